This is an optimization exercise on Yosys and OpenROAD, whose aim is small area, not a production implementation. At most, simulation tests tie the RTL to the original design; equivalence was not proved. Order is by start time. A run may have started before the one above it ended, and the first run may already hold edits. The series may have gaps, and a smaller design here may also do less where the tests do not look. No functional check of the RTL was part of runs 4, 5 and 21. Power figures rest on the tool's default switching activity, not on a simulated workload.

===== design/flow/run.sh =====
#!/bin/bash
# synth_recipe.tcl (not shown) runs the flow's synth.tcl, then flattens the netlist and writes it again
# the make line also repeats each setting of config.mk as NAME=value (left out here)
make -C /OpenROAD-flow-scripts/flow DESIGN_CONFIG=/design/flow/config.mk WORK_HOME=/design/flow/orfs CLKGATE_MAP_FILE= SYNTH_SCRIPT=/design/flow/synth_recipe.tcl finish

===== design/flow/config.mk =====
export PLATFORM = sky130hd
export DESIGN_NAME = MULTI_FIFOS
export DESIGN_NICKNAME = MULTI_FIFOS
export VERILOG_FILES = /design/flow/design.v
export SDC_FILE = /design/flow/constraint.sdc
export NUM_CORES = 4
export LEC_CHECK = 0
export CAP_MARGIN = 20
export CORE_MARGIN = 2
export CORE_UTILIZATION = 40
export SLEW_MARGIN = 20

===== design/flow/constraint.sdc =====
create_clock -name core_clock -period 5.0 [get_ports {CLK}]
set_input_delay 1.0000 -clock core_clock [delete_from_list [all_inputs] [get_ports {CLK}]]
set_output_delay 1.0000 -clock core_clock [all_outputs]
set_load 0.01 [all_outputs]

===== design/flow/design.v =====
module FIFO #(
    parameter DATA_WIDTH = 8,            
    parameter FIFO_DEPTH = 16            
)(
    input  wire CLK,                     
    input  wire RST_N,                   
    input  wire WR_EN,                   
    input  wire RD_EN,                   
    input  wire [DATA_WIDTH-1:0] DIN,    
    output reg  [DATA_WIDTH-1:0] DOUT,   
    output reg  FULL,                    
    output reg  EMPTY,                   
    output reg  [1:0] ERROR_FLAGS        
);
    reg [DATA_WIDTH-1:0] mem [FIFO_DEPTH-1:0];   
    reg [$clog2(FIFO_DEPTH):0] write_ptr;    
    reg [$clog2(FIFO_DEPTH):0] read_ptr;     
    reg [$clog2(FIFO_DEPTH):0] fifo_count;   
    always @(*) begin
        if (!RST_N) begin
            FULL = 1'b0;
        end else begin
            FULL = (fifo_count == FIFO_DEPTH);
        end
    end
    always @(*) begin
        if (!RST_N) begin
            EMPTY = 1'b1;
        end else begin
            EMPTY = (fifo_count == 0);
        end
    end
    always @(posedge CLK or negedge RST_N) begin
        if (!RST_N) begin
            write_ptr <= 1'b0;
        end else if (WR_EN && !FULL && !RD_EN) begin
            mem[write_ptr] <= DIN;
            write_ptr <= (write_ptr == FIFO_DEPTH-1) ? 0 : (write_ptr + 1);
        end
    end
    always @(posedge CLK or negedge RST_N) begin
        if (!RST_N) begin
            read_ptr <= 1'b0;
            DOUT <= 0;
        end else if (RD_EN && !EMPTY && !WR_EN) begin
            DOUT <= mem[read_ptr];
            read_ptr <= (read_ptr == FIFO_DEPTH-1) ? 0 : (read_ptr + 1);
        end else if (EMPTY) begin
          	DOUT <= 0;
        end
    end
    always @(posedge CLK or negedge RST_N) begin
        if (!RST_N) begin
            fifo_count <= 0;
        end else begin
            case ({WR_EN, RD_EN})
                2'b10: if (!FULL) fifo_count <= fifo_count + 1;      
                2'b01: if (!EMPTY) fifo_count <= fifo_count - 1;     
                default: ;                                           
            endcase
        end
    end
    always @(posedge CLK or negedge RST_N) begin
        if (!RST_N) begin
            ERROR_FLAGS <= 2'b00;
        end else begin
            ERROR_FLAGS[1] <= WR_EN && FULL && !RD_EN;               
            ERROR_FLAGS[0] <= RD_EN && EMPTY && !WR_EN;              
        end
    end
endmodule
module MULTI_FIFOS #(
    parameter DATA_WIDTH = 8,                        
    parameter FIFO_DEPTH = 16,                       
    parameter NUM_FIFOS = 4                          
)(
    input  wire CLK,
    input  wire RST_N,
    input  wire [NUM_FIFOS-1:0] WR_EN,                
    input  wire [NUM_FIFOS-1:0] RD_EN,                
    input  wire [NUM_FIFOS*DATA_WIDTH-1:0] DIN,       
    output wire [NUM_FIFOS*DATA_WIDTH-1:0] DOUT,     
    output wire [NUM_FIFOS-1:0] FULL,                
    output wire [NUM_FIFOS-1:0] EMPTY                
);
    genvar i;
    generate
        for (i=0; i<NUM_FIFOS; i=i+1) begin : fifo_instances
            FIFO #(
                .DATA_WIDTH(DATA_WIDTH),
                .FIFO_DEPTH(FIFO_DEPTH)
            ) fifo_inst (
                .CLK(CLK),
                .RST_N(RST_N),
                .WR_EN(WR_EN[i]),
                .RD_EN(RD_EN[i]),
                .DIN(DIN[(i + 1) * DATA_WIDTH - 1:i * DATA_WIDTH]),
                .DOUT(DOUT[(i + 1) * DATA_WIDTH - 1:i * DATA_WIDTH]),
                .FULL(FULL[i]),
                .EMPTY(EMPTY[i])
            );
        end
    endgenerate
endmodule

==> reports/results.ini, run 1 <==
[outcome]
status = timing/DRC/antenna clean

[detailed_routing]
antenna_left = 0
avgViaCountPerCell = 5.709
vias = 15610
dr.first_iter.drc_count = 1680
firstDrtPassIters = 8
route.detailed.drc = 0
finalWirelength_um = 63980
wire_per_inst_um = 23.39

[logic_synthesis]
synth_ff_type = edfxtp_1
synth_xor_area_share_pct = 0.9784
yosysUniqueCellTypes = 66
synth_compound_area_share_pct = 12.57
synth_area_per_cell_um2 = 14.17
synth_top_family_by_area = compound AO/OA/AOI/OAI gates
yosys_warnings = 2
ys_ff_latch = 604
synthAdderAreaFrac_pct = 2.915
synth-edff-count = 512
syn_nets = 1867
synthArstFlopShare_pct = 15.23
synth-simple-area-share_pct = 8.586
netlist_area_mm2 = 0.02506
synth_seq_area_share_pct = 70.53
netlist_instances = 1769
yosys-mux-area-fraction_pct = 1.747

[power]
powerDensity_mw_per_mm2 = 528.1
ir_drop_v = 0.0002871
leakage_nw = 9.676

[clock_network]
root_buffer = clkbuf_16
clk_pin_slew_ns = 0.06
insertion_delay_ns = 0.61
htree_levels = 3
cts.sinks = 604
cts_tree = done
cts.path.max_buffers = 3
post-cts-setup-buffers = 0
cts_resized = 0
cts_made_buffers = 67
ctsHoldBuffers = 0

[worst_setup_path]
path_cells = or4_1, nor2_1, clkdlybuf4s50_1
startpoint_type = flop
crit_path_max_fanout = 4
worstSetupPathType = flop to output port
end_kind = output port
slowest_delay_ns = 0.69
worstPathRequired_ns = 4.00
crit_family = simple AND/OR/NAND/NOR gates
arrival_ns = 2.63
crit_slowest_cell = or4_1
crit_buf_inv = 1

[global_routing]
antenna_found_initial = 0
grt_pass1_wl_um = 96030
grt_max_degree = 52
grt_pass1_vias = 15620
grt.overflow.total = 0
track_usage_pct = 19.85

[sta]
hold_viol = 0
tns_ns = 0
setup_viol = 0
rsz0062_at_grt = no
clock_skew_ns = 0.02778
maxSlewHeadroom_pct = 28.08
fin_crit_sh_pct = 72.50
clock.fmax_mhz = 275.9
period_needed_ns = 3.625
drv_slew = 0
tightest_slew_ns = 1.075

[final_layout]
nFillCells = 5373
fin_area_mm2 = 0.02899
utilization_pct = 46.89
drive_above_1_share_pct = 8.746
antenna_cells = 0
nNetsFinal = 1941
areaGrowthSynthToFinish_pct = 15.67

[die]
die_w_um = 254.3
coreArea_mm2 = 0.06183
die_area_mm2 = 0.06468
rows = 91
fp.dieH_um = 254.3
initial_core_util_pct = 40.54
io_pins = 82

[run]
maxCapViolations = 0

[hold_path]
hold_path.class = input port to asynchronous set/reset pin

[placed_design]
port_buffers = 81
dp_hpwl_um = 41200
post_dp_cell_area_mm2 = 0.02672
place_congestion = 0.8686

==> layout by cell type, fill, tap and decap left out, types with 15 or more instances in the layout <==
cell,instances
clkbuf_16,70
a31oi_1,15
or3_1,18
nand3_1,50
and3_1,16
nor3_1,30
xnor2_1,28
o211ai_1,18
nand3b_1,18
mux2i_1,28
o22ai_1,22
inv_1,50
clkbuf_1,15
ha_1,49
buf_4,35
a22oi_1,64
a21oi_1,63
dfrtp_1,90
nor2_1,84
edfxtp_1,512
nand2b_1,19
nor2b_1,18
o21ai_0,89
a221oi_1,42
a222oi_1,20
o21a_1,15
clkdlybuf4s50_1,80
nand2_1,125
==> registers in the layout (all words and copies together), names as in the netlist <==
| name | flops |
|---|---|
| fifo_instances.fifo_inst.mem | 512 |
| fifo_instances.fifo_inst.read_ptr | 20 |
| fifo_instances.fifo_inst.DOUT | 32 |
| fifo_instances.fifo_inst.write_ptr | 20 |
| fifo_instances.fifo_inst.fifo_count | 20 |
==> worst register-to-register path: cells and delay by family (launching register included) <==
family,cells,cell delay [ns]
AO/OA/AOI/OAI,4,1.32
buffers and inverters,1,0.12
adder cells (fa/ha/maj),1,0.85
AND/OR/NAND/NOR,1,0.47
flip-flops,1,0.43
==> final cells by class <==
class	count	area (µm²)	area share, %
well taps	837	1047	3.612
multi-input cells	1003	6744	23.26
flip-flops and latches	604	17680	60.98
clock buffers	87	1836	6.331
repair buffers	117	1080	3.724
inverters	50	187.7	0.6474
clock inverters	37	417.9	1.441
==> cell usage after synthesis (22+ instances only) <==
library cell	n	area, µm²
edfxtp_1	512	15370
nand2_1	125	469.2
dfrtp_1	92	2302
o21ai_0	89	445.4
nor2_1	84	315.3
clkbuf_1	68	255.2
a22oi_1	64	480.5
a21oi_1	63	315.3
ha_1	52	650.6
inv_1	50	187.7
nand3_1	50	250.2
a221oi_1	42	367.9
nor3_1	30	150.1
mux2i_1	28	280.3
xnor2_1	28	245.2
o22ai_1	22	137.6
==> path summary, 6_finish.rpt <==
check	start	end	slack, ns	cells after the start
hold / removal	RST_N	fifo_instances[2].fifo_inst.DOUT[3]$_DFFE_PN0P_	0.34	1
setup reg to reg	fifo_instances[3].fifo_inst.read_ptr[0]$_DFFE_PN0P_	fifo_instances[3].fifo_inst.DOUT[3]$_DFFE_PN0P_	1.66	7
min in group core_clock	fifo_instances[3].fifo_inst.DOUT[2]$_DFFE_PN0P_	fifo_instances[3].fifo_inst.DOUT[2]$_DFFE_PN0P_	0.48	2
max in group asynchronous	RST_N	fifo_instances[3].fifo_inst.DOUT[7]$_DFFE_PN0P_	3.86	2
hold reg to reg	fifo_instances[3].fifo_inst.DOUT[2]$_DFFE_PN0P_	fifo_instances[3].fifo_inst.DOUT[2]$_DFFE_PN0P_	0.48	2
setup / recovery	fifo_instances[0].fifo_inst.fifo_count[1]$_DFFE_PN0P_	FULL[0]	1.37	3
==> power by group <==
group	internal, mW	total (mW)	leakage, nW	switching [mW]
logic	1.48	4.01	2.80	2.53
clock network	3.02	5.03	1.10	2.00
registers	5.83	6.27	5.77	0.438
total	10.3	15.3	9.68	4.97
==> stage by stage <==
stage	power, mW	setup slack, ns	hold WS, ns	std cells
5_1_grt	16.02	1.255	0.3355	2735
3_5_place_dp	10.35	1.312	0.4738	2610
2_1_floorplan	8.894	2.218	0.4487	1769
4_1_cts	15.39	1.315	0.3183	2734
3_3_place_gp	10.28	1.381	0.4680	2610
6_report	15.31	1.375	0.3357	2735
==> per-layer routing <==
metal	global-route usage (%)	routed length, µm	vias to the layer above
li1	-	-	7055
met1	26.90	27080	7815
met2	32.18	30740	613
met3	3.593	4159	130
met4	7.076	1996	0
met5	0	0	-
==> logic make-up (layout without fill, tap and decap cells) <==
kind of cell               after synthesis  in the layout
adders and majority gates               56             56
buffers and inverters                  162            291
xor gates and xnor gates                28             28
and+or+nand+nor                        431            431
AOI/OAI and AO/OA                      446            446
muxes                                   42             42
DFF                                    604            604
==> run 2: changes to the inputs <==
==> design/flow/design.v (replaced) <==
module FIFO #(
    parameter DATA_WIDTH = 8,
    parameter FIFO_DEPTH = 16
)(
    input  wire CLK,
    input  wire RST_N,
    input  wire WR_EN,
    input  wire RD_EN,
    input  wire [DATA_WIDTH-1:0] DIN,
    output reg  [DATA_WIDTH-1:0] DOUT,
    output wire FULL,
    output wire EMPTY
);
    reg [DATA_WIDTH-1:0] mem [0:15];
    reg [4:0] sn;
    wire [4:0] s = ~sn;             
    assign EMPTY = s[4];
    assign FULL  = (s == 5'd15);
    wire wr_ok = WR_EN & ~RD_EN & ~FULL;
    wire rd_ok = RD_EN & ~WR_EN & ~EMPTY;
    integer k;
    always @(posedge CLK) begin
        if (wr_ok) begin
            mem[0] <= DIN;
            for (k = 1; k < 16; k = k + 1)
                mem[k] <= mem[k-1];
        end
    end
    always @(posedge CLK or negedge RST_N) begin
        if (!RST_N)
            sn <= 5'd0;
        else if (wr_ok)
            sn <= sn - 1'b1;
        else if (rd_ok)
            sn <= sn + 1'b1;
    end
    wire [15:0] oh;
    genvar g;
    generate
        for (g = 0; g < 16; g = g + 1) begin : dec
            assign oh[g] = rd_ok & (s[3:0] == g);
        end
    endgenerate
    wire hold = ~rd_ok & ~EMPTY;
    wire [DATA_WIDTH-1:0] dnext;
    generate
        for (g = 0; g < DATA_WIDTH; g = g + 1) begin : bit_
            wire [4:0] t;
            AO222 a0 (.a(mem[0][g]),  .sa(oh[0]),  .b(mem[1][g]),  .sb(oh[1]),  .c(mem[2][g]),  .sc(oh[2]),  .yn(t[0]));
            AO222 a1 (.a(mem[3][g]),  .sa(oh[3]),  .b(mem[4][g]),  .sb(oh[4]),  .c(mem[5][g]),  .sc(oh[5]),  .yn(t[1]));
            AO222 a2 (.a(mem[6][g]),  .sa(oh[6]),  .b(mem[7][g]),  .sb(oh[7]),  .c(mem[8][g]),  .sc(oh[8]),  .yn(t[2]));
            AO222 a3 (.a(mem[9][g]),  .sa(oh[9]),  .b(mem[10][g]), .sb(oh[10]), .c(mem[11][g]), .sc(oh[11]), .yn(t[3]));
            AO222 a4 (.a(mem[12][g]), .sa(oh[12]), .b(mem[13][g]), .sb(oh[13]), .c(mem[14][g]), .sc(oh[14]), .yn(t[4]));
            SELTAIL tl (.tn(t), .a(mem[15][g]), .sa(oh[15]), .b(DOUT[g]), .sb(hold), .y(dnext[g]));
        end
    endgenerate
    always @(posedge CLK or negedge RST_N) begin
        if (!RST_N)
            DOUT <= 0;
        else
            DOUT <= dnext;
    end
endmodule
module AO222 (
    input  wire a, sa, b, sb, c, sc,
    output wire yn
);
    assign yn = ~((a & sa) | (b & sb) | (c & sc));
endmodule
module SELTAIL (
    input  wire [4:0] tn,
    input  wire a, sa, b, sb,
    output wire y
);
    assign y = ~&tn | (a & sa) | (b & sb);
endmodule
module MULTI_FIFOS #(
    parameter DATA_WIDTH = 8,                        
    parameter FIFO_DEPTH = 16,                       
    parameter NUM_FIFOS = 4                          
)(
    input  wire CLK,
    input  wire RST_N,
    input  wire [NUM_FIFOS-1:0] WR_EN,                
    input  wire [NUM_FIFOS-1:0] RD_EN,                
    input  wire [NUM_FIFOS*DATA_WIDTH-1:0] DIN,       
    output wire [NUM_FIFOS*DATA_WIDTH-1:0] DOUT,     
    output wire [NUM_FIFOS-1:0] FULL,                
    output wire [NUM_FIFOS-1:0] EMPTY                
);
    genvar i;
    generate
        for (i=0; i<NUM_FIFOS; i=i+1) begin : fifo_instances
            FIFO #(
                .DATA_WIDTH(DATA_WIDTH),
                .FIFO_DEPTH(FIFO_DEPTH)
            ) fifo_inst (
                .CLK(CLK),
                .RST_N(RST_N),
                .WR_EN(WR_EN[i]),
                .RD_EN(RD_EN[i]),
                .DIN(DIN[(i + 1) * DATA_WIDTH - 1:i * DATA_WIDTH]),
                .DOUT(DOUT[(i + 1) * DATA_WIDTH - 1:i * DATA_WIDTH]),
                .FULL(FULL[i]),
                .EMPTY(EMPTY[i])
            );
        end
    endgenerate
endmodule
--- a/design/flow/config.mk
+++ b/design/flow/config.mk
@@ -9,3 +9,5 @@
 export CORE_MARGIN = 2
 export CORE_UTILIZATION = 40
 export SLEW_MARGIN = 20
+export SYNTH_HIERARCHICAL = 1
+export SYNTH_MINIMUM_KEEP_SIZE = 0
==> run 2 against run 1 <==
Effect of this change: global-route usage decreased by 4.8 points; power down 24%; synthesized area fell by 17%; final area is 16% lower; combinational power down 65%; setup slack improved by 0.43 ns; critical path depth is the same; clock power is 16% lower; fmax rose by 13%.
==> reports/results.ini, run 2 <==
[global_routing]
grt_pass1_wl_um = 64120  ; -33%
track_usage_pct = 15.08  ; -4.8 points
antenna_found_initial = 8  ; +8
grt.overflow.total = 0  ; unchanged
grt_pass1_vias = 11160  ; -29%
grt_max_degree = 129  ; +150%

[sta]
clock_skew_ns = 0.01800  ; -0.009772 ns
setup_viol = 0  ; unchanged
period_needed_ns = 3.198  ; -0.4275 ns
drv_slew = 0  ; unchanged
hold_viol = 0  ; unchanged
rsz0062_at_grt = no
fin_crit_sh_pct = 63.95  ; -8.6 points
tightest_slew_ns = 1.036  ; -0.03876 ns
maxSlewHeadroom_pct = 30.39  ; +2.3 points
tns_ns = 0  ; unchanged
clock.fmax_mhz = 312.7  ; +13%

[final_layout]
utilization_pct = 47.32  ; +0.42 points
fin_area_mm2 = 0.02437  ; -16%
nNetsFinal = 1329  ; -32%
nFillCells = 4384  ; -18%
antenna_cells = 0  ; unchanged
final-instance-count-excl-fill = 1999  ; -27%
final_common_cell = edfxtp_1
regMostFlops = fifo_instances.fifo_inst.mem
reg.largest.list = fifo_instances.fifo_inst.mem x512, fifo_instances.fifo_inst.DOUT x32, fifo_instances.fifo_inst.sn x20
largest_reg_flops = 512  ; unchanged
drive_above_1_share_pct = 8.719  ; -0.027 points
areaGrowthSynthToFinish_pct = 16.47
layout_common_cells = edfxtp_1, a222oi_1, clkdlybuf4s50_1

[detailed_routing]
antenna_left = 0  ; unchanged
finalWirelength_um = 40900  ; -36%
vias = 11410  ; -27%
dr.first_iter.drc_count = 1846  ; +9.9%
firstDrtPassIters = 9  ; +1
route.detailed.drc = 0  ; unchanged
avgViaCountPerCell = 5.707  ; about the same
wire_per_inst_um = 20.46  ; -13%

[clock_network]
cts_resized = 0  ; unchanged
cts.path.max_buffers = 3  ; unchanged
insertion_delay_ns = 0.61  ; about the same
clk_pin_slew_ns = 0.06  ; about the same
cts_tree = done
ctsHoldBuffers = 0  ; unchanged
post-cts-setup-buffers = 0  ; unchanged
root_buffer = clkbuf_16
cts_made_buffers = 58  ; -13%
cts.sinks = 564  ; -6.6%
htree_levels = 2  ; -1

[run]
maxCapViolations = 0  ; unchanged

[logic_synthesis]
yosysMostFrequentCell = edfxtp_1
yosys.area.top_type = edfxtp_1
syn_nets = 1198  ; -36%
netlist_instances = 1140  ; -36%
ys_ff_latch = 564  ; -6.6%
synth_top_area_share_pct = 73.48  ; +12 points
netlist_area_mm2 = 0.02093  ; -17%
synth_seq_area_share_pct = 79.69  ; +9.2 points
synth-edff-count = 512  ; unchanged
synthTopCellsByCount = edfxtp_1, a222oi_1, nand2_1
yosys_warnings = 9  ; +7
synth_ff_type = edfxtp_1
ys_top_cells_by_area = edfxtp_1, a222oi_1, dfrtp_1
yosysUniqueCellTypes = 32  ; -52%
synth_area_per_cell_um2 = 18.36  ; +30%
synthArstFlopShare_pct = 9.220  ; -6.0 points

[power]
leakage_nw = 8.379  ; -13%
ir_drop_v = 0.0002858  ; -0.45%
finalPower_mw = 11.61  ; -24%
powerDensity_mw_per_mm2 = 476.2  ; -9.8%

[die]
die_w_um = 232.7  ; -8.5%
coreArea_mm2 = 0.05151  ; -17%
fp.dieH_um = 232.7  ; -8.5%
io_pins = 82  ; unchanged
die_area_mm2 = 0.05416  ; -16%
initial_core_util_pct = 40.62  ; +0.084 points
rows = 83  ; -8.8%

[placed_design]
dp_hpwl_um = 26180  ; -36%
placed_cells = 1891  ; -28%
place_congestion = 0.8255  ; -5.0%
port_buffers = 81  ; unchanged
post_dp_cell_area_mm2 = 0.02250  ; -16%

[hold_path]
hold_path.class = input port to asynchronous set/reset pin

[worst_setup_path]
startpoint_type = flop
worstPathRequired_ns = 4.00  ; about the same
worstSetupPathType = flop to output port
end_kind = output port
arrival_ns = 2.20  ; -0.43 ns
crit_path_max_fanout = 10  ; +6

[outcome]
status = timing/DRC/antenna clean

-- run 2: worst paths after layout --
| path | from | endpoint | slack (ns) | cells past startpoint |
|---|---|---|---|---|
| max in group asynchronous | RST_N | fifo_instances[2].fifo_inst.sn[0]$_DFFE_PN0P_ | 3.61 | 2 |
| max | fifo_instances[2].fifo_inst.sn[2]$_DFFE_PN0P_ | FULL[2] | 1.80 | 3 |
| min in group core_clock | fifo_instances[1].fifo_inst.mem[4][3]$_DFFE_PP_ | fifo_instances[1].fifo_inst.mem[5][3]$_DFFE_PP_ | 0.44 | 0 |
| min reg2reg | fifo_instances[1].fifo_inst.mem[4][3]$_DFFE_PP_ | fifo_instances[1].fifo_inst.mem[5][3]$_DFFE_PP_ | 0.44 | 0 |
| max reg2reg | fifo_instances[1].fifo_inst.sn[2]$_DFFE_PN0P_ | fifo_instances[1].fifo_inst.sn[4]$_DFFE_PN0P_ | 2.49 | 10 |
| min | RST_N | fifo_instances[3].fifo_inst.DOUT[6]$_DFF_PN0_ | 0.43 | 1 |
-- run 2: through the flow --
step	hold slack, ns	setup WS [ns]
after floorplan	0.4260	0.5039
after global placement	0.4273	1.406
after detailed placement	0.4313	1.278
after CTS	0.4076	1.767
after global routing	0.4359	1.602
final	0.4254	1.802
-- run 2: critical path: stages, from the launching register on --
cell	delay, ns
dfrtp_1	0.51
nor4_4	0.32
and2_4	0.22
clkdlybuf4s50_1	0.53
-- run 2: kinds of logic (layout without fill, tap and decap cells) --
logic type,Yosys count,count (layout),synth area share [%]
compound gates,256,256,10.95
xor+xnor,12,12,0.5023
fa+ha+maj,16,16,1.100
buf+inv,44,223,1.411
flops,564,564,79.69
mux,4,4,0.1913
simple gates,244,244,6.147
-- run 2: per-layer routing --
metal	wire length, µm	global-route usage, %	vias to the layer above
li1	-	-	5175
met1	18870	22.68	5678
met2	17820	21.54	470
met3	3249	3.480	70
met4	855	4.996	16
met5	104	0	-
-- run 2: final cells by class --
cell class | instances | area [µm²] | area share, %
inverters | 24 | 105.1 | 0.4312
well taps | 680 | 850.8 | 3.491
multi-input cells | 532 | 3954 | 16.22
repair buffers | 91 | 918.4 | 3.768
clock inverters | 29 | 307.8 | 1.263
flip-flops and latches | 564 | 16680 | 68.42
clock buffers | 79 | 1560 | 6.402
-- run 2: Yosys stat by module (local to each module, per instance), a selection --
module | flops+latches | cells
AO222 | 0 | 1
SELTAIL | 0 | 4
-- run 2: report_power, final --
| part | switching, mW | internal, mW |
|---|---|---|
| clock network | 1.78 | 2.45 |
| registers | 0.391 | 5.59 |
| logic | 0.776 | 0.621 |
| total | 2.95 | 8.66 |
==> run 3: changes to the inputs <==
==> design/flow/flow/run.sh (new file) <==
#!/bin/bash
# Standard ORFS layout (standard.sh, unchanged synthesis) with two changes:
# port buffers use the smallest buffer cell, and clock tree synthesis uses
# small clock buffers without dummy loads.
set -euo pipefail
cd "$(dirname "$0")/.."
source flow/settings.sh
bash standard.sh > flow_make.log 2>&1
==> design/flow/flow/settings.sh (new file) <==
export BUFFER_PORTS_ARGS="-buffer_cell sky130_fd_sc_hd__buf_1"
export CTS_ARGS="-sink_clustering_enable -repair_clock_nets -dont_use_dummy_load -sink_clustering_size 20 -sink_clustering_max_diameter 50 -buf_list sky130_fd_sc_hd__clkbuf_8"
==> design/flow/standard.sh (new file) <==
#!/bin/bash
# synth_recipe.tcl (not shown) runs the flow's synth.tcl, then flattens the netlist and writes it again
# the make line also repeats each setting of config.mk as NAME=value (left out here)
make -C /OpenROAD-flow-scripts/flow DESIGN_CONFIG=/design/flow/config.mk WORK_HOME=/design/flow/orfs CLKGATE_MAP_FILE= SYNTH_SCRIPT=/design/flow/synth_recipe.tcl "${@:-finish}"
--- a/design/flow/config.mk
+++ b/design/flow/config.mk
@@ -7,7 +7,7 @@
 export LEC_CHECK = 0
 export CAP_MARGIN = 20
 export CORE_MARGIN = 2
-export CORE_UTILIZATION = 40
+export CORE_UTILIZATION = 60
 export SLEW_MARGIN = 20
 export SYNTH_HIERARCHICAL = 1
 export SYNTH_MINIMUM_KEEP_SIZE = 0
removed: design/flow/run.sh
==> run 3 against run 2 <==
Effect of this change: still clean; synthesized area unchanged; clock power down about 50%; register-to-register slack worse by 0.46 ns; die area down 33%; clock skew up 0.051 ns; synthesized cell count unchanged; critical path depth up 3; core utilization up 17 points; setup slack better by 0.19 ns.
==> reports/results.ini, run 3 <==
[outcome]
status = timing/DRC/antenna clean

[logic_synthesis]
ys_ff_latch = 564  ; unchanged
synth-edff-count = 512  ; unchanged
yosysMostFrequentCell = edfxtp_1
synth_area_per_cell_um2 = 18.36  ; unchanged
yosysUniqueCellTypes = 32  ; unchanged
ys_top_cells_by_area = edfxtp_1, a222oi_1, dfrtp_1
synthTopCellsByCount = edfxtp_1, a222oi_1, nand2_1
synth_ff_type = edfxtp_1
synth_top_area_share_pct = 73.48  ; unchanged
synth_compound_area_share_pct = 10.95  ; unchanged
synthArstFlopShare_pct = 9.220  ; unchanged
synth-simple-area-share_pct = 6.147  ; unchanged
netlist_area_mm2 = 0.02093  ; unchanged
yosys-mux-area-fraction_pct = 0.1913  ; unchanged
yosys.area.top_type = edfxtp_1
yosys_warnings = 9  ; unchanged
synthAdderAreaFrac_pct = 1.100  ; unchanged
synth_top_family_by_area = compound AO/OA/AOI/OAI gates
syn_nets = 1198  ; unchanged
synth_seq_area_share_pct = 79.69  ; unchanged
netlist_instances = 1140  ; unchanged
synth_xor_area_share_pct = 0.5023  ; unchanged

[clock_network]
cts_resized = 0  ; unchanged
cts.path.max_buffers = 3  ; unchanged
ctsHoldBuffers = 0  ; unchanged
cts_tree = done
root_buffer = clkbuf_8
htree_levels = 2  ; unchanged
post-cts-setup-buffers = 0  ; unchanged
cts.sinks = 564  ; unchanged
insertion_delay_ns = 0.60  ; about the same
clk_pin_slew_ns = 0.11  ; +0.05 ns
cts_made_buffers = 44  ; -24%

[worst_setup_path]
worstPathRequired_ns = 5.17  ; +1.17 ns
end_kind = flop
crit_start = RD_EN[0]
startpoint_type = input port
arrival_ns = 3.18  ; +0.98 ns
crit_buf_inv = 4  ; +3
crit_slowest_cell = buf_4
worstSetupPathType = input port to flop
crit_family = buffers and inverters
slowest_delay_ns = 0.86  ; +0.33 ns
crit_path_max_fanout = 81  ; +71
cpMostUsedCell = buf_4
path_cells = buf_1, a21oi_2, nand2_2, clkinvlp_4, buf_4, buf_4
reg2reg_from = fifo_instances[0].fifo_inst.sn[3]$_DFFE_PN0P_

[run]
maxCapViolations = 0  ; unchanged

[detailed_routing]
finalWirelength_um = 38220  ; -6.5%
route.detailed.drc = 0  ; unchanged
avgViaCountPerCell = 6.551  ; +15%
firstDrtPassIters = 8  ; -1
dr_wl_met2_um = 17430  ; -2.2%
m1WireLength_um = 17070  ; -9.5%
vias = 11210  ; -1.8%
antenna_left = 0  ; unchanged
wire_per_inst_um = 22.34  ; +9.2%
dr.first_iter.drc_count = 1609  ; -13%
dr.max_layer_used = met4
met3_length_um = 2925  ; -10%

[die]
coreArea_mm2 = 0.03446  ; -33%
die_w_um = 190.8  ; -18%
rows = 68  ; -18%
io_pins = 82  ; unchanged
fp.dieH_um = 190.8  ; -18%
initial_core_util_pct = 60.73  ; +20 points
die_area_mm2 = 0.03639  ; -33%

[sta]
fin_crit_sh_pct = 60.06  ; -3.9 points
drv_slew = 0  ; unchanged
tns_ns = 0  ; unchanged
setup_viol = 0  ; unchanged
clock.fmax_mhz = 333.0  ; +6.5%
rsz0062_at_grt = no
maxSlewHeadroom_pct = 27.08  ; -3.3 points
tightest_slew_ns = 1.094  ; +0.05772 ns
clock_skew_ns = 0.06939  ; +0.05138 ns
period_needed_ns = 3.003  ; -0.1945 ns
hold_viol = 0  ; unchanged

[placed_design]
place_congestion = 0.8099  ; -1.9%
dp_hpwl_um = 24790  ; -5.3%
port_buffers = 81  ; unchanged

[final_layout]
drive_above_1_share_pct = 6.688  ; -2.0 points
areaGrowthSynthToFinish_pct = 6.637
layout_common_cells = edfxtp_1, a222oi_1, buf_1
largest_reg_flops = 512  ; unchanged
antenna_cells = 0  ; unchanged
regMostFlops = fifo_instances.fifo_inst.mem
reg.largest.list = fifo_instances.fifo_inst.mem x512, fifo_instances.fifo_inst.DOUT x32, fifo_instances.fifo_inst.sn x20
final_common_cell = edfxtp_1
utilization_pct = 64.76  ; +17 points
nNetsFinal = 1316  ; -0.98%

[hold_path]
hold_path.class = flop to flop
min_from = fifo_instances[0].fifo_inst.mem[10][4]$_DFFE_PP_

[global_routing]
track_usage_pct = 21.05  ; +6.0 points
antenna_found_initial = 0  ; -8
grt.overflow.total = 0  ; unchanged
grt_pass1_vias = 10630  ; -4.7%
grt_pass1_wl_um = 59530  ; -7.2%
grt_max_degree = 129  ; unchanged

[power]
powerDensity_mw_per_mm2 = 416.6  ; -13%
p_int_mw = 6.845  ; -21%
ir_drop_v = 0.0002582  ; -9.7%
pwr-share-seq_pct = 64.1  ; +13 points
p_switching_mw = 2.450  ; -17%
p_comb_share_pct = 13.4  ; +1.4 points
leakage_nw = 7.590  ; -9.4%
pwr-share-clk_pct = 22.6  ; -14 points
switching_share_pct = 26.36  ; +0.98 points

## run 3: cell count changes in the layout (fill, tap and decap cells not counted), moves of 3 or more
cell,previous run,this run
buf_1,0,80
bufinv_16,5,0
clkbuf_1,18,0
clkbuf_16,58,0
clkbuf_8,3,44
clkdlybuf4s50_1,80,0
clkinv_1,14,0
clkinv_2,3,0
## run 3: kinds of logic (layout without fill, tap and decap cells)
group / after synthesis / after routing
muxes: 4 / 4
AOI/OAI and AO/OA: 256 / 256
and+or+nand+nor: 244 / 244
adders and majority gates: 16 / 16
DFF: 564 / 564
xor gates and xnor gates: 12 / 12
buffers and inverters: 44 / 160
## run 3: modules after synthesis, one instance, submodules excluded, a selection
module | flops+latches | area [µm²] | times used
AO222 | 0 | 10.01 | 160
SELTAIL | 0 | 23.77 | 32
## run 3: layout make-up
class | count | area (µm²)
clock buffer | 44 | 605.6
fill | 2417 | 12140
inverter | 24 | 105.1
multi-input combinational | 532 | 3954
sequential | 564 | 16680
tap | 455 | 569.3
timing repair buffer | 92 | 404.1
## run 3: power by group through the flow
stage                     clock network (mW)  logic, mW  registers (mW)
after global routing                    2.33       1.40            6.01
after global placement                     0       1.21            6.05
after floorplan                            0       1.05            5.91
after CTS                               2.19       1.24            5.95
after detailed placement                   0       1.24            6.06
final                                   2.10       1.24            5.96
## run 3: layer usage
layer / GRT usage (%) / vias up
li1: - / 5074
met3: 3.570 / 64
met2: 31.35 / 440
met4: 5.844 / 0
met5: 0 / -
met1: 32.57 / 5630
## run 3: path summary, 6_finish.rpt
path,slack (ns),cells past startpoint,endpoint
setup / recovery,2.00,6,fifo_instances[0].fifo_inst.mem[6][0]$_DFFE_PP_
hold / removal,0.42,0,fifo_instances[0].fifo_inst.mem[11][4]$_DFFE_PP_
setup reg to reg,2.03,6,fifo_instances[0].fifo_inst.mem[6][0]$_DFFE_PP_
hold reg to reg,0.42,0,fifo_instances[0].fifo_inst.mem[11][4]$_DFFE_PP_
max in group asynchronous,3.63,2,fifo_instances[2].fifo_inst.sn[3]$_DFFE_PN0P_
min in group asynchronous,0.43,1,fifo_instances[0].fifo_inst.sn[0]$_DFFE_PN0P_
## run 3: metrics by stage
stage / instances / setup WS, ns / total power [mW] / cell area, µm² / hold WS, ns
finish: 1711 / 1.997 / 9.295 / 22310 / 0.4189
global placement: 1667 / 1.534 / 7.260 / 21700 / 0.4268
global route: 1711 / 1.781 / 9.738 / 22310 / 0.4281
detailed placement: 1667 / 1.410 / 7.296 / 21700 / 0.4319
CTS: 1711 / 2.014 / 9.382 / 22310 / 0.4194
floorplan: 1140 / 0.5039 / 6.962 / 20940 / 0.4260
==> run 4: changes to the inputs <==
--- a/design/flow/design.v
+++ b/design/flow/design.v
@@ -26,13 +26,22 @@
                 mem[k] <= mem[k-1];
         end
     end
+    wire [4:0] lo1, lo0;
+    assign lo1[0] = 1'b1;
+    assign lo0[0] = 1'b1;
+    genvar i;
+    generate
+        for (i = 1; i < 5; i = i + 1) begin : pfx
+            assign lo1[i] = lo1[i-1] & sn[i-1];
+            assign lo0[i] = lo0[i-1] & ~sn[i-1];
+        end
+    endgenerate
+    wire [4:0] tgl = ({5{rd_ok}} & lo1) | ({5{wr_ok}} & lo0);
     always @(posedge CLK or negedge RST_N) begin
         if (!RST_N)
             sn <= 5'd0;
-        else if (wr_ok)
-            sn <= sn - 1'b1;
-        else if (rd_ok)
-            sn <= sn + 1'b1;
+        else
+            sn <= sn ^ tgl;
     end
     wire [15:0] oh;
     genvar g;
==> design/flow/flow/settings.sh (replaced) <==
export BUFFER_PORTS_ARGS="-buffer_cell sky130_fd_sc_hd__buf_1"
export CTS_ARGS="-sink_clustering_enable -repair_clock_nets -dont_use_dummy_load -sink_clustering_size 12 -sink_clustering_max_diameter 40 -buf_list sky130_fd_sc_hd__clkbuf_4"
==> run 4 against run 3 <==
Effect of this change: non-clock buffer count is 1 higher; core utilization is 0.53 points higher; critical path depth is 3 lower; largest power group unchanged; sequential share of layout area is 1.4 points higher; clock power is 6% lower; highest routed layer unchanged; largest cell class unchanged; sequential power is 2% higher; die area is 2.2% lower; wire length is 5.7% higher; final area is 1.9% lower; synthesized cell count is 3.5% lower.
==> reports/results.ini, run 4 <==
[final_layout]
fin_area_mm2 = 0.02189  ; -1.9%
drive_above_1_share_pct = 9.670  ; +3.0 points
nNetsFinal = 1285  ; -2.4%
areaGrowthSynthToFinish_pct = 6.976
layout_common_cells = edfxtp_1, a222oi_1, buf_1
regMostFlops = fifo_instances.fifo_inst.mem
final_common_cell = edfxtp_1
reg.largest.list = fifo_instances.fifo_inst.mem x512, fifo_instances.fifo_inst.DOUT x32, fifo_instances.fifo_inst.sn x20
largest_reg_flops = 512  ; unchanged
nFillCells = 2368  ; -2.0%

[logic_synthesis]
syn_nets = 1142  ; -4.7%
ys_ff_latch = 564  ; unchanged
synthTopCellsByCount = edfxtp_1, a222oi_1, nor2_1
synthAdderAreaFrac_pct = 0  ; -1.1 points
yosysUniqueCellTypes = 33  ; +3.1%
synth_xor_area_share_pct = 0  ; -0.50 points
synth-simple-area-share_pct = 6.163  ; +0.016 points
synth_seq_area_share_pct = 81.49  ; +1.8 points
synth_area_per_cell_um2 = 18.60  ; +1.4%
netlist_instances = 1100  ; -3.5%
yosys.area.top_type = edfxtp_1
synth-edff-count = 512  ; unchanged
yosys-mux-area-fraction_pct = 0  ; -0.19 points
ys_top_cells_by_area = edfxtp_1, a222oi_1, dfrtp_1
yosys_warnings = 9  ; unchanged
synth_top_family_by_area = compound AO/OA/AOI/OAI gates
synth_top_area_share_pct = 75.13  ; +1.7 points
synthArstFlopShare_pct = 9.220  ; unchanged
yosysMostFrequentCell = edfxtp_1
synth_compound_area_share_pct = 11.67  ; +0.71 points
netlist_area_mm2 = 0.02046  ; -2.2%
synth_ff_type = edfxtp_1

[power]
powerDensity_mw_per_mm2 = 424.5  ; +1.9%
finalPower_mw = 9.293  ; about the same
pwr-share-clk_pct = 21.3  ; -1.3 points
ir_drop_v = 0.0002549  ; -1.3%
p_switching_mw = 2.502  ; +2.1%
leakage_nw = 7.343  ; -3.3%
p_comb_share_pct = 13.6  ; +0.2 points
pwr-share-seq_pct = 65.1  ; +1.0 points
p_int_mw = 6.791  ; -0.79%
switching_share_pct = 26.92  ; +0.56 points

[die]
die_area_mm2 = 0.03560  ; -2.2%
die_w_um = 188.7  ; -1.1%
io_pins = 82  ; unchanged
coreArea_mm2 = 0.03353  ; -2.7%
fp.dieH_um = 188.7  ; -1.1%
rows = 67  ; -1.5%
initial_core_util_pct = 61.03  ; +0.30 points

[detailed_routing]
avgViaCountPerCell = 6.683  ; +2.0%
route.detailed.drc = 0  ; unchanged
antenna_left = 0  ; unchanged
vias = 11300  ; +0.78%
firstDrtPassIters = 8  ; unchanged
wire_per_inst_um = 23.91  ; +7.0%
finalWirelength_um = 40400  ; +5.7%
dr.first_iter.drc_count = 1571  ; -2.4%

[clock_network]
root_buffer = clkbuf_4
cts_made_buffers = 68  ; +55%
cts_tree = done
insertion_delay_ns = 0.75  ; +0.15 ns
cts_resized = 0  ; unchanged
post-cts-setup-buffers = 0  ; unchanged
cts.path.max_buffers = 3  ; unchanged
ctsHoldBuffers = 0  ; unchanged
clk_pin_slew_ns = 0.12  ; about the same
htree_levels = 3  ; +1
cts.sinks = 564  ; unchanged

[worst_setup_path]
arrival_ns = 2.31  ; -0.87 ns
crit_slowest_cell = dfrtp_1
path_cells = or2_2, nor3_1, buf_1
crit_path_max_fanout = 10  ; -88%
startpoint_type = flop
slowest_delay_ns = 0.48  ; -0.38 ns
end_kind = output port
worstPathRequired_ns = 4.00  ; -1.17 ns
worst-r2r-setup-slack_ns = 2.38  ; +0.35 ns
worstSetupPathType = flop to output port

[global_routing]
grt.overflow.total = 0  ; unchanged
grt_max_degree = 85  ; -34%
track_usage_pct = 22.72  ; +1.7 points
grt_pass1_vias = 10800  ; +1.6%
grt_pass1_wl_um = 61630  ; +3.5%
antenna_found_initial = 1  ; +1

[sta]
fin_crit_sh_pct = 66.15  ; +6.1 points
maxSlewHeadroom_pct = 28.34  ; +1.3 points
hold_viol = 0  ; unchanged
setup_viol = 0  ; unchanged
drv_slew = 0  ; unchanged
clock.fmax_mhz = 302.3  ; -9.2%
tightest_slew_ns = 1.067  ; -0.02713 ns
period_needed_ns = 3.308  ; +0.3046 ns
clock_skew_ns = 0.07871  ; +0.009325 ns
rsz0062_at_grt = no
tns_ns = 0  ; unchanged
holdWs_ns = 0.2129  ; -0.2061 ns

[run]
maxCapViolations = 0  ; unchanged

[hold_path]
hold_path.class = input port to asynchronous set/reset pin

[outcome]
status = timing/DRC/antenna clean

[placed_design]
post_dp_cell_area_mm2 = 0.02137  ; -1.5%
dp_hpwl_um = 24530  ; -1.1%
port_buffers = 81  ; unchanged
place_congestion = 0.8125  ; +0.32%

==> run 4: cell count changes after synthesis, sizes merged, moves of 12 or more <==
cell and change:
xnor2 -12, a21oi -20, buf -12, nand2 -28
clkbuf +12, nand2b +12, or2 +12, ha -12
==> run 4: through the flow <==
stage | util (%) | setup slack, ns | std cells
after floorplan | - | 0.6876 | 1100
after global placement | 63.73 | 1.934 | 1621
after detailed placement | 63.73 | 1.867 | 1621
after CTS | 65.25 | 1.533 | 1689
after global routing | 65.29 | 1.443 | 1690
final | 65.29 | 1.692 | 1690
==> run 4: final timing paths <==
path / startpoint / to / cells after the start
worst min-delay path: RST_N / fifo_instances[0].fifo_inst.DOUT[5]$_DFF_PN0_ / 1
worst max register to register: fifo_instances[0].fifo_inst.sn[0]$_DFF_PN0_ / fifo_instances[0].fifo_inst.mem[8][6]$_DFFE_PP_ / 4
worst max-delay path: fifo_instances[0].fifo_inst.sn[2]$_DFF_PN0_ / FULL[0] / 3
worst min register to register: fifo_instances[3].fifo_inst.mem[1][7]$_DFFE_PP_ / fifo_instances[3].fifo_inst.mem[2][7]$_DFFE_PP_ / 0
min in group core_clock: fifo_instances[3].fifo_inst.mem[1][7]$_DFFE_PP_ / fifo_instances[3].fifo_inst.mem[2][7]$_DFFE_PP_ / 0
max in group asynchronous: RST_N / fifo_instances[3].fifo_inst.sn[1]$_DFF_PN0_ / 2
==> run 4: metal layers <==
layer,track usage [%],vias up,wire length (µm)
li1,-,5077,-
met2,33.88,496,18640
met3,5.532,56,3298
met1,33.82,5666,17800
met5,0,-,0
met4,6.761,0,665
==> run 4: power by group through the flow <==
stage	Sequential, mW	Clock (mW)	Combinational (mW)
after floorplan	6.04	0	0.910
after detailed placement	6.15	0	1.26
after global placement	6.14	0	1.24
after global routing	6.12	2.27	1.40
final	6.05	1.98	1.26
after CTS	6.05	2.08	1.26
==> run 4: final cells by class <==
type | instances | area, µm² | area share [%]
Clock buffer | 68 | 510.5 | 2.332
Inverter | 16 | 70.07 | 0.3201
Tap cell | 448 | 560.5 | 2.560
Multi-Input combinational cell | 500 | 3665 | 16.74
Antenna cell | 1 | 2.502 | 0.01143
Sequential cell | 564 | 16680 | 76.17
Timing Repair Buffer | 93 | 407.9 | 1.863
==> run 4: cells by family (layout without fill, tap and decap cells) <==
kind of cell / Yosys count / count (layout)
buf+inv: 36 / 177
flops: 564 / 564
compound gates: 256 / 256
other cells: 0 / 1
simple gates: 244 / 244
==> run 4: per-module statistics from Yosys, one instance, submodules excluded, a selection <==
module / flip-flops and latches / copies in the design
SELTAIL: 0 / 32
AO222: 0 / 160
==> run 4: worst max-delay path: cells and delay by family (launching register included) <==
family / cells / cell delay (ns)
and+or+nand+nor: 2 / 0.87
DFF: 1 / 0.48
buffers and inverters: 1 / 0.22
==> run 5: changes to the inputs <==
--- a/design/flow/design.v
+++ b/design/flow/design.v
@@ -81,7 +81,15 @@
     input  wire a, sa, b, sb,
     output wire y
 );
-    assign y = ~&tn | (a & sa) | (b & sb);
+    wire q;
+    NAND3 u_q (.a(tn[0]), .b(tn[1]), .c(tn[2]), .y(q));
+    TAIL2 u_y (.q(q), .t3(tn[3]), .t4(tn[4]), .a(a), .sa(sa), .b(b), .sb(sb), .y(y));
+endmodule
+module NAND3 (input wire a, b, c, output wire y);
+    assign y = ~(a & b & c);
+endmodule
+module TAIL2 (input wire q, t3, t4, a, sa, b, sb, output wire y);
+    assign y = q | ~t3 | ~t4 | (a & sa) | (b & sb);
 endmodule
 module MULTI_FIFOS #(
     parameter DATA_WIDTH = 8,                        
==> design/flow/flow/settings.sh (replaced) <==
export BUFFER_PORTS_ARGS="-buffer_cell sky130_fd_sc_hd__buf_1"
export CTS_ARGS="-sink_clustering_enable -repair_clock_nets -dont_use_dummy_load -sink_clustering_size 10 -sink_clustering_max_diameter 40 -buf_list sky130_fd_sc_hd__clkbuf_4"
==> run 5 against run 4 <==
Effect of this change: first-iteration DRC count increased by 12%; global-route usage decreased by 0.87 points; critical path depth unchanged; worst hold slack improved by 0.12 ns; largest cell class unchanged; count of clock-buffer cells in the layout increased by 7; flip-flop and latch count unchanged; synthesized cell count decreased by 2.9%; register-to-register slack improved by 0.08 ns; power increased by 0.59%; via count decreased by 0.39%.
==> reports/results.ini, run 5 <==
[sta]
rsz0062_at_grt = no
period_needed_ns = 3.091  ; -0.2170 ns
setup_viol = 0  ; unchanged
fin_crit_sh_pct = 61.81  ; -4.3 points
tns_ns = 0  ; unchanged
clock_skew_ns = 0.04605  ; -0.03266 ns
clock.fmax_mhz = 323.6  ; +7.0%
hold_viol = 0  ; unchanged
tightest_slew_ns = 0.9592  ; -0.1075 ns
drv_slew = 0  ; unchanged
maxSlewHeadroom_pct = 35.52  ; +7.2 points

[logic_synthesis]
yosysUniqueCellTypes = 32  ; -3.0%
synth-edff-count = 512  ; unchanged
yosys.area.top_type = edfxtp_1
yosysMostFrequentCell = edfxtp_1
netlist_instances = 1068  ; -2.9%
ys_top_cells_by_area = edfxtp_1, a222oi_1, dfrtp_1
synthArstFlopShare_pct = 9.220  ; unchanged
yosys_warnings = 9  ; unchanged
ys_ff_latch = 564  ; unchanged
synth_top_area_share_pct = 75.42  ; +0.30 points
synth_ff_type = edfxtp_1
netlist_area_mm2 = 0.02038  ; -0.39%
synth_area_per_cell_um2 = 19.09  ; +2.6%
synth_seq_area_share_pct = 81.81  ; +0.32 points
syn_nets = 1110  ; -2.8%
synthTopCellsByCount = edfxtp_1, a222oi_1, nor2_1

[clock_network]
ctsHoldBuffers = 0  ; unchanged
cts_resized = 0  ; unchanged
cts.sinks = 564  ; unchanged
insertion_delay_ns = 0.72  ; -0.03 ns
cts_tree = done
root_buffer = clkbuf_4
htree_levels = 3  ; unchanged
cts.path.max_buffers = 3  ; unchanged
clk_pin_slew_ns = 0.11  ; about the same
post-cts-setup-buffers = 0  ; unchanged
cts_made_buffers = 75  ; +10%

[detailed_routing]
dr.first_iter.drc_count = 1754  ; +12%
antenna_left = 0  ; unchanged
finalWirelength_um = 38710  ; -4.2%
wire_per_inst_um = 23.26  ; -2.7%
avgViaCountPerCell = 6.761  ; +1.2%
firstDrtPassIters = 10  ; +2
met3_length_um = 2893  ; -12%
route.detailed.drc = 0  ; unchanged
m1WireLength_um = 17580  ; -1.2%
dr_wl_met2_um = 17680  ; -5.1%
dr.max_layer_used = met4
vias = 11250  ; -0.39%

[worst_setup_path]
worstPathRequired_ns = 4.00  ; about the same
worst-r2r-setup-slack_ns = 2.46  ; +0.08 ns
slowest_delay_ns = 0.48  ; about the same
crit_slowest_cell = dfrtp_1
crit_start = fifo_instances[3].fifo_inst.sn[2]$_DFF_PN0_
startpoint_type = flop
r2r_end = fifo_instances[1].fifo_inst.mem[7][3]$_DFFE_PP_
arrival_ns = 2.09  ; -0.22 ns
crit_path_max_fanout = 10  ; unchanged
end_kind = output port
rr_worst_depth = 4  ; unchanged
endpoint = FULL[3]
reg2reg_from = fifo_instances[1].fifo_inst.sn[0]$_DFF_PN0_
worstSetupPathType = flop to output port
path_cells = or2_2, nor3_1, buf_1

[power]
leakage_nw = 7.040  ; -4.1%
powerDensity_mw_per_mm2 = 427.4  ; +0.67%
finalPower_mw = 9.348  ; +0.59%
ir_drop_v = 0.0002548  ; about the same

[global_routing]
track_usage_pct = 21.84  ; -0.87 points
grt_pass1_vias = 10740  ; -0.60%
antenna_found_initial = 1  ; unchanged
grt_max_degree = 129  ; +52%
grt.overflow.total = 0  ; unchanged
grt_pass1_wl_um = 60690  ; -1.5%

[outcome]
status = timing/DRC/antenna clean

[die]
fp.dieH_um = 188.3  ; -0.19%
die_w_um = 188.3  ; -0.19%
die_area_mm2 = 0.03546  ; -0.38%
initial_core_util_pct = 60.79  ; -0.24 points
coreArea_mm2 = 0.03353  ; unchanged
io_pins = 82  ; unchanged
rows = 67  ; unchanged

[final_layout]
nFillCells = 2361  ; -0.30%
seqCellArea_mm2 = 0.01668  ; unchanged
multi_input_area_mm2 = 0.003591  ; -2.0%
nNetsFinal = 1259  ; -2.0%
layout_common_cells = edfxtp_1, a222oi_1, buf_1
largest_reg_flops = 512  ; unchanged
final_common_cell = edfxtp_1
areaGrowthSynthToFinish_pct = 7.304
reg.largest.list = fifo_instances.fifo_inst.mem x512, fifo_instances.fifo_inst.DOUT x32, fifo_instances.fifo_inst.sn x20
regMostFlops = fifo_instances.fifo_inst.mem
drive_above_1_share_pct = 10.45  ; +0.78 points

[placed_design]
dp_hpwl_um = 24630  ; +0.44%
place_congestion = 0.8103  ; -0.27%
port_buffers = 81  ; unchanged

[run]
maxCapViolations = 0  ; unchanged

[hold_path]
hold_path.class = input port to asynchronous set/reset pin

run 5: cell types whose count changed after synthesis, sizes merged:
cell	change
nand4b	+32
a22oi	+32
or3	-32
a22o	-32
nand2	-32
run 5: where the power goes:
part	total (mW)	switching (mW)	internal [mW]
combinational	1.23	0.767	0.459
clock	2.06	1.36	0.693
sequential	6.06	0.391	5.67
run 5: area by class of cell:
cell class / count / area share (%)
flip-flops and latches: 564 / 76.24
repair buffers: 92 / 1.876
diodes: 1 / 0.01144
multi-input cells: 468 / 16.42
clock buffers: 75 / 2.574
well taps: 448 / 2.563
inverters: 16 / 0.3203
run 5: how the worst min path moves through the flow:
stage	to	slack (ns)	from
after global routing	fifo_instances[1].fifo_inst.DOUT[2]$_DFF_PN0_	0.30	RST_N
final	fifo_instances[1].fifo_inst.DOUT[2]$_DFF_PN0_	0.34	RST_N
after global placement	fifo_instances[2].fifo_inst.mem[6][6]$_DFFE_PP_	0.43	fifo_instances[2].fifo_inst.mem[5][6]$_DFFE_PP_
after floorplan	fifo_instances[0].fifo_inst.mem[10][0]$_DFFE_PP_	0.43	fifo_instances[0].fifo_inst.mem[9][0]$_DFFE_PP_
after CTS	fifo_instances[1].fifo_inst.DOUT[2]$_DFF_PN0_	0.28	RST_N
after detailed placement	fifo_instances[3].fifo_inst.mem[10][3]$_DFFE_PP_	0.43	fifo_instances[3].fifo_inst.mem[9][3]$_DFFE_PP_
run 5: per-layer routing:
| metal | up-vias | GRT usage [%] |
|---|---|---|
| met5 | - | 0 |
| met4 | 0 | 6.791 |
| met3 | 49 | 4.880 |
| met2 | 510 | 31.61 |
| met1 | 5678 | 33.74 |
| li1 | 5014 | - |
run 5: metrics by stage:
stage | instances | hold WS (ns) | utilization, % | setup slack (ns) | area, µm²
after floorplan | 1068 | 0.4260 | - | 0.6876 | 20380
after global placement | 1587 | 0.4283 | 63.50 | 1.933 | 21290
after detailed placement | 1588 | 0.4320 | 63.51 | 1.884 | 21300
after CTS | 1663 | 0.2762 | 65.19 | 1.773 | 21860
after global routing | 1664 | 0.3025 | 65.23 | 1.757 | 21870
final | 1664 | 0.3363 | 65.23 | 1.909 | 21870
run 5: logic make-up (layout without fill, tap and decap cells):
kind of cell | count (synthesis) | count (layout) | synth area share, %
flops | 564 | 564 | 81.81
compound gates | 256 | 256 | 11.51
simple gates | 212 | 212 | 5.991
buf+inv | 36 | 183 | 0.6875
other cells | 0 | 1 | 0
run 5: critical path, delay by kind of cell, from the launching register on:
family	cells	cell delay, ns
and+or+nand+nor	2	0.70
DFF	1	0.48
buffers and inverters	1	0.22
run 5: per-module statistics from Yosys (local to each module, per instance), a selection:
module,copies in the design,flops+latches,area [µm²],cells
TAIL2,32,0,16.27,2
AO222,160,0,10.01,1
NAND3,32,0,5.005,1
==> run 6: changes to the inputs <==
--- a/design/flow/design.v
+++ b/design/flow/design.v
@@ -12,12 +12,12 @@
     output wire EMPTY
 );
     reg [DATA_WIDTH-1:0] mem [0:15];
-    reg [4:0] sn;
-    wire [4:0] s = ~sn;             
-    assign EMPTY = s[4];
-    assign FULL  = (s == 5'd15);
-    wire wr_ok = WR_EN & ~RD_EN & ~FULL;
-    wire rd_ok = RD_EN & ~WR_EN & ~EMPTY;
+    wire wr_ok, hold;
+    wire [15:0] oh;
+    FIFO_CTRL u_ctrl (
+        .CLK(CLK), .RST_N(RST_N), .WR_EN(WR_EN), .RD_EN(RD_EN),
+        .wr_ok(wr_ok), .oh(oh), .hold(hold), .FULL(FULL), .EMPTY(EMPTY)
+    );
     integer k;
     always @(posedge CLK) begin
         if (wr_ok) begin
@@ -26,31 +26,7 @@
                 mem[k] <= mem[k-1];
         end
     end
-    wire [4:0] lo1, lo0;
-    assign lo1[0] = 1'b1;
-    assign lo0[0] = 1'b1;
-    genvar i;
-    generate
-        for (i = 1; i < 5; i = i + 1) begin : pfx
-            assign lo1[i] = lo1[i-1] & sn[i-1];
-            assign lo0[i] = lo0[i-1] & ~sn[i-1];
-        end
-    endgenerate
-    wire [4:0] tgl = ({5{rd_ok}} & lo1) | ({5{wr_ok}} & lo0);
-    always @(posedge CLK or negedge RST_N) begin
-        if (!RST_N)
-            sn <= 5'd0;
-        else
-            sn <= sn ^ tgl;
-    end
-    wire [15:0] oh;
     genvar g;
-    generate
-        for (g = 0; g < 16; g = g + 1) begin : dec
-            assign oh[g] = rd_ok & (s[3:0] == g);
-        end
-    endgenerate
-    wire hold = ~rd_ok & ~EMPTY;
     wire [DATA_WIDTH-1:0] dnext;
     generate
         for (g = 0; g < DATA_WIDTH; g = g + 1) begin : bit_
@@ -70,6 +46,77 @@
             DOUT <= dnext;
     end
 endmodule
+module FIFO_CTRL (
+    input  wire CLK,
+    input  wire RST_N,
+    input  wire WR_EN,
+    input  wire RD_EN,
+    output wire wr_ok,
+    output wire [15:0] oh,
+    output wire hold,
+    output wire FULL,
+    output wire EMPTY
+);
+    reg  [4:0] s;
+    wire [4:0] s_nx;
+    always @(posedge CLK or negedge RST_N) begin
+        if (!RST_N)
+            s <= 5'b11111;
+        else
+            s <= s_nx;
+    end
+    assign EMPTY = s[4];
+    wire hin3, rd_ok;
+    G_NAND2  g_hin3 (.a(s[3]), .b(s[2]), .y(hin3));             
+    wire lon0, lon1, lon2, lon3;
+    G_NAND2  g_lon3 (.a(s[1]), .b(s[0]), .y(lon3));             
+    G_NOR3   g_full (.a(s[4]), .b(lon3), .c(hin3), .y(FULL));   
+    G_NOR3B  g_wrok (.a(RD_EN), .b(FULL), .cn(WR_EN), .y(wr_ok));
+    G_NOR3B  g_rdok (.a(WR_EN), .b(s[4]), .cn(RD_EN), .y(rd_ok));
+    G_NOR2   g_hold (.a(rd_ok), .b(s[4]), .y(hold));
+    G_OR2    g_lon0 (.a(s[1]), .b(s[0]), .y(lon0));
+    G_NAND2B g_lon1 (.an(s[1]), .b(s[0]), .y(lon1));
+    G_NAND2B g_lon2 (.an(s[0]), .b(s[1]), .y(lon2));
+    wire [3:0] lon = {lon3, lon2, lon1, lon0};
+    wire [3:0] hrn;
+    G_OR3B   g_hrn0 (.a(s[3]), .b(s[2]), .cn(rd_ok), .y(hrn[0]));
+    G_NAND3B g_hrn1 (.an(s[3]), .b(s[2]), .c(rd_ok), .y(hrn[1]));
+    G_NAND3B g_hrn2 (.an(s[2]), .b(s[3]), .c(rd_ok), .y(hrn[2]));
+    G_NAND3  g_hrn3 (.a(s[3]), .b(s[2]), .c(rd_ok), .y(hrn[3]));
+    genvar g;
+    generate
+        for (g = 0; g < 16; g = g + 1) begin : dec
+            G_NOR2 g_oh (.a(lon[g%4]), .b(hrn[g/4]), .y(oh[g]));
+        end
+    endgenerate
+    wire act, t1n, w, r, t2, t3n, neq, t4;
+    G_OR2    g_act  (.a(wr_ok), .b(rd_ok), .y(act));
+    G_XOR2   g_s0   (.a(s[0]), .b(act), .y(s_nx[0]));
+    G_MUX2I  g_t1   (.a0(rd_ok), .a1(wr_ok), .s(s[0]), .y(t1n));    
+    G_XNOR2  g_s1   (.a(s[1]), .b(t1n), .y(s_nx[1]));
+    G_AND3   g_w    (.a(wr_ok), .b(s[1]), .c(s[0]), .y(w));
+    G_NOR3B  g_r    (.a(s[1]), .b(s[0]), .cn(rd_ok), .y(r));
+    G_OR2    g_t2   (.a(w), .b(r), .y(t2));
+    G_XOR2   g_s2   (.a(s[2]), .b(t2), .y(s_nx[2]));
+    G_MUX2I  g_t3   (.a0(r), .a1(w), .s(s[2]), .y(t3n));           
+    G_XNOR2  g_s3   (.a(s[3]), .b(t3n), .y(s_nx[3]));
+    G_XOR2   g_neq  (.a(s[3]), .b(s[2]), .y(neq));
+    G_NOR2   g_t4   (.a(t3n), .b(neq), .y(t4));
+    G_XOR2   g_s4   (.a(s[4]), .b(t4), .y(s_nx[4]));
+endmodule
+module G_NOR2   (input wire a, b, output wire y);        assign y = ~(a | b);        endmodule
+module G_NAND2  (input wire a, b, output wire y);        assign y = ~(a & b);        endmodule
+module G_OR2    (input wire a, b, output wire y);        assign y = a | b;           endmodule
+module G_NAND2B (input wire an, b, output wire y);       assign y = ~(~an & b);      endmodule
+module G_NOR3   (input wire a, b, c, output wire y);     assign y = ~(a | b | c);    endmodule
+module G_NOR3B  (input wire a, b, cn, output wire y);    assign y = ~(a | b | ~cn);  endmodule
+module G_OR3B   (input wire a, b, cn, output wire y);    assign y = a | b | ~cn;     endmodule
+module G_NAND3  (input wire a, b, c, output wire y);     assign y = ~(a & b & c);    endmodule
+module G_NAND3B (input wire an, b, c, output wire y);    assign y = ~(~an & b & c);  endmodule
+module G_AND3   (input wire a, b, c, output wire y);     assign y = a & b & c;       endmodule
+module G_XOR2   (input wire a, b, output wire y);        assign y = a ^ b;           endmodule
+module G_XNOR2  (input wire a, b, output wire y);        assign y = ~(a ^ b);        endmodule
+module G_MUX2I  (input wire a0, a1, s, output wire y);   assign y = ~(s ? a1 : a0);  endmodule
 module AO222 (
     input  wire a, sa, b, sb, c, sc,
     output wire yn
==> run 6 against run 5 <==
Effect of this change: still clean; clock power is essentially flat; power decreased by 1.8%; wire length shrank 7.0%; clock skew grew 0.026 ns; count of clock-buffer cells in the layout decreased by 3; die area down 1.7%; non-clock buffer count fell by 4; critical path type unchanged; critical endpoint is now FULL[1]; highest routed layer unchanged.
==> reports/results.ini, run 6 <==
[outcome]
status = timing/DRC/antenna clean

[final_layout]
utilization_pct = 65.94  ; +0.70 points
drive_above_1_share_pct = 10.10  ; -0.35 points
areaGrowthSynthToFinish_pct = 7.652
nFillCells = 2244  ; -5.0%
final_common_cell = edfxtp_1
fin_area_mm2 = 0.02156  ; -1.4%
regMostFlops = fifo_instances.fifo_inst.mem
reg.largest.list = fifo_instances.fifo_inst.mem x512, fifo_instances.fifo_inst.DOUT x32, fifo_instances.fifo_inst.u_ctrl.s x20
layout_common_cells = edfxtp_1, a222oi_1, buf_1
nNetsFinal = 1192  ; -5.3%
largest_reg_flops = 512  ; unchanged

[placed_design]
pre_cts_ws_ns = 1.769  ; -0.1155 ns
post_dp_cell_area_mm2 = 0.02101  ; -1.4%
place_congestion = 0.7773  ; -4.1%
port_buffers = 81  ; unchanged
dp_hpwl_um = 22500  ; -8.7%

[global_routing]
antenna_found_initial = 1  ; unchanged
grt_pass1_vias = 9994  ; -6.9%
track_usage_pct = 20.53  ; -1.3 points
grt_max_degree = 132  ; +2.3%
grt.overflow.total = 0  ; unchanged
grt_pass1_wl_um = 56520  ; -6.9%

[detailed_routing]
finalWirelength_um = 35990  ; -7.0%
wire_per_inst_um = 22.62  ; -2.8%
dr.first_iter.drc_count = 1742  ; -0.68%
antenna_left = 0  ; unchanged
firstDrtPassIters = 9  ; -1
vias = 10570  ; -6.1%
route.detailed.drc = 0  ; unchanged
avgViaCountPerCell = 6.644  ; -1.7%

[die]
initial_core_util_pct = 61.25  ; +0.46 points
fp.dieH_um = 186.7  ; -0.86%
rows = 66  ; -1.5%
coreArea_mm2 = 0.03270  ; -2.5%
die_w_um = 186.7  ; -0.86%
io_pins = 82  ; unchanged
die_area_mm2 = 0.03486  ; -1.7%

[sta]
clock_skew_ns = 0.07249  ; +0.02644 ns
tightest_slew_ns = 0.8093  ; -0.1499 ns
setup_viol = 0  ; unchanged
period_needed_ns = 3.057  ; -0.03347 ns
hold_viol = 0  ; unchanged
maxSlewHeadroom_pct = 45.85  ; +10 points
clock.fmax_mhz = 327.1  ; +1.1%
rsz0062_at_grt = no
drv_slew = 0  ; unchanged
holdWs_ns = 0.3837  ; +0.04741 ns
worst_slack_ns = 1.943  ; +0.03347 ns
fin_crit_sh_pct = 61.14  ; -0.67 points

[power]
ir_drop_v = 0.0002922  ; +15%
leakage_nw = 6.937  ; -1.5%
powerDensity_mw_per_mm2 = 425.6  ; -0.40%

[worst_setup_path]
worstPathRequired_ns = 4.00  ; about the same
arrival_ns = 2.06  ; -0.03 ns
crit_slowest_cell = dfstp_2
crit_buf_inv = 1  ; unchanged
path_cells = nand2_1, nor3_2, buf_1
reg2reg_from = fifo_instances[1].fifo_inst.u_ctrl.s[4]$_DFF_PN1_
end_kind = output port
rr_worst_depth = 6  ; +2
worst-r2r-setup-slack_ns = 2.46  ; about the same
worstSetupPathType = flop to output port
r2r_end = fifo_instances[1].fifo_inst.DOUT[7]$_DFF_PN0_
crit_path_max_fanout = 8  ; -2
startpoint_type = flop
crit_family = flip-flops
cp.depth = 3  ; unchanged
slowest_delay_ns = 0.62  ; +0.14 ns

[logic_synthesis]
synth_top_area_share_pct = 76.76  ; +1.3 points
yosysUniqueCellTypes = 19  ; -41%
yosys.area.top_type = edfxtp_1
yosys_warnings = 10  ; +1
synth_seq_area_share_pct = 83.38  ; +1.6 points
netlist_instances = 988  ; -7.5%
yosysMostFrequentCell = edfxtp_1
ys_ff_latch = 564  ; unchanged
synth_area_per_cell_um2 = 20.27  ; +6.2%
synthTopCellsByCount = edfxtp_1, a222oi_1, nor2_1
synthArstFlopShare_pct = 9.220  ; unchanged
ys_top_cells_by_area = edfxtp_1, a222oi_1, dfrtp_1
syn_nets = 1030  ; -7.2%
synth_ff_type = edfxtp_1
netlist_area_mm2 = 0.02003  ; -1.7%
synth-edff-count = 512  ; unchanged

[clock_network]
post-cts-setup-buffers = 0  ; unchanged
ctsHoldBuffers = 0  ; unchanged
cts.sinks = 564  ; unchanged
cts.path.max_buffers = 3  ; unchanged
cts_made_buffers = 72  ; -4.0%
cts_tree = done
cts_resized = 0  ; unchanged
clk_pin_slew_ns = 0.10  ; about the same
htree_levels = 3  ; unchanged
insertion_delay_ns = 0.75  ; +0.03 ns
root_buffer = clkbuf_4

[run]
maxCapViolations = 0  ; unchanged

[hold_path]
min_from = fifo_instances[3].fifo_inst.mem[9][0]$_DFFE_PP_
hold_path_depth = 0
hold_path.class = flop to flop
hold_end = fifo_instances[3].fifo_inst.mem[10][0]$_DFFE_PP_

run 6: layout make-up:
| cell class | instances | area (µm²) | share of cell area [%] |
|---|---|---|---|
| diodes | 1 | 2.502 | 0.01161 |
| clock buffers | 72 | 540.5 | 2.507 |
| multi-input cells | 424 | 3353 | 15.55 |
| flip-flops and latches | 564 | 16700 | 77.46 |
| well taps | 442 | 553.0 | 2.565 |
| repair buffers | 88 | 411.6 | 1.909 |
run 6: how the worst max path moves through the flow:
| stage | start | to | slack [ns] |
|---|---|---|---|
| global placement | RD_EN[0] | fifo_instances[0].fifo_inst.DOUT[3]$_DFF_PN0_ | 1.84 |
| CTS | fifo_instances[3].fifo_inst.u_ctrl.s[0]$_DFF_PN1_ | FULL[3] | 1.86 |
| detailed placement | RD_EN[0] | fifo_instances[0].fifo_inst.DOUT[3]$_DFF_PN0_ | 1.77 |
| floorplan | WR_EN[0] | fifo_instances[0].fifo_inst.u_ctrl.s[4]$_DFF_PN1_ | -0.16 |
| global route | fifo_instances[1].fifo_inst.u_ctrl.s[0]$_DFF_PN1_ | FULL[1] | 1.83 |
| finish | fifo_instances[1].fifo_inst.u_ctrl.s[0]$_DFF_PN1_ | FULL[1] | 1.94 |
run 6: modules after synthesis (local to each module, per instance), a selection:
module / flops+latches / times used / area, µm²
AO222: 0 / 160 / 10.01
G_AND3: 0 / 4 / 6.256
G_MUX2I: 0 / 8 / 10.01
G_NAND2: 0 / 8 / 3.754
G_NAND2B: 0 / 8 / 6.256
G_NAND3B: 0 / 8 / 7.507
G_NOR2: 0 / 72 / 3.754
G_NOR3: 0 / 4 / 10.01
G_NOR3B: 0 / 12 / 12.51
G_OR2: 0 / 12 / 6.256
G_XNOR2: 0 / 8 / 8.758
G_XOR2: 0 / 16 / 8.758
TAIL2: 0 / 32 / 16.27
run 6: logic make-up (layout without fill, tap and decap cells):
logic type	Yosys count	after routing	share of synthesized area, %
flops	564	564	83.38
other cells	0	1	0
buf+inv	0	160	0
compound gates	192	192	9.195
mux	8	8	0.3998
xor+xnor	24	24	1.049
simple gates	200	200	5.972
run 6: worst register-to-register path, cell delays in order, from the launching register on:
cell and delay (ns):
dfstp_2 0.43, nor3b_2 0.52, or3b_1 0.48, nor2_1 0.49
a222oi_1 0.26, nand3_1 0.19, nand4b_1 0.12
run 6: where the power goes:
part | total (mW) | switching [mW] | internal (mW)
registers | 6.10 | 0.373 | 5.72
clock network | 2.03 | 1.36 | 0.666
logic | 1.05 | 0.662 | 0.390
total | 9.18 | 2.40 | 6.78
run 6: metal layers:
layer	wire [µm]	vias to the layer above	global-route usage (%)
li1	-	4692	-
met1	16280	5355	32.12
met4	718	0	7.234
met2	16300	472	29.57
met5	0	-	0
met3	2681	51	3.592
run 6: per-stage QoR:
step	TNS [ns]	cells	power, mW
6_report	0	1591	9.178
5_1_grt	0	1591	9.622
4_1_cts	0	1589	9.272
3_5_place_dp	0	1517	7.248
3_3_place_gp	0	1517	7.202
2_1_floorplan	-1.084	988	6.831
==> run 7: changes to the inputs <==
==> design/flow/flow/recover.tcl (new file) <==
# Downsize cells off the critical paths (area/power recovery) before detailed placement.
log_cmd repair_timing -recover_power 100
==> design/flow/flow/settings.sh (replaced) <==
export BUFFER_PORTS_ARGS="-buffer_cell sky130_fd_sc_hd__buf_1"
export CTS_ARGS="-sink_clustering_enable -repair_clock_nets -dont_use_dummy_load -sink_clustering_size 10 -sink_clustering_max_diameter 40 -buf_list sky130_fd_sc_hd__clkbuf_4"
export POST_RESIZE_TCL="$PWD/flow/recover.tcl"
==> run 7 against run 6 <==
Effect of this change: still clean; combinational power is essentially flat; power shrank 0.48%; first-iteration DRC count shrank 5.5%; wire length shrank 0.48%; synthesized area is the same; clock skew grew 0.0029 ns; critical path depth is the same; largest cell class unchanged.
==> reports/results.ini, run 7 <==
[die]
coreArea_mm2 = 0.03270  ; unchanged
rows = 66  ; unchanged
initial_core_util_pct = 61.25  ; unchanged
die_area_mm2 = 0.03486  ; unchanged
fp.dieH_um = 186.7  ; unchanged
io_pins = 82  ; unchanged
die_w_um = 186.7  ; unchanged

[logic_synthesis]
yosysUniqueCellTypes = 19  ; unchanged
synthAdderAreaFrac_pct = 0  ; unchanged
synth-simple-area-share_pct = 5.972  ; unchanged
synth_ff_type = edfxtp_1
yosys.area.top_type = edfxtp_1
synth_compound_area_share_pct = 9.195  ; unchanged
synthArstFlopShare_pct = 9.220  ; unchanged
synth_xor_area_share_pct = 1.049  ; unchanged
ys_top_cells_by_area = edfxtp_1, a222oi_1, dfrtp_1
netlist_area_mm2 = 0.02003  ; unchanged
synth_seq_area_share_pct = 83.38  ; unchanged
synth_area_per_cell_um2 = 20.27  ; unchanged
yosys_warnings = 10  ; unchanged
synthTopCellsByCount = edfxtp_1, a222oi_1, nor2_1
synth-edff-count = 512  ; unchanged
ys_ff_latch = 564  ; unchanged
yosys-mux-area-fraction_pct = 0.3998  ; unchanged
synth_top_area_share_pct = 76.76  ; unchanged
netlist_instances = 988  ; unchanged
syn_nets = 1030  ; unchanged
yosysMostFrequentCell = edfxtp_1
synth_top_family_by_area = compound AO/OA/AOI/OAI gates

[global_routing]
grt.overflow.total = 0  ; unchanged
antenna_found_initial = 2  ; +1
grt_pass1_vias = 10020  ; +0.30%
grt_pass1_wl_um = 56100  ; -0.73%
grt_max_degree = 132  ; unchanged
track_usage_pct = 20.40  ; -0.13 points

[worst_setup_path]
crit_path_max_fanout = 8  ; unchanged
reg2reg_from = fifo_instances[2].fifo_inst.u_ctrl.s[4]$_DFF_PN1_
rr_worst_depth = 6  ; unchanged
r2r_end = fifo_instances[2].fifo_inst.DOUT[4]$_DFF_PN0_
path_cells = nand2_1, nor3_1, buf_1
endpoint = FULL[3]
startpoint_type = flop
crit_family = flip-flops
end_kind = output port
arrival_ns = 2.21  ; +0.15 ns
crit_slowest_cell = dfstp_2
crit_start = fifo_instances[3].fifo_inst.u_ctrl.s[0]$_DFF_PN1_
slowest_delay_ns = 0.63  ; about the same
cp.depth = 3  ; unchanged
worstSetupPathType = flop to output port
worstPathRequired_ns = 4.00  ; about the same
worst-r2r-setup-slack_ns = 2.10  ; -0.36 ns
crit_buf_inv = 1  ; unchanged

[clock_network]
clk_pin_slew_ns = 0.11  ; about the same
insertion_delay_ns = 0.75  ; about the same
cts_resized = 0  ; unchanged
cts.path.max_buffers = 3  ; unchanged
cts_made_buffers = 71  ; -1.4%
cts_tree = done
post-cts-setup-buffers = 0  ; unchanged
cts.sinks = 564  ; unchanged
ctsHoldBuffers = 0  ; unchanged
htree_levels = 3  ; unchanged
root_buffer = clkbuf_4

[final_layout]
reg.largest.list = fifo_instances.fifo_inst.mem x512, fifo_instances.fifo_inst.DOUT x32, fifo_instances.fifo_inst.u_ctrl.s x20
areaGrowthSynthToFinish_pct = 7.334
final-instance-count-excl-fill = 1592  ; +0.063%
largest_reg_flops = 512  ; unchanged
layout_common_cells = edfxtp_1, a222oi_1, buf_1
nFillCells = 2272  ; +1.2%
nNetsFinal = 1192  ; unchanged
drive_above_1_share_pct = 8.711  ; -1.4 points
final_common_cell = edfxtp_1
regMostFlops = fifo_instances.fifo_inst.mem

[detailed_routing]
vias = 10590  ; +0.21%
finalWirelength_um = 35810  ; -0.48%
firstDrtPassIters = 11  ; +2
dr.first_iter.drc_count = 1646  ; -5.5%
wire_per_inst_um = 22.49  ; -0.55%
avgViaCountPerCell = 6.653  ; +0.15%
route.detailed.drc = 0  ; unchanged
antenna_left = 0  ; unchanged

[power]
leakage_nw = 6.919  ; -0.26%
p_int_mw = 6.762  ; -0.28%
pwr-share-seq_pct = 66.6  ; +0.2 points
p_comb_share_pct = 11.3  ; -0.2 points
powerDensity_mw_per_mm2 = 424.8  ; -0.19%
p_switching_mw = 2.371  ; -1.1%
pwr-share-clk_pct = 22.1  ; about the same
switching_share_pct = 25.96  ; -0.15 points
ir_drop_v = 0.0002967  ; +1.5%

[sta]
clock_skew_ns = 0.07540  ; +0.002919 ns
tightest_slew_ns = 0.9208  ; +0.1115 ns
clock.fmax_mhz = 311.6  ; -4.7%
tns_ns = 0  ; unchanged
maxSlewHeadroom_pct = 38.48  ; -7.4 points
rsz0062_at_grt = no
drv_slew = 0  ; unchanged
period_needed_ns = 3.210  ; +0.1524 ns
fin_crit_sh_pct = 64.19  ; +3.0 points
setup_viol = 0  ; unchanged
hold_viol = 0  ; unchanged

[placed_design]
dp_hpwl_um = 22480  ; about the same
place_congestion = 0.7773  ; unchanged
placed_cells = 1517  ; unchanged
port_buffers = 81  ; unchanged

[run]
maxCapViolations = 0  ; unchanged

[outcome]
status = timing/DRC/antenna clean

[hold_path]
hold_path.class = flop to flop

-- run 7: cell counts after synthesis --
Identical to the previous run, type by type.
-- run 7: kinds of logic after synthesis --
| group | Yosys count |
|---|---|
| xor gates and xnor gates | 24 |
| AOI/OAI and AO/OA | 192 |
| DFF | 564 |
| muxes | 8 |
| and+or+nand+nor | 200 |
-- run 7: worst reg2reg max path: stages (launching register included) --
cell      delay, ns
dfstp_1        0.42
nor3b_1        0.75
or3b_1         0.48
nor2_1         0.57
a222oi_1       0.30
nand3_1        0.18
nand4b_1       0.13
-- run 7: per-layer routing --
layer / track usage (%) / wire length (µm) / vias to the layer above
met5: 0 / 0 / -
met4: 6.288 / 672 / 0
met3: 4.326 / 2770 / 62
met2: 29.84 / 16220 / 475
met1: 31.35 / 16150 / 5345
li1: - / - / 4710
-- run 7: worst min-delay path by stage --
stage                                                                 from                                                to  cells after the start
after detailed placement   fifo_instances[2].fifo_inst.mem[9][4]$_DFFE_PP_  fifo_instances[2].fifo_inst.mem[10][4]$_DFFE_PP_                      0
after floorplan            fifo_instances[0].fifo_inst.mem[9][0]$_DFFE_PP_  fifo_instances[0].fifo_inst.mem[10][0]$_DFFE_PP_                      0
after global placement    fifo_instances[0].fifo_inst.mem[12][6]$_DFFE_PP_  fifo_instances[0].fifo_inst.mem[13][6]$_DFFE_PP_                      0
final                      fifo_instances[3].fifo_inst.mem[9][7]$_DFFE_PP_  fifo_instances[3].fifo_inst.mem[10][7]$_DFFE_PP_                      0
after CTS                                                          DIN[22]   fifo_instances[2].fifo_inst.mem[0][6]$_DFFE_PP_                      1
after global routing                                               DIN[10]   fifo_instances[1].fifo_inst.mem[0][2]$_DFFE_PP_                      1
-- run 7: power by group through the flow --
| stage | sequential [mW] | clock [mW] | combinational [mW] |
|---|---|---|---|
| floorplan | 6.14 | 0 | 0.689 |
| global placement | 6.17 | 0 | 1.03 |
| detailed placement | 6.19 | 0 | 1.03 |
| CTS | 6.09 | 2.10 | 1.03 |
| global route | 6.14 | 2.28 | 1.14 |
| finish | 6.08 | 2.02 | 1.04 |
-- run 7: stage by stage --
| step | power (mW) | utilization (%) | area (µm²) | setup WS, ns | hold WS [ns] |
|---|---|---|---|---|---|
| after global placement | 7.202 | 64.24 | 21010 | 1.840 | 0.4281 |
| after detailed placement | 7.220 | 63.94 | 20910 | 1.278 | 0.4312 |
| after global routing | 9.566 | 65.74 | 21500 | 1.631 | 0.3355 |
| after CTS | 9.222 | 65.57 | 21440 | 1.659 | 0.3242 |
| final | 9.133 | 65.74 | 21500 | 1.790 | 0.3997 |
| after floorplan | 6.831 | - | 20050 | -0.1640 | 0.4260 |
-- run 7: per-module statistics from Yosys (local to each module, per instance), excerpt --
module | flops+latches | cells | area [µm²] | times used
FIFO_CTRL | 5 | 5 | 131.4 | 4
TAIL2 | 0 | 2 | 16.27 | 32
AO222 | 0 | 1 | 10.01 | 160
G_AND3 | 0 | 1 | 6.256 | 4
G_NAND3 | 0 | 1 | 5.005 | 4
NAND3 | 0 | 1 | 5.005 | 32
-- run 7: final cells by class --
| class | count | area (µm²) | area share, % |
|---|---|---|---|
| Sequential cell | 564 | 16700 | 77.69 |
| Timing Repair Buffer | 89 | 431.7 | 2.008 |
| Multi-Input combinational cell | 424 | 3274 | 15.23 |
| Antenna cell | 2 | 5.005 | 0.02328 |
| Clock buffer | 71 | 533.0 | 2.479 |
| Tap cell | 442 | 553.0 | 2.572 |
==> run 8: changes to the inputs <==
--- a/design/flow/config.mk
+++ b/design/flow/config.mk
@@ -7,7 +7,7 @@
 export LEC_CHECK = 0
 export CAP_MARGIN = 20
 export CORE_MARGIN = 2
-export CORE_UTILIZATION = 60
+export CORE_UTILIZATION = 75
 export SLEW_MARGIN = 20
 export SYNTH_HIERARCHICAL = 1
 export SYNTH_MINIMUM_KEEP_SIZE = 0
==> run 8 against run 7 <==
Effect of this change: still clean; clock power down 4%; die area down 20%; non-clock buffer count down 1; power down 0.49%; synthesized cell count unchanged; flip-flop and latch count unchanged; via count up 2.2%; synthesized area unchanged; final area down 0.82%; critical path type unchanged; largest power group unchanged; highest routed layer unchanged.
==> reports/results.ini, run 8 <==
[sta]
period_needed_ns = 3.122  ; -0.08714 ns
clock.fmax_mhz = 320.3  ; +2.8%
tightest_slew_ns = 1.024  ; +0.1036 ns
maxSlewHeadroom_pct = 31.63  ; -6.8 points
drv_slew = 0  ; unchanged
hold_viol = 0  ; unchanged
rsz0062_at_grt = no
tns_ns = 0  ; unchanged
clock_skew_ns = 0.05245  ; -0.02296 ns
fin_crit_sh_pct = 62.45  ; -1.7 points
setup_viol = 0  ; unchanged

[logic_synthesis]
synthTopCellsByCount = edfxtp_1, a222oi_1, nor2_1
synth-edff-count = 512  ; unchanged
netlist_area_mm2 = 0.02003  ; unchanged
yosysMostFrequentCell = edfxtp_1
netlist_instances = 988  ; unchanged
yosys_warnings = 10  ; unchanged
synthArstFlopShare_pct = 9.220  ; unchanged
yosysUniqueCellTypes = 19  ; unchanged
syn_nets = 1030  ; unchanged
synth_seq_area_share_pct = 83.38  ; unchanged
synth_area_per_cell_um2 = 20.27  ; unchanged
synth_ff_type = edfxtp_1
yosys.area.top_type = edfxtp_1
ys_ff_latch = 564  ; unchanged
synth_top_area_share_pct = 76.76  ; unchanged
ys_top_cells_by_area = edfxtp_1, a222oi_1, dfrtp_1

[clock_network]
htree_levels = 3  ; unchanged
root_buffer = clkbuf_4
cts_resized = 0  ; unchanged
cts.path.max_buffers = 3  ; unchanged
insertion_delay_ns = 0.69  ; -0.06 ns
cts_made_buffers = 67  ; -5.6%
clk_pin_slew_ns = 0.10  ; about the same
post-cts-setup-buffers = 0  ; unchanged
cts.sinks = 564  ; unchanged
ctsHoldBuffers = 0  ; unchanged
cts_tree = done

[run]
maxCapViolations = 0  ; unchanged

[die]
die_w_um = 167.4  ; -10%
fp.dieH_um = 167.4  ; -10%
io_pins = 82  ; unchanged
initial_core_util_pct = 76.64  ; +15 points
die_area_mm2 = 0.02803  ; -20%
coreArea_mm2 = 0.02613  ; -20%
rows = 59  ; -11%

[power]
pwr-share-seq_pct = 67.1  ; +0.5 points
ir_drop_v = 0.0003007  ; +1.4%
powerDensity_mw_per_mm2 = 426.3  ; +0.34%
p_int_mw = 6.727  ; -0.51%
leakage_nw = 6.895  ; -0.35%
p_switching_mw = 2.362  ; -0.40%
p_comb_share_pct = 11.6  ; +0.3 points
pwr-share-clk_pct = 21.3  ; -0.8 points
switching_share_pct = 25.99  ; about the same

[final_layout]
areaGrowthSynthToFinish_pct = 6.453
nNetsFinal = 1187  ; -0.42%
drive_above_1_share_pct = 8.399  ; -0.31 points
layout_common_cells = edfxtp_1, a222oi_1, buf_1
final-instance-count-excl-fill = 1479  ; -7.1%
largest_reg_flops = 512  ; unchanged
regMostFlops = fifo_instances.fifo_inst.mem
reg.largest.list = fifo_instances.fifo_inst.mem x512, fifo_instances.fifo_inst.DOUT x32, fifo_instances.fifo_inst.u_ctrl.s x20
final_common_cell = edfxtp_1

[detailed_routing]
route.detailed.drc = 0  ; unchanged
antenna_left = 0  ; unchanged
vias = 10830  ; +2.2%
dr.first_iter.drc_count = 1960  ; +19%
finalWirelength_um = 35730  ; -0.22%
avgViaCountPerCell = 7.322  ; +10%
wire_per_inst_um = 24.16  ; +7.4%
firstDrtPassIters = 22  ; +11

[global_routing]
track_usage_pct = 25.50  ; +5.1 points
grt_pass1_vias = 10290  ; +2.7%
grt_max_degree = 132  ; unchanged
grt.overflow.total = 0  ; unchanged
antenna_found_initial = 1  ; -1
grt_pass1_wl_um = 55590  ; -0.91%

[worst_setup_path]
rr_worst_depth = 6  ; unchanged
path_cells = nand2_1, nor3_1, buf_1
worstPathRequired_ns = 4.00  ; about the same
arrival_ns = 2.12  ; -0.09 ns
crit_family = flip-flops
worstSetupPathType = flop to output port
slowest_delay_ns = 0.63  ; about the same
end_kind = output port
startpoint_type = flop
cp.depth = 3  ; unchanged
crit_slowest_cell = dfstp_2
crit_path_max_fanout = 8  ; unchanged
crit_buf_inv = 1  ; unchanged

[placed_design]
port_buffers = 81  ; unchanged
placed_cells = 1410  ; -7.1%
dp_hpwl_um = 22720  ; +1.1%
place_congestion = 0.8180  ; +5.2%

[outcome]
status = timing/DRC/antenna clean

[hold_path]
hold_path_depth = 0  ; unchanged
hold_path.class = flop to flop

-- run 8: cell counts after synthesis --
Identical to the previous run, type by type.
-- run 8: kinds of logic (layout without fill, tap and decap cells) --
logic type	after synthesis	after routing	synth area share, %
AO/OA/AOI/OAI	192	192	9.195
XOR/XNOR	24	24	1.049
buffers and inverters	0	155	0
flip-flops	564	564	83.38
multiplexers	8	8	0.3998
other	0	1	0
AND/OR/NAND/NOR	200	200	5.972
-- run 8: power by group through the flow --
| stage | Clock [mW] | Combinational, mW | Sequential, mW |
|---|---|---|---|
| after global placement | 0 | 1.01 | 6.17 |
| after global routing | 2.17 | 1.15 | 6.15 |
| after CTS | 2.00 | 1.04 | 6.10 |
| after floorplan | 0 | 0.689 | 6.14 |
| final | 1.94 | 1.05 | 6.10 |
| after detailed placement | 0 | 1.04 | 6.20 |
-- run 8: metal layers --
layer	global-route usage [%]	share of wire, %
met5	0	0
met4	8.015	2.4
met3	5.152	9.7
met2	38.07	47
met1	39.48	41
-- run 8: layout make-up --
class,count,area [µm²]
Sequential cell,564,16700
Multi-Input combinational cell,424,3279
Tap cell,335,419.2
Antenna cell,1,2.502
Fill cell,1320,4811
Timing Repair Buffer,88,416.7
Clock buffer,67,503.0
-- run 8: final timing paths --
kind,end,slack [ns],from
worst max-delay path,FULL[1],1.88,fifo_instances[1].fifo_inst.u_ctrl.s[0]$_DFF_PN1_
worst min-delay path,fifo_instances[0].fifo_inst.mem[5][5]$_DFFE_PP_,0.41,fifo_instances[0].fifo_inst.mem[4][5]$_DFFE_PP_
worst max register to register,fifo_instances[0].fifo_inst.DOUT[5]$_DFF_PN0_,2.17,fifo_instances[0].fifo_inst.u_ctrl.s[4]$_DFF_PN1_
worst min register to register,fifo_instances[0].fifo_inst.mem[5][5]$_DFFE_PP_,0.41,fifo_instances[0].fifo_inst.mem[4][5]$_DFFE_PP_
max in group asynchronous,fifo_instances[3].fifo_inst.DOUT[2]$_DFF_PN0_,3.99,RST_N
min in group asynchronous,fifo_instances[0].fifo_inst.DOUT[4]$_DFF_PN0_,0.44,RST_N
-- run 8: per-module statistics from Yosys, one instance, submodules excluded, a selection --
module | area (µm²) | copies in the design | flip-flops and latches
FIFO_CTRL | 131.4 | 4 | 5
G_MUX2I | 10.01 | 8 | 0
AO222 | 10.01 | 160 | 0
G_NOR3 | 10.01 | 4 | 0
G_NAND3B | 7.507 | 8 | 0
G_AND3 | 6.256 | 4 | 0
G_OR2 | 6.256 | 12 | 0
G_NAND2B | 6.256 | 8 | 0
G_NAND3 | 5.005 | 4 | 0
G_NOR2 | 3.754 | 72 | 0
-- run 8: metrics by stage --
step                setup WS (ns)  utilization (%)  hold slack, ns  power [mW]  cell area (µm²)
finish                      1.878            81.59          0.4119       9.089            21320
global route                1.691            81.59          0.3919       9.467            21320
CTS                         1.748            81.45          0.4015       9.134            21280
detailed placement          1.394            79.52          0.4334       7.234            20780
global placement            1.908            79.88          0.4273       7.176            20870
floorplan                 -0.1640                -          0.4260       6.831            20050
==> run 9: changes to the inputs <==
--- a/design/flow/design.v
+++ b/design/flow/design.v
@@ -66,11 +66,11 @@
             s <= s_nx;
     end
     assign EMPTY = s[4];
-    wire hin3, rd_ok;
-    G_NAND2  g_hin3 (.a(s[3]), .b(s[2]), .y(hin3));             
+    wire ones, rd_ok;
+    G_NAND4  g_ones (.a(s[3]), .b(s[2]), .c(s[1]), .d(s[0]), .y(ones));  
+    G_NOR2   g_full (.a(s[4]), .b(ones), .y(FULL));                      
     wire lon0, lon1, lon2, lon3;
     G_NAND2  g_lon3 (.a(s[1]), .b(s[0]), .y(lon3));             
-    G_NOR3   g_full (.a(s[4]), .b(lon3), .c(hin3), .y(FULL));   
     G_NOR3B  g_wrok (.a(RD_EN), .b(FULL), .cn(WR_EN), .y(wr_ok));
     G_NOR3B  g_rdok (.a(WR_EN), .b(s[4]), .cn(RD_EN), .y(rd_ok));
     G_NOR2   g_hold (.a(rd_ok), .b(s[4]), .y(hold));
@@ -108,7 +108,7 @@
 module G_NAND2  (input wire a, b, output wire y);        assign y = ~(a & b);        endmodule
 module G_OR2    (input wire a, b, output wire y);        assign y = a | b;           endmodule
 module G_NAND2B (input wire an, b, output wire y);       assign y = ~(~an & b);      endmodule
-module G_NOR3   (input wire a, b, c, output wire y);     assign y = ~(a | b | c);    endmodule
+module G_NAND4  (input wire a, b, c, d, output wire y);  assign y = ~(a & b & c & d); endmodule
 module G_NOR3B  (input wire a, b, cn, output wire y);    assign y = ~(a | b | ~cn);  endmodule
 module G_OR3B   (input wire a, b, cn, output wire y);    assign y = a | b | ~cn;     endmodule
 module G_NAND3  (input wire a, b, c, output wire y);     assign y = ~(a & b & c);    endmodule
==> design/flow/flow/settings.sh (replaced) <==
export BUFFER_PORTS_ARGS="-buffer_cell sky130_fd_sc_hd__buf_1"
export CTS_ARGS="-sink_clustering_enable -repair_clock_nets -dont_use_dummy_load -sink_clustering_size 16 -sink_clustering_max_diameter 40 -buf_list sky130_fd_sc_hd__clkbuf_8"
export POST_RESIZE_TCL="$PWD/flow/recover.tcl"
--- a/design/flow/config.mk
+++ b/design/flow/config.mk
@@ -7,7 +7,7 @@
 export LEC_CHECK = 0
 export CAP_MARGIN = 20
 export CORE_MARGIN = 2
-export CORE_UTILIZATION = 75
+export CORE_UTILIZATION = 60
 export SLEW_MARGIN = 20
 export SYNTH_HIERARCHICAL = 1
 export SYNTH_MINIMUM_KEEP_SIZE = 0
==> run 9 against run 8 <==
Effect of this change: via count decreased by 2.9%; final cell count grew 6.4%; global-route usage decreased by 4.9 points; critical path depth increased by 4; sequential share of layout area is 1.4 points lower; worst hold slack worse by 0.0038 ns; sequential power is essentially flat; count of clock-buffer cells in the layout is 11 lower; core utilization is 15 points lower.
==> reports/results.ini, run 9 <==
[power]
ir_drop_v = 0.0002510  ; -17%
finalPower_mw = 9.491  ; +4.4%
leakage_nw = 6.982  ; +1.3%
powerDensity_mw_per_mm2 = 437.1  ; +2.5%

[clock_network]
ctsHoldBuffers = 0  ; unchanged
clk_pin_slew_ns = 0.10  ; about the same
cts_resized = 0  ; unchanged
cts.path.max_buffers = 3  ; unchanged
htree_levels = 2  ; -1
root_buffer = clkbuf_8
cts_made_buffers = 56  ; -16%
cts_tree = done
cts.sinks = 564  ; unchanged
insertion_delay_ns = 0.63  ; -0.06 ns
post-cts-setup-buffers = 0  ; unchanged

[detailed_routing]
antenna_left = 0  ; unchanged
dr.first_iter.drc_count = 1693  ; -14%
firstDrtPassIters = 10  ; -55%
finalWirelength_um = 36170  ; +1.2%
vias = 10510  ; -2.9%
route.detailed.drc = 0  ; unchanged
wire_per_inst_um = 22.98  ; -4.9%
avgViaCountPerCell = 6.677  ; -8.8%

[sta]
maxSlewHeadroom_pct = 41.34  ; +9.7 points
drv_slew = 0  ; unchanged
clock_skew_ns = 0.04820  ; -0.004249 ns
clock.fmax_mhz = 350.8  ; +9.5%
hold_viol = 0  ; unchanged
tightest_slew_ns = 0.8767  ; -0.1477 ns
fin_crit_sh_pct = 57.01  ; -5.4 points
setup_viol = 0  ; unchanged
rsz0062_at_grt = no
period_needed_ns = 2.850  ; -0.2720 ns
holdWs_ns = 0.4080  ; -0.003849 ns

[die]
io_pins = 82  ; unchanged
die_w_um = 186.6  ; +11%
fp.dieH_um = 186.6  ; +11%
die_area_mm2 = 0.03483  ; +24%
coreArea_mm2 = 0.03270  ; +25%
rows = 66  ; +12%
initial_core_util_pct = 61.20  ; -15 points

[logic_synthesis]
yosys.area.top_type = edfxtp_1
netlist_instances = 988  ; unchanged
yosysUniqueCellTypes = 19  ; unchanged
netlist_area_mm2 = 0.02001  ; about the same
synth_ff_type = edfxtp_1
syn_nets = 1030  ; unchanged
synthArstFlopShare_pct = 9.220  ; unchanged
yosys_warnings = 10  ; unchanged
ys_top_cells_by_area = edfxtp_1, a222oi_1, dfrtp_1
synth_area_per_cell_um2 = 20.26  ; about the same
yosysMostFrequentCell = edfxtp_1
synth_top_area_share_pct = 76.82  ; about the same
synth_seq_area_share_pct = 83.45  ; about the same
synthTopCellsByCount = edfxtp_1, a222oi_1, nor2_1
synth-edff-count = 512  ; unchanged
ys_ff_latch = 564  ; unchanged

[placed_design]
port_buffers = 81  ; unchanged
place_congestion = 0.8025  ; -1.9%
dp_hpwl_um = 22500  ; -0.97%

[final_layout]
layout_common_cells = edfxtp_1, a222oi_1, buf_1
areaGrowthSynthToFinish_pct = 8.489
drive_above_1_share_pct = 7.067  ; -1.3 points
largest_reg_flops = 512  ; unchanged
multi_input_area_mm2 = 0.003273  ; -0.19%
reg.largest.list = fifo_instances.fifo_inst.mem x512, fifo_instances.fifo_inst.DOUT x32, fifo_instances.fifo_inst.u_ctrl.s x20
regMostFlops = fifo_instances.fifo_inst.mem
seqCellArea_mm2 = 0.01670  ; unchanged
antenna_cells = 0  ; -1
nFillCells = 2256  ; +71%
final_common_cell = edfxtp_1
nNetsFinal = 1176  ; -0.93%

[worst_setup_path]
worstSetupPathType = input port to flop
crit_path_max_fanout = 8  ; unchanged
rr_worst_depth = 6  ; unchanged
startpoint_type = input port
worst-r2r-setup-slack_ns = 2.23  ; +0.06 ns
reg2reg_from = fifo_instances[0].fifo_inst.u_ctrl.s[4]$_DFF_PN1_
end_kind = flop
crit_start = RD_EN[0]
r2r_end = fifo_instances[0].fifo_inst.DOUT[0]$_DFF_PN0_
arrival_ns = 3.40  ; +1.28 ns
worstPathRequired_ns = 5.55  ; +1.55 ns

[global_routing]
grt.overflow.total = 0  ; unchanged
grt_pass1_wl_um = 56860  ; +2.3%
antenna_found_initial = 0  ; -1
track_usage_pct = 20.60  ; -4.9 points
grt_pass1_vias = 9962  ; -3.2%
grt_max_degree = 132  ; unchanged

[hold_path]
hold_path_depth = 0  ; unchanged
hold_end = fifo_instances[2].fifo_inst.mem[8][2]$_DFFE_PP_
hold_path.class = flop to flop
min_from = fifo_instances[2].fifo_inst.mem[7][2]$_DFFE_PP_

[run]
maxCapViolations = 0  ; unchanged

[outcome]
status = timing/DRC/antenna clean

-- run 9: worst max-delay path by stage --
stage / to / slack, ns / cells after the start
finish: fifo_instances[0].fifo_inst.DOUT[0]$_DFF_PN0_ / 2.15 / 7
global route: fifo_instances[0].fifo_inst.DOUT[0]$_DFF_PN0_ / 2.04 / 7
CTS: fifo_instances[1].fifo_inst.mem[2][4]$_DFFE_PP_ / 1.50 / 3
detailed placement: fifo_instances[1].fifo_inst.mem[7][7]$_DFFE_PP_ / 1.07 / 3
global placement: fifo_instances[2].fifo_inst.DOUT[7]$_DFF_PN0_ / 1.81 / 7
floorplan: fifo_instances[0].fifo_inst.u_ctrl.s[4]$_DFF_PN1_ / -0.16 / 5
-- run 9: per-module statistics from Yosys (local to each module, per instance), a selection --
module	flops+latches	area (µm²)
G_NAND2	0	3.754
TAIL2	0	16.27
G_XOR2	0	8.758
FIFO_CTRL	5	131.4
G_XNOR2	0	8.758
NAND3	0	5.005
G_NAND3	0	5.005
-- run 9: layout make-up --
cell class / instances / share of cell area (%)
sequential: 564 / 76.92
multi-input combinational: 424 / 15.07
tap: 442 / 2.547
clock buffer: 56 / 3.550
timing repair buffer: 88 / 1.913
-- run 9: metrics by stage --
stage	utilization, %	instances	setup slack [ns]	instance area [µm²]	TNS, ns
final	66.40	1574	2.150	21710	0
after global routing	66.40	1574	2.039	21710	0
after CTS	66.30	1573	1.501	21680	0
after detailed placement	63.94	1517	1.071	20910	0
after global placement	64.16	1517	1.815	20980	0
after floorplan	-	988	-0.1640	20040	-1.084
-- run 9: kinds of logic (layout without fill, tap and decap cells) --
family	Yosys count	in the layout	synth area share, %
compound gates	192	192	9.202
simple gates	200	200	5.901
buf+inv	0	144	0
flops	564	564	83.45
mux	8	8	0.4001
xor+xnor	24	24	1.050
-- run 9: critical path, stage by stage --
cell      delay [ns]
buf_1           0.09
nor3b_1         0.67
or3b_1          0.48
nor2_1          0.56
a222oi_1        0.30
nand3_1         0.18
nand4b_1        0.12
-- run 9: where the power goes --
| group | total, mW | switching, mW | internal [mW] | leakage, nW |
|---|---|---|---|---|
| sequential | 6.09 | 0.372 | 5.72 | 5.43 |
| clock | 2.36 | 1.37 | 0.992 | 0.403 |
| combinational | 1.03 | 0.652 | 0.383 | 1.15 |
-- run 9: per-layer routing --
metal | wire length [µm] | global-route usage (%)
met5 | 0 | 0
met3 | 2640 | 3.066
met1 | 16440 | 32.58
met4 | 833 | 6.807
met2 | 16260 | 29.93
==> run 10: changes to the inputs <==
==> design/flow/flow/settings.sh (replaced) <==
export BUFFER_PORTS_ARGS="-buffer_cell sky130_fd_sc_hd__buf_1"
export CTS_ARGS="-sink_clustering_enable -repair_clock_nets -dont_use_dummy_load -sink_clustering_size 5 -sink_clustering_max_diameter 30 -buf_list sky130_fd_sc_hd__clkbuf_2"
export POST_RESIZE_TCL="$PWD/flow/recover.tcl"
==> run 10 against run 9 <==
Effect of this change: still clean; power decreased by 1.7%; final area decreased by 0.45%; first-iteration DRC count decreased by 1.2%; setup slack got worse by 0.29 ns; flip-flop and latch count unchanged; sequential share of layout area increased by 0.35 points; clock skew increased by 0.021 ns; fmax decreased by 9.1%; non-clock buffer count unchanged; wire length increased by 2.0%; via count increased by 2.4%; core utilization decreased by 0.30 points.
==> reports/results.ini, run 10 <==
[outcome]
status = timing/DRC/antenna clean

[final_layout]
reg.largest.list = fifo_instances.fifo_inst.mem x512, fifo_instances.fifo_inst.DOUT x32, fifo_instances.fifo_inst.u_ctrl.s x20
nFillCells = 2316  ; +2.7%
regMostFlops = fifo_instances.fifo_inst.mem
final-instance-count-excl-fill = 1653  ; +5.0%
largest_reg_flops = 512  ; unchanged
layout_common_cells = edfxtp_1, a222oi_1, clkbuf_2
utilization_pct = 66.10  ; -0.30 points
fin_area_mm2 = 0.02162  ; -0.45%
nNetsFinal = 1254  ; +6.6%
drive_above_1_share_pct = 13.06  ; +6.0 points
areaGrowthSynthToFinish_pct = 8.002
final_common_cell = edfxtp_1

[placed_design]
pre_cts_ws_ns = 1.071  ; unchanged
post_dp_cell_area_mm2 = 0.02091  ; unchanged
placed_cells = 1517  ; unchanged
place_congestion = 0.8025  ; unchanged
dp_hpwl_um = 22500  ; unchanged
port_buffers = 81  ; unchanged

[clock_network]
cts.path.max_buffers = 3  ; unchanged
post-cts-setup-buffers = 0  ; unchanged
clk_pin_slew_ns = 0.09  ; about the same
insertion_delay_ns = 0.94  ; +0.31 ns
cts.sinks = 564  ; unchanged
root_buffer = clkbuf_2
htree_levels = 4  ; +2
ctsHoldBuffers = 0  ; unchanged
cts_resized = 0  ; unchanged
cts_made_buffers = 134  ; +140%
cts_tree = done

[die]
die_w_um = 186.6  ; unchanged
fp.dieH_um = 186.6  ; unchanged
coreArea_mm2 = 0.03270  ; unchanged
die_area_mm2 = 0.03483  ; unchanged
rows = 66  ; unchanged
initial_core_util_pct = 61.20  ; unchanged
io_pins = 82  ; unchanged

[sta]
clock.fmax_mhz = 318.9  ; -9.1%
setup_viol = 0  ; unchanged
hold_viol = 0  ; unchanged
rsz0062_at_grt = no
holdWs_ns = 0.2260  ; -0.1820 ns
drv_slew = 0  ; unchanged
period_needed_ns = 3.136  ; +0.2852 ns
tns_ns = 0  ; unchanged
clock_skew_ns = 0.06912  ; +0.02092 ns
maxSlewHeadroom_pct = 40.62  ; -0.71 points
fin_crit_sh_pct = 62.71  ; +5.7 points
tightest_slew_ns = 0.8874  ; +0.01064 ns
worst_slack_ns = 1.864  ; -0.2852 ns

[logic_synthesis]
synth_seq_area_share_pct = 83.45  ; unchanged
syn_nets = 1030  ; unchanged
synth-edff-count = 512  ; unchanged
synth_top_area_share_pct = 76.82  ; unchanged
synthTopCellsByCount = edfxtp_1, a222oi_1, nor2_1
ys_top_cells_by_area = edfxtp_1, a222oi_1, dfrtp_1
yosysMostFrequentCell = edfxtp_1
synth_ff_type = edfxtp_1
netlist_area_mm2 = 0.02001  ; unchanged
yosys_warnings = 10  ; unchanged
yosys.area.top_type = edfxtp_1
netlist_instances = 988  ; unchanged
yosysUniqueCellTypes = 19  ; unchanged
synthArstFlopShare_pct = 9.220  ; unchanged
ys_ff_latch = 564  ; unchanged
synth_area_per_cell_um2 = 20.26  ; unchanged

[worst_setup_path]
crit_path_max_fanout = 9  ; +1
end_kind = output port
crit_buf_inv = 1  ; unchanged
slowest_delay_ns = 0.74  ; +0.07 ns
crit_family = flip-flops
path_cells = nand4_1, nor2_1, buf_1
crit_slowest_cell = dfstp_1
arrival_ns = 2.14  ; -1.26 ns
worstSetupPathType = flop to output port
worstPathRequired_ns = 4.00  ; -1.55 ns
startpoint_type = flop

[hold_path]
hold_path.class = input port to flop

[power]
ir_drop_v = 0.0002387  ; -4.9%
finalPower_mw = 9.327  ; -1.7%
powerDensity_mw_per_mm2 = 431.5  ; -1.3%
leakage_nw = 7.136  ; +2.2%

[detailed_routing]
dr.first_iter.drc_count = 1673  ; -1.2%
avgViaCountPerCell = 6.511  ; -2.5%
firstDrtPassIters = 7  ; -3
antenna_left = 0  ; unchanged
route.detailed.drc = 0  ; unchanged
wire_per_inst_um = 22.32  ; -2.9%
vias = 10760  ; +2.4%
finalWirelength_um = 36890  ; +2.0%

[global_routing]
grt_pass1_vias = 10510  ; +5.5%
track_usage_pct = 21.13  ; +0.53 points
grt_max_degree = 132  ; unchanged
grt_pass1_wl_um = 58150  ; +2.3%
grt.overflow.total = 0  ; unchanged
antenna_found_initial = 1  ; +1

[run]
maxCapViolations = 0  ; unchanged

[run 10: per-layer routing]
| metal | GRT usage [%] | up-vias | share of wire (%) |
|---|---|---|---|
| li1 | - | 4843 | - |
| met1 | 32.80 | 5397 | 46 |
| met2 | 29.95 | 502 | 45 |
| met3 | 5.134 | 21 | 7.7 |
| met4 | 6.716 | 0 | 0.79 |
| met5 | 0 | - | 0 |
[run 10: worst paths after layout]
path,endpoint,slack (ns),cells past startpoint,start
max,FULL[3],1.86,3,fifo_instances[3].fifo_inst.u_ctrl.s[0]$_DFF_PN1_
min,fifo_instances[2].fifo_inst.mem[0][7]$_DFFE_PP_,0.23,1,DIN[23]
max reg2reg,fifo_instances[0].fifo_inst.DOUT[4]$_DFF_PN0_,2.19,6,fifo_instances[0].fifo_inst.u_ctrl.s[4]$_DFF_PN1_
min reg2reg,fifo_instances[3].fifo_inst.mem[11][6]$_DFFE_PP_,0.42,0,fifo_instances[3].fifo_inst.mem[10][6]$_DFFE_PP_
max in group asynchronous,fifo_instances[1].fifo_inst.DOUT[2]$_DFF_PN0_,4.18,2,RST_N
min in group asynchronous,fifo_instances[0].fifo_inst.DOUT[0]$_DFF_PN0_,0.25,2,RST_N
[run 10: Yosys stat by module (local to each module, per instance), a selection]
module    cells inside  times used  area (µm²)  flip-flops and latches
TAIL2                2          32       16.27                       0
G_MUX2I              1           8       10.01                       0
G_OR3B               1           4       8.758                       0
G_XNOR2              1           8       8.758                       0
G_AND3               1           4       6.256                       0
G_NAND2B             1           8       6.256                       0
G_NOR2               1          76       3.754                       0
[run 10: worst register-to-register path, stage by stage, from the launching register on]
cell	delay, ns
dfstp_1	0.41
nor3b_1	0.69
or3b_1	0.48
nor2_1	0.57
a222oi_1	0.29
nand3_1	0.16
nand4b_1	0.11
[run 10: cells by family (layout without fill, tap and decap cells)]
family	count (synthesis)	count (layout)	synth area share [%]
muxes	8	8	0.4001
xor gates and xnor gates	24	24	1.050
DFF	564	564	83.45
other	0	1	0
AOI/OAI and AO/OA	192	192	9.202
buffers and inverters	0	222	0
and+or+nand+nor	200	200	5.901
[run 10: where the power goes]
part	switching (mW)	internal, mW
registers	0.373	5.72
logic	0.656	0.383
clock network	1.50	0.699
[run 10: final cells by class]
| type | instances | area, µm² | share of cell area [%] |
|---|---|---|---|
| antenna | 1 | 2.502 | 0.01158 |
| clock buffer | 134 | 670.6 | 3.103 |
| multi-input combinational | 424 | 3273 | 15.14 |
| sequential | 564 | 16700 | 77.26 |
| tap | 442 | 553.0 | 2.558 |
| timing repair buffer | 88 | 415.4 | 1.922 |
==> run 11: changes to the inputs <==
==> design/flow/flow/settings.sh (replaced) <==
export BUFFER_PORTS_ARGS="-buffer_cell sky130_fd_sc_hd__buf_1"
export CTS_ARGS="-sink_clustering_enable -repair_clock_nets -dont_use_dummy_load -sink_clustering_size 10 -sink_clustering_max_diameter 40 -buf_list sky130_fd_sc_hd__clkbuf_4"
export POST_RESIZE_TCL="$PWD/flow/recover.tcl"
--- a/design/flow/config.mk
+++ b/design/flow/config.mk
@@ -5,9 +5,9 @@
 export SDC_FILE = /design/flow/constraint.sdc
 export NUM_CORES = 4
 export LEC_CHECK = 0
-export CAP_MARGIN = 20
+export CAP_MARGIN = 0
 export CORE_MARGIN = 2
 export CORE_UTILIZATION = 60
-export SLEW_MARGIN = 20
+export SLEW_MARGIN = 0
 export SYNTH_HIERARCHICAL = 1
 export SYNTH_MINIMUM_KEEP_SIZE = 0
==> run 11 against run 10 <==
Effect of this change: via count down 1.8%; register-to-register slack barely moved; fmax up 6.7%; clock skew down 0.025 ns; critical path depth stayed put; count of clock-buffer cells in the layout down 64; highest routed layer unchanged; combinational power is essentially flat; die area did not move; still clean on timing, DRC and antenna; setup slack better by 0.20 ns; sequential power hardly changed; sequential share of layout area is 0.56 points higher; wire length shrank 0.94%; critical path type unchanged.
==> reports/results.ini, run 11 <==
[global_routing]
grt.overflow.total = 0  ; unchanged
grt_pass1_wl_um = 57600  ; -0.95%
grt_pass1_vias = 10090  ; -4.0%
antenna_found_initial = 1  ; unchanged
track_usage_pct = 20.95  ; -0.18 points
grt_max_degree = 132  ; unchanged

[detailed_routing]
firstDrtPassIters = 12  ; +5
wire_per_inst_um = 23.00  ; +3.0%
antenna_left = 0  ; unchanged
dr.first_iter.drc_count = 1701  ; +1.7%
finalWirelength_um = 36540  ; -0.94%
route.detailed.drc = 0  ; unchanged
vias = 10570  ; -1.8%
avgViaCountPerCell = 6.649  ; +2.1%

[die]
fp.dieH_um = 186.6  ; unchanged
rows = 66  ; unchanged
die_area_mm2 = 0.03483  ; unchanged
die_w_um = 186.6  ; unchanged
initial_core_util_pct = 61.20  ; unchanged
coreArea_mm2 = 0.03270  ; unchanged
io_pins = 82  ; unchanged

[hold_path]
min_from = fifo_instances[1].fifo_inst.mem[5][7]$_DFFE_PP_
hold_path.class = flop to flop
hold_end = fifo_instances[1].fifo_inst.mem[6][7]$_DFFE_PP_
hold_path_depth = 0  ; -1

[final_layout]
layout_common_cells = edfxtp_1, a222oi_1, buf_1
areaGrowthSynthToFinish_pct = 7.227
fin_area_mm2 = 0.02146  ; -0.72%
reg.largest.list = fifo_instances.fifo_inst.mem x512, fifo_instances.fifo_inst.DOUT x32, fifo_instances.fifo_inst.u_ctrl.s x20
final_common_cell = edfxtp_1
largest_reg_flops = 512  ; unchanged
regMostFlops = fifo_instances.fifo_inst.mem
seqCellArea_mm2 = 0.01670  ; unchanged
drive_above_1_share_pct = 8.202  ; -4.9 points
multi_input_area_mm2 = 0.003273  ; unchanged
nNetsFinal = 1190  ; -5.1%
nFillCells = 2321  ; +0.22%
utilization_pct = 65.63  ; -0.47 points

[placed_design]
port_buffers = 81  ; unchanged
post_dp_cell_area_mm2 = 0.02091  ; unchanged
dp_hpwl_um = 22500  ; unchanged
place_congestion = 0.8025  ; unchanged

[logic_synthesis]
netlist_area_mm2 = 0.02001  ; unchanged
synth-edff-count = 512  ; unchanged
yosysUniqueCellTypes = 19  ; unchanged
synthTopCellsByCount = edfxtp_1, a222oi_1, nor2_1
synth_top_area_share_pct = 76.82  ; unchanged
synth_ff_type = edfxtp_1
ys_ff_latch = 564  ; unchanged
yosys.area.top_type = edfxtp_1
ys_top_cells_by_area = edfxtp_1, a222oi_1, dfrtp_1
synth_area_per_cell_um2 = 20.26  ; unchanged
netlist_instances = 988  ; unchanged
synthArstFlopShare_pct = 9.220  ; unchanged
yosys_warnings = 10  ; unchanged
yosysMostFrequentCell = edfxtp_1
synth_seq_area_share_pct = 83.45  ; unchanged
syn_nets = 1030  ; unchanged

[worst_setup_path]
end_kind = output port
worstPathRequired_ns = 4.00  ; about the same
rr_worst_depth = 6  ; unchanged
startpoint_type = flop
crit_slowest_cell = dfstp_1
crit_path_max_fanout = 9  ; unchanged
r2r_end = fifo_instances[0].fifo_inst.DOUT[0]$_DFF_PN0_
slowest_delay_ns = 0.73  ; about the same
reg2reg_from = fifo_instances[0].fifo_inst.u_ctrl.s[4]$_DFF_PN1_
crit_family = flip-flops
crit_buf_inv = 1  ; unchanged
worst-r2r-setup-slack_ns = 2.18  ; about the same
path_cells = nand4_1, nor2_1, buf_1
arrival_ns = 1.94  ; -0.20 ns
worstSetupPathType = flop to output port

[clock_network]
post-cts-setup-buffers = 0  ; unchanged
cts_resized = 0  ; unchanged
cts_made_buffers = 70  ; -48%
ctsHoldBuffers = 0  ; unchanged
clk_pin_slew_ns = 0.09  ; about the same
htree_levels = 3  ; -1
insertion_delay_ns = 0.74  ; -0.20 ns
cts.path.max_buffers = 3  ; unchanged
root_buffer = clkbuf_4
cts.sinks = 564  ; unchanged
cts_tree = done

[sta]
fin_crit_sh_pct = 58.79  ; -3.9 points
setup_viol = 0  ; unchanged
maxSlewHeadroom_pct = 36.65  ; -4.0 points
rsz0062_at_grt = no
drv_slew = 0  ; unchanged
clock_skew_ns = 0.04367  ; -0.02545 ns
tightest_slew_ns = 0.9503  ; +0.06289 ns
clock.fmax_mhz = 340.2  ; +6.7%
hold_viol = 0  ; unchanged
period_needed_ns = 2.939  ; -0.1962 ns

[power]
finalPower_mw = 9.125  ; -2.2%
ir_drop_v = 0.0002578  ; +8.0%
leakage_nw = 6.898  ; -3.3%
powerDensity_mw_per_mm2 = 425.2  ; -1.5%

[outcome]
status = timing/DRC/antenna clean

[run]
maxCapViolations = 0  ; unchanged

## run 11: kinds of logic after synthesis
logic type | Yosys count | synth area share [%]
flip-flops | 564 | 83.45
AO/OA/AOI/OAI | 192 | 9.202
AND/OR/NAND/NOR | 200 | 5.901
XOR/XNOR | 24 | 1.050
multiplexers | 8 | 0.4001
## run 11: metal layers
layer  GRT usage, %  part of all wire [%]
met5              0                     0
met4          7.143                   1.9
met2          30.00                    45
met3          3.762                   7.7
met1          32.98                    46
## run 11: worst max path at each step
stage / from / to / cells past startpoint
final: fifo_instances[3].fifo_inst.u_ctrl.s[0]$_DFF_PN1_ / FULL[3] / 3
after floorplan: WR_EN[0] / fifo_instances[0].fifo_inst.u_ctrl.s[4]$_DFF_PN1_ / 5
after CTS: fifo_instances[1].fifo_inst.u_ctrl.s[4]$_DFF_PN1_ / fifo_instances[1].fifo_inst.mem[5][7]$_DFFE_PP_ / 3
after global routing: fifo_instances[0].fifo_inst.u_ctrl.s[0]$_DFF_PN1_ / FULL[0] / 3
after global placement: RD_EN[2] / fifo_instances[2].fifo_inst.DOUT[7]$_DFF_PN0_ / 7
after detailed placement: WR_EN[1] / fifo_instances[1].fifo_inst.mem[7][7]$_DFFE_PP_ / 3
## run 11: layout make-up
type,count,area share (%)
multi-input cells,424,15.25
clock buffers,70,2.449
repair buffers,88,1.889
well taps,442,2.577
flip-flops and latches,564,77.82
diodes,1,0.01166
## run 11: through the flow
stage | cells | hold WS [ns] | setup slack (ns) | setup TNS [ns]
final | 1589 | 0.4180 | 2.061 | 0
after floorplan | 988 | 0.4260 | -0.1640 | -1.084
after CTS | 1587 | 0.3300 | 1.493 | 0
after detailed placement | 1517 | 0.4313 | 1.071 | 0
after global routing | 1589 | 0.3508 | 1.908 | 0
after global placement | 1517 | 0.4285 | 1.815 | 0
## run 11: power breakdown
group / leakage [nW] / switching (mW) / internal, mW / total [mW]
Clock: 0.322 / 1.36 / 0.648 / 2.00
Combinational: 1.14 / 0.651 / 0.382 / 1.03
Sequential: 5.43 / 0.372 / 5.72 / 6.09
Total: 6.90 / 2.38 / 6.75 / 9.13
## run 11: per-module statistics from Yosys (local to each module, per instance), a selection
module	copies in the design	area, µm²	flops+latches	cells inside
G_OR2	12	6.256	0	1
G_AND3	4	6.256	0	1
G_NAND3B	8	7.507	0	1
NAND3	32	5.005	0	1
G_MUX2I	8	10.01	0	1
G_XNOR2	8	8.758	0	1
G_XOR2	16	8.758	0	1
G_NAND2B	8	6.256	0	1
G_NAND4	4	6.256	0	1
G_NOR2	76	3.754	0	1
G_NOR3B	12	12.51	0	1
FIFO_CTRL	4	131.4	5	5
G_OR3B	4	8.758	0	1
G_NAND2	4	3.754	0	1
==> run 12: changes to the inputs <==
--- a/design/flow/config.mk
+++ b/design/flow/config.mk
@@ -7,7 +7,7 @@
 export LEC_CHECK = 0
 export CAP_MARGIN = 0
 export CORE_MARGIN = 2
-export CORE_UTILIZATION = 60
+export CORE_UTILIZATION = 70
 export SLEW_MARGIN = 0
 export SYNTH_HIERARCHICAL = 1
 export SYNTH_MINIMUM_KEEP_SIZE = 0
==> run 12 against run 11 <==
Effect of this change: core utilization grew 11 points; largest cell class unchanged; critical endpoint is now FULL[1]; die area down 14%; critical path type unchanged; wire length down 2.2%; register-to-register slack better by 0.07 ns; power down 0.26%; synthesized area unchanged; still clean on timing, DRC and antenna.
==> reports/results.ini, run 12 <==
[outcome]
status = timing/DRC/antenna clean

[clock_network]
cts_resized = 0  ; unchanged
cts_tree = done
clk_pin_slew_ns = 0.11  ; +0.02 ns
ctsHoldBuffers = 0  ; unchanged
cts.sinks = 564  ; unchanged
insertion_delay_ns = 0.70  ; -0.04 ns
root_buffer = clkbuf_4
cts.path.max_buffers = 3  ; unchanged
cts_made_buffers = 69  ; -1.4%
htree_levels = 3  ; unchanged
post-cts-setup-buffers = 0  ; unchanged

[worst_setup_path]
arrival_ns = 1.91  ; -0.03 ns
end_kind = output port
startpoint_type = flop
worstSetupPathType = flop to output port
path_cells = nand4_1, nor2_1, buf_1
crit_buf_inv = 1  ; unchanged
slowest_delay_ns = 0.73  ; about the same
crit_path_max_fanout = 9  ; unchanged
crit_slowest_cell = dfstp_1
crit_family = flip-flops
worstPathRequired_ns = 4.00  ; about the same

[final_layout]
drive_above_1_share_pct = 7.948  ; -0.25 points
final_common_cell = edfxtp_1
regMostFlops = fifo_instances.fifo_inst.mem
nFillCells = 1609  ; -31%
nNetsFinal = 1189  ; -0.084%
layout_common_cells = edfxtp_1, a222oi_1, buf_1
areaGrowthSynthToFinish_pct = 6.827
largest_reg_flops = 512  ; unchanged
reg.largest.list = fifo_instances.fifo_inst.mem x512, fifo_instances.fifo_inst.DOUT x32, fifo_instances.fifo_inst.u_ctrl.s x20

[detailed_routing]
wire_per_inst_um = 23.42  ; +1.9%
avgViaCountPerCell = 7.053  ; +6.1%
finalWirelength_um = 35720  ; -2.2%
dr.first_iter.drc_count = 2027  ; +19%
antenna_left = 0  ; unchanged
firstDrtPassIters = 9  ; -3
route.detailed.drc = 0  ; unchanged
vias = 10760  ; +1.8%

[die]
io_pins = 82  ; unchanged
coreArea_mm2 = 0.02793  ; -15%
die_area_mm2 = 0.02996  ; -14%
fp.dieH_um = 173.1  ; -7.3%
initial_core_util_pct = 71.65  ; +10 points
rows = 61  ; -7.6%
die_w_um = 173.1  ; -7.3%

[logic_synthesis]
netlist_area_mm2 = 0.02001  ; unchanged
synthTopCellsByCount = edfxtp_1, a222oi_1, nor2_1
synthArstFlopShare_pct = 9.220  ; unchanged
synth_area_per_cell_um2 = 20.26  ; unchanged
ys_ff_latch = 564  ; unchanged
yosysMostFrequentCell = edfxtp_1
synth_top_area_share_pct = 76.82  ; unchanged
netlist_instances = 988  ; unchanged
yosys.area.top_type = edfxtp_1
ys_top_cells_by_area = edfxtp_1, a222oi_1, dfrtp_1
synth_ff_type = edfxtp_1
syn_nets = 1030  ; unchanged
yosysUniqueCellTypes = 19  ; unchanged
synth_seq_area_share_pct = 83.45  ; unchanged
yosys_warnings = 10  ; unchanged
synth-edff-count = 512  ; unchanged

[sta]
period_needed_ns = 2.912  ; -0.02731 ns
rsz0062_at_grt = no
tightest_slew_ns = 1.182  ; +0.2320 ns
clock.fmax_mhz = 343.4  ; +0.94%
drv_slew = 0  ; unchanged
clock_skew_ns = 0.05181  ; +0.008147 ns
setup_viol = 0  ; unchanged
tns_ns = 0  ; unchanged
maxSlewHeadroom_pct = 21.18  ; -15 points
fin_crit_sh_pct = 58.24  ; -0.55 points
hold_viol = 0  ; unchanged

[placed_design]
dp_hpwl_um = 22710  ; +0.97%
place_congestion = 0.7956  ; -0.86%
port_buffers = 81  ; unchanged

[global_routing]
grt.overflow.total = 0  ; unchanged
grt_max_degree = 132  ; unchanged
grt_pass1_wl_um = 55880  ; -3.0%
grt_pass1_vias = 10120  ; +0.30%
antenna_found_initial = 2  ; +1
track_usage_pct = 23.71  ; +2.8 points

[power]
finalPower_mw = 9.101  ; -0.26%
ir_drop_v = 0.0003283  ; +27%
leakage_nw = 6.888  ; -0.14%
powerDensity_mw_per_mm2 = 425.7  ; +0.11%

[hold_path]
hold_path.class = input port to asynchronous set/reset pin

[run]
maxCapViolations = 0  ; unchanged

## run 12: layer usage
metal,vias to the layer above,global-route usage (%),wire (µm)
met5,-,0,0
met4,0,7.627,840
met3,71,4.442,2943
met2,592,35.67,16700
met1,5409,36.24,15240
li1,4684,-,-
## run 12: per-module statistics from Yosys, one instance, submodules excluded, excerpt
module / cells / cell area (µm²) / flip-flops and latches / times used
FIFO_CTRL: 5 / 131.4 / 5 / 4
TAIL2: 2 / 16.27 / 0 / 32
G_NOR3B: 1 / 12.51 / 0 / 12
AO222: 1 / 10.01 / 0 / 160
G_NAND3B: 1 / 7.507 / 0 / 8
G_AND3: 1 / 6.256 / 0 / 4
G_OR2: 1 / 6.256 / 0 / 12
G_NAND3: 1 / 5.005 / 0 / 4
## run 12: logic make-up after synthesis
| group | after synthesis | synth area share, % |
|---|---|---|
| flip-flops | 564 | 83.45 |
| AND/OR/NAND/NOR | 200 | 5.901 |
| XOR/XNOR | 24 | 1.050 |
| AO/OA/AOI/OAI | 192 | 9.202 |
| multiplexers | 8 | 0.4001 |
## run 12: through the flow
| step | area, µm² | cells | hold WS [ns] | setup WS, ns | util, % |
|---|---|---|---|---|---|
| floorplan | 20040 | 988 | 0.4260 | -0.1640 | - |
| global placement | 20910 | 1453 | 0.4282 | 1.890 | 74.86 |
| detailed placement | 20830 | 1453 | 0.4313 | 1.256 | 74.56 |
| CTS | 21350 | 1522 | 0.1039 | 1.668 | 76.41 |
| global route | 21380 | 1524 | 0.09952 | 1.937 | 76.53 |
| finish | 21380 | 1525 | 0.1348 | 2.088 | 76.54 |
## run 12: area by class of cell
class	instances	area, µm²	area share [%]
diodes	2	5.005	0.02341
repair buffers	88	410.4	1.919
well taps	378	473.0	2.212
flip-flops and latches	564	16700	78.11
multi-input cells	424	3273	15.31
clock buffers	69	518.0	2.423
## run 12: power by group
part           total (mW)  switching [mW]  internal [mW]  leakage, nW
sequential           6.10           0.382           5.72         5.43
combinational        1.03           0.646          0.382         1.14
clock                1.97            1.33          0.640        0.317
## run 12: worst paths after layout
kind	start	end	slack, ns	cells after the start
hold / removal	RST_N	fifo_instances[0].fifo_inst.DOUT[3]$_DFF_PN0_	0.13	1
max in group asynchronous	RST_N	fifo_instances[1].fifo_inst.DOUT[2]$_DFF_PN0_	3.85	2
hold reg to reg	fifo_instances[0].fifo_inst.mem[10][5]$_DFFE_PP_	fifo_instances[0].fifo_inst.mem[11][5]$_DFFE_PP_	0.41	0
setup reg to reg	fifo_instances[2].fifo_inst.u_ctrl.s[4]$_DFF_PN1_	fifo_instances[2].fifo_inst.DOUT[7]$_DFF_PN0_	2.25	6
min in group core_clock	fifo_instances[0].fifo_inst.mem[10][5]$_DFFE_PP_	fifo_instances[0].fifo_inst.mem[11][5]$_DFFE_PP_	0.41	0
setup / recovery	fifo_instances[1].fifo_inst.u_ctrl.s[0]$_DFF_PN1_	FULL[1]	2.09	3
==> run 13: changes to the inputs <==
--- a/design/flow/config.mk
+++ b/design/flow/config.mk
@@ -7,7 +7,7 @@
 export LEC_CHECK = 0
 export CAP_MARGIN = 0
 export CORE_MARGIN = 2
-export CORE_UTILIZATION = 70
+export CORE_UTILIZATION = 80
 export SLEW_MARGIN = 0
 export SYNTH_HIERARCHICAL = 1
 export SYNTH_MINIMUM_KEEP_SIZE = 0
==> run 13 against run 12 <==
Effect of this change: largest cell class unchanged; sequential share of layout area up 0.33 points; critical path depth unchanged; power about the same; via count up 2.4%.
==> reports/results.ini, run 13 <==
[worst_setup_path]
end_kind = output port
crit_path_max_fanout = 9  ; unchanged
path_cells = nand4_1, nor2_1, buf_1
crit_slowest_cell = dfstp_1
worstPathRequired_ns = 4.00  ; about the same
worstSetupPathType = flop to output port
startpoint_type = flop
arrival_ns = 2.04  ; +0.13 ns
slowest_delay_ns = 0.75  ; +0.02 ns

[sta]
clock_skew_ns = 0.05725  ; +0.005439 ns
tns_ns = 0  ; unchanged
clock.fmax_mhz = 328.8  ; -4.3%
hold_viol = 0  ; unchanged
drv_slew = 0  ; unchanged
setup_viol = 0  ; unchanged
fin_crit_sh_pct = 60.83  ; +2.6 points
holdWs_ns = 0.4308  ; +0.2961 ns
maxSlewHeadroom_pct = 20.89  ; -0.29 points
rsz0062_at_grt = no
tightest_slew_ns = 1.185  ; +0.003096 ns
period_needed_ns = 3.042  ; +0.1295 ns

[detailed_routing]
dr.first_iter.drc_count = 2272  ; +12%
route.detailed.drc = 0  ; unchanged
finalWirelength_um = 37450  ; +4.8%
avgViaCountPerCell = 7.516  ; +6.6%
antenna_left = 0  ; unchanged
firstDrtPassIters = 10  ; +1
vias = 11020  ; +2.4%
wire_per_inst_um = 25.54  ; +9.1%

[placed_design]
dp_hpwl_um = 24490  ; +7.8%
placed_cells = 1398  ; -3.8%
port_buffers = 81  ; unchanged
place_congestion = 0.8372  ; +5.2%

[final_layout]
nFillCells = 1003  ; -38%
final_common_cell = edfxtp_1
reg.largest.list = fifo_instances.fifo_inst.mem x512, fifo_instances.fifo_inst.DOUT x32, fifo_instances.fifo_inst.u_ctrl.s x20
utilization_pct = 87.03  ; +10 points
multi_input_area_mm2 = 0.003284  ; +0.34%
layout_common_cells = edfxtp_1, a222oi_1, buf_1
regMostFlops = fifo_instances.fifo_inst.mem
nNetsFinal = 1185  ; -0.34%
final-instance-count-excl-fill = 1466  ; -3.9%
drive_above_1_share_pct = 7.888  ; -0.060 points
seqCellArea_mm2 = 0.01670  ; unchanged
areaGrowthSynthToFinish_pct = 6.371
largest_reg_flops = 512  ; unchanged

[clock_network]
post-cts-setup-buffers = 0  ; unchanged
clk_pin_slew_ns = 0.10  ; about the same
insertion_delay_ns = 0.69  ; about the same
htree_levels = 3  ; unchanged
cts_resized = 0  ; unchanged
cts_tree = done
cts.sinks = 564  ; unchanged
cts_made_buffers = 67  ; -2.9%
ctsHoldBuffers = 0  ; unchanged
cts.path.max_buffers = 3  ; unchanged
root_buffer = clkbuf_4

[logic_synthesis]
yosys.area.top_type = edfxtp_1
synth_top_area_share_pct = 76.82  ; unchanged
synth_xor_area_share_pct = 1.050  ; unchanged
synthArstFlopShare_pct = 9.220  ; unchanged
yosys-mux-area-fraction_pct = 0.4001  ; unchanged
ys_top_cells_by_area = edfxtp_1, a222oi_1, dfrtp_1
netlist_area_mm2 = 0.02001  ; unchanged
synth-edff-count = 512  ; unchanged
yosysMostFrequentCell = edfxtp_1
synth_ff_type = edfxtp_1
synthAdderAreaFrac_pct = 0  ; unchanged
synthTopCellsByCount = edfxtp_1, a222oi_1, nor2_1
syn_nets = 1030  ; unchanged
netlist_instances = 988  ; unchanged
synth_seq_area_share_pct = 83.45  ; unchanged
ys_ff_latch = 564  ; unchanged
synth_compound_area_share_pct = 9.202  ; unchanged
synth_top_family_by_area = compound AO/OA/AOI/OAI gates
synth_area_per_cell_um2 = 20.26  ; unchanged
yosysUniqueCellTypes = 19  ; unchanged
yosys_warnings = 10  ; unchanged
synth-simple-area-share_pct = 5.901  ; unchanged

[power]
leakage_nw = 6.877  ; -0.15%
ir_drop_v = 0.0002989  ; -8.9%
powerDensity_mw_per_mm2 = 427.4  ; +0.42%

[run]
maxCapViolations = 0  ; unchanged

[global_routing]
grt_pass1_wl_um = 57720  ; +3.3%
grt_max_degree = 132  ; unchanged
antenna_found_initial = 1  ; -1
grt_pass1_vias = 10660  ; +5.3%
track_usage_pct = 28.64  ; +4.9 points
grt.overflow.total = 0  ; unchanged

[hold_path]
hold_path.class = flop to flop

[die]
io_pins = 82  ; unchanged
coreArea_mm2 = 0.02446  ; -12%
die_w_um = 162.2  ; -6.3%
die_area_mm2 = 0.02630  ; -12%
fp.dieH_um = 162.2  ; -6.3%
initial_core_util_pct = 81.82  ; +10 points
rows = 57  ; -6.6%

[outcome]
status = timing/DRC/antenna clean

## run 13: cell counts after synthesis
No cell type changed its count.
## run 13: final timing paths
| kind | from | endpoint | slack [ns] | cells past startpoint |
|---|---|---|---|---|
| worst max-delay path | fifo_instances[3].fifo_inst.u_ctrl.s[0]$_DFF_PN1_ | FULL[3] | 1.96 | 3 |
| worst min-delay path | fifo_instances[0].fifo_inst.mem[8][6]$_DFFE_PP_ | fifo_instances[0].fifo_inst.mem[9][6]$_DFFE_PP_ | 0.43 | 0 |
| worst max register to register | fifo_instances[0].fifo_inst.u_ctrl.s[4]$_DFF_PN1_ | fifo_instances[0].fifo_inst.DOUT[4]$_DFF_PN0_ | 2.12 | 6 |
| worst min register to register | fifo_instances[0].fifo_inst.mem[8][6]$_DFFE_PP_ | fifo_instances[0].fifo_inst.mem[9][6]$_DFFE_PP_ | 0.43 | 0 |
| max in group asynchronous | RST_N | fifo_instances[3].fifo_inst.DOUT[2]$_DFF_PN0_ | 3.99 | 2 |
| min in group asynchronous | RST_N | fifo_instances[0].fifo_inst.DOUT[2]$_DFF_PN0_ | 0.44 | 2 |
## run 13: through the flow
step	area, µm²	setup WS, ns	total power, mW
2_1_floorplan	20040	-0.1640	6.826
3_3_place_gp	20840	1.922	7.152
3_5_place_dp	20780	1.513	7.251
4_1_cts	21290	1.919	9.115
5_1_grt	21290	1.852	9.430
6_report	21290	1.958	9.100
## run 13: layer usage
layer / vias to the layer above / wire [µm] / track usage (%) / share of wire [%]
met5: - / 0 / 0 / 0
met4: 0 / 764 / 9.252 / 2.0
met3: 65 / 3396 / 5.516 / 9.1
met2: 739 / 18520 / 45.36 / 49
met1: 5532 / 14770 / 42.02 / 39
li1: 4682 / - / - / -
## run 13: layout make-up
type | count | share of cell area (%)
tap | 324 | 1.904
antenna | 1 | 0.01175
clock buffer | 67 | 2.363
multi-input combinational | 424 | 15.43
timing repair buffer | 86 | 1.845
sequential | 564 | 78.45
## run 13: kinds of logic after synthesis
| family | Yosys count |
|---|---|
| flip-flops | 564 |
| XOR/XNOR | 24 |
| AND/OR/NAND/NOR | 200 |
| AO/OA/AOI/OAI | 192 |
| multiplexers | 8 |
## run 13: modules after synthesis (local to each module, per instance), a selection
module	cells inside	copies in the design	cell area [µm²]	flip-flops and latches
G_AND3	1	4	6.256	0
FIFO_CTRL	5	4	131.4	5
G_NAND2B	1	8	6.256	0
G_NAND4	1	4	6.256	0
G_NAND3	1	4	5.005	0
NAND3	1	32	5.005	0
G_NAND2	1	4	3.754	0
G_XNOR2	1	8	8.758	0
## run 13: report_power, final
group / switching, mW / internal [mW] / total (mW)
Combinational: 0.684 / 0.381 / 1.07
Clock: 1.30 / 0.622 / 1.92
Sequential: 0.399 / 5.72 / 6.12
## run 13: critical path: cells and delay by family (launching register included)
| kind | cells | cell delay (ns) |
|---|---|---|
| buffers and inverters | 1 | 0.19 |
| flip-flops | 1 | 0.75 |
| AND/OR/NAND/NOR | 2 | 0.45 |
==> run 14: changes to the inputs <==
==> design/flow/flow/run.sh (replaced) <==
#!/bin/bash
# Standard ORFS layout (standard.sh, unchanged synthesis) with three changes,
# all set in settings.sh: port buffers use the smallest buffer cell, clock
# tree synthesis uses small clock buffers without dummy loads, and after the
# placement repair, cells off the critical paths are sized down
# (recover.tcl). ORFS writes each step's log under orfs/logs; make's own
# output goes to flow_make.log.
set -euo pipefail
cd "$(dirname "$0")/.."
source flow/settings.sh
bash standard.sh > flow_make.log 2>&1
--- a/design/flow/config.mk
+++ b/design/flow/config.mk
@@ -7,7 +7,7 @@
 export LEC_CHECK = 0
 export CAP_MARGIN = 0
 export CORE_MARGIN = 2
-export CORE_UTILIZATION = 80
+export CORE_UTILIZATION = 70
 export SLEW_MARGIN = 0
 export SYNTH_HIERARCHICAL = 1
 export SYNTH_MINIMUM_KEEP_SIZE = 0
==> run 14 against run 13 <==
Effect of this change: still clean on timing, DRC and antenna; count of clock-buffer cells in the layout increased by 2; core utilization decreased by 10 points; critical path type unchanged; critical endpoint is now FULL[1]; final area is 0.43% higher; synthesized area unchanged; largest power group unchanged; critical path depth stayed put; worst hold slack got worse by 0.30 ns; setup slack improved by 0.13 ns.
==> reports/results.ini, run 14 <==
[outcome]
status = timing/DRC/antenna clean

[logic_synthesis]
synth-edff-count = 512  ; unchanged
synthAdderAreaFrac_pct = 0  ; unchanged
synth-simple-area-share_pct = 5.901  ; unchanged
ys_ff_latch = 564  ; unchanged
synth_xor_area_share_pct = 1.050  ; unchanged
yosysMostFrequentCell = edfxtp_1
synth_area_per_cell_um2 = 20.26  ; unchanged
synthArstFlopShare_pct = 9.220  ; unchanged
netlist_area_mm2 = 0.02001  ; unchanged
synth_ff_type = edfxtp_1
yosys.area.top_type = edfxtp_1
yosys_warnings = 10  ; unchanged
synth_compound_area_share_pct = 9.202  ; unchanged
yosysUniqueCellTypes = 19  ; unchanged
synth_top_family_by_area = compound AO/OA/AOI/OAI gates
ys_top_cells_by_area = edfxtp_1, a222oi_1, dfrtp_1
syn_nets = 1030  ; unchanged
netlist_instances = 988  ; unchanged
synthTopCellsByCount = edfxtp_1, a222oi_1, nor2_1
synth_top_area_share_pct = 76.82  ; unchanged
synth_seq_area_share_pct = 83.45  ; unchanged
yosys-mux-area-fraction_pct = 0.4001  ; unchanged

[sta]
clock.fmax_mhz = 343.4  ; +4.4%
rsz0062_at_grt = no
tightest_slew_ns = 1.182  ; -0.003096 ns
maxSlewHeadroom_pct = 21.18  ; +0.29 points
worst_slack_ns = 2.088  ; +0.1295 ns
fin_crit_sh_pct = 58.24  ; -2.6 points
hold_viol = 0  ; unchanged
drv_slew = 0  ; unchanged
period_needed_ns = 2.912  ; -0.1295 ns
clock_skew_ns = 0.05181  ; -0.005439 ns
setup_viol = 0  ; unchanged

[clock_network]
cts_made_buffers = 69  ; +3.0%
ctsHoldBuffers = 0  ; unchanged
cts.path.max_buffers = 3  ; unchanged
post-cts-setup-buffers = 0  ; unchanged
clk_pin_slew_ns = 0.11  ; about the same
cts_resized = 0  ; unchanged
root_buffer = clkbuf_4
cts.sinks = 564  ; unchanged
insertion_delay_ns = 0.70  ; about the same
cts_tree = done
htree_levels = 3  ; unchanged

[die]
fp.dieH_um = 173.1  ; +6.7%
initial_core_util_pct = 71.65  ; -10 points
die_w_um = 173.1  ; +6.7%
die_area_mm2 = 0.02996  ; +14%
io_pins = 82  ; unchanged
coreArea_mm2 = 0.02793  ; +14%
rows = 61  ; +7.0%

[detailed_routing]
dr.max_layer_used = met4
met3_length_um = 2943  ; -13%
m1WireLength_um = 15240  ; +3.2%
firstDrtPassIters = 9  ; -1
route.detailed.drc = 0  ; unchanged
avgViaCountPerCell = 7.053  ; -6.2%
vias = 10760  ; -2.4%
antenna_left = 0  ; unchanged
dr_wl_met2_um = 16700  ; -9.8%
wire_per_inst_um = 23.42  ; -8.3%
finalWirelength_um = 35720  ; -4.6%
dr.first_iter.drc_count = 2027  ; -11%

[final_layout]
nFillCells = 1609  ; +60%
areaGrowthSynthToFinish_pct = 6.827
final-instance-count-excl-fill = 1525  ; +4.0%
multi_input_area_mm2 = 0.003273  ; -0.34%
seqCellArea_mm2 = 0.01670  ; unchanged
layout_common_cells = edfxtp_1, a222oi_1, buf_1
regMostFlops = fifo_instances.fifo_inst.mem
utilization_pct = 76.54  ; -10 points
largest_reg_flops = 512  ; unchanged
drive_above_1_share_pct = 7.948  ; +0.060 points
reg.largest.list = fifo_instances.fifo_inst.mem x512, fifo_instances.fifo_inst.DOUT x32, fifo_instances.fifo_inst.u_ctrl.s x20
final_common_cell = edfxtp_1
nNetsFinal = 1189  ; +0.34%

[power]
powerDensity_mw_per_mm2 = 425.7  ; -0.42%
ir_drop_v = 0.0003283  ; +9.8%
pwr-share-clk_pct = 21.7  ; +0.6 points
p_comb_share_pct = 11.3  ; -0.4 points
switching_share_pct = 25.96  ; -0.17 points
p_switching_mw = 2.362  ; -0.66%
p_int_mw = 6.738  ; +0.25%
leakage_nw = 6.888  ; +0.15%
pwr-share-seq_pct = 67.0  ; -0.2 points
finalPower_mw = 9.101  ; about the same

[global_routing]
antenna_found_initial = 2  ; +1
grt_pass1_vias = 10120  ; -5.0%
grt_pass1_wl_um = 55880  ; -3.2%
track_usage_pct = 23.71  ; -4.9 points
grt.overflow.total = 0  ; unchanged
grt_max_degree = 132  ; unchanged

[placed_design]
dp_hpwl_um = 22710  ; -7.3%
place_congestion = 0.7956  ; -5.0%
port_buffers = 81  ; unchanged
placed_cells = 1453  ; +3.9%
pre_cts_ws_ns = 1.256  ; -0.2574 ns

[worst_setup_path]
worstSetupPathType = flop to output port
worstPathRequired_ns = 4.00  ; about the same
crit_buf_inv = 1  ; unchanged
crit_slowest_cell = dfstp_1
crit_family = flip-flops
end_kind = output port
slowest_delay_ns = 0.73  ; -0.02 ns
startpoint_type = flop
arrival_ns = 1.91  ; -0.13 ns
path_cells = nand4_1, nor2_1, buf_1
crit_path_max_fanout = 9  ; unchanged

[hold_path]
hold_path.class = input port to asynchronous set/reset pin

[run]
maxCapViolations = 0  ; unchanged

run 14: cell counts after synthesis:
Identical to the previous run, type by type.
run 14: per-module statistics from Yosys, one instance, submodules excluded, excerpt:
module,area (µm²),cells
G_NAND2,3.754,1
G_NAND3,5.005,1
G_MUX2I,10.01,1
G_XNOR2,8.758,1
G_NAND4,6.256,1
AO222,10.01,1
G_OR2,6.256,1
G_NOR3B,12.51,1
G_NAND2B,6.256,1
G_XOR2,8.758,1
FIFO_CTRL,131.4,5
G_NOR2,3.754,1
NAND3,5.005,1
run 14: kinds of logic (layout without fill, tap and decap cells):
family / Yosys count / after routing
xor gates and xnor gates: 24 / 24
other: 0 / 2
and+or+nand+nor: 200 / 200
AOI/OAI and AO/OA: 192 / 192
buffers and inverters: 0 / 157
DFF: 564 / 564
muxes: 8 / 8
run 14: cell type report:
type	instances	area share, %
Tap cell	378	2.212
Timing Repair Buffer	88	1.919
Sequential cell	564	78.11
Multi-Input combinational cell	424	15.31
Clock buffer	69	2.423
Antenna cell	2	0.02341
run 14: metrics by stage:
step / area [µm²] / setup TNS (ns) / hold slack [ns]
3_3_place_gp: 20910 / 0 / 0.4282
3_5_place_dp: 20830 / 0 / 0.4313
4_1_cts: 21350 / 0 / 0.1039
6_report: 21380 / 0 / 0.1348
2_1_floorplan: 20040 / -1.084 / 0.4260
5_1_grt: 21380 / 0 / 0.09952
run 14: worst paths after layout:
| check | slack, ns | from | depth (start not counted) | to |
|---|---|---|---|---|
| max | 2.09 | fifo_instances[1].fifo_inst.u_ctrl.s[0]$_DFF_PN1_ | 3 | FULL[1] |
| min | 0.13 | RST_N | 1 | fifo_instances[0].fifo_inst.DOUT[3]$_DFF_PN0_ |
| max reg2reg | 2.25 | fifo_instances[2].fifo_inst.u_ctrl.s[4]$_DFF_PN1_ | 6 | fifo_instances[2].fifo_inst.DOUT[7]$_DFF_PN0_ |
| min reg2reg | 0.41 | fifo_instances[0].fifo_inst.mem[10][5]$_DFFE_PP_ | 0 | fifo_instances[0].fifo_inst.mem[11][5]$_DFFE_PP_ |
| max in group asynchronous | 3.85 | RST_N | 2 | fifo_instances[1].fifo_inst.DOUT[2]$_DFF_PN0_ |
| min in group core_clock | 0.41 | fifo_instances[0].fifo_inst.mem[10][5]$_DFFE_PP_ | 0 | fifo_instances[0].fifo_inst.mem[11][5]$_DFFE_PP_ |
run 14: worst reg2reg max path, cell delays in order, from the launching register on:
cell and delay [ns]:
dfstp_1 0.41, nor3b_1 0.69, or3b_1 0.48, nor2_1 0.53
a222oi_1 0.29, nand3_1 0.17, nand4b_1 0.12
run 14: power by group through the flow:
| stage | Sequential (mW) | Clock (mW) | Combinational, mW |
|---|---|---|---|
| after global routing | 6.15 | 2.21 | 1.13 |
| after CTS | 6.10 | 2.03 | 1.02 |
| after global placement | 6.18 | 0 | 0.997 |
| after detailed placement | 6.20 | 0 | 1.02 |
| final | 6.10 | 1.97 | 1.03 |
| after floorplan | 6.15 | 0 | 0.678 |
run 14: routing by layer:
layer | global-route usage (%) | vias up
met5 | 0 | -
met4 | 7.627 | 0
met3 | 4.442 | 71
met2 | 35.67 | 592
met1 | 36.24 | 5409
li1 | - | 4684
==> run 15: changes to the inputs <==
--- a/design/flow/design.v
+++ b/design/flow/design.v
@@ -57,66 +57,123 @@
     output wire FULL,
     output wire EMPTY
 );
-    reg  [4:0] s;
-    wire [4:0] s_nx;
+    reg  [4:0] x;
+    wire [4:0] x_nx;
     always @(posedge CLK or negedge RST_N) begin
         if (!RST_N)
-            s <= 5'b11111;
+            x <= 5'd0;
         else
-            s <= s_nx;
+            x <= x_nx;
     end
-    assign EMPTY = s[4];
-    wire ones, rd_ok;
-    G_NAND4  g_ones (.a(s[3]), .b(s[2]), .c(s[1]), .d(s[0]), .y(ones));  
-    G_NOR2   g_full (.a(s[4]), .b(ones), .y(FULL));                      
-    wire lon0, lon1, lon2, lon3;
-    G_NAND2  g_lon3 (.a(s[1]), .b(s[0]), .y(lon3));             
-    G_NOR3B  g_wrok (.a(RD_EN), .b(FULL), .cn(WR_EN), .y(wr_ok));
-    G_NOR3B  g_rdok (.a(WR_EN), .b(s[4]), .cn(RD_EN), .y(rd_ok));
-    G_NOR2   g_hold (.a(rd_ok), .b(s[4]), .y(hold));
-    G_OR2    g_lon0 (.a(s[1]), .b(s[0]), .y(lon0));
-    G_NAND2B g_lon1 (.an(s[1]), .b(s[0]), .y(lon1));
-    G_NAND2B g_lon2 (.an(s[0]), .b(s[1]), .y(lon2));
-    wire [3:0] lon = {lon3, lon2, lon1, lon0};
-    wire [3:0] hrn;
-    G_OR3B   g_hrn0 (.a(s[3]), .b(s[2]), .cn(rd_ok), .y(hrn[0]));
-    G_NAND3B g_hrn1 (.an(s[3]), .b(s[2]), .c(rd_ok), .y(hrn[1]));
-    G_NAND3B g_hrn2 (.an(s[2]), .b(s[3]), .c(rd_ok), .y(hrn[2]));
-    G_NAND3  g_hrn3 (.a(s[3]), .b(s[2]), .c(rd_ok), .y(hrn[3]));
-    genvar g;
-    generate
-        for (g = 0; g < 16; g = g + 1) begin : dec
-            G_NOR2 g_oh (.a(lon[g%4]), .b(hrn[g/4]), .y(oh[g]));
-        end
-    endgenerate
-    wire act, t1n, w, r, t2, t3n, neq, t4;
-    G_OR2    g_act  (.a(wr_ok), .b(rd_ok), .y(act));
-    G_XOR2   g_s0   (.a(s[0]), .b(act), .y(s_nx[0]));
-    G_MUX2I  g_t1   (.a0(rd_ok), .a1(wr_ok), .s(s[0]), .y(t1n));    
-    G_XNOR2  g_s1   (.a(s[1]), .b(t1n), .y(s_nx[1]));
-    G_AND3   g_w    (.a(wr_ok), .b(s[1]), .c(s[0]), .y(w));
-    G_NOR3B  g_r    (.a(s[1]), .b(s[0]), .cn(rd_ok), .y(r));
-    G_OR2    g_t2   (.a(w), .b(r), .y(t2));
-    G_XOR2   g_s2   (.a(s[2]), .b(t2), .y(s_nx[2]));
-    G_MUX2I  g_t3   (.a0(r), .a1(w), .s(s[2]), .y(t3n));           
-    G_XNOR2  g_s3   (.a(s[3]), .b(t3n), .y(s_nx[3]));
-    G_XOR2   g_neq  (.a(s[3]), .b(s[2]), .y(neq));
-    G_NOR2   g_t4   (.a(t3n), .b(neq), .y(t4));
-    G_XOR2   g_s4   (.a(s[4]), .b(t4), .y(s_nx[4]));
-endmodule
-module G_NOR2   (input wire a, b, output wire y);        assign y = ~(a | b);        endmodule
-module G_NAND2  (input wire a, b, output wire y);        assign y = ~(a & b);        endmodule
-module G_OR2    (input wire a, b, output wire y);        assign y = a | b;           endmodule
-module G_NAND2B (input wire an, b, output wire y);       assign y = ~(~an & b);      endmodule
-module G_NAND4  (input wire a, b, c, d, output wire y);  assign y = ~(a & b & c & d); endmodule
-module G_NOR3B  (input wire a, b, cn, output wire y);    assign y = ~(a | b | ~cn);  endmodule
-module G_OR3B   (input wire a, b, cn, output wire y);    assign y = a | b | ~cn;     endmodule
-module G_NAND3  (input wire a, b, c, output wire y);     assign y = ~(a & b & c);    endmodule
-module G_NAND3B (input wire an, b, c, output wire y);    assign y = ~(~an & b & c);  endmodule
-module G_AND3   (input wire a, b, c, output wire y);     assign y = a & b & c;       endmodule
-module G_XOR2   (input wire a, b, output wire y);        assign y = a ^ b;           endmodule
-module G_XNOR2  (input wire a, b, output wire y);        assign y = ~(a ^ b);        endmodule
-module G_MUX2I  (input wire a0, a1, s, output wire y);   assign y = ~(s ? a1 : a0);  endmodule
+    FIFO_CTRL_COMB u_comb (
+        .WR(WR_EN), .RD(RD_EN), .x(x), .wr_ok(wr_ok), .oh(oh), .hold(hold),
+        .FULL(FULL), .EMPTY(EMPTY), .x_nx(x_nx)
+    );
+endmodule
+module FIFO_CTRL_COMB(WR, RD, x, wr_ok, oh, hold, FULL, EMPTY, x_nx);
+  input WR;
+  input RD;
+  input [4:0] x;
+  output wr_ok;
+  output [15:0] oh;
+  output hold;
+  output FULL;
+  output EMPTY;
+  output [4:0] x_nx;
+  wire _00_;
+  wire _01_;
+  wire _02_;
+  wire _03_;
+  wire _04_;
+  wire _05_;
+  wire _06_;
+  wire _07_;
+  wire _08_;
+  wire _09_;
+  wire _10_;
+  wire _11_;
+  wire _12_;
+  wire _13_;
+  wire _14_;
+  wire _15_;
+  wire _16_;
+  wire _17_;
+  wire _18_;
+  wire _19_;
+  wire _20_;
+  wire _21_;
+  wire _22_;
+  wire _23_;
+  wire _24_;
+  wire _25_;
+  wire _26_;
+  G_clkinv_1 u27 (.A(x[4]), .Y(EMPTY));
+  G_nor2_1 u28 (.A(x[3]), .B(x[2]), .Y(_00_));
+  G_clkinv_1 u29 (.A(_00_), .Y(_01_));
+  G_nor4_1 u30 (.A(x[0]), .B(x[1]), .C(EMPTY), .D(_01_), .Y(FULL));
+  G_clkinv_1 u31 (.A(x[1]), .Y(_02_));
+  G_clkinv_1 u32 (.A(RD), .Y(_03_));
+  G_nor2_1 u33 (.A(WR), .B(_03_), .Y(_04_));
+  G_nand2_1 u34 (.A(_04_), .B(x[0]), .Y(_05_));
+  G_clkinv_1 u35 (.A(_05_), .Y(_06_));
+  G_nand3_1 u36 (.A(_06_), .B(_02_), .C(x[4]), .Y(_07_));
+  G_nor2_1 u37 (.A(EMPTY), .B(_06_), .Y(_08_));
+  G_nand2_1 u38 (.A(_08_), .B(x[1]), .Y(_09_));
+  G_o21ai_0 u39 (.A1(x[0]), .A2(_04_), .B1(_08_), .Y(_10_));
+  G_nand2_1 u40 (.A(_03_), .B(WR), .Y(_11_));
+  G_nor2_1 u41 (.A(_11_), .B(FULL), .Y(wr_ok));
+  G_nand4_1 u42 (.A(_10_), .B(_09_), .C(_07_), .D(wr_ok), .Y(_12_));
+  G_nor3_1 u43 (.A(_02_), .B(EMPTY), .C(_05_), .Y(_13_));
+  G_o22ai_1 u44 (.A1(x[3]), .A2(_13_), .B1(x[2]), .B2(_12_), .Y(_14_));
+  G_clkinv_1 u45 (.A(_13_), .Y(_15_));
+  G_nand2_1 u46 (.A(x[3]), .B(x[2]), .Y(_16_));
+  G_nor2_1 u47 (.A(_16_), .B(_15_), .Y(oh[0]));
+  G_o21ai_0 u48 (.A1(EMPTY), .A2(oh[0]), .B1(_12_), .Y(x_nx[4]));
+  G_o21ai_0 u49 (.A1(_01_), .A2(_15_), .B1(x_nx[4]), .Y(_17_));
+  G_a21oi_1 u50 (.A1(x[4]), .A2(_14_), .B1(_17_), .Y(x_nx[3]));
+  G_a22o_2 u51 (.A1(_09_), .A2(_07_), .B1(_10_), .B2(wr_ok), .X(_18_));
+  G_nand2_1 u52 (.A(_18_), .B(_12_), .Y(x_nx[1]));
+  G_nand2_1 u53 (.A(_12_), .B(_15_), .Y(_19_));
+  G_clkinv_1 u54 (.A(x[2]), .Y(_20_));
+  G_nor2_1 u55 (.A(_20_), .B(EMPTY), .Y(_21_));
+  G_xor2_1 u56 (.A(_21_), .B(_19_), .X(x_nx[2]));
+  G_nor2_1 u57 (.A(_01_), .B(_07_), .Y(oh[14]));
+  G_nand3_1 u58 (.A(_08_), .B(x[1]), .C(_04_), .Y(_22_));
+  G_nor2_1 u59 (.A(_01_), .B(_22_), .Y(oh[13]));
+  G_nor2_1 u60 (.A(_01_), .B(_15_), .Y(oh[12]));
+  G_nor2_1 u61 (.A(x[0]), .B(x[1]), .Y(_23_));
+  G_nand3_1 u62 (.A(_04_), .B(x[4]), .C(_23_), .Y(_24_));
+  G_or2_2 u63 (.A(x[3]), .B(_20_), .X(_25_));
+  G_nor2_1 u64 (.A(_25_), .B(_24_), .Y(oh[11]));
+  G_nor2_1 u65 (.A(_25_), .B(_07_), .Y(oh[10]));
+  G_nor2_1 u66 (.A(_25_), .B(_22_), .Y(oh[9]));
+  G_nor2_1 u67 (.A(_25_), .B(_15_), .Y(oh[8]));
+  G_nand2_1 u68 (.A(_20_), .B(x[3]), .Y(_26_));
+  G_nor2_1 u69 (.A(_26_), .B(_24_), .Y(oh[7]));
+  G_nor2_1 u70 (.A(_26_), .B(_07_), .Y(oh[6]));
+  G_nor2_1 u71 (.A(_26_), .B(_22_), .Y(oh[5]));
+  G_nor2_1 u72 (.A(_26_), .B(_15_), .Y(oh[4]));
+  G_nor2_1 u73 (.A(_16_), .B(_24_), .Y(oh[3]));
+  G_nor2_1 u74 (.A(_16_), .B(_07_), .Y(oh[2]));
+  G_nor2_1 u75 (.A(_01_), .B(_24_), .Y(oh[15]));
+  G_nor2_1 u76 (.A(_16_), .B(_22_), .Y(oh[1]));
+  G_xnor2_1 u77 (.A(wr_ok), .B(_10_), .Y(x_nx[0]));
+  G_nor2_1 u78 (.A(EMPTY), .B(_04_), .Y(hold));
+endmodule
+module G_a21oi_1 (input wire A1, input wire A2, input wire B1, output wire Y); assign Y = (~A1&~B1) | (~A2&~B1); endmodule
+module G_a22o_2 (input wire A1, input wire A2, input wire B1, input wire B2, output wire X); assign X = (B1&B2) | (A1&A2); endmodule
+module G_clkinv_1 (input wire A, output wire Y); assign Y = (~A); endmodule
+module G_nand2_1 (input wire A, input wire B, output wire Y); assign Y = (~A) | (~B); endmodule
+module G_nand3_1 (input wire A, input wire B, input wire C, output wire Y); assign Y = (~A) | (~B) | (~C); endmodule
+module G_nand4_1 (input wire A, input wire B, input wire C, input wire D, output wire Y); assign Y = (~A) | (~B) | (~C) | (~D); endmodule
+module G_nor2_1 (input wire A, input wire B, output wire Y); assign Y = (~A&~B); endmodule
+module G_nor3_1 (input wire A, input wire B, input wire C, output wire Y); assign Y = (~A&~B&~C); endmodule
+module G_nor4_1 (input wire A, input wire B, input wire C, input wire D, output wire Y); assign Y = (~A&~B&~C&~D); endmodule
+module G_o21ai_0 (input wire A1, input wire A2, input wire B1, output wire Y); assign Y = (~A1&~A2) | (~B1); endmodule
+module G_o22ai_1 (input wire A1, input wire A2, input wire B1, input wire B2, output wire Y); assign Y = (~B1&~B2) | (~A1&~A2); endmodule
+module G_or2_2 (input wire A, input wire B, output wire X); assign X = (A) | (B); endmodule
+module G_xnor2_1 (input wire A, input wire B, output wire Y); assign Y = (~A&~B) | (A&B); endmodule
+module G_xor2_1 (input wire A, input wire B, output wire X); assign X = (A&~B) | (~A&B); endmodule
 module AO222 (
     input  wire a, sa, b, sb, c, sc,
     output wire yn
==> design/flow/flow/settings.sh (replaced) <==
export BUFFER_PORTS_ARGS="-buffer_cell sky130_fd_sc_hd__buf_1"
export CTS_ARGS="-sink_clustering_enable -repair_clock_nets -dont_use_dummy_load -sink_clustering_size 9 -sink_clustering_max_diameter 35 -buf_list sky130_fd_sc_hd__clkbuf_4"
export POST_RESIZE_TCL="$PWD/flow/recover.tcl"
--- a/design/flow/config.mk
+++ b/design/flow/config.mk
@@ -7,7 +7,7 @@
 export LEC_CHECK = 0
 export CAP_MARGIN = 0
 export CORE_MARGIN = 2
-export CORE_UTILIZATION = 70
+export CORE_UTILIZATION = 80
 export SLEW_MARGIN = 0
 export SYNTH_HIERARCHICAL = 1
 export SYNTH_MINIMUM_KEEP_SIZE = 0
==> run 15 against run 14 <==
Effect of this change: critical path depth up 1; core utilization rose by 11 points; first-iteration DRC count increased by 22%; setup slack got worse by 0.53 ns; critical path type unchanged; critical endpoint unchanged; largest power group unchanged.
==> reports/results.ini, run 15 <==
[die]
initial_core_util_pct = 81.75  ; +10 points
die_w_um = 161.9  ; -6.5%
io_pins = 82  ; unchanged
fp.dieH_um = 161.9  ; -6.5%
coreArea_mm2 = 0.02439  ; -13%
die_area_mm2 = 0.02620  ; -13%
rows = 57  ; -6.6%

[outcome]
status = timing/DRC/antenna clean

[worst_setup_path]
crit_slowest_cell = nor4_1
crit_start = fifo_instances[1].fifo_inst.u_ctrl.x[2]$_DFF_PN0_
path_cells = nor2_1, inv_1, nor4_1, buf_1
worstPathRequired_ns = 4.00  ; about the same
worstSetupPathType = flop to output port
arrival_ns = 2.44  ; +0.53 ns
slowest_delay_ns = 0.83  ; +0.10 ns
reg2reg_from = fifo_instances[1].fifo_inst.u_ctrl.x[2]$_DFF_PN0_
crit_path_max_fanout = 6  ; -3
startpoint_type = flop
end_kind = output port

[final_layout]
layout_common_cells = edfxtp_1, a222oi_1, nor2_1
reg.largest.list = fifo_instances.fifo_inst.mem x512, fifo_instances.fifo_inst.DOUT x32, fifo_instances.fifo_inst.u_ctrl.x x20
regMostFlops = fifo_instances.fifo_inst.mem
nNetsFinal = 1235  ; +3.9%
areaGrowthSynthToFinish_pct = 6.852  ; about the same
nFillCells = 1001  ; -38%
largest_reg_flops = 512  ; unchanged
drive_above_1_share_pct = 7.809  ; -0.14 points
final_common_cell = edfxtp_1

[logic_synthesis]
ys_top_cells_by_area = edfxtp_1, a222oi_1, dfrtp_1
synth_compound_area_share_pct = 10.02  ; +0.81 points
ys_ff_latch = 564  ; unchanged
yosysUniqueCellTypes = 19  ; unchanged
synth_ff_type = edfxtp_1
syn_nets = 1070  ; +3.9%
synth_area_per_cell_um2 = 19.40  ; -4.3%
synth-simple-area-share_pct = 5.472  ; -0.43 points
yosysMostFrequentCell = edfxtp_1
yosys-mux-area-fraction_pct = 0  ; -0.40 points
synth_top_area_share_pct = 77.11  ; +0.29 points
yosys_warnings = 10  ; unchanged
synth_seq_area_share_pct = 83.63  ; +0.19 points
synth_xor_area_share_pct = 0.3514  ; -0.70 points
synth-edff-count = 512  ; unchanged
netlist_area_mm2 = 0.01994  ; -0.38%
yosys.area.top_type = edfxtp_1
netlist_instances = 1028  ; +4.0%
synth_top_family_by_area = compound AO/OA/AOI/OAI gates
synthArstFlopShare_pct = 9.220  ; unchanged
synthAdderAreaFrac_pct = 0  ; unchanged
synthTopCellsByCount = edfxtp_1, a222oi_1, nor2_1

[clock_network]
clk_pin_slew_ns = 0.10  ; about the same
insertion_delay_ns = 0.70  ; about the same
htree_levels = 3  ; unchanged
cts_tree = done
cts_resized = 0  ; unchanged
cts_made_buffers = 74  ; +7.2%
ctsHoldBuffers = 0  ; unchanged
post-cts-setup-buffers = 0  ; unchanged
root_buffer = clkbuf_4
cts.sinks = 564  ; unchanged
cts.path.max_buffers = 3  ; unchanged

[sta]
period_needed_ns = 3.443  ; +0.5307 ns
drv_slew = 0  ; unchanged
tightest_slew_ns = 1.047  ; -0.1354 ns
maxSlewHeadroom_pct = 30.04  ; +8.9 points
clock_skew_ns = 0.06032  ; +0.008504 ns
setup_viol = 0  ; unchanged
fin_crit_sh_pct = 68.86  ; +11 points
rsz0062_at_grt = no
clock.fmax_mhz = 290.5  ; -15%
tns_ns = 0  ; unchanged
hold_viol = 0  ; unchanged

[detailed_routing]
wire_per_inst_um = 25.09  ; +7.1%
avgViaCountPerCell = 7.457  ; +5.7%
finalWirelength_um = 38040  ; +6.5%
route.detailed.drc = 0  ; unchanged
dr.first_iter.drc_count = 2471  ; +22%
firstDrtPassIters = 11  ; +2
antenna_left = 0  ; unchanged
vias = 11310  ; +5.1%

[global_routing]
track_usage_pct = 28.88  ; +5.2 points
grt_max_degree = 113  ; -14%
grt.overflow.total = 0  ; unchanged
antenna_found_initial = 1  ; -1
grt_pass1_vias = 10940  ; +8.1%
grt_pass1_wl_um = 58160  ; +4.1%

[power]
powerDensity_mw_per_mm2 = 457.7  ; +7.5%
leakage_nw = 7.026  ; +2.0%
finalPower_mw = 9.752  ; +7.2%
ir_drop_v = 0.0003818  ; +16%

[placed_design]
place_congestion = 0.8550  ; +7.5%
dp_hpwl_um = 24840  ; +9.4%
port_buffers = 81  ; unchanged

[hold_path]
hold_path.class = flop to flop
min_from = fifo_instances[1].fifo_inst.mem[5][6]$_DFFE_PP_

[run]
maxCapViolations = 0  ; unchanged

## run 15: cell count changes in the layout (fill, tap and decap cells not counted), sizes merged, moves of 12 or more
cell   previous run  this run
nor3b            12         0
dfrtp            32        52
dfstp            20         0
o21ai             0        12
nand2             4        28
xor2             16         4
nor2             76        92
inv               0        28
## run 15: stage by stage
step / hold slack (ns) / cells / instance area, µm² / util (%) / setup WS, ns
finish: 0.4012 / 1516 / 21310 / 87.35 / 1.557
global route: 0.4061 / 1516 / 21310 / 87.35 / 1.477
CTS: 0.3902 / 1513 / 21270 / 87.20 / 1.625
detailed placement: 0.4335 / 1439 / 20710 / 84.92 / 1.141
global placement: 0.4266 / 1439 / 20760 / 85.12 / 2.044
floorplan: 0.4260 / 1028 / 19970 / - / 1.079
## run 15: kinds of logic (layout without fill, tap and decap cells)
logic type,count (synthesis),in the layout
AOI/OAI and AO/OA,216,216
xor gates and xnor gates,8,8
buffers and inverters,28,191
DFF,564,564
other,0,1
and+or+nand+nor,212,212
## run 15: worst paths after layout
kind / slack (ns) / to / depth (start not counted)
max: 1.56 / FULL[1] / 4
min reg2reg: 0.40 / fifo_instances[1].fifo_inst.mem[6][6]$_DFFE_PP_ / 0
max in group asynchronous: 3.99 / fifo_instances[1].fifo_inst.DOUT[2]$_DFF_PN0_ / 2
max reg2reg: 2.16 / fifo_instances[1].fifo_inst.u_ctrl.x[1]$_DFF_PN0_ / 8
min: 0.40 / fifo_instances[1].fifo_inst.mem[6][6]$_DFFE_PP_ / 0
min in group asynchronous: 0.43 / fifo_instances[0].fifo_inst.DOUT[2]$_DFF_PN0_ / 2
## run 15: power breakdown
part	switching [mW]	internal, mW
logic	1.00	0.461
clock network	1.33	0.684
registers	0.392	5.88
## run 15: final cells by class
cell class	instances	area (µm²)	share of cell area [%]
diodes	1	2.502	0.01175
flip-flops and latches	564	16680	78.27
clock buffers	74	555.5	2.607
multi-input cells	436	3143	14.75
well taps	324	405.4	1.903
inverters	28	105.1	0.4933
repair buffers	89	417.9	1.961
## run 15: critical path: cells and delay by family, from the launching register on
kind                   cells  cell delay [ns]
flip-flops                 1             0.43
buffers and inverters      2             0.35
AND/OR/NAND/NOR            2             0.98
## run 15: routing by layer
metal	GRT usage (%)	wire length [µm]
met1	41.67	14390
met2	46.09	18610
met3	5.592	4060
met4	10.02	977
met5	0	0
## run 15: Yosys stat by module (local to each module, per instance), a selection
module	flops+latches	cell area (µm²)	cells inside	copies in the design
NAND3	0	5.005	1	32
FIFO_CTRL	5	125.1	5	4
G_nor3_1	0	10.01	1	4
G_o21ai_0	0	5.005	1	12
AO222	0	10.01	1	160
G_nand2_1	0	3.754	1	28
G_nor4_1	0	12.51	1	4
G_xnor2_1	0	8.758	1	4
G_nand4_1	0	6.256	1	4
G_clkinv_1	0	3.754	1	28
G_or2_2	0	6.256	1	4
==> run 16: changes to the inputs <==
==> design/flow/flow/settings.sh (replaced) <==
export BUFFER_PORTS_ARGS="-buffer_cell sky130_fd_sc_hd__buf_1"
export CTS_ARGS="-sink_clustering_enable -repair_clock_nets -dont_use_dummy_load -sink_clustering_size 10 -sink_clustering_max_diameter 40 -buf_list sky130_fd_sc_hd__clkbuf_4"
export POST_RESIZE_TCL="$PWD/flow/recover.tcl"
--- a/design/flow/config.mk
+++ b/design/flow/config.mk
@@ -7,7 +7,7 @@
 export LEC_CHECK = 0
 export CAP_MARGIN = 0
 export CORE_MARGIN = 2
-export CORE_UTILIZATION = 80
+export CORE_UTILIZATION = 70
 export SLEW_MARGIN = 0
 export SYNTH_HIERARCHICAL = 1
 export SYNTH_MINIMUM_KEEP_SIZE = 0
==> run 16 against run 15 <==
Effect of this change: still clean on timing, DRC and antenna; register-to-register slack got worse by 0.14 ns; setup slack better by 0.21 ns; synthesized cell count is the same; worst hold slack gained 0.0064 ns; fmax grew 6.5%; critical path depth did not move; power decreased by 1.4%; clock power decreased by 2%; die area is 14% higher; first-iteration DRC count down 27%; via count fell by 3.3%; critical path type unchanged; highest routed layer unchanged.
==> reports/results.ini, run 16 <==
[outcome]
status = timing/DRC/antenna clean

[logic_synthesis]
synth_area_per_cell_um2 = 19.40  ; unchanged
netlist_area_mm2 = 0.01994  ; unchanged
synth_top_area_share_pct = 77.11  ; unchanged
synth_ff_type = edfxtp_1
ys_top_cells_by_area = edfxtp_1, a222oi_1, dfrtp_1
synthTopCellsByCount = edfxtp_1, a222oi_1, nor2_1
synthArstFlopShare_pct = 9.220  ; unchanged
netlist_instances = 1028  ; unchanged
syn_nets = 1070  ; unchanged
yosys.area.top_type = edfxtp_1
yosysUniqueCellTypes = 19  ; unchanged
ys_ff_latch = 564  ; unchanged
yosys_warnings = 10  ; unchanged
synth_seq_area_share_pct = 83.63  ; unchanged
synth-edff-count = 512  ; unchanged
yosysMostFrequentCell = edfxtp_1

[sta]
period_needed_ns = 3.234  ; -0.2092 ns
tightest_slew_ns = 1.041  ; -0.005849 ns
drv_slew = 0  ; unchanged
tns_ns = 0  ; unchanged
hold_viol = 0  ; unchanged
setup_viol = 0  ; unchanged
maxSlewHeadroom_pct = 30.43  ; +0.39 points
fin_crit_sh_pct = 64.67  ; -4.2 points
clock_skew_ns = 0.06892  ; +0.008599 ns
rsz0062_at_grt = no
holdWs_ns = 0.4075  ; +0.006355 ns
clock.fmax_mhz = 309.2  ; +6.5%

[clock_network]
post-cts-setup-buffers = 0  ; unchanged
insertion_delay_ns = 0.72  ; +0.02 ns
cts_made_buffers = 69  ; -6.8%
ctsHoldBuffers = 0  ; unchanged
clk_pin_slew_ns = 0.10  ; about the same
cts_tree = done
cts.sinks = 564  ; unchanged
cts_resized = 0  ; unchanged
htree_levels = 3  ; unchanged
cts.path.max_buffers = 3  ; unchanged
root_buffer = clkbuf_4

[detailed_routing]
firstDrtPassIters = 12  ; +1
dr.first_iter.drc_count = 1816  ; -27%
route.detailed.drc = 0  ; unchanged
wire_per_inst_um = 22.75  ; -9.3%
vias = 10930  ; -3.3%
avgViaCountPerCell = 6.980  ; -6.4%
finalWirelength_um = 35630  ; -6.3%
antenna_left = 0  ; unchanged

[final_layout]
nNetsFinal = 1231  ; -0.32%
layout_common_cells = edfxtp_1, a222oi_1, nor2_1
drive_above_1_share_pct = 7.245  ; -0.56 points
areaGrowthSynthToFinish_pct = 7.078
largest_reg_flops = 512  ; unchanged
regMostFlops = fifo_instances.fifo_inst.mem
final_common_cell = edfxtp_1
nFillCells = 1635  ; +63%
reg.largest.list = fifo_instances.fifo_inst.mem x512, fifo_instances.fifo_inst.DOUT x32, fifo_instances.fifo_inst.u_ctrl.x x20

[worst_setup_path]
r2r_end = fifo_instances[3].fifo_inst.mem[13][4]$_DFFE_PP_
rr_worst_depth = 5  ; -3
end_kind = output port
worstPathRequired_ns = 4.00  ; about the same
startpoint_type = flop
worst-r2r-setup-slack_ns = 2.02  ; -0.14 ns
crit_start = fifo_instances[1].fifo_inst.u_ctrl.x[2]$_DFF_PN0_
reg2reg_from = fifo_instances[3].fifo_inst.u_ctrl.x[3]$_DFF_PN0_
arrival_ns = 2.23  ; -0.21 ns
worstSetupPathType = flop to output port
endpoint = FULL[1]
crit_path_max_fanout = 6  ; unchanged

[power]
p_int_mw = 6.981  ; -0.61%
switching_share_pct = 27.37  ; -0.60 points
pwr-share-seq_pct = 65.0  ; +0.7 points
powerDensity_mw_per_mm2 = 450.2  ; -1.6%
ir_drop_v = 0.0003455  ; -9.5%
p_comb_share_pct = 14.6  ; -0.4 points
leakage_nw = 7.008  ; -0.27%
p_switching_mw = 2.631  ; -3.6%
pwr-share-clk_pct = 20.4  ; -0.3 points

[placed_design]
place_congestion = 0.8441  ; -1.3%
dp_hpwl_um = 22990  ; -7.5%
port_buffers = 81  ; unchanged

[hold_path]
hold_path.class = flop to flop

[die]
coreArea_mm2 = 0.02793  ; +15%
io_pins = 82  ; unchanged
fp.dieH_um = 172.8  ; +6.7%
initial_core_util_pct = 71.38  ; -10 points
die_w_um = 172.8  ; +6.7%
rows = 61  ; +7.0%
die_area_mm2 = 0.02985  ; +14%

[global_routing]
grt_pass1_vias = 10320  ; -5.6%
grt.overflow.total = 0  ; unchanged
antenna_found_initial = 1  ; unchanged
grt_pass1_wl_um = 55890  ; -3.9%
track_usage_pct = 23.58  ; -5.3 points
grt_max_degree = 129  ; +14%

[run]
maxCapViolations = 0  ; unchanged

==> run 16: cell count changes in the layout (fill, tap and decap cells not counted), sizes merged <==
cell / change
clkbuf: -4
==> run 16: how the worst min path moves through the flow <==
stage / startpoint / to / slack (ns) / cells past startpoint
after floorplan: fifo_instances[0].fifo_inst.mem[9][0]$_DFFE_PP_ / fifo_instances[0].fifo_inst.mem[10][0]$_DFFE_PP_ / 0.43 / 0
after global placement: fifo_instances[1].fifo_inst.mem[12][3]$_DFFE_PP_ / fifo_instances[1].fifo_inst.mem[13][3]$_DFFE_PP_ / 0.43 / 0
after detailed placement: fifo_instances[3].fifo_inst.mem[3][2]$_DFFE_PP_ / fifo_instances[3].fifo_inst.mem[4][2]$_DFFE_PP_ / 0.43 / 0
after CTS: fifo_instances[0].fifo_inst.mem[6][3]$_DFFE_PP_ / fifo_instances[0].fifo_inst.mem[7][3]$_DFFE_PP_ / 0.39 / 0
after global routing: fifo_instances[2].fifo_inst.mem[10][7]$_DFFE_PP_ / fifo_instances[2].fifo_inst.mem[11][7]$_DFFE_PP_ / 0.41 / 0
final: fifo_instances[0].fifo_inst.mem[8][1]$_DFFE_PP_ / fifo_instances[0].fifo_inst.mem[9][1]$_DFFE_PP_ / 0.41 / 0
==> run 16: layout make-up <==
cell class / instances / area [µm²] / share of cell area (%)
sequential: 564 / 16680 / 78.11
multi-input combinational: 436 / 3138 / 14.70
clock buffer: 69 / 518.0 / 2.426
tap: 378 / 473.0 / 2.215
timing repair buffer: 90 / 437.9 / 2.051
inverter: 28 / 105.1 / 0.4923
antenna: 1 / 2.502 / 0.01172
==> run 16: metal layers <==
metal,GRT usage (%),part of all wire (%)
met5,0,0
met4,7.451,2.7
met3,4.024,7.8
met2,35.68,46
met1,36.32,43
==> run 16: per-module statistics from Yosys (local to each module, per instance), a selection <==
module,flip-flops and latches,copies in the design
AO222,0,160
FIFO_CTRL,5,4
G_a21oi_1,0,4
G_a22o_2,0,4
G_nand2_1,0,28
G_nand3_1,0,12
G_nand4_1,0,4
G_nor3_1,0,4
G_o21ai_0,0,12
G_o22ai_1,0,4
G_or2_2,0,4
G_xnor2_1,0,4
TAIL2,0,32
==> run 16: logic make-up (layout without fill, tap and decap cells) <==
group	count (synthesis)	in the layout	share of synthesized area [%]
flops	564	564	83.63
compound gates	216	216	10.02
simple gates	212	212	5.472
buf+inv	28	187	0.5271
xor+xnor	8	8	0.3514
other cells	0	1	0
==> run 16: metrics by stage <==
| step | setup WS [ns] | power, mW | utilization [%] | cell area, µm² | instances |
|---|---|---|---|---|---|
| 2_1_floorplan | 1.079 | 7.214 | - | 19970 | 1028 |
| 3_3_place_gp | 2.013 | 7.667 | 74.68 | 20860 | 1494 |
| 3_5_place_dp | 0.9124 | 7.738 | 74.38 | 20780 | 1494 |
| 4_1_cts | 1.093 | 9.672 | 76.23 | 21290 | 1563 |
| 5_1_grt | 1.669 | 10.05 | 76.43 | 21350 | 1566 |
| 6_report | 1.766 | 9.612 | 76.43 | 21350 | 1566 |
==> run 16: worst max-delay path, stage by stage, from the launching register on <==
cell and delay [ns]:
dfrtp_1 0.42, nor2_1 0.11, inv_1 0.10, nor4_1 0.70, buf_1 0.22
==> run 16: power by group through the flow <==
stage               clock, mW  sequential [mW]  combinational, mW
global route             2.19             6.31               1.55
global placement            0             6.31               1.36
finish                   1.97             6.24               1.40
floorplan                   0             6.29              0.923
CTS                      2.03             6.25               1.38
detailed placement          0             6.36               1.38
==> run 17: changes to the inputs <==
==> design/flow/flow/settings.sh (replaced) <==
export BUFFER_PORTS_ARGS="-buffer_cell sky130_fd_sc_hd__buf_1"
export CTS_ARGS="-sink_clustering_enable -repair_clock_nets -dont_use_dummy_load -sink_clustering_size 12 -sink_clustering_max_diameter 30 -buf_list sky130_fd_sc_hd__clkbuf_4"
export POST_RESIZE_TCL="$PWD/flow/recover.tcl"
==> run 17 against run 16 <==
Effect of this change: largest power group unchanged; core utilization up 0.46 points; worst hold slack worse by 0.014 ns; synthesized area unchanged; final cell count up 1.1%; register-to-register slack about the same; synthesized cell count unchanged; clock skew up 0.021 ns.
==> reports/results.ini, run 17 <==
[logic_synthesis]
synthAdderAreaFrac_pct = 0  ; unchanged
syn_nets = 1070  ; unchanged
netlist_instances = 1028  ; unchanged
yosys-mux-area-fraction_pct = 0  ; unchanged
netlist_area_mm2 = 0.01994  ; unchanged
synth_xor_area_share_pct = 0.3514  ; unchanged
synth_seq_area_share_pct = 83.63  ; unchanged
yosys_warnings = 10  ; unchanged
synth-edff-count = 512  ; unchanged
yosysMostFrequentCell = edfxtp_1
synthArstFlopShare_pct = 9.220  ; unchanged
synth_top_family_by_area = compound AO/OA/AOI/OAI gates
ys_top_cells_by_area = edfxtp_1, a222oi_1, dfrtp_1
synth_area_per_cell_um2 = 19.40  ; unchanged
synth_top_area_share_pct = 77.11  ; unchanged
yosysUniqueCellTypes = 19  ; unchanged
synth_compound_area_share_pct = 10.02  ; unchanged
synthTopCellsByCount = edfxtp_1, a222oi_1, nor2_1
yosys.area.top_type = edfxtp_1
synth-simple-area-share_pct = 5.472  ; unchanged
ys_ff_latch = 564  ; unchanged
synth_ff_type = edfxtp_1

[placed_design]
dp_hpwl_um = 22990  ; unchanged
port_buffers = 81  ; unchanged
post_dp_cell_area_mm2 = 0.02078  ; unchanged
place_congestion = 0.8441  ; unchanged

[die]
fp.dieH_um = 172.8  ; unchanged
io_pins = 82  ; unchanged
initial_core_util_pct = 71.38  ; unchanged
coreArea_mm2 = 0.02793  ; unchanged
die_w_um = 172.8  ; unchanged
rows = 61  ; unchanged
die_area_mm2 = 0.02985  ; unchanged

[worst_setup_path]
rr_worst_depth = 5  ; unchanged
end_kind = output port
crit_path_max_fanout = 6  ; unchanged
arrival_ns = 2.28  ; +0.05 ns
worstPathRequired_ns = 4.00  ; about the same
startpoint_type = flop
worstSetupPathType = flop to output port

[global_routing]
grt_max_degree = 129  ; unchanged
grt_pass1_vias = 10490  ; +1.7%
track_usage_pct = 23.65  ; +0.069 points
grt.overflow.total = 0  ; unchanged
antenna_found_initial = 1  ; unchanged
grt_pass1_wl_um = 56170  ; +0.49%

[detailed_routing]
finalWirelength_um = 35490  ; -0.39%
antenna_left = 0  ; unchanged
avgViaCountPerCell = 6.934  ; -0.67%
firstDrtPassIters = 13  ; +1
vias = 10980  ; +0.41%
route.detailed.drc = 0  ; unchanged
wire_per_inst_um = 22.42  ; -1.5%
dr.first_iter.drc_count = 2024  ; +11%

[final_layout]
fin_area_mm2 = 0.02148  ; +0.60%
nFillCells = 1623  ; -0.73%
regMostFlops = fifo_instances.fifo_inst.mem
nNetsFinal = 1248  ; +1.4%
largest_reg_flops = 512  ; unchanged
drive_above_1_share_pct = 8.555  ; +1.3 points
reg.largest.list = fifo_instances.fifo_inst.mem x512, fifo_instances.fifo_inst.DOUT x32, fifo_instances.fifo_inst.u_ctrl.x x20
final_common_cell = edfxtp_1
areaGrowthSynthToFinish_pct = 7.718
layout_common_cells = edfxtp_1, a222oi_1, nor2_1

[power]
powerDensity_mw_per_mm2 = 455.5  ; +1.2%
leakage_nw = 7.086  ; +1.1%
ir_drop_v = 0.0003198  ; -7.5%

[hold_path]
hold_path.class = flop to flop
hold_path_depth = 0  ; unchanged

[sta]
tightest_slew_ns = 1.038  ; -0.003524 ns
hold_viol = 0  ; unchanged
holdWs_ns = 0.3936  ; -0.01393 ns
period_needed_ns = 3.282  ; +0.04803 ns
tns_ns = 0  ; unchanged
maxSlewHeadroom_pct = 30.67  ; +0.24 points
rsz0062_at_grt = no
setup_viol = 0  ; unchanged
clock_skew_ns = 0.08949  ; +0.02057 ns
drv_slew = 0  ; unchanged
clock.fmax_mhz = 304.7  ; -1.5%
fin_crit_sh_pct = 65.63  ; +0.96 points

[outcome]
status = timing/DRC/antenna clean

[clock_network]
post-cts-setup-buffers = 0  ; unchanged
cts_tree = done
insertion_delay_ns = 0.71  ; about the same
ctsHoldBuffers = 0  ; unchanged
cts_made_buffers = 86  ; +25%
root_buffer = clkbuf_4
cts_resized = 0  ; unchanged
clk_pin_slew_ns = 0.12  ; +0.02 ns
htree_levels = 3  ; unchanged
cts.path.max_buffers = 3  ; unchanged
cts.sinks = 564  ; unchanged

[run]
maxCapViolations = 0  ; unchanged

## run 17: layout make-up
| type | instances | area [µm²] | area share [%] |
|---|---|---|---|
| clock buffers | 86 | 645.6 | 3.006 |
| inverters | 28 | 105.1 | 0.4893 |
| diodes | 1 | 2.502 | 0.01165 |
| repair buffers | 90 | 437.9 | 2.039 |
| flip-flops and latches | 564 | 16680 | 77.64 |
| well taps | 378 | 473.0 | 2.202 |
| multi-input cells | 436 | 3138 | 14.61 |
## run 17: path summary, 6_finish.rpt
path / start / slack [ns] / end
worst min register to register: fifo_instances[3].fifo_inst.mem[5][0]$_DFFE_PP_ / 0.39 / fifo_instances[3].fifo_inst.mem[6][0]$_DFFE_PP_
worst min-delay path: fifo_instances[3].fifo_inst.mem[5][0]$_DFFE_PP_ / 0.39 / fifo_instances[3].fifo_inst.mem[6][0]$_DFFE_PP_
min in group asynchronous: RST_N / 0.44 / fifo_instances[0].fifo_inst.DOUT[4]$_DFF_PN0_
max in group asynchronous: RST_N / 3.96 / fifo_instances[1].fifo_inst.DOUT[6]$_DFF_PN0_
worst max register to register: fifo_instances[3].fifo_inst.u_ctrl.x[2]$_DFF_PN0_ / 2.03 / fifo_instances[3].fifo_inst.mem[15][0]$_DFFE_PP_
worst max-delay path: fifo_instances[1].fifo_inst.u_ctrl.x[2]$_DFF_PN0_ / 1.72 / FULL[1]
## run 17: per-layer routing
| layer | wire length, µm | vias up | track usage, % |
|---|---|---|---|
| met5 | 0 | - | 0 |
| met4 | 729 | 0 | 7.698 |
| met3 | 2701 | 67 | 3.628 |
| met2 | 16670 | 552 | 36.09 |
| met1 | 15390 | 5495 | 36.32 |
| li1 | - | 4862 | - |
## run 17: kinds of logic (layout without fill, tap and decap cells)
| kind of cell | after synthesis | after routing |
|---|---|---|
| and+or+nand+nor | 212 | 212 |
| xor gates and xnor gates | 8 | 8 |
| DFF | 564 | 564 |
| buffers and inverters | 28 | 204 |
| AOI/OAI and AO/OA | 216 | 216 |
| other | 0 | 1 |
## run 17: where the power goes
part           switching [mW]  internal (mW)  total (mW)
clock                    1.34          0.789        2.13
combinational           0.941          0.464        1.41
sequential              0.365           5.88        6.25
total                    2.65           7.13        9.78
## run 17: critical path: stages, from the launching register on
cell and delay [ns]:
dfrtp_1 0.43, nor2_1 0.11, inv_1 0.10, nor4_1 0.71
buf_1 0.22
## run 17: modules after synthesis, one instance, submodules excluded, a selection
| module | copies in the design | cell area, µm² | cells inside |
|---|---|---|---|
| G_clkinv_1 | 28 | 3.754 | 1 |
| G_a21oi_1 | 4 | 8.758 | 1 |
| TAIL2 | 32 | 16.27 | 2 |
| G_o22ai_1 | 4 | 6.256 | 1 |
| G_nand3_1 | 12 | 5.005 | 1 |
| G_xnor2_1 | 4 | 8.758 | 1 |
| G_nand2_1 | 28 | 3.754 | 1 |
| G_or2_2 | 4 | 6.256 | 1 |
| NAND3 | 32 | 5.005 | 1 |
| G_nand4_1 | 4 | 6.256 | 1 |
| FIFO_CTRL | 4 | 125.1 | 5 |
| G_xor2_1 | 4 | 8.758 | 1 |
| G_a22o_2 | 4 | 8.758 | 1 |
| G_o21ai_0 | 12 | 5.005 | 1 |
## run 17: metrics by stage
stage | instances | power, mW | worst slack [ns] | util (%)
after floorplan | 1028 | 7.214 | 1.079 | -
after global placement | 1494 | 7.667 | 2.013 | 74.68
after detailed placement | 1494 | 7.738 | 0.9124 | 74.38
after CTS | 1580 | 9.852 | 1.104 | 76.69
after global routing | 1583 | 10.25 | 1.642 | 76.89
final | 1583 | 9.783 | 1.718 | 76.89
==> run 18: changes to the inputs <==
==> design/flow/flow/settings.sh (replaced) <==
export BUFFER_PORTS_ARGS="-buffer_cell sky130_fd_sc_hd__buf_1"
export CTS_ARGS="-sink_clustering_enable -repair_clock_nets -dont_use_dummy_load -sink_clustering_size 10 -sink_clustering_max_diameter 100 -buf_list sky130_fd_sc_hd__clkbuf_4"
export POST_RESIZE_TCL="$PWD/flow/recover.tcl"
==> run 18 against run 17 <==
Effect of this change: non-clock buffer count did not move; final cell count fell by 1.2%; setup slack improved by 0.034 ns; clock skew fell by 0.018 ns; sequential power barely moved; worst hold slack improved by 0.020 ns; combinational power barely moved; largest power group unchanged; sequential share of layout area rose by 0.54 points; fmax rose by 1.0%.
==> reports/results.ini, run 18 <==
[outcome]
status = timing/DRC/antenna clean

[placed_design]
post_dp_cell_area_mm2 = 0.02078  ; unchanged
place_congestion = 0.8441  ; unchanged
placed_cells = 1494  ; unchanged
pre_cts_ws_ns = 0.9124  ; unchanged
port_buffers = 81  ; unchanged
dp_hpwl_um = 22990  ; unchanged

[detailed_routing]
vias = 10890  ; -0.82%
antenna_left = 0  ; unchanged
route.detailed.drc = 0  ; unchanged
dr.first_iter.drc_count = 2034  ; +0.49%
finalWirelength_um = 35570  ; +0.23%
wire_per_inst_um = 22.74  ; +1.4%
firstDrtPassIters = 12  ; -1
avgViaCountPerCell = 6.960  ; +0.38%

[hold_path]
hold_path.class = flop to flop
hold_path_depth = 0  ; unchanged

[power]
leakage_nw = 6.994  ; -1.3%
finalPower_mw = 9.578  ; -2.1%
powerDensity_mw_per_mm2 = 449.0  ; -1.4%
ir_drop_v = 0.0003099  ; -3.1%

[worst_setup_path]
crit_slowest_cell = nor4_1
path_cells = nor2_1, inv_1, nor4_1, buf_1
worstPathRequired_ns = 4.00  ; about the same
arrival_ns = 2.25  ; -0.03 ns
worstSetupPathType = flop to output port
rr_worst_depth = 5  ; unchanged
end_kind = output port
crit_path_max_fanout = 6  ; unchanged
startpoint_type = flop
slowest_delay_ns = 0.69  ; -0.02 ns

[sta]
period_needed_ns = 3.248  ; -0.03409 ns
tns_ns = 0  ; unchanged
maxSlewHeadroom_pct = 30.14  ; -0.53 points
rsz0062_at_grt = no
fin_crit_sh_pct = 64.95  ; -0.68 points
setup_viol = 0  ; unchanged
clock.fmax_mhz = 307.9  ; +1.0%
worst_slack_ns = 1.752  ; +0.03409 ns
tightest_slew_ns = 1.045  ; +0.007921 ns
clock_skew_ns = 0.07185  ; -0.01764 ns
drv_slew = 0  ; unchanged
hold_viol = 0  ; unchanged

[logic_synthesis]
yosysMostFrequentCell = edfxtp_1
ys_top_cells_by_area = edfxtp_1, a222oi_1, dfrtp_1
synth-edff-count = 512  ; unchanged
synth_seq_area_share_pct = 83.63  ; unchanged
ys_ff_latch = 564  ; unchanged
synthTopCellsByCount = edfxtp_1, a222oi_1, nor2_1
yosysUniqueCellTypes = 19  ; unchanged
yosys.area.top_type = edfxtp_1
synthArstFlopShare_pct = 9.220  ; unchanged
syn_nets = 1070  ; unchanged
netlist_instances = 1028  ; unchanged
synth_area_per_cell_um2 = 19.40  ; unchanged
yosys_warnings = 10  ; unchanged
synth_ff_type = edfxtp_1
netlist_area_mm2 = 0.01994  ; unchanged
synth_top_area_share_pct = 77.11  ; unchanged

[clock_network]
cts.sinks = 564  ; unchanged
cts_resized = 0  ; unchanged
ctsHoldBuffers = 0  ; unchanged
cts_tree = done
clk_pin_slew_ns = 0.10  ; -0.02 ns
cts.path.max_buffers = 3  ; unchanged
cts_made_buffers = 66  ; -23%
post-cts-setup-buffers = 0  ; unchanged
root_buffer = clkbuf_4
htree_levels = 3  ; unchanged
insertion_delay_ns = 0.72  ; about the same

[final_layout]
regMostFlops = fifo_instances.fifo_inst.mem
reg.largest.list = fifo_instances.fifo_inst.mem x512, fifo_instances.fifo_inst.DOUT x32, fifo_instances.fifo_inst.u_ctrl.x x20
layout_common_cells = edfxtp_1, a222oi_1, nor2_1
largest_reg_flops = 512  ; unchanged
drive_above_1_share_pct = 7.010  ; -1.5 points
fin_area_mm2 = 0.02133  ; -0.69%
nNetsFinal = 1228  ; -1.6%
areaGrowthSynthToFinish_pct = 6.978
final_common_cell = edfxtp_1
final-instance-count-excl-fill = 1564  ; -1.2%

[global_routing]
grt_max_degree = 129  ; unchanged
grt.overflow.total = 0  ; unchanged
grt_pass1_vias = 10290  ; -1.9%
track_usage_pct = 23.74  ; +0.092 points
grt_pass1_wl_um = 56100  ; -0.11%
antenna_found_initial = 1  ; unchanged

[die]
fp.dieH_um = 172.8  ; unchanged
coreArea_mm2 = 0.02793  ; unchanged
initial_core_util_pct = 71.38  ; unchanged
die_area_mm2 = 0.02985  ; unchanged
io_pins = 82  ; unchanged
rows = 61  ; unchanged
die_w_um = 172.8  ; unchanged

[run]
maxCapViolations = 0  ; unchanged

==> run 18: cell counts after synthesis <==
Identical to the previous run, type by type.
==> run 18: cell type report <==
type / count / area, µm²
well taps: 378 / 473.0
fillers: 1641 / 6604
flip-flops and latches: 564 / 16680
clock buffers: 66 / 495.5
multi-input cells: 436 / 3138
diodes: 2 / 5.005
repair buffers: 90 / 437.9
inverters: 28 / 105.1
==> run 18: kinds of logic (layout without fill, tap and decap cells) <==
group	Yosys count	in the layout	synth area share (%)
flip-flops	564	564	83.63
AO/OA/AOI/OAI	216	216	10.02
AND/OR/NAND/NOR	212	212	5.472
buffers and inverters	28	184	0.5271
XOR/XNOR	8	8	0.3514
other	0	2	0
==> run 18: Yosys stat by module (local to each module, per instance), a selection <==
module / flip-flops and latches / area (µm²)
G_nor3_1: 0 / 10.01
G_nor2_1: 0 / 3.754
FIFO_CTRL: 5 / 125.1
G_o21ai_0: 0 / 5.005
G_a21oi_1: 0 / 8.758
G_xor2_1: 0 / 8.758
G_a22o_2: 0 / 8.758
TAIL2: 0 / 16.27
AO222: 0 / 10.01
G_xnor2_1: 0 / 8.758
G_clkinv_1: 0 / 3.754
==> run 18: path summary, 6_finish.rpt <==
check,start,end,slack [ns]
worst max-delay path,fifo_instances[1].fifo_inst.u_ctrl.x[2]$_DFF_PN0_,FULL[1],1.75
worst min-delay path,fifo_instances[3].fifo_inst.mem[5][3]$_DFFE_PP_,fifo_instances[3].fifo_inst.mem[6][3]$_DFFE_PP_,0.41
worst max register to register,fifo_instances[3].fifo_inst.u_ctrl.x[3]$_DFF_PN0_,fifo_instances[3].fifo_inst.mem[3][4]$_DFFE_PP_,2.09
worst min register to register,fifo_instances[3].fifo_inst.mem[5][3]$_DFFE_PP_,fifo_instances[3].fifo_inst.mem[6][3]$_DFFE_PP_,0.41
max in group asynchronous,RST_N,fifo_instances[3].fifo_inst.u_ctrl.x[2]$_DFF_PN0_,4.00
min in group asynchronous,RST_N,fifo_instances[0].fifo_inst.DOUT[7]$_DFF_PN0_,0.45
==> run 18: report_power, final <==
group | total, mW | switching (mW) | internal, mW | leakage [nW]
logic | 1.40 | 0.939 | 0.464 | 1.27
clock network | 1.93 | 1.32 | 0.612 | 0.304
registers | 6.24 | 0.364 | 5.88 | 5.42
==> run 18: layer usage <==
metal	GRT usage (%)	vias up	share of wire [%]
met5	0	-	0
li1	-	4809	-
met2	36.01	596	47
met3	3.826	53	8.8
met1	36.86	5428	42
met4	7.062	0	1.7
==> run 18: worst max-delay path, delay by kind of cell (launching register included) <==
kind / cells / cell delay [ns]
buf+inv: 2 / 0.32
flops: 1 / 0.42
simple gates: 2 / 0.80
==> run 18: through the flow <==
| step | utilization, % | hold WS (ns) |
|---|---|---|
| 2_1_floorplan | - | 0.4260 |
| 3_3_place_gp | 74.68 | 0.4273 |
| 3_5_place_dp | 74.38 | 0.4336 |
| 4_1_cts | 76.15 | 0.3957 |
| 5_1_grt | 76.36 | 0.3932 |
| 6_report | 76.36 | 0.4132 |
==> run 19: changes to the inputs <==
==> design/flow/flow/settings.sh (replaced) <==
export BUFFER_PORTS_ARGS="-buffer_cell sky130_fd_sc_hd__buf_1"
export CTS_ARGS="-sink_clustering_enable -repair_clock_nets -dont_use_dummy_load -sink_clustering_size 10 -sink_clustering_max_diameter 60 -buf_list sky130_fd_sc_hd__clkbuf_4"
export POST_RESIZE_TCL="$PWD/flow/recover.tcl"
--- a/design/flow/config.mk
+++ b/design/flow/config.mk
@@ -7,7 +7,7 @@
 export LEC_CHECK = 0
 export CAP_MARGIN = 0
 export CORE_MARGIN = 2
-export CORE_UTILIZATION = 70
+export CORE_UTILIZATION = 75
 export SLEW_MARGIN = 0
 export SYNTH_HIERARCHICAL = 1
 export SYNTH_MINIMUM_KEEP_SIZE = 0
==> run 19 against run 18 <==
Effect of this change: non-clock buffer count unchanged; synthesized area unchanged; sequential power hardly changed; synthesized cell count is the same; fmax increased by 4.1%; count of clock-buffer cells in the layout stayed put; flip-flop and latch count did not move; die area decreased by 6.5%; combinational power is essentially flat; critical endpoint unchanged.
==> reports/results.ini, run 19 <==
[outcome]
status = timing/DRC/antenna clean

[logic_synthesis]
synth_ff_type = edfxtp_1
synth_seq_area_share_pct = 83.63  ; unchanged
synth-edff-count = 512  ; unchanged
netlist_area_mm2 = 0.01994  ; unchanged
syn_nets = 1070  ; unchanged
yosysMostFrequentCell = edfxtp_1
yosysUniqueCellTypes = 19  ; unchanged
synthTopCellsByCount = edfxtp_1, a222oi_1, nor2_1
ys_top_cells_by_area = edfxtp_1, a222oi_1, dfrtp_1
ys_ff_latch = 564  ; unchanged
netlist_instances = 1028  ; unchanged
yosys.area.top_type = edfxtp_1
yosys_warnings = 10  ; unchanged
synthArstFlopShare_pct = 9.220  ; unchanged
synth_top_area_share_pct = 77.11  ; unchanged
synth_area_per_cell_um2 = 19.40  ; unchanged

[global_routing]
antenna_found_initial = 1  ; unchanged
grt_pass1_vias = 10530  ; +2.4%
grt.overflow.total = 0  ; unchanged
grt_pass1_wl_um = 56700  ; +1.1%
track_usage_pct = 25.89  ; +2.2 points
grt_max_degree = 106  ; -18%

[clock_network]
ctsHoldBuffers = 0  ; unchanged
insertion_delay_ns = 0.70  ; -0.02 ns
cts.path.max_buffers = 3  ; unchanged
post-cts-setup-buffers = 0  ; unchanged
root_buffer = clkbuf_4
clk_pin_slew_ns = 0.11  ; about the same
cts_resized = 0  ; unchanged
htree_levels = 3  ; unchanged
cts_tree = done
cts_made_buffers = 66  ; unchanged
cts.sinks = 564  ; unchanged

[final_layout]
largest_reg_flops = 512  ; unchanged
fin_area_mm2 = 0.02126  ; -0.32%
layout_common_cells = edfxtp_1, a222oi_1, nor2_1
reg.largest.list = fifo_instances.fifo_inst.mem x512, fifo_instances.fifo_inst.DOUT x32, fifo_instances.fifo_inst.u_ctrl.x x20
nNetsFinal = 1228  ; unchanged
final-instance-count-excl-fill = 1520  ; -2.8%
drive_above_1_share_pct = 7.179  ; +0.17 points
areaGrowthSynthToFinish_pct = 6.639
final_common_cell = edfxtp_1
regMostFlops = fifo_instances.fifo_inst.mem
nFillCells = 1310  ; -20%
multi_input_area_mm2 = 0.003143  ; +0.16%
seqCellArea_mm2 = 0.01668  ; unchanged

[sta]
rsz0062_at_grt = no
clock.fmax_mhz = 320.6  ; +4.1%
drv_slew = 0  ; unchanged
clock_skew_ns = 0.05632  ; -0.01554 ns
fin_crit_sh_pct = 62.38  ; -2.6 points
maxSlewHeadroom_pct = 40.57  ; +10 points
hold_viol = 0  ; unchanged
tightest_slew_ns = 0.8914  ; -0.1540 ns
period_needed_ns = 3.119  ; -0.1288 ns
setup_viol = 0  ; unchanged
tns_ns = 0  ; unchanged

[worst_setup_path]
crit_path_max_fanout = 6  ; unchanged
rr_worst_depth = 9  ; +4
worst-r2r-setup-slack_ns = 2.09  ; about the same
worstPathRequired_ns = 4.00  ; about the same
startpoint_type = flop
path_cells = nor2_1, inv_1, nor4_1, buf_1
slowest_delay_ns = 0.53  ; -0.16 ns
arrival_ns = 2.12  ; -0.13 ns
end_kind = output port
crit_slowest_cell = nor4_1
reg2reg_from = fifo_instances[1].fifo_inst.u_ctrl.x[4]$_DFF_PN0_
worstSetupPathType = flop to output port
crit_start = fifo_instances[1].fifo_inst.u_ctrl.x[2]$_DFF_PN0_
r2r_end = fifo_instances[1].fifo_inst.u_ctrl.x[3]$_DFF_PN0_

[detailed_routing]
vias = 11060  ; +1.6%
avgViaCountPerCell = 7.279  ; +4.6%
dr.first_iter.drc_count = 2293  ; +13%
antenna_left = 0  ; unchanged
finalWirelength_um = 36470  ; +2.5%
route.detailed.drc = 0  ; unchanged
firstDrtPassIters = 14  ; +2
wire_per_inst_um = 23.99  ; +5.5%

[hold_path]
hold_path_depth = 0  ; unchanged
hold_end = fifo_instances[0].fifo_inst.mem[6][3]$_DFFE_PP_
hold_path.class = flop to flop
min_from = fifo_instances[0].fifo_inst.mem[5][3]$_DFFE_PP_

[power]
finalPower_mw = 9.604  ; +0.27%
ir_drop_v = 0.0003269  ; +5.5%
powerDensity_mw_per_mm2 = 451.7  ; +0.59%
leakage_nw = 6.991  ; about the same

[die]
initial_core_util_pct = 76.52  ; +5.1 points
die_area_mm2 = 0.02791  ; -6.5%
coreArea_mm2 = 0.02606  ; -6.7%
rows = 59  ; -3.3%
fp.dieH_um = 167.1  ; -3.3%
io_pins = 82  ; unchanged
die_w_um = 167.1  ; -3.3%

[placed_design]
place_congestion = 0.8860  ; +5.0%
placed_cells = 1451  ; -2.9%
dp_hpwl_um = 23550  ; +2.5%
post_dp_cell_area_mm2 = 0.02071  ; -0.30%
port_buffers = 81  ; unchanged

[run]
maxCapViolations = 0  ; unchanged

==> run 19: cell counts after synthesis <==
Identical to the previous run, type by type.
==> run 19: per-stage QoR <==
step	setup slack [ns]	hold WS (ns)	utilization, %
after floorplan	1.079	0.4260	-
after global placement	1.952	0.4273	79.76
after detailed placement	0.7760	0.4319	79.49
after CTS	1.162	0.4080	81.39
after global routing	1.700	0.4087	81.60
final	1.881	0.4292	81.60
==> run 19: area by class of cell <==
type                       instances  share of cell area [%]
timing repair buffer              90                   1.983
sequential                       564                   78.43
clock buffer                      66                   2.330
tap                              335                   1.971
inverter                          28                  0.4943
antenna                            1                 0.01177
multi-input combinational        436                   14.78
==> run 19: critical path: cells and delay by family (launching register included) <==
kind / cells / cell delay [ns]
buffers and inverters: 2 / 0.35
DFF: 1 / 0.43
and+or+nand+nor: 2 / 0.65
==> run 19: Yosys stat by module (local to each module, per instance), a selection <==
module     cells  copies in the design  flip-flops and latches  area [µm²]
TAIL2          2                    32                       0       16.27
G_nand2_1      1                    28                       0       3.754
G_xnor2_1      1                     4                       0       8.758
G_nor2_1       1                    92                       0       3.754
G_or2_2        1                     4                       0       6.256
FIFO_CTRL      5                     4                       5       125.1
==> run 19: worst max path at each step <==
stage / end / slack (ns) / cells past startpoint
global placement: fifo_instances[0].fifo_inst.DOUT[0]$_DFF_PN0_ / 1.95 / 10
finish: FULL[1] / 1.88 / 4
floorplan: fifo_instances[0].fifo_inst.u_ctrl.x[3]$_DFF_PN0_ / 1.08 / 6
detailed placement: fifo_instances[1].fifo_inst.u_ctrl.x[1]$_DFF_PN0_ / 0.78 / 8
CTS: fifo_instances[1].fifo_inst.mem[5][3]$_DFFE_PP_ / 1.16 / 5
global route: FULL[3] / 1.70 / 4
==> run 19: power by group <==
part	internal, mW	switching (mW)
registers	5.88	0.374
clock network	0.613	1.32
logic	0.461	0.962
total	6.95	2.65
==> run 19: cell families (layout without fill, tap and decap cells) <==
family          Yosys count  count (layout)  share of synthesized area, %
flops                   564             564                         83.63
simple gates            212             212                         5.472
compound gates          216             216                         10.02
other cells               0               1                             0
buf+inv                  28             184                        0.5271
xor+xnor                  8               8                        0.3514
==> run 19: layer usage <==
layer  wire, µm  vias up  GRT usage [%]  share of wire (%)
met1      14920     5498          39.22                 41
met5          0        -              0                  0
met4        660        0          8.583                1.8
met3       3345       52          4.990                9.2
li1           -     4799              -                  -
met2      17540      715          39.38                 48
==> run 20: changes to the inputs <==
--- a/design/flow/config.mk
+++ b/design/flow/config.mk
@@ -7,7 +7,7 @@
 export LEC_CHECK = 0
 export CAP_MARGIN = 0
 export CORE_MARGIN = 2
-export CORE_UTILIZATION = 75
+export CORE_UTILIZATION = 70
 export SLEW_MARGIN = 0
 export SYNTH_HIERARCHICAL = 1
 export SYNTH_MINIMUM_KEEP_SIZE = 0
==> run 20 against run 19 <==
Effect of this change: still clean; final area is 0.32% higher; global-route usage is 2.2 points lower; wire length is 2.5% lower; synthesized area stayed put; combinational power hardly changed; largest cell class unchanged; largest power group unchanged.
==> reports/results.ini, run 20 <==
[clock_network]
cts_resized = 0  ; unchanged
cts.sinks = 564  ; unchanged
htree_levels = 3  ; unchanged
insertion_delay_ns = 0.72  ; +0.02 ns
cts.path.max_buffers = 3  ; unchanged
ctsHoldBuffers = 0  ; unchanged
cts_made_buffers = 66  ; unchanged
cts_tree = done
clk_pin_slew_ns = 0.10  ; about the same
root_buffer = clkbuf_4
post-cts-setup-buffers = 0  ; unchanged

[hold_path]
hold_path.class = flop to flop
min_from = fifo_instances[3].fifo_inst.mem[5][3]$_DFFE_PP_

[logic_synthesis]
synth_area_per_cell_um2 = 19.40  ; unchanged
synthTopCellsByCount = edfxtp_1, a222oi_1, nor2_1
yosys.area.top_type = edfxtp_1
netlist_area_mm2 = 0.01994  ; unchanged
ys_top_cells_by_area = edfxtp_1, a222oi_1, dfrtp_1
synth_top_area_share_pct = 77.11  ; unchanged
netlist_instances = 1028  ; unchanged
synth-edff-count = 512  ; unchanged
ys_ff_latch = 564  ; unchanged
synth_top_family_by_area = compound AO/OA/AOI/OAI gates
synthAdderAreaFrac_pct = 0  ; unchanged
yosys-mux-area-fraction_pct = 0  ; unchanged
synth_ff_type = edfxtp_1
yosysUniqueCellTypes = 19  ; unchanged
yosys_warnings = 10  ; unchanged
yosysMostFrequentCell = edfxtp_1
synth_xor_area_share_pct = 0.3514  ; unchanged
synth-simple-area-share_pct = 5.472  ; unchanged
synthArstFlopShare_pct = 9.220  ; unchanged
syn_nets = 1070  ; unchanged
synth_seq_area_share_pct = 83.63  ; unchanged
synth_compound_area_share_pct = 10.02  ; unchanged

[sta]
setup_viol = 0  ; unchanged
holdWs_ns = 0.4132  ; -0.01600 ns
period_needed_ns = 3.248  ; +0.1288 ns
tns_ns = 0  ; unchanged
tightest_slew_ns = 1.045  ; +0.1540 ns
rsz0062_at_grt = no
clock.fmax_mhz = 307.9  ; -4.0%
fin_crit_sh_pct = 64.95  ; +2.6 points
drv_slew = 0  ; unchanged
hold_viol = 0  ; unchanged
clock_skew_ns = 0.07185  ; +0.01554 ns
maxSlewHeadroom_pct = 30.14  ; -10 points

[final_layout]
drive_above_1_share_pct = 7.010  ; -0.17 points
final_common_cell = edfxtp_1
areaGrowthSynthToFinish_pct = 6.978
nNetsFinal = 1228  ; unchanged
layout_common_cells = edfxtp_1, a222oi_1, nor2_1
largest_reg_flops = 512  ; unchanged
nFillCells = 1641  ; +25%
fin_area_mm2 = 0.02133  ; +0.32%
regMostFlops = fifo_instances.fifo_inst.mem
utilization_pct = 76.36  ; -5.2 points
reg.largest.list = fifo_instances.fifo_inst.mem x512, fifo_instances.fifo_inst.DOUT x32, fifo_instances.fifo_inst.u_ctrl.x x20

[placed_design]
place_congestion = 0.8441  ; -4.7%
post_dp_cell_area_mm2 = 0.02078  ; +0.30%
port_buffers = 81  ; unchanged
dp_hpwl_um = 22990  ; -2.4%

[power]
finalPower_mw = 9.578  ; -0.27%
powerDensity_mw_per_mm2 = 449.0  ; -0.58%
ir_drop_v = 0.0003099  ; -5.2%
leakage_nw = 6.994  ; about the same

[worst_setup_path]
worst-r2r-setup-slack_ns = 2.09  ; about the same
end_kind = output port
reg2reg_from = fifo_instances[3].fifo_inst.u_ctrl.x[3]$_DFF_PN0_
worstPathRequired_ns = 4.00  ; about the same
path_cells = nor2_1, inv_1, nor4_1, buf_1
slowest_delay_ns = 0.69  ; +0.16 ns
startpoint_type = flop
arrival_ns = 2.25  ; +0.13 ns
crit_start = fifo_instances[1].fifo_inst.u_ctrl.x[2]$_DFF_PN0_
crit_slowest_cell = nor4_1
worstSetupPathType = flop to output port
crit_path_max_fanout = 6  ; unchanged

[die]
die_area_mm2 = 0.02985  ; +7.0%
coreArea_mm2 = 0.02793  ; +7.2%
die_w_um = 172.8  ; +3.4%
io_pins = 82  ; unchanged
rows = 61  ; +3.4%
initial_core_util_pct = 71.38  ; -5.1 points
fp.dieH_um = 172.8  ; +3.4%

[global_routing]
grt.overflow.total = 0  ; unchanged
grt_pass1_wl_um = 56100  ; -1.1%
antenna_found_initial = 1  ; unchanged
track_usage_pct = 23.74  ; -2.2 points
grt_max_degree = 129  ; +22%
grt_pass1_vias = 10290  ; -2.3%

[detailed_routing]
vias = 10890  ; -1.6%
route.detailed.drc = 0  ; unchanged
finalWirelength_um = 35570  ; -2.5%
wire_per_inst_um = 22.74  ; -5.2%
firstDrtPassIters = 12  ; -2
avgViaCountPerCell = 6.960  ; -4.4%
dr.first_iter.drc_count = 2034  ; -11%
antenna_left = 0  ; unchanged

[run]
maxCapViolations = 0  ; unchanged

[outcome]
status = timing/DRC/antenna clean

[run 20: kinds of logic (layout without fill, tap and decap cells)]
logic type                count (synthesis)  count (layout)
DFF                                     564             564
AOI/OAI and AO/OA                       216             216
and+or+nand+nor                         212             212
buffers and inverters                    28             184
xor gates and xnor gates                  8               8
other                                     0               2
[run 20: per-module statistics from Yosys (local to each module, per instance), a selection]
module     cell area (µm²)  times used  cells
FIFO_CTRL            125.1           4      5
TAIL2                16.27          32      2
G_nor3_1             10.01           4      1
AO222                10.01         160      1
G_xor2_1             8.758           4      1
G_xnor2_1            8.758           4      1
G_a22o_2             8.758           4      1
G_nand4_1            6.256           4      1
G_or2_2              6.256           4      1
G_o22ai_1            6.256           4      1
G_o21ai_0            5.005          12      1
G_nand3_1            5.005          12      1
G_nor2_1             3.754          92      1
G_nand2_1            3.754          28      1
[run 20: critical path, delay by kind of cell, from the launching register on]
kind	cells	cell delay [ns]
buffers and inverters	2	0.32
DFF	1	0.42
and+or+nand+nor	2	0.80
[run 20: cell type report]
cell class	instances	area [µm²]	area share, %
inverters	28	105.1	0.4927
well taps	378	473.0	2.217
clock buffers	66	495.5	2.323
repair buffers	90	437.9	2.053
diodes	2	5.005	0.02346
multi-input cells	436	3138	14.71
flip-flops and latches	564	16680	78.18
[run 20: path summary, 6_finish.rpt]
kind	end	depth (start not counted)
worst max-delay path	FULL[1]	4
worst min-delay path	fifo_instances[3].fifo_inst.mem[6][3]$_DFFE_PP_	0
worst max register to register	fifo_instances[3].fifo_inst.mem[3][4]$_DFFE_PP_	5
worst min register to register	fifo_instances[3].fifo_inst.mem[6][3]$_DFFE_PP_	0
max in group asynchronous	fifo_instances[3].fifo_inst.u_ctrl.x[2]$_DFF_PN0_	2
min in group asynchronous	fifo_instances[0].fifo_inst.DOUT[7]$_DFF_PN0_	2
[run 20: where the power goes]
group	leakage (nW)	internal, mW	switching [mW]
clock network	0.304	0.612	1.32
registers	5.42	5.88	0.364
logic	1.27	0.464	0.939
[run 20: per-stage QoR]
step,cells,setup slack (ns)
2_1_floorplan,1028,1.079
3_3_place_gp,1494,2.013
3_5_place_dp,1494,0.9124
4_1_cts,1560,1.155
5_1_grt,1564,1.664
6_report,1564,1.752
[run 20: per-layer routing]
metal	GRT usage [%]	part of all wire, %
met5	0	0
met4	7.062	1.7
met3	3.826	8.8
met2	36.01	47
met1	36.86	42
==> run 21: changes to the inputs <==
--- a/design/flow/design.v
+++ b/design/flow/design.v
@@ -13,18 +13,22 @@
 );
     reg [DATA_WIDTH-1:0] mem [0:15];
     wire wr_ok, hold;
+    wire [3:1] wr_okq;
     wire [15:0] oh;
     FIFO_CTRL u_ctrl (
         .CLK(CLK), .RST_N(RST_N), .WR_EN(WR_EN), .RD_EN(RD_EN),
-        .wr_ok(wr_ok), .oh(oh), .hold(hold), .FULL(FULL), .EMPTY(EMPTY)
+        .wr_ok(wr_ok), .wr_okq(wr_okq), .oh(oh), .hold(hold), .FULL(FULL), .EMPTY(EMPTY)
     );
     integer k;
     always @(posedge CLK) begin
         if (wr_ok) begin
             mem[0] <= DIN;
-            for (k = 1; k < 16; k = k + 1)
+            for (k = 1; k < 4; k = k + 1)
                 mem[k] <= mem[k-1];
         end
+        for (k = 4; k < 16; k = k + 1)
+            if (wr_okq[k/4])
+                mem[k] <= mem[k-1];
     end
     genvar g;
     wire [DATA_WIDTH-1:0] dnext;
@@ -52,6 +56,7 @@
     input  wire WR_EN,
     input  wire RD_EN,
     output wire wr_ok,
+    output wire [3:1] wr_okq,
     output wire [15:0] oh,
     output wire hold,
     output wire FULL,
@@ -66,15 +71,16 @@
             x <= x_nx;
     end
     FIFO_CTRL_COMB u_comb (
-        .WR(WR_EN), .RD(RD_EN), .x(x), .wr_ok(wr_ok), .oh(oh), .hold(hold),
+        .WR(WR_EN), .RD(RD_EN), .x(x), .wr_ok(wr_ok), .wr_okq(wr_okq), .oh(oh), .hold(hold),
         .FULL(FULL), .EMPTY(EMPTY), .x_nx(x_nx)
     );
 endmodule
-module FIFO_CTRL_COMB(WR, RD, x, wr_ok, oh, hold, FULL, EMPTY, x_nx);
+module FIFO_CTRL_COMB(WR, RD, x, wr_ok, wr_okq, oh, hold, FULL, EMPTY, x_nx);
   input WR;
   input RD;
   input [4:0] x;
   output wr_ok;
+  output [3:1] wr_okq;
   output [15:0] oh;
   output hold;
   output FULL;
@@ -122,6 +128,9 @@
   G_o21ai_0 u39 (.A1(x[0]), .A2(_04_), .B1(_08_), .Y(_10_));
   G_nand2_1 u40 (.A(_03_), .B(WR), .Y(_11_));
   G_nor2_1 u41 (.A(_11_), .B(FULL), .Y(wr_ok));
+  G_nor2_1 u41b (.A(_11_), .B(FULL), .Y(wr_okq[1]));
+  G_nor2_1 u41c (.A(_11_), .B(FULL), .Y(wr_okq[2]));
+  G_nor2_1 u41d (.A(_11_), .B(FULL), .Y(wr_okq[3]));
   G_nand4_1 u42 (.A(_10_), .B(_09_), .C(_07_), .D(wr_ok), .Y(_12_));
   G_nor3_1 u43 (.A(_02_), .B(EMPTY), .C(_05_), .Y(_13_));
   G_o22ai_1 u44 (.A1(x[3]), .A2(_13_), .B1(x[2]), .B2(_12_), .Y(_14_));
==> run 21 against run 20 <==
Effect of this change: combinational power about the same; largest cell class unchanged; still clean on timing, DRC and antenna; fmax is 9.9% lower; critical path depth unchanged.
==> reports/results.ini, run 21 <==
[logic_synthesis]
synth_ff_type = edfxtp_1
yosysUniqueCellTypes = 19  ; unchanged
synth_seq_area_share_pct = 83.45  ; -0.19 points
netlist_instances = 1040  ; +1.2%
synthTopCellsByCount = edfxtp_1, a222oi_1, nor2_1
synth-edff-count = 512  ; unchanged
synthArstFlopShare_pct = 9.220  ; unchanged
netlist_area_mm2 = 0.01998  ; +0.23%
synth_area_per_cell_um2 = 19.22  ; -0.93%
synth_top_area_share_pct = 76.93  ; -0.17 points
yosys.area.top_type = edfxtp_1
ys_top_cells_by_area = edfxtp_1, a222oi_1, dfrtp_1
yosysMostFrequentCell = edfxtp_1
yosys_warnings = 10  ; unchanged
syn_nets = 1082  ; +1.1%
ys_ff_latch = 564  ; unchanged

[detailed_routing]
avgViaCountPerCell = 6.875  ; -1.2%
finalWirelength_um = 35820  ; +0.70%
antenna_left = 0  ; unchanged
wire_per_inst_um = 22.66  ; -0.39%
dr.first_iter.drc_count = 1730  ; -15%
vias = 10870  ; -0.15%
firstDrtPassIters = 10  ; -2
route.detailed.drc = 0  ; unchanged

[run]
maxCapViolations = 0  ; unchanged

[die]
rows = 61  ; unchanged
fp.dieH_um = 173.0  ; +0.11%
die_w_um = 173.0  ; +0.11%
initial_core_util_pct = 71.54  ; +0.16 points
coreArea_mm2 = 0.02793  ; unchanged
io_pins = 82  ; unchanged
die_area_mm2 = 0.02992  ; +0.22%

[final_layout]
layout_common_cells = edfxtp_1, a222oi_1, nor2_1
regMostFlops = fifo_instances.fifo_inst.mem
reg.largest.list = fifo_instances.fifo_inst.mem x512, fifo_instances.fifo_inst.DOUT x32, fifo_instances.fifo_inst.u_ctrl.x x20
final_common_cell = edfxtp_1
areaGrowthSynthToFinish_pct = 6.950  ; about the same
drive_above_1_share_pct = 8.569  ; +1.6 points
nNetsFinal = 1246  ; +1.5%
largest_reg_flops = 512  ; unchanged
utilization_pct = 76.51  ; +0.15 points

[clock_network]
insertion_delay_ns = 0.75  ; +0.03 ns
clk_pin_slew_ns = 0.11  ; about the same
cts_made_buffers = 66  ; unchanged
cts_resized = 0  ; unchanged
post-cts-setup-buffers = 0  ; unchanged
htree_levels = 3  ; unchanged
cts.sinks = 564  ; unchanged
cts.path.max_buffers = 3  ; unchanged
ctsHoldBuffers = 0  ; unchanged
cts_tree = done
root_buffer = clkbuf_4

[worst_setup_path]
arrival_ns = 2.60  ; +0.35 ns
crit_start = fifo_instances[0].fifo_inst.u_ctrl.x[2]$_DFF_PN0_
worstSetupPathType = flop to output port
crit_slowest_cell = nor4_1
reg2reg_from = fifo_instances[0].fifo_inst.u_ctrl.x[2]$_DFF_PN0_
path_cells = nor2_1, inv_1, nor4_1, buf_1
worst-r2r-setup-slack_ns = 2.08  ; about the same
endpoint = FULL[0]
end_kind = output port
rr_worst_depth = 8  ; +3
crit_path_max_fanout = 6  ; unchanged
slowest_delay_ns = 1.03  ; +0.34 ns
startpoint_type = flop
r2r_end = fifo_instances[0].fifo_inst.u_ctrl.x[3]$_DFF_PN0_
worstPathRequired_ns = 4.00  ; about the same

[global_routing]
grt.overflow.total = 0  ; unchanged
grt_pass1_vias = 10470  ; +1.8%
track_usage_pct = 23.68  ; -0.061 points
antenna_found_initial = 1  ; unchanged
grt_pass1_wl_um = 56190  ; +0.16%
grt_max_degree = 36  ; -72%

[sta]
clock.fmax_mhz = 277.5  ; -9.9%
rsz0062_at_grt = no
drv_slew = 0  ; unchanged
hold_viol = 0  ; unchanged
tightest_slew_ns = 1.269  ; +0.2237 ns
setup_viol = 0  ; unchanged
clock_skew_ns = 0.07088  ; -0.0009749 ns
period_needed_ns = 3.604  ; +0.3561 ns
maxSlewHeadroom_pct = 14.61  ; -16 points
tns_ns = 0  ; unchanged
fin_crit_sh_pct = 72.07  ; +7.1 points

[placed_design]
dp_hpwl_um = 23820  ; +3.6%
port_buffers = 81  ; unchanged
place_congestion = 0.8440  ; about the same

[outcome]
status = timing/DRC/antenna clean

[power]
leakage_nw = 7.042  ; +0.69%
ir_drop_v = 0.0003144  ; +1.4%
finalPower_mw = 9.604  ; +0.27%
powerDensity_mw_per_mm2 = 449.3  ; about the same

[hold_path]
hold_path.class = input port to asynchronous set/reset pin

[run 21: cell count changes after synthesis, sizes merged]
cell	delta
nor2	+12
[run 21: per-module statistics from Yosys (local to each module, per instance), a selection]
module | cells inside | area [µm²] | times used
G_nor3_1 | 1 | 10.01 | 4
TAIL2 | 2 | 16.27 | 32
G_nor2_1 | 1 | 3.754 | 104
G_xnor2_1 | 1 | 8.758 | 4
G_o22ai_1 | 1 | 6.256 | 4
G_nor4_1 | 1 | 12.51 | 4
FIFO_CTRL | 5 | 125.1 | 4
[run 21: kinds of logic (layout without fill, tap and decap cells)]
logic type / count (synthesis) / in the layout / share of synthesized area (%)
xor+xnor: 8 / 8 / 0.3506
compound gates: 216 / 216 / 9.992
simple gates: 224 / 224 / 5.685
buf+inv: 28 / 190 / 0.5259
flops: 564 / 564 / 83.45
other cells: 0 / 1 / 0
[run 21: per-stage QoR]
stage | area [µm²] | hold slack (ns) | worst slack (ns) | cells
3_3_place_gp | 20920 | 0.4277 | 1.990 | 1512
2_1_floorplan | 19980 | 0.4260 | 1.552 | 1040
6_report | 21370 | 0.2655 | 1.396 | 1581
4_1_cts | 21330 | 0.3767 | 1.346 | 1578
5_1_grt | 21370 | 0.2880 | 1.234 | 1581
3_5_place_dp | 20830 | 0.4327 | 1.025 | 1512
[run 21: layout make-up]
cell class	count	area (µm²)
multi-input cells	448	3226
well taps	378	473.0
inverters	28	105.1
flip-flops and latches	564	16680
clock buffers	66	495.5
repair buffers	96	395.4
diodes	1	2.502
fillers	1604	6561
[run 21: worst min-delay path by stage]
stage | slack (ns) | end | start | cells past startpoint
global route | 0.29 | fifo_instances[2].fifo_inst.DOUT[6]$_DFF_PN0_ | RST_N | 1
floorplan | 0.43 | fifo_instances[0].fifo_inst.mem[10][0]$_DFFE_PP_ | fifo_instances[0].fifo_inst.mem[9][0]$_DFFE_PP_ | 0
finish | 0.27 | fifo_instances[2].fifo_inst.DOUT[6]$_DFF_PN0_ | RST_N | 1
CTS | 0.38 | fifo_instances[0].fifo_inst.mem[0][1]$_DFFE_PP_ | DIN[1] | 1
detailed placement | 0.43 | fifo_instances[1].fifo_inst.mem[4][7]$_DFFE_PP_ | fifo_instances[1].fifo_inst.mem[3][7]$_DFFE_PP_ | 0
global placement | 0.43 | fifo_instances[3].fifo_inst.mem[13][6]$_DFFE_PP_ | fifo_instances[3].fifo_inst.mem[12][6]$_DFFE_PP_ | 0
[run 21: routing by layer]
layer	share of wire [%]	up-vias	wire length (µm)	global-route usage, %
met1	43	5351	15320	35.55
met3	8.3	70	2986	4.595
met2	47	608	16690	35.90
met5	0	-	0	0
li1	-	4841	-	-
met4	2.3	0	823	8.157
[run 21: worst max-delay path, delay by kind of cell (launching register included)]
family                 cells  cell delay (ns)
and+or+nand+nor            2             1.15
DFF                        1             0.42
buffers and inverters      2             0.33
[run 21: power breakdown]
part	internal (mW)	switching (mW)
clock network	0.612	1.32
logic	0.459	0.960
registers	5.88	0.367
total	6.95	2.65
==> run 22: changes to the inputs <==
--- a/design/flow/design.v
+++ b/design/flow/design.v
@@ -12,23 +12,23 @@
     output wire EMPTY
 );
     reg [DATA_WIDTH-1:0] mem [0:15];
-    wire wr_ok, hold;
-    wire [3:1] wr_okq;
+    wire wr_ok, wr_ok_hi, hold;
     wire [15:0] oh;
     FIFO_CTRL u_ctrl (
         .CLK(CLK), .RST_N(RST_N), .WR_EN(WR_EN), .RD_EN(RD_EN),
-        .wr_ok(wr_ok), .wr_okq(wr_okq), .oh(oh), .hold(hold), .FULL(FULL), .EMPTY(EMPTY)
+        .wr_ok(wr_ok), .wr_ok_hi(wr_ok_hi), .oh(oh), .hold(hold), .FULL(FULL), .EMPTY(EMPTY)
     );
     integer k;
     always @(posedge CLK) begin
         if (wr_ok) begin
             mem[0] <= DIN;
-            for (k = 1; k < 4; k = k + 1)
+            for (k = 1; k < 8; k = k + 1)
                 mem[k] <= mem[k-1];
         end
-        for (k = 4; k < 16; k = k + 1)
-            if (wr_okq[k/4])
+        if (wr_ok_hi) begin
+            for (k = 8; k < 16; k = k + 1)
                 mem[k] <= mem[k-1];
+        end
     end
     genvar g;
     wire [DATA_WIDTH-1:0] dnext;
@@ -56,7 +56,7 @@
     input  wire WR_EN,
     input  wire RD_EN,
     output wire wr_ok,
-    output wire [3:1] wr_okq,
+    output wire wr_ok_hi,
     output wire [15:0] oh,
     output wire hold,
     output wire FULL,
@@ -71,16 +71,16 @@
             x <= x_nx;
     end
     FIFO_CTRL_COMB u_comb (
-        .WR(WR_EN), .RD(RD_EN), .x(x), .wr_ok(wr_ok), .wr_okq(wr_okq), .oh(oh), .hold(hold),
+        .WR(WR_EN), .RD(RD_EN), .x(x), .wr_ok(wr_ok), .wr_ok_hi(wr_ok_hi), .oh(oh), .hold(hold),
         .FULL(FULL), .EMPTY(EMPTY), .x_nx(x_nx)
     );
 endmodule
-module FIFO_CTRL_COMB(WR, RD, x, wr_ok, wr_okq, oh, hold, FULL, EMPTY, x_nx);
+module FIFO_CTRL_COMB(WR, RD, x, wr_ok, wr_ok_hi, oh, hold, FULL, EMPTY, x_nx);
   input WR;
   input RD;
   input [4:0] x;
   output wr_ok;
-  output [3:1] wr_okq;
+  output wr_ok_hi;
   output [15:0] oh;
   output hold;
   output FULL;
@@ -128,9 +128,7 @@
   G_o21ai_0 u39 (.A1(x[0]), .A2(_04_), .B1(_08_), .Y(_10_));
   G_nand2_1 u40 (.A(_03_), .B(WR), .Y(_11_));
   G_nor2_1 u41 (.A(_11_), .B(FULL), .Y(wr_ok));
-  G_nor2_1 u41b (.A(_11_), .B(FULL), .Y(wr_okq[1]));
-  G_nor2_1 u41c (.A(_11_), .B(FULL), .Y(wr_okq[2]));
-  G_nor2_1 u41d (.A(_11_), .B(FULL), .Y(wr_okq[3]));
+  G_nor2_1 u41b (.A(_11_), .B(FULL), .Y(wr_ok_hi));
   G_nand4_1 u42 (.A(_10_), .B(_09_), .C(_07_), .D(wr_ok), .Y(_12_));
   G_nor3_1 u43 (.A(_02_), .B(EMPTY), .C(_05_), .Y(_13_));
   G_o22ai_1 u44 (.A1(x[3]), .A2(_13_), .B1(x[2]), .B2(_12_), .Y(_14_));
==> run 22 against run 21 <==
Effect of this change: core utilization shrank 0.22 points; synthesized area shrank 0.15%; flip-flop and latch count is the same; non-clock buffer count shrank 3; critical path type unchanged.
==> reports/results.ini, run 22 <==
[final_layout]
largest_reg_flops = 512  ; unchanged
seqCellArea_mm2 = 0.01668  ; unchanged
layout_common_cells = edfxtp_1, a222oi_1, nor2_1
final_common_cell = edfxtp_1
regMostFlops = fifo_instances.fifo_inst.mem
reg.largest.list = fifo_instances.fifo_inst.mem x512, fifo_instances.fifo_inst.DOUT x32, fifo_instances.fifo_inst.u_ctrl.x x20
fin_area_mm2 = 0.02131  ; -0.29%
nFillCells = 1637  ; +2.1%
nNetsFinal = 1235  ; -0.88%
multi_input_area_mm2 = 0.003176  ; -1.6%
drive_above_1_share_pct = 7.305  ; -1.3 points
areaGrowthSynthToFinish_pct = 6.797

[logic_synthesis]
yosys_warnings = 10  ; unchanged
synthArstFlopShare_pct = 9.220  ; unchanged
syn_nets = 1074  ; -0.74%
netlist_area_mm2 = 0.01995  ; -0.15%
synthTopCellsByCount = edfxtp_1, a222oi_1, nor2_1
netlist_instances = 1032  ; -0.77%
synth_top_area_share_pct = 77.05  ; +0.12 points
yosysMostFrequentCell = edfxtp_1
synth_ff_type = edfxtp_1
yosys.area.top_type = edfxtp_1
yosysUniqueCellTypes = 19  ; unchanged
ys_top_cells_by_area = edfxtp_1, a222oi_1, dfrtp_1
ys_ff_latch = 564  ; unchanged
synth_area_per_cell_um2 = 19.34  ; +0.62%
synth-edff-count = 512  ; unchanged
synth_seq_area_share_pct = 83.57  ; +0.13 points

[detailed_routing]
m1WireLength_um = 15560  ; +1.6%
dr_wl_met2_um = 16560  ; -0.80%
vias = 10810  ; -0.57%
wire_per_inst_um = 22.56  ; -0.43%
dr.max_layer_used = met4
finalWirelength_um = 35420  ; -1.1%
met3_length_um = 2780  ; -6.9%
route.detailed.drc = 0  ; unchanged
avgViaCountPerCell = 6.884  ; +0.13%
antenna_left = 0  ; unchanged
firstDrtPassIters = 9  ; -1
dr.first_iter.drc_count = 1998  ; +15%

[worst_setup_path]
arrival_ns = 2.33  ; -0.27 ns
r2r_end = fifo_instances[1].fifo_inst.mem[11][4]$_DFFE_PP_
crit_start = fifo_instances[0].fifo_inst.u_ctrl.x[2]$_DFF_PN0_
startpoint_type = flop
path_cells = nor2_1, inv_1, nor4_1, buf_1
reg2reg_from = fifo_instances[1].fifo_inst.u_ctrl.x[3]$_DFF_PN0_
end_kind = output port
crit_slowest_cell = nor4_1
worst-r2r-setup-slack_ns = 1.87  ; -0.21 ns
endpoint = FULL[0]
rr_worst_depth = 5  ; -3
worstSetupPathType = flop to output port
crit_path_max_fanout = 6  ; unchanged
worstPathRequired_ns = 4.00  ; about the same
slowest_delay_ns = 0.84  ; -0.19 ns

[clock_network]
ctsHoldBuffers = 0  ; unchanged
cts_made_buffers = 66  ; unchanged
post-cts-setup-buffers = 0  ; unchanged
htree_levels = 3  ; unchanged
insertion_delay_ns = 0.70  ; -0.05 ns
cts_tree = done
clk_pin_slew_ns = 0.10  ; about the same
root_buffer = clkbuf_4
cts.path.max_buffers = 3  ; unchanged
cts.sinks = 564  ; unchanged
cts_resized = 0  ; unchanged

[run]
maxCapViolations = 0  ; unchanged

[sta]
period_needed_ns = 3.334  ; -0.2700 ns
maxSlewHeadroom_pct = 12.04  ; -2.6 points
setup_viol = 0  ; unchanged
tightest_slew_ns = 1.319  ; +0.05017 ns
rsz0062_at_grt = no
fin_crit_sh_pct = 66.67  ; -5.4 points
clock_skew_ns = 0.06757  ; -0.003302 ns
drv_slew = 0  ; unchanged
clock.fmax_mhz = 300.0  ; +8.1%
hold_viol = 0  ; unchanged
tns_ns = 0  ; unchanged

[placed_design]
place_congestion = 0.8422  ; -0.21%
port_buffers = 81  ; unchanged
dp_hpwl_um = 23090  ; -3.1%
post_dp_cell_area_mm2 = 0.02078  ; -0.23%

[global_routing]
grt_max_degree = 68  ; +89%
grt_pass1_wl_um = 55660  ; -0.96%
antenna_found_initial = 1  ; unchanged
grt_pass1_vias = 10350  ; -1.2%
track_usage_pct = 23.42  ; -0.26 points
grt.overflow.total = 0  ; unchanged

[die]
io_pins = 82  ; unchanged
coreArea_mm2 = 0.02793  ; unchanged
die_w_um = 172.8  ; about the same
initial_core_util_pct = 71.43  ; -0.11 points
die_area_mm2 = 0.02987  ; -0.15%
rows = 61  ; unchanged
fp.dieH_um = 172.8  ; about the same

[power]
leakage_nw = 6.992  ; -0.70%
ir_drop_v = 0.0002799  ; -11%
powerDensity_mw_per_mm2 = 448.6  ; -0.17%

[hold_path]
hold_path.class = flop to flop

[outcome]
status = timing/DRC/antenna clean

run 22: cell count changes in the layout (fill, tap and decap cells not counted), sizes merged:
cell / before / now
buf: 81 / 86
clkbuf: 81 / 73
nor2: 104 / 96
run 22: layout make-up:
class	count	share of cell area, %
Sequential cell	564	78.25
Multi-Input combinational cell	440	14.90
Clock buffer	66	2.325
Tap cell	378	2.219
Timing Repair Buffer	93	1.797
Inverter	28	0.4932
Antenna cell	1	0.01174
run 22: per-stage QoR:
stage                     instances  setup slack, ns  hold slack (ns)  total power, mW  util [%]
after floorplan                1032          0.05081           0.4260            7.224         -
after global placement         1502            1.941           0.4266            7.682     74.73
after detailed placement       1502           0.8902           0.4334            7.730     74.41
after CTS                      1568            1.389           0.3921            9.629     76.18
after global routing           1570            1.505           0.3839            10.04     76.29
final                          1570            1.666           0.4131            9.559     76.29
run 22: report_power, final:
part           total (mW)  switching (mW)  leakage [nW]  internal, mW
Clock                1.92            1.31         0.304         0.613
Sequential           6.24           0.363          5.42          5.88
Combinational        1.40           0.940          1.27         0.455
Total                9.56            2.61          6.99          6.95
run 22: per-layer routing:
metal	track usage, %	up-vias
met5	0	-
met4	6.674	0
met3	4.661	52
met2	34.83	571
met1	36.41	5373
li1	-	4812
run 22: worst min-delay path by stage:
| stage | from | endpoint | slack, ns | depth (start not counted) |
|---|---|---|---|---|
| CTS | DIN[19] | fifo_instances[2].fifo_inst.mem[0][3]$_DFFE_PP_ | 0.39 | 1 |
| global placement | fifo_instances[1].fifo_inst.mem[9][3]$_DFFE_PP_ | fifo_instances[1].fifo_inst.mem[10][3]$_DFFE_PP_ | 0.43 | 0 |
| finish | fifo_instances[1].fifo_inst.mem[5][1]$_DFFE_PP_ | fifo_instances[1].fifo_inst.mem[6][1]$_DFFE_PP_ | 0.41 | 0 |
| global route | DIN[28] | fifo_instances[3].fifo_inst.mem[0][4]$_DFFE_PP_ | 0.38 | 1 |
| detailed placement | fifo_instances[3].fifo_inst.mem[12][6]$_DFFE_PP_ | fifo_instances[3].fifo_inst.mem[13][6]$_DFFE_PP_ | 0.43 | 0 |
| floorplan | fifo_instances[0].fifo_inst.mem[9][0]$_DFFE_PP_ | fifo_instances[0].fifo_inst.mem[10][0]$_DFFE_PP_ | 0.43 | 0 |
run 22: cell families (layout without fill, tap and decap cells):
kind of cell / Yosys count / in the layout / synth area share (%)
other: 0 / 1 / 0
AO/OA/AOI/OAI: 216 / 216 / 10.01
flip-flops: 564 / 564 / 83.57
buffers and inverters: 28 / 187 / 0.5267
AND/OR/NAND/NOR: 216 / 216 / 5.543
XOR/XNOR: 8 / 8 / 0.3511
run 22: critical path, delay by kind of cell (launching register included):
family	cells	cell delay, ns
AND/OR/NAND/NOR	2	0.95
buffers and inverters	2	0.32
flip-flops	1	0.42
run 22: Yosys stat by module (local to each module, per instance), excerpt:
module      cells inside  times used  cell area [µm²]
G_a22o_2               1           4            8.758
G_or2_2                1           4            6.256
G_xor2_1               1           4            8.758
TAIL2                  2          32            16.27
G_a21oi_1              1           4            8.758
G_clkinv_1             1          28            3.754
==> run 23: changes to the inputs <==
--- a/design/flow/config.mk
+++ b/design/flow/config.mk
@@ -7,7 +7,7 @@
 export LEC_CHECK = 0
 export CAP_MARGIN = 0
 export CORE_MARGIN = 2
-export CORE_UTILIZATION = 70
+export CORE_UTILIZATION = 75
 export SLEW_MARGIN = 0
 export SYNTH_HIERARCHICAL = 1
 export SYNTH_MINIMUM_KEEP_SIZE = 0
==> run 23 against run 22 <==
Effect of this change: non-clock buffer count unchanged; register-to-register slack gained 0.05 ns; synthesized area unchanged; final area decreased by 0.19%; critical path depth unchanged; fmax fell by 0.33%; global-route usage is 2.5 points higher; still clean on timing, DRC and antenna; critical endpoint is now FULL[2]; largest power group unchanged; final cell count fell by 2.7%; wire length increased by 1.9%.
==> reports/results.ini, run 23 <==
[outcome]
status = timing/DRC/antenna clean

[global_routing]
grt_pass1_wl_um = 56860  ; +2.2%
grt_pass1_vias = 10630  ; +2.7%
antenna_found_initial = 1  ; unchanged
track_usage_pct = 25.90  ; +2.5 points
grt.overflow.total = 0  ; unchanged
grt_max_degree = 68  ; unchanged

[die]
io_pins = 82  ; unchanged
die_area_mm2 = 0.02793  ; -6.5%
rows = 59  ; -3.3%
coreArea_mm2 = 0.02606  ; -6.7%
initial_core_util_pct = 76.57  ; +5.1 points
fp.dieH_um = 167.1  ; -3.3%
die_w_um = 167.1  ; -3.3%

[logic_synthesis]
synth_top_area_share_pct = 77.05  ; unchanged
netlist_area_mm2 = 0.01995  ; unchanged
yosysMostFrequentCell = edfxtp_1
yosys_warnings = 10  ; unchanged
yosysUniqueCellTypes = 19  ; unchanged
netlist_instances = 1032  ; unchanged
syn_nets = 1074  ; unchanged
yosys.area.top_type = edfxtp_1
synth_seq_area_share_pct = 83.57  ; unchanged
synthArstFlopShare_pct = 9.220  ; unchanged
ys_ff_latch = 564  ; unchanged
synth-edff-count = 512  ; unchanged
synth_ff_type = edfxtp_1
synth_area_per_cell_um2 = 19.34  ; unchanged
ys_top_cells_by_area = edfxtp_1, a222oi_1, dfrtp_1
synthTopCellsByCount = edfxtp_1, a222oi_1, nor2_1

[placed_design]
post_dp_cell_area_mm2 = 0.02072  ; -0.29%
dp_hpwl_um = 24040  ; +4.1%
place_congestion = 0.8207  ; -2.6%
port_buffers = 81  ; unchanged

[worst_setup_path]
path_cells = nor2_1, inv_1, nor4_1, buf_1
worstPathRequired_ns = 4.00  ; about the same
end_kind = output port
crit_start = fifo_instances[2].fifo_inst.u_ctrl.x[3]$_DFF_PN0_
worstSetupPathType = flop to output port
arrival_ns = 2.34  ; about the same
startpoint_type = flop
crit_slowest_cell = nor4_1
reg2reg_from = fifo_instances[1].fifo_inst.u_ctrl.x[4]$_DFF_PN0_
crit_path_max_fanout = 6  ; unchanged
slowest_delay_ns = 0.82  ; -0.02 ns

[clock_network]
cts.sinks = 564  ; unchanged
cts_resized = 0  ; unchanged
htree_levels = 3  ; unchanged
cts_made_buffers = 66  ; unchanged
cts_tree = done
ctsHoldBuffers = 0  ; unchanged
post-cts-setup-buffers = 0  ; unchanged
root_buffer = clkbuf_4
cts.path.max_buffers = 3  ; unchanged
insertion_delay_ns = 0.68  ; -0.02 ns
clk_pin_slew_ns = 0.10  ; about the same

[final_layout]
multi_input_area_mm2 = 0.003183  ; +0.24%
fin_area_mm2 = 0.02127  ; -0.19%
layout_common_cells = edfxtp_1, a222oi_1, nor2_1
largest_reg_flops = 512  ; unchanged
drive_above_1_share_pct = 7.389  ; +0.084 points
final_common_cell = edfxtp_1
seqCellArea_mm2 = 0.01668  ; unchanged
regMostFlops = fifo_instances.fifo_inst.mem
reg.largest.list = fifo_instances.fifo_inst.mem x512, fifo_instances.fifo_inst.DOUT x32, fifo_instances.fifo_inst.u_ctrl.x x20
areaGrowthSynthToFinish_pct = 6.590
nFillCells = 1344  ; -18%
nNetsFinal = 1235  ; unchanged

[detailed_routing]
dr.first_iter.drc_count = 2198  ; +10%
antenna_left = 0  ; unchanged
wire_per_inst_um = 23.63  ; +4.8%
finalWirelength_um = 36090  ; +1.9%
vias = 10970  ; +1.5%
avgViaCountPerCell = 7.186  ; +4.4%
route.detailed.drc = 0  ; unchanged
firstDrtPassIters = 12  ; +3

[power]
pwr-share-clk_pct = 19.9  ; -0.2 points
pwr-share-seq_pct = 65.2  ; about the same
powerDensity_mw_per_mm2 = 450.7  ; +0.48%
p_switching_mw = 2.634  ; +0.94%
switching_share_pct = 27.48  ; +0.18 points
ir_drop_v = 0.0003609  ; +29%
p_int_mw = 6.952  ; about the same
p_comb_share_pct = 14.9  ; +0.3 points
leakage_nw = 6.994  ; about the same

[sta]
rsz0062_at_grt = no
tns_ns = 0  ; unchanged
clock_skew_ns = 0.06819  ; +0.0006125 ns
fin_crit_sh_pct = 66.90  ; +0.22 points
maxSlewHeadroom_pct = 15.88  ; +3.8 points
clock.fmax_mhz = 299.0  ; -0.33%
drv_slew = 0  ; unchanged
hold_viol = 0  ; unchanged
setup_viol = 0  ; unchanged
period_needed_ns = 3.345  ; +0.01115 ns
tightest_slew_ns = 1.262  ; -0.05749 ns

[run]
maxCapViolations = 0  ; unchanged

[hold_path]
hold_path.class = input port to asynchronous set/reset pin

==> run 23: layer usage <==
layer	global-route usage, %	share of wire (%)	vias up
met3	3.947	8.3	51
li1	-	-	4820
met5	1.217	0.11	-
met2	40.45	48	625
met1	39.34	41	5475
met4	7.796	1.7	2
==> run 23: layout make-up <==
type,count,share of cell area (%)
Timing Repair Buffer,93,1.824
Tap cell,335,1.971
Sequential cell,564,78.40
Inverter,28,0.4941
Clock buffer,66,2.330
Multi-Input combinational cell,440,14.97
Antenna cell,1,0.01177
==> run 23: per-module statistics from Yosys, one instance, submodules excluded, excerpt <==
module	flops+latches	times used	cells	area, µm²
G_nor4_1	0	4	1	12.51
G_nand2_1	0	28	1	3.754
G_nor3_1	0	4	1	10.01
FIFO_CTRL	5	4	5	125.1
G_xnor2_1	0	4	1	8.758
NAND3	0	32	1	5.005
G_a21oi_1	0	4	1	8.758
G_o21ai_0	0	12	1	5.005
G_nand3_1	0	12	1	5.005
G_or2_2	0	4	1	6.256
AO222	0	160	1	10.01
G_xor2_1	0	4	1	8.758
G_nand4_1	0	4	1	6.256
==> run 23: worst paths after layout <==
path,end,slack [ns],cells after the start
setup / recovery,FULL[2],1.66,4
hold / removal,fifo_instances[0].fifo_inst.DOUT[1]$_DFF_PN0_,0.32,1
setup reg to reg,fifo_instances[1].fifo_inst.mem[14][0]$_DFFE_PP_,1.92,4
hold reg to reg,fifo_instances[1].fifo_inst.mem[15][0]$_DFFE_PP_,0.41,0
max in group asynchronous,fifo_instances[1].fifo_inst.u_ctrl.x[1]$_DFF_PN0_,3.27,2
min in group core_clock,fifo_instances[1].fifo_inst.mem[15][0]$_DFFE_PP_,0.41,0
==> run 23: worst max-delay path, delay by kind of cell (launching register included) <==
kind | cells | cell delay (ns)
AND/OR/NAND/NOR | 2 | 0.93
flip-flops | 1 | 0.44
buffers and inverters | 2 | 0.34
==> run 23: power by group through the flow <==
| stage | clock, mW | sequential (mW) | combinational [mW] |
|---|---|---|---|
| 6_report | 1.91 | 6.25 | 1.43 |
| 5_1_grt | 2.14 | 6.32 | 1.57 |
| 4_1_cts | 1.98 | 6.25 | 1.40 |
| 3_5_place_dp | 0 | 6.35 | 1.40 |
| 3_3_place_gp | 0 | 6.31 | 1.35 |
| 2_1_floorplan | 0 | 6.31 | 0.917 |
==> run 23: cell families after synthesis <==
kind of cell	after synthesis	share of synthesized area [%]
AO/OA/AOI/OAI	216	10.01
XOR/XNOR	8	0.3511
buffers and inverters	28	0.5267
flip-flops	564	83.57
AND/OR/NAND/NOR	216	5.543
==> run 23: per-stage QoR <==
stage	setup WS (ns)	std cells	utilization (%)	hold WS [ns]	power, mW
global route	1.481	1527	81.62	0.3255	10.03
detailed placement	0.9024	1458	79.53	0.4320	7.758
global placement	2.005	1458	79.87	0.4267	7.659
finish	1.655	1527	81.62	0.3244	9.586
floorplan	0.05081	1032	-	0.4260	7.224
CTS	1.414	1524	81.43	0.3982	9.632
==> run 24: changes to the inputs <==
--- a/design/flow/design.v
+++ b/design/flow/design.v
@@ -192,15 +192,15 @@
     input  wire a, sa, b, sb,
     output wire y
 );
-    wire q;
-    NAND3 u_q (.a(tn[0]), .b(tn[1]), .c(tn[2]), .y(q));
-    TAIL2 u_y (.q(q), .t3(tn[3]), .t4(tn[4]), .a(a), .sa(sa), .b(b), .sb(sb), .y(y));
-endmodule
-module NAND3 (input wire a, b, c, output wire y);
-    assign y = ~(a & b & c);
-endmodule
-module TAIL2 (input wire q, t3, t4, a, sa, b, sb, output wire y);
-    assign y = q | ~t3 | ~t4 | (a & sa) | (b & sb);
+    wire c;
+    AND3 u_c (.a(tn[0]), .b(tn[1]), .c(tn[2]), .y(c));
+    TAIL3 u_y (.c(c), .t3(tn[3]), .t4(tn[4]), .a(a), .sa(sa), .b(b), .sb(sb), .y(y));
+endmodule
+module AND3 (input wire a, b, c, output wire y);
+    assign y = a & b & c;
+endmodule
+module TAIL3 (input wire c, t3, t4, a, sa, b, sb, output wire y);
+    assign y = ~(c & t3 & t4 & ~((a & sa) | (b & sb)));
 endmodule
 module MULTI_FIFOS #(
     parameter DATA_WIDTH = 8,                        
--- a/design/flow/config.mk
+++ b/design/flow/config.mk
@@ -7,7 +7,7 @@
 export LEC_CHECK = 0
 export CAP_MARGIN = 0
 export CORE_MARGIN = 2
-export CORE_UTILIZATION = 75
+export CORE_UTILIZATION = 70
 export SLEW_MARGIN = 0
 export SYNTH_HIERARCHICAL = 1
 export SYNTH_MINIMUM_KEEP_SIZE = 0
==> run 24 against run 23 <==
Effect of this change: highest routed layer is now met4; wire length fell by 2.5%; largest power group unchanged; clock skew down 0.0088 ns; flip-flop and latch count unchanged; register-to-register slack improved by 0.18 ns; still clean; setup slack gained 0.040 ns; non-clock buffer count up 3.
==> reports/results.ini, run 24 <==
[final_layout]
areaGrowthSynthToFinish_pct = 6.949
drive_above_1_share_pct = 7.286  ; -0.10 points
multi_input_area_mm2 = 0.003128  ; -1.7%
nFillCells = 1667  ; +24%
reg.largest.list = fifo_instances.fifo_inst.mem x512, fifo_instances.fifo_inst.DOUT x32, fifo_instances.fifo_inst.u_ctrl.x x20
regMostFlops = fifo_instances.fifo_inst.mem
largest_reg_flops = 512  ; unchanged
layout_common_cells = edfxtp_1, a222oi_1, nor2_1
seqCellArea_mm2 = 0.01668  ; unchanged
final-instance-count-excl-fill = 1573  ; +3.0%
final_common_cell = edfxtp_1
nNetsFinal = 1238  ; +0.24%

[die]
fp.dieH_um = 172.7  ; +3.3%
die_area_mm2 = 0.02981  ; +6.8%
die_w_um = 172.7  ; +3.3%
coreArea_mm2 = 0.02793  ; +7.2%
rows = 61  ; +3.4%
io_pins = 82  ; unchanged
initial_core_util_pct = 71.29  ; -5.3 points

[logic_synthesis]
yosysUniqueCellTypes = 19  ; unchanged
yosys-mux-area-fraction_pct = 0  ; unchanged
synth-simple-area-share_pct = 5.353  ; -0.19 points
yosys_warnings = 10  ; unchanged
synth_xor_area_share_pct = 0.3518  ; +0.00071 points
ys_ff_latch = 564  ; unchanged
synth_area_per_cell_um2 = 19.30  ; -0.20%
synth_compound_area_share_pct = 10.03  ; +0.020 points
syn_nets = 1074  ; unchanged
synth-edff-count = 512  ; unchanged
yosysMostFrequentCell = edfxtp_1
netlist_instances = 1032  ; unchanged
netlist_area_mm2 = 0.01991  ; -0.20%
synthTopCellsByCount = edfxtp_1, a222oi_1, nor2_1
synth_top_family_by_area = compound AO/OA/AOI/OAI gates
synth_ff_type = edfxtp_1
synthAdderAreaFrac_pct = 0  ; unchanged
ys_top_cells_by_area = edfxtp_1, a222oi_1, dfrtp_1
synthArstFlopShare_pct = 9.220  ; unchanged
synth_top_area_share_pct = 77.21  ; +0.15 points
yosys.area.top_type = edfxtp_1
synth_seq_area_share_pct = 83.74  ; +0.17 points

[sta]
fin_crit_sh_pct = 66.09  ; -0.80 points
hold_viol = 0  ; unchanged
maxSlewHeadroom_pct = 22.14  ; +6.3 points
tns_ns = 0  ; unchanged
clock_skew_ns = 0.05942  ; -0.008771 ns
drv_slew = 0  ; unchanged
rsz0062_at_grt = no
clock.fmax_mhz = 302.6  ; +1.2%
setup_viol = 0  ; unchanged
period_needed_ns = 3.305  ; -0.04018 ns
tightest_slew_ns = 1.168  ; -0.09390 ns

[worst_setup_path]
arrival_ns = 2.30  ; -0.04 ns
crit_path_max_fanout = 6  ; unchanged
worstPathRequired_ns = 4.00  ; about the same
worstSetupPathType = flop to output port
startpoint_type = flop
end_kind = output port
worst-r2r-setup-slack_ns = 2.10  ; +0.18 ns

[clock_network]
root_buffer = clkbuf_4
cts_made_buffers = 66  ; unchanged
post-cts-setup-buffers = 0  ; unchanged
cts.path.max_buffers = 3  ; unchanged
clk_pin_slew_ns = 0.10  ; about the same
cts_tree = done
cts_resized = 0  ; unchanged
htree_levels = 3  ; unchanged
cts.sinks = 564  ; unchanged
ctsHoldBuffers = 0  ; unchanged
insertion_delay_ns = 0.68  ; about the same

[global_routing]
grt_max_degree = 68  ; unchanged
grt_pass1_wl_um = 56660  ; -0.36%
track_usage_pct = 23.84  ; -2.1 points
grt.overflow.total = 0  ; unchanged
antenna_found_initial = 1  ; unchanged
grt_pass1_vias = 10310  ; -3.0%

[detailed_routing]
route.detailed.drc = 0  ; unchanged
avgViaCountPerCell = 6.886  ; -4.2%
antenna_left = 0  ; unchanged
finalWirelength_um = 35170  ; -2.5%
firstDrtPassIters = 9  ; -3
dr.first_iter.drc_count = 1784  ; -19%
wire_per_inst_um = 22.36  ; -5.4%
vias = 10830  ; -1.3%

[placed_design]
dp_hpwl_um = 22940  ; -4.5%
placed_cells = 1503  ; +3.1%
place_congestion = 0.8475  ; +3.3%
port_buffers = 81  ; unchanged

[power]
ir_drop_v = 0.0003064  ; -15%
powerDensity_mw_per_mm2 = 449.0  ; -0.37%
leakage_nw = 6.873  ; -1.7%
finalPower_mw = 9.564  ; -0.23%

[outcome]
status = timing/DRC/antenna clean

[run]
maxCapViolations = 0  ; unchanged

[hold_path]
hold_path.class = flop to flop

==> run 24: changes by cell type in the layout (fill, tap and decap cells not counted), moves of 3 or more <==
cell      before  now
nand4b_1      32    0
o21ai_1        6    3
nand4_1        4   36
nand3_1       44   12
o21ai_0        6    9
and3_1         0   32
==> run 24: path summary, 6_finish.rpt <==
check / startpoint / depth (start not counted) / to
max in group asynchronous: RST_N / 2 / fifo_instances[3].fifo_inst.DOUT[0]$_DFF_PN0_
hold / removal: fifo_instances[1].fifo_inst.mem[4][7]$_DFFE_PP_ / 0 / fifo_instances[1].fifo_inst.mem[5][7]$_DFFE_PP_
setup / recovery: fifo_instances[2].fifo_inst.u_ctrl.x[2]$_DFF_PN0_ / 4 / FULL[2]
hold reg to reg: fifo_instances[1].fifo_inst.mem[4][7]$_DFFE_PP_ / 0 / fifo_instances[1].fifo_inst.mem[5][7]$_DFFE_PP_
setup reg to reg: fifo_instances[3].fifo_inst.u_ctrl.x[2]$_DFF_PN0_ / 5 / fifo_instances[3].fifo_inst.mem[3][1]$_DFFE_PP_
min in group asynchronous: RST_N / 2 / fifo_instances[0].fifo_inst.DOUT[4]$_DFF_PN0_
==> run 24: cell type report <==
cell class | count | share of cell area, %
Clock buffer | 66 | 2.326
Antenna cell | 1 | 0.01175
Timing Repair Buffer | 96 | 1.962
Inverter | 28 | 0.4935
Sequential cell | 564 | 78.30
Tap cell | 378 | 2.221
Multi-Input combinational cell | 440 | 14.69
==> run 24: logic make-up (layout without fill, tap and decap cells) <==
family                    Yosys count  after routing
and+or+nand+nor                   216            216
other                               0              1
xor gates and xnor gates            8              8
DFF                               564            564
AOI/OAI and AO/OA                 216            216
buffers and inverters              28            190
==> run 24: routing by layer <==
layer  up-vias  share of wire, %  GRT usage (%)
met5         -                 0              0
met4         0               1.5          6.073
met3        55               8.6          4.727
met2       566                46          36.19
met1      5376                43          36.78
li1       4834                 -              -
==> run 24: critical path: stages (launching register included) <==
cell	delay [ns]
dfrtp_1	0.42
nor2_1	0.12
inv_1	0.11
nor4_1	0.80
buf_1	0.22
==> run 24: per-module statistics from Yosys, one instance, submodules excluded, excerpt <==
module / copies in the design / cells inside / cell area [µm²]
G_nor4_1: 4 / 1 / 12.51
AND3: 32 / 1 / 6.256
AO222: 160 / 1 / 10.01
G_nor3_1: 4 / 1 / 10.01
G_clkinv_1: 28 / 1 / 3.754
G_o22ai_1: 4 / 1 / 6.256
G_or2_2: 4 / 1 / 6.256
G_a22o_2: 4 / 1 / 8.758
FIFO_CTRL: 4 / 5 / 125.1
G_xor2_1: 4 / 1 / 8.758
G_nor2_1: 96 / 1 / 3.754
G_nand2_1: 28 / 1 / 3.754
G_a21oi_1: 4 / 1 / 8.758
G_xnor2_1: 4 / 1 / 8.758
G_nand4_1: 4 / 1 / 6.256
G_o21ai_0: 12 / 1 / 5.005
==> run 24: report_power, final <==
| group | total [mW] | internal [mW] | switching (mW) |
|---|---|---|---|
| Clock | 1.93 | 0.613 | 1.32 |
| Combinational | 1.40 | 0.458 | 0.937 |
| Sequential | 6.24 | 5.88 | 0.360 |
| Total | 9.56 | 6.95 | 2.61 |
==> run 24: per-stage QoR <==
step / area, µm² / util (%) / setup slack [ns] / hold slack [ns]
global placement: 20840 / 74.61 / 1.970 / 0.4275
global route: 21300 / 76.24 / 1.457 / 0.4040
detailed placement: 20740 / 74.25 / 0.9829 / 0.4329
floorplan: 19910 / - / 0.05081 / 0.4260
finish: 21300 / 76.24 / 1.695 / 0.4157
CTS: 21240 / 76.02 / 1.472 / 0.3927
==> run 25: changes to the inputs <==
==> design/flow/flow/recover.tcl (replaced) <==
# Downsize cells off the critical paths (area/power recovery) before detailed placement.
log_cmd repair_timing -recover_power 100
# Then try the smallest drive strength of every remaining logic gate,
# keeping the change only if the worst setup slack stays above 0.5 ns
# and no new slew or capacitance violation appears.
foreach inst [get_cells *] {
  set ref [get_property $inst ref_name]
  if { ![regexp {^(sky130_fd_sc_hd__[a-z0-9]+)_([2-9]|1[0-9])$} $ref -> base size] } { continue }
  if { [regexp {__(buf|clkbuf|inv|clkinv|df|edf|sdf|dl)} $base] } { continue }
  set small [get_lib_cells -quiet */${base}_1]
  if { [llength $small] == 0 } { set small [get_lib_cells -quiet */${base}_0] }
  if { [llength $small] == 0 } { continue }
  set slew0 [sta::max_slew_violation_count]
  set cap0 [sta::max_capacitance_violation_count]
  replace_cell $inst [lindex $small 0]
  estimate_parasitics -placement
  set after [sta::worst_slack_cmd max]
  set bad [expr { $after < 0.5e-9 || [sta::max_slew_violation_count] > $slew0 || [sta::max_capacitance_violation_count] > $cap0 }]
  if { $bad } {
    replace_cell $inst [get_lib_cells */$ref]
    estimate_parasitics -placement
  } else {
    puts "downsized [get_full_name $inst] $ref -> [get_name [lindex $small 0]]"
  }
}
==> run 25 against run 24 <==
Effect of this change: still clean; critical path depth unchanged; wire length increased by 0.54%; highest routed layer unchanged; flip-flop and latch count unchanged; synthesized cell count unchanged; register-to-register slack got worse by 0.02 ns; setup slack improved by 0.071 ns; global-route usage decreased by 0.26 points; combinational power about the same; sequential share of layout area increased by 0.10 points.
==> reports/results.ini, run 25 <==
[outcome]
status = timing/DRC/antenna clean

[final_layout]
reg.largest.list = fifo_instances.fifo_inst.mem x512, fifo_instances.fifo_inst.DOUT x32, fifo_instances.fifo_inst.u_ctrl.x x20
largest_reg_flops = 512  ; unchanged
areaGrowthSynthToFinish_pct = 6.811
utilization_pct = 76.14  ; -0.099 points
final_common_cell = edfxtp_1
regMostFlops = fifo_instances.fifo_inst.mem
layout_common_cells = edfxtp_1, a222oi_1, nor2_1
drive_above_1_share_pct = 6.784  ; -0.50 points
nNetsFinal = 1238  ; unchanged
nFillCells = 1664  ; -0.18%

[logic_synthesis]
ys_top_cells_by_area = edfxtp_1, a222oi_1, dfrtp_1
ys_ff_latch = 564  ; unchanged
yosysMostFrequentCell = edfxtp_1
yosys.area.top_type = edfxtp_1
synthTopCellsByCount = edfxtp_1, a222oi_1, nor2_1
netlist_area_mm2 = 0.01991  ; unchanged
syn_nets = 1074  ; unchanged
synth_area_per_cell_um2 = 19.30  ; unchanged
synth_ff_type = edfxtp_1
synthArstFlopShare_pct = 9.220  ; unchanged
yosys_warnings = 10  ; unchanged
synth-edff-count = 512  ; unchanged
synth_seq_area_share_pct = 83.74  ; unchanged
synth_top_area_share_pct = 77.21  ; unchanged
yosysUniqueCellTypes = 19  ; unchanged
netlist_instances = 1032  ; unchanged

[clock_network]
clk_pin_slew_ns = 0.11  ; about the same
htree_levels = 3  ; unchanged
cts_made_buffers = 66  ; unchanged
cts_resized = 0  ; unchanged
cts_tree = done
cts.path.max_buffers = 3  ; unchanged
insertion_delay_ns = 0.71  ; +0.03 ns
root_buffer = clkbuf_4
post-cts-setup-buffers = 0  ; unchanged
cts.sinks = 564  ; unchanged
ctsHoldBuffers = 0  ; unchanged

[power]
powerDensity_mw_per_mm2 = 449.1  ; about the same
leakage_nw = 6.869  ; about the same
ir_drop_v = 0.0003052  ; -0.38%
finalPower_mw = 9.553  ; -0.12%

[global_routing]
grt_max_degree = 68  ; unchanged
grt.overflow.total = 0  ; unchanged
grt_pass1_wl_um = 55770  ; -1.6%
grt_pass1_vias = 10330  ; +0.19%
track_usage_pct = 23.58  ; -0.26 points
antenna_found_initial = 1  ; unchanged

[sta]
period_needed_ns = 3.233  ; -0.07140 ns
clock_skew_ns = 0.05311  ; -0.006311 ns
setup_viol = 0  ; unchanged
worst_slack_ns = 1.767  ; +0.07140 ns
fin_crit_sh_pct = 64.66  ; -1.4 points
maxSlewHeadroom_pct = 20.29  ; -1.9 points
holdWs_ns = 0.4229  ; +0.007180 ns
hold_viol = 0  ; unchanged
drv_slew = 0  ; unchanged
tightest_slew_ns = 1.196  ; +0.02777 ns
tns_ns = 0  ; unchanged
clock.fmax_mhz = 309.3  ; +2.2%
rsz0062_at_grt = no

[detailed_routing]
dr.first_iter.drc_count = 1833  ; +2.7%
wire_per_inst_um = 22.48  ; +0.54%
avgViaCountPerCell = 6.892  ; about the same
m1WireLength_um = 15550  ; +1.8%
met3_length_um = 2761  ; -9.0%
vias = 10840  ; +0.092%
route.detailed.drc = 0  ; unchanged
dr.max_layer_used = met4
dr_wl_met2_um = 16040  ; -1.9%
antenna_left = 0  ; unchanged
finalWirelength_um = 35360  ; +0.54%
firstDrtPassIters = 7  ; -2

[worst_setup_path]
reg2reg_from = fifo_instances[3].fifo_inst.u_ctrl.x[2]$_DFF_PN0_
crit_buf_inv = 2  ; unchanged
arrival_ns = 2.23  ; -0.07 ns
rr_worst_depth = 5  ; unchanged
worst-r2r-setup-slack_ns = 2.08  ; -0.02 ns
worstPathRequired_ns = 4.00  ; about the same
end_kind = output port
slowest_delay_ns = 0.68  ; -0.12 ns
path_cells = nor2_1, inv_1, nor4_1, buf_1
r2r_end = fifo_instances[3].fifo_inst.mem[7][1]$_DFFE_PP_
startpoint_type = flop
cp.depth = 4  ; unchanged
endpoint = FULL[1]
crit_path_max_fanout = 6  ; unchanged
crit_start = fifo_instances[1].fifo_inst.u_ctrl.x[3]$_DFF_PN0_
crit_slowest_cell = nor4_1
crit_family = simple AND/OR/NAND/NOR gates
worstSetupPathType = flop to output port

[hold_path]
hold_path.class = flop to flop
hold_path_depth = 0  ; unchanged

[die]
die_w_um = 172.7  ; unchanged
rows = 61  ; unchanged
die_area_mm2 = 0.02981  ; unchanged
initial_core_util_pct = 71.29  ; unchanged
io_pins = 82  ; unchanged
coreArea_mm2 = 0.02793  ; unchanged
fp.dieH_um = 172.7  ; unchanged

[placed_design]
place_congestion = 0.8475  ; unchanged
port_buffers = 81  ; unchanged
pre_cts_ws_ns = 0.9826  ; -0.0002150 ns
dp_hpwl_um = 22890  ; -0.22%

[run]
maxCapViolations = 0  ; unchanged

run 25: cell count changes in the layout (fill, tap and decap cells not counted):
cell and delta:
a21oi_1 +4, a21oi_2 -4, nor2_1 +1, nor2_4 -1, nor3_1 +1, nor3_2 -1
run 25: modules after synthesis, one instance, submodules excluded, a selection:
module      cells  cell area [µm²]  copies in the design  flops+latches
G_nand2_1       1            3.754                    28              0
FIFO_CTRL       5            125.1                     4              5
G_xor2_1        1            8.758                     4              0
G_nand3_1       1            5.005                    12              0
G_nand4_1       1            6.256                     4              0
G_xnor2_1       1            8.758                     4              0
G_clkinv_1      1            3.754                    28              0
AO222           1            10.01                   160              0
AND3            1            6.256                    32              0
G_o21ai_0       1            5.005                    12              0
G_or2_2         1            6.256                     4              0
G_nor3_1        1            10.01                     4              0
G_nor4_1        1            12.51                     4              0
run 25: layout make-up:
cell class                      instances  area, µm²  share of cell area, %
Inverter                               28      105.1                 0.4941
Tap cell                              378      473.0                  2.224
Clock buffer                           66      495.5                  2.329
Multi-Input combinational cell        440       3100                  14.58
Timing Repair Buffer                   96      417.9                  1.965
Antenna cell                            1      2.502                0.01176
Sequential cell                       564      16680                  78.40
run 25: kinds of logic (layout without fill, tap and decap cells):
| group | after synthesis | in the layout | synth area share [%] |
|---|---|---|---|
| XOR/XNOR | 8 | 8 | 0.3518 |
| buffers and inverters | 28 | 190 | 0.5278 |
| other | 0 | 1 | 0 |
| flip-flops | 564 | 564 | 83.74 |
| AND/OR/NAND/NOR | 216 | 216 | 5.353 |
| AO/OA/AOI/OAI | 216 | 216 | 10.03 |
run 25: power breakdown:
part / internal [mW] / switching (mW) / leakage, nW
clock network: 0.612 / 1.32 / 0.304
logic: 0.450 / 0.931 / 1.14
registers: 5.88 / 0.360 / 5.42
total: 6.94 / 2.61 / 6.87
run 25: worst min path at each step:
stage                                               startpoint                                                to
2_1_floorplan  fifo_instances[0].fifo_inst.mem[9][0]$_DFFE_PP_  fifo_instances[0].fifo_inst.mem[10][0]$_DFFE_PP_
3_3_place_gp   fifo_instances[1].fifo_inst.mem[5][3]$_DFFE_PP_   fifo_instances[1].fifo_inst.mem[6][3]$_DFFE_PP_
3_5_place_dp   fifo_instances[2].fifo_inst.mem[6][0]$_DFFE_PP_   fifo_instances[2].fifo_inst.mem[7][0]$_DFFE_PP_
4_1_cts                                                DIN[13]   fifo_instances[1].fifo_inst.mem[0][5]$_DFFE_PP_
5_1_grt                                                DIN[12]   fifo_instances[1].fifo_inst.mem[0][4]$_DFFE_PP_
6_report       fifo_instances[0].fifo_inst.mem[6][7]$_DFFE_PP_   fifo_instances[0].fifo_inst.mem[7][7]$_DFFE_PP_
run 25: per-stage QoR:
stage | std cells | cell area, µm²
after floorplan | 1032 | 19910
after global placement | 1503 | 20840
after detailed placement | 1503 | 20710
after CTS | 1569 | 21210
after global routing | 1573 | 21270
final | 1573 | 21270
run 25: metal layers:
metal / up-vias / global-route usage [%]
met1: 5406 / 35.16
met4: 0 / 8.121
met5: - / 0
li1: 4832 / -
met3: 73 / 4.991
met2: 530 / 35.76
==> run 26: changes to the inputs <==
==> design/flow/flow/run.sh (replaced) <==
#!/bin/bash
# Standard ORFS layout (standard.sh, unchanged synthesis) with three changes,
# all set in settings.sh: port buffers use the smallest buffer cell, clock
# tree synthesis uses small clock buffers without dummy loads, and after the
# placement repair, logic cells off the critical paths are sized down
# (recover.tcl). ORFS writes each step's log under orfs/logs; make's own
# output goes to flow_make.log.
set -euo pipefail
cd "$(dirname "$0")/.."
source flow/settings.sh
bash standard.sh > flow_make.log 2>&1
==> run 26 against run 25 <==
Effect of this change: still clean on timing, DRC and antenna; setup slack is the same; via count did not move; worst hold slack did not move; sequential share of layout area unchanged; count of clock-buffer cells in the layout stayed put; flip-flop and latch count unchanged; clock skew is the same; final cell count unchanged; global-route usage unchanged; critical path depth unchanged; core utilization unchanged; non-clock buffer count unchanged.
==> reports/results.ini, run 26 <==
[die]
die_w_um = 172.7  ; unchanged
coreArea_mm2 = 0.02793  ; unchanged
rows = 61  ; unchanged
die_area_mm2 = 0.02981  ; unchanged
initial_core_util_pct = 71.29  ; unchanged
fp.dieH_um = 172.7  ; unchanged
io_pins = 82  ; unchanged

[clock_network]
htree_levels = 3  ; unchanged
cts_made_buffers = 66  ; unchanged
clk_pin_slew_ns = 0.11  ; about the same
cts.path.max_buffers = 3  ; unchanged
post-cts-setup-buffers = 0  ; unchanged
cts_tree = done
root_buffer = clkbuf_4
insertion_delay_ns = 0.71  ; about the same
cts.sinks = 564  ; unchanged
cts_resized = 0  ; unchanged
ctsHoldBuffers = 0  ; unchanged

[final_layout]
nNetsFinal = 1238  ; unchanged
multi_input_area_mm2 = 0.003100  ; unchanged
layout_common_cells = edfxtp_1, a222oi_1, nor2_1
reg.largest.list = fifo_instances.fifo_inst.mem x512, fifo_instances.fifo_inst.DOUT x32, fifo_instances.fifo_inst.u_ctrl.x x20
drive_above_1_share_pct = 6.784  ; unchanged
largest_reg_flops = 512  ; unchanged
seqCellArea_mm2 = 0.01668  ; unchanged
areaGrowthSynthToFinish_pct = 6.811  ; unchanged
nFillCells = 1664  ; unchanged
final_common_cell = edfxtp_1
regMostFlops = fifo_instances.fifo_inst.mem

[logic_synthesis]
synthAdderAreaFrac_pct = 0  ; unchanged
netlist_instances = 1032  ; unchanged
synth_top_family_by_area = compound AO/OA/AOI/OAI gates
synth_seq_area_share_pct = 83.74  ; unchanged
synthArstFlopShare_pct = 9.220  ; unchanged
yosys_warnings = 10  ; unchanged
synth_area_per_cell_um2 = 19.30  ; unchanged
synth_compound_area_share_pct = 10.03  ; unchanged
synth_xor_area_share_pct = 0.3518  ; unchanged
yosys.area.top_type = edfxtp_1
synth_top_area_share_pct = 77.21  ; unchanged
netlist_area_mm2 = 0.01991  ; unchanged
synth-simple-area-share_pct = 5.353  ; unchanged
yosys-mux-area-fraction_pct = 0  ; unchanged
synth-edff-count = 512  ; unchanged
yosysUniqueCellTypes = 19  ; unchanged
synth_ff_type = edfxtp_1
ys_ff_latch = 564  ; unchanged
syn_nets = 1074  ; unchanged
yosysMostFrequentCell = edfxtp_1
synthTopCellsByCount = edfxtp_1, a222oi_1, nor2_1
ys_top_cells_by_area = edfxtp_1, a222oi_1, dfrtp_1

[sta]
fin_crit_sh_pct = 64.66  ; unchanged
tns_ns = 0  ; unchanged
rsz0062_at_grt = no
drv_slew = 0  ; unchanged
clock_skew_ns = 0.05311  ; unchanged
period_needed_ns = 3.233  ; unchanged
setup_viol = 0  ; unchanged
maxSlewHeadroom_pct = 20.29  ; unchanged
clock.fmax_mhz = 309.3  ; unchanged
hold_viol = 0  ; unchanged
tightest_slew_ns = 1.196  ; unchanged

[detailed_routing]
dr.first_iter.drc_count = 1833  ; unchanged
route.detailed.drc = 0  ; unchanged
firstDrtPassIters = 7  ; unchanged
avgViaCountPerCell = 6.892  ; unchanged
antenna_left = 0  ; unchanged
wire_per_inst_um = 22.48  ; unchanged
finalWirelength_um = 35360  ; unchanged
vias = 10840  ; unchanged

[global_routing]
grt_pass1_vias = 10330  ; unchanged
grt_pass1_wl_um = 55770  ; unchanged
grt.overflow.total = 0  ; unchanged
antenna_found_initial = 1  ; unchanged
grt_max_degree = 68  ; unchanged
track_usage_pct = 23.58  ; unchanged

[placed_design]
port_buffers = 81  ; unchanged
place_congestion = 0.8475  ; unchanged
dp_hpwl_um = 22890  ; unchanged

[outcome]
status = timing/DRC/antenna clean

[worst_setup_path]
crit_path_max_fanout = 6  ; unchanged
worstSetupPathType = flop to output port
startpoint_type = flop
arrival_ns = 2.23  ; about the same
end_kind = output port
worstPathRequired_ns = 4.00  ; about the same

[power]
ir_drop_v = 0.0003052  ; unchanged
leakage_nw = 6.869  ; unchanged
finalPower_mw = 9.553  ; unchanged
powerDensity_mw_per_mm2 = 449.1  ; unchanged

[hold_path]
hold_path.class = flop to flop

[run]
maxCapViolations = 0  ; unchanged

-- run 26: cell counts after synthesis --
No cell type changed its count.
-- run 26: final cells by class --
cell class,instances,area share [%]
Inverter,28,0.4941
Antenna cell,1,0.01176
Multi-Input combinational cell,440,14.58
Timing Repair Buffer,96,1.965
Clock buffer,66,2.329
Tap cell,378,2.224
Sequential cell,564,78.40
-- run 26: cells by family (layout without fill, tap and decap cells) --
kind of cell | after synthesis | count (layout)
buffers and inverters | 28 | 190
AO/OA/AOI/OAI | 216 | 216
other | 0 | 1
XOR/XNOR | 8 | 8
flip-flops | 564 | 564
AND/OR/NAND/NOR | 216 | 216
-- run 26: where the power goes --
part           internal, mW  switching, mW
clock                 0.612           1.32
combinational         0.450          0.931
sequential             5.88          0.360
-- run 26: path summary, 6_finish.rpt --
check                                                                  end  slack [ns]  cells after the start                                               from
min reg2reg                fifo_instances[0].fifo_inst.mem[7][7]$_DFFE_PP_        0.42                      0    fifo_instances[0].fifo_inst.mem[6][7]$_DFFE_PP_
min in group asynchronous    fifo_instances[0].fifo_inst.DOUT[3]$_DFF_PN0_        0.44                      2                                              RST_N
max in group asynchronous    fifo_instances[3].fifo_inst.DOUT[7]$_DFF_PN0_        4.01                      2                                              RST_N
min                        fifo_instances[0].fifo_inst.mem[7][7]$_DFFE_PP_        0.42                      0    fifo_instances[0].fifo_inst.mem[6][7]$_DFFE_PP_
max                                                                FULL[1]        1.77                      4  fifo_instances[1].fifo_inst.u_ctrl.x[3]$_DFF_PN0_
max reg2reg                fifo_instances[3].fifo_inst.mem[7][1]$_DFFE_PP_        2.08                      5  fifo_instances[3].fifo_inst.u_ctrl.x[2]$_DFF_PN0_
-- run 26: per-stage QoR --
stage               instances  hold slack [ns]  setup WS, ns  instance area [µm²]  utilization, %
floorplan                1032           0.4260       0.05081                19910               -
global placement         1503           0.4275         1.970                20840           74.61
detailed placement       1503           0.4329        0.9826                20710           74.15
CTS                      1569           0.3885         1.435                21210           75.92
global route             1573           0.3974         1.588                21270           76.14
finish                   1573           0.4229         1.767                21270           76.14
-- run 26: Yosys stat by module, one instance, submodules excluded, a selection --
module | flops+latches | times used
G_o21ai_0 | 0 | 12
G_o22ai_1 | 0 | 4
FIFO_CTRL | 5 | 4
G_xnor2_1 | 0 | 4
G_xor2_1 | 0 | 4
AND3 | 0 | 32
G_a21oi_1 | 0 | 4
AO222 | 0 | 160
G_or2_2 | 0 | 4
G_nor2_1 | 0 | 96
G_clkinv_1 | 0 | 28
TAIL3 | 0 | 32
G_a22o_2 | 0 | 4
G_nor4_1 | 0 | 4
G_nor3_1 | 0 | 4
-- run 26: critical path: stages, from the launching register on --
cell and delay (ns):
dfrtp_1 0.43, nor2_1 0.10, inv_1 0.11, nor4_1 0.68, buf_1 0.22
-- run 26: per-layer routing --
metal | vias to the layer above | routed length, µm | GRT usage, %
li1 | 4832 | - | -
met5 | - | 0 | 0
met3 | 73 | 2761 | 4.991
met4 | 0 | 1014 | 8.121
met1 | 5406 | 15550 | 35.16
met2 | 530 | 16040 | 35.76
==> run 27: changes to the inputs <==
==> design/flow/flow/run.sh (replaced) <==
#!/bin/bash
# Standard ORFS layout (standard.sh, unchanged synthesis) with three changes,
# all set in settings.sh: port buffers use the smallest buffer cell, clock
# tree synthesis uses small clock buffers without dummy loads, and after the
# placement repair, cells off the critical paths are sized down
# (recover.tcl). ORFS writes each step's log under orfs/logs; make's own
# output goes to flow_make.log.
set -euo pipefail
cd "$(dirname "$0")/.."
source flow/settings.sh
bash standard.sh > flow_make.log 2>&1
--- a/design/flow/flow/recover.tcl
+++ b/design/flow/flow/recover.tcl
@@ -6,7 +6,7 @@
 foreach inst [get_cells *] {
   set ref [get_property $inst ref_name]
   if { ![regexp {^(sky130_fd_sc_hd__[a-z0-9]+)_([2-9]|1[0-9])$} $ref -> base size] } { continue }
-  if { [regexp {__(buf|clkbuf|inv|clkinv|df|edf|sdf|dl)} $base] } { continue }
+  if { [regexp {__(clkbuf|clkinv|df|edf|sdf|dl)} $base] } { continue }
   set small [get_lib_cells -quiet */${base}_1]
   if { [llength $small] == 0 } { set small [get_lib_cells -quiet */${base}_0] }
   if { [llength $small] == 0 } { continue }
==> run 27 against run 26 <==
Effect of this change: clock power about the same; combinational power about the same; worst hold slack unchanged; core utilization unchanged; sequential power about the same; global-route usage unchanged; count of clock-buffer cells in the layout unchanged; register-to-register slack about the same; clock skew unchanged; via count unchanged; first-iteration DRC count unchanged; synthesized area unchanged; largest cell class unchanged.
==> reports/results.ini, run 27 <==
[outcome]
status = timing/DRC/antenna clean

[power]
leakage_nw = 6.869  ; unchanged
powerDensity_mw_per_mm2 = 449.1  ; unchanged
ir_drop_v = 0.0003052  ; unchanged
finalPower_mw = 9.553  ; unchanged

[sta]
tns_ns = 0  ; unchanged
hold_viol = 0  ; unchanged
worst_slack_ns = 1.767  ; unchanged
clock_skew_ns = 0.05311  ; unchanged
fin_crit_sh_pct = 64.66  ; unchanged
drv_slew = 0  ; unchanged
holdWs_ns = 0.4229  ; unchanged
maxSlewHeadroom_pct = 20.29  ; unchanged
clock.fmax_mhz = 309.3  ; unchanged
period_needed_ns = 3.233  ; unchanged
tightest_slew_ns = 1.196  ; unchanged
setup_viol = 0  ; unchanged
rsz0062_at_grt = no

[worst_setup_path]
arrival_ns = 2.23  ; about the same
worstPathRequired_ns = 4.00  ; about the same
end_kind = output port
crit_path_max_fanout = 6  ; unchanged
startpoint_type = flop
worstSetupPathType = flop to output port

[global_routing]
grt_max_degree = 68  ; unchanged
antenna_found_initial = 1  ; unchanged
track_usage_pct = 23.58  ; unchanged
grt_pass1_vias = 10330  ; unchanged
grt_pass1_wl_um = 55770  ; unchanged
grt.overflow.total = 0  ; unchanged

[placed_design]
port_buffers = 81  ; unchanged
dp_hpwl_um = 22890  ; unchanged
placed_cells = 1503  ; unchanged
post_dp_cell_area_mm2 = 0.02071  ; unchanged
place_congestion = 0.8475  ; unchanged
pre_cts_ws_ns = 0.9826  ; unchanged

[final_layout]
layout_common_cells = edfxtp_1, a222oi_1, nor2_1
utilization_pct = 76.14  ; unchanged
final_common_cell = edfxtp_1
nNetsFinal = 1238  ; unchanged
final-instance-count-excl-fill = 1573  ; unchanged
areaGrowthSynthToFinish_pct = 6.811  ; unchanged
reg.largest.list = fifo_instances.fifo_inst.mem x512, fifo_instances.fifo_inst.DOUT x32, fifo_instances.fifo_inst.u_ctrl.x x20
largest_reg_flops = 512  ; unchanged
drive_above_1_share_pct = 6.784  ; unchanged
fin_area_mm2 = 0.02127  ; unchanged
regMostFlops = fifo_instances.fifo_inst.mem

[logic_synthesis]
synthTopCellsByCount = edfxtp_1, a222oi_1, nor2_1
syn_nets = 1074  ; unchanged
ys_ff_latch = 564  ; unchanged
synth-edff-count = 512  ; unchanged
synth_ff_type = edfxtp_1
synth_area_per_cell_um2 = 19.30  ; unchanged
yosys.area.top_type = edfxtp_1
synth_top_area_share_pct = 77.21  ; unchanged
yosysUniqueCellTypes = 19  ; unchanged
synth_seq_area_share_pct = 83.74  ; unchanged
ys_top_cells_by_area = edfxtp_1, a222oi_1, dfrtp_1
yosysMostFrequentCell = edfxtp_1
synthArstFlopShare_pct = 9.220  ; unchanged
netlist_instances = 1032  ; unchanged
netlist_area_mm2 = 0.01991  ; unchanged
yosys_warnings = 10  ; unchanged

[detailed_routing]
firstDrtPassIters = 7  ; unchanged
avgViaCountPerCell = 6.892  ; unchanged
route.detailed.drc = 0  ; unchanged
wire_per_inst_um = 22.48  ; unchanged
dr.first_iter.drc_count = 1833  ; unchanged
finalWirelength_um = 35360  ; unchanged
antenna_left = 0  ; unchanged
vias = 10840  ; unchanged

[clock_network]
cts_tree = done
post-cts-setup-buffers = 0  ; unchanged
insertion_delay_ns = 0.71  ; about the same
cts.path.max_buffers = 3  ; unchanged
cts_made_buffers = 66  ; unchanged
htree_levels = 3  ; unchanged
root_buffer = clkbuf_4
ctsHoldBuffers = 0  ; unchanged
clk_pin_slew_ns = 0.11  ; about the same
cts_resized = 0  ; unchanged
cts.sinks = 564  ; unchanged

[die]
initial_core_util_pct = 71.29  ; unchanged
rows = 61  ; unchanged
die_area_mm2 = 0.02981  ; unchanged
io_pins = 82  ; unchanged
die_w_um = 172.7  ; unchanged
fp.dieH_um = 172.7  ; unchanged
coreArea_mm2 = 0.02793  ; unchanged

[hold_path]
hold_path.class = flop to flop

[run]
maxCapViolations = 0  ; unchanged

run 27: cell counts in the layout (fill, tap and decap cells not counted):
Identical to the previous run, type by type.
run 27: logic make-up (layout without fill, tap and decap cells):
kind of cell | count (synthesis) | count (layout) | synth area share [%]
compound gates | 216 | 216 | 10.03
xor+xnor | 8 | 8 | 0.3518
other cells | 0 | 1 | 0
flops | 564 | 564 | 83.74
simple gates | 216 | 216 | 5.353
buf+inv | 28 | 190 | 0.5278
run 27: final timing paths:
| kind | endpoint | slack (ns) | cells past startpoint | start |
|---|---|---|---|---|
| worst min-delay path | fifo_instances[0].fifo_inst.mem[7][7]$_DFFE_PP_ | 0.42 | 0 | fifo_instances[0].fifo_inst.mem[6][7]$_DFFE_PP_ |
| worst min register to register | fifo_instances[0].fifo_inst.mem[7][7]$_DFFE_PP_ | 0.42 | 0 | fifo_instances[0].fifo_inst.mem[6][7]$_DFFE_PP_ |
| max in group asynchronous | fifo_instances[3].fifo_inst.DOUT[7]$_DFF_PN0_ | 4.01 | 2 | RST_N |
| worst max-delay path | FULL[1] | 1.77 | 4 | fifo_instances[1].fifo_inst.u_ctrl.x[3]$_DFF_PN0_ |
| worst max register to register | fifo_instances[3].fifo_inst.mem[7][1]$_DFFE_PP_ | 2.08 | 5 | fifo_instances[3].fifo_inst.u_ctrl.x[2]$_DFF_PN0_ |
| min in group asynchronous | fifo_instances[0].fifo_inst.DOUT[3]$_DFF_PN0_ | 0.44 | 2 | RST_N |
run 27: modules after synthesis, one instance, submodules excluded, a selection:
module,area (µm²),cells inside,times used
G_clkinv_1,3.754,1,28
G_xor2_1,8.758,1,4
G_a21oi_1,8.758,1,4
G_nor2_1,3.754,1,96
AND3,6.256,1,32
G_o21ai_0,5.005,1,12
G_nor3_1,10.01,1,4
FIFO_CTRL,125.1,5,4
TAIL3,13.76,2,32
G_xnor2_1,8.758,1,4
G_nand2_1,3.754,1,28
G_nor4_1,12.51,1,4
G_nand3_1,5.005,1,12
G_or2_2,6.256,1,4
G_a22o_2,8.758,1,4
G_nand4_1,6.256,1,4
run 27: layer usage:
metal  routed length, µm  global-route usage, %  vias to the layer above
met5                   0                      0                        -
met3                2761                  4.991                       73
met1               15550                  35.16                     5406
li1                    -                      -                     4832
met4                1014                  8.121                        0
met2               16040                  35.76                      530
run 27: area by class of cell:
cell class | count | area, µm²
inverters | 28 | 105.1
well taps | 378 | 473.0
diodes | 1 | 2.502
multi-input cells | 440 | 3100
repair buffers | 96 | 417.9
flip-flops and latches | 564 | 16680
clock buffers | 66 | 495.5
fillers | 1664 | 6664
run 27: power by group:
| part | internal (mW) | total (mW) | switching (mW) |
|---|---|---|---|
| clock network | 0.612 | 1.93 | 1.32 |
| registers | 5.88 | 6.24 | 0.360 |
| logic | 0.450 | 1.38 | 0.931 |
run 27: worst max-delay path, cell delays in order, from the launching register on:
cell and delay (ns):
dfrtp_1 0.43, nor2_1 0.10, inv_1 0.11, nor4_1 0.68, buf_1 0.22
==> run 28: changes to the inputs <==
==> design/flow/flow/run.sh (replaced) <==
#!/bin/bash
# Standard ORFS layout (standard.sh, unchanged synthesis) with three changes,
# all set in settings.sh: port buffers use the smallest buffer cell, clock
# tree synthesis uses small clock buffers without dummy loads, and after the
# placement repair, logic cells off the critical paths are sized down
# (recover.tcl). ORFS writes each step's log under orfs/logs; make's own
# output goes to flow_make.log.
set -euo pipefail
cd "$(dirname "$0")/.."
source flow/settings.sh
bash standard.sh > flow_make.log 2>&1
--- a/design/flow/flow/recover.tcl
+++ b/design/flow/flow/recover.tcl
@@ -6,7 +6,7 @@
 foreach inst [get_cells *] {
   set ref [get_property $inst ref_name]
   if { ![regexp {^(sky130_fd_sc_hd__[a-z0-9]+)_([2-9]|1[0-9])$} $ref -> base size] } { continue }
-  if { [regexp {__(clkbuf|clkinv|df|edf|sdf|dl)} $base] } { continue }
+  if { [regexp {__(buf|clkbuf|inv|clkinv|df|edf|sdf|dl)} $base] } { continue }
   set small [get_lib_cells -quiet */${base}_1]
   if { [llength $small] == 0 } { set small [get_lib_cells -quiet */${base}_0] }
   if { [llength $small] == 0 } { continue }
==> design/flow/flow/settings.sh (replaced) <==
export BUFFER_PORTS_ARGS="-buffer_cell sky130_fd_sc_hd__buf_1"
export CTS_ARGS="-sink_clustering_enable -repair_clock_nets -dont_use_dummy_load -sink_clustering_size 10 -sink_clustering_max_diameter 60 -buf_list {sky130_fd_sc_hd__clkbuf_2 sky130_fd_sc_hd__clkbuf_4}"
export POST_RESIZE_TCL="$PWD/flow/recover.tcl"
==> run 28 against run 27 <==
Effect of this change: still clean; count of clock-buffer cells in the layout stayed put; synthesized area is the same; die area is the same; power unchanged; core utilization did not move; non-clock buffer count did not move; final cell count is the same; final area did not move; synthesized cell count is the same; register-to-register slack about the same; sequential power about the same.
==> reports/results.ini, run 28 <==
[placed_design]
port_buffers = 81  ; unchanged
dp_hpwl_um = 22890  ; unchanged
post_dp_cell_area_mm2 = 0.02071  ; unchanged
placed_cells = 1503  ; unchanged
place_congestion = 0.8475  ; unchanged

[global_routing]
track_usage_pct = 23.58  ; unchanged
grt_pass1_vias = 10330  ; unchanged
grt_max_degree = 68  ; unchanged
grt.overflow.total = 0  ; unchanged
antenna_found_initial = 1  ; unchanged
grt_pass1_wl_um = 55770  ; unchanged

[final_layout]
final_common_cell = edfxtp_1
drive_above_1_share_pct = 6.784  ; unchanged
reg.largest.list = fifo_instances.fifo_inst.mem x512, fifo_instances.fifo_inst.DOUT x32, fifo_instances.fifo_inst.u_ctrl.x x20
utilization_pct = 76.14  ; unchanged
layout_common_cells = edfxtp_1, a222oi_1, nor2_1
regMostFlops = fifo_instances.fifo_inst.mem
nNetsFinal = 1238  ; unchanged
largest_reg_flops = 512  ; unchanged
fin_area_mm2 = 0.02127  ; unchanged
final-instance-count-excl-fill = 1573  ; unchanged
areaGrowthSynthToFinish_pct = 6.811  ; unchanged

[power]
p_switching_mw = 2.611  ; unchanged
leakage_nw = 6.869  ; unchanged
switching_share_pct = 27.34  ; unchanged
pwr-share-clk_pct = 20.2  ; about the same
p_comb_share_pct = 14.5  ; about the same
ir_drop_v = 0.0003052  ; unchanged
powerDensity_mw_per_mm2 = 449.1  ; unchanged
pwr-share-seq_pct = 65.3  ; about the same
p_int_mw = 6.941  ; unchanged

[run]
maxCapViolations = 0  ; unchanged

[worst_setup_path]
worstSetupPathType = flop to output port
rr_worst_depth = 5  ; unchanged
worstPathRequired_ns = 4.00  ; about the same
worst-r2r-setup-slack_ns = 2.08  ; about the same
endpoint = FULL[1]
crit_path_max_fanout = 6  ; unchanged
startpoint_type = flop
end_kind = output port
arrival_ns = 2.23  ; about the same
reg2reg_from = fifo_instances[3].fifo_inst.u_ctrl.x[2]$_DFF_PN0_
crit_start = fifo_instances[1].fifo_inst.u_ctrl.x[3]$_DFF_PN0_
r2r_end = fifo_instances[3].fifo_inst.mem[7][1]$_DFFE_PP_

[sta]
fin_crit_sh_pct = 64.66  ; unchanged
period_needed_ns = 3.233  ; unchanged
tightest_slew_ns = 1.196  ; unchanged
tns_ns = 0  ; unchanged
clock_skew_ns = 0.05311  ; unchanged
setup_viol = 0  ; unchanged
clock.fmax_mhz = 309.3  ; unchanged
holdWs_ns = 0.4229  ; unchanged
maxSlewHeadroom_pct = 20.29  ; unchanged
hold_viol = 0  ; unchanged
rsz0062_at_grt = no
drv_slew = 0  ; unchanged

[die]
io_pins = 82  ; unchanged
die_area_mm2 = 0.02981  ; unchanged
rows = 61  ; unchanged
initial_core_util_pct = 71.29  ; unchanged
coreArea_mm2 = 0.02793  ; unchanged
fp.dieH_um = 172.7  ; unchanged
die_w_um = 172.7  ; unchanged

[logic_synthesis]
yosys.area.top_type = edfxtp_1
netlist_instances = 1032  ; unchanged
synth_top_area_share_pct = 77.21  ; unchanged
yosysUniqueCellTypes = 19  ; unchanged
synthTopCellsByCount = edfxtp_1, a222oi_1, nor2_1
synthArstFlopShare_pct = 9.220  ; unchanged
ys_ff_latch = 564  ; unchanged
synth_area_per_cell_um2 = 19.30  ; unchanged
netlist_area_mm2 = 0.01991  ; unchanged
yosysMostFrequentCell = edfxtp_1
synth-edff-count = 512  ; unchanged
ys_top_cells_by_area = edfxtp_1, a222oi_1, dfrtp_1
syn_nets = 1074  ; unchanged
synth_seq_area_share_pct = 83.74  ; unchanged
synth_ff_type = edfxtp_1
yosys_warnings = 10  ; unchanged

[detailed_routing]
dr.first_iter.drc_count = 1833  ; unchanged
firstDrtPassIters = 7  ; unchanged
route.detailed.drc = 0  ; unchanged
vias = 10840  ; unchanged
antenna_left = 0  ; unchanged
avgViaCountPerCell = 6.892  ; unchanged
finalWirelength_um = 35360  ; unchanged
wire_per_inst_um = 22.48  ; unchanged

[clock_network]
root_buffer = clkbuf_4
cts_made_buffers = 66  ; unchanged
cts.path.max_buffers = 3  ; unchanged
htree_levels = 3  ; unchanged
clk_pin_slew_ns = 0.11  ; about the same
cts_resized = 0  ; unchanged
insertion_delay_ns = 0.71  ; about the same
ctsHoldBuffers = 0  ; unchanged
cts_tree = done
cts.sinks = 564  ; unchanged
post-cts-setup-buffers = 0  ; unchanged

[hold_path]
hold_path_depth = 0  ; unchanged
hold_path.class = flop to flop

[outcome]
status = timing/DRC/antenna clean

## run 28: metrics by stage
| stage | setup slack, ns | total power [mW] |
|---|---|---|
| floorplan | 0.05081 | 7.223 |
| global route | 1.588 | 10.01 |
| finish | 1.767 | 9.553 |
| CTS | 1.435 | 9.602 |
| detailed placement | 0.9826 | 7.695 |
| global placement | 1.970 | 7.677 |
## run 28: power by group through the flow
stage	clock, mW	combinational, mW	sequential (mW)
6_report	1.93	1.38	6.24
5_1_grt	2.17	1.53	6.31
4_1_cts	2.01	1.36	6.24
3_5_place_dp	0	1.36	6.34
3_3_place_gp	0	1.37	6.31
2_1_floorplan	0	0.915	6.31
## run 28: how the worst min path moves through the flow
stage | from | end | slack, ns
after detailed placement | fifo_instances[2].fifo_inst.mem[6][0]$_DFFE_PP_ | fifo_instances[2].fifo_inst.mem[7][0]$_DFFE_PP_ | 0.43
after global placement | fifo_instances[1].fifo_inst.mem[5][3]$_DFFE_PP_ | fifo_instances[1].fifo_inst.mem[6][3]$_DFFE_PP_ | 0.43
after global routing | DIN[12] | fifo_instances[1].fifo_inst.mem[0][4]$_DFFE_PP_ | 0.40
final | fifo_instances[0].fifo_inst.mem[6][7]$_DFFE_PP_ | fifo_instances[0].fifo_inst.mem[7][7]$_DFFE_PP_ | 0.42
after floorplan | fifo_instances[0].fifo_inst.mem[9][0]$_DFFE_PP_ | fifo_instances[0].fifo_inst.mem[10][0]$_DFFE_PP_ | 0.43
after CTS | DIN[13] | fifo_instances[1].fifo_inst.mem[0][5]$_DFFE_PP_ | 0.39
## run 28: cell type report
class,count,area [µm²]
Timing Repair Buffer,96,417.9
Multi-Input combinational cell,440,3100
Fill cell,1664,6664
Clock buffer,66,495.5
Inverter,28,105.1
Tap cell,378,473.0
Sequential cell,564,16680
Antenna cell,1,2.502
## run 28: metal layers
metal	GRT usage (%)	vias to the layer above	share of wire, %
li1	-	4832	-
met1	35.16	5406	44
met2	35.76	530	45
met3	4.991	73	7.8
met4	8.121	0	2.9
met5	0	-	0
## run 28: kinds of logic after synthesis
family	count (synthesis)	synth area share (%)
flip-flops	564	83.74
AO/OA/AOI/OAI	216	10.03
AND/OR/NAND/NOR	216	5.353
buffers and inverters	28	0.5278
XOR/XNOR	8	0.3518
## run 28: per-module statistics from Yosys, one instance, submodules excluded, a selection
module      flops+latches  cells inside  cell area (µm²)
G_nor2_1                0             1            3.754
G_a21oi_1               0             1            8.758
G_nand2_1               0             1            3.754
G_nand3_1               0             1            5.005
G_nand4_1               0             1            6.256
TAIL3                   0             2            13.76
FIFO_CTRL               5             5            125.1
G_nor4_1                0             1            12.51
G_o21ai_0               0             1            5.005
G_o22ai_1               0             1            6.256
G_xnor2_1               0             1            8.758
G_or2_2                 0             1            6.256
AND3                    0             1            6.256
G_clkinv_1              0             1            3.754
## run 28: critical path, stage by stage (launching register included)
cell     delay [ns]
dfrtp_1        0.43
nor2_1         0.10
inv_1          0.11
nor4_1         0.68
buf_1          0.22

-- afterwards: timing with drivers on the ports --
The results above use ideal ports. As a check the final layouts listed here were re-extracted and re-timed, cells and wires unchanged. Step 1, drivers: a clkbuf_16 drives CLK and a buf_2 each remaining input, both assumed. Step 2 times the ports against the registers' clock, not the clock port: input delays grow and output delays shrink by t, the midpoint of the rising clock arrivals with the driver on. Slacks: ideal ports / drivers / drivers and shift; pairs: ideal ports / drivers.
run | t (ns) | setup WS [ns] | latest minus earliest clock arrival (ns) | worst data-port slew with drivers (ns) | pins driven straight from the clock port
run 1 | 0.655 | 1.375 / 1.315 / 1.321 | 0.028 / 0.028 | 0.04 | 1
run 2 | 0.663 | 1.802 / 1.743 / 1.246 | 0.021 / 0.021 | 0.08 | 1
run 3 | 0.623 | 1.997 / 2.025 / 1.406 | 0.078 / 0.078 | 0.04 | 1
run 4 | 0.762 | 1.692 / 1.642 / 1.842 | 0.098 / 0.097 | 0.03 | 1
run 5 | 0.748 | 1.909 / 1.859 / 1.880 | 0.052 / 0.052 | 0.04 | 1
run 6 | 0.760 | 1.943 / 1.895 / 1.713 | 0.076 / 0.077 | 0.03 | 1
run 7 | 0.753 | 1.790 / 1.748 / 1.424 | 0.078 / 0.078 | 0.03 | 1
run 8 | 0.715 | 1.878 / 1.832 / 1.502 | 0.058 / 0.057 | 0.04 | 1
run 9 | 0.657 | 2.150 / 2.134 / 1.516 | 0.048 / 0.049 | 0.04 | 1
run 10 | 0.951 | 1.864 / 1.814 / 1.534 | 0.074 / 0.073 | 0.04 | 1
run 11 | 0.768 | 2.061 / 2.013 / 1.493 | 0.049 / 0.049 | 0.04 | 1
run 12 | 0.728 | 2.088 / 2.041 / 1.567 | 0.065 / 0.065 | 0.05 | 1
run 13 | 0.707 | 1.958 / 1.913 / 1.417 | 0.061 / 0.061 | 0.04 | 1
run 14 | 0.728 | 2.088 / 2.041 / 1.567 | 0.065 / 0.065 | 0.05 | 1
run 15 | 0.708 | 1.557 / 1.514 / 1.703 | 0.072 / 0.072 | 0.05 | 1
run 16 | 0.728 | 1.766 / 1.719 / 1.638 | 0.077 / 0.077 | 0.04 | 1
run 17 | 0.708 | 1.718 / 1.677 / 1.639 | 0.090 / 0.090 | 0.04 | 1
run 18 | 0.724 | 1.752 / 1.709 / 1.685 | 0.078 / 0.078 | 0.04 | 1
run 19 | 0.717 | 1.881 / 1.835 / 1.679 | 0.059 / 0.059 | 0.04 | 1
run 20 | 0.724 | 1.752 / 1.709 / 1.685 | 0.078 / 0.078 | 0.04 | 1
run 21 | 0.746 | 1.396 / 1.353 / 1.739 | 0.089 / 0.089 | 0.04 | 1
run 22 | 0.713 | 1.666 / 1.621 / 1.450 | 0.069 / 0.069 | 0.04 | 1
run 23 | 0.695 | 1.655 / 1.612 / 1.453 | 0.071 / 0.071 | 0.04 | 1
run 24 | 0.707 | 1.695 / 1.649 / 1.686 | 0.077 / 0.077 | 0.03 | 1
run 25 | 0.726 | 1.767 / 1.721 / 1.654 | 0.056 / 0.056 | 0.03 | 1
run 26 | 0.726 | 1.767 / 1.721 / 1.654 | 0.056 / 0.056 | 0.03 | 1
run 27 | 0.726 | 1.767 / 1.721 / 1.654 | 0.056 / 0.056 | 0.03 | 1
run 28 | 0.726 | 1.767 / 1.721 / 1.654 | 0.056 / 0.056 | 0.03 | 1
After both steps setup and hold are still met in every run listed. For run 9, which loses most, drivers alone change the setup slack by -0.016 ns; drivers and shift together by -0.634 ns.
